What follows belongs to an exercise in optimizing a design on an open flow for small area and a short achievable clock period; a production flow would make more cautious choices.
Where RTL was checked, it was by simulation tests only, not by an equivalence proof against the original.
Runs are listed by start time; runs that overlapped did not see each other's results, and the first one shown may already differ from the original design.
The series may have gaps, and a smaller design here may also do less where the tests do not look.
The RTL of runs 2 to 5, 13 and 15 to 20 was laid out without a check of its function.

**flow/config.mk**
```make
export PLATFORM = sky130hd
export DESIGN_NAME = cordic
export DESIGN_NICKNAME = cordic
export VERILOG_FILES = /design/flow/design.v
export SDC_FILE = /design/flow/constraint.sdc
export NUM_CORES = 4
export LEC_CHECK = 0
export CAP_MARGIN = 20
export CORE_MARGIN = 2
export CORE_UTILIZATION = 40
export PLACE_DENSITY = 0.6
export SLEW_MARGIN = 20
```
**flow/constraint.sdc**
```tcl
create_clock -name core_clock -period 13.0 [get_ports {clk}]
set_input_delay 2.6000 -clock core_clock [delete_from_list [all_inputs] [get_ports {clk}]]
set_output_delay 2.6000 -clock core_clock [all_outputs]
set_load 0.01 [all_outputs]
```
**flow/design.v**
```verilog
module lut (
    input   [7:0] index,
    input         enable,
    output  logic [15:0] value
);
    always_comb begin
        value = 0;
        if(enable == 1) begin
            case (index)
                0: value = 1;
                1: value = 16'h4dbc;
                2: value = 16'h4dbc;
                3: value = 16'h679f;
                4: value = 16'h4db7;
                5: value = 16'h3e2c;
                6: value = 16'h33cf;
                7: value = 16'h2c68;
                8: value = 16'h26db;
                9: value = 16'h228a;
                10: value = 16'h1f16;
                11: value = 16'h1c42;
                12: value = 16'h19e7;
                13: value = 16'h17e9;
                14: value = 16'h1634;
                15: value = 16'h14b9;
                16: value = 16'h136d;
                17: value = 16'h1249;
                18: value = 16'h1145;
                19: value = 16'h105c;
                20: value = 16'h0f8b;
                21: value = 16'h0ecd;
                22: value = 16'h0e21;
                23: value = 16'h0d84;
                24: value = 16'h0cf3;
                25: value = 16'h0c6f;
                26: value = 16'h0bf4;
                27: value = 16'h0b83;
                28: value = 16'h0b1a;
                29: value = 16'h0ab8;
                30: value = 16'h0a5c;
                31: value = 16'h0a07;
                32: value = 16'h09b6;
                33: value = 16'h096b;
                34: value = 16'h0924;
                35: value = 16'h08e1;
                36: value = 16'h08a2;
                37: value = 16'h0866;
                38: value = 16'h082e;
                39: value = 16'h07f8;
                40: value = 16'h07c5;
                41: value = 16'h0795;
                42: value = 16'h0766;
                43: value = 16'h073a;
                44: value = 16'h0710;
                45: value = 16'h06e8;
                46: value = 16'h06c2;
                47: value = 16'h069d;
                48: value = 16'h0679;
                49: value = 16'h0658;
                50: value = 16'h0637;
                51: value = 16'h0618;
                52: value = 16'h05fa;
                53: value = 16'h05dd;
                54: value = 16'h05c1;
                55: value = 16'h05a6;
                56: value = 16'h058d;
                57: value = 16'h0574;
                58: value = 16'h055c;
                59: value = 16'h0544;
                60: value = 16'h052e;
                61: value = 16'h0518;
                62: value = 16'h0503;
                63: value = 16'h04ef;
                64: value = 16'h04db;
                65: value = 16'h04c8;
                66: value = 16'h04b5;
                67: value = 16'h04a3;
                68: value = 16'h0492;
                69: value = 16'h0481;
                70: value = 16'h0470;
                71: value = 16'h0460;
                72: value = 16'h0451;
                73: value = 16'h0442;
                74: value = 16'h0433;
                75: value = 16'h0425;
                76: value = 16'h0417;
                77: value = 16'h0409;
                78: value = 16'h03fc;
                79: value = 16'h03ef;
                80: value = 16'h03e2;
                81: value = 16'h03d6;
                82: value = 16'h03ca;
                83: value = 16'h03be;
                84: value = 16'h03b3;
                85: value = 16'h03a8;
                86: value = 16'h039d;
                87: value = 16'h0392;
                88: value = 16'h0388;
                89: value = 16'h037e;
                90: value = 16'h0374;
                91: value = 16'h036a;
                92: value = 16'h0361;
                93: value = 16'h0357;
                94: value = 16'h034e;
                95: value = 16'h0345;
                96: value = 16'h033c;
                97: value = 16'h0334;
                98: value = 16'h032c;
                99: value = 16'h0323;
                100: value = 16'h031b;
                101: value = 16'h0313;
                102: value = 16'h030c;
                103: value = 16'h0304;
                104: value = 16'h02fd;
                105: value = 16'h02f5;
                106: value = 16'h02ee;
                107: value = 16'h02e7;
                108: value = 16'h02e0;
                109: value = 16'h02da;
                110: value = 16'h02d3;
                111: value = 16'h02cc;
                112: value = 16'h02c6;
                113: value = 16'h02c0;
                114: value = 16'h02ba;
                115: value = 16'h02b4;
                116: value = 16'h02ae;
                117: value = 16'h02a8;
                118: value = 16'h02a2;
                119: value = 16'h029c;
                120: value = 16'h0297;
                121: value = 16'h0291;
                122: value = 16'h028c;
                123: value = 16'h0287;
                124: value = 16'h0281;
                125: value = 16'h027c;
                126: value = 16'h0277;
                127: value = 16'h0272;
                128: value = 16'h026d;
                129: value = 16'h0268;
                130: value = 16'h0264;
                131: value = 16'h025f;
                132: value = 16'h025a;
                133: value = 16'h0256;
                134: value = 16'h0251;
                135: value = 16'h024d;
                136: value = 16'h0249;
                137: value = 16'h0244;
                138: value = 16'h0240;
                139: value = 16'h023c;
                140: value = 16'h0238;
                141: value = 16'h0234;
                142: value = 16'h0230;
                143: value = 16'h022c;
                144: value = 16'h0228;
                145: value = 16'h0224;
                146: value = 16'h0221;
                147: value = 16'h021d;
                148: value = 16'h0219;
                149: value = 16'h0216;
                150: value = 16'h0212;
                151: value = 16'h020f;
                152: value = 16'h020b;
                153: value = 16'h0208;
                154: value = 16'h0204;
                155: value = 16'h0201;
                156: value = 16'h01fe;
                157: value = 16'h01fa;
                158: value = 16'h01f7;
                159: value = 16'h01f4;
                160: value = 16'h01f1;
                161: value = 16'h01ee;
                162: value = 16'h01eb;
                163: value = 16'h01e8;
                164: value = 16'h01e5;
                165: value = 16'h01e2;
                166: value = 16'h01df;
                167: value = 16'h01dc;
                168: value = 16'h01d9;
                169: value = 16'h01d6;
                170: value = 16'h01d4;
                171: value = 16'h01d1;
                172: value = 16'h01ce;
                173: value = 16'h01cc;
                174: value = 16'h01c9;
                175: value = 16'h01c6;
                176: value = 16'h01c4;
                177: value = 16'h01c1;
                178: value = 16'h01bf;
                179: value = 16'h01bc;
                180: value = 16'h01ba;
                181: value = 16'h01b7;
                182: value = 16'h01b5;
                183: value = 16'h01b2;
                184: value = 16'h01b0;
                185: value = 16'h01ae;
                186: value = 16'h01ab;
                187: value = 16'h01a9;
                188: value = 16'h01a7;
                189: value = 16'h01a5;
                190: value = 16'h01a2;
                191: value = 16'h01a0;
                192: value = 16'h019e;
                193: value = 16'h019c;
                194: value = 16'h019a;
                195: value = 16'h0198;
                196: value = 16'h0196;
                197: value = 16'h0193;
                198: value = 16'h0191;
                199: value = 16'h018f;
                200: value = 16'h018d;
                201: value = 16'h018b;
                202: value = 16'h0189;
                203: value = 16'h0188;
                204: value = 16'h0186;
                205: value = 16'h0184;
                206: value = 16'h0182;
                207: value = 16'h0180;
                208: value = 16'h017e;
                209: value = 16'h017c;
                210: value = 16'h017a;
                211: value = 16'h0179;
                212: value = 16'h0177;
                213: value = 16'h0175;
                214: value = 16'h0173;
                215: value = 16'h0172;
                216: value = 16'h0170;
                217: value = 16'h016e;
                218: value = 16'h016d;
                219: value = 16'h016b;
                220: value = 16'h0169;
                221: value = 16'h0168;
                222: value = 16'h0166;
                223: value = 16'h0164;
                224: value = 16'h0163;
                225: value = 16'h0161;
                226: value = 16'h0160;
                227: value = 16'h015e;
                228: value = 16'h015d;
                229: value = 16'h015b;
                230: value = 16'h015a;
                231: value = 16'h0158;
                232: value = 16'h0157;
                233: value = 16'h0155;
                234: value = 16'h0154;
                235: value = 16'h0152;
                236: value = 16'h0151;
                237: value = 16'h014f;
                238: value = 16'h014e;
                239: value = 16'h014c;
                240: value = 16'h014b;
                241: value = 16'h014a;
                242: value = 16'h0148;
                243: value = 16'h0147;
                244: value = 16'h0146;
                245: value = 16'h0144;
                246: value = 16'h0143;
                247: value = 16'h0142;
                248: value = 16'h0140;
                249: value = 16'h013f;
                250: value = 16'h013e;
                251: value = 16'h013d;
                252: value = 16'h013b;
                253: value = 16'h013a;
                254: value = 16'h0139;
                255: value = 16'h0138;
            endcase
        end
    end
endmodule
module cordic # (parameter DATA_WIDTH = 16) (
    input                       clk,
    input                       rst_n,
    input                       start,
    input  [2:0]                mode,
    input  [3:0]                shift,
    input  [DATA_WIDTH*2 - 1 : 0] opa,
    input  [DATA_WIDTH*2 - 1 : 0] opb,
    output logic [DATA_WIDTH*2 - 1 : 0] data_o
);
    localparam [15:0] SCL = 16'sh4dbc;
    logic [DATA_WIDTH-1:0] opa_r, opa_i, opb_r, opb_i, out_r, out_i;
    assign opa_r = opa[DATA_WIDTH*2-1:DATA_WIDTH];
    assign opa_i = opa[DATA_WIDTH-1:0];
    assign opb_r = opb[DATA_WIDTH*2-1:DATA_WIDTH];
    assign opb_i = opb[DATA_WIDTH-1:0];
    assign data_o = {out_r,out_i};
    logic  start1;
    logic  [2:0] mode1;
    always_ff @ (posedge clk or negedge rst_n) begin
        if (rst_n == 0) begin
            start1 <= '0;
        end
        else begin
            start1 <= start;
        end
    end
    always_ff @ (posedge clk or negedge rst_n) begin
        if (rst_n == 0) begin
            mode1 <= '0;
        end
        else if (start) begin
            mode1 <= mode;
        end
    end
    logic signed  [DATA_WIDTH - 1 : 0] real_opa_r;
    logic signed  [DATA_WIDTH - 1 : 0] real_opa_i;
    logic signed  [DATA_WIDTH - 1 : 0] real_opb_r;
    logic signed  [DATA_WIDTH - 1 : 0] real_opb_i;
    assign real_opa_r = (start == 1)? opa_r : '0;
    assign real_opa_i = (start == 1)? opa_i : '0;
    assign real_opb_r = (start == 1)? opb_r : '0;
    assign real_opb_i = (start == 1)? opb_i : '0;
    logic [3:0] shiftd;
    logic signed [DATA_WIDTH + 2 : 0] xs, ys;
    logic signed [DATA_WIDTH - 1 : 0] zs;
    logic signed [DATA_WIDTH/2 - 1 : 0] ws;
    logic signed [DATA_WIDTH + 2 : 0] x0, y0;
    logic signed [DATA_WIDTH - 1 : 0] z0;
    logic signed [DATA_WIDTH/2 - 1 : 0] w0;
    logic pre_shift, x_small, y_small, w_small;
    assign x_small = real_opa_r[DATA_WIDTH-1:8] == '1 || real_opa_r[DATA_WIDTH-1:8] == 0;
    assign y_small = real_opa_i[DATA_WIDTH-1:8] == '1 || real_opa_i[DATA_WIDTH-1:8] == 0;
    assign w_small = real_opb_r[DATA_WIDTH-1:8] == '1 || real_opb_r[DATA_WIDTH-1:8] == 0;
    assign pre_shift = x_small && y_small;
    always_comb begin
        xs = 0;
        ys = 0;
        ws = 0;
        if (pre_shift == 1) begin
            xs = {real_opa_r[DATA_WIDTH-1], real_opa_r[DATA_WIDTH-1], real_opa_r[DATA_WIDTH-1], real_opa_r[7:0], 8'b0};
            ys = {real_opa_i[DATA_WIDTH-1], real_opa_i[DATA_WIDTH-1], real_opa_i[DATA_WIDTH-1], real_opa_i[7:0], 8'b0};
        end
        else begin
            xs = {real_opa_r[DATA_WIDTH-1], real_opa_r[DATA_WIDTH-1], real_opa_r[DATA_WIDTH-1], real_opa_r};
            ys = {real_opa_i[DATA_WIDTH-1], real_opa_i[DATA_WIDTH-1], real_opa_i[DATA_WIDTH-1], real_opa_i};
        end
        if (w_small == 1) begin
            ws = real_opb_r [DATA_WIDTH/2 - 1 : 0];
        end
        else begin
            ws = real_opb_r [DATA_WIDTH - 1 : DATA_WIDTH/2];
        end
    end
    assign zs = (mode[2] == 1)? (~real_opb_i + 1) : real_opb_r;
    logic  vectoring;
    assign vectoring = (mode[2] == 0 && mode [1:0] != 0);
    assign w0 = ws;
    always_comb begin
       x0 = 0;
       y0 = 0;
       z0 = 0;
       if (vectoring == 1) begin
          case ({ys[DATA_WIDTH+2], xs[DATA_WIDTH+2]})
             2'b00: begin
                x0 = xs;
                y0 = ys;
                z0 = {2'b00, zs[DATA_WIDTH - 3 : 0]};
             end
             2'b01: begin
                x0 = ys;
                y0 = ~xs + 1;
                z0 = {2'b01, zs[DATA_WIDTH - 3 : 0]};
             end
             2'b10: begin
                x0 = ~xs+1;
                y0 = ~ys+1;
                z0 = {2'b10, zs[DATA_WIDTH - 3 : 0]};
             end
             2'b11: begin
                x0 = ~ys + 1;
                y0 = xs;
                z0 = {2'b11, zs[DATA_WIDTH - 3 : 0]};
             end
          endcase
       end
       else begin
          z0 = {2'b00, zs[DATA_WIDTH-3:0]};
          case (zs[DATA_WIDTH-1 : DATA_WIDTH-2])
              2'b00: begin
                 x0 = xs;
                 y0 = ys;
              end
              2'b01: begin
                 x0 = ~ys + 1;
                 y0 = xs;
              end
              2'b10: begin
                 x0 = ~xs + 1;
                 y0 = ~ys + 1;
              end
              2'b11: begin
                 x0 = ys;
                 y0 = ~xs + 1;
              end
          endcase
       end
    end
    logic signed [DATA_WIDTH + 2 : 0] x1, y1;
    logic signed [DATA_WIDTH - 1 : 0] z1;
    logic signed [DATA_WIDTH/2 - 1 : 0] w1;
    logic pre_shiftd, wsmalld;
    logic wactivate;
    always_ff @ (posedge clk or negedge rst_n) begin
       if (rst_n == 0) begin
          x1 <= '0;
          y1 <= '0;
          z1 <= '0;
          w1 <= '0;
          pre_shiftd <= '0;
          wsmalld <= '0;
          shiftd <= '0;
          wactivate <= '0;
       end
       else if (start ==1) begin
          x1 <= x0;
          y1 <= y0;
          z1 <= z0;
          w1 <= w0;
          pre_shiftd <= pre_shift;
          wsmalld <= w_small;
          shiftd <= shift;
          wactivate <= mode[2];
       end
    end
    logic signed [5:0][DATA_WIDTH + 2 : 0] x_pipe, y_pipe;
    logic signed [5:0][DATA_WIDTH - 1 : 0] z_pipe;
    logic [5:0] preshift_pipe;
    logic [5:0] [2:0] mode_pipe;
    assign x_pipe[0] = x1;
    assign y_pipe[0] = y1;
    assign z_pipe[0] = z1;
    assign mode_pipe[0] = mode1;
    assign preshift_pipe [0] = pre_shiftd;
    genvar i;
    generate
        for (i = 0; i < 5; i = i + 1) begin
            corker #(.DATA_WIDTH(DATA_WIDTH), .ITER(i)) ck (
                .clk(clk),
                .rst_n(rst_n),
                .start(start),
                .mode (mode_pipe[i]),
                .moded (mode_pipe[i+1]),
                .preshift (preshift_pipe[i]),
                .preshiftd (preshift_pipe[i+1]),
                .x (x_pipe[i]),
                .y (y_pipe[i]),
                .z (z_pipe[i]),
                .x_new (x_pipe[i+1]),
                .y_new (y_pipe[i+1]),
                .z_new (z_pipe[i+1])
            );
        end
    endgenerate
    logic [DATA_WIDTH - 1 : 0] mult_value;
    logic [5:0] final_shift;
    reciprocal r1 (
        .*,
        .shift(shiftd)
    );
    logic signed [DATA_WIDTH - 1 : 0]  final_mult;
    logic [5:0]  shift_amount;
    assign final_mult = (mode_pipe[5][2]) ? mult_value : $signed(SCL);
    assign shift_amount  = (mode_pipe[5][2]) ? final_shift : ((preshift_pipe[5])? 23 : 15);
    logic signed [2*DATA_WIDTH + 2 : 0] m_result0_pre, m_result1_pre;
    logic signed [2*DATA_WIDTH + 2 : 0] m_result0_sat, m_result1_sat;
    logic signed [DATA_WIDTH - 1 : 0] m_result0, m_result1;
    assign m_result0_pre = final_mult * $signed(x_pipe[5]);
    assign m_result1_pre = final_mult * $signed(y_pipe[5]);
    assign m_result0_sat = m_result0_pre >>> shift_amount;
    assign m_result1_sat = m_result1_pre >>> shift_amount;
    logic [DATA_WIDTH - 1 : 0] pos_ext, neg_ext;
    assign pos_ext = {1'b0, {(DATA_WIDTH-1){1'b1}}};
    assign neg_ext = {1'b1, {(DATA_WIDTH-1){1'b0}}};
    always_comb begin
        m_result0 = '0;
        if (m_result0_sat[2*DATA_WIDTH + 2] == 0) begin
            if (m_result0_sat[2*DATA_WIDTH + 2 : DATA_WIDTH - 1] == 0) m_result0 = m_result0_sat [DATA_WIDTH - 1 : 0];
            else m_result0 = pos_ext;
        end
        else begin
            if (m_result0_sat[2*DATA_WIDTH + 2 : DATA_WIDTH - 1] == '1) m_result0 = m_result0_sat [DATA_WIDTH - 1 : 0];
            else m_result0 = neg_ext;
        end
    end
    always_comb begin
        m_result1 = '0;
        if (m_result1_sat[2*DATA_WIDTH + 2] == 0) begin
            if (m_result1_sat[2*DATA_WIDTH + 2 : DATA_WIDTH - 1] == 0) m_result1 = m_result1_sat [DATA_WIDTH - 1 : 0];
            else m_result1 = pos_ext;
        end
        else begin
            if (m_result1_sat[2*DATA_WIDTH + 2 : DATA_WIDTH - 1] == '1) m_result1 = m_result1_sat [DATA_WIDTH - 1 : 0];
            else m_result1 = neg_ext;
        end
    end
    logic [DATA_WIDTH - 1 : 0] out_r_pre, out_i_pre;
    always_comb begin
        out_r_pre = '0;
        out_i_pre = '0;
        if (mode_pipe[5][2] == 1 || mode_pipe[5][1:0] == 0) begin
            out_r_pre = m_result0;
            out_i_pre = m_result1;
        end
        else if (mode_pipe[5][1:0] == 1) begin
            out_r_pre = z_pipe[5];
            out_i_pre = '0;
        end
        else if (mode_pipe[5][1:0] == 2) begin
            out_r_pre = m_result0;
            out_i_pre = '0;
        end
        else if (mode_pipe[5][1:0] == 3) begin
            out_r_pre = m_result0;
            out_i_pre = z_pipe[5];
        end
    end
    assign out_r = out_r_pre;
    assign out_i = out_i_pre;
endmodule
module reciprocal #(parameter DATA_WIDTH = 8) (
    input               clk,
    input               rst_n,
    input  [DATA_WIDTH - 1 : 0] w1,
    input               pre_shiftd,   
    input               wsmalld,      
    input               wactivate,
    input               start,
    input  [3:0]        shift,
    output logic  [2*DATA_WIDTH - 1 : 0] mult_value,
    output logic  [5:0]     final_shift
);
    logic [2*DATA_WIDTH - 1 : 0] lut_value0, lut_value1;
    logic [5:0] constant_shift, shift0, shift1;
    lut l1 (.index(w1), .enable(wactivate), .value(lut_value0));
    assign shift0 = constant_shift - shift;
    always_comb begin
       constant_shift = '0;
       if (w1 == 1) begin
       constant_shift = 15;
       case ({pre_shiftd, wsmalld})
           2'b10: constant_shift = 31;
           2'b00: constant_shift = 23;
           2'b11: constant_shift = 23;
           default: begin
           end
       endcase
       end
       else if (w1 == 2) begin
       constant_shift = 16;
       case ({pre_shiftd, wsmalld})
           2'b10: constant_shift = 32;
           2'b00: constant_shift = 24;
           2'b11: constant_shift = 24;
           default: begin
           end
       endcase
       end
       else begin
       constant_shift = 17;
       case ({pre_shiftd, wsmalld})
           2'b10: constant_shift = 33;
           2'b00: constant_shift = 25;
           2'b11: constant_shift = 25;
           default: begin
           end
       endcase
       end
    end
    logic start0, start1, start2, start3, start4;
    assign start0 = wactivate;
    always_ff @ (posedge clk or negedge rst_n) begin
       if (rst_n == 0) begin
          start1 <= '0;
          start2 <= '0;
          start3 <= '0;
          start4 <= '0;
       end
       else if (start) begin
          start1 <= start0;
          start2 <= start1;
          start3 <= start2;
          start4 <= start3;
       end
    end
    always_ff @(posedge clk or negedge rst_n) begin
       if (rst_n == 0) begin
          lut_value1 <= '0;
          shift1 <= '0;
       end
       else if (start && start0) begin
          lut_value1 <= lut_value0;
          shift1 <= shift0;
       end
    end
    logic [2*DATA_WIDTH - 1 : 0] lut_value2, lut_value3, lut_value4, lut_value2_pre;
    logic [5:0] shift2, shift3, shift4;
    assign lut_value2_pre = lut_value1;
    always_ff @ (posedge clk or negedge rst_n) begin
       if (rst_n == 0) begin
          lut_value2 <= '0;
          shift2 <= '0;
       end
       else if (start && start1) begin
          lut_value2 <= lut_value2_pre;
          shift2 <= shift1;
       end
    end
    always_ff @ (posedge clk or negedge rst_n) begin
       if (rst_n == 0) begin
          lut_value3 <= '0;
          shift3 <= '0;
       end
       else if (start && start2) begin
          lut_value3 <= lut_value2;
          shift3 <= shift2;
       end
    end
    always_ff @ (posedge clk or negedge rst_n) begin
       if (rst_n == 0) begin
          lut_value4 <= '0;
          shift4 <= '0;
       end
       else if (start && start3) begin
          lut_value4 <= lut_value3;
          shift4 <= shift3;
       end
    end
    always_ff @ (posedge clk or negedge rst_n) begin
       if (rst_n == 0) begin
          mult_value <= '0;
          final_shift <= '0;
       end
       else if (start && start4) begin
          mult_value <= lut_value4;
          final_shift <= shift4;
       end
    end
endmodule
module corker #(parameter DATA_WIDTH = 16, ITER = 0) (
    input   clk,
    input   rst_n,
    input   preshift,
    output logic preshiftd,
    input  [2:0] mode,
    input start,
    output logic [2:0] moded,
    input signed [DATA_WIDTH + 2 : 0] x,
    input signed [DATA_WIDTH + 2 : 0] y,
    input signed [DATA_WIDTH - 1 : 0] z,
    output logic signed [DATA_WIDTH + 2 : 0] x_new,
    output logic signed [DATA_WIDTH + 2 : 0] y_new,
    output logic signed [DATA_WIDTH - 1 : 0] z_new
);
    localparam [159:0] NEW_ATAN = {
        16'd0020,
        16'd0040,
        16'd0081,
        16'd0162,
        16'd0325,
        16'd0651,
        16'd1297,
        16'd2555,
        16'd4836,
        16'd8192
    };
    logic signed [DATA_WIDTH + 2 : 0] ximm1, yimm1, ximm2, yimm2;
    logic signed [DATA_WIDTH - 1 : 0] zimm1, zimm2;
    logic vectoring;
    assign vectoring = mode [2] == 0 && mode[1:0] != 0;
    always_comb begin
        ximm1 = 0;
        yimm1 = 0;
        zimm1 = 0;
        ximm2 = 0;
        yimm2 = 0;
        zimm2 = 0;
        if (start == 1 && vectoring == 1) begin
            if (y[DATA_WIDTH + 2] == 1) begin
                ximm1 = x - $signed(y >>> 2*ITER);
                yimm1 = y + $signed(x >>> 2*ITER);
                zimm1 = z - $signed(NEW_ATAN[16*(2*ITER) +: 16]);
            end
            else begin
                ximm1 = x + $signed(y >>> 2*ITER);
                yimm1 = y - $signed(x >>> 2*ITER);
                zimm1 = z + $signed(NEW_ATAN[16*(2*ITER) +: 16]);
            end
            if (yimm1[DATA_WIDTH + 2] == 1) begin
                ximm2 = ximm1 - $signed(yimm1 >>> (2*ITER+1));
                yimm2 = yimm1 + $signed(ximm1 >>> (2*ITER+1));
                zimm2 = zimm1 - $signed(NEW_ATAN[16*(2*ITER+1) +: 16]);
            end
            else begin
                ximm2 = ximm1 + $signed(yimm1 >>> (2*ITER+1));
                yimm2 = yimm1 - $signed(ximm1 >>> (2*ITER+1));
                zimm2 = zimm1 + $signed(NEW_ATAN[16*(2*ITER+1) +: 16]);
            end
        end
        else if (start == 1) begin
            if (z[DATA_WIDTH - 1] == 1) begin
                ximm1 = x + $signed(y >>> 2*ITER);
                yimm1 = y - $signed(x >>> 2*ITER);
                zimm1 = z + $signed(NEW_ATAN[16*(2*ITER) +: 16]);
            end
            else begin
                ximm1 = x - $signed(y >>> 2*ITER);
                yimm1 = y + $signed(x >>> 2*ITER);
                zimm1 = z - $signed(NEW_ATAN[16*(2*ITER) +: 16]);
            end
            if (zimm1[DATA_WIDTH - 1] == 1) begin
                ximm2 = ximm1 + $signed(yimm1 >>> (2*ITER+1));
                yimm2 = yimm1 - $signed(ximm1 >>> (2*ITER+1));
                zimm2 = zimm1 + $signed(NEW_ATAN[16*(2*ITER+1) +: 16]);
            end
            else begin
                ximm2 = ximm1 - $signed(yimm1 >>> (2*ITER+1));
                yimm2 = yimm1 + $signed(ximm1 >>> (2*ITER+1));
                zimm2 = zimm1 - $signed(NEW_ATAN[16*(2*ITER+1) +: 16]);
            end
        end
    end
    always_ff @ (posedge clk or negedge rst_n) begin
        if (rst_n == 0) begin
            moded <= '0;
            x_new <= '0;
            y_new <= '0;
            z_new <= '0;
            preshiftd <= '0;
        end
        else if (start == 1) begin
            moded <= mode;
            x_new <= ximm2;
            y_new <= yimm2;
            z_new <= zimm2;
            preshiftd <= preshift;
        end
    end
endmodule
```
**flow/run.sh**
```bash
#!/bin/bash
# synth_recipe.tcl (not shown) runs the flow's synth.tcl, then flattens the netlist and writes it again
# the make line also repeats each setting of config.mk as NAME=value (left out here)
make -C /OpenROAD-flow-scripts/flow DESIGN_CONFIG=/design/flow/config.mk WORK_HOME=/design/flow/orfs CLKGATE_MAP_FILE= SYNTH_SCRIPT=/design/flow/synth_recipe.tcl finish
```
==> qor.txt, run 1 <==
Critical Path AT -> 10.12 ns
Wire per inst -> 20.9 µm
Port-buffer cells -> 105
GRT Resource Usage Total -> 0.259
FF/Latch Area -> 11700 µm²
Largest cells by area after synthesis -> ha_1 (13%), fa_1 (12%), dfrtp_1 (11%)
Critical path class -> flop to output port
# DRC -> 0
Root buffer cell -> clkbuf_16
FILL cells -> 26.4k
Initial antenna violation count -> 4
Crit-path max FO -> 25
Placed inst area -> 107000 µm²
Die width -> 511 µm
Hold_ws -> 0.478 ns
Drt initial violations -> 8592
I/O pin count -> 106
Dominant cell type by area after synthesis -> ha_1
Die Ht -> 511 µm
Fin crit share -> 0.979
Buffer depth of the longest clock path -> 3
Fraction of registers with async set/reset -> 1.00
Worst slew pin tran -> 1.17 ns
Pin count of the biggest net entering global routing -> 140
Die ar. -> 261000 µm²
Final hold violations -> 0
FF+latch count, synth -> 466
Clock transition at the registers of the reported paths -> 0.06 ns
Crit-path max cell delay -> 0.56 ns
H-Tree Level Count -> 3
Fin area -> 110000 µm²
CTS Hold Bufs -> 0
Peak Freq -> 78.6 MHz
Critical path's slowest cell -> dfrtp_4
Critical path startpoint category -> flop
Final setup skew -> 0.0328 ns
TritonCTS Buffers -> 67
Layout area overhead -> 6.90%
HPWL Detailed -> 277 mm
Mapped Avg Cell Area -> 7.56 µm²
Row count -> 186
Clock latency at the later pin of the worst-skew pair -> 0.73 ns
Synth cell types -> 119
Critical Path End Type -> output port
Pre-antenna DRT Iters -> 6
Core area -> 256000 µm²
Sequential area share after synthesis -> 0.113
Layout cells sized above 1 -> 0.0556
Total grt overflow -> 0
CTS tree -> yes
Vias per inst -> 5.78
Gp weighted congestion -> 0.980
Worst R2R Path Depth -> 31
Via count -> 96.5k
WP data required -> 10.40 ns
Multi-input logic area -> 83800 µm²
Post-DRT Antenna Nets -> 0
Post-synth EDFFs -> 0
Initial Util -> 0.402
Slew headroom -> 0.212
Mapped cell area -> 103000 µm²
Main synth FF type -> dfrtp_1
Worst hold stages -> 2
Slack of the critical path -> 0.275 ns
Minimum clock period -> 12.72 ns
Crit-path most repeated cell -> fa_1
Slew Viols, Final -> 0
Synthesized instance count -> 13.6k
Yosys top cell area share -> 0.129
Status -> complete, no violations
Final Setup Violations -> 0
Final #Nets -> 15.0k
Final Core Density -> 0.429
Vias in the first global route -> 91.9k
Routed Wire Length -> 349 mm
HP Class -> flop to flop
Clock sinks -> 466
Place WS -> 0.531 ns
Total of warnings raised by yosys -> 8
MaxCap Viol Count -> 0
First-pass GRT wire length -> 542 mm
-- critical path: cells and delay by family (launching register included) --
family | cells | cell delay [ns]
adder cells (fa/ha/maj) | 7 | 3.33
XOR/XNOR | 1 | 0.11
flip-flops | 1 | 0.56
AO/OA/AOI/OAI | 6 | 1.66
multiplexers | 1 | 0.52
buffers and inverters | 10 | 1.81
AND/OR/NAND/NOR | 5 | 1.32
-- layout by cell type (no fill, tap or decap), types with 232 or more instances in the layout --
| cell | Yosys | final |
|---|---|---|
| xnor2_1 | 859 | 853 |
| a21oi_1 | 1093 | 1087 |
| ha_1 | 1064 | 1060 |
| fa_1 | 620 | 619 |
| inv_1 | 1332 | 1332 |
| nor2_1 | 1149 | 1142 |
| xor2_1 | 321 | 320 |
| and2_1 | 241 | 240 |
| nand3_1 | 232 | 232 |
| o21ai_0 | 907 | 904 |
| nor3_1 | 356 | 353 |
| dfrtp_1 | 466 | 454 |
| nand2_1 | 1204 | 1203 |
| mux2i_1 | 267 | 261 |
-- metal layers --
layer / up-vias / wire length, µm / share of wire / GRT usage
met4: 6 / 17100 / 0.049 / 0.113
met2: 3231 / 161000 / 0.46 / 0.428
li1: 46430 / - / - / -
met1: 46179 / 149000 / 0.43 / 0.339
met5: - / 37 / 0.00011 / 0
met3: 654 / 21400 / 0.061 / 0.0313
-- state kept, by name, indices dropped and copies added, names as in the netlist, 16 cells and up --
name              cells
genblk1.ck.x_new     95
genblk1.ck.y_new     95
genblk1.ck.z_new     80
x1                   19
y1                   19
z1                   16
-- metrics by stage --
stage / TNS [ns] / std cells
5_1_grt: -0.476 / 16706
2_1_floorplan: 0 / 13620
3_3_place_gp: 0 / 16569
4_1_cts: 0 / 16692
3_5_place_dp: 0 / 16569
6_report: 0 / 16708
-- cell type report --
| cell class | instances | area share |
|---|---|---|
| Multi-Input combinational cell | 11068 | 0.762 |
| Sequential cell | 466 | 0.106 |
| Inverter | 1346 | 0.0460 |
| Tap cell | 3384 | 0.0385 |
| Timing Repair Buffer | 320 | 0.0254 |
| Clock buffer | 84 | 0.0167 |
| Clock inverter | 38 | 0.00503 |
| Antenna cell | 2 | 0.0000455 |
-- cell usage after synthesis, drive strengths merged, types with 113 or more instances --
library cell / number
o21ai: 926
mux2: 184
clkbuf: 612
mux2i: 268
nor2: 1149
nand2b: 134
buf: 130
nor2b: 132
a31oi: 151
nand3: 232
o211ai: 160
a21oi: 1099
a21o: 196
xnor2: 859
ha: 1064
nor3: 358
inv: 1334
a211oi: 171
and2: 242
and3: 221
xor2: 321
or3: 141
o21a: 113
fa: 620
nand2: 1204
dfrtp: 466
-- worst paths after layout --
| kind | endpoint | slack [ns] | start |
|---|---|---|---|
| worst min register to register | r1.lut_value1[8]$_DFFE_PN0P_ | 0.48 | r1.lut_value1[8]$_DFFE_PN0P_ |
| max in group asynchronous | genblk1[4].ck.moded[2]$_DFFE_PN0P_ | 9.06 | rst_n |
| worst min-delay path | r1.lut_value1[8]$_DFFE_PN0P_ | 0.48 | r1.lut_value1[8]$_DFFE_PN0P_ |
| worst max register to register | genblk1[1].ck.y_new[17]$_DFFE_PN0P_ | 4.48 | genblk1[0].ck.x_new[2]$_DFFE_PN0P_ |
| worst max-delay path | data_o[22] | 0.28 | genblk1[4].ck.moded[2]$_DFFE_PN0P_ |
| min in group asynchronous | shiftd[2]$_DFFE_PN0P_ | 1.88 | rst_n |
-- what timing repair did --
item,in CTS,in global routing
gates cloned,0,3
setup buffers,1,11
gates resized for setup,8,66
setup endpoints to repair,30,30
pin swaps,0,9
-- cells by family after synthesis --
kind of cell	Yosys count	synth area share
xor+xnor	1186	0.102
compound gates	3611	0.221
buf+inv	2088	0.0767
simple gates	4126	0.189
flops	466	0.113
fa+ha+maj	1684	0.250
mux	459	0.0479
Power of run 1 is not shown: default switching activity piles up to over one toggle a cycle in this logic, so the estimate is an artifact.
==> inputs of run 2 (changes only) <==
==> flow/design.v (replaced) <==
module lut (
    input        [7:0]  index,
    output logic [15:0] value
);
    always_comb begin
        case (index)
            8'd0: value = 16'h0001;
            8'd1: value = 16'h4dbc;
            8'd2: value = 16'h4dbc;
            8'd3: value = 16'h679f;
            8'd4: value = 16'h4db7;
            8'd5: value = 16'h3e2c;
            8'd6: value = 16'h33cf;
            8'd7: value = 16'h2c68;
            8'd8: value = 16'h26db;
            8'd9: value = 16'h228a;
            8'd10: value = 16'h1f16;
            8'd11: value = 16'h1c42;
            8'd12: value = 16'h19e7;
            8'd13: value = 16'h17e9;
            8'd14: value = 16'h1634;
            8'd15: value = 16'h14b9;
            8'd16: value = 16'h136d;
            8'd17: value = 16'h1249;
            8'd18: value = 16'h1145;
            8'd19: value = 16'h105c;
            8'd20: value = 16'h0f8b;
            8'd21: value = 16'h0ecd;
            8'd22: value = 16'h0e21;
            8'd23: value = 16'h0d84;
            8'd24: value = 16'h0cf3;
            8'd25: value = 16'h0c6f;
            8'd26: value = 16'h0bf4;
            8'd27: value = 16'h0b83;
            8'd28: value = 16'h0b1a;
            8'd29: value = 16'h0ab8;
            8'd30: value = 16'h0a5c;
            8'd31: value = 16'h0a07;
            8'd32: value = 16'h09b6;
            8'd33: value = 16'h096b;
            8'd34: value = 16'h0924;
            8'd35: value = 16'h08e1;
            8'd36: value = 16'h08a2;
            8'd37: value = 16'h0866;
            8'd38: value = 16'h082e;
            8'd39: value = 16'h07f8;
            8'd40: value = 16'h07c5;
            8'd41: value = 16'h0795;
            8'd42: value = 16'h0766;
            8'd43: value = 16'h073a;
            8'd44: value = 16'h0710;
            8'd45: value = 16'h06e8;
            8'd46: value = 16'h06c2;
            8'd47: value = 16'h069d;
            8'd48: value = 16'h0679;
            8'd49: value = 16'h0658;
            8'd50: value = 16'h0637;
            8'd51: value = 16'h0618;
            8'd52: value = 16'h05fa;
            8'd53: value = 16'h05dd;
            8'd54: value = 16'h05c1;
            8'd55: value = 16'h05a6;
            8'd56: value = 16'h058d;
            8'd57: value = 16'h0574;
            8'd58: value = 16'h055c;
            8'd59: value = 16'h0544;
            8'd60: value = 16'h052e;
            8'd61: value = 16'h0518;
            8'd62: value = 16'h0503;
            8'd63: value = 16'h04ef;
            8'd64: value = 16'h04db;
            8'd65: value = 16'h04c8;
            8'd66: value = 16'h04b5;
            8'd67: value = 16'h04a3;
            8'd68: value = 16'h0492;
            8'd69: value = 16'h0481;
            8'd70: value = 16'h0470;
            8'd71: value = 16'h0460;
            8'd72: value = 16'h0451;
            8'd73: value = 16'h0442;
            8'd74: value = 16'h0433;
            8'd75: value = 16'h0425;
            8'd76: value = 16'h0417;
            8'd77: value = 16'h0409;
            8'd78: value = 16'h03fc;
            8'd79: value = 16'h03ef;
            8'd80: value = 16'h03e2;
            8'd81: value = 16'h03d6;
            8'd82: value = 16'h03ca;
            8'd83: value = 16'h03be;
            8'd84: value = 16'h03b3;
            8'd85: value = 16'h03a8;
            8'd86: value = 16'h039d;
            8'd87: value = 16'h0392;
            8'd88: value = 16'h0388;
            8'd89: value = 16'h037e;
            8'd90: value = 16'h0374;
            8'd91: value = 16'h036a;
            8'd92: value = 16'h0361;
            8'd93: value = 16'h0357;
            8'd94: value = 16'h034e;
            8'd95: value = 16'h0345;
            8'd96: value = 16'h033c;
            8'd97: value = 16'h0334;
            8'd98: value = 16'h032c;
            8'd99: value = 16'h0323;
            8'd100: value = 16'h031b;
            8'd101: value = 16'h0313;
            8'd102: value = 16'h030c;
            8'd103: value = 16'h0304;
            8'd104: value = 16'h02fd;
            8'd105: value = 16'h02f5;
            8'd106: value = 16'h02ee;
            8'd107: value = 16'h02e7;
            8'd108: value = 16'h02e0;
            8'd109: value = 16'h02da;
            8'd110: value = 16'h02d3;
            8'd111: value = 16'h02cc;
            8'd112: value = 16'h02c6;
            8'd113: value = 16'h02c0;
            8'd114: value = 16'h02ba;
            8'd115: value = 16'h02b4;
            8'd116: value = 16'h02ae;
            8'd117: value = 16'h02a8;
            8'd118: value = 16'h02a2;
            8'd119: value = 16'h029c;
            8'd120: value = 16'h0297;
            8'd121: value = 16'h0291;
            8'd122: value = 16'h028c;
            8'd123: value = 16'h0287;
            8'd124: value = 16'h0281;
            8'd125: value = 16'h027c;
            8'd126: value = 16'h0277;
            8'd127: value = 16'h0272;
            8'd128: value = 16'h026d;
            8'd129: value = 16'h0268;
            8'd130: value = 16'h0264;
            8'd131: value = 16'h025f;
            8'd132: value = 16'h025a;
            8'd133: value = 16'h0256;
            8'd134: value = 16'h0251;
            8'd135: value = 16'h024d;
            8'd136: value = 16'h0249;
            8'd137: value = 16'h0244;
            8'd138: value = 16'h0240;
            8'd139: value = 16'h023c;
            8'd140: value = 16'h0238;
            8'd141: value = 16'h0234;
            8'd142: value = 16'h0230;
            8'd143: value = 16'h022c;
            8'd144: value = 16'h0228;
            8'd145: value = 16'h0224;
            8'd146: value = 16'h0221;
            8'd147: value = 16'h021d;
            8'd148: value = 16'h0219;
            8'd149: value = 16'h0216;
            8'd150: value = 16'h0212;
            8'd151: value = 16'h020f;
            8'd152: value = 16'h020b;
            8'd153: value = 16'h0208;
            8'd154: value = 16'h0204;
            8'd155: value = 16'h0201;
            8'd156: value = 16'h01fe;
            8'd157: value = 16'h01fa;
            8'd158: value = 16'h01f7;
            8'd159: value = 16'h01f4;
            8'd160: value = 16'h01f1;
            8'd161: value = 16'h01ee;
            8'd162: value = 16'h01eb;
            8'd163: value = 16'h01e8;
            8'd164: value = 16'h01e5;
            8'd165: value = 16'h01e2;
            8'd166: value = 16'h01df;
            8'd167: value = 16'h01dc;
            8'd168: value = 16'h01d9;
            8'd169: value = 16'h01d6;
            8'd170: value = 16'h01d4;
            8'd171: value = 16'h01d1;
            8'd172: value = 16'h01ce;
            8'd173: value = 16'h01cc;
            8'd174: value = 16'h01c9;
            8'd175: value = 16'h01c6;
            8'd176: value = 16'h01c4;
            8'd177: value = 16'h01c1;
            8'd178: value = 16'h01bf;
            8'd179: value = 16'h01bc;
            8'd180: value = 16'h01ba;
            8'd181: value = 16'h01b7;
            8'd182: value = 16'h01b5;
            8'd183: value = 16'h01b2;
            8'd184: value = 16'h01b0;
            8'd185: value = 16'h01ae;
            8'd186: value = 16'h01ab;
            8'd187: value = 16'h01a9;
            8'd188: value = 16'h01a7;
            8'd189: value = 16'h01a5;
            8'd190: value = 16'h01a2;
            8'd191: value = 16'h01a0;
            8'd192: value = 16'h019e;
            8'd193: value = 16'h019c;
            8'd194: value = 16'h019a;
            8'd195: value = 16'h0198;
            8'd196: value = 16'h0196;
            8'd197: value = 16'h0193;
            8'd198: value = 16'h0191;
            8'd199: value = 16'h018f;
            8'd200: value = 16'h018d;
            8'd201: value = 16'h018b;
            8'd202: value = 16'h0189;
            8'd203: value = 16'h0188;
            8'd204: value = 16'h0186;
            8'd205: value = 16'h0184;
            8'd206: value = 16'h0182;
            8'd207: value = 16'h0180;
            8'd208: value = 16'h017e;
            8'd209: value = 16'h017c;
            8'd210: value = 16'h017a;
            8'd211: value = 16'h0179;
            8'd212: value = 16'h0177;
            8'd213: value = 16'h0175;
            8'd214: value = 16'h0173;
            8'd215: value = 16'h0172;
            8'd216: value = 16'h0170;
            8'd217: value = 16'h016e;
            8'd218: value = 16'h016d;
            8'd219: value = 16'h016b;
            8'd220: value = 16'h0169;
            8'd221: value = 16'h0168;
            8'd222: value = 16'h0166;
            8'd223: value = 16'h0164;
            8'd224: value = 16'h0163;
            8'd225: value = 16'h0161;
            8'd226: value = 16'h0160;
            8'd227: value = 16'h015e;
            8'd228: value = 16'h015d;
            8'd229: value = 16'h015b;
            8'd230: value = 16'h015a;
            8'd231: value = 16'h0158;
            8'd232: value = 16'h0157;
            8'd233: value = 16'h0155;
            8'd234: value = 16'h0154;
            8'd235: value = 16'h0152;
            8'd236: value = 16'h0151;
            8'd237: value = 16'h014f;
            8'd238: value = 16'h014e;
            8'd239: value = 16'h014c;
            8'd240: value = 16'h014b;
            8'd241: value = 16'h014a;
            8'd242: value = 16'h0148;
            8'd243: value = 16'h0147;
            8'd244: value = 16'h0146;
            8'd245: value = 16'h0144;
            8'd246: value = 16'h0143;
            8'd247: value = 16'h0142;
            8'd248: value = 16'h0140;
            8'd249: value = 16'h013f;
            8'd250: value = 16'h013e;
            8'd251: value = 16'h013d;
            8'd252: value = 16'h013b;
            8'd253: value = 16'h013a;
            8'd254: value = 16'h0139;
            8'd255: value = 16'h0138;
            default: value = 16'h0000;
        endcase
    end
endmodule
module cordic # (parameter DATA_WIDTH = 16) (
    input                       clk,
    input                       rst_n,
    input                       start,
    input  [2:0]                mode,
    input  [3:0]                shift,
    input  [DATA_WIDTH*2 - 1 : 0] opa,
    input  [DATA_WIDTH*2 - 1 : 0] opb,
    output logic [DATA_WIDTH*2 - 1 : 0] data_o
);
    localparam [11:0] RA = 12'b0110_1001_0010;
    localparam [15:0] SCL = 16'h4dbc;
    localparam [159:0] ATAN = {
        16'd20, 16'd40, 16'd81, 16'd162, 16'd325,
        16'd651, 16'd1297, 16'd2555, 16'd4836, 16'd8192
    };
    wire [15:0] ar = opa[31:16];
    wire [15:0] ai = opa[15:0];
    wire [15:0] br = opb[31:16];
    wire [15:0] bi = opb[15:0];
    wire x_small = (&ar[15:8]) | ~(|ar[15:8]);
    wire y_small = (&ai[15:8]) | ~(|ai[15:8]);
    wire w_small = (&br[15:8]) | ~(|br[15:8]);
    logic [15:0] r1_ar, r1_ai, r1_z;
    logic        r1_ps, r1_ws, r1_zneg, r1_vec;
    logic [1:0]  r1_mode;
    logic [3:0]  r1_shift;
    logic [7:0]  r1_w;
    always_ff @(posedge clk or negedge rst_n) begin
        if (!rst_n) begin
            r1_ar <= '0; r1_ai <= '0; r1_z <= '0; r1_ps <= 1'b0; r1_ws <= 1'b0;
            r1_zneg <= 1'b0; r1_vec <= 1'b0; r1_mode <= '0; r1_shift <= '0; r1_w <= '0;
        end else if (start) begin
            r1_ar    <= ar;
            r1_ai    <= ai;
            r1_z     <= mode[2] ? bi : br;
            r1_zneg  <= mode[2];
            r1_vec   <= ~mode[2] & (|mode[1:0]);
            r1_mode  <= mode[1:0];
            r1_ps    <= x_small & y_small;
            r1_ws    <= w_small;
            r1_shift <= shift;
            r1_w     <= w_small ? br[7:0] : br[15:8];
        end
    end
    logic [5:0] cshift, shamt0;
    logic [7:0] widx0;
    always_comb begin
        if (r1_w == 8'd1)      cshift = 6'd15;
        else if (r1_w == 8'd2) cshift = 6'd16;
        else                   cshift = 6'd17;
        if (r1_ps & ~r1_ws)      cshift = cshift + 6'd16;
        else if (r1_ps == r1_ws) cshift = cshift + 6'd8;
        if (r1_zneg) shamt0 = cshift - {2'b00, r1_shift};
        else         shamt0 = r1_ps ? 6'd23 : 6'd15;
        widx0 = r1_zneg ? r1_w : 8'd1;    
    end
    logic signed [18:0] sx [0:12];
    logic signed [18:0] sy [0:12];
    logic        [15:0] sz [0:12];
    logic        [2:0]  sm [0:12];
    logic        [5:0]  ssh[0:12];
    logic        [7:0]  sw [0:12];
    logic        [14:0] sk [0:12];    
    logic signed [34:0] spx[0:12];
    logic signed [34:0] spy[0:12];
    logic        [31:0] sd [0:12];
    logic signed [18:0] nx [0:11];
    logic signed [18:0] ny [0:11];
    logic        [15:0] nz [0:11];
    logic        [2:0]  nm [0:11];
    logic        [5:0]  nsh[0:11];
    logic        [7:0]  nw [0:11];
    logic        [14:0] nk [0:11];
    logic signed [34:0] npx[0:11];
    logic signed [34:0] npy[0:11];
    logic        [31:0] nd [0:11];
    wire signed [18:0] xs = r1_ps ? {{3{r1_ar[15]}}, r1_ar[7:0], 8'b0} : {{3{r1_ar[15]}}, r1_ar};
    wire signed [18:0] ys = r1_ps ? {{3{r1_ai[15]}}, r1_ai[7:0], 8'b0} : {{3{r1_ai[15]}}, r1_ai};
    wire [15:0] zs = r1_zneg ? (~r1_z + 16'd1) : r1_z;
    wire vec0 = r1_vec;
    always_comb begin : p_step0
        logic signed [18:0] x0, y0;
        logic [15:0] z0;
        logic [1:0] q;
        q = vec0 ? {r1_ai[15], r1_ar[15]} : zs[15:14];
        case (q)
            2'b00: begin x0 = xs;  y0 = ys;  end
            2'b01: begin x0 = vec0 ? ys : -ys;  y0 = vec0 ? -xs : xs; end
            2'b10: begin x0 = -xs; y0 = -ys; end
            default: begin x0 = vec0 ? -ys : ys; y0 = vec0 ? xs : -xs; end
        endcase
        z0 = {vec0 ? q : 2'b00, zs[13:0]};
        if (vec0 ? y0[18] : ~z0[15]) begin
            nx[0] = x0 - y0;
            ny[0] = y0 + x0;
            nz[0] = z0 - 16'd8192;
        end else begin
            nx[0] = x0 + y0;
            ny[0] = y0 - x0;
            nz[0] = z0 + 16'd8192;
        end
        nm[0] = {r1_vec, r1_mode};
        nsh[0] = shamt0;
        nw[0] = widx0;
        nk[0] = '0;
        npx[0] = '0;
        npy[0] = '0;
        nd[0] = '0;
    end
    logic [15:0] lut_v;
    lut l1 (.index(sw[9]), .value(lut_v));
    genvar i;
    generate
        for (i = 1; i <= 9; i = i + 1) begin : g_rot
            always_comb begin : p_rot
                logic vec, neg;
                vec = sm[i][2];
                neg = vec ? sy[i][18] : ~sz[i][15];
                if (neg) begin
                    nx[i] = sx[i] - (sy[i] >>> i);
                    ny[i] = sy[i] + (sx[i] >>> i);
                    nz[i] = sz[i] - ATAN[16*i +: 16];
                end else begin
                    nx[i] = sx[i] + (sy[i] >>> i);
                    ny[i] = sy[i] - (sx[i] >>> i);
                    nz[i] = sz[i] + ATAN[16*i +: 16];
                end
                nm[i] = sm[i];
                nsh[i] = ssh[i];
                nw[i] = (i == 9) ? '0 : sw[i];
                nk[i] = (i == 9) ? lut_v[14:0] : '0;
                npx[i] = '0;
                npy[i] = '0;
                nd[i] = '0;
            end
        end
    endgenerate
    function automatic [34:0] bmul(input logic [14:0] k, input logic signed [18:0] x);
        logic [16:0] kk;
        logic [34:0] acc;
        logic b2, b1, b0, neg, one, two;
        logic [19:0] m, pp, row;
        kk = {2'b00, k};
        acc = 35'd0;
        for (int j = 0; j < 8; j++) begin
            b2 = kk[2*j+1];
            b1 = kk[2*j];
            b0 = (j == 0) ? 1'b0 : kk[2*j-1];
            neg = b2 & ~(b1 & b0);
            one = b1 ^ b0;
            two = (b2 & ~b1 & ~b0) | (~b2 & b1 & b0);
            m = one ? {x[18], x} : (two ? {x, 1'b0} : 20'd0);
            pp = m ^ {20{neg}};
            row = {~pp[19], pp[18:0]};
            acc = acc + ({15'd0, row} << (2*j)) + ({34'd0, neg} << (2*j));
        end
        bmul = acc - 35'h2AAA80000;
    endfunction
    always_comb begin : p_mul
        nx[10] = '0;
        ny[10] = '0;
        nz[10] = sz[10];
        nm[10] = sm[10];
        nsh[10] = ssh[10];
        nw[10] = '0;
        nk[10] = '0;
        npx[10] = bmul(sk[10], sx[10]);
        npy[10] = bmul(sk[10], sy[10]);
        nd[10] = '0;
    end
    function automatic [15:0] sat16(input logic signed [34:0] p, input logic [5:0] sh);
        logic [34:0] r;
        logic [19:0] e;
        logic ok;
        r = p >>> sh;
        e[19] = 1'b1;
        for (int j = 18; j >= 0; j--) e[j] = e[j+1] & (p[15+j] == p[34]);
        ok = (sh >= 6'd20) ? 1'b1 : e[sh];
        sat16 = ok ? r[15:0] : (p[34] ? 16'h8000 : 16'h7fff);
    endfunction
    always_comb begin : p_out
        logic [15:0] m0, m1;
        m0 = sat16(spx[11], ssh[11]);
        m1 = sat16(spy[11], ssh[11]);
        nx[11] = '0;
        ny[11] = '0;
        nz[11] = '0;
        nm[11] = '0;
        nsh[11] = '0;
        nw[11] = '0;
        nk[11] = '0;
        npx[11] = '0;
        npy[11] = '0;
        if (!sm[11][2])                      nd[11] = {m0, m1};
        else if (sm[11][1:0] == 2'd1)        nd[11] = {sz[11], 16'd0};
        else if (sm[11][1:0] == 2'd2)        nd[11] = {m0, 16'd0};
        else                                 nd[11] = {m0, sz[11]};
    end
    assign sx[0] = '0; assign sy[0] = '0; assign sz[0] = '0; assign sm[0] = '0;
    assign ssh[0] = '0; assign sw[0] = '0; assign sk[0] = '0;
    assign spx[0] = '0; assign spy[0] = '0; assign sd[0] = '0;
    generate
        for (i = 0; i < 12; i = i + 1) begin : g_stage
            if (RA[i]) begin : g_reg
                always_ff @(posedge clk or negedge rst_n) begin
                    if (!rst_n) begin
                        sx[i+1] <= '0; sy[i+1] <= '0; sz[i+1] <= '0; sm[i+1] <= '0;
                        ssh[i+1] <= '0; sw[i+1] <= '0; sk[i+1] <= '0;
                        spx[i+1] <= '0; spy[i+1] <= '0; sd[i+1] <= '0;
                    end else if (start) begin
                        sx[i+1] <= nx[i]; sy[i+1] <= ny[i]; sz[i+1] <= nz[i]; sm[i+1] <= nm[i];
                        ssh[i+1] <= nsh[i]; sw[i+1] <= nw[i]; sk[i+1] <= nk[i];
                        spx[i+1] <= npx[i]; spy[i+1] <= npy[i]; sd[i+1] <= nd[i];
                    end
                end
            end else begin : g_wire
                assign sx[i+1] = nx[i]; assign sy[i+1] = ny[i]; assign sz[i+1] = nz[i];
                assign sm[i+1] = nm[i]; assign ssh[i+1] = nsh[i]; assign sw[i+1] = nw[i];
                assign sk[i+1] = nk[i]; assign spx[i+1] = npx[i]; assign spy[i+1] = npy[i];
                assign sd[i+1] = nd[i];
            end
        end
    endgenerate
    assign data_o = RA[11] ? sd[12] : nd[11];
endmodule
==> run 2 against run 1 <==
Against the previous run: via count fell by 32%; sequential cell count shrank 14; critical endpoint is now sx[2][16]$_DFFE_PN0P_; global-route usage decreased by 1.8 points; wire length shrank 35%; clock skew increased by 0.0062 ns; first-iteration DRC count is 36% lower; cell count fell by 33%; largest cell class unchanged; fmax grew 6.4%; highest routed layer is now met4; critical path depth up 7; synthesized cell count shrank 34%.
==> qor.txt, run 2 <==
Die width -> 429 µm (-16%)
Count leader, synth -> nor2_1
Root buffer cell -> clkbuf_16
Core area -> 180000 µm² (-30%)
Critical path's slowest cell -> a2111oi_0
Pre-antenna DRT Iters -> 6 (unchanged)
Clock latency at the later pin of the worst-skew pair -> 0.69 ns (-0.04 ns)
CTS tree -> yes
HPWL Detailed -> 176 mm (-37%)
Max reg flops -> 80
I/O pin count -> 106 (unchanged)
Via count -> 65.4k (-32%)
Final Setup Violations -> 0 (unchanged)
FILL cells -> 18.2k (-31%)
Post-DRT Antenna Nets -> 0 (unchanged)
Peak Freq -> 83.6 MHz (+6.4%)
Crit-path max FO -> 18 (-28%)
Vias in the first global route -> 64.0k (-30%)
Fraction of registers with async set/reset -> 1.00 (unchanged)
Routed Wire Length -> 227 mm (-35%)
Total grt overflow -> 0 (unchanged)
Wire per inst -> 20.2 µm (-3.1%)
Crit-path most repeated cell -> o21ai_0
Final setup skew -> 0.0389 ns (+0.00616 ns)
Sequential area share after synthesis -> 0.156 (+0.0429)
Total of warnings raised by yosys -> 162 (+154)
Layout cells sized above 1 -> 0.0812 (+0.0256)
Setup TNS -> 0 ns (unchanged)
HP Class -> flop to flop
Synth cell types -> 120 (+0.84%)
RSZ-0062 raised after global routing -> false
Mapped cell area -> 72400 µm² (-30%)
Slew Viols, Final -> 0 (unchanged)
Most flop-heavy register -> sz
Placed inst area -> 75400 µm² (-30%)
Yosys top cell area share -> 0.156 (+0.0269)
CTS Hold Bufs -> 0 (unchanged)
Clock sinks -> 452 (-3.0%)
Buffer depth of the longest clock path -> 3 (unchanged)
Crit-path max cell delay -> 0.96 ns (+0.40 ns)
Final #Nets -> 9852 (-34%)
Dominant cell type by area after synthesis -> dfrtp_1
Final Core Density -> 0.430 (+0.000702)
Post-synth EDFFs -> 0 (unchanged)
# DRC -> 0 (unchanged)
Initial antenna violation count -> 2 (-2)
Main synth FF type -> dfrtp_1
Hold_ws -> 0.482 ns (+0.00329 ns)
Layout area overhead -> 7.13%
MaxCap Viol Count -> 0 (unchanged)
Row count -> 156 (-16%)
Mapped Avg Cell Area -> 8.00 µm² (+5.9%)
Slew headroom -> 0.249 (+0.0370)
Vias per inst -> 5.82 (+0.71%)
Pin count of the biggest net entering global routing -> 207 (+48%)
Most common cell after layout, fill and taps aside -> nor2_1
Largest cells by area after synthesis -> dfrtp_1 (16%), ha_1 (13%), xnor2_1 (8.3%)
WP data required -> 13.57 ns (+3.17 ns)
Gp weighted congestion -> 0.915 (-6.7%)
Die ar. -> 184000 µm² (-29%)
H-Tree Level Count -> 2 (-1)
Worst slew pin tran -> 1.10 ns (-0.0691 ns)
GRT Resource Usage Total -> 0.240 (-0.0185)
Die Ht -> 429 µm (-16%)
Commonest non-fill, non-tap cells in the layout -> nor2_1 (912), ha_1 (723), xnor2_1 (684), a21oi_1 (665), nand2_1 (663)
TritonCTS Buffers -> 60 (-10%)
Critical path class -> flop to flop
FF+latch count, synth -> 452 (-3.0%)
Critical path startpoint category -> flop
Clock transition at the registers of the reported paths -> 0.06 ns (about the same)
Synthesized instance count -> 9049 (-34%)
Fin crit share -> 0.920 (-0.0586)
Port-buffer cells -> 105 (unchanged)
First-pass GRT wire length -> 362 mm (-33%)
Fin area -> 77600 µm² (-29%)
Synth cell count leaders -> nor2_1 (912), ha_1 (730), xnor2_1 (684)
Drt initial violations -> 5539 (-36%)
Minimum clock period -> 11.96 ns (-0.762 ns)
Final hold violations -> 0 (unchanged)
Critical Path End Type -> flop
Critical Path AT -> 12.54 ns (+2.42 ns)
Initial Util -> 0.401 (about the same)
Status -> complete, no violations
-- run 2: changes by cell type in the layout (fill, tap and decap cells not counted), moves of 337 or more --
| cell | before | now |
|---|---|---|
| o21ai_0 | 904 | 567 |
| inv_1 | 1332 | 582 |
| ha_1 | 1060 | 723 |
| fa_1 | 619 | 230 |
| a21oi_1 | 1087 | 665 |
| nand2_1 | 1203 | 663 |
-- run 2: through the flow --
step           cells  worst slack [ns]
5_1_grt        11236             0.178
6_report       11237              1.04
4_1_cts        11232              1.07
2_1_floorplan   9049              2.93
3_3_place_gp   11121              1.27
3_5_place_dp   11122              1.16
-- run 2: final timing paths --
check | slack [ns] | cells past startpoint | from | end
worst max-delay path | 1.04 | 37 | r1_z[4]$_DFFE_PN0P_ | sx[2][16]$_DFFE_PN0P_
worst min-delay path | 0.48 | 2 | sw[5][4]$_DFFE_PN0P_ | sw[8][4]$_DFFE_PN0P_
worst max register to register | 1.04 | 37 | r1_z[4]$_DFFE_PN0P_ | sx[2][16]$_DFFE_PN0P_
worst min register to register | 0.48 | 2 | sw[5][4]$_DFFE_PN0P_ | sw[8][4]$_DFFE_PN0P_
max in group asynchronous | 8.84 | 3 | rst_n | spy[11][34]$_DFFE_PN0P_
min in group asynchronous | 1.96 | 1 | rst_n | sk[10][8]$_DFFE_PN0P_
-- run 2: logic make-up (layout without fill, tap and decap cells) --
family / Yosys count / after routing / share of synthesized area
adder cells (fa/ha/maj): 961 / 961 / 0.190
flip-flops: 452 / 452 / 0.156
buffers and inverters: 1095 / 912 / 0.0573
other: 0 / 1 / 0
XOR/XNOR: 946 / 946 / 0.117
AO/OA/AOI/OAI: 2364 / 2364 / 0.209
AND/OR/NAND/NOR: 2532 / 2532 / 0.162
multiplexers: 699 / 699 / 0.109
-- run 2: critical path, delay by kind of cell (launching register included) --
family / cells / cell delay [ns]
AO/OA/AOI/OAI: 21 / 6.41
multiplexers: 1 / 0.26
AND/OR/NAND/NOR: 9 / 2.29
buffers and inverters: 2 / 0.67
XOR/XNOR: 2 / 0.89
flip-flops: 1 / 0.44
adder cells (fa/ha/maj): 2 / 0.84
-- run 2: layout make-up --
type                    instances  area (µm²)  share of cell area
flip-flops and latches        452       11300               0.146
diodes                          1        2.50           0.0000323
clock buffers                  78        1720              0.0222
clock inverters                32         388             0.00500
repair buffers                207        1860              0.0239
multi-input cells            7502       57100               0.736
inverters                     595        2240              0.0289
well taps                    2370        2970              0.0382
-- run 2: routing by layer --
layer / vias to the layer above / global-route usage / wire length [µm]
met5: - / 0 / 0
met4: 0 / 0.0756 / 7670
met3: 384 / 0.0294 / 13000
met2: 1981 / 0.406 / 106000
met1: 31479 / 0.319 / 101000
li1: 31516 / - / -
-- run 2: repair_timing --
action                     in CTS  in global routing
setup endpoints to repair       0                  1
buffers inserted                0                  4
gates resized for setup         0                  1
Power of run 2 is left out for the same reason.
==> inputs of run 3 (changes only) <==
--- a/flow/design.v
+++ b/flow/design.v
@@ -275,5 +275,5 @@
     output logic [DATA_WIDTH*2 - 1 : 0] data_o
 );
-    localparam [11:0] RA = 12'b0110_1001_0010;
+    localparam [11:0] RA = 12'b1101_0010_0100;
     localparam [15:0] SCL = 16'h4dbc;
     localparam [159:0] ATAN = {
==> run 3 against run 2 <==
Against the previous run: die area down 6.1%; global-route usage increased by 0.26 points; non-clock buffer count grew 87; synthesized cell count shrank 5.0%; cell count shrank 4.2%; critical path type unchanged; critical endpoint is now sx[3][18]$_DFFE_PN0P_; largest cell class unchanged; highest routed layer unchanged.
==> qor.txt, run 3 <==
Status -> complete, no violations
Clock sinks -> 406 (-10%)
Clock latency at the later pin of the worst-skew pair -> 0.66 ns (-0.03 ns)
Slew Viols, Final -> 0 (unchanged)
Final hold violations -> 0 (unchanged)
Routed Wire Length -> 217 mm (-4.2%)
Clock transition at the registers of the reported paths -> 0.06 ns (about the same)
Fraction of registers with async set/reset -> 1.00 (unchanged)
Final Setup Violations -> 0 (unchanged)
Fin crit share -> 0.936 (+0.0163)
FILL cells -> 16.9k (-7.3%)
Total grt overflow -> 0 (unchanged)
CTS tree -> yes
Yosys top cell area share -> 0.149 (-0.00675)
Pin count of the biggest net entering global routing -> 197 (-4.8%)
Pre-antenna DRT Iters -> 6 (unchanged)
Row count -> 151 (-3.2%)
Die ar. -> 173000 µm² (-6.1%)
Critical path class -> flop to flop
Mapped cell area -> 68000 µm² (-6.1%)
MaxCap Viol Count -> 0 (unchanged)
WP data required -> 13.53 ns (-0.04 ns)
Final setup skew -> 0.0449 ns (+0.00602 ns)
GRT Resource Usage Total -> 0.243 (+0.00261)
Post-synth EDFFs -> 0 (unchanged)
Most common cell after layout, fill and taps aside -> nor2_1
HPWL Detailed -> 168 mm (-4.0%)
Most flop-heavy register -> sz
Total of warnings raised by yosys -> 142 (-12%)
Core area -> 169000 µm² (-6.2%)
Synthesized instance count -> 8597 (-5.0%)
Main synth FF type -> dfrtp_1
Largest cells by area after synthesis -> dfrtp_1 (15%), ha_1 (13%), xnor2_1 (7.8%)
Count leader, synth -> nor2_1
I/O pin count -> 106 (unchanged)
Worst slew pin tran -> 1.13 ns (+0.0335 ns)
First-pass GRT wire length -> 344 mm (-5.2%)
Slew headroom -> 0.243 (-0.00598)
Met3 usage -> 0.0227 (-0.00672)
CTS Hold Bufs -> 0 (unchanged)
Dominant cell type by area after synthesis -> dfrtp_1
TritonCTS Buffers -> 51 (-15%)
Peak Freq -> 82.1 MHz (-1.7%)
N_diodes -> 0 (-1)
Synth cell count leaders -> nor2_1 (739), ha_1 (733), a21oi_1 (681)
Gp weighted congestion -> 0.918 (+0.27%)
Die width -> 416 µm (-3.1%)
Sequential area share after synthesis -> 0.149 (-0.00675)
Vias per inst -> 5.88 (+1.1%)
Root buffer cell -> clkbuf_16
Critical path startpoint category -> flop
Critical path's slowest cell -> or4b_2
HP Class -> flop to flop
Mapped Avg Cell Area -> 7.91 µm² (-1.2%)
Max reg flops -> 64 (-20%)
Synth cell types -> 101 (-16%)
Critical Path End Type -> flop
Port-buffer cells -> 105 (unchanged)
Buffer depth of the longest clock path -> 3 (unchanged)
Final #Nets -> 9546 (-3.1%)
Crit-path max cell delay -> 0.65 ns (-0.31 ns)
Commonest non-fill, non-tap cells in the layout -> nor2_1 (735), ha_1 (726), a21oi_1 (674), inv_1 (609), nand2_1 (605)
Drt initial violations -> 5203 (-6.1%)
Initial Util -> 0.402 (+0.000526)
Layout cells sized above 1 -> 0.0841 (+0.00290)
Met2 GRT Util -> 0.418 (+0.0123)
Crit-path most repeated cell -> a21oi_1
Met1 usage -> 0.315 (-0.00367)
Crit-path max FO -> 12 (-6)
Post-DRT Antenna Nets -> 0 (unchanged)
Wire per inst -> 20.2 µm (about the same)
FF+latch count, synth -> 406 (-10%)
Hold_ws -> 0.490 ns (+0.00818 ns)
Die Ht -> 416 µm (-3.1%)
GR peak layer -> met2
Via count -> 63.3k (-3.1%)
H-Tree Level Count -> 2 (unchanged)
# DRC -> 0 (unchanged)
Minimum clock period -> 12.17 ns (+0.212 ns)
Critical Path AT -> 12.71 ns (+0.17 ns)
Layout area overhead -> 8.48%
Initial antenna violation count -> 1 (-1)
Vias in the first global route -> 61.4k (-4.1%)
## run 3: worst paths after layout
check                                startpoint  cells past startpoint                      to  slack, ns
max                         r1_z[0]$_DFFE_PN0P_                     55   sx[3][18]$_DFFE_PN0P_       0.83
min                        sz[3][6]$_DFFE_PN0P_                      1    sz[3][6]$_DFFE_PN0P_       0.49
max reg2reg                 r1_z[0]$_DFFE_PN0P_                     55   sx[3][18]$_DFFE_PN0P_       0.83
min reg2reg                sz[3][6]$_DFFE_PN0P_                      1    sz[3][6]$_DFFE_PN0P_       0.49
max in group asynchronous                 rst_n                      3  ssh[11][1]$_DFFE_PN0P_       9.18
min in group asynchronous                 rst_n                      1    r1_ar[7]$_DFFE_PN0P_       1.87
## run 3: logic make-up (layout without fill, tap and decap cells)
family,Yosys count,after routing,synth area share
AO/OA/AOI/OAI,2464,2464,0.232
AND/OR/NAND/NOR,2324,2324,0.160
buffers and inverters,1059,1010,0.0587
adder cells (fa/ha/maj),963,963,0.203
XOR/XNOR,952,952,0.124
multiplexers,429,429,0.0736
flip-flops,406,406,0.149
## run 3: per-stage QoR
stage | instances | area, µm² | setup TNS [ns] | setup slack (ns) | util
floorplan | 8597 | 68000 | 0 | 0.551 | -
global placement | 10670 | 71700 | 0 | 0.499 | 0.424
detailed placement | 10670 | 71700 | 0 | 0.379 | 0.424
CTS | 10762 | 73500 | 0 | 0.234 | 0.435
global route | 10766 | 73700 | -0.158 | -0.0673 | 0.436
finish | 10766 | 73700 | 0 | 0.826 | 0.436
## run 3: cell type report
class,count,area [µm²],share of cell area
Tap cell,2218,2780,0.0376
Clock inverter,25,375,0.00509
Timing Repair Buffer,294,2520,0.0342
Inverter,624,2360,0.0320
Clock buffer,67,1480,0.0200
Multi-Input combinational cell,7132,54000,0.733
Sequential cell,406,10200,0.138
## run 3: repair_timing
| item | CTS | global route |
|---|---|---|
| buffers inserted | 0 | 4 |
| resized for setup | 0 | 39 |
| endpoints found under the hold margin | 0 | 0 |
| setup endpoints to repair | 0 | 24 |
## run 3: metal layers
layer / vias to the layer above / wire length (µm)
met5: - / 0
li1: 30459 / -
met2: 1825 / 105000
met1: 30597 / 94400
met3: 426 / 9950
met4: 0 / 8570
## run 3: critical path, delay by kind of cell (launching register included)
family                   cells  cell delay (ns)
AO/OA/AOI/OAI               33             6.74
XOR/XNOR                     5             0.73
adder cells (fa/ha/maj)      4             1.23
buffers and inverters        4             0.61
flip-flops                   1             0.38
AND/OR/NAND/NOR              9             2.33
Power of run 3 is left out for the same reason.
==> inputs of run 4 (changes only) <==
--- a/flow/design.v
+++ b/flow/design.v
@@ -275,10 +275,30 @@
     output logic [DATA_WIDTH*2 - 1 : 0] data_o
 );
-    localparam [11:0] RA = 12'b1101_0010_0100;
-    localparam [15:0] SCL = 16'h4dbc;
     localparam [159:0] ATAN = {
         16'd20, 16'd40, 16'd81, 16'd162, 16'd325,
         16'd651, 16'd1297, 16'd2555, 16'd4836, 16'd8192
     };
+    function automatic [53:0] urot(input logic signed [18:0] x, input logic signed [18:0] y,
+                                   input logic [15:0] z, input logic vec, input integer k);
+        logic neg;
+        logic signed [18:0] xn, yn;
+        logic [15:0] zn;
+        neg = vec ? y[18] : ~z[15];
+        if (neg) begin
+            xn = x - (y >>> k);
+            yn = y + (x >>> k);
+            zn = z - ATAN[16*k +: 16];
+        end else begin
+            xn = x + (y >>> k);
+            yn = y - (x >>> k);
+            zn = z + ATAN[16*k +: 16];
+        end
+        urot = {xn, yn, zn};
+    endfunction
+    logic [6:1] vld;
+    always_ff @(posedge clk or negedge rst_n) begin
+        if (!rst_n)     vld <= '0;
+        else if (start) vld <= {vld[5:1], 1'b1};
+    end
     wire [15:0] ar = opa[31:16];
     wire [15:0] ai = opa[15:0];
@@ -288,151 +308,198 @@
     wire y_small = (&ai[15:8]) | ~(|ai[15:8]);
     wire w_small = (&br[15:8]) | ~(|br[15:8]);
-    logic [15:0] r1_ar, r1_ai, r1_z;
-    logic        r1_ps, r1_ws, r1_zneg, r1_vec;
-    logic [1:0]  r1_mode;
-    logic [3:0]  r1_shift;
-    logic [7:0]  r1_w;
-    always_ff @(posedge clk or negedge rst_n) begin
-        if (!rst_n) begin
-            r1_ar <= '0; r1_ai <= '0; r1_z <= '0; r1_ps <= 1'b0; r1_ws <= 1'b0;
-            r1_zneg <= 1'b0; r1_vec <= 1'b0; r1_mode <= '0; r1_shift <= '0; r1_w <= '0;
-        end else if (start) begin
-            r1_ar    <= ar;
-            r1_ai    <= ai;
-            r1_z     <= mode[2] ? bi : br;
-            r1_zneg  <= mode[2];
-            r1_vec   <= ~mode[2] & (|mode[1:0]);
-            r1_mode  <= mode[1:0];
-            r1_ps    <= x_small & y_small;
-            r1_ws    <= w_small;
-            r1_shift <= shift;
-            r1_w     <= w_small ? br[7:0] : br[15:8];
+    wire pre_shift = x_small & y_small;
+    wire vec_in = ~mode[2] & (|mode[1:0]);
+    wire signed [18:0] xs = pre_shift ? {{3{ar[15]}}, ar[7:0], 8'b0} : {{3{ar[15]}}, ar};
+    wire signed [18:0] ys = pre_shift ? {{3{ai[15]}}, ai[7:0], 8'b0} : {{3{ai[15]}}, ai};
+    wire [15:0] nbi = ~bi + 16'd1;
+    wire [15:0] zs = mode[2] ? nbi : br;
+    logic [1:0] qe;
+    always_comb begin
+        if (!vec_in)      qe = zs[15:14];
+        else if (ai[15])  qe = 2'b01;
+        else if (ar[15])  qe = 2'b10;
+        else              qe = 2'b11;
+    end
+    wire cx = qe[1] ^ qe[0];
+    wire dx = ~qe[1];
+    wire cy = qe[1];
+    wire dy = qe[1] ^ qe[0];
+    wire signed [18:0] x1_in = (xs ^ {19{cx}}) + (ys ^ {19{dx}}) + {17'd0, cx & dx, cx ^ dx};
+    wire signed [18:0] y1_in = (xs ^ {19{cy}}) + (ys ^ {19{dy}}) + {17'd0, cy & dy, cy ^ dy};
+    logic [15:0] z1_in;
+    always_comb begin
+        if (!vec_in)                   z1_in = {2'b00, zs[13:0]} - 16'd8192;
+        else if (ai[15] & ar[15])      z1_in = {2'b11, zs[13:0]} - 16'd8192;
+        else                           z1_in = {ai[15], ar[15], zs[13:0]} + 16'd8192;
+    end
+    logic signed [18:0] x1, y1;
+    logic [15:0] z1;
+    logic        vec1, ps1, ws1, m2_1;
+    logic [1:0]  md1;
+    logic [3:0]  sft1;
+    logic [7:0]  w1;
+    always_ff @(posedge clk) begin
+        if (start) begin
+            x1   <= x1_in;
+            y1   <= y1_in;
+            z1   <= z1_in;
+            vec1 <= vec_in;
+            md1  <= mode[1:0];
+            m2_1 <= mode[2];
+            ps1  <= pre_shift;
+            ws1  <= w_small;
+            sft1 <= shift;
+            w1   <= w_small ? br[7:0] : br[15:8];
         end
     end
-    logic [5:0] cshift, shamt0;
-    logic [7:0] widx0;
+    logic [5:0] cshift, shamt_1;
     always_comb begin
-        if (r1_w == 8'd1)      cshift = 6'd15;
-        else if (r1_w == 8'd2) cshift = 6'd16;
-        else                   cshift = 6'd17;
-        if (r1_ps & ~r1_ws)      cshift = cshift + 6'd16;
-        else if (r1_ps == r1_ws) cshift = cshift + 6'd8;
-        if (r1_zneg) shamt0 = cshift - {2'b00, r1_shift};
-        else         shamt0 = r1_ps ? 6'd23 : 6'd15;
-        widx0 = r1_zneg ? r1_w : 8'd1;    
-    end
-    logic signed [18:0] sx [0:12];
-    logic signed [18:0] sy [0:12];
-    logic        [15:0] sz [0:12];
-    logic        [2:0]  sm [0:12];
-    logic        [5:0]  ssh[0:12];
-    logic        [7:0]  sw [0:12];
-    logic        [14:0] sk [0:12];    
-    logic signed [34:0] spx[0:12];
-    logic signed [34:0] spy[0:12];
-    logic        [31:0] sd [0:12];
-    logic signed [18:0] nx [0:11];
-    logic signed [18:0] ny [0:11];
-    logic        [15:0] nz [0:11];
-    logic        [2:0]  nm [0:11];
-    logic        [5:0]  nsh[0:11];
-    logic        [7:0]  nw [0:11];
-    logic        [14:0] nk [0:11];
-    logic signed [34:0] npx[0:11];
-    logic signed [34:0] npy[0:11];
-    logic        [31:0] nd [0:11];
-    wire signed [18:0] xs = r1_ps ? {{3{r1_ar[15]}}, r1_ar[7:0], 8'b0} : {{3{r1_ar[15]}}, r1_ar};
-    wire signed [18:0] ys = r1_ps ? {{3{r1_ai[15]}}, r1_ai[7:0], 8'b0} : {{3{r1_ai[15]}}, r1_ai};
-    wire [15:0] zs = r1_zneg ? (~r1_z + 16'd1) : r1_z;
-    wire vec0 = r1_vec;
-    always_comb begin : p_step0
-        logic signed [18:0] x0, y0;
-        logic [15:0] z0;
-        logic [1:0] q;
-        q = vec0 ? {r1_ai[15], r1_ar[15]} : zs[15:14];
-        case (q)
-            2'b00: begin x0 = xs;  y0 = ys;  end
-            2'b01: begin x0 = vec0 ? ys : -ys;  y0 = vec0 ? -xs : xs; end
-            2'b10: begin x0 = -xs; y0 = -ys; end
-            default: begin x0 = vec0 ? -ys : ys; y0 = vec0 ? xs : -xs; end
-        endcase
-        z0 = {vec0 ? q : 2'b00, zs[13:0]};
-        if (vec0 ? y0[18] : ~z0[15]) begin
-            nx[0] = x0 - y0;
-            ny[0] = y0 + x0;
-            nz[0] = z0 - 16'd8192;
-        end else begin
-            nx[0] = x0 + y0;
-            ny[0] = y0 - x0;
-            nz[0] = z0 + 16'd8192;
-        end
-        nm[0] = {r1_vec, r1_mode};
-        nsh[0] = shamt0;
-        nw[0] = widx0;
-        nk[0] = '0;
-        npx[0] = '0;
-        npy[0] = '0;
-        nd[0] = '0;
-    end
-    logic [15:0] lut_v;
-    lut l1 (.index(sw[9]), .value(lut_v));
-    genvar i;
-    generate
-        for (i = 1; i <= 9; i = i + 1) begin : g_rot
-            always_comb begin : p_rot
-                logic vec, neg;
-                vec = sm[i][2];
-                neg = vec ? sy[i][18] : ~sz[i][15];
-                if (neg) begin
-                    nx[i] = sx[i] - (sy[i] >>> i);
-                    ny[i] = sy[i] + (sx[i] >>> i);
-                    nz[i] = sz[i] - ATAN[16*i +: 16];
-                end else begin
-                    nx[i] = sx[i] + (sy[i] >>> i);
-                    ny[i] = sy[i] - (sx[i] >>> i);
-                    nz[i] = sz[i] + ATAN[16*i +: 16];
-                end
-                nm[i] = sm[i];
-                nsh[i] = ssh[i];
-                nw[i] = (i == 9) ? '0 : sw[i];
-                nk[i] = (i == 9) ? lut_v[14:0] : '0;
-                npx[i] = '0;
-                npy[i] = '0;
-                nd[i] = '0;
-            end
+        if (w1 == 8'd1)      cshift = 6'd15;
+        else if (w1 == 8'd2) cshift = 6'd16;
+        else                 cshift = 6'd17;
+        if (ps1 & ~ws1)      cshift = cshift + 6'd16;
+        else if (ps1 == ws1) cshift = cshift + 6'd8;
+        if (m2_1) shamt_1 = cshift - {2'b00, sft1};
+        else      shamt_1 = ps1 ? 6'd23 : 6'd15;
+    end
+    logic [53:0] r1a, r1b;
+    assign r1a = urot(x1, y1, z1, vec1, 1);
+    assign r1b = urot(r1a[53:35], r1a[34:16], r1a[15:0], vec1, 2);
+    logic signed [18:0] x2, y2;
+    logic [15:0] z2;
+    logic        vec2;
+    logic [1:0]  md2;
+    logic [5:0]  sh2;
+    logic [7:0]  w2;
+    always_ff @(posedge clk) begin
+        if (start) begin
+            {x2, y2, z2} <= r1b;
+            vec2 <= vec1;
+            md2  <= md1;
+            sh2  <= shamt_1;
+            w2   <= m2_1 ? w1 : 8'd1;    
+        end
+    end
+    logic [53:0] r2a, r2b;
+    assign r2a = urot(x2, y2, z2, vec2, 3);
+    assign r2b = urot(r2a[53:35], r2a[34:16], r2a[15:0], vec2, 4);
+    logic signed [18:0] x3, y3;
+    logic [15:0] z3;
+    logic        vec3;
+    logic [1:0]  md3;
+    logic [5:0]  sh3;
+    logic [7:0]  w3;
+    always_ff @(posedge clk) begin
+        if (start) begin
+            {x3, y3, z3} <= r2b;
+            vec3 <= vec2;
+            md3  <= md2;
+            sh3  <= sh2;
+            w3   <= w2;
         end
-    endgenerate
-    function automatic [34:0] bmul(input logic [14:0] k, input logic signed [18:0] x);
+    end
+    logic [53:0] r3a, r3b;
+    assign r3a = urot(x3, y3, z3, vec3, 5);
+    assign r3b = urot(r3a[53:35], r3a[34:16], r3a[15:0], vec3, 6);
+    logic signed [18:0] x4, y4;
+    logic [15:0] z4;
+    logic        vec4;
+    logic [1:0]  md4;
+    logic [5:0]  sh4;
+    logic [7:0]  w4;
+    always_ff @(posedge clk) begin
+        if (start) begin
+            {x4, y4, z4} <= r3b;
+            vec4 <= vec3;
+            md4  <= md3;
+            sh4  <= sh3;
+            w4   <= w3;
+        end
+    end
+    logic [53:0] r4a, r4b;
+    assign r4a = urot(x4, y4, z4, vec4, 7);
+    assign r4b = urot(r4a[53:35], r4a[34:16], r4a[15:0], vec4, 8);
+    logic [15:0] kval;
+    lut l1 (.index(w4), .value(kval));
+    logic [7:0] bneg_4, bone_4, btwo_4;
+    always_comb begin : p_booth
         logic [16:0] kk;
-        logic [34:0] acc;
-        logic b2, b1, b0, neg, one, two;
-        logic [19:0] m, pp, row;
-        kk = {2'b00, k};
-        acc = 35'd0;
+        logic b2, b1, b0;
+        kk = {1'b0, kval};
         for (int j = 0; j < 8; j++) begin
             b2 = kk[2*j+1];
             b1 = kk[2*j];
             b0 = (j == 0) ? 1'b0 : kk[2*j-1];
-            neg = b2 & ~(b1 & b0);
-            one = b1 ^ b0;
-            two = (b2 & ~b1 & ~b0) | (~b2 & b1 & b0);
-            m = one ? {x[18], x} : (two ? {x, 1'b0} : 20'd0);
-            pp = m ^ {20{neg}};
-            row = {~pp[19], pp[18:0]};
-            acc = acc + ({15'd0, row} << (2*j)) + ({34'd0, neg} << (2*j));
+            bneg_4[j] = b2 & ~(b1 & b0);
+            bone_4[j] = b1 ^ b0;
+            btwo_4[j] = (b2 & ~b1 & ~b0) | (~b2 & b1 & b0);
+        end
+    end
+    logic signed [18:0] x5, y5;
+    logic [15:0] z5;
+    logic        vec5;
+    logic [1:0]  md5;
+    logic [5:0]  sh5;
+    logic [7:0]  bneg5, bone5, btwo5;
+    always_ff @(posedge clk) begin
+        if (start) begin
+            {x5, y5, z5} <= r4b;
+            vec5  <= vec4;
+            md5   <= md4;
+            sh5   <= sh4;
+            bneg5 <= bneg_4;
+            bone5 <= bone_4;
+            btwo5 <= btwo_4;
+        end
+    end
+    logic [53:0] r5a;
+    assign r5a = urot(x5, y5, z5, vec5, 9);
+    function automatic [69:0] bmul_cs(input logic [7:0] bneg, input logic [7:0] bone,
+                                      input logic [7:0] btwo, input logic signed [18:0] x);
+        logic [34:0] row [0:8];
+        logic [34:0] s, c, t0, t1, t2;
+        logic [19:0] m, pp;
+        for (int j = 0; j < 8; j++) begin
+            m = bone[j] ? {x[18], x} : (btwo[j] ? {x, 1'b0} : 20'd0);
+            pp = m ^ {20{bneg[j]}};
+            row[j] = ({15'd0, ~pp[19], pp[18:0]} << (2*j)) | ((j > 0) ? ({34'd0, bneg[j-1]} << (2*j-2)) : 35'd0);
+        end
+        row[8] = 35'h555580000 | ({34'd0, bneg[7]} << 14);
+        for (int j = 0; j < 3; j++) begin
+            t0 = row[3*j] ^ row[3*j+1] ^ row[3*j+2];
+            t1 = ((row[3*j] & row[3*j+1]) | (row[3*j] & row[3*j+2]) | (row[3*j+1] & row[3*j+2])) << 1;
+            row[2*j] = t0;
+            row[2*j+1] = t1;
         end
-        bmul = acc - 35'h2AAA80000;
+        for (int j = 0; j < 2; j++) begin
+            t0 = row[3*j] ^ row[3*j+1] ^ row[3*j+2];
+            t1 = ((row[3*j] & row[3*j+1]) | (row[3*j] & row[3*j+2]) | (row[3*j+1] & row[3*j+2])) << 1;
+            row[2*j] = t0;
+            row[2*j+1] = t1;
+        end
+        t0 = row[0] ^ row[1] ^ row[2];
+        t1 = ((row[0] & row[1]) | (row[0] & row[2]) | (row[1] & row[2])) << 1;
+        t2 = row[3];
+        s = t0 ^ t1 ^ t2;
+        c = ((t0 & t1) | (t0 & t2) | (t1 & t2)) << 1;
+        bmul_cs = {s, c};
     endfunction
-    always_comb begin : p_mul
-        nx[10] = '0;
-        ny[10] = '0;
-        nz[10] = sz[10];
-        nm[10] = sm[10];
-        nsh[10] = ssh[10];
-        nw[10] = '0;
-        nk[10] = '0;
-        npx[10] = bmul(sk[10], sx[10]);
-        npy[10] = bmul(sk[10], sy[10]);
-        nd[10] = '0;
+    logic [69:0] csx, csy;
+    assign csx = bmul_cs(bneg5, bone5, btwo5, r5a[53:35]);
+    assign csy = bmul_cs(bneg5, bone5, btwo5, r5a[34:16]);
+    logic [34:0] px_s, px_c, py_s, py_c;
+    logic [15:0] z6;
+    logic        vec6;
+    logic [1:0]  md6;
+    logic [5:0]  sh6;
+    always_ff @(posedge clk) begin
+        if (start) begin
+            {px_s, px_c} <= csx;
+            {py_s, py_c} <= csy;
+            z6   <= r5a[15:0];
+            vec6 <= vec5;
+            md6  <= md5;
+            sh6  <= sh5;
+        end
     end
     function automatic [15:0] sat16(input logic signed [34:0] p, input logic [5:0] sh);
@@ -446,47 +513,15 @@
         sat16 = ok ? r[15:0] : (p[34] ? 16'h8000 : 16'h7fff);
     endfunction
-    always_comb begin : p_out
-        logic [15:0] m0, m1;
-        m0 = sat16(spx[11], ssh[11]);
-        m1 = sat16(spy[11], ssh[11]);
-        nx[11] = '0;
-        ny[11] = '0;
-        nz[11] = '0;
-        nm[11] = '0;
-        nsh[11] = '0;
-        nw[11] = '0;
-        nk[11] = '0;
-        npx[11] = '0;
-        npy[11] = '0;
-        if (!sm[11][2])                      nd[11] = {m0, m1};
-        else if (sm[11][1:0] == 2'd1)        nd[11] = {sz[11], 16'd0};
-        else if (sm[11][1:0] == 2'd2)        nd[11] = {m0, 16'd0};
-        else                                 nd[11] = {m0, sz[11]};
-    end
-    assign sx[0] = '0; assign sy[0] = '0; assign sz[0] = '0; assign sm[0] = '0;
-    assign ssh[0] = '0; assign sw[0] = '0; assign sk[0] = '0;
-    assign spx[0] = '0; assign spy[0] = '0; assign sd[0] = '0;
-    generate
-        for (i = 0; i < 12; i = i + 1) begin : g_stage
-            if (RA[i]) begin : g_reg
-                always_ff @(posedge clk or negedge rst_n) begin
-                    if (!rst_n) begin
-                        sx[i+1] <= '0; sy[i+1] <= '0; sz[i+1] <= '0; sm[i+1] <= '0;
-                        ssh[i+1] <= '0; sw[i+1] <= '0; sk[i+1] <= '0;
-                        spx[i+1] <= '0; spy[i+1] <= '0; sd[i+1] <= '0;
-                    end else if (start) begin
-                        sx[i+1] <= nx[i]; sy[i+1] <= ny[i]; sz[i+1] <= nz[i]; sm[i+1] <= nm[i];
-                        ssh[i+1] <= nsh[i]; sw[i+1] <= nw[i]; sk[i+1] <= nk[i];
-                        spx[i+1] <= npx[i]; spy[i+1] <= npy[i]; sd[i+1] <= nd[i];
-                    end
-                end
-            end else begin : g_wire
-                assign sx[i+1] = nx[i]; assign sy[i+1] = ny[i]; assign sz[i+1] = nz[i];
-                assign sm[i+1] = nm[i]; assign ssh[i+1] = nsh[i]; assign sw[i+1] = nw[i];
-                assign sk[i+1] = nk[i]; assign spx[i+1] = npx[i]; assign spy[i+1] = npy[i];
-                assign sd[i+1] = nd[i];
-            end
-        end
-    endgenerate
-    assign data_o = RA[11] ? sd[12] : nd[11];
+    wire signed [34:0] px = px_s + px_c;
+    wire signed [34:0] py = py_s + py_c;
+    wire [15:0] m0 = sat16(px, sh6);
+    wire [15:0] m1 = sat16(py, sh6);
+    logic [31:0] dout;
+    always_comb begin
+        if (!vec6)               dout = {m0, m1};
+        else if (md6 == 2'd1)    dout = {z6, 16'd0};
+        else if (md6 == 2'd2)    dout = {m0, 16'd0};
+        else                     dout = {m0, z6};
+    end
+    assign data_o = vld[6] ? dout : 32'd0;
 endmodule
==> run 4 against run 3 <==
Against the previous run: via count fell by 6.8%; core utilization hardly changed; design area is 1.8% higher; cell count shrank 5.5%; die area is 2.0% higher; global-route usage is 2.0 points lower; sequential share of layout area increased by 7.9 points; non-clock buffer count is 101 lower; highest routed layer unchanged.
==> qor.txt, run 4 <==
Status -> complete, no violations
First-pass GRT wire length -> 317 mm (-7.6%)
Final #Nets -> 8854 (-7.2%)
Pre-antenna DRT Iters -> 6 (unchanged)
Critical path class -> primary input to flop
Critical path buffer and inverter count -> 4 (unchanged)
Port-buffer cells -> 105 (unchanged)
Vias per inst -> 5.80 (-1.4%)
Mapped cell area -> 69300 µm² (+2.0%)
Multiplexer share of the synthesized area -> 0.0336 (-0.0400)
Worst reg2reg path startpoint -> vec1$_DFFE_PP_
Die Ht -> 420 µm (+0.98%)
Post-Synth XOR/XNOR Area -> 0.126 (+0.00220)
Largest family of logic cells by synthesized area -> compound AO/OA/AOI/OAI gates
RSZ-0062 raised after global routing -> false
FF+latch count, synth -> 547 (+35%)
Slew Viols, Final -> 0 (unchanged)
# DRC -> 0 (unchanged)
CTS Hold Bufs -> 0 (unchanged)
Largest cells by area after synthesis -> edfxtp_1 (23%), ha_1 (13%), xnor2_1 (7.5%)
Drt initial violations -> 4731 (-9.1%)
WP data required -> 13.40 ns (-0.13 ns)
Post-DRT Antenna Nets -> 0 (unchanged)
Slew headroom -> 0.251 (+0.00826)
Root buffer cell -> clkbuf_16
Critical Path AT -> 10.32 ns (-2.39 ns)
Wire per inst -> 19.6 µm (-2.9%)
Sequential area share after synthesis -> 0.234 (+0.0849)
Clock sinks -> 547 (+35%)
HP Class -> flop to flop
Clock transition at the registers of the reported paths -> 0.07 ns (about the same)
Worst Setup SP -> opb[3]
Synth cell types -> 123 (+22%)
Dominant cell type by area after synthesis -> edfxtp_1
Main synth FF type -> edfxtp_1
FILL cells -> 16.9k (+0.40%)
Vias in the first global route -> 58.0k (-5.5%)
Final Setup Violations -> 0 (unchanged)
Routed Wire Length -> 200 mm (-8.2%)
TritonCTS Buffers -> 70 (+37%)
Mapped Avg Cell Area -> 8.78 µm² (+11%)
Flop-to-flop setup slack -> 4.13 ns (+3.30 ns)
RR Endpoint -> y2[18]$_DFFE_PP_
Most common cell after layout, fill and taps aside -> ha_1
Synthesized instance count -> 7896 (-8.2%)
Die width -> 420 µm (+0.98%)
MaxCap Viol Count -> 0 (unchanged)
WP depth -> 30 (-45%)
Post-Synth Adder-Cell Area -> 0.201 (-0.00177)
Commonest non-fill, non-tap cells in the layout -> ha_1 (737), nor2_1 (634), xnor2_1 (593), inv_1 (574), nand2_1 (534)
Final setup skew -> 0.0417 ns (-0.00328 ns)
Layout area overhead -> 8.26%
Post-CTS Setup Inserts -> 0 (unchanged)
Synth cell count leaders -> ha_1 (737), nor2_1 (636), xnor2_1 (597)
Total of warnings raised by yosys -> 4 (-97%)
Worst slew pin tran -> 1.12 ns (-0.0109 ns)
Critical Path End Type -> flop
Slack of the critical path -> 3.07 ns (+2.25 ns)
FF/Latch Area -> 16200 µm² (+60%)
Row count -> 152 (+0.66%)
Layout cells sized above 1 -> 0.0521 (-0.0320)
Initial Util -> 0.403 (+0.00121)
Place WS -> 2.50 ns (+2.12 ns)
Total grt overflow -> 0 (unchanged)
Peak Freq -> 101 MHz (+23%)
CTS tree -> yes
Crit-path max FO -> 36 (+24)
Fraction of registers with async set/reset -> 0.0110 (-0.989)
Crit-path max cell delay -> 0.80 ns (+0.15 ns)
Via count -> 59.0k (-6.8%)
H-Tree Level Count -> 3 (+1)
Critical path's slowest cell -> ha_1
Final hold violations -> 0 (unchanged)
Count leader, synth -> ha_1
Critical path capture point -> y1[17]$_DFFE_PP_
HPWL Detailed -> 152 mm (-9.5%)
Critical path startpoint category -> primary input
GRT Resource Usage Total -> 0.223 (-0.0201)
Setup TNS -> 0 ns (unchanged)
Simple-gate area share of the yosys netlist -> 0.141 (-0.0191)
Post-synth EDFFs -> 526 (+526)
Initial antenna violation count -> 2 (+1)
Post-CTS resize count -> 0 (unchanged)
Buffer depth of the longest clock path -> 3 (unchanged)
Worst R2R Path Depth -> 33 (-40%)
Yosys top cell area share -> 0.228 (+0.0784)
Clock latency at the later pin of the worst-skew pair -> 0.70 ns (+0.04 ns)
Minimum clock period -> 9.93 ns (-2.25 ns)
Crit-path leading delay family -> compound AO/OA/AOI/OAI gates
Core area -> 172000 µm² (+1.7%)
Synth Area in Compound Gates -> 0.212 (-0.0192)
Gp weighted congestion -> 0.916 (-0.14%)
Multi-input logic area -> 49700 µm² (-8.0%)
Die ar. -> 177000 µm² (+2.0%)
Pin count of the biggest net entering global routing -> 165 (-16%)
I/O pin count -> 106 (unchanged)
Crit-path most repeated cell -> o21ai_0
Fin crit share -> 0.763 (-0.173)
[run 4: changes by cell type after synthesis, sizes merged, moves of 121 or more]
cell	before	now
a21oi	682	518
a22oi	146	267
dfrtp	406	6
edfxtp	0	526
mux2	261	59
o21ai	581	456
[run 4: layer usage]
metal  up-vias  part of all wire  GRT usage
li1      28484                 -          -
met1     28437              0.43      0.282
met2      1725              0.48      0.389
met3       360             0.050     0.0262
met4         0             0.036     0.0797
met5         -                 0          0
[run 4: kinds of logic after synthesis]
family                     after synthesis
adders and majority gates              972
xor gates and xnor gates               985
AOI/OAI and AO/OA                     2190
and+or+nand+nor                       2070
muxes                                  195
DFF                                    547
buffers and inverters                  937
[run 4: worst min path at each step]
stage,start,to,slack [ns],depth (start not counted)
2_1_floorplan,md1[0]$_DFFE_PP_,md2[0]$_DFFE_PP_,0.40,0
3_3_place_gp,sh5[0]$_DFFE_PP_,sh6[0]$_DFFE_PP_,0.40,0
3_5_place_dp,md5[1]$_DFFE_PP_,md6[1]$_DFFE_PP_,0.40,0
4_1_cts,w2[7]$_SDFFCE_PN0P_,w3[7]$_DFFE_PP_,0.40,0
5_1_grt,w2[1]$_SDFFCE_PN0P_,w3[1]$_DFFE_PP_,0.40,0
6_report,w2[7]$_SDFFCE_PN0P_,w3[7]$_DFFE_PP_,0.40,0
[run 4: final cells by class]
cell class,instances,share of cell area
Tap cell,2310,0.0385
Multi-Input combinational cell,6412,0.662
Clock buffer,86,0.0250
Sequential cell,547,0.217
Antenna cell,3,0.000100
Clock inverter,41,0.00519
Timing Repair Buffer,193,0.0232
Inverter,584,0.0292
[run 4: worst register-to-register path, delay by kind of cell (launching register included)]
family	cells	cell delay, ns
AO/OA/AOI/OAI	18	4.65
buffers and inverters	6	1.52
adder cells (fa/ha/maj)	2	0.74
XOR/XNOR	4	0.66
flip-flops	1	0.53
AND/OR/NAND/NOR	2	0.27
multiplexers	1	0.25
[run 4: per-stage QoR]
step	utilization	cell area (µm²)	hold slack (ns)	std cells
2_1_floorplan	-	69300	0.400	7896
3_3_place_gp	0.423	72800	0.401	10046
3_5_place_dp	0.423	72800	0.405	10046
4_1_cts	0.436	75000	0.398	10173
5_1_grt	0.436	75000	0.395	10174
6_report	0.436	75000	0.395	10176
Power of run 4 is left out for the same reason.
==> inputs of run 5 (changes only) <==
--- a/flow/config.mk
+++ b/flow/config.mk
@@ -6,4 +6,5 @@
 export NUM_CORES = 4
 export LEC_CHECK = 0
+export ABC_AREA = 1
 export CAP_MARGIN = 20
 export CORE_MARGIN = 2
==> run 5 against run 4 <==
Against the previous run: critical path depth is 7 higher; sequential share of layout area is 0.22 points lower; die area is 1.2% higher; area after synthesis is 1.2% higher; core utilization is 0.082 points lower; synthesized cell count is 19% higher; fmax is 5.4% higher; first-iteration DRC count is 3.8% higher; hold slack better by 0.020 ns; critical endpoint unchanged; wire length is 13% higher; global-route usage is 2.4 points higher; clock skew is 0.014 ns lower.
==> qor.txt, run 5 <==
Status -> complete, no violations
Main synth FF type -> edfxtp_1
Via count -> 63.1k (+7.0%)
Largest cells by area after synthesis -> edfxtp_1 (23%), ha_1 (13%), nand2_1 (11%)
Die width -> 423 µm (+0.61%)
Final #Nets -> 10.4k (+18%)
Most common cell after layout, fill and taps aside -> nand2_1
Post-CTS Setup Inserts -> 0 (unchanged)
Mapped Avg Cell Area -> 7.47 µm² (-15%)
Final setup skew -> 0.0273 ns (-0.0143 ns)
Mapped cell area -> 70200 µm² (+1.2%)
Pin count of the biggest net entering global routing -> 159 (-3.6%)
Fraction of registers with async set/reset -> 0.0110 (unchanged)
Slew Viols, Final -> 0 (unchanged)
Peak Freq -> 106 MHz (+5.4%)
Fin crit share -> 0.725 (-0.0389)
Final Setup Violations -> 0 (unchanged)
Drt initial violations -> 4911 (+3.8%)
RSZ-0062 raised after global routing -> false
Root buffer cell -> clkbuf_16
Fin area -> 75800 µm² (+1.0%)
First-pass GRT wire length -> 350 mm (+10%)
Dominant cell type by area after synthesis -> edfxtp_1
Crit-path most repeated cell -> nand2_1
Post-CTS resize count -> 0 (unchanged)
Port-buffer cells -> 105 (unchanged)
Post-synth EDFFs -> 526 (unchanged)
Slew headroom -> 0.250 (-0.00128)
HP Class -> flop to flop
Critical Path End Type -> flop
Total grt overflow -> 0 (unchanged)
Count leader, synth -> nand2_1
TritonCTS Buffers -> 67 (-4.3%)
Critical Path AT -> 9.84 ns (-0.48 ns)
I/O pin count -> 106 (unchanged)
Synth cell types -> 85 (-31%)
Core area -> 174000 µm² (+1.2%)
Die Ht -> 423 µm (+0.61%)
Worst slew pin tran -> 1.13 ns (+0.00431 ns)
Layout cells sized above 1 -> 0.0444 (-0.00771)
Crit-path max FO -> 37 (+2.8%)
Clock transition at the registers of the reported paths -> 0.06 ns (about the same)
Gp weighted congestion -> 0.981 (+7.0%)
GRT Resource Usage Total -> 0.247 (+0.0243)
Die ar. -> 179000 µm² (+1.2%)
Vias per inst -> 5.37 (-7.4%)
Vias in the first global route -> 62.1k (+7.0%)
Clock sinks -> 547 (unchanged)
Clock latency at the later pin of the worst-skew pair -> 0.68 ns (-0.02 ns)
Routed Wire Length -> 225 mm (+13%)
FF+latch count, synth -> 547 (unchanged)
Final hold violations -> 0 (unchanged)
CTS tree -> yes
Wire per inst -> 19.2 µm (-2.4%)
HPWL Detailed -> 181 mm (+19%)
Initial Util -> 0.403 (about the same)
FILL cells -> 17.8k (+4.8%)
Synthesized instance count -> 9391 (+19%)
Row count -> 153 (+0.66%)
Critical path class -> primary input to flop
Crit-path max cell delay -> 1.13 ns (+0.33 ns)
Pre-antenna DRT Iters -> 8 (+2)
Yosys top cell area share -> 0.225 (-0.00276)
MaxCap Viol Count -> 0 (unchanged)
Sequential area share after synthesis -> 0.232 (-0.00284)
Critical path startpoint category -> primary input
Minimum clock period -> 9.42 ns (-0.506 ns)
CTS Hold Bufs -> 0 (unchanged)
Buffer depth of the longest clock path -> 3 (unchanged)
Post-DRT Antenna Nets -> 0 (unchanged)
Hold_ws -> 0.415 ns (+0.0196 ns)
Commonest non-fill, non-tap cells in the layout -> nand2_1 (2098), inv_1 (1333), xor2_1 (818), ha_1 (737), a21oi_1 (592)
Setup TNS -> 0 ns (unchanged)
Total of warnings raised by yosys -> 4 (unchanged)
Placed inst area -> 73600 µm² (+1.2%)
WP data required -> 13.42 ns (+0.02 ns)
# DRC -> 0 (unchanged)
H-Tree Level Count -> 3 (unchanged)
Critical path's slowest cell -> ha_1
Initial antenna violation count -> 6 (+4)
Synth cell count leaders -> nand2_1 (2099), inv_1 (1333), xor2_1 (821)
Layout area overhead -> 8.05%
## run 5: cell types whose count changed after synthesis, sizes merged, moves of 98 or more
cell | previous run | this run
a21o | 141 | 30
a21oi | 518 | 619
a22oi | 267 | 6
clkbuf | 285 | 187
inv | 581 | 1363
mux2i | 112 | 5
nand2 | 535 | 2149
nand3 | 131 | 474
nor2b | 99 | 0
nor3 | 251 | 120
o22ai | 18 | 273
xnor2 | 599 | 192
xor2 | 380 | 822
## run 5: final timing paths
check	startpoint	endpoint	slack, ns	cells after the start
worst max-delay path	opb[2]	y1[17]$_DFFE_PP_	3.58	37
worst min-delay path	sh5[0]$_DFFE_PP_	sh6[0]$_DFFE_PP_	0.42	0
worst max register to register	vec3$_DFFE_PP_	y4[16]$_DFFE_PP_	5.04	35
worst min register to register	sh5[0]$_DFFE_PP_	sh6[0]$_DFFE_PP_	0.42	0
max in group asynchronous	rst_n	vld[6]$_DFFE_PN0P_	10.42	1
min in group asynchronous	rst_n	vld[2]$_DFFE_PN0P_	2.25	1
## run 5: final cells by class
class	count	area, µm²	area share
Clock buffer	80	1770	0.0233
Antenna cell	5	12.5	0.000165
Tap cell	2325	2910	0.0384
Multi-Input combinational cell	7190	47600	0.628
Clock inverter	37	370	0.00489
Timing Repair Buffer	191	1710	0.0226
Sequential cell	547	16200	0.214
Inverter	1385	5200	0.0686
## run 5: kinds of logic (layout without fill, tap and decap cells)
logic type | count (synthesis) | after routing | synth area share
xor+xnor | 1014 | 1014 | 0.127
mux | 6 | 6 | 0.000874
compound gates | 1709 | 1709 | 0.142
simple gates | 3489 | 3489 | 0.210
other cells | 0 | 5 | 0
fa+ha+maj | 972 | 972 | 0.198
flops | 547 | 547 | 0.232
buf+inv | 1654 | 1693 | 0.0910
## run 5: metrics by stage
stage / std cells / util / setup WS (ns)
floorplan: 9391 / - / 4.64
global placement: 11638 / 0.423 / 2.67
CTS: 11755 / 0.436 / 3.60
finish: 11760 / 0.436 / 3.58
global route: 11759 / 0.436 / 2.95
detailed placement: 11638 / 0.423 / 2.90
## run 5: critical path, delay by kind of cell
family / cells / cell delay, ns
simple gates: 20 / 2.70
fa+ha+maj: 4 / 2.31
buf+inv: 5 / 1.08
compound gates: 5 / 0.69
xor+xnor: 3 / 0.43
## run 5: layer usage
metal | GRT usage | wire, µm | up-vias
met4 | 0.123 | 11800 | 4
met3 | 0.0268 | 12300 | 453
met5 | 0 | 22 | -
met1 | 0.307 | 94400 | 29594
met2 | 0.425 | 107000 | 1924
li1 | - | - | 31142
Power of run 5 is left out for the same reason.
==> inputs of run 6 (changes only) <==
--- a/flow/design.v
+++ b/flow/design.v
@@ -275,25 +275,4 @@
     output logic [DATA_WIDTH*2 - 1 : 0] data_o
 );
-    localparam [159:0] ATAN = {
-        16'd20, 16'd40, 16'd81, 16'd162, 16'd325,
-        16'd651, 16'd1297, 16'd2555, 16'd4836, 16'd8192
-    };
-    function automatic [53:0] urot(input logic signed [18:0] x, input logic signed [18:0] y,
-                                   input logic [15:0] z, input logic vec, input integer k);
-        logic neg;
-        logic signed [18:0] xn, yn;
-        logic [15:0] zn;
-        neg = vec ? y[18] : ~z[15];
-        if (neg) begin
-            xn = x - (y >>> k);
-            yn = y + (x >>> k);
-            zn = z - ATAN[16*k +: 16];
-        end else begin
-            xn = x + (y >>> k);
-            yn = y - (x >>> k);
-            zn = z + ATAN[16*k +: 16];
-        end
-        urot = {xn, yn, zn};
-    endfunction
     logic [6:1] vld;
     always_ff @(posedge clk or negedge rst_n) begin
@@ -314,23 +293,8 @@
     wire [15:0] nbi = ~bi + 16'd1;
     wire [15:0] zs = mode[2] ? nbi : br;
-    logic [1:0] qe;
-    always_comb begin
-        if (!vec_in)      qe = zs[15:14];
-        else if (ai[15])  qe = 2'b01;
-        else if (ar[15])  qe = 2'b10;
-        else              qe = 2'b11;
-    end
-    wire cx = qe[1] ^ qe[0];
-    wire dx = ~qe[1];
-    wire cy = qe[1];
-    wire dy = qe[1] ^ qe[0];
-    wire signed [18:0] x1_in = (xs ^ {19{cx}}) + (ys ^ {19{dx}}) + {17'd0, cx & dx, cx ^ dx};
-    wire signed [18:0] y1_in = (xs ^ {19{cy}}) + (ys ^ {19{dy}}) + {17'd0, cy & dy, cy ^ dy};
+    logic signed [18:0] x1_in, y1_in;
     logic [15:0] z1_in;
-    always_comb begin
-        if (!vec_in)                   z1_in = {2'b00, zs[13:0]} - 16'd8192;
-        else if (ai[15] & ar[15])      z1_in = {2'b11, zs[13:0]} - 16'd8192;
-        else                           z1_in = {ai[15], ar[15], zs[13:0]} + 16'd8192;
-    end
+    cordic_pre u_pre (.xs(xs), .ys(ys), .zs(zs), .vec(vec_in), .sx(ar[15]), .sy(ai[15]),
+                      .x1(x1_in), .y1(y1_in), .z1(z1_in));
     logic signed [18:0] x1, y1;
     logic [15:0] z1;
@@ -363,7 +327,6 @@
         else      shamt_1 = ps1 ? 6'd23 : 6'd15;
     end
-    logic [53:0] r1a, r1b;
-    assign r1a = urot(x1, y1, z1, vec1, 1);
-    assign r1b = urot(r1a[53:35], r1a[34:16], r1a[15:0], vec1, 2);
+    logic [53:0] r1b;
+    cordic_rot2 #(.K(1)) u_rot1 (.x(x1), .y(y1), .z(z1), .vec(vec1), .r(r1b));
     logic signed [18:0] x2, y2;
     logic [15:0] z2;
@@ -381,7 +344,6 @@
         end
     end
-    logic [53:0] r2a, r2b;
-    assign r2a = urot(x2, y2, z2, vec2, 3);
-    assign r2b = urot(r2a[53:35], r2a[34:16], r2a[15:0], vec2, 4);
+    logic [53:0] r2b;
+    cordic_rot2 #(.K(3)) u_rot3 (.x(x2), .y(y2), .z(z2), .vec(vec2), .r(r2b));
     logic signed [18:0] x3, y3;
     logic [15:0] z3;
@@ -399,7 +361,6 @@
         end
     end
-    logic [53:0] r3a, r3b;
-    assign r3a = urot(x3, y3, z3, vec3, 5);
-    assign r3b = urot(r3a[53:35], r3a[34:16], r3a[15:0], vec3, 6);
+    logic [53:0] r3b;
+    cordic_rot2 #(.K(5)) u_rot5 (.x(x3), .y(y3), .z(z3), .vec(vec3), .r(r3b));
     logic signed [18:0] x4, y4;
     logic [15:0] z4;
@@ -417,7 +378,6 @@
         end
     end
-    logic [53:0] r4a, r4b;
-    assign r4a = urot(x4, y4, z4, vec4, 7);
-    assign r4b = urot(r4a[53:35], r4a[34:16], r4a[15:0], vec4, 8);
+    logic [53:0] r4b;
+    cordic_rot2 #(.K(7)) u_rot7 (.x(x4), .y(y4), .z(z4), .vec(vec4), .r(r4b));
     logic [15:0] kval;
     lut l1 (.index(w4), .value(kval));
@@ -454,5 +414,119 @@
     end
     logic [53:0] r5a;
-    assign r5a = urot(x5, y5, z5, vec5, 9);
+    cordic_rot1 #(.K(9)) u_rot9 (.x(x5), .y(y5), .z(z5), .vec(vec5), .r(r5a));
+    logic [69:0] csx, csy;
+    cordic_mulcs u_mulx (.bneg(bneg5), .bone(bone5), .btwo(btwo5), .x(r5a[53:35]), .cs(csx));
+    cordic_mulcs u_muly (.bneg(bneg5), .bone(bone5), .btwo(btwo5), .x(r5a[34:16]), .cs(csy));
+    logic [34:0] px_s, px_c, py_s, py_c;
+    logic [15:0] z6;
+    logic        vec6;
+    logic [1:0]  md6;
+    logic [5:0]  sh6;
+    always_ff @(posedge clk) begin
+        if (start) begin
+            {px_s, px_c} <= csx;
+            {py_s, py_c} <= csy;
+            z6   <= r5a[15:0];
+            vec6 <= vec5;
+            md6  <= md5;
+            sh6  <= sh5;
+        end
+    end
+    logic [31:0] dout;
+    cordic_out u_out (.px_s(px_s), .px_c(px_c), .py_s(py_s), .py_c(py_c), .z(z6), .vec(vec6),
+                      .md(md6), .sh(sh6), .dout(dout));
+    assign data_o = vld[6] ? dout : 32'd0;
+endmodule
+module cordic_pre (
+    input  logic signed [18:0] xs, ys,
+    input  logic [15:0] zs,
+    input  logic vec, sx, sy,
+    output logic signed [18:0] x1, y1,
+    output logic [15:0] z1
+);
+    logic [1:0] qe;
+    always_comb begin
+        if (!vec)      qe = zs[15:14];
+        else if (sy)   qe = 2'b01;
+        else if (sx)   qe = 2'b10;
+        else           qe = 2'b11;
+    end
+    wire cx = qe[1] ^ qe[0];
+    wire dx = ~qe[1];
+    wire cy = qe[1];
+    wire dy = qe[1] ^ qe[0];
+    assign x1 = (xs ^ {19{cx}}) + (ys ^ {19{dx}}) + {17'd0, cx & dx, cx ^ dx};
+    assign y1 = (xs ^ {19{cy}}) + (ys ^ {19{dy}}) + {17'd0, cy & dy, cy ^ dy};
+    always_comb begin
+        if (!vec)          z1 = {2'b00, zs[13:0]} - 16'd8192;
+        else if (sy & sx)  z1 = {2'b11, zs[13:0]} - 16'd8192;
+        else               z1 = {sy, sx, zs[13:0]} + 16'd8192;
+    end
+endmodule
+module cordic_rot2 #(parameter K = 1) (
+    input  logic signed [18:0] x, y,
+    input  logic [15:0] z,
+    input  logic vec,
+    output logic [53:0] r
+);
+    localparam [159:0] ATAN = {
+        16'd20, 16'd40, 16'd81, 16'd162, 16'd325,
+        16'd651, 16'd1297, 16'd2555, 16'd4836, 16'd8192
+    };
+    function automatic [53:0] urot(input logic signed [18:0] x, input logic signed [18:0] y,
+                                   input logic [15:0] z, input logic vec, input integer k);
+        logic neg;
+        logic signed [18:0] xn, yn;
+        logic [15:0] zn;
+        neg = vec ? y[18] : ~z[15];
+        if (neg) begin
+            xn = x - (y >>> k);
+            yn = y + (x >>> k);
+            zn = z - ATAN[16*k +: 16];
+        end else begin
+            xn = x + (y >>> k);
+            yn = y - (x >>> k);
+            zn = z + ATAN[16*k +: 16];
+        end
+        urot = {xn, yn, zn};
+    endfunction
+    logic [53:0] ra;
+    assign ra = urot(x, y, z, vec, K);
+    assign r = urot(ra[53:35], ra[34:16], ra[15:0], vec, K + 1);
+endmodule
+module cordic_rot1 #(parameter K = 9) (
+    input  logic signed [18:0] x, y,
+    input  logic [15:0] z,
+    input  logic vec,
+    output logic [53:0] r
+);
+    localparam [159:0] ATAN = {
+        16'd20, 16'd40, 16'd81, 16'd162, 16'd325,
+        16'd651, 16'd1297, 16'd2555, 16'd4836, 16'd8192
+    };
+    function automatic [53:0] urot(input logic signed [18:0] x, input logic signed [18:0] y,
+                                   input logic [15:0] z, input logic vec, input integer k);
+        logic neg;
+        logic signed [18:0] xn, yn;
+        logic [15:0] zn;
+        neg = vec ? y[18] : ~z[15];
+        if (neg) begin
+            xn = x - (y >>> k);
+            yn = y + (x >>> k);
+            zn = z - ATAN[16*k +: 16];
+        end else begin
+            xn = x + (y >>> k);
+            yn = y - (x >>> k);
+            zn = z + ATAN[16*k +: 16];
+        end
+        urot = {xn, yn, zn};
+    endfunction
+    assign r = urot(x, y, z, vec, K);
+endmodule
+module cordic_mulcs (
+    input  logic [7:0] bneg, bone, btwo,
+    input  logic signed [18:0] x,
+    output logic [69:0] cs
+);
     function automatic [69:0] bmul_cs(input logic [7:0] bneg, input logic [7:0] bone,
                                       input logic [7:0] btwo, input logic signed [18:0] x);
@@ -485,22 +559,14 @@
         bmul_cs = {s, c};
     endfunction
-    logic [69:0] csx, csy;
-    assign csx = bmul_cs(bneg5, bone5, btwo5, r5a[53:35]);
-    assign csy = bmul_cs(bneg5, bone5, btwo5, r5a[34:16]);
-    logic [34:0] px_s, px_c, py_s, py_c;
-    logic [15:0] z6;
-    logic        vec6;
-    logic [1:0]  md6;
-    logic [5:0]  sh6;
-    always_ff @(posedge clk) begin
-        if (start) begin
-            {px_s, px_c} <= csx;
-            {py_s, py_c} <= csy;
-            z6   <= r5a[15:0];
-            vec6 <= vec5;
-            md6  <= md5;
-            sh6  <= sh5;
-        end
-    end
+    assign cs = bmul_cs(bneg, bone, btwo, x);
+endmodule
+module cordic_out (
+    input  logic [34:0] px_s, px_c, py_s, py_c,
+    input  logic [15:0] z,
+    input  logic vec,
+    input  logic [1:0] md,
+    input  logic [5:0] sh,
+    output logic [31:0] dout
+);
     function automatic [15:0] sat16(input logic signed [34:0] p, input logic [5:0] sh);
         logic [34:0] r;
@@ -515,13 +581,11 @@
     wire signed [34:0] px = px_s + px_c;
     wire signed [34:0] py = py_s + py_c;
-    wire [15:0] m0 = sat16(px, sh6);
-    wire [15:0] m1 = sat16(py, sh6);
-    logic [31:0] dout;
+    wire [15:0] m0 = sat16(px, sh);
+    wire [15:0] m1 = sat16(py, sh);
     always_comb begin
-        if (!vec6)               dout = {m0, m1};
-        else if (md6 == 2'd1)    dout = {z6, 16'd0};
-        else if (md6 == 2'd2)    dout = {m0, 16'd0};
-        else                     dout = {m0, z6};
+        if (!vec)               dout = {m0, m1};
+        else if (md == 2'd1)    dout = {z, 16'd0};
+        else if (md == 2'd2)    dout = {m0, 16'd0};
+        else                     dout = {m0, z};
     end
-    assign data_o = vld[6] ? dout : 32'd0;
 endmodule
--- a/flow/config.mk
+++ b/flow/config.mk
@@ -6,5 +6,4 @@
 export NUM_CORES = 4
 export LEC_CHECK = 0
-export ABC_AREA = 1
 export CAP_MARGIN = 20
 export CORE_MARGIN = 2
@@ -12,2 +11,3 @@
 export PLACE_DENSITY = 0.6
 export SLEW_MARGIN = 20
+export SYNTH_HIERARCHICAL = 1
==> run 6 against run 5 <==
Against the previous run: first-iteration DRC count rose by 3.8%; global-route usage down 2.5 points; clock-buffer cell count shrank 2; non-clock buffer count increased by 21; critical endpoint is now data_o[11]; fmax increased by 3.9%; area after synthesis increased by 5.5%; critical path depth decreased by 20.
==> qor.txt, run 6 <==
Status -> complete, no violations
Commonest non-fill, non-tap cells in the layout -> ha_1 (757), xnor2_1 (718), nand2_1 (684), edfxtp_1 (537), o21ai_0 (536)
Peak Freq -> 110 MHz (+3.9%)
Yosys top cell area share -> 0.218 (-0.00720)
First-pass GRT wire length -> 339 mm (-3.0%)
GRT Resource Usage Total -> 0.222 (-0.0252)
Critical Path End Type -> output port
Die width -> 434 µm (+2.7%)
Mapped Avg Cell Area -> 8.81 µm² (+18%)
Port-buffer cells -> 105 (unchanged)
Drt initial violations -> 5100 (+3.8%)
Synth cell types -> 156 (+84%)
Post-CTS resize count -> 0 (unchanged)
Fraction of registers with async set/reset -> 0.0110 (+0.0000808)
Multi-input logic area -> 53500 µm² (+12%)
Synth cell count leaders -> ha_1 (758), xnor2_1 (720), nand2_1 (684)
FF/Latch Area -> 16300 µm² (+0.18%)
Total of warnings raised by yosys -> 17 (+13)
Place WS -> 4.24 ns (+1.35 ns)
FILL cells -> 18.1k (+1.8%)
Pre-antenna DRT Iters -> 6 (-2)
Largest cells by area after synthesis -> edfxtp_1 (22%), ha_1 (13%), xnor2_1 (8.5%)
Slack of the critical path -> 3.93 ns (+0.353 ns)
Vias in the first global route -> 60.8k (-2.1%)
Final #Nets -> 9305 (-11%)
WP data required -> 10.40 ns (-3.02 ns)
Count leader, synth -> ha_1
Initial Util -> 0.403 (about the same)
Final setup skew -> 0.0311 ns (+0.00372 ns)
CTS Hold Bufs -> 0 (unchanged)
Routed Wire Length -> 212 mm (-5.7%)
Row count -> 157 (+2.6%)
Layout cells sized above 1 -> 0.0685 (+0.0241)
Main synth FF type -> edfxtp_1
HP Class -> flop to flop
Sequential area share after synthesis -> 0.220 (-0.0116)
HPWL Detailed -> 162 mm (-10%)
# DRC -> 0 (unchanged)
Die Ht -> 434 µm (+2.7%)
Die ar. -> 188000 µm² (+5.4%)
MaxCap Viol Count -> 0 (unchanged)
Critical path class -> flop to output port
Post-CTS Setup Inserts -> 0 (unchanged)
Critical path startpoint category -> flop
TritonCTS Buffers -> 68 (+1.5%)
Buffer depth of the longest clock path -> 3 (unchanged)
RSZ-0062 raised after global routing -> false
Clock sinks -> 543 (-0.73%)
Final Core Density -> 0.430 (-0.00532)
Setup TNS -> 0 ns (unchanged)
Post-DRT Antenna Nets -> 0 (unchanged)
Synthesized instance count -> 8397 (-11%)
Slew Viols, Final -> 0 (unchanged)
I/O pin count -> 106 (unchanged)
Mapped cell area -> 74000 µm² (+5.5%)
Layout area overhead -> 6.70%
Worst slew pin tran -> 1.24 ns (+0.115 ns)
Wire per inst -> 19.8 µm (+3.2%)
Root buffer cell -> clkbuf_16
Post-synth EDFFs -> 537 (+2.1%)
Clock transition at the registers of the reported paths -> 0.08 ns (+0.02 ns)
Slew headroom -> 0.172 (-0.0775)
Crit-path max FO -> 24 (-35%)
CTS tree -> yes
Minimum clock period -> 9.07 ns (-0.354 ns)
H-Tree Level Count -> 3 (unchanged)
N_diodes -> 0 (-5)
Final Setup Violations -> 0 (unchanged)
Core area -> 183000 µm² (+5.4%)
Gp weighted congestion -> 0.933 (-4.8%)
Critical Path AT -> 6.47 ns (-3.37 ns)
Vias per inst -> 5.80 (+8.1%)
Most common cell after layout, fill and taps aside -> ha_1
Pin count of the biggest net entering global routing -> 156 (-1.9%)
Total grt overflow -> 0 (unchanged)
Fin crit share -> 0.697 (-0.0272)
Clock latency at the later pin of the worst-skew pair -> 0.68 ns (about the same)
Initial antenna violation count -> 1 (-5)
Final hold violations -> 0 (unchanged)
Dominant cell type by area after synthesis -> edfxtp_1
FF+latch count, synth -> 543 (-0.73%)
Via count -> 62.4k (-1.1%)
==> run 6: cell families after synthesis <==
kind of cell    synth area share
buf+inv                   0.0590
xor+xnor                   0.134
mux                       0.0302
compound gates             0.216
flops                      0.220
other cells             0.000152
simple gates               0.149
fa+ha+maj                  0.192
==> run 6: path summary, 6_finish.rpt <==
| kind | startpoint | end | slack, ns | cells after the start |
|---|---|---|---|---|
| setup reg to reg | vec3$_DFFE_PP_ | y4[17]$_DFFE_PP_ | 4.73 | 27 |
| setup / recovery | py_s[0]$_DFFE_PP_ | data_o[11] | 3.93 | 17 |
| hold reg to reg | md3[1]$_DFFE_PP_ | md4[1]$_DFFE_PP_ | 0.41 | 0 |
| max in group asynchronous | rst_n | vld[6]$_DFFE_PN0P_ | 10.62 | 1 |
| hold / removal | md3[1]$_DFFE_PP_ | md4[1]$_DFFE_PP_ | 0.41 | 0 |
| min in group asynchronous | rst_n | vld[1]$_DFFE_PN0P_ | 2.18 | 1 |
==> run 6: per-module statistics from Yosys (local to each module, per instance), excerpt <==
module	copies in the design	flops+latches	area, µm²	cells
cordic	1	543	18200	806
cordic_mulcs	2	0	6830	827
cordic_out	1	0	9280	1407
cordic_pre	1	0	3030	363
lut	1	0	3280	503
==> run 6: critical path, cell delays in order (launching register included) <==
cell and delay, ns:
edfxtp_1 0.37, ha_1 0.24, fa_1 0.41, a21oi_1 0.29, o22ai_2 0.18, a22oi_1 0.35
a21oi_1 0.21, o21ai_1 0.19, nand3b_1 0.62, o41ai_1 0.54, o311ai_0 0.15, a2111o_1 0.42
o2111a_1 0.17, a2111o_1 0.55, a21oi_4 0.26, a221o_1 0.18, and2_1 0.12, clkdlybuf4s50_1 0.54
==> run 6: final cells by class <==
| type | instances | area share |
|---|---|---|
| clock inverters | 44 | 0.00494 |
| multi-input cells | 6865 | 0.677 |
| repair buffers | 212 | 0.0238 |
| clock buffers | 78 | 0.0228 |
| inverters | 549 | 0.0261 |
| well taps | 2464 | 0.0390 |
| flip-flops and latches | 543 | 0.206 |
==> run 6: routing by layer <==
| layer | global-route usage | up-vias | part of all wire |
|---|---|---|---|
| met5 | 0 | - | 0.000094 |
| met4 | 0.0644 | 2 | 0.029 |
| met3 | 0.0321 | 370 | 0.061 |
| met2 | 0.360 | 1972 | 0.45 |
| met1 | 0.305 | 29976 | 0.46 |
| li1 | - | 30091 | - |
==> run 6: metrics by stage <==
step | area [µm²] | hold slack, ns | std cells
finish | 79000 | 0.407 | 10755
global route | 79000 | 0.423 | 10755
CTS | 78900 | 0.415 | 10753
detailed placement | 76700 | 0.405 | 10631
global placement | 76700 | 0.401 | 10631
floorplan | 74000 | 0.400 | 8405
Power of run 6 is left out for the same reason.
==> inputs of run 7 (changes only) <==
--- a/flow/config.mk
+++ b/flow/config.mk
@@ -6,4 +6,5 @@
 export NUM_CORES = 4
 export LEC_CHECK = 0
+export ABC_AREA = 1
 export CAP_MARGIN = 20
 export CORE_MARGIN = 2
==> run 7 against run 6 <==
Against the previous run: sequential cell count did not move; still clean on timing, DRC and antenna; die area rose by 9.7%; sequential share of layout area fell by 1.9 points; highest routed layer is now met4; register-to-register slack improved by 0.83 ns; design area rose by 9.9%; area after synthesis rose by 9.8%; clock-buffer cell count rose by 3; via count rose by 27%; wire length rose by 29%.
==> qor.txt, run 7 <==
Status -> complete, no violations
Vias per inst -> 5.34 (-8.1%)
Post-CTS Setup Inserts -> 0 (unchanged)
Flop-to-flop setup slack -> 5.56 ns (+0.83 ns)
Main synth FF type -> edfxtp_1
TritonCTS Buffers -> 73 (+7.4%)
Synth cell types -> 79 (-49%)
Slew Viols, Final -> 0 (unchanged)
Gp weighted congestion -> 0.961 (+2.9%)
Placed Cells -> 14.7k (+39%)
Clock latency at the later pin of the worst-skew pair -> 0.71 ns (+0.03 ns)
GR peak layer -> met2
Final setup skew -> 0.0337 ns (+0.00263 ns)
I/O pin count -> 106 (unchanged)
# DRC -> 0 (unchanged)
First-pass GRT wire length -> 430 mm (+27%)
Final Core Density -> 0.429 (-0.000986)
HPWL Detailed -> 218 mm (+34%)
GRT Resource Usage Total -> 0.262 (+0.0400)
RSZ-0062 raised after global routing -> false
CTS tree -> yes
Routed Wire Length -> 275 mm (+29%)
Pin count of the biggest net entering global routing -> 156 (unchanged)
Slew headroom -> 0.318 (+0.146)
Buffer depth of the longest clock path -> 3 (unchanged)
Port-buffer cells -> 105 (unchanged)
HP Class -> flop to flop
Core area -> 202000 µm² (+10%)
Layout area overhead -> 6.80% (about the same)
Dominant cell type by area after synthesis -> edfxtp_1
Fin crit share -> 0.623 (-0.0748)
Worst slew pin tran -> 1.02 ns (-0.222 ns)
Drt initial violations -> 6741 (+32%)
Crit-path max FO -> 4 (-83%)
Post-DRT Antenna Nets -> 0 (unchanged)
Pre-antenna DRT Iters -> 7 (+1)
FF+latch count, synth -> 543 (unchanged)
Met2 GRT Util -> 0.433 (+0.0731)
Initial Util -> 0.402 (-0.00131)
Synthesized instance count -> 12.3k (+46%)
Critical path class -> flop to output port
Total grt overflow -> 0 (unchanged)
Peak Freq -> 124 MHz (+12%)
Placed inst area -> 84200 µm² (+9.8%)
Total of warnings raised by yosys -> 17 (unchanged)
MaxCap Viol Count -> 0 (unchanged)
Clock transition at the registers of the reported paths -> 0.06 ns (-0.02 ns)
WP data required -> 10.40 ns (about the same)
Post-synth EDFFs -> 537 (unchanged)
Fin area -> 86800 µm² (+9.9%)
Wire per inst -> 18.4 µm (-6.6%)
Fin cells -> 14.9k (+38%)
Fraction of registers with async set/reset -> 0.0110 (unchanged)
Row count -> 165 (+5.1%)
Largest cells by area after synthesis -> edfxtp_1 (20%), nand2_1 (17%), ha_1 (12%)
Post-CTS resize count -> 0 (unchanged)
Synth cell count leaders -> nand2_1 (3687), inv_1 (1806), nor2_1 (798)
Most common cell after layout, fill and taps aside -> nand2_1
Mapped cell area -> 81200 µm² (+9.8%)
Vias in the first global route -> 76.1k (+25%)
Die ar. -> 207000 µm² (+9.7%)
Sequential area share after synthesis -> 0.200 (-0.0196)
Final #Nets -> 13.2k (+42%)
Initial antenna violation count -> 3 (+2)
Layout cells sized above 1 -> 0.0509 (-0.0176)
Critical path startpoint category -> flop
Final Setup Violations -> 0 (unchanged)
Count leader, synth -> nand2_1
Final hold violations -> 0 (unchanged)
Clock sinks -> 543 (unchanged)
H-Tree Level Count -> 3 (unchanged)
Via count -> 79.4k (+27%)
Root buffer cell -> clkbuf_16
Commonest non-fill, non-tap cells in the layout -> nand2_1 (3687), inv_1 (1806), nor2_1 (797), nand3_1 (785), ha_1 (757)
Met3 usage -> 0.0414 (+0.00929)
Mapped Avg Cell Area -> 6.63 µm² (-25%)
Critical Path AT -> 5.49 ns (-0.98 ns)
Critical Path End Type -> output port
Yosys top cell area share -> 0.198 (-0.0195)
Die width -> 455 µm (+4.7%)
Die Ht -> 455 µm (+4.7%)
Met1 usage -> 0.343 (+0.0382)
Minimum clock period -> 8.09 ns (-0.972 ns)
Setup TNS -> 0 ns (unchanged)
CTS Hold Bufs -> 0 (unchanged)
-- run 7: cell types whose count changed after synthesis, sizes merged, moves of 98 or more --
cell,previous run,this run
a21o,162,25
a21oi,547,645
a22oi,184,1
and2,117,17
inv,545,1910
nand2,685,3780
nand2b,110,1
nand3,127,802
nor2,495,837
nor2b,113,0
o21ai,595,1008
xnor2,728,215
-- run 7: layer usage --
layer  routed length [µm]  share of wire
met3                19200          0.070
met4                10900          0.040
met5                    0              0
met1               120000           0.44
met2               124000           0.45
-- run 7: cells by family (layout without fill, tap and decap cells) --
kind of cell,after synthesis,count (layout),synth area share
fa+ha+maj,992,992,0.174
simple gates,5738,5738,0.294
flops,543,543,0.200
mux,6,6,0.000739
buf+inv,2268,2218,0.113
xor+xnor,685,685,0.0765
compound gates,2016,2016,0.141
other cells,3,14,0.000139
-- run 7: final timing paths --
kind | cells after the start | from | endpoint
max reg2reg | 21 | z5[15]$_DFFE_PP_ | px_s[21]$_DFFE_PP_
min in group asynchronous | 1 | rst_n | vld[5]$_DFFE_PN0P_
max | 26 | py_s[0]$_DFFE_PP_ | data_o[6]
min | 0 | w3[7]$_DFFE_PP_ | w4[7]$_DFFE_PP_
max in group asynchronous | 1 | rst_n | vld[1]$_DFFE_PN0P_
min reg2reg | 0 | w3[7]$_DFFE_PP_ | w4[7]$_DFFE_PP_
-- run 7: worst max-delay path, stage by stage, from the launching register on --
cell and delay, ns:
edfxtp_1 0.37, ha_1 0.29, fa_1 0.51, nand3_1 0.11, nand3_1 0.13, nand2_1 0.09, nand2_1 0.13, nand2_1 0.10
nand2_1 0.13, nand2_1 0.10, nand2_1 0.10, xor2_1 0.38, nand2_1 0.08, o21ai_0 0.16, nand2_1 0.13, nand3_1 0.14
nand3_1 0.08, a21oi_1 0.37, o21ai_0 0.18, nand2_1 0.11, nand2_1 0.07, nand2_1 0.07, nand2_1 0.19, nand2_1 0.12
nand2_1 0.05, inv_1 0.08, clkdlybuf4s50_1 0.53
-- run 7: layout make-up --
class	instances	area, µm²
Fill cell	21158	115000
Multi-Input combinational cell	9448	55900
Sequential cell	543	16300
Inverter	1920	7220
Tap cell	2672	3340
Clock buffer	81	1900
Timing Repair Buffer	166	1560
Clock inverter	51	613
Antenna cell	3	7.51
-- run 7: stage by stage --
step,hold WS [ns],setup slack (ns)
floorplan,0.400,6.24
global placement,0.402,4.42
detailed placement,0.405,4.46
CTS,0.418,4.93
global route,0.423,4.37
finish,0.416,4.91
-- run 7: modules after synthesis (local to each module, per instance), excerpt --
module / cells inside / cell area, µm²
cordic: 989 / 18500
cordic_mulcs: 1338 / 8160
cordic_out: 2105 / 9900
cordic_pre: 533 / 3610
lut: 593 / 2730
Power of run 7 is left out for the same reason.
==> inputs of run 8 (changes only) <==
--- a/flow/design.v
+++ b/flow/design.v
@@ -289,11 +289,9 @@
     wire pre_shift = x_small & y_small;
     wire vec_in = ~mode[2] & (|mode[1:0]);
-    wire signed [18:0] xs = pre_shift ? {{3{ar[15]}}, ar[7:0], 8'b0} : {{3{ar[15]}}, ar};
-    wire signed [18:0] ys = pre_shift ? {{3{ai[15]}}, ai[7:0], 8'b0} : {{3{ai[15]}}, ai};
     wire [15:0] nbi = ~bi + 16'd1;
     wire [15:0] zs = mode[2] ? nbi : br;
     logic signed [18:0] x1_in, y1_in;
     logic [15:0] z1_in;
-    cordic_pre u_pre (.xs(xs), .ys(ys), .zs(zs), .vec(vec_in), .sx(ar[15]), .sy(ai[15]),
+    cordic_pre u_pre (.ar(ar), .ai(ai), .ps(pre_shift), .zs(zs), .vec(vec_in), .sx(ar[15]), .sy(ai[15]),
                       .x1(x1_in), .y1(y1_in), .z1(z1_in));
     logic signed [18:0] x1, y1;
@@ -413,10 +411,12 @@
         end
     end
-    logic [53:0] r5a;
-    cordic_rot1 #(.K(9)) u_rot9 (.x(x5), .y(y5), .z(z5), .vec(vec5), .r(r5a));
-    logic [69:0] csx, csy;
-    cordic_mulcs u_mulx (.bneg(bneg5), .bone(bone5), .btwo(btwo5), .x(r5a[53:35]), .cs(csx));
-    cordic_mulcs u_muly (.bneg(bneg5), .bone(bone5), .btwo(btwo5), .x(r5a[34:16]), .cs(csy));
-    logic [34:0] px_s, px_c, py_s, py_c;
+    wire neg9 = vec5 ? y5[18] : ~z5[15];
+    wire signed [18:0] x5s = x5 >>> 9;
+    wire signed [18:0] y5s = y5 >>> 9;
+    wire [15:0] z9 = neg9 ? z5 - 16'd20 : z5 + 16'd20;
+    logic signed [34:0] px_n, py_n;
+    cordic_mul9 u_mulx (.bneg(bneg5), .bone(bone5), .btwo(btwo5), .x(x5), .v(y5s[9:0]), .vneg(neg9),  .p(px_n));
+    cordic_mul9 u_muly (.bneg(bneg5), .bone(bone5), .btwo(btwo5), .x(y5), .v(x5s[9:0]), .vneg(~neg9), .p(py_n));
+    logic signed [34:0] px, py;
     logic [15:0] z6;
     logic        vec6;
@@ -425,7 +425,7 @@
     always_ff @(posedge clk) begin
         if (start) begin
-            {px_s, px_c} <= csx;
-            {py_s, py_c} <= csy;
-            z6   <= r5a[15:0];
+            px   <= px_n;
+            py   <= py_n;
+            z6   <= z9;
             vec6 <= vec5;
             md6  <= md5;
@@ -434,10 +434,10 @@
     end
     logic [31:0] dout;
-    cordic_out u_out (.px_s(px_s), .px_c(px_c), .py_s(py_s), .py_c(py_c), .z(z6), .vec(vec6),
-                      .md(md6), .sh(sh6), .dout(dout));
+    cordic_out u_out (.px(px), .py(py), .z(z6), .vec(vec6), .md(md6), .sh(sh6), .dout(dout));
     assign data_o = vld[6] ? dout : 32'd0;
 endmodule
 module cordic_pre (
-    input  logic signed [18:0] xs, ys,
+    input  logic [15:0] ar, ai,
+    input  logic ps,
     input  logic [15:0] zs,
     input  logic vec, sx, sy,
@@ -445,4 +445,13 @@
     output logic [15:0] z1
 );
+    wire signed [17:0] a = {{2{ar[15]}}, ar};
+    wire signed [17:0] b = {{2{ai[15]}}, ai};
+    wire signed [17:0] sa  = a + b;
+    wire signed [17:0] sb  = a - b;
+    wire signed [17:0] sna = ~a + ~b + 18'd2;
+    wire signed [17:0] snb = b - a;
+    function automatic [18:0] scl(input logic signed [17:0] v, input logic p);
+        scl = p ? {v[10:0], 8'b0} : {v[17], v};
+    endfunction
     logic [1:0] qe;
     always_comb begin
@@ -452,10 +461,15 @@
         else           qe = 2'b11;
     end
-    wire cx = qe[1] ^ qe[0];
-    wire dx = ~qe[1];
-    wire cy = qe[1];
-    wire dy = qe[1] ^ qe[0];
-    assign x1 = (xs ^ {19{cx}}) + (ys ^ {19{dx}}) + {17'd0, cx & dx, cx ^ dx};
-    assign y1 = (xs ^ {19{cy}}) + (ys ^ {19{dy}}) + {17'd0, cy & dy, cy ^ dy};
+    logic signed [17:0] x1v, y1v;
+    always_comb begin
+        case (qe)
+            2'b00:   begin x1v = sb;  y1v = sa;  end
+            2'b01:   begin x1v = sna; y1v = sb;  end
+            2'b10:   begin x1v = snb; y1v = sna; end
+            default: begin x1v = sa;  y1v = snb; end
+        endcase
+    end
+    assign x1 = scl(x1v, ps);
+    assign y1 = scl(y1v, ps);
     always_comb begin
         if (!vec)          z1 = {2'b00, zs[13:0]} - 16'd8192;
@@ -524,43 +538,50 @@
     assign r = urot(x, y, z, vec, K);
 endmodule
-module cordic_mulcs (
+module cordic_mul9 (
     input  logic [7:0] bneg, bone, btwo,
     input  logic signed [18:0] x,
-    output logic [69:0] cs
+    input  logic signed [9:0] v,
+    input  logic vneg,
+    output logic signed [34:0] p
 );
-    function automatic [69:0] bmul_cs(input logic [7:0] bneg, input logic [7:0] bone,
-                                      input logic [7:0] btwo, input logic signed [18:0] x);
-        logic [34:0] row [0:8];
-        logic [34:0] s, c, t0, t1, t2;
+    logic [17:0][34:0] r;
+    logic [11:0][34:0] l1;
+    logic [7:0][34:0]  l2;
+    logic [5:0][34:0]  l3;
+    logic [3:0][34:0]  l4;
+    logic [2:0][34:0]  l5;
+    logic [1:0][34:0]  l6;
+    function automatic [69:0] csa(input logic [34:0] a, input logic [34:0] b, input logic [34:0] c);
+        csa = {a ^ b ^ c, ((a & b) | (a & c) | (b & c)) << 1};
+    endfunction
+    always_comb begin : p_rows
         logic [19:0] m, pp;
+        logic [10:0] mv, ppv;
+        logic nv;
         for (int j = 0; j < 8; j++) begin
             m = bone[j] ? {x[18], x} : (btwo[j] ? {x, 1'b0} : 20'd0);
             pp = m ^ {20{bneg[j]}};
-            row[j] = ({15'd0, ~pp[19], pp[18:0]} << (2*j)) | ((j > 0) ? ({34'd0, bneg[j-1]} << (2*j-2)) : 35'd0);
-        end
-        row[8] = 35'h555580000 | ({34'd0, bneg[7]} << 14);
-        for (int j = 0; j < 3; j++) begin
-            t0 = row[3*j] ^ row[3*j+1] ^ row[3*j+2];
-            t1 = ((row[3*j] & row[3*j+1]) | (row[3*j] & row[3*j+2]) | (row[3*j+1] & row[3*j+2])) << 1;
-            row[2*j] = t0;
-            row[2*j+1] = t1;
-        end
-        for (int j = 0; j < 2; j++) begin
-            t0 = row[3*j] ^ row[3*j+1] ^ row[3*j+2];
-            t1 = ((row[3*j] & row[3*j+1]) | (row[3*j] & row[3*j+2]) | (row[3*j+1] & row[3*j+2])) << 1;
-            row[2*j] = t0;
-            row[2*j+1] = t1;
-        end
-        t0 = row[0] ^ row[1] ^ row[2];
-        t1 = ((row[0] & row[1]) | (row[0] & row[2]) | (row[1] & row[2])) << 1;
-        t2 = row[3];
-        s = t0 ^ t1 ^ t2;
-        c = ((t0 & t1) | (t0 & t2) | (t1 & t2)) << 1;
-        bmul_cs = {s, c};
-    endfunction
-    assign cs = bmul_cs(bneg, bone, btwo, x);
+            r[j] = ({15'd0, ~pp[19], pp[18:0]} << (2*j)) | ((j > 0) ? ({34'd0, bneg[j-1]} << (2*j-2)) : 35'd0);
+            nv = bneg[j] ^ vneg;
+            mv = bone[j] ? {v[9], v} : (btwo[j] ? {v, 1'b0} : 11'd0);
+            ppv = mv ^ {11{nv}};
+            r[8+j] = ({24'd0, ~ppv[10], ppv[9:0]} << (2*j)) | ((j > 0) ? ({34'd0, bneg[j-1] ^ vneg} << (2*j-2)) : 35'd0);
+        end
+        r[16] = 35'h555580000 + 35'h7FEAAAC00;
+        r[17] = ({34'd0, bneg[7]} << 14) + ({34'd0, bneg[7] ^ vneg} << 14);
+        for (int j = 0; j < 6; j++) {l1[2*j+1], l1[2*j]} = csa(r[3*j], r[3*j+1], r[3*j+2]);
+        for (int j = 0; j < 4; j++) {l2[2*j+1], l2[2*j]} = csa(l1[3*j], l1[3*j+1], l1[3*j+2]);
+        for (int j = 0; j < 2; j++) {l3[2*j+1], l3[2*j]} = csa(l2[3*j], l2[3*j+1], l2[3*j+2]);
+        l3[4] = l2[6];
+        l3[5] = l2[7];
+        for (int j = 0; j < 2; j++) {l4[2*j+1], l4[2*j]} = csa(l3[3*j], l3[3*j+1], l3[3*j+2]);
+        {l5[1], l5[0]} = csa(l4[0], l4[1], l4[2]);
+        l5[2] = l4[3];
+        {l6[1], l6[0]} = csa(l5[0], l5[1], l5[2]);
+    end
+    assign p = l6[0] + l6[1];
 endmodule
 module cordic_out (
-    input  logic [34:0] px_s, px_c, py_s, py_c,
+    input  logic signed [34:0] px, py,
     input  logic [15:0] z,
     input  logic vec,
@@ -579,6 +600,4 @@
         sat16 = ok ? r[15:0] : (p[34] ? 16'h8000 : 16'h7fff);
     endfunction
-    wire signed [34:0] px = px_s + px_c;
-    wire signed [34:0] py = py_s + py_c;
     wire [15:0] m0 = sat16(px, sh);
     wire [15:0] m1 = sat16(py, sh);
@@ -587,5 +606,5 @@
         else if (md == 2'd1)    dout = {z, 16'd0};
         else if (md == 2'd2)    dout = {m0, 16'd0};
-        else                     dout = {m0, z};
+        else                    dout = {m0, z};
     end
 endmodule
--- a/flow/config.mk
+++ b/flow/config.mk
@@ -6,9 +6,9 @@
 export NUM_CORES = 4
 export LEC_CHECK = 0
-export ABC_AREA = 1
 export CAP_MARGIN = 20
 export CORE_MARGIN = 2
 export CORE_UTILIZATION = 40
 export PLACE_DENSITY = 0.6
+export SETUP_SLACK_MARGIN = 5
 export SLEW_MARGIN = 20
 export SYNTH_HIERARCHICAL = 1
==> run 8 against run 7 <==
Against the previous run: still clean on timing, DRC and antenna; area after synthesis shrank 3.9%; fmax increased by 6.0%; non-clock buffer count up 70; design area fell by 4.2%; register-to-register slack worse by 0.20 ns; first-iteration DRC count shrank 21%; hold slack got worse by 0.00073 ns.
==> qor.txt, run 8 <==
Count leader, synth -> ha_1
N_diodes -> 0 (-3)
Flop-to-flop setup slack -> 5.36 ns (-0.20 ns)
Initial Util -> 0.402 (-0.000444)
# DRC -> 0 (unchanged)
Clock transition at the registers of the reported paths -> 0.06 ns (about the same)
Die Ht -> 446 µm (-2.0%)
Slew Viols, Final -> 0 (unchanged)
Status -> complete, no violations
Drt initial violations -> 5310 (-21%)
FF+latch count, synth -> 473 (-13%)
Place WS -> 4.81 ns (+0.349 ns)
Pin count of the biggest net entering global routing -> 94 (-40%)
Fin crit share -> 0.587 (-0.0353)
Synth cell types -> 141 (+78%)
FILL cells -> 19.0k (-10%)
Vias in the first global route -> 65.6k (-14%)
Buffer depth of the longest clock path -> 3 (unchanged)
Port-buffer cells -> 105 (unchanged)
Row count -> 162 (-1.8%)
Multiplexer share of the synthesized area -> 0.0386 (+0.0378)
Vias per inst -> 5.85 (+9.6%)
Layout area overhead -> 6.55%
Multi-input logic area -> 58900 µm² (+5.4%)
RSZ-0062 raised after global routing -> true
Post-synth EDFFs -> 467 (-13%)
Pre-antenna DRT Iters -> 7 (unchanged)
Post-DRT Antenna Nets -> 0 (unchanged)
Met2 GRT Util -> 0.394 (-0.0394)
Synthesized instance count -> 8995 (-27%)
Die width -> 446 µm (-2.0%)
Wire per inst -> 20.9 µm (+13%)
Worst slew pin tran -> 1.09 ns (+0.0672 ns)
GR peak layer -> met2
Via count -> 66.4k (-16%)
Setup TNS -> 0 ns (unchanged)
Final #Nets -> 10.1k (-24%)
HP Class -> flop to flop
Minimum clock period -> 7.64 ns (-0.459 ns)
FF/Latch Area -> 14200 µm² (-13%)
Mapped Avg Cell Area -> 8.68 µm² (+31%)
Die ar. -> 199000 µm² (-3.9%)
WP data required -> 13.41 ns (+3.01 ns)
Slew headroom -> 0.272 (-0.0455)
Critical path startpoint category -> flop
Fraction of registers with async set/reset -> 0.0127 (+0.00164)
Mapped cell area -> 78100 µm² (-3.9%)
Fin cells -> 11.4k (-24%)
Met1 usage -> 0.313 (-0.0307)
Most common cell after layout, fill and taps aside -> ha_1
Critical Path AT -> 8.04 ns (+2.55 ns)
Synth Area in Compound Gates -> 0.200 (+0.0594)
I/O pin count -> 106 (unchanged)
Final hold violations -> 0 (unchanged)
Initial antenna violation count -> 2 (-1)
HPWL Detailed -> 182 mm (-16%)
Layout cells sized above 1 -> 0.0564 (+0.00541)
Gp weighted congestion -> 0.949 (-1.2%)
Root buffer cell -> clkbuf_16
Total of warnings raised by yosys -> 15 (-2)
Fin area -> 83200 µm² (-4.2%)
Clock sinks -> 473 (-13%)
Core area -> 194000 µm² (-3.8%)
Placed Cells -> 11.2k (-24%)
Post-Synth XOR/XNOR Area -> 0.134 (+0.0577)
Met3 usage -> 0.0310 (-0.0104)
Peak Freq -> 131 MHz (+6.0%)
TritonCTS Buffers -> 57 (-22%)
MaxCap Viol Count -> 0 (unchanged)
Dominant cell type by area after synthesis -> edfxtp_1
GRT Resource Usage Total -> 0.234 (-0.0279)
H-Tree Level Count -> 2 (-1)
First-pass GRT wire length -> 374 mm (-13%)
Crit-path max FO -> 34 (+30)
Final Setup Violations -> 0 (unchanged)
Routed Wire Length -> 238 mm (-13%)
Post-Synth Adder-Cell Area -> 0.244 (+0.0695)
Commonest non-fill, non-tap cells in the layout -> ha_1 (835), xnor2_1 (778), inv_1 (753), nand2_1 (708), a21oi_1 (542)
Final setup skew -> 0.0523 ns (+0.0186 ns)
Total grt overflow -> 0 (unchanged)
Synth cell count leaders -> ha_1 (835), xnor2_1 (782), inv_1 (754)
Sequential area share after synthesis -> 0.182 (-0.0187)
Critical Path End Type -> flop
Slack of the critical path -> 5.36 ns (+0.459 ns)
Placed inst area -> 81000 µm² (-3.8%)
Simple-gate area share of the yosys netlist -> 0.135 (-0.159)
Yosys top cell area share -> 0.180 (-0.0188)
Largest cells by area after synthesis -> edfxtp_1 (18%), ha_1 (13%), fa_1 (11%)
CTS tree -> yes
Critical path class -> flop to flop
Largest family of logic cells by synthesized area -> adder cells
Clock latency at the later pin of the worst-skew pair -> 0.71 ns (about the same)
Main synth FF type -> edfxtp_1
==> run 8: cell count changes in the layout (fill, tap and decap cells not counted), moves of 112 or more <==
cell,change
fa_1,+194
nor2_1,-299
inv_1,-1053
a21o_1,+112
o21ai_1,-401
nand2_1,-2979
a22oi_1,+319
xnor2_1,+583
nand3_1,-666
==> run 8: layer usage <==
metal / up-vias / wire length, µm / share of wire
li1: 31393 / - / -
met1: 32280 / 103000 / 0.43
met2: 2373 / 111000 / 0.47
met3: 365 / 16300 / 0.069
met4: 0 / 6740 / 0.028
met5: - / 0 / 0
==> run 8: logic make-up (layout without fill, tap and decap cells) <==
group,Yosys count,count (layout)
AND/OR/NAND/NOR,2174,2174
buffers and inverters,1290,1114
other,1,1
XOR/XNOR,1186,1186
multiplexers,226,226
flip-flops,473,473
adder cells (fa/ha/maj),1265,1265
AO/OA/AOI/OAI,2380,2380
==> run 8: metrics by stage <==
step,hold WS [ns],util
after floorplan,0.400,-
after global placement,0.401,0.417
after detailed placement,0.405,0.417
after CTS,0.418,0.427
after global routing,0.421,0.428
final,0.415,0.428
==> run 8: worst paths after layout <==
| check | start | to | cells past startpoint |
|---|---|---|---|
| worst max-delay path | y5[18]$_DFFE_PP_ | px[34]$_DFFE_PP_ | 22 |
| worst min-delay path | w2[5]$_SDFFCE_PN0P_ | w3[5]$_DFFE_PP_ | 0 |
| worst max register to register | y5[18]$_DFFE_PP_ | px[34]$_DFFE_PP_ | 22 |
| worst min register to register | w2[5]$_SDFFCE_PN0P_ | w3[5]$_DFFE_PP_ | 0 |
| max in group asynchronous | rst_n | vld[2]$_DFFE_PN0P_ | 1 |
| min in group asynchronous | rst_n | vld[3]$_DFFE_PN0P_ | 1 |
==> run 8: final cells by class <==
class / instances / area share
multi-input combinational: 7232 / 0.708
sequential: 473 / 0.170
inverter: 771 / 0.0350
clock buffer: 65 / 0.0175
tap: 2542 / 0.0382
clock inverter: 42 / 0.00579
timing repair buffer: 236 / 0.0247
==> run 8: modules after synthesis, one instance, submodules excluded, a selection <==
module | area [µm²] | times used
cordic_mul9 | 12900 | 2
cordic_pre | 4820 | 1
lut | 3180 | 1
cordic_out | 4320 | 1
cordic | 16500 | 1
==> run 8: timing repair <==
item,4_1_cts,5_1_grt
pin swaps,0,0
resized for setup,4,28
hold buffers,0,0
endpoints found under the setup margin,13,43
setup buffers,1,8
hold endpoints to repair,0,0
==> run 8: critical path, cell delays in order (launching register included) <==
cell	delay [ns]
edfxtp_1	0.43
buf_4	0.30
nand2b_1	0.27
and2_2	0.36
xnor2_1	0.66
buf_4	0.28
xnor2_1	0.19
fa_1	0.49
fa_1	0.51
inv_1	0.05
fa_1	0.45
fa_1	0.44
fa_1	0.49
inv_1	0.05
fa_1	0.40
ha_1	0.37
a21o_1	0.23
a311o_1	0.37
a2111oi_2	0.26
a21bo_2	0.29
a21o_1	0.22
a31oi_1	0.18
a21oi_1	0.06
Power of run 8 is left out for the same reason.
==> inputs of run 9 (changes only) <==
==> flow/design.v: back to that of run 6 <==
==> run 9 against run 8 <==
Against the previous run: design area down 3.3%; non-clock buffer count up 52; global-route usage down 1.1 points; critical path depth down 3; cell count down 4.6%; critical path type is now flop to output port; critical endpoint is now data_o[11].
==> qor.txt, run 9 <==
Dominant cell type by area after synthesis -> edfxtp_1
Most common cell after layout, fill and taps aside -> ha_1
Critical Path AT -> 5.30 ns (-2.74 ns)
Worst slew pin tran -> 1.25 ns (+0.168 ns)
RSZ-0062 raised after global routing -> true
WP data required -> 10.40 ns (-3.01 ns)
Row count -> 157 (-3.1%)
Die width -> 434 µm (-2.6%)
Final hold violations -> 0 (unchanged)
Synth cell count leaders -> ha_1 (758), xnor2_1 (720), nand2_1 (684)
Critical Path End Type -> output port
TritonCTS Buffers -> 68 (+19%)
Routed Wire Length -> 215 mm (-9.6%)
Clock transition at the registers of the reported paths -> 0.08 ns (+0.02 ns)
Die Ht -> 434 µm (-2.6%)
Critical path capture point -> data_o[11]
# DRC -> 0 (unchanged)
Setup TNS -> 0 ns (unchanged)
First-pass GRT wire length -> 341 mm (-8.8%)
Critical path's slowest cell -> a2111o_1
HP Class -> flop to flop
Via count -> 62.8k (-5.4%)
Vias in the first global route -> 61.2k (-6.7%)
Critical path class -> flop to output port
Post-synth EDFFs -> 537 (+15%)
Status -> complete, no violations
Yosys top cell area share -> 0.218 (+0.0383)
Slew Viols, Final -> 0 (unchanged)
Vias per inst -> 5.80 (-0.82%)
Final #Nets -> 9384 (-7.2%)
Pre-antenna DRT Iters -> 6 (-1)
I/O pin count -> 106 (unchanged)
Commonest non-fill, non-tap cells in the layout -> ha_1 (729), xnor2_1 (713), nand2_1 (684), edfxtp_1 (537), inv_1 (531)
Count leader, synth -> ha_1
CTS tree -> yes
Minimum clock period -> 7.90 ns (+0.265 ns)
Fraction of registers with async set/reset -> 0.0110 (-0.00164)
Root buffer cell -> clkbuf_16
RR Endpoint -> y2[17]$_DFFE_PP_
Mapped cell area -> 74000 µm² (-5.2%)
Worst path cell trace -> ha_4, and2_4, a221oi_4, a21oi_2, o2111a_2, nor3_4, xor2_1, a2111oi_2, o311ai_1, a2111o_1, o2111a_2, a2111o_1, a21oi_4, buf_4, buf_6, buf_4, a221o_1, and2_1, buf_2
Worst reg2reg path startpoint -> x1[2]$_DFFE_PP_
Synth cell types -> 156 (+11%)
Final Setup Violations -> 0 (unchanged)
H-Tree Level Count -> 3 (+1)
Wire per inst -> 19.8 µm (-5.2%)
Drt initial violations -> 5244 (-1.2%)
Initial antenna violation count -> 1 (-1)
Buffer depth of the longest clock path -> 3 (unchanged)
Largest cells by area after synthesis -> edfxtp_1 (22%), ha_1 (13%), xnor2_1 (8.5%)
Worst R2R Path Depth -> 26 (+18%)
MaxCap Viol Count -> 0 (unchanged)
Flop-to-flop setup slack -> 5.46 ns (+0.10 ns)
Critical path startpoint category -> flop
Main synth FF type -> edfxtp_1
Core area -> 183000 µm² (-5.6%)
Mapped Avg Cell Area -> 8.81 µm² (+1.6%)
GRT Resource Usage Total -> 0.223 (-0.0107)
FF+latch count, synth -> 543 (+15%)
Peak Freq -> 127 MHz (-3.4%)
Critical path buffer and inverter count -> 4 (unchanged)
Port-buffer cells -> 105 (unchanged)
Initial Util -> 0.403 (+0.00176)
Clock sinks -> 543 (+15%)
Clock latency at the later pin of the worst-skew pair -> 0.68 ns (-0.03 ns)
Pin count of the biggest net entering global routing -> 156 (+66%)
Total grt overflow -> 0 (unchanged)
Post-DRT Antenna Nets -> 0 (unchanged)
Fin crit share -> 0.608 (+0.0204)
Crit-path leading delay family -> compound AO/OA/AOI/OAI gates
Crit-path max FO -> 6 (-82%)
Slew headroom -> 0.163 (-0.109)
HPWL Detailed -> 162 mm (-11%)
Synthesized instance count -> 8397 (-6.6%)
Total of warnings raised by yosys -> 17 (+2)
Layout area overhead -> 8.70%
WP depth -> 19 (-14%)
Final setup skew -> 0.0330 ns (-0.0193 ns)
N_diodes -> 0 (unchanged)
Crit-path max cell delay -> 0.53 ns (-0.13 ns)
Sequential area share after synthesis -> 0.220 (+0.0384)
Layout cells sized above 1 -> 0.0933 (+0.0370)
CTS Hold Bufs -> 0 (unchanged)
Die ar. -> 188000 µm² (-5.2%)
Worst Setup SP -> py_c[4]$_DFFE_PP_
Gp weighted congestion -> 0.933 (-1.7%)
## run 9: cell count changes after synthesis, sizes merged, moves of 77 or more
cell,before,now
inv,765,545
fa,428,234
clkbuf,351,179
a22oi,320,184
buf,168,269
ha,835,758
## run 9: repair_timing
item,4_1_cts,5_1_grt
resized for setup,109,143
pin swaps,23,40
setup buffers,30,44
setup endpoints to repair,36,64
cloned,4,2
## run 9: cell families after synthesis
kind of cell,synth area share
other,0.000152
and+or+nand+nor,0.149
xor gates and xnor gates,0.134
AOI/OAI and AO/OA,0.216
adders and majority gates,0.192
DFF,0.220
muxes,0.0302
buffers and inverters,0.0590
## run 9: layout make-up
type | count | area, µm²
sequential | 543 | 16300
clock buffer | 78 | 1800
timing repair buffer | 288 | 2460
clock inverter | 44 | 390
multi-input combinational | 6867 | 54300
inverter | 549 | 2080
fill | 17934 | 103000
tap | 2464 | 3080
timing repair inverter | 1 | 5.00
## run 9: worst min path at each step
stage / from / end / slack (ns) / cells after the start
6_report: md3[1]$_DFFE_PP_ / md4[1]$_DFFE_PP_ / 0.40 / 0
5_1_grt: w3[2]$_DFFE_PP_ / w4[2]$_DFFE_PP_ / 0.42 / 0
4_1_cts: w2[7]$_SDFFCE_PN0P_ / w3[7]$_DFFE_PP_ / 0.42 / 0
3_5_place_dp: md1[0]$_DFFE_PP_ / md2[0]$_DFFE_PP_ / 0.40 / 0
3_3_place_gp: w3[7]$_DFFE_PP_ / w4[7]$_DFFE_PP_ / 0.40 / 0
2_1_floorplan: md1[0]$_DFFE_PP_ / md2[0]$_DFFE_PP_ / 0.40 / 0
## run 9: modules after synthesis (local to each module, per instance), a selection
| module | times used | area [µm²] | cells inside | flip-flops and latches |
|---|---|---|---|---|
| lut | 1 | 3280 | 503 | 0 |
| cordic | 1 | 18200 | 806 | 543 |
| cordic_pre | 1 | 3030 | 363 | 0 |
| cordic_out | 1 | 9280 | 1407 | 0 |
| cordic_mulcs | 2 | 6830 | 827 | 0 |
## run 9: metrics by stage
step                       util  cells  hold WS, ns  cell area (µm²)  worst slack [ns]
after global placement    0.418  10631        0.401            76700              4.20
after CTS                 0.434  10787        0.415            79600              4.89
after global routing      0.438  10834        0.423            80400              4.82
after floorplan               -   8405        0.400            74000              5.06
final                     0.438  10834        0.405            80400              5.10
after detailed placement  0.418  10631        0.405            76700              4.24
## run 9: worst reg2reg max path, stage by stage (launching register included)
cell and delay, ns:
edfxtp_1 0.50, or4_1 0.53, or4_1 0.53, or3b_2 0.50, o21ai_0 0.20, xnor2_1 0.16
ha_1 0.30, a21o_1 0.20, or2_2 0.30, a2bb2oi_1 0.15, o21ai_1 0.12, a31o_2 0.32
xnor2_2 0.31, mux2i_4 0.18, buf_12 0.23, o21ai_0 0.23, ha_1 0.27, a21o_1 0.15
a21oi_1 0.27, o21ai_0 0.17, a211oi_1 0.33, o31ai_1 0.18, nor4_1 0.45, o41ai_2 0.22
a21o_1 0.22, a21oi_1 0.17, xnor2_1 0.09
## run 9: layer usage
layer,vias up,part of all wire,GRT usage
li1,30225,-,-
met5,-,0.000093,0
met2,1960,0.45,0.363
met4,2,0.031,0.0655
met1,30228,0.46,0.306
met3,396,0.060,0.0330
Power of run 9 is left out for the same reason.
==> inputs of run 10 (changes only) <==
==> flow/design.v: back to that of run 8 <==
--- a/flow/config.mk
+++ b/flow/config.mk
@@ -8,6 +8,6 @@
 export CAP_MARGIN = 20
 export CORE_MARGIN = 2
-export CORE_UTILIZATION = 40
-export PLACE_DENSITY = 0.6
+export CORE_UTILIZATION = 60
+export PLACE_DENSITY = 0.8
 export SETUP_SLACK_MARGIN = 5
 export SLEW_MARGIN = 20
==> run 10 against run 9 <==
Against the previous run: critical path depth increased by 2; highest routed layer unchanged; global-route usage increased by 12 points; sequential cell count decreased by 70.
==> qor.txt, run 10 <==
Sequential area share after synthesis -> 0.182 (-0.0384)
Count leader, synth -> ha_1
Slew Viols, Final -> 0 (unchanged)
Dominant cell type by area after synthesis -> edfxtp_1
# DRC -> 0 (unchanged)
Fin crit share -> 0.592 (-0.0154)
Status -> complete, no violations
Crit-path max cell delay -> 0.87 ns (+0.34 ns)
Crit-path max FO -> 33 (+27)
Total grt overflow -> 0 (unchanged)
Critical path's slowest cell -> edfxtp_1
Fin area -> 82300 µm² (+2.3%)
Die Ht -> 365 µm (-16%)
Clock sinks -> 473 (-13%)
Final hold violations -> 0 (unchanged)
Wire per inst -> 21.7 µm (+9.3%)
Mapped cell area -> 78100 µm² (+5.5%)
FF+latch count, synth -> 473 (-13%)
H-Tree Level Count -> 2 (-1)
Root buffer cell -> clkbuf_16
Critical path class -> flop to flop
Pin count of the biggest net entering global routing -> 158 (+1.3%)
Fraction of registers with async set/reset -> 0.0127 (+0.00164)
Via count -> 68.4k (+8.9%)
Die ar. -> 133000 µm² (-29%)
Gp weighted congestion -> 0.968 (+3.7%)
Placed inst area -> 80100 µm² (+4.4%)
Peak Freq -> 130 MHz (+2.6%)
Core area -> 129000 µm² (-30%)
MaxCap Viol Count -> 0 (unchanged)
Final Setup Violations -> 0 (unchanged)
Row count -> 132 (-16%)
Final #Nets -> 10.1k (+7.8%)
Buffer depth of the longest clock path -> 3 (unchanged)
Clock latency at the later pin of the worst-skew pair -> 0.74 ns (+0.06 ns)
Critical Path AT -> 8.12 ns (+2.82 ns)
Post-DRT Antenna Nets -> 0 (unchanged)
WP data required -> 13.42 ns (+3.02 ns)
Crit-path most repeated cell -> fa_1
Final setup skew -> 0.0665 ns (+0.0335 ns)
RSZ-0062 raised after global routing -> true
Synth cell count leaders -> ha_1 (835), xnor2_1 (782), inv_1 (754)
Vias in the first global route -> 67.2k (+9.7%)
Setup TNS -> 0 ns (unchanged)
Layout area overhead -> 5.42%
GRT Resource Usage Total -> 0.339 (+0.116)
TritonCTS Buffers -> 56 (-18%)
CTS tree -> yes
Critical Path End Type -> flop
Most common cell after layout, fill and taps aside -> ha_1
I/O pin count -> 106 (unchanged)
Die width -> 365 µm (-16%)
Clock transition at the registers of the reported paths -> 0.07 ns (about the same)
Initial antenna violation count -> 10 (+9)
Mapped Avg Cell Area -> 8.68 µm² (-1.5%)
Final Core Density -> 0.636 (+0.198)
Post-synth EDFFs -> 467 (-13%)
Layout cells sized above 1 -> 0.0570 (-0.0363)
Total of warnings raised by yosys -> 15 (-2)
Port-buffer cells -> 105 (unchanged)
Drt initial violations -> 7780 (+48%)
Largest cells by area after synthesis -> edfxtp_1 (18%), ha_1 (13%), fa_1 (11%)
Synth cell types -> 141 (-9.6%)
HPWL Detailed -> 172 mm (+6.2%)
Worst slew pin tran -> 1.10 ns (-0.149 ns)
Worst path cell trace -> buf_4, xnor2_1, inv_2, xnor2_1, fa_1, inv_1, ha_1, inv_1, fa_1, fa_1, fa_1, inv_1, fa_1, ha_1, a21o_1, a311o_1, a2111oi_2, a21bo_2, a21o_1, a31oi_1, a21oi_1
Main synth FF type -> edfxtp_1
First-pass GRT wire length -> 364 mm (+6.5%)
Critical path startpoint category -> flop
Routed Wire Length -> 229 mm (+6.7%)
Vias per inst -> 6.47 (+12%)
Slew headroom -> 0.262 (+0.0987)
FILL cells -> 10.7k (-40%)
Yosys top cell area share -> 0.180 (-0.0383)
Commonest non-fill, non-tap cells in the layout -> ha_1 (835), xnor2_1 (780), inv_1 (753), nand2_1 (708), a21oi_1 (542)
HP Class -> flop to flop
Minimum clock period -> 7.70 ns (-0.200 ns)
Synthesized instance count -> 8995 (+7.1%)
Pre-antenna DRT Iters -> 9 (+3)
CTS Hold Bufs -> 0 (unchanged)
Initial Util -> 0.604 (+0.200)
-- run 10: changes by cell type in the layout (fill, tap and decap cells not counted), sizes merged, moves of 27 or more --
cell           change
o21ai             -32
edfxtp            -70
nand4             -29
xnor2             +59
a22oi            +136
ha                +77
nor3              +34
mux2i             +43
fa               +194
clkbuf            -29
inv              +221
clkdlybuf4s50     +27
buf               -43
-- run 10: cell type report --
| cell class | instances | area [µm²] | area share |
|---|---|---|---|
| diodes | 1 | 2.50 | 0.0000304 |
| multi-input cells | 7233 | 58900 | 0.716 |
| well taps | 1742 | 2180 | 0.0265 |
| repair inverters | 1 | 5.00 | 0.0000608 |
| repair buffers | 245 | 2130 | 0.0259 |
| clock buffers | 61 | 1420 | 0.0173 |
| inverters | 771 | 2910 | 0.0353 |
| flip-flops and latches | 473 | 14200 | 0.172 |
| clock inverters | 44 | 578 | 0.00703 |
-- run 10: layer usage --
metal,track usage,up-vias,part of all wire,wire (µm)
li1,-,31435,-,-
met1,0.437,32760,0.40,91200
met2,0.557,3449,0.46,106000
met3,0.0639,740,0.096,21900
met4,0.146,10,0.045,10300
met5,0,-,0.00030,69
-- run 10: cells by family after synthesis --
group | after synthesis | share of synthesized area
AO/OA/AOI/OAI | 2380 | 0.200
AND/OR/NAND/NOR | 2174 | 0.135
buffers and inverters | 1290 | 0.0659
adder cells (fa/ha/maj) | 1265 | 0.244
XOR/XNOR | 1186 | 0.134
flip-flops | 473 | 0.182
multiplexers | 226 | 0.0386
other | 1 | 0.0000480
-- run 10: final timing paths --
check / startpoint / to / slack, ns / depth (start not counted)
setup / recovery: bneg5[6]$_DFFE_PP_ / px[34]$_DFFE_PP_ / 5.30 / 21
hold / removal: sh3[1]$_DFFE_PP_ / sh4[1]$_DFFE_PP_ / 0.42 / 0
setup reg to reg: bneg5[6]$_DFFE_PP_ / px[34]$_DFFE_PP_ / 5.30 / 21
hold reg to reg: sh3[1]$_DFFE_PP_ / sh4[1]$_DFFE_PP_ / 0.42 / 0
min in group asynchronous: rst_n / vld[3]$_DFFE_PN0P_ / 2.15 / 1
max in group asynchronous: rst_n / vld[5]$_DFFE_PN0P_ / 10.64 / 1
-- run 10: per-stage QoR --
step | setup WS, ns | std cells | hold slack [ns]
global placement | 4.79 | 10453 | 0.402
global route | 4.87 | 10570 | 0.424
finish | 5.30 | 10571 | 0.419
detailed placement | 4.63 | 10453 | 0.405
CTS | 5.05 | 10561 | 0.418
floorplan | 5.81 | 8995 | 0.400
-- run 10: per-module statistics from Yosys, one instance, submodules excluded, excerpt --
module / flip-flops and latches / cells
cordic_mul9: 0 / 1558
cordic_out: 0 / 604
cordic: 473 / 795
cordic_pre: 0 / 673
lut: 0 / 514
-- run 10: critical path, delay by kind of cell (launching register included) --
kind / cells / cell delay [ns]
xor gates and xnor gates: 2 / 0.69
buffers and inverters: 5 / 1.15
DFF: 1 / 0.87
adders and majority gates: 7 / 2.96
AOI/OAI and AO/OA: 7 / 1.66
-- run 10: repair_timing --
| item | 4_1_cts | 5_1_grt |
|---|---|---|
| setup buffers | 1 | 9 |
| resized for setup | 1 | 24 |
| endpoints found under the setup margin | 2 | 39 |
| cloned | 2 | 0 |
Power of run 10 is left out for the same reason.
==> inputs of run 11 (changes only) <==
==> flow/flow/run.sh (new file) <==
#!/bin/bash
# Layout with the standard flow (standard synthesis, floorplan, placement, CTS, routing);
# the only change is a larger setup margin for the resizer's repair_timing, so that it keeps
# improving the slowest paths past the point where they just meet the clock period.
set -euo pipefail
bash standard.sh SETUP_SLACK_MARGIN=7 finish > standard_flow.log 2>&1
==> flow/standard.sh (new file) <==
#!/bin/bash
# synth_recipe.tcl (not shown) runs the flow's synth.tcl, then flattens the netlist and writes it again
# the make line also repeats each setting of config.mk as NAME=value (left out here)
make -C /OpenROAD-flow-scripts/flow DESIGN_CONFIG=/design/flow/config.mk WORK_HOME=/design/flow/orfs CLKGATE_MAP_FILE= SYNTH_SCRIPT=/design/flow/synth_recipe.tcl "${@:-finish}"
--- a/flow/config.mk
+++ b/flow/config.mk
@@ -8,7 +8,6 @@
 export CAP_MARGIN = 20
 export CORE_MARGIN = 2
-export CORE_UTILIZATION = 60
-export PLACE_DENSITY = 0.8
-export SETUP_SLACK_MARGIN = 5
+export CORE_UTILIZATION = 40
+export PLACE_DENSITY = 0.6
 export SLEW_MARGIN = 20
 export SYNTH_HIERARCHICAL = 1
removed: flow/run.sh
==> run 11 against run 10 <==
Against the previous run: still clean on timing, DRC and antenna; die area up 49%; non-clock buffer count up 738; sequential share of layout area down 2.6 points; fmax up 17%; clock-buffer cell count up 6; setup slack better by 1.1 ns; design area up 18%; clock skew up 0.0080 ns; via count up 4.9%; critical endpoint is now x2[18]$_DFFE_PP_.
==> qor.txt, run 11 <==
Synthesized instance count -> 8995 (unchanged)
Setup TNS -> 0 ns (unchanged)
Total of warnings raised by yosys -> 15 (unchanged)
MaxCap Viol Count -> 0 (unchanged)
GRT Resource Usage Total -> 0.260 (-0.0793)
Crit-path max cell delay -> 0.57 ns (-0.30 ns)
Clock latency at the later pin of the worst-skew pair -> 0.75 ns (about the same)
Minimum clock period -> 6.59 ns (-1.11 ns)
Critical path buffer and inverter count -> 2 (-3)
First-pass GRT wire length -> 409 mm (+13%)
Mapped cell area -> 78100 µm² (unchanged)
Via count -> 71.8k (+4.9%)
Critical path class -> flop to flop
Yosys top cell area share -> 0.180 (unchanged)
Flop-to-flop setup slack -> 6.41 ns (+1.11 ns)
TritonCTS Buffers -> 60 (+7.1%)
Critical Path End Type -> flop
Fin crit share -> 0.507 (-0.0857)
Status -> complete, no violations
Slew Viols, Final -> 0 (unchanged)
Final hold violations -> 0 (unchanged)
Die width -> 446 µm (+22%)
Vias in the first global route -> 69.9k (+4.1%)
Worst slew pin tran -> 1.03 ns (-0.0785 ns)
FILL cells -> 17.7k (+65%)
Critical path startpoint category -> flop
Final Setup Violations -> 0 (unchanged)
RSZ-0062 raised after global routing -> true
Worst reg2reg path startpoint -> x1[8]$_DFFE_PP_
Post-synth EDFFs -> 467 (unchanged)
Place WS -> 5.38 ns (+0.752 ns)
Most common cell after layout, fill and taps aside -> ha_1
Met2 GRT Util -> 0.424 (-0.133)
Layout cells sized above 1 -> 0.225 (+0.168)
Peak Freq -> 152 MHz (+17%)
Dominant cell type by area after synthesis -> edfxtp_1
H-Tree Level Count -> 2 (unchanged)
Die ar. -> 199000 µm² (+49%)
Crit-path max FO -> 6 (-82%)
Final #Nets -> 10.9k (+7.4%)
Core area -> 194000 µm² (+50%)
Commonest non-fill, non-tap cells in the layout -> ha_1 (769), xnor2_1 (710), inv_1 (704), nand2_1 (687), buf_4 (600)
Vias per inst -> 5.92 (-8.5%)
Slack of the critical path -> 6.41 ns (+1.11 ns)
Drt initial violations -> 7007 (-9.9%)
Clock sinks -> 473 (unchanged)
GR peak layer -> met2
Post-DRT Antenna Nets -> 0 (unchanged)
Gp weighted congestion -> 0.932 (-3.8%)
Synth cell types -> 141 (unchanged)
HP Class -> flop to flop
Initial Util -> 0.402 (-0.202)
Wire per inst -> 22.4 µm (+3.3%)
Initial antenna violation count -> 10 (unchanged)
WP data required -> 13.49 ns (+0.07 ns)
Crit-path leading delay family -> simple AND/OR/NAND/NOR gates
Fraction of registers with async set/reset -> 0.0127 (unchanged)
Buffer depth of the longest clock path -> 3 (unchanged)
Critical path's slowest cell -> or4_4
Met1 usage -> 0.339 (-0.0975)
# DRC -> 0 (unchanged)
Met3 usage -> 0.0431 (-0.0208)
Final setup skew -> 0.0745 ns (+0.00798 ns)
I/O pin count -> 106 (unchanged)
Root buffer cell -> clkbuf_16
Clock transition at the registers of the reported paths -> 0.06 ns (about the same)
Row count -> 162 (+23%)
Mapped Avg Cell Area -> 8.68 µm² (unchanged)
Worst R2R Path Depth -> 27 (+29%)
RR Endpoint -> x2[18]$_DFFE_PP_
CTS tree -> yes
Port-buffer cells -> 105 (unchanged)
Synth cell count leaders -> ha_1 (835), xnor2_1 (782), inv_1 (754)
Critical path capture point -> x2[18]$_DFFE_PP_
FF+latch count, synth -> 473 (unchanged)
Layout area overhead -> 24.3%
HPWL Detailed -> 184 mm (+7.0%)
Main synth FF type -> edfxtp_1
Sequential area share after synthesis -> 0.182 (unchanged)
Worst Setup SP -> x1[8]$_DFFE_PP_
Pre-antenna DRT Iters -> 8 (-1)
Routed Wire Length -> 271 mm (+18%)
Largest cells by area after synthesis -> edfxtp_1 (18%), ha_1 (13%), fa_1 (11%)
Count leader, synth -> ha_1
Total grt overflow -> 0 (unchanged)
Slew headroom -> 0.307 (+0.0452)
Pin count of the biggest net entering global routing -> 152 (-3.8%)
WP depth -> 27 (+29%)
N_diodes -> 0 (-1)
Worst hold stages -> 0 (unchanged)
CTS Hold Bufs -> 0 (unchanged)
Die Ht -> 446 µm (+22%)
Critical Path AT -> 7.08 ns (-1.04 ns)
-- run 11: changes by cell type in the layout (fill, tap and decap cells not counted), sizes merged, moves of 3 or more --
cell	previous run	this run
buf	141	881
inv	771	774
bufinv	10	4
clkbuf	61	69
clkdlybuf4s50	104	74
bufbuf	0	25
clkinv	29	33
-- run 11: area by class of cell --
class | count | area (µm²) | share of cell area
Timing Repair Buffer | 983 | 10000 | 0.104
Clock buffer | 67 | 1530 | 0.0157
Multi-Input combinational cell | 7235 | 64600 | 0.665
Inverter | 771 | 3030 | 0.0312
Sequential cell | 473 | 14200 | 0.146
Tap cell | 2542 | 3180 | 0.0328
Clock inverter | 43 | 454 | 0.00468
Timing Repair inverter | 5 | 40.0 | 0.000413
-- run 11: what timing repair did --
| action | 4_1_cts | 5_1_grt |
|---|---|---|
| pin swaps | 404 | 463 |
| cloned | 46 | 2 |
| gates resized for setup | 952 | 599 |
| setup endpoints to repair | 234 | 186 |
| setup buffers | 473 | 243 |
| hold endpoints to repair | 0 | 0 |
-- run 11: kinds of logic (layout without fill, tap and decap cells) --
group | after synthesis | count (layout) | synth area share
AO/OA/AOI/OAI | 2380 | 2382 | 0.200
AND/OR/NAND/NOR | 2174 | 2175 | 0.135
buffers and inverters | 1290 | 1869 | 0.0659
adder cells (fa/ha/maj) | 1265 | 1265 | 0.244
XOR/XNOR | 1186 | 1186 | 0.134
flip-flops | 473 | 473 | 0.182
multiplexers | 226 | 226 | 0.0386
other | 1 | 1 | 0.0000480
-- run 11: worst register-to-register path, delay by kind of cell, from the launching register on --
family / cells / cell delay, ns
AO/OA/AOI/OAI: 11 / 1.82
XOR/XNOR: 3 / 0.39
adder cells (fa/ha/maj): 2 / 0.72
buffers and inverters: 2 / 0.23
flip-flops: 1 / 0.42
multiplexers: 1 / 0.17
AND/OR/NAND/NOR: 8 / 2.55
-- run 11: through the flow --
step | cell area [µm²] | hold slack [ns] | util | std cells
floorplan | 79300 | 0.400 | - | 8995
global placement | 81900 | 0.402 | 0.422 | 11245
detailed placement | 81900 | 0.405 | 0.422 | 11245
CTS | 92500 | 0.419 | 0.476 | 11874
global route | 97000 | 0.424 | 0.499 | 12119
finish | 97000 | 0.415 | 0.499 | 12119
-- run 11: per-module statistics from Yosys, one instance, submodules excluded, excerpt --
module	times used	cells	flops+latches
cordic	1	795	473
cordic_out	1	604	0
lut	1	514	0
cordic_mul9	2	1558	0
cordic_pre	1	673	0
-- run 11: per-layer routing --
layer  up-vias  wire length (µm)
met5         -                69
met4        10             13600
met3       700             20800
met2      3030            125000
met1     35099            112000
li1      32935                 -
-- run 11: worst min path at each step --
stage                           from               end  slack [ns]
floorplan           md1[0]$_DFFE_PP_  md2[0]$_DFFE_PP_        0.40
global placement     w3[0]$_DFFE_PP_   w4[0]$_DFFE_PP_        0.40
detailed placement   w3[6]$_DFFE_PP_   w4[6]$_DFFE_PP_        0.40
CTS                  w3[7]$_DFFE_PP_   w4[7]$_DFFE_PP_        0.42
global route        md4[0]$_DFFE_PP_  md5[0]$_DFFE_PP_        0.42
finish              md4[1]$_DFFE_PP_  md5[1]$_DFFE_PP_        0.41
Power of run 11 is left out for the same reason.
==> inputs of run 12 (changes only) <==
--- a/flow/flow/run.sh
+++ b/flow/flow/run.sh
@@ -4,3 +4,3 @@
 # improving the slowest paths past the point where they just meet the clock period.
 set -euo pipefail
-bash standard.sh SETUP_SLACK_MARGIN=7 finish > standard_flow.log 2>&1
+bash standard.sh SETUP_SLACK_MARGIN=6 finish > standard_flow.log 2>&1
==> run 12 against run 11 <==
Against the previous run: synthesized cell count stayed put; clock-buffer cell count is 1 higher; wire length is 11% lower; critical path depth is 4 lower; first-iteration DRC count is 20% lower; cell count is 5.2% lower; setup slack worse by 0.32 ns; clock skew is 0.022 ns lower; via count is 6.4% lower; register-to-register slack worse by 0.32 ns; highest routed layer unchanged.
==> qor.txt, run 12 <==
Status -> complete, no violations
WP data required -> 13.44 ns (-0.05 ns)
Final #Nets -> 10.2k (-5.8%)
CTS tree -> yes
Synth cell types -> 141 (unchanged)
Die ar. -> 199000 µm² (unchanged)
Worst R2R Path Depth -> 23 (-15%)
# DRC -> 0 (unchanged)
Critical path class -> flop to flop
Final setup skew -> 0.0522 ns (-0.0223 ns)
FF+latch count, synth -> 473 (unchanged)
Sequential area share after synthesis -> 0.182 (unchanged)
Largest cells by area after synthesis -> edfxtp_1 (18%), ha_1 (13%), fa_1 (11%)
Fin crit share -> 0.531 (+0.0246)
Crit-path max FO -> 11 (+5)
Count leader, synth -> ha_1
Yosys top cell area share -> 0.180 (unchanged)
Endpoint, Worst Hold -> sh6[4]$_DFFE_PP_
CTS Hold Bufs -> 0 (unchanged)
Critical path startpoint category -> flop
Layout cells sized above 1 -> 0.0833 (-0.142)
Slew headroom -> 0.269 (-0.0379)
Initial antenna violation count -> 4 (-6)
Clock latency at the later pin of the worst-skew pair -> 0.71 ns (-0.04 ns)
Main synth FF type -> edfxtp_1
Initial Util -> 0.402 (unchanged)
Post-DRT Antenna Nets -> 0 (unchanged)
Mapped Avg Cell Area -> 8.68 µm² (unchanged)
Root buffer cell -> clkbuf_16
Pin count of the biggest net entering global routing -> 136 (-11%)
Final Setup Violations -> 0 (unchanged)
Routed Wire Length -> 243 mm (-11%)
Worst path cell trace -> nand2b_4, and2_4, clkinvlp_4, buf_12, xor2_2, buf_6, xnor2_1, ha_1, fa_1, inv_1, fa_1, fa_1, fa_1, inv_1, fa_1, ha_2, a21o_1, a311o_1, a2111oi_2, a21bo_2, a21o_1, a21oi_2, xnor2_1
Gp weighted congestion -> 0.924 (-0.83%)
Critical path buffer and inverter count -> 5 (+3)
First-pass GRT wire length -> 379 mm (-7.3%)
Vias in the first global route -> 66.6k (-4.6%)
RR Endpoint -> py[26]$_DFFE_PP_
Worst Setup SP -> vec5$_DFFE_PP_
Row count -> 162 (unchanged)
Minimum clock period -> 6.91 ns (+0.320 ns)
Die Ht -> 446 µm (unchanged)
Dominant cell type by area after synthesis -> edfxtp_1
Worst hold stages -> 0 (unchanged)
Critical Path AT -> 7.35 ns (+0.27 ns)
Port-buffer cells -> 105 (unchanged)
Layout area overhead -> 9.51%
Slew Viols, Final -> 0 (unchanged)
Vias per inst -> 5.85 (-1.3%)
Final hold violations -> 0 (unchanged)
TritonCTS Buffers -> 56 (-6.7%)
Total of warnings raised by yosys -> 15 (unchanged)
Total grt overflow -> 0 (unchanged)
Setup TNS -> 0 ns (unchanged)
Wire per inst -> 21.1 µm (-5.6%)
Pre-antenna DRT Iters -> 9 (+1)
Synth cell count leaders -> ha_1 (835), xnor2_1 (782), inv_1 (754)
Crit-path leading delay family -> adder cells
Most common cell after layout, fill and taps aside -> ha_1
HP Class -> flop to flop
Die width -> 446 µm (unchanged)
Buffer depth of the longest clock path -> 3 (unchanged)
I/O pin count -> 106 (unchanged)
HPWL Detailed -> 181 mm (-1.6%)
Peak Freq -> 145 MHz (-4.6%)
GRT Resource Usage Total -> 0.237 (-0.0223)
Critical Path End Type -> flop
Flop-to-flop setup slack -> 6.09 ns (-0.32 ns)
Commonest non-fill, non-tap cells in the layout -> ha_1 (822), xnor2_1 (767), inv_1 (750), nand2_1 (708), a21oi_1 (528)
Crit-path most repeated cell -> fa_1
RSZ-0062 raised after global routing -> true
Min-delay src -> sh5[4]$_DFFE_PP_
Critical path's slowest cell -> edfxtp_1
Worst slew pin tran -> 1.09 ns (+0.0621 ns)
Crit-path max cell delay -> 0.62 ns (+0.05 ns)
Clock sinks -> 473 (unchanged)
Via count -> 67.2k (-6.4%)
FILL cells -> 18.9k (+6.9%)
H-Tree Level Count -> 2 (unchanged)
Drt initial violations -> 5583 (-20%)
Clock transition at the registers of the reported paths -> 0.06 ns (about the same)
Fraction of registers with async set/reset -> 0.0127 (unchanged)
Worst reg2reg path startpoint -> vec5$_DFFE_PP_
Post-synth EDFFs -> 467 (unchanged)
Core area -> 194000 µm² (unchanged)
MaxCap Viol Count -> 0 (unchanged)
Mapped cell area -> 78100 µm² (unchanged)
Synthesized instance count -> 8995 (unchanged)
## run 12: per-layer routing
layer  up-vias  global-route usage  routed length [µm]
met5         -                   0                  56
li1      31701                   -                   -
met2      2515               0.396              113000
met4         2              0.0798                9030
met3       493              0.0404               18800
met1     32454               0.310              102000
## run 12: modules after synthesis (local to each module, per instance), excerpt
module / cells inside / flip-flops and latches / copies in the design
cordic: 795 / 473 / 1
cordic_mul9: 1558 / 0 / 2
cordic_pre: 673 / 0 / 1
cordic_out: 604 / 0 / 1
lut: 514 / 0 / 1
## run 12: area by class of cell
class | count | area, µm² | share of cell area
tap | 2542 | 3180 | 0.0372
clock buffer | 68 | 1470 | 0.0172
inverter | 771 | 2940 | 0.0344
timing repair buffer | 366 | 3660 | 0.0428
multi-input combinational | 7232 | 59600 | 0.698
timing repair inverter | 1 | 7.51 | 0.0000878
clock inverter | 33 | 405 | 0.00474
sequential | 473 | 14200 | 0.166
antenna | 2 | 5.00 | 0.0000586
## run 12: cell families after synthesis
family | share of synthesized area
buf+inv | 0.0659
xor+xnor | 0.134
mux | 0.0386
compound gates | 0.200
fa+ha+maj | 0.244
flops | 0.182
simple gates | 0.135
other cells | 0.0000480
## run 12: timing repair
| item | in CTS | in global routing |
|---|---|---|
| endpoints found under the setup margin | 129 | 105 |
| pin swaps | 9 | 36 |
| setup buffers | 60 | 76 |
| cloned | 2 | 7 |
| gates resized for setup | 120 | 174 |
| endpoints found under the hold margin | 0 | 0 |
## run 12: worst max path at each step
stage | end | cells past startpoint
5_1_grt | y4[16]$_DFFE_PP_ | 31
6_report | py[26]$_DFFE_PP_ | 23
4_1_cts | y4[16]$_DFFE_PP_ | 30
3_5_place_dp | y4[16]$_DFFE_PP_ | 30
2_1_floorplan | y3[18]$_DFFE_PP_ | 31
3_3_place_gp | y4[16]$_DFFE_PP_ | 30
## run 12: metrics by stage
stage | utilization | instances | instance area (µm²) | hold WS, ns | setup WS (ns)
CTS | 0.432 | 11403 | 84000 | 0.405 | 6.00
detailed placement | 0.417 | 11240 | 81000 | 0.405 | 4.94
finish | 0.440 | 11488 | 85500 | 0.392 | 6.09
floorplan | - | 8995 | 78100 | 0.400 | 6.00
global route | 0.440 | 11486 | 85500 | 0.419 | 5.85
global placement | 0.417 | 11240 | 81000 | 0.401 | 4.85
Power of run 12 is left out for the same reason.
==> inputs of run 13 (changes only) <==
--- a/flow/design.v
+++ b/flow/design.v
@@ -377,21 +377,7 @@
     end
     logic [53:0] r4b;
-    cordic_rot2 #(.K(7)) u_rot7 (.x(x4), .y(y4), .z(z4), .vec(vec4), .r(r4b));
-    logic [15:0] kval;
-    lut l1 (.index(w4), .value(kval));
     logic [7:0] bneg_4, bone_4, btwo_4;
-    always_comb begin : p_booth
-        logic [16:0] kk;
-        logic b2, b1, b0;
-        kk = {1'b0, kval};
-        for (int j = 0; j < 8; j++) begin
-            b2 = kk[2*j+1];
-            b1 = kk[2*j];
-            b0 = (j == 0) ? 1'b0 : kk[2*j-1];
-            bneg_4[j] = b2 & ~(b1 & b0);
-            bone_4[j] = b1 ^ b0;
-            btwo_4[j] = (b2 & ~b1 & ~b0) | (~b2 & b1 & b0);
-        end
-    end
+    cordic_rot78 u_rot7 (.x(x4), .y(y4), .z(z4), .vec(vec4), .w(w4), .r(r4b),
+                         .bneg(bneg_4), .bone(bone_4), .btwo(btwo_4));
     logic signed [18:0] x5, y5;
     logic [15:0] z5;
@@ -486,4 +472,52 @@
     localparam [159:0] ATAN = {
         16'd20, 16'd40, 16'd81, 16'd162, 16'd325,
+        16'd651, 16'd1297, 16'd2555, 16'd4836, 16'd8192
+    };
+    function automatic [53:0] urot(input logic signed [18:0] x, input logic signed [18:0] y,
+                                   input logic [15:0] z, input logic vec, input integer k);
+        logic neg;
+        logic signed [18:0] xn, yn;
+        logic [15:0] zn;
+        neg = vec ? y[18] : ~z[15];
+        if (neg) begin
+            xn = x - (y >>> k);
+            yn = y + (x >>> k);
+            zn = z - ATAN[16*k +: 16];
+        end else begin
+            xn = x + (y >>> k);
+            yn = y - (x >>> k);
+            zn = z + ATAN[16*k +: 16];
+        end
+        urot = {xn, yn, zn};
+    endfunction
+    logic [53:0] ra;
+    assign ra = urot(x, y, z, vec, K);
+    assign r = urot(ra[53:35], ra[34:16], ra[15:0], vec, K + 1);
+endmodule
+module cordic_rot78 #(parameter K = 7) (
+    input  logic signed [18:0] x, y,
+    input  logic [15:0] z,
+    input  logic vec,
+    input  logic [7:0] w,
+    output logic [53:0] r,
+    output logic [7:0] bneg, bone, btwo
+);
+    logic [15:0] kval;
+    lut l1 (.index(w), .value(kval));
+    always_comb begin : p_booth
+        logic [16:0] kk;
+        logic b2, b1, b0;
+        kk = {1'b0, kval};
+        for (int j = 0; j < 8; j++) begin
+            b2 = kk[2*j+1];
+            b1 = kk[2*j];
+            b0 = (j == 0) ? 1'b0 : kk[2*j-1];
+            bneg[j] = b2 & ~(b1 & b0);
+            bone[j] = b1 ^ b0;
+            btwo[j] = (b2 & ~b1 & ~b0) | (~b2 & b1 & b0);
+        end
+    end
+    localparam [159:0] ATAN = {
+        16'd20, 16'd40, 16'd81, 16'd162, 16'd325,
         16'd651, 16'd1297, 16'd2555, 16'd4836, 16'd8192
     };
--- a/flow/config.mk
+++ b/flow/config.mk
@@ -12,2 +12,3 @@
 export SLEW_MARGIN = 20
 export SYNTH_HIERARCHICAL = 1
+export SYNTH_MINIMUM_KEEP_SIZE = 1000
==> run 13 against run 12 <==
Against the previous run: clock skew increased by 0.042 ns; clock-buffer cell count fell by 5; global-route usage fell by 0.47 points; hold slack gained 0.024 ns.
==> qor.txt, run 13 <==
Mapped cell area -> 76700 µm² (-1.7%)
Layout cells sized above 1 -> 0.0930 (+0.00972)
Status -> complete, no violations
Pre-antenna DRT Iters -> 8 (-1)
Initial antenna violation count -> 2 (-2)
Root buffer cell -> clkbuf_16
I/O pin count -> 106 (unchanged)
Critical Path End Type -> flop
Count leader, synth -> ha_1
TritonCTS Buffers -> 58 (+3.6%)
Sequential area share after synthesis -> 0.184 (+0.00279)
Slew Viols, Final -> 0 (unchanged)
Synth cell types -> 121 (-14%)
Die width -> 442 µm (-0.86%)
HP Class -> flop to flop
Total grt overflow -> 0 (unchanged)
Yosys top cell area share -> 0.182 (+0.00276)
Worst slew pin tran -> 1.09 ns (+0.00228 ns)
Drt initial violations -> 5591 (+0.14%)
Most common cell after layout, fill and taps aside -> ha_1
Synthesized instance count -> 8844 (-1.7%)
Clock transition at the registers of the reported paths -> 0.06 ns (about the same)
Slew headroom -> 0.273 (+0.00369)
Setup TNS -> 0 ns (unchanged)
H-Tree Level Count -> 2 (unchanged)
Critical path capture point -> y3[17]$_DFFE_PP_
Final #Nets -> 10.2k (-0.86%)
Post-DRT Antenna Nets -> 0 (unchanged)
Crit-path most repeated cell -> a21o_1
MaxCap Viol Count -> 0 (unchanged)
Synth cell count leaders -> ha_1 (827), xnor2_1 (775), inv_1 (751)
FF+latch count, synth -> 472 (-0.21%)
Final setup skew -> 0.0941 ns (+0.0419 ns)
Pin count of the biggest net entering global routing -> 130 (-4.4%)
Layout area overhead -> 10.8%
Critical path's slowest cell -> or4_4
Critical path buffer and inverter count -> 2 (-3)
Via count -> 66.1k (-1.6%)
RR Endpoint -> y3[17]$_DFFE_PP_
HPWL Detailed -> 176 mm (-2.6%)
Fin crit share -> 0.527 (-0.00436)
Core area -> 190000 µm² (-2.1%)
Critical Path AT -> 7.33 ns (-0.02 ns)
Crit-path max cell delay -> 0.59 ns (-0.03 ns)
Row count -> 160 (-1.2%)
Dominant cell type by area after synthesis -> edfxtp_1
Vias per inst -> 5.81 (-0.68%)
Critical path startpoint category -> flop
Post-synth EDFFs -> 466 (-0.21%)
Clock latency at the later pin of the worst-skew pair -> 0.74 ns (+0.03 ns)
Crit-path max FO -> 8 (-3)
WP depth -> 28 (+22%)
Minimum clock period -> 6.85 ns (-0.0567 ns)
Worst Setup SP -> x2[7]$_DFFE_PP_
Crit-path leading delay family -> compound AO/OA/AOI/OAI gates
Routed Wire Length -> 238 mm (-2.2%)
N_diodes -> 0 (-2)
Clock sinks -> 472 (-0.21%)
Gp weighted congestion -> 0.932 (+0.87%)
Commonest non-fill, non-tap cells in the layout -> ha_1 (816), xnor2_1 (760), inv_1 (744), nand2_1 (719), a21oi_1 (535)
Die ar. -> 195000 µm² (-1.7%)
Flop-to-flop setup slack -> 6.15 ns (+0.06 ns)
Vias in the first global route -> 65.0k (-2.5%)
Mapped Avg Cell Area -> 8.67 µm² (about the same)
Final hold violations -> 0 (unchanged)
Worst R2R Path Depth -> 28 (+22%)
Buffer depth of the longest clock path -> 3 (unchanged)
Largest cells by area after synthesis -> edfxtp_1 (18%), ha_1 (13%), fa_1 (11%)
GRT Resource Usage Total -> 0.233 (-0.00474)
Port-buffer cells -> 105 (unchanged)
Critical path class -> flop to flop
CTS tree -> yes
First-pass GRT wire length -> 369 mm (-2.7%)
RSZ-0062 raised after global routing -> true
Main synth FF type -> edfxtp_1
# DRC -> 0 (unchanged)
Wire per inst -> 20.9 µm (-1.3%)
Die Ht -> 442 µm (-0.86%)
Initial Util -> 0.403 (+0.00137)
WP data required -> 13.48 ns (+0.04 ns)
Final Setup Violations -> 0 (unchanged)
Worst reg2reg path startpoint -> x2[7]$_DFFE_PP_
Fraction of registers with async set/reset -> 0.0127 (+0.0000269)
Peak Freq -> 146 MHz (+0.83%)
Total of warnings raised by yosys -> 15 (unchanged)
-- run 13: worst min path at each step --
stage | slack (ns) | from | depth (start not counted) | to
after floorplan | 0.40 | md1[0]$_DFFE_PP_ | 0 | md2[0]$_DFFE_PP_
after global placement | 0.40 | md5[1]$_DFFE_PP_ | 0 | md6[1]$_DFFE_PP_
after detailed placement | 0.40 | md1[0]$_DFFE_PP_ | 0 | md2[0]$_DFFE_PP_
after CTS | 0.42 | w3[4]$_DFFE_PP_ | 0 | w4[4]$_DFFE_PP_
after global routing | 0.42 | w3[4]$_DFFE_PP_ | 0 | w4[4]$_DFFE_PP_
final | 0.42 | md1[0]$_DFFE_PP_ | 0 | md2[0]$_DFFE_PP_
-- run 13: timing repair --
action,4_1_cts,5_1_grt
setup endpoints to repair,186,112
pin swaps,8,58
gates cloned,4,10
hold buffers,0,0
setup buffers,61,113
resized for setup,127,212
-- run 13: metrics by stage --
stage          cell area [µm²]  cells  worst slack, ns  hold WS, ns   util
3_5_place_dp             79800  11082             4.37        0.405  0.419
2_1_floorplan            76700   8844             6.01        0.400      -
3_3_place_gp             79800  11081             4.28        0.400  0.419
5_1_grt                  85000  11380             5.91        0.422  0.446
4_1_cts                  83000  11257             5.93        0.418  0.436
6_report                 85000  11380             6.15        0.416  0.446
-- run 13: routing by layer --
| layer | vias to the layer above | track usage | wire (µm) |
|---|---|---|---|
| met2 | 2439 | 0.377 | 107000 |
| met3 | 412 | 0.0354 | 18300 |
| li1 | 31190 | - | - |
| met4 | 0 | 0.0677 | 7200 |
| met1 | 32043 | 0.320 | 105000 |
| met5 | - | 0 | 0 |
-- run 13: cells by family after synthesis --
group,Yosys count,share of synthesized area
AND/OR/NAND/NOR,2114,0.131
buffers and inverters,1264,0.0640
flip-flops,472,0.184
adder cells (fa/ha/maj),1257,0.247
AO/OA/AOI/OAI,2328,0.199
other,1,0.0000489
multiplexers,217,0.0374
XOR/XNOR,1191,0.137
-- run 13: cell type report --
class | instances | area [µm²]
fillers | 18327 | 105000
multi-input cells | 7111 | 58800
flip-flops and latches | 472 | 14100
repair buffers | 411 | 3980
well taps | 2511 | 3140
inverters | 765 | 2930
clock buffers | 63 | 1470
clock inverters | 47 | 510
-- run 13: modules after synthesis (local to each module, per instance) --
module        cells  area, µm²  flops+latches  copies in the design
cordic         3810      37600            472                     1
cordic_mul9    1558      12900              0                     2
cordic_rot78    817       5920              0                     1
cordic_out      604       4320              0                     1
lut             497       3130              0                     1
Power of run 13 is left out for the same reason.
==> inputs of run 14 (changes only) <==
==> flow/design.v: back to that of run 8 <==
--- a/flow/config.mk
+++ b/flow/config.mk
@@ -11,4 +11,2 @@
 export PLACE_DENSITY = 0.6
 export SLEW_MARGIN = 20
-export SYNTH_HIERARCHICAL = 1
-export SYNTH_MINIMUM_KEEP_SIZE = 1000
==> run 14 against run 13 <==
Against the previous run: still clean; clock skew decreased by 0.070 ns; hold slack improved by 0.0015 ns; via count decreased by 1.8%; critical path depth decreased by 8; die area decreased by 4.0%; fmax decreased by 5.6%; register-to-register slack got worse by 0.41 ns; core utilization increased by 1.6 points; area after synthesis decreased by 4.1%; clock-buffer cell count increased by 3.
==> qor.txt, run 14 <==
Synthesized instance count -> 8504 (-3.8%)
Clock sinks -> 486 (+3.0%)
Initial antenna violation count -> 6 (+4)
Fin crit share -> 0.558 (+0.0315)
WP data required -> 13.42 ns (-0.06 ns)
HPWL Detailed -> 180 mm (+2.0%)
Post-synth EDFFs -> 465 (-0.21%)
MaxCap Viol Count -> 0 (unchanged)
Fin cells -> 11.2k (-1.8%)
Placed Cells -> 10.7k (-3.0%)
TritonCTS Buffers -> 57 (-1.7%)
Row count -> 157 (-1.9%)
# DRC -> 0 (unchanged)
Minimum clock period -> 7.26 ns (+0.410 ns)
H-Tree Level Count -> 2 (unchanged)
CTS Hold Bufs -> 0 (unchanged)
Count leader, synth -> ha_1
FILL cells -> 17.4k (-4.8%)
Sequential area share after synthesis -> 0.196 (+0.0115)
Critical Path End Type -> flop
Setup TNS -> 0 ns (unchanged)
Yosys top cell area share -> 0.190 (+0.00732)
Vias per inst -> 5.81 (about the same)
Wire per inst -> 22.0 µm (+5.2%)
HP Class -> flop to flop
Peak Freq -> 138 MHz (-5.6%)
Die width -> 433 µm (-2.0%)
Total grt overflow -> 0 (unchanged)
Synth cell types -> 100 (-17%)
Critical path class -> flop to flop
Root buffer cell -> clkbuf_16
Final Setup Violations -> 0 (unchanged)
Worst slew pin tran -> 1.13 ns (+0.0393 ns)
Layout cells sized above 1 -> 0.114 (+0.0211)
Port-buffer cells -> 105 (unchanged)
Final #Nets -> 9975 (-1.7%)
Dominant cell type by area after synthesis -> edfxtp_1
Most common cell after layout, fill and taps aside -> ha_1
Critical path startpoint category -> flop
Clock transition at the registers of the reported paths -> 0.06 ns (about the same)
Slew Viols, Final -> 0 (unchanged)
Die ar. -> 187000 µm² (-4.0%)
Pin count of the biggest net entering global routing -> 97 (-25%)
FF+latch count, synth -> 486 (+3.0%)
Fraction of registers with async set/reset -> 0.0123 (-0.000366)
Core area -> 183000 µm² (-3.9%)
Commonest non-fill, non-tap cells in the layout -> ha_1 (789), inv_1 (750), nor2_1 (637), xnor2_1 (617), nand2_1 (585)
Pre-antenna DRT Iters -> 6 (-2)
Slew headroom -> 0.247 (-0.0262)
GRT Resource Usage Total -> 0.253 (+0.0204)
Largest cells by area after synthesis -> edfxtp_1 (19%), ha_1 (14%), fa_1 (12%)
Routed Wire Length -> 245 mm (+3.3%)
Via count -> 64.9k (-1.8%)
Gp weighted congestion -> 0.997 (+7.0%)
Final setup skew -> 0.0238 ns (-0.0703 ns)
Final hold violations -> 0 (unchanged)
First-pass GRT wire length -> 372 mm (+0.77%)
Post-DRT Antenna Nets -> 0 (unchanged)
Mapped Avg Cell Area -> 8.65 µm² (-0.23%)
Die Ht -> 433 µm (-2.0%)
Critical Path AT -> 7.68 ns (+0.35 ns)
RSZ-0062 raised after global routing -> true
I/O pin count -> 106 (unchanged)
Drt initial violations -> 6146 (+9.9%)
CTS tree -> yes
Buffer depth of the longest clock path -> 3 (unchanged)
Final Core Density -> 0.462 (+0.0160)
Clock latency at the later pin of the worst-skew pair -> 0.69 ns (-0.05 ns)
Total of warnings raised by yosys -> 9 (-6)
Main synth FF type -> edfxtp_1
Slack of the critical path -> 5.74 ns (-0.410 ns)
Status -> complete, no violations
Synth cell count leaders -> ha_1 (816), inv_1 (765), nor2_1 (653)
Vias in the first global route -> 63.6k (-2.1%)
Place WS -> 4.18 ns (-0.195 ns)
Initial Util -> 0.402 (-0.000529)
Mapped cell area -> 73600 µm² (-4.1%)
Crit-path max FO -> 16 (+8)
Layout area overhead -> 14.9%
[run 14: repair_timing]
item                                    CTS  global route
gates resized for setup                 315           227
setup buffers                           195            86
hold endpoints to repair                  0             0
gates cloned                             26             9
pin swaps                               103           126
endpoints found under the setup margin  154           119
[run 14: critical path, stage by stage, from the launching register on]
cell,delay (ns)
edfxtp_1,1.09
a22oi_1,0.25
xor2_1,0.23
fa_1,0.49
fa_2,0.68
fa_1,0.46
fa_1,0.49
fa_1,0.51
inv_1,0.05
fa_1,0.53
ha_4,0.31
nand2_1,0.09
or3_1,0.37
a211oi_2,0.28
nor3_2,0.08
o31ai_2,0.31
o211ai_1,0.16
a31oi_1,0.27
o21a_1,0.18
nor2_2,0.04
xnor2_1,0.13
[run 14: final cells by class]
| cell class | instances | area, µm² | share of cell area |
|---|---|---|---|
| multi-input cells | 6842 | 56900 | 0.673 |
| flip-flops and latches | 486 | 14400 | 0.170 |
| repair inverters | 2 | 12.5 | 0.000148 |
| clock buffers | 66 | 1530 | 0.0181 |
| repair buffers | 495 | 5200 | 0.0615 |
| clock inverters | 41 | 497 | 0.00587 |
| inverters | 772 | 2920 | 0.0346 |
| diodes | 3 | 7.51 | 0.0000888 |
| well taps | 2464 | 3080 | 0.0365 |
[run 14: stage by stage]
stage          area (µm²)  hold WS, ns
6_report            84600        0.417
5_1_grt             84600        0.424
4_1_cts             82700        0.419
3_5_place_dp        77000        0.405
3_3_place_gp        77000        0.401
2_1_floorplan       73600        0.400
[run 14: final timing paths]
kind / endpoint / from / cells past startpoint / slack [ns]
hold / removal: md5[0]$_DFFE_PP_ / md4[0]$_DFFE_PP_ / 0 / 0.42
setup reg to reg: py[33]$_DFFE_PP_ / y5[1]$_DFFE_PP_ / 20 / 5.74
min in group asynchronous: vld[3]$_DFFE_PN0P_ / rst_n / 1 / 2.17
hold reg to reg: md5[0]$_DFFE_PP_ / md4[0]$_DFFE_PP_ / 0 / 0.42
max in group asynchronous: vld[1]$_DFFE_PN0P_ / rst_n / 1 / 10.60
setup / recovery: py[33]$_DFFE_PP_ / y5[1]$_DFFE_PP_ / 20 / 5.74
[run 14: routing by layer]
| metal | up-vias | GRT usage | routed length (µm) | share of wire |
|---|---|---|---|---|
| li1 | 30383 | - | - | - |
| met1 | 31357 | 0.316 | 98400 | 0.40 |
| met2 | 2531 | 0.429 | 115000 | 0.47 |
| met3 | 628 | 0.0438 | 18700 | 0.076 |
| met4 | 4 | 0.108 | 12800 | 0.052 |
| met5 | - | 0 | 30 | 0.00012 |
[run 14: kinds of logic after synthesis]
| logic type | after synthesis | share of synthesized area |
|---|---|---|
| AO/OA/AOI/OAI | 2247 | 0.196 |
| AND/OR/NAND/NOR | 2082 | 0.132 |
| adder cells (fa/ha/maj) | 1245 | 0.255 |
| buffers and inverters | 1179 | 0.0602 |
| XOR/XNOR | 1085 | 0.129 |
| flip-flops | 486 | 0.196 |
| multiplexers | 180 | 0.0316 |
Power of run 14 is left out for the same reason.
==> inputs of run 15 (changes only) <==
==> flow/design.v: back to that of run 13 <==
--- a/flow/flow/run.sh
+++ b/flow/flow/run.sh
@@ -4,3 +4,3 @@
 # improving the slowest paths past the point where they just meet the clock period.
 set -euo pipefail
-bash standard.sh SETUP_SLACK_MARGIN=6 finish > standard_flow.log 2>&1
+bash standard.sh SETUP_SLACK_MARGIN=5.5 finish > standard_flow.log 2>&1
--- a/flow/config.mk
+++ b/flow/config.mk
@@ -11,2 +11,4 @@
 export PLACE_DENSITY = 0.6
 export SLEW_MARGIN = 20
+export SYNTH_HIERARCHICAL = 1
+export SYNTH_MINIMUM_KEEP_SIZE = 1000
==> run 15 against run 14 <==
Against the previous run: sequential share of layout area grew 0.069 points; clock-buffer cell count grew 5; cell count grew 0.70%; still clean on timing, DRC and antenna; hold slack is essentially flat; critical path depth shrank 9; core utilization shrank 2.8 points; critical path type is now flop to output port; wire length shrank 6.1%; first-iteration DRC count shrank 7.9%; synthesized cell count grew 4.0%; design area shrank 2.3%.
==> qor.txt, run 15 <==
GRT Resource Usage Total -> 0.229 (-0.0246)
Flop-to-flop setup slack -> 5.81 ns (+0.07 ns)
Worst reg2reg path startpoint -> y5[18]$_DFFE_PP_
Endpoint, Worst Hold -> md4[1]$_DFFE_PP_
Final Setup Violations -> 0 (unchanged)
Total grt overflow -> 0 (unchanged)
Most common cell after layout, fill and taps aside -> ha_1
RSZ-0062 raised after global routing -> true
Pin count of the biggest net entering global routing -> 154 (+59%)
Slew Viols, Final -> 0 (unchanged)
HPWL Detailed -> 175 mm (-3.0%)
Root buffer cell -> clkbuf_16
Die ar. -> 195000 µm² (+4.2%)
Layout cells sized above 1 -> 0.0651 (-0.0490)
FF+latch count, synth -> 472 (-2.9%)
CTS Hold Bufs -> 0 (unchanged)
Critical path startpoint category -> flop
MaxCap Viol Count -> 0 (unchanged)
Die Ht -> 442 µm (+2.1%)
Final setup skew -> 0.0390 ns (+0.0152 ns)
First-pass GRT wire length -> 364 mm (-2.2%)
# DRC -> 0 (unchanged)
Clock transition at the registers of the reported paths -> 0.06 ns (about the same)
Mapped cell area -> 76700 µm² (+4.2%)
RR Endpoint -> px[34]$_DFFE_PP_
Total of warnings raised by yosys -> 15 (+6)
Critical path class -> flop to output port
Worst slew pin tran -> 1.01 ns (-0.119 ns)
Clock sinks -> 472 (-2.9%)
Routed Wire Length -> 230 mm (-6.1%)
H-Tree Level Count -> 2 (unchanged)
Final hold violations -> 0 (unchanged)
Final #Nets -> 10.0k (+0.44%)
Peak Freq -> 137 MHz (-0.62%)
Critical Path End Type -> output port
Minimum clock period -> 7.30 ns (+0.0455 ns)
Setup TNS -> 0 ns (unchanged)
Wire per inst -> 20.5 µm (-6.7%)
Fin crit share -> 0.562 (+0.00350)
TritonCTS Buffers -> 58 (+1.8%)
Vias in the first global route -> 64.4k (+1.2%)
Vias per inst -> 5.80 (-0.22%)
CTS tree -> yes
Via count -> 65.2k (+0.48%)
Sequential area share after synthesis -> 0.184 (-0.0115)
Yosys top cell area share -> 0.182 (-0.00732)
Post-synth EDFFs -> 466 (+0.22%)
HP Class -> flop to flop
Layout area overhead -> 7.73%
Main synth FF type -> edfxtp_1
Count leader, synth -> ha_1
Post-DRT Antenna Nets -> 0 (unchanged)
Worst R2R Path Depth -> 23 (+15%)
Status -> complete, no violations
Critical Path AT -> 4.70 ns (-2.98 ns)
I/O pin count -> 106 (unchanged)
Initial Util -> 0.403 (+0.000529)
Gp weighted congestion -> 0.941 (-5.6%)
Pre-antenna DRT Iters -> 6 (unchanged)
Clock latency at the later pin of the worst-skew pair -> 0.71 ns (+0.02 ns)
Synth cell count leaders -> ha_1 (827), xnor2_1 (775), inv_1 (751)
Min-delay src -> md3[1]$_DFFE_PP_
Drt initial violations -> 5658 (-7.9%)
Crit-path max FO -> 36 (+20)
Buffer depth of the longest clock path -> 3 (unchanged)
Die width -> 442 µm (+2.1%)
WP data required -> 10.40 ns (-3.02 ns)
Mapped Avg Cell Area -> 8.67 µm² (+0.23%)
Commonest non-fill, non-tap cells in the layout -> ha_1 (827), xnor2_1 (769), inv_1 (746), nand2_1 (722), a21oi_1 (553)
Core area -> 190000 µm² (+4.1%)
Row count -> 160 (+1.9%)
Synthesized instance count -> 8844 (+4.0%)
Largest cells by area after synthesis -> edfxtp_1 (18%), ha_1 (13%), fa_1 (11%)
Dominant cell type by area after synthesis -> edfxtp_1
Worst hold stages -> 0 (unchanged)
Fraction of registers with async set/reset -> 0.0127 (+0.000366)
Port-buffer cells -> 105 (unchanged)
Slew headroom -> 0.326 (+0.0793)
Synth cell types -> 121 (+21%)
Initial antenna violation count -> 2 (-4)
N_diodes -> 0 (-3)
run 15: modules after synthesis, one instance, submodules excluded:
module        copies in the design  cells  flip-flops and latches
cordic_out                       1    604                       0
cordic_rot78                     1    817                       0
lut                              1    497                       0
cordic                           1   3810                     472
cordic_mul9                      2   1558                       0
run 15: logic make-up (layout without fill, tap and decap cells):
logic type | count (synthesis) | in the layout | synth area share
flip-flops | 472 | 472 | 0.184
adder cells (fa/ha/maj) | 1257 | 1257 | 0.247
multiplexers | 217 | 219 | 0.0374
other | 1 | 1 | 0.0000489
XOR/XNOR | 1191 | 1191 | 0.137
AND/OR/NAND/NOR | 2114 | 2114 | 0.131
AO/OA/AOI/OAI | 2328 | 2329 | 0.199
buffers and inverters | 1264 | 1155 | 0.0640
run 15: timing repair:
item / CTS / global route
resized for setup: 34 / 61
setup endpoints to repair: 103 / 103
pin swaps: 0 / 7
gates cloned: 2 / 1
endpoints found under the hold margin: 0 / 0
setup buffers: 10 / 37
run 15: area by class of cell:
| class | count | area (µm²) |
|---|---|---|
| fill | 18569 | 108000 |
| multi-input combinational | 7111 | 58000 |
| sequential | 472 | 14100 |
| tap | 2511 | 3140 |
| inverter | 765 | 2900 |
| timing repair buffer | 280 | 2540 |
| clock buffer | 71 | 1550 |
| clock inverter | 39 | 342 |
run 15: worst max-delay path by stage:
stage	cells past startpoint	end	start	slack, ns
after floorplan	28	y4[17]$_DFFE_PP_	vec3$_DFFE_PP_	5.88
after global placement	31	x2[18]$_DFFE_PP_	vec1$_DFFE_PP_	4.44
after detailed placement	31	x2[18]$_DFFE_PP_	vec1$_DFFE_PP_	4.40
after CTS	27	y3[17]$_DFFE_PP_	x2[5]$_DFFE_PP_	5.50
after global routing	31	x2[17]$_DFFE_PP_	vec1$_DFFE_PP_	5.41
final	11	data_o[27]	sh6[0]$_DFFE_PP_	5.70
run 15: critical path: stages (launching register included):
cell	delay, ns
edfxtp_1	0.47
clkinvlp_4	0.27
buf_4	0.46
a2111oi_1	0.17
o21ai_0	0.39
a22oi_2	0.13
o211ai_2	0.41
nor2_1	0.10
a211oi_2	0.58
nor3_1	0.13
and2_1	0.30
clkdlybuf4s50_1	0.57
run 15: per-layer routing:
layer	routed length (µm)	global-route usage	vias up
met5	0	0	-
met3	16100	0.0343	385
met1	104000	0.314	31653
li1	-	-	30937
met4	6970	0.0678	0
met2	104000	0.370	2238
run 15: metrics by stage:
step	worst slack (ns)	area, µm²	instances	util	hold WS, ns
2_1_floorplan	5.88	76700	8844	-	0.400
3_3_place_gp	4.44	79900	11088	0.419	0.400
3_5_place_dp	4.40	79900	11089	0.420	0.405
4_1_cts	5.50	82100	11211	0.431	0.418
5_1_grt	5.41	82600	11249	0.434	0.425
6_report	5.70	82600	11249	0.434	0.417
Power of run 15 is left out for the same reason.
==> inputs of run 16 (changes only) <==
--- a/flow/flow/run.sh
+++ b/flow/flow/run.sh
@@ -4,3 +4,3 @@
 # improving the slowest paths past the point where they just meet the clock period.
 set -euo pipefail
-bash standard.sh SETUP_SLACK_MARGIN=5.5 finish > standard_flow.log 2>&1
+bash standard.sh SETUP_SLACK_MARGIN=6.5 finish > standard_flow.log 2>&1
==> run 16 against run 15 <==
Against the previous run: still clean; fmax is 11% higher; global-route usage grew 1.6 points; clock skew increased by 0.0024 ns; wire length increased by 8.2%; design area grew 8.6%; first-iteration DRC count grew 1.7%; cell count is 3.3% higher; clock-buffer cell count shrank 6; critical path type is now flop to flop; highest routed layer is now met5.
==> qor.txt, run 16 <==
Slew Viols, Final -> 0 (unchanged)
Critical path startpoint category -> flop
Sequential area share after synthesis -> 0.184 (unchanged)
Worst slew pin tran -> 0.987 ns (-0.0241 ns)
Pre-antenna DRT Iters -> 7 (+1)
Total of warnings raised by yosys -> 15 (unchanged)
Worst hold stages -> 0 (unchanged)
Drt initial violations -> 5752 (+1.7%)
Critical Path AT -> 7.01 ns (+2.31 ns)
Crit-path max cell delay -> 0.57 ns (about the same)
Slew headroom -> 0.342 (+0.0161)
Port-buffer cells -> 105 (unchanged)
Worst path cell trace -> buf_8, nor2b_4, buf_4, a22oi_1, xnor2_1, fa_1, inv_1, fa_1, fa_1, fa_1, fa_1, inv_2, fa_2, ha_4, a21o_1, a311o_1, a2111oi_4, a21bo_4, a21o_1, a31oi_1, a21oi_1
Peak Freq -> 152 MHz (+11%)
Worst Setup SP -> btwo5[1]$_DFFE_PP_
Via count -> 67.5k (+3.5%)
Clock latency at the later pin of the worst-skew pair -> 0.70 ns (about the same)
Fraction of registers with async set/reset -> 0.0127 (unchanged)
Largest cells by area after synthesis -> edfxtp_1 (18%), ha_1 (13%), fa_1 (11%)
Pin count of the biggest net entering global routing -> 82 (-47%)
Yosys top cell area share -> 0.182 (unchanged)
Synth cell types -> 121 (unchanged)
Vias per inst -> 5.81 (+0.19%)
MaxCap Viol Count -> 0 (unchanged)
Critical path buffer and inverter count -> 4 (+1)
H-Tree Level Count -> 2 (unchanged)
Core area -> 190000 µm² (unchanged)
Final #Nets -> 10.4k (+3.8%)
Final hold violations -> 0 (unchanged)
Endpoint, Worst Hold -> sh3[5]$_DFFE_PP_
Count leader, synth -> ha_1
Worst reg2reg path startpoint -> btwo5[1]$_DFFE_PP_
Die Ht -> 442 µm (unchanged)
Initial antenna violation count -> 2 (unchanged)
HP Class -> flop to flop
CTS Hold Bufs -> 0 (unchanged)
Row count -> 160 (unchanged)
Layout cells sized above 1 -> 0.154 (+0.0889)
Fin crit share -> 0.507 (-0.0550)
Mapped Avg Cell Area -> 8.67 µm² (unchanged)
Layout area overhead -> 17.0%
Commonest non-fill, non-tap cells in the layout -> ha_1 (783), xnor2_1 (739), nand2_1 (716), inv_1 (714)
Mapped cell area -> 76700 µm² (unchanged)
Min-delay src -> sh2[5]$_SDFFCE_PN0P_
Clock transition at the registers of the reported paths -> 0.06 ns (about the same)
RSZ-0062 raised after global routing -> true
Post-DRT Antenna Nets -> 0 (unchanged)
Buffer depth of the longest clock path -> 3 (unchanged)
Vias in the first global route -> 66.6k (+3.4%)
Synthesized instance count -> 8844 (unchanged)
Crit-path max FO -> 17 (-53%)
Die width -> 442 µm (unchanged)
Flop-to-flop setup slack -> 6.41 ns (+0.60 ns)
Main synth FF type -> edfxtp_1
Critical Path End Type -> flop
Final setup skew -> 0.0414 ns (+0.00244 ns)
Minimum clock period -> 6.59 ns (-0.715 ns)
Final Setup Violations -> 0 (unchanged)
Crit-path most repeated cell -> fa_1
Initial Util -> 0.403 (unchanged)
Dominant cell type by area after synthesis -> edfxtp_1
I/O pin count -> 106 (unchanged)
GRT Resource Usage Total -> 0.244 (+0.0157)
# DRC -> 0 (unchanged)
Root buffer cell -> clkbuf_16
CTS tree -> yes
Crit-path leading delay family -> adder cells
HPWL Detailed -> 177 mm (+1.3%)
Most common cell after layout, fill and taps aside -> ha_1
Die ar. -> 195000 µm² (unchanged)
Wire per inst -> 21.5 µm (+4.8%)
Critical path's slowest cell -> fa_1
Routed Wire Length -> 249 mm (+8.2%)
Total grt overflow -> 0 (unchanged)
Status -> complete, no violations
Gp weighted congestion -> 0.923 (-1.9%)
RR Endpoint -> px[34]$_DFFE_PP_
FF+latch count, synth -> 472 (unchanged)
Post-synth EDFFs -> 466 (unchanged)
TritonCTS Buffers -> 57 (-1.7%)
Clock sinks -> 472 (unchanged)
N_diodes -> 0 (unchanged)
Setup TNS -> 0 ns (unchanged)
Worst R2R Path Depth -> 21 (-8.7%)
WP data required -> 13.42 ns (+3.02 ns)
Critical path class -> flop to flop
Synth cell count leaders -> ha_1 (827), xnor2_1 (775), inv_1 (751)
First-pass GRT wire length -> 383 mm (+5.4%)
==> run 16: Yosys stat by module (local to each module, per instance) <==
module,cell area [µm²],cells,flip-flops and latches,copies in the design
cordic,37600,3810,472,1
cordic_mul9,12900,1558,0,2
cordic_out,4320,604,0,1
cordic_rot78,5920,817,0,1
lut,3130,497,0,1
==> run 16: worst max-delay path by stage <==
| stage | cells past startpoint | end | slack, ns |
|---|---|---|---|
| floorplan | 22 | py[34]$_DFFE_PP_ | 6.44 |
| global placement | 23 | py[33]$_DFFE_PP_ | 4.82 |
| detailed placement | 22 | py[34]$_DFFE_PP_ | 5.06 |
| CTS | 29 | y3[18]$_DFFE_PP_ | 6.36 |
| global route | 26 | py[23]$_DFFE_PP_ | 6.22 |
| finish | 21 | px[34]$_DFFE_PP_ | 6.41 |
==> run 16: through the flow <==
step	instance area [µm²]	utilization	cells	setup WS, ns	hold slack [ns]
after floorplan	77000	-	8844	6.44	0.400
after global placement	80000	0.420	11077	4.82	0.401
after detailed placement	80000	0.420	11077	5.06	0.405
after CTS	86900	0.456	11478	6.36	0.418
after global routing	89800	0.472	11622	6.22	0.422
final	89800	0.472	11622	6.41	0.417
==> run 16: kinds of logic (layout without fill, tap and decap cells) <==
family / after synthesis / count (layout) / synth area share
compound gates: 2328 / 2329 / 0.199
xor+xnor: 1191 / 1191 / 0.137
fa+ha+maj: 1257 / 1257 / 0.247
buf+inv: 1264 / 1526 / 0.0640
flops: 472 / 472 / 0.184
mux: 217 / 219 / 0.0374
other cells: 1 / 1 / 0.0000489
simple gates: 2114 / 2116 / 0.131
==> run 16: worst reg2reg max path, cell delays in order, from the launching register on <==
cell and delay, ns:
edfxtp_1 0.40, buf_8 0.24, nor2b_4 0.31, buf_4 0.16, a22oi_1 0.07, xnor2_1 0.19
fa_1 0.53, inv_1 0.05, fa_1 0.48, fa_1 0.44, fa_1 0.52, fa_1 0.57
inv_2 0.04, fa_2 0.57, ha_4 0.21, a21o_1 0.17, a311o_1 0.43, a2111oi_4 0.21
a21bo_4 0.30, a21o_1 0.21, a31oi_1 0.17, a21oi_1 0.06
==> run 16: routing by layer <==
metal  up-vias  wire length [µm]  GRT usage
met2      2534            115000      0.402
met1     32799            107000      0.326
met3       483             18000     0.0353
met5         -                17          0
li1      31685                 -          -
met4         2              9690     0.0859
==> run 16: timing repair <==
action / 4_1_cts / 5_1_grt
setup endpoints to repair: 203 / 129
cloned: 24 / 5
buffers inserted: 273 / 139
pin swaps: 185 / 284
gates resized for setup: 487 / 381
==> run 16: area by class of cell <==
| cell class | instances | area, µm² |
|---|---|---|
| clock buffer | 65 | 1480 |
| tap | 2511 | 3140 |
| clock inverter | 39 | 448 |
| sequential | 472 | 14100 |
| inverter | 765 | 2930 |
| fill | 17891 | 101000 |
| timing repair buffer | 655 | 6640 |
| timing repair inverter | 2 | 13.8 |
| multi-input combinational | 7113 | 61000 |
Power of run 16 is left out for the same reason.
==> inputs of run 17 (changes only) <==
--- a/flow/design.v
+++ b/flow/design.v
@@ -397,11 +397,8 @@
         end
     end
-    wire neg9 = vec5 ? y5[18] : ~z5[15];
-    wire signed [18:0] x5s = x5 >>> 9;
-    wire signed [18:0] y5s = y5 >>> 9;
-    wire [15:0] z9 = neg9 ? z5 - 16'd20 : z5 + 16'd20;
     logic signed [34:0] px_n, py_n;
-    cordic_mul9 u_mulx (.bneg(bneg5), .bone(bone5), .btwo(btwo5), .x(x5), .v(y5s[9:0]), .vneg(neg9),  .p(px_n));
-    cordic_mul9 u_muly (.bneg(bneg5), .bone(bone5), .btwo(btwo5), .x(y5), .v(x5s[9:0]), .vneg(~neg9), .p(py_n));
+    logic [15:0] z9;
+    cordic_s5 u_s5 (.x(x5), .y(y5), .z(z5), .vec(vec5), .bneg(bneg5), .bone(bone5), .btwo(btwo5),
+                    .px(px_n), .py(py_n), .z9(z9));
     logic signed [34:0] px, py;
     logic [15:0] z6;
@@ -543,10 +540,13 @@
     assign r = urot(ra[53:35], ra[34:16], ra[15:0], vec, K + 1);
 endmodule
-module cordic_rot1 #(parameter K = 9) (
+module cordic_s5 #(parameter K = 9) (
     input  logic signed [18:0] x, y,
     input  logic [15:0] z,
     input  logic vec,
-    output logic [53:0] r
+    input  logic [7:0] bneg, bone, btwo,
+    output logic signed [34:0] px, py,
+    output logic [15:0] z9
 );
+    logic [53:0] r;
     localparam [159:0] ATAN = {
         16'd20, 16'd40, 16'd81, 16'd162, 16'd325,
@@ -571,19 +571,18 @@
     endfunction
     assign r = urot(x, y, z, vec, K);
+    assign z9 = r[15:0];
+    cordic_mul u_mulx (.bneg(bneg), .bone(bone), .btwo(btwo), .x(r[53:35]), .p(px));
+    cordic_mul u_muly (.bneg(bneg), .bone(bone), .btwo(btwo), .x(r[34:16]), .p(py));
 endmodule
-module cordic_mul9 (
+module cordic_mul (
     input  logic [7:0] bneg, bone, btwo,
     input  logic signed [18:0] x,
-    input  logic signed [9:0] v,
-    input  logic vneg,
     output logic signed [34:0] p
 );
-    logic [17:0][34:0] r;
-    logic [11:0][34:0] l1;
-    logic [7:0][34:0]  l2;
-    logic [5:0][34:0]  l3;
-    logic [3:0][34:0]  l4;
-    logic [2:0][34:0]  l5;
-    logic [1:0][34:0]  l6;
+    logic [8:0][34:0] r;
+    logic [5:0][34:0] l1;
+    logic [3:0][34:0] l2;
+    logic [2:0][34:0] l3;
+    logic [1:0][34:0] l4;
     function automatic [69:0] csa(input logic [34:0] a, input logic [34:0] b, input logic [34:0] c);
         csa = {a ^ b ^ c, ((a & b) | (a & c) | (b & c)) << 1};
@@ -591,28 +590,17 @@
     always_comb begin : p_rows
         logic [19:0] m, pp;
-        logic [10:0] mv, ppv;
-        logic nv;
         for (int j = 0; j < 8; j++) begin
             m = bone[j] ? {x[18], x} : (btwo[j] ? {x, 1'b0} : 20'd0);
             pp = m ^ {20{bneg[j]}};
             r[j] = ({15'd0, ~pp[19], pp[18:0]} << (2*j)) | ((j > 0) ? ({34'd0, bneg[j-1]} << (2*j-2)) : 35'd0);
-            nv = bneg[j] ^ vneg;
-            mv = bone[j] ? {v[9], v} : (btwo[j] ? {v, 1'b0} : 11'd0);
-            ppv = mv ^ {11{nv}};
-            r[8+j] = ({24'd0, ~ppv[10], ppv[9:0]} << (2*j)) | ((j > 0) ? ({34'd0, bneg[j-1] ^ vneg} << (2*j-2)) : 35'd0);
-        end
-        r[16] = 35'h555580000 + 35'h7FEAAAC00;
-        r[17] = ({34'd0, bneg[7]} << 14) + ({34'd0, bneg[7] ^ vneg} << 14);
-        for (int j = 0; j < 6; j++) {l1[2*j+1], l1[2*j]} = csa(r[3*j], r[3*j+1], r[3*j+2]);
-        for (int j = 0; j < 4; j++) {l2[2*j+1], l2[2*j]} = csa(l1[3*j], l1[3*j+1], l1[3*j+2]);
-        for (int j = 0; j < 2; j++) {l3[2*j+1], l3[2*j]} = csa(l2[3*j], l2[3*j+1], l2[3*j+2]);
-        l3[4] = l2[6];
-        l3[5] = l2[7];
-        for (int j = 0; j < 2; j++) {l4[2*j+1], l4[2*j]} = csa(l3[3*j], l3[3*j+1], l3[3*j+2]);
-        {l5[1], l5[0]} = csa(l4[0], l4[1], l4[2]);
-        l5[2] = l4[3];
-        {l6[1], l6[0]} = csa(l5[0], l5[1], l5[2]);
+        end
+        r[8] = 35'h555580000 | ({34'd0, bneg[7]} << 14);
+        for (int j = 0; j < 3; j++) {l1[2*j+1], l1[2*j]} = csa(r[3*j], r[3*j+1], r[3*j+2]);
+        for (int j = 0; j < 2; j++) {l2[2*j+1], l2[2*j]} = csa(l1[3*j], l1[3*j+1], l1[3*j+2]);
+        {l3[1], l3[0]} = csa(l2[0], l2[1], l2[2]);
+        l3[2] = l2[3];
+        {l4[1], l4[0]} = csa(l3[0], l3[1], l3[2]);
     end
-    assign p = l6[0] + l6[1];
+    assign p = l4[0] + l4[1];
 endmodule
 module cordic_out (
--- a/flow/flow/run.sh
+++ b/flow/flow/run.sh
@@ -4,3 +4,3 @@
 # improving the slowest paths past the point where they just meet the clock period.
 set -euo pipefail
-bash standard.sh SETUP_SLACK_MARGIN=6.5 finish > standard_flow.log 2>&1
+bash standard.sh SETUP_SLACK_MARGIN=6 finish > standard_flow.log 2>&1
--- a/flow/config.mk
+++ b/flow/config.mk
@@ -12,3 +12,2 @@
 export SLEW_MARGIN = 20
 export SYNTH_HIERARCHICAL = 1
-export SYNTH_MINIMUM_KEEP_SIZE = 1000
==> run 17 against run 16 <==
Against the previous run: still clean; clock-buffer cell count rose by 1; global-route usage shrank 0.85 points; clock skew up 0.0082 ns; wire length is 11% lower; die area fell by 7.0%; sequential cell count increased by 1; highest routed layer is now met4.
==> qor.txt, run 17 <==
I/O pin count -> 106 (unchanged)
Critical Path AT -> 7.82 ns (+0.81 ns)
Crit-path max cell delay -> 0.55 ns (-0.02 ns)
Peak Freq -> 136 MHz (-10%)
Wire per inst -> 20.6 µm (-4.1%)
Slew Viols, Final -> 0 (unchanged)
Clock sinks -> 473 (+0.21%)
Main synth FF type -> edfxtp_1
Status -> complete, no violations
TritonCTS Buffers -> 60 (+5.3%)
Slew headroom -> 0.171 (-0.172)
Initial antenna violation count -> 2 (unchanged)
CTS tree -> yes
Initial Util -> 0.403 (+0.000514)
Row count -> 154 (-3.8%)
Final Setup Violations -> 0 (unchanged)
First-pass GRT wire length -> 347 mm (-9.5%)
CTS Hold Bufs -> 0 (unchanged)
Post-synth EDFFs -> 467 (+0.21%)
Sequential area share after synthesis -> 0.199 (+0.0145)
Total grt overflow -> 0 (unchanged)
Final setup skew -> 0.0497 ns (+0.00824 ns)
Synth cell count leaders -> ha_1 (764), xnor2_1 (649), nand2_1 (643)
Synthesized instance count -> 8286 (-6.3%)
H-Tree Level Count -> 2 (unchanged)
Synth cell types -> 154 (+27%)
Clock latency at the later pin of the worst-skew pair -> 0.71 ns (about the same)
WP data required -> 13.46 ns (+0.04 ns)
Pin count of the biggest net entering global routing -> 178 (+120%)
RSZ-0062 raised after global routing -> true
Endpoint, Worst Hold -> sh5[1]$_DFFE_PP_
Commonest non-fill, non-tap cells in the layout -> ha_1 (708), nand2_1 (628), xnor2_1 (623), inv_1 (576)
Mapped Avg Cell Area -> 8.60 µm² (-0.81%)
Port-buffer cells -> 105 (unchanged)
Critical path's slowest cell -> fa_1
MaxCap Viol Count -> 0 (unchanged)
FF+latch count, synth -> 473 (+0.21%)
Pre-antenna DRT Iters -> 6 (-1)
Worst R2R Path Depth -> 30 (+43%)
Worst slew pin tran -> 1.24 ns (+0.255 ns)
Vias per inst -> 5.86 (+0.91%)
Vias in the first global route -> 62.0k (-6.9%)
Place WS -> 4.80 ns (-0.268 ns)
Critical path startpoint category -> flop
Die Ht -> 426 µm (-3.6%)
# DRC -> 0 (unchanged)
Final hold violations -> 0 (unchanged)
Dominant cell type by area after synthesis -> edfxtp_1
Min-delay src -> sh4[1]$_DFFE_PP_
Critical Path End Type -> flop
HP Class -> flop to flop
Total of warnings raised by yosys -> 16 (+1)
Slack of the critical path -> 5.64 ns (-0.767 ns)
HPWL Detailed -> 164 mm (-7.2%)
Final #Nets -> 9469 (-8.9%)
Placed inst area -> 74100 µm² (-7.3%)
Layout cells sized above 1 -> 0.144 (-0.0101)
Count leader, synth -> ha_1
Yosys top cell area share -> 0.197 (+0.0143)
GRT Resource Usage Total -> 0.236 (-0.00847)
Mapped cell area -> 71300 µm² (-7.1%)
Fin area -> 81600 µm² (-9.1%)
Drt initial violations -> 5667 (-1.5%)
Fraction of registers with async set/reset -> 0.0127 (-0.0000269)
Worst hold stages -> 0 (unchanged)
Minimum clock period -> 7.36 ns (+0.767 ns)
Buffer depth of the longest clock path -> 3 (unchanged)
FILL cells -> 16.8k (-5.8%)
Crit-path max FO -> 7 (-10)
Flop-to-flop setup slack -> 5.64 ns (-0.77 ns)
Most common cell after layout, fill and taps aside -> ha_1
Crit-path most repeated cell -> fa_1
Core area -> 177000 µm² (-7.2%)
Layout area overhead -> 14.4%
Gp weighted congestion -> 0.934 (+1.2%)
Largest cells by area after synthesis -> edfxtp_1 (20%), ha_1 (13%), xnor2_1 (8.0%)
Critical path class -> flop to flop
Die width -> 426 µm (-3.6%)
Routed Wire Length -> 222 mm (-11%)
Die ar. -> 182000 µm² (-7.0%)
Worst reg2reg path startpoint -> y5[18]$_DFFE_PP_
Root buffer cell -> clkbuf_16
RR Endpoint -> py[33]$_DFFE_PP_
Via count -> 63.2k (-6.3%)
Setup TNS -> 0 ns (unchanged)
Clock transition at the registers of the reported paths -> 0.07 ns (about the same)
Post-DRT Antenna Nets -> 0 (unchanged)
Final Core Density -> 0.462 (-0.00985)
Fin crit share -> 0.566 (+0.0590)
run 17: cell count changes after synthesis, sizes merged, moves of 46 or more:
cell,previous run,this run
nand2,723,646
inv,758,617
xnor2,779,655
clkbuf,368,304
ha,827,764
o21ai,528,482
fa,430,235
a22oi,317,233
run 17: timing repair:
action                                  in CTS  in global routing
buffers inserted                           153                127
cloned                                       6                  3
gates resized for setup                    360                318
pin swaps                                  172                181
endpoints found under the setup margin     122                110
run 17: layout make-up:
class	instances	area [µm²]	area share
Tap cell	2340	2930	0.0359
Inverter	622	2380	0.0291
Timing Repair Buffer	504	4520	0.0554
Timing Repair inverter	3	30.0	0.000368
Clock buffer	66	1520	0.0187
Antenna cell	2	5.00	0.0000613
Clock inverter	48	601	0.00736
Multi-Input combinational cell	6732	55400	0.679
Sequential cell	473	14200	0.174
run 17: logic make-up (layout without fill, tap and decap cells):
group,after synthesis,after routing,synth area share
adder cells (fa/ha/maj),1000,1000,0.200
flip-flops,473,473,0.199
AO/OA/AOI/OAI,2325,2325,0.220
multiplexers,196,196,0.0381
other,1,3,0.0000526
buffers and inverters,1081,1243,0.0623
XOR/XNOR,1027,1027,0.128
AND/OR/NAND/NOR,2183,2183,0.152
run 17: per-layer routing:
layer / routed length, µm / part of all wire / track usage / up-vias
met5: 0 / 0 / 0 / -
met4: 11100 / 0.050 / 0.106 / 0
met2: 105000 / 0.47 / 0.400 / 2075
li1: - / - / - / 30109
met3: 13800 / 0.062 / 0.0338 / 485
met1: 92000 / 0.41 / 0.296 / 30575
run 17: per-module statistics from Yosys, one instance, submodules excluded, excerpt:
module        cells  copies in the design  flops+latches  cell area (µm²)
cordic_rot78    849                     1              0             6070
cordic_mul      994                     2              0             7990
cordic          662                     1            473            15500
cordic_pre      721                     1              0             4970
cordic_out      600                     1              0             4540
cordic_s5       402                     1              0             2950
lut             510                     1              0             3010
run 17: how the worst max path moves through the flow:
stage	start	endpoint	slack (ns)	depth (start not counted)
after CTS	x5[10]$_DFFE_PP_	py[33]$_DFFE_PP_	5.75	33
final	y5[18]$_DFFE_PP_	py[33]$_DFFE_PP_	5.64	30
after global routing	x5[9]$_DFFE_PP_	py[33]$_DFFE_PP_	5.44	34
after floorplan	vec5$_DFFE_PP_	px[33]$_DFFE_PP_	6.00	31
after detailed placement	y5[18]$_DFFE_PP_	py[33]$_DFFE_PP_	4.80	28
after global placement	y5[18]$_DFFE_PP_	px[22]$_DFFE_PP_	4.87	30
run 17: stage by stage:
stage               hold WS [ns]  instances
finish                     0.416      10790
global route               0.422      10788
CTS                        0.419      10658
detailed placement         0.405      10385
global placement           0.400      10385
floorplan                  0.400       8286
run 17: critical path, delay by kind of cell (launching register included):
family	cells	cell delay [ns]
flops	1	0.39
buf+inv	6	0.59
xor+xnor	4	0.66
simple gates	6	1.18
mux	1	0.31
fa+ha+maj	6	2.79
compound gates	7	1.16
Power of run 17 is left out for the same reason.
==> inputs of run 18 (changes only) <==
==> flow/design.v: back to that of run 13 <==
--- a/flow/config.mk
+++ b/flow/config.mk
@@ -6,8 +6,9 @@
 export NUM_CORES = 4
 export LEC_CHECK = 0
-export CAP_MARGIN = 20
+export CAP_MARGIN = 5
 export CORE_MARGIN = 2
 export CORE_UTILIZATION = 40
 export PLACE_DENSITY = 0.6
-export SLEW_MARGIN = 20
+export SLEW_MARGIN = 5
 export SYNTH_HIERARCHICAL = 1
+export SYNTH_MINIMUM_KEEP_SIZE = 1000
==> run 18 against run 17 <==
Against the previous run: still clean on timing, DRC and antenna; register-to-register slack improved by 0.56 ns; global-route usage decreased by 0.37 points; core utilization decreased by 1.7 points; clock skew increased by 0.029 ns; area after synthesis increased by 7.6%; cell count increased by 5.4%.
==> qor.txt, run 18 <==
Worst hold stages -> 0 (unchanged)
Port-buffer cells -> 105 (unchanged)
Routed Wire Length -> 236 mm (+6.2%)
Crit-path most repeated cell -> a2111oi_1
Worst R2R Path Depth -> 28 (-6.7%)
Critical path startpoint category -> flop
Final Setup Violations -> 0 (unchanged)
Placed inst area -> 79800 µm² (+7.7%)
Worst slew pin tran -> 1.18 ns (-0.0599 ns)
Peak Freq -> 145 MHz (+6.7%)
Largest cells by area after synthesis -> edfxtp_1 (18%), ha_1 (13%), fa_1 (11%)
Root buffer cell -> clkbuf_16
H-Tree Level Count -> 2 (unchanged)
Main synth FF type -> edfxtp_1
Slew Viols, Final -> 0 (unchanged)
CTS tree -> yes
Fin crit share -> 0.531 (-0.0353)
Critical Path End Type -> output port
HP Class -> flop to flop
Buffer depth of the longest clock path -> 3 (unchanged)
Setup TNS -> 0 ns (unchanged)
Synth cell types -> 121 (-21%)
Via count -> 65.9k (+4.2%)
Sequential area share after synthesis -> 0.184 (-0.0145)
Clock transition at the registers of the reported paths -> 0.06 ns (about the same)
Status -> complete, no violations
RR Endpoint -> y3[17]$_DFFE_PP_
HPWL Detailed -> 176 mm (+7.5%)
Wire per inst -> 20.7 µm (+0.72%)
Synth cell count leaders -> ha_1 (827), xnor2_1 (775), inv_1 (751)
I/O pin count -> 106 (unchanged)
Pin count of the biggest net entering global routing -> 130 (-27%)
# DRC -> 0 (unchanged)
Final Core Density -> 0.445 (-0.0167)
Initial antenna violation count -> 3 (+1)
Slew headroom -> 0.207 (+0.0363)
Layout cells sized above 1 -> 0.0914 (-0.0525)
Final #Nets -> 10.1k (+7.1%)
Final hold violations -> 0 (unchanged)
Pre-antenna DRT Iters -> 6 (unchanged)
Synthesized instance count -> 8844 (+6.7%)
FILL cells -> 18.4k (+9.1%)
FF+latch count, synth -> 472 (-0.21%)
Crit-path max cell delay -> 0.52 ns (-0.03 ns)
TritonCTS Buffers -> 58 (-3.3%)
Total grt overflow -> 0 (unchanged)
First-pass GRT wire length -> 368 mm (+6.1%)
RSZ-0062 raised after global routing -> true
Worst reg2reg path startpoint -> x2[7]$_DFFE_PP_
Endpoint, Worst Hold -> w3[7]$_DFFE_PP_
MaxCap Viol Count -> 0 (unchanged)
Min-delay src -> w2[7]$_SDFFCE_PN0P_
Post-synth EDFFs -> 466 (-0.21%)
Layout area overhead -> 10.5%
Total of warnings raised by yosys -> 15 (-1)
Dominant cell type by area after synthesis -> edfxtp_1
Fin area -> 84700 µm² (+3.9%)
Yosys top cell area share -> 0.182 (-0.0143)
Initial Util -> 0.403 (-0.000514)
Die width -> 442 µm (+3.7%)
Crit-path max FO -> 25 (+18)
Vias per inst -> 5.79 (-1.2%)
Minimum clock period -> 6.90 ns (-0.459 ns)
Clock sinks -> 472 (-0.21%)
Critical path's slowest cell -> a311o_2
Die ar. -> 195000 µm² (+7.5%)
GRT Resource Usage Total -> 0.232 (-0.00366)
Die Ht -> 442 µm (+3.7%)
Flop-to-flop setup slack -> 6.20 ns (+0.56 ns)
Critical path class -> flop to output port
Count leader, synth -> ha_1
WP data required -> 10.40 ns (-3.06 ns)
Critical Path AT -> 4.30 ns (-3.52 ns)
Mapped Avg Cell Area -> 8.67 µm² (+0.82%)
Clock latency at the later pin of the worst-skew pair -> 0.73 ns (+0.02 ns)
Vias in the first global route -> 64.8k (+4.6%)
Mapped cell area -> 76700 µm² (+7.6%)
Core area -> 190000 µm² (+7.7%)
Row count -> 160 (+3.9%)
Commonest non-fill, non-tap cells in the layout -> ha_1 (816), xnor2_1 (763), inv_1 (744), nand2_1 (720), a21oi_1 (537)
Post-DRT Antenna Nets -> 0 (unchanged)
Fraction of registers with async set/reset -> 0.0127 (+0.0000269)
Worst path cell trace -> buf_12, buf_16, clkinvlp_4, buf_4, a21oi_1, nor2_1, a2111oi_1, a31oi_1, a311o_2, a2111oi_1, o21ai_1, and2_1, clkdlybuf4s50_1
Most common cell after layout, fill and taps aside -> ha_1
Gp weighted congestion -> 0.932 (-0.22%)
Drt initial violations -> 5550 (-2.1%)
Final setup skew -> 0.0783 ns (+0.0287 ns)
run 18: worst max-delay path, delay by kind of cell, from the launching register on:
family	cells	cell delay, ns
flip-flops	1	0.41
AO/OA/AOI/OAI	6	1.80
AND/OR/NAND/NOR	2	0.24
buffers and inverters	5	1.17
run 18: logic make-up (layout without fill, tap and decap cells):
group,after synthesis,after routing,share of synthesized area
compound gates,2328,2329,0.199
xor+xnor,1191,1191,0.137
buf+inv,1264,1278,0.0640
simple gates,2114,2114,0.131
fa+ha+maj,1257,1257,0.247
mux,217,219,0.0374
flops,472,472,0.184
other cells,1,2,0.0000489
run 18: how the worst max path moves through the flow:
stage | start | end | slack, ns | cells past startpoint
6_report | sh6[1]$_DFFE_PP_ | data_o[11] | 6.10 | 13
5_1_grt | x2[7]$_DFFE_PP_ | x3[18]$_DFFE_PP_ | 5.92 | 28
4_1_cts | y5[18]$_DFFE_PP_ | px[26]$_DFFE_PP_ | 5.93 | 23
3_5_place_dp | vec1$_DFFE_PP_ | x2[18]$_DFFE_PP_ | 4.44 | 32
3_3_place_gp | vec1$_DFFE_PP_ | x2[18]$_DFFE_PP_ | 4.28 | 32
2_1_floorplan | y5[18]$_DFFE_PP_ | py[34]$_DFFE_PP_ | 6.01 | 23
run 18: layout make-up:
class	instances	area [µm²]	area share
sequential	472	14100	0.167
timing repair buffer	404	3830	0.0452
inverter	765	2920	0.0344
tap	2511	3140	0.0371
multi-input combinational	7111	58700	0.693
antenna	1	2.50	0.0000295
clock inverter	49	514	0.00607
clock buffer	60	1460	0.0172
run 18: repair_timing:
item / CTS / global route
pin swaps: 5 / 62
setup endpoints to repair: 183 / 108
cloned: 6 / 4
hold buffers: 0 / 0
setup buffers: 65 / 107
gates resized for setup: 119 / 195
run 18: Yosys stat by module, one instance, submodules excluded:
module / times used / area, µm²
cordic: 1 / 37600
cordic_mul9: 2 / 12900
cordic_rot78: 1 / 5920
cordic_out: 1 / 4320
lut: 1 / 3130
run 18: metrics by stage:
| step | worst slack, ns | instances | hold WS [ns] |
|---|---|---|---|
| global placement | 4.28 | 11081 | 0.400 |
| detailed placement | 4.44 | 11081 | 0.405 |
| finish | 6.10 | 11373 | 0.418 |
| global route | 5.92 | 11372 | 0.422 |
| floorplan | 6.01 | 8844 | 0.400 |
| CTS | 5.93 | 11261 | 0.419 |
run 18: per-layer routing:
layer	routed length [µm]	GRT usage
met5	7	0
met4	6660	0.0635
met3	17000	0.0339
met2	107000	0.378
met1	105000	0.320
Power of run 18 is left out for the same reason.
==> inputs of run 19 (changes only) <==
--- a/flow/config.mk
+++ b/flow/config.mk
@@ -6,9 +6,9 @@
 export NUM_CORES = 4
 export LEC_CHECK = 0
-export CAP_MARGIN = 5
+export CAP_MARGIN = 20
 export CORE_MARGIN = 2
-export CORE_UTILIZATION = 40
-export PLACE_DENSITY = 0.6
-export SLEW_MARGIN = 5
+export CORE_UTILIZATION = 50
+export PLACE_DENSITY = 0.7
+export SLEW_MARGIN = 20
 export SYNTH_HIERARCHICAL = 1
 export SYNTH_MINIMUM_KEEP_SIZE = 1000
==> run 19 against run 18 <==
Against the previous run: non-clock buffer count down 17; sequential share of layout area is 0.15 points higher; critical path depth is 11 higher; sequential cell count did not move; via count up 1.7%; area after synthesis stayed put; cell count decreased by 4.4%.
==> qor.txt, run 19 <==
Total grt overflow -> 0 (unchanged)
Worst reg2reg path startpoint -> x3[11]$_DFFE_PP_
Critical path startpoint category -> flop
CTS tree -> yes
Synth cell types -> 121 (unchanged)
MaxCap Viol Count -> 0 (unchanged)
Clock sinks -> 472 (unchanged)
Worst path cell trace -> or4_4, or4_4, o21ai_1, xnor2_1, ha_2, a21o_1, a21o_1, a21o_1, or4_4, nand2_2, xnor2_2, or4_4, or4_4, nor3_2, nor4b_1, a211o_1, ha_1, a21oi_1, a31oi_1, a21o_1, a21oi_1, nor2b_1, o41ai_2, xnor2_1
Layout area overhead -> 9.44%
Wire per inst -> 21.2 µm (+2.2%)
Drt initial violations -> 6356 (+15%)
Status -> complete, no violations
Clock transition at the registers of the reported paths -> 0.06 ns (about the same)
Slew headroom -> 0.314 (+0.107)
Die Ht -> 396 µm (-10%)
Vias per inst -> 6.16 (+6.4%)
HPWL Detailed -> 169 mm (-4.2%)
Peak Freq -> 145 MHz (-0.12%)
Critical Path AT -> 7.32 ns (+3.02 ns)
Crit-path max FO -> 6 (-76%)
Post-DRT Antenna Nets -> 0 (unchanged)
Commonest non-fill, non-tap cells in the layout -> ha_1 (815), xnor2_1 (766), inv_1 (746), nand2_1 (720), a21oi_1 (538)
Layout cells sized above 1 -> 0.0888 (-0.00261)
Metal3 WL -> 18.8 mm (+10%)
RSZ-0062 raised after global routing -> true
Row count -> 143 (-11%)
FF+latch count, synth -> 472 (unchanged)
# DRC -> 0 (unchanged)
Initial Util -> 0.504 (+0.101)
Synth cell count leaders -> ha_1 (827), xnor2_1 (775), inv_1 (751)
Final setup skew -> 0.0441 ns (-0.0342 ns)
Pin count of the biggest net entering global routing -> 165 (+27%)
Final hold violations -> 0 (unchanged)
Mapped cell area -> 76700 µm² (unchanged)
Min-delay src -> sh4[2]$_DFFE_PP_
GRT Resource Usage Total -> 0.282 (+0.0496)
Post-synth EDFFs -> 466 (unchanged)
Die ar. -> 157000 µm² (-20%)
Clock latency at the later pin of the worst-skew pair -> 0.68 ns (-0.05 ns)
Critical path's slowest cell -> or4_4
Yosys top cell area share -> 0.182 (unchanged)
DR WL met2 -> 106 mm (-0.92%)
Slew Viols, Final -> 0 (unchanged)
Uppermost routed layer -> met5
Minimum clock period -> 6.91 ns (+0.00828 ns)
Final Setup Violations -> 0 (unchanged)
Routed Wire Length -> 230 mm (-2.3%)
Buffer depth of the longest clock path -> 3 (unchanged)
Setup TNS -> 0 ns (unchanged)
Sequential area share after synthesis -> 0.184 (unchanged)
Die width -> 396 µm (-10%)
Crit-path most repeated cell -> or4_4
Pre-antenna DRT Iters -> 9 (+3)
Total of warnings raised by yosys -> 15 (unchanged)
First-pass GRT wire length -> 358 mm (-2.8%)
Core area -> 152000 µm² (-20%)
HP Class -> flop to flop
Main synth FF type -> edfxtp_1
Routed met1 length -> 96.4 mm (-8.4%)
Via count -> 67.0k (+1.7%)
WP data required -> 13.41 ns (+3.01 ns)
H-Tree Level Count -> 2 (unchanged)
FILL cells -> 13.6k (-26%)
Mapped Avg Cell Area -> 8.67 µm² (unchanged)
Vias in the first global route -> 64.8k (-0.037%)
Port-buffer cells -> 105 (unchanged)
Largest cells by area after synthesis -> edfxtp_1 (18%), ha_1 (13%), fa_1 (11%)
Synthesized instance count -> 8844 (unchanged)
Initial antenna violation count -> 2 (-1)
Root buffer cell -> clkbuf_16
Fin crit share -> 0.531 (+0.000637)
Fraction of registers with async set/reset -> 0.0127 (unchanged)
Critical Path End Type -> flop
Critical path class -> flop to flop
I/O pin count -> 106 (unchanged)
CTS Hold Bufs -> 0 (unchanged)
Gp weighted congestion -> 0.951 (+2.0%)
Final #Nets -> 10.1k (-0.18%)
Dominant cell type by area after synthesis -> edfxtp_1
Crit-path max cell delay -> 0.58 ns (+0.06 ns)
Worst slew pin tran -> 1.02 ns (-0.166 ns)
Worst Setup SP -> x3[11]$_DFFE_PP_
TritonCTS Buffers -> 56 (-3.4%)
Most common cell after layout, fill and taps aside -> ha_1
Count leader, synth -> ha_1
-- run 19: kinds of logic after synthesis --
group                      after synthesis  share of synthesized area
muxes                                  217                     0.0374
DFF                                    472                      0.184
and+or+nand+nor                       2114                      0.131
adders and majority gates             1257                      0.247
xor gates and xnor gates              1191                      0.137
other                                    1                  0.0000489
AOI/OAI and AO/OA                     2328                      0.199
buffers and inverters                 1264                     0.0640
-- run 19: worst paths after layout --
check / end / slack, ns / cells past startpoint
worst max register to register: x4[18]$_DFFE_PP_ / 6.09 / 24
worst min register to register: sh5[2]$_DFFE_PP_ / 0.42 / 0
worst max-delay path: x4[18]$_DFFE_PP_ / 6.09 / 24
worst min-delay path: sh5[2]$_DFFE_PP_ / 0.42 / 0
min in group asynchronous: vld[2]$_DFFE_PN0P_ / 2.20 / 1
max in group asynchronous: vld[1]$_DFFE_PN0P_ / 10.59 / 1
-- run 19: timing repair --
item                                    CTS  global route
gates resized for setup                 113           189
pin swaps                                 3            45
cloned                                    4             8
buffers inserted                         59            91
endpoints found under the setup margin  166           119
-- run 19: layout make-up --
cell class / instances / area (µm²) / area share
repair buffers: 387 / 3790 / 0.0451
clock inverters: 40 / 409 / 0.00487
clock buffers: 64 / 1450 / 0.0173
multi-input cells: 7112 / 58700 / 0.699
flip-flops and latches: 472 / 14100 / 0.168
inverters: 765 / 2920 / 0.0348
diodes: 2 / 5.00 / 0.0000596
well taps: 2030 / 2540 / 0.0303
-- run 19: metrics by stage --
step	cells	util	hold slack (ns)	cell area, µm²	worst slack (ns)
after floorplan	8844	-	0.400	76700	6.01
after global placement	10604	0.521	0.402	79300	4.58
after detailed placement	10604	0.521	0.405	79300	4.56
after CTS	10771	0.541	0.415	82200	5.88
after global routing	10870	0.552	0.421	83900	5.90
final	10872	0.552	0.416	84000	6.09
-- run 19: modules after synthesis (local to each module, per instance) --
module / copies in the design / flops+latches / cell area [µm²] / cells inside
cordic_mul9: 2 / 0 / 12900 / 1558
cordic_out: 1 / 0 / 4320 / 604
cordic: 1 / 472 / 37600 / 3810
cordic_rot78: 1 / 0 / 5920 / 817
lut: 1 / 0 / 3130 / 497
-- run 19: worst max-delay path: cells and delay by family, from the launching register on --
kind                       cells  cell delay, ns
adders and majority gates      2            0.68
DFF                            1            0.43
xor gates and xnor gates       3            0.45
and+or+nand+nor                9            3.13
AOI/OAI and AO/OA             10            1.94
-- run 19: per-layer routing --
metal,GRT usage,vias up
li1,-,31151
met1,0.375,32393
met2,0.465,2857
met3,0.0411,589
met4,0.101,4
met5,0.00154,-
Power of run 19 is left out for the same reason.
==> inputs of run 20 (changes only) <==
--- a/flow/design.v
+++ b/flow/design.v
@@ -289,9 +289,11 @@
     wire pre_shift = x_small & y_small;
     wire vec_in = ~mode[2] & (|mode[1:0]);
+    wire signed [18:0] xs = pre_shift ? {{3{ar[15]}}, ar[7:0], 8'b0} : {{3{ar[15]}}, ar};
+    wire signed [18:0] ys = pre_shift ? {{3{ai[15]}}, ai[7:0], 8'b0} : {{3{ai[15]}}, ai};
     wire [15:0] nbi = ~bi + 16'd1;
     wire [15:0] zs = mode[2] ? nbi : br;
     logic signed [18:0] x1_in, y1_in;
     logic [15:0] z1_in;
-    cordic_pre u_pre (.ar(ar), .ai(ai), .ps(pre_shift), .zs(zs), .vec(vec_in), .sx(ar[15]), .sy(ai[15]),
+    cordic_pre u_pre (.xs(xs), .ys(ys), .zs(zs), .vec(vec_in), .sx(ar[15]), .sy(ai[15]),
                       .x1(x1_in), .y1(y1_in), .z1(z1_in));
     logic signed [18:0] x1, y1;
@@ -424,6 +426,5 @@
 endmodule
 module cordic_pre (
-    input  logic [15:0] ar, ai,
-    input  logic ps,
+    input  logic signed [18:0] xs, ys,
     input  logic [15:0] zs,
     input  logic vec, sx, sy,
@@ -431,13 +432,4 @@
     output logic [15:0] z1
 );
-    wire signed [17:0] a = {{2{ar[15]}}, ar};
-    wire signed [17:0] b = {{2{ai[15]}}, ai};
-    wire signed [17:0] sa  = a + b;
-    wire signed [17:0] sb  = a - b;
-    wire signed [17:0] sna = ~a + ~b + 18'd2;
-    wire signed [17:0] snb = b - a;
-    function automatic [18:0] scl(input logic signed [17:0] v, input logic p);
-        scl = p ? {v[10:0], 8'b0} : {v[17], v};
-    endfunction
     logic [1:0] qe;
     always_comb begin
@@ -447,15 +439,10 @@
         else           qe = 2'b11;
     end
-    logic signed [17:0] x1v, y1v;
-    always_comb begin
-        case (qe)
-            2'b00:   begin x1v = sb;  y1v = sa;  end
-            2'b01:   begin x1v = sna; y1v = sb;  end
-            2'b10:   begin x1v = snb; y1v = sna; end
-            default: begin x1v = sa;  y1v = snb; end
-        endcase
-    end
-    assign x1 = scl(x1v, ps);
-    assign y1 = scl(y1v, ps);
+    wire cx = qe[1] ^ qe[0];
+    wire dx = ~qe[1];
+    wire cy = qe[1];
+    wire dy = qe[1] ^ qe[0];
+    assign x1 = (xs ^ {19{cx}}) + (ys ^ {19{dx}}) + {17'd0, cx & dx, cx ^ dx};
+    assign y1 = (xs ^ {19{cy}}) + (ys ^ {19{dy}}) + {17'd0, cy & dy, cy ^ dy};
     always_comb begin
         if (!vec)          z1 = {2'b00, zs[13:0]} - 16'd8192;
@@ -543,33 +530,4 @@
     assign r = urot(ra[53:35], ra[34:16], ra[15:0], vec, K + 1);
 endmodule
-module cordic_rot1 #(parameter K = 9) (
-    input  logic signed [18:0] x, y,
-    input  logic [15:0] z,
-    input  logic vec,
-    output logic [53:0] r
-);
-    localparam [159:0] ATAN = {
-        16'd20, 16'd40, 16'd81, 16'd162, 16'd325,
-        16'd651, 16'd1297, 16'd2555, 16'd4836, 16'd8192
-    };
-    function automatic [53:0] urot(input logic signed [18:0] x, input logic signed [18:0] y,
-                                   input logic [15:0] z, input logic vec, input integer k);
-        logic neg;
-        logic signed [18:0] xn, yn;
-        logic [15:0] zn;
-        neg = vec ? y[18] : ~z[15];
-        if (neg) begin
-            xn = x - (y >>> k);
-            yn = y + (x >>> k);
-            zn = z - ATAN[16*k +: 16];
-        end else begin
-            xn = x + (y >>> k);
-            yn = y - (x >>> k);
-            zn = z + ATAN[16*k +: 16];
-        end
-        urot = {xn, yn, zn};
-    endfunction
-    assign r = urot(x, y, z, vec, K);
-endmodule
 module cordic_mul9 (
     input  logic [7:0] bneg, bone, btwo,
--- a/flow/config.mk
+++ b/flow/config.mk
@@ -8,6 +8,6 @@
 export CAP_MARGIN = 20
 export CORE_MARGIN = 2
-export CORE_UTILIZATION = 50
-export PLACE_DENSITY = 0.7
+export CORE_UTILIZATION = 40
+export PLACE_DENSITY = 0.6
 export SLEW_MARGIN = 20
 export SYNTH_HIERARCHICAL = 1
==> run 20 against run 19 <==
Against the previous run: critical path depth up 4; wire length shrank 0.67%; first-iteration DRC count decreased by 15%; core utilization decreased by 10 points; global-route usage decreased by 5.5 points; still clean; fmax fell by 9.6%; clock skew grew 0.015 ns; critical endpoint is now x1[15]$_DFFE_PP_; area after synthesis shrank 1.5%; register-to-register slack about the same; design area grew 1.2%.
==> qor.txt, run 20 <==
Status -> complete, no violations
Initial antenna violation count -> 4 (+2)
GRT Resource Usage Total -> 0.227 (-0.0545)
HP Class -> flop to flop
Core area -> 188000 µm² (+23%)
Mapped cell area -> 75600 µm² (-1.5%)
WP data required -> 13.47 ns (+0.06 ns)
Root buffer cell -> clkbuf_16
Pin count of the biggest net entering global routing -> 150 (-9.1%)
Synth cell types -> 118 (-2.5%)
Port-buffer cells -> 105 (unchanged)
Clock sinks -> 473 (+0.21%)
Crit-path max FO -> 8 (+2)
TritonCTS Buffers -> 57 (+1.8%)
Final setup skew -> 0.0591 ns (+0.0150 ns)
Initial Util -> 0.402 (-0.102)
Met1 usage -> 0.310 (-0.0645)
Synthesized instance count -> 8662 (-2.1%)
Gp weighted congestion -> 0.922 (-3.0%)
MaxCap Viol Count -> 0 (unchanged)
Vias per inst -> 5.73 (-7.0%)
Synth cell count leaders -> ha_1 (816), xnor2_1 (798), inv_1 (723)
Fraction of registers with async set/reset -> 0.0127 (-0.0000269)
Met2 GRT Util -> 0.378 (-0.0872)
Mapped Avg Cell Area -> 8.73 µm² (+0.61%)
Post-DRT Antenna Nets -> 0 (unchanged)
Clock latency at the later pin of the worst-skew pair -> 0.72 ns (+0.04 ns)
Drt initial violations -> 5383 (-15%)
GR peak layer -> met2
Critical path startpoint category -> primary input
Total grt overflow -> 0 (unchanged)
Die Ht -> 439 µm (+11%)
Fin crit share -> 0.588 (+0.0567)
Die width -> 439 µm (+11%)
Dominant cell type by area after synthesis -> edfxtp_1
Commonest non-fill, non-tap cells in the layout -> ha_1 (793), xnor2_1 (781), inv_1 (712), nand2_1 (693), nor2_1 (516)
Count leader, synth -> ha_1
Crit-path max cell delay -> 0.55 ns (-0.03 ns)
Worst slew pin tran -> 1.06 ns (+0.0404 ns)
Routed Wire Length -> 229 mm (-0.67%)
Clock transition at the registers of the reported paths -> 0.06 ns (about the same)
Critical path class -> primary input to flop
Via count -> 64.5k (-3.7%)
Post-synth EDFFs -> 467 (+0.21%)
Layout area overhead -> 12.4%
Yosys top cell area share -> 0.186 (+0.00310)
Setup TNS -> 0 ns (unchanged)
Total of warnings raised by yosys -> 15 (unchanged)
I/O pin count -> 106 (unchanged)
Most common cell after layout, fill and taps aside -> ha_1
Final Setup Violations -> 0 (unchanged)
First-pass GRT wire length -> 353 mm (-1.3%)
RSZ-0062 raised after global routing -> true
Largest cells by area after synthesis -> edfxtp_1 (19%), ha_1 (14%), fa_1 (11%)
Critical Path End Type -> flop
Buffer depth of the longest clock path -> 3 (unchanged)
Critical Path AT -> 8.12 ns (+0.80 ns)
# DRC -> 0 (unchanged)
Minimum clock period -> 7.64 ns (+0.737 ns)
Peak Freq -> 131 MHz (-9.6%)
Slew headroom -> 0.285 (-0.0292)
Final #Nets -> 10.0k (-0.85%)
Pre-antenna DRT Iters -> 26 (+17)
Met3 usage -> 0.0283 (-0.0128)
Layout cells sized above 1 -> 0.106 (+0.0172)
CTS tree -> yes
Wire per inst -> 20.3 µm (-4.1%)
Main synth FF type -> edfxtp_1
Die ar. -> 192000 µm² (+23%)
Sequential area share after synthesis -> 0.188 (+0.00313)
Final hold violations -> 0 (unchanged)
Row count -> 159 (+11%)
HPWL Detailed -> 170 mm (+0.27%)
FF+latch count, synth -> 473 (+0.21%)
Vias in the first global route -> 62.9k (-3.0%)
H-Tree Level Count -> 2 (unchanged)
Slew Viols, Final -> 0 (unchanged)
Critical path's slowest cell -> or4_4
[run 20: cell count changes after synthesis, moves of 16 or more]
| cell | previous run | this run |
|---|---|---|
| nand2_1 | 722 | 697 |
| xor2_1 | 410 | 435 |
| clkbuf_1 | 368 | 350 |
| inv_1 | 751 | 723 |
| a21oi_1 | 557 | 477 |
| a21o_1 | 141 | 119 |
| mux2_2 | 71 | 53 |
| nor2_1 | 507 | 526 |
| o21ai_1 | 22 | 39 |
| xnor2_1 | 775 | 798 |
| o21bai_1 | 65 | 47 |
| nor2b_1 | 121 | 100 |
| o31ai_1 | 58 | 42 |
[run 20: cells by family after synthesis]
group | count (synthesis) | share of synthesized area
other | 1 | 0.0000496
and+or+nand+nor | 2110 | 0.133
adders and majority gates | 1247 | 0.249
xor gates and xnor gates | 1237 | 0.144
DFF | 473 | 0.188
buffers and inverters | 1221 | 0.0635
AOI/OAI and AO/OA | 2175 | 0.188
muxes | 198 | 0.0345
[run 20: repair_timing]
item                       4_1_cts  5_1_grt
gates resized for setup        189      263
hold buffers                     0        0
gates cloned                     6       10
pin swaps                       51      102
buffers inserted               105      135
setup endpoints to repair      218      137
[run 20: cell type report]
class / count / area [µm²]
antenna: 1 / 2.50
clock buffer: 60 / 1440
clock inverter: 43 / 526
fill: 18138 / 103000
inverter: 736 / 2830
multi-input combinational: 6970 / 58200
sequential: 473 / 14200
tap: 2495 / 3120
timing repair buffer: 477 / 4700
timing repair inverter: 3 / 18.8
[run 20: layer usage]
metal,wire (µm),vias to the layer above
li1,-,30658
met1,101000,31277
met2,106000,2207
met3,15000,385
met4,6400,4
met5,26,-
[run 20: path summary, 6_finish.rpt]
check,from,to,slack (ns),cells past startpoint
setup / recovery,opb[4],x1[15]$_DFFE_PP_,5.36,28
hold / removal,z5[1]$_DFFE_PP_,z6[1]$_DFFE_PP_,0.42,0
setup reg to reg,bone5[2]$_DFFE_PP_,px[34]$_DFFE_PP_,6.09,21
hold reg to reg,z5[1]$_DFFE_PP_,z6[1]$_DFFE_PP_,0.42,0
max in group asynchronous,rst_n,vld[3]$_DFFE_PN0P_,10.61,1
min in group asynchronous,rst_n,vld[4]$_DFFE_PN0P_,2.18,1
[run 20: critical path, delay by kind of cell]
family | cells | cell delay [ns]
AO/OA/AOI/OAI | 9 | 1.44
XOR/XNOR | 3 | 0.39
AND/OR/NAND/NOR | 7 | 1.93
adder cells (fa/ha/maj) | 4 | 1.22
buffers and inverters | 5 | 0.53
[run 20: per-module statistics from Yosys, one instance, submodules excluded]
module,flip-flops and latches,cell area (µm²)
cordic,473,36600
cordic_out,0,4320
cordic_mul9,0,12900
cordic_rot78,0,5810
lut,0,3110
[run 20: metrics by stage]
stage | setup slack [ns] | utilization | std cells | hold WS (ns) | cell area, µm²
6_report | 5.36 | 0.452 | 11258 | 0.419 | 85000
5_1_grt | 5.15 | 0.452 | 11257 | 0.424 | 85000
4_1_cts | 5.31 | 0.440 | 11112 | 0.417 | 82600
3_5_place_dp | 3.41 | 0.420 | 10898 | 0.405 | 78800
3_3_place_gp | 3.33 | 0.420 | 10897 | 0.401 | 78800
2_1_floorplan | 4.61 | - | 8662 | 0.400 | 75800
Power of run 20 is left out for the same reason.
==> inputs of run 21 (changes only) <==
--- a/flow/design.v
+++ b/flow/design.v
@@ -289,11 +289,9 @@
     wire pre_shift = x_small & y_small;
     wire vec_in = ~mode[2] & (|mode[1:0]);
-    wire signed [18:0] xs = pre_shift ? {{3{ar[15]}}, ar[7:0], 8'b0} : {{3{ar[15]}}, ar};
-    wire signed [18:0] ys = pre_shift ? {{3{ai[15]}}, ai[7:0], 8'b0} : {{3{ai[15]}}, ai};
     wire [15:0] nbi = ~bi + 16'd1;
     wire [15:0] zs = mode[2] ? nbi : br;
     logic signed [18:0] x1_in, y1_in;
     logic [15:0] z1_in;
-    cordic_pre u_pre (.xs(xs), .ys(ys), .zs(zs), .vec(vec_in), .sx(ar[15]), .sy(ai[15]),
+    cordic_pre u_pre (.ar(ar), .ai(ai), .ps(pre_shift), .zs(zs), .vec(vec_in), .sx(ar[15]), .sy(ai[15]),
                       .x1(x1_in), .y1(y1_in), .z1(z1_in));
     logic signed [18:0] x1, y1;
@@ -426,5 +424,6 @@
 endmodule
 module cordic_pre (
-    input  logic signed [18:0] xs, ys,
+    input  logic [15:0] ar, ai,
+    input  logic ps,
     input  logic [15:0] zs,
     input  logic vec, sx, sy,
@@ -432,4 +431,13 @@
     output logic [15:0] z1
 );
+    wire signed [17:0] a = {{2{ar[15]}}, ar};
+    wire signed [17:0] b = {{2{ai[15]}}, ai};
+    wire signed [17:0] sa  = a + b;
+    wire signed [17:0] sb  = a - b;
+    wire signed [17:0] sna = ~a + ~b + 18'd2;
+    wire signed [17:0] snb = b - a;
+    function automatic [18:0] scl(input logic signed [17:0] v, input logic p);
+        scl = p ? {v[10:0], 8'b0} : {v[17], v};
+    endfunction
     logic [1:0] qe;
     always_comb begin
@@ -439,10 +447,15 @@
         else           qe = 2'b11;
     end
-    wire cx = qe[1] ^ qe[0];
-    wire dx = ~qe[1];
-    wire cy = qe[1];
-    wire dy = qe[1] ^ qe[0];
-    assign x1 = (xs ^ {19{cx}}) + (ys ^ {19{dx}}) + {17'd0, cx & dx, cx ^ dx};
-    assign y1 = (xs ^ {19{cy}}) + (ys ^ {19{dy}}) + {17'd0, cy & dy, cy ^ dy};
+    logic signed [17:0] x1v, y1v;
+    always_comb begin
+        case (qe)
+            2'b00:   begin x1v = sb;  y1v = sa;  end
+            2'b01:   begin x1v = sna; y1v = sb;  end
+            2'b10:   begin x1v = snb; y1v = sna; end
+            default: begin x1v = sa;  y1v = snb; end
+        endcase
+    end
+    assign x1 = scl(x1v, ps);
+    assign y1 = scl(y1v, ps);
     always_comb begin
         if (!vec)          z1 = {2'b00, zs[13:0]} - 16'd8192;
==> run 21 against run 20 <==
Against the previous run: still clean on timing, DRC and antenna; synthesized cell count increased by 1.9%; core utilization decreased by 0.93 points; fmax increased by 12%; die area increased by 1.0%; critical path type is now flop to flop.
==> qor.txt, run 21 <==
MaxCap Viol Count -> 0 (unchanged)
Critical path's slowest cell -> fa_1
Setup TNS -> 0 ns (unchanged)
Pin count of the biggest net entering global routing -> 158 (+5.3%)
Dominant cell type by area after synthesis -> edfxtp_1
Critical path class -> flop to flop
Post-DRT Antenna Nets -> 0 (unchanged)
Initial antenna violation count -> 1 (-3)
Clock transition at the registers of the reported paths -> 0.06 ns (about the same)
Layout area overhead -> 10.2%
Clock latency at the later pin of the worst-skew pair -> 0.73 ns (about the same)
Root buffer cell -> clkbuf_16
Critical path buffer and inverter count -> 4 (-1)
I/O pin count -> 106 (unchanged)
Buffer depth of the longest clock path -> 3 (unchanged)
Vias in the first global route -> 64.1k (+2.0%)
Main synth FF type -> edfxtp_1
Met2 GRT Util -> 0.377 (-0.000727)
Drt initial violations -> 6061 (+13%)
HP Class -> flop to flop
Total of warnings raised by yosys -> 15 (unchanged)
Met1 usage -> 0.327 (+0.0164)
Count leader, synth -> ha_1
Die width -> 441 µm (+0.52%)
Die ar. -> 194000 µm² (+1.0%)
Most common cell after layout, fill and taps aside -> ha_1
Fin crit share -> 0.525 (-0.0626)
Post-synth EDFFs -> 466 (-0.21%)
Slack of the critical path -> 6.17 ns (+0.814 ns)
First-pass GRT wire length -> 366 mm (+3.7%)
Synthesized instance count -> 8823 (+1.9%)
GRT Resource Usage Total -> 0.235 (+0.00779)
GR peak layer -> met2
Final Setup Violations -> 0 (unchanged)
# DRC -> 0 (unchanged)
Placed inst area -> 79600 µm² (+0.99%)
CTS Hold Bufs -> 0 (unchanged)
Worst slew pin tran -> 1.16 ns (+0.103 ns)
Routed Wire Length -> 237 mm (+3.5%)
Synth cell count leaders -> ha_1 (827), xnor2_1 (770), inv_1 (745)
Sequential area share after synthesis -> 0.185 (-0.00236)
Crit-path max FO -> 30 (+22)
Clock sinks -> 472 (-0.21%)
Initial Util -> 0.402 (-0.000408)
Peak Freq -> 146 MHz (+12%)
Crit-path max cell delay -> 0.60 ns (+0.05 ns)
Commonest non-fill, non-tap cells in the layout -> ha_1 (818), xnor2_1 (760), inv_1 (741), nand2_1 (702), a21oi_1 (530)
Worst path cell trace -> buf_12, buf_16, nor2b_4, buf_8, a22oi_1, xor2_1, fa_1, fa_1, fa_1, fa_1, fa_1, inv_1, fa_1, ha_4, a21o_1, a311o_1, a2111oi_2, a21bo_2, a21o_1, a31oi_1, a21oi_1
Port-buffer cells -> 105 (unchanged)
Layout cells sized above 1 -> 0.0802 (-0.0258)
Crit-path most repeated cell -> fa_1
Slew headroom -> 0.217 (-0.0673)
WP data required -> 13.41 ns (-0.06 ns)
Final #Nets -> 10.1k (+0.45%)
Status -> complete, no violations
Mapped Avg Cell Area -> 8.66 µm² (-0.78%)
Slew Viols, Final -> 0 (unchanged)
Pre-antenna DRT Iters -> 8 (-69%)
Via count -> 65.8k (+2.0%)
Core area -> 190000 µm² (+1.2%)
Gp weighted congestion -> 0.937 (+1.6%)
TritonCTS Buffers -> 56 (-1.8%)
Crit-path leading delay family -> adder cells
H-Tree Level Count -> 2 (unchanged)
CTS tree -> yes
Wire per inst -> 20.9 µm (+3.0%)
Row count -> 160 (+0.63%)
Critical Path AT -> 7.24 ns (-0.88 ns)
HPWL Detailed -> 177 mm (+4.3%)
Total grt overflow -> 0 (unchanged)
Synth cell types -> 113 (-4.2%)
Die Ht -> 441 µm (+0.52%)
Yosys top cell area share -> 0.183 (-0.00234)
FF+latch count, synth -> 472 (-0.21%)
Vias per inst -> 5.82 (+1.5%)
Fraction of registers with async set/reset -> 0.0127 (+0.0000269)
Largest cells by area after synthesis -> edfxtp_1 (18%), ha_1 (14%), fa_1 (11%)
Final setup skew -> 0.0681 ns (+0.00893 ns)
N_diodes -> 0 (-1)
Critical path startpoint category -> flop
Final hold violations -> 0 (unchanged)
Mapped cell area -> 76400 µm² (+1.1%)
RSZ-0062 raised after global routing -> false
Critical Path End Type -> flop
Fin area -> 84200 µm² (-0.91%)
Met3 usage -> 0.0361 (+0.00785)
Minimum clock period -> 6.83 ns (-0.814 ns)
Place WS -> 4.67 ns (+1.26 ns)
-- run 21: changes by cell type after synthesis, sizes merged, moves of 12 or more --
| cell | change |
|---|---|
| a21oi | +64 |
| clkbuf | +28 |
| xnor2 | -27 |
| inv | +21 |
| or3 | +21 |
| nor2b | +20 |
| o21bai | +20 |
| o31ai | +19 |
| a211o | +13 |
| xor2 | -13 |
| and3 | -12 |
| nand2b | -12 |
| o22ai | +12 |
-- run 21: path summary, 6_finish.rpt --
check / startpoint / endpoint / slack, ns / cells after the start
worst max-delay path: bone5[3]$_DFFE_PP_ / px[34]$_DFFE_PP_ / 6.17 / 21
worst min-delay path: w2[0]$_SDFFCE_PN1P_ / w3[0]$_DFFE_PP_ / 0.42 / 0
worst max register to register: bone5[3]$_DFFE_PP_ / px[34]$_DFFE_PP_ / 6.17 / 21
worst min register to register: w2[0]$_SDFFCE_PN1P_ / w3[0]$_DFFE_PP_ / 0.42 / 0
max in group asynchronous: rst_n / vld[2]$_DFFE_PN0P_ / 10.61 / 1
min in group asynchronous: rst_n / vld[4]$_DFFE_PN0P_ / 2.18 / 1
-- run 21: routing by layer --
metal  vias to the layer above  wire length (µm)
li1                      30999                 -
met3                       469             18000
met4                         0              7700
met5                         -                 0
met2                      2546            107000
met1                     31817            104000
-- run 21: repair_timing --
| item | in CTS | in global routing |
|---|---|---|
| resized for setup | 104 | 182 |
| endpoints found under the setup margin | 154 | 118 |
| buffers inserted | 38 | 89 |
| pin swaps | 4 | 25 |
| gates cloned | 2 | 10 |
-- run 21: layout make-up --
type,instances,area (µm²)
Clock buffer,60,1420
Sequential cell,472,14100
Clock inverter,45,588
Multi-Input combinational cell,7093,58200
Inverter,758,2870
Fill cell,18246,106000
Timing Repair Buffer,372,3830
Tap cell,2511,3140
-- run 21: kinds of logic (layout without fill, tap and decap cells) --
group / after synthesis / count (layout) / synth area share
AOI/OAI and AO/OA: 2299 / 2300 / 0.197
and+or+nand+nor: 2131 / 2131 / 0.133
other: 1 / 1 / 0.0000491
DFF: 472 / 472 / 0.185
adders and majority gates: 1257 / 1257 / 0.248
muxes: 208 / 209 / 0.0360
xor gates and xnor gates: 1195 / 1195 / 0.137
buffers and inverters: 1260 / 1235 / 0.0639
-- run 21: modules after synthesis, one instance, submodules excluded --
module | flops+latches | area, µm²
cordic | 472 | 37200
lut | 0 | 3130
cordic_mul9 | 0 | 12900
cordic_rot78 | 0 | 5920
cordic_out | 0 | 4320
-- run 21: per-stage QoR --
stage                     cells  utilization  hold slack, ns
after floorplan            8823            -           0.400
after global placement    11067        0.419           0.400
after detailed placement  11067        0.419           0.405
after CTS                 11212        0.434           0.419
after global routing      11311        0.443           0.425
final                     11311        0.443           0.416
Power of run 21 is left out for the same reason.
==> inputs of run 22 (changes only) <==
--- a/flow/config.mk
+++ b/flow/config.mk
@@ -6,9 +6,9 @@
 export NUM_CORES = 4
 export LEC_CHECK = 0
-export CAP_MARGIN = 20
+export CAP_MARGIN = 5
 export CORE_MARGIN = 2
 export CORE_UTILIZATION = 40
 export PLACE_DENSITY = 0.6
-export SLEW_MARGIN = 20
+export SLEW_MARGIN = 5
 export SYNTH_HIERARCHICAL = 1
 export SYNTH_MINIMUM_KEEP_SIZE = 1000
==> run 22 against run 21 <==
Against the previous run: still clean on timing, DRC and antenna; non-clock buffer count unchanged; via count about the same; clock-buffer cell count unchanged; design area about the same; clock skew about the same; area after synthesis unchanged; die area unchanged; sequential cell count unchanged; setup slack got worse by 0.013 ns; cell count unchanged; fmax decreased by 0.19%; critical path type unchanged; sequential share of layout area about the same.
==> qor.txt, run 22 <==
Critical path class -> flop to flop
Post-synth EDFFs -> 466 (unchanged)
Buffer depth of the longest clock path -> 3 (unchanged)
Crit-path max cell delay -> 0.56 ns (-0.04 ns)
Core area -> 190000 µm² (unchanged)
FF+latch count, synth -> 472 (unchanged)
Wire per inst -> 21.0 µm (about the same)
Setup TNS -> 0 ns (unchanged)
Minimum clock period -> 6.84 ns (+0.0131 ns)
Slew Viols, Final -> 0 (unchanged)
Critical Path AT -> 7.25 ns (about the same)
# DRC -> 0 (unchanged)
Slew headroom -> 0.218 (+0.000759)
Final hold violations -> 0 (unchanged)
Mapped Avg Cell Area -> 8.66 µm² (unchanged)
Worst reg2reg path startpoint -> bone5[0]$_DFFE_PP_
Worst path cell trace -> buf_12, buf_16, nor2b_1, buf_6, a22oi_1, xor2_1, fa_1, fa_1, fa_1, fa_1, fa_1, inv_1, fa_1, ha_4, a21o_1, a311o_1, a2111oi_2, a21bo_2, a21o_1, a31oi_1, a21oi_1
WP depth -> 21 (unchanged)
Port-buffer cells -> 105 (unchanged)
Clock latency at the later pin of the worst-skew pair -> 0.73 ns (about the same)
Synthesized instance count -> 8823 (unchanged)
Pre-antenna DRT Iters -> 6 (-2)
Fraction of registers with async set/reset -> 0.0127 (unchanged)
First-pass GRT wire length -> 366 mm (unchanged)
Place WS -> 4.67 ns (unchanged)
WP data required -> 13.41 ns (about the same)
Clock transition at the registers of the reported paths -> 0.07 ns (about the same)
Sequential area share after synthesis -> 0.185 (unchanged)
Critical path buffer and inverter count -> 4 (unchanged)
Total grt overflow -> 0 (unchanged)
TritonCTS Buffers -> 56 (unchanged)
Via count -> 65.8k (+0.0076%)
Gp weighted congestion -> 0.937 (unchanged)
Dominant cell type by area after synthesis -> edfxtp_1
Status -> complete, no violations
Critical path's slowest cell -> fa_1
RR Endpoint -> px[34]$_DFFE_PP_
Crit-path leading delay family -> adder cells
Initial Util -> 0.402 (unchanged)
Critical path capture point -> px[34]$_DFFE_PP_
Root buffer cell -> clkbuf_16
CTS tree -> yes
Fin crit share -> 0.526 (+0.00101)
Final Setup Violations -> 0 (unchanged)
Flop-to-flop setup slack -> 6.16 ns (about the same)
Worst Setup SP -> bone5[0]$_DFFE_PP_
Pin count of the biggest net entering global routing -> 158 (unchanged)
Final setup skew -> 0.0680 ns (-0.0000557 ns)
Peak Freq -> 146 MHz (-0.19%)
Layout area overhead -> 10.2% (about the same)
Vias in the first global route -> 64.1k (unchanged)
Initial antenna violation count -> 1 (unchanged)
HP Class -> flop to flop
HPWL Detailed -> 177 mm (unchanged)
Worst R2R Path Depth -> 21 (unchanged)
Largest cells by area after synthesis -> edfxtp_1 (18%), ha_1 (14%), fa_1 (11%)
Post-DRT Antenna Nets -> 0 (unchanged)
Final Core Density -> 0.443 (about the same)
Synth cell types -> 113 (unchanged)
Vias per inst -> 5.82 (about the same)
MaxCap Viol Count -> 0 (unchanged)
Drt initial violations -> 6389 (+5.4%)
Slack of the critical path -> 6.16 ns (-0.0131 ns)
Final #Nets -> 10.1k (unchanged)
Row count -> 160 (unchanged)
Crit-path max FO -> 33 (+10%)
Most common cell after layout, fill and taps aside -> ha_1
Routed Wire Length -> 237 mm (about the same)
Critical Path End Type -> flop
Yosys top cell area share -> 0.183 (unchanged)
Critical path startpoint category -> flop
Commonest non-fill, non-tap cells in the layout -> ha_1 (818), xnor2_1 (760), inv_1 (741), nand2_1 (702), a21oi_1 (530)
Synth cell count leaders -> ha_1 (827), xnor2_1 (770), inv_1 (745)
Die width -> 441 µm (unchanged)
Worst slew pin tran -> 1.16 ns (-0.00112 ns)
Total of warnings raised by yosys -> 15 (unchanged)
GRT Resource Usage Total -> 0.235 (unchanged)
Count leader, synth -> ha_1
I/O pin count -> 106 (unchanged)
Clock sinks -> 472 (unchanged)
Mapped cell area -> 76400 µm² (unchanged)
N_diodes -> 0 (unchanged)
Hold_ws -> 0.416 ns (-0.00000700 ns)
RSZ-0062 raised after global routing -> false
H-Tree Level Count -> 2 (unchanged)
Crit-path most repeated cell -> fa_1
Layout cells sized above 1 -> 0.0801 (-0.000114)
Die Ht -> 441 µm (unchanged)
Die ar. -> 194000 µm² (unchanged)
Main synth FF type -> edfxtp_1
run 22: layout make-up:
type,instances,area (µm²)
timing repair buffer,372,3830
multi-input combinational,7093,58200
inverter,758,2870
fill,18247,106000
clock buffer,60,1420
tap,2511,3140
sequential,472,14100
clock inverter,45,588
run 22: timing repair:
action | in CTS | in global routing
gates resized for setup | 104 | 182
hold buffers | 0 | 0
setup endpoints to repair | 154 | 118
setup buffers | 38 | 89
cloned | 2 | 10
pin swaps | 4 | 25
run 22: per-stage QoR:
stage / cell area [µm²] / instances
after detailed placement: 79600 / 11067
after floorplan: 76400 / 8823
after global routing: 84200 / 11311
after global placement: 79600 / 11067
final: 84200 / 11311
after CTS: 82500 / 11212
run 22: cell families after synthesis:
family / synth area share
AO/OA/AOI/OAI: 0.197
AND/OR/NAND/NOR: 0.133
buffers and inverters: 0.0639
adder cells (fa/ha/maj): 0.248
XOR/XNOR: 0.137
flip-flops: 0.185
multiplexers: 0.0360
other: 0.0000491
run 22: worst min path at each step:
stage / start / to / slack [ns] / depth (start not counted)
4_1_cts: w2[0]$_SDFFCE_PN1P_ / w3[0]$_DFFE_PP_ / 0.42 / 0
5_1_grt: w2[1]$_SDFFCE_PN0P_ / w3[1]$_DFFE_PP_ / 0.43 / 0
6_report: w2[0]$_SDFFCE_PN1P_ / w3[0]$_DFFE_PP_ / 0.42 / 0
3_5_place_dp: md2[1]$_DFFE_PP_ / md3[1]$_DFFE_PP_ / 0.40 / 0
2_1_floorplan: md1[0]$_DFFE_PP_ / md2[0]$_DFFE_PP_ / 0.40 / 0
3_3_place_gp: md3[1]$_DFFE_PP_ / md4[1]$_DFFE_PP_ / 0.40 / 0
run 22: modules after synthesis (local to each module, per instance):
module | flops+latches | area (µm²)
lut | 0 | 3130
cordic_out | 0 | 4320
cordic | 472 | 37200
cordic_rot78 | 0 | 5920
cordic_mul9 | 0 | 12900
run 22: per-layer routing:
layer	vias up	track usage	share of wire
li1	31003	-	-
met4	0	0.0642	0.032
met1	31884	0.327	0.44
met3	459	0.0361	0.074
met2	2490	0.377	0.45
met5	-	0	0
Power of run 22 is left out for the same reason.
==> inputs of run 23 (changes only) <==
--- a/flow/flow/run.sh
+++ b/flow/flow/run.sh
@@ -4,3 +4,3 @@
 # improving the slowest paths past the point where they just meet the clock period.
 set -euo pipefail
-bash standard.sh SETUP_SLACK_MARGIN=6 finish > standard_flow.log 2>&1
+bash standard.sh SETUP_SLACK_MARGIN=6.25 finish > standard_flow.log 2>&1
==> run 23 against run 22 <==
Against the previous run: sequential cell count unchanged; cell count increased by 1.3%; register-to-register slack improved by 0.18 ns; wire length increased by 2.5%; critical path depth increased by 4; via count increased by 0.81%; fmax increased by 2.7%; synthesized cell count unchanged; sequential share of layout area decreased by 0.42 points; critical path type unchanged; largest cell class unchanged.
==> qor.txt, run 23 <==
Status -> complete, no violations
Final #Nets -> 10.2k (+1.4%)
Slew headroom -> 0.239 (+0.0208)
Layout cells sized above 1 -> 0.110 (+0.0299)
Main synth FF type -> edfxtp_1
Root buffer cell -> clkbuf_16
Crit-path most repeated cell -> fa_1
Gp weighted congestion -> 0.940 (+0.35%)
Dominant cell type by area after synthesis -> edfxtp_1
Clock latency at the later pin of the worst-skew pair -> 0.70 ns (-0.03 ns)
H-Tree Level Count -> 2 (unchanged)
Final setup skew -> 0.0406 ns (-0.0274 ns)
Clock sinks -> 472 (unchanged)
Fraction of registers with async set/reset -> 0.0127 (unchanged)
Total of warnings raised by yosys -> 15 (unchanged)
Minimum clock period -> 6.66 ns (-0.182 ns)
FF+latch count, synth -> 472 (unchanged)
Worst hold stages -> 0 (unchanged)
Met3 usage -> 0.0339 (-0.00223)
Flop-to-flop setup slack -> 6.34 ns (+0.18 ns)
Mapped cell area -> 76400 µm² (unchanged)
Clock transition at the registers of the reported paths -> 0.09 ns (+0.02 ns)
Critical path's slowest cell -> fa_1
Critical Path AT -> 7.11 ns (-0.14 ns)
CTS Hold Bufs -> 0 (unchanged)
Synth cell count leaders -> ha_1 (827), xnor2_1 (770), inv_1 (745)
Layout area overhead -> 13.0%
Worst slew pin tran -> 1.13 ns (-0.0242 ns)
Vias in the first global route -> 64.4k (+0.49%)
Port-buffer cells -> 105 (unchanged)
Sequential area share after synthesis -> 0.185 (unchanged)
# DRC -> 0 (unchanged)
MaxCap Viol Count -> 0 (unchanged)
Die width -> 441 µm (unchanged)
First-pass GRT wire length -> 370 mm (+1.0%)
Worst R2R Path Depth -> 25 (+19%)
CTS tree -> yes
Yosys top cell area share -> 0.183 (unchanged)
Initial antenna violation count -> 1 (unchanged)
Largest cells by area after synthesis -> edfxtp_1 (18%), ha_1 (14%), fa_1 (11%)
FILL cells -> 18.3k (+0.25%)
Mapped Avg Cell Area -> 8.66 µm² (unchanged)
Vias per inst -> 5.79 (-0.45%)
WP data required -> 13.45 ns (+0.04 ns)
Setup TNS -> 0 ns (unchanged)
Post-DRT Antenna Nets -> 0 (unchanged)
RR Endpoint -> py[23]$_DFFE_PP_
TritonCTS Buffers -> 56 (unchanged)
HPWL Detailed -> 177 mm (about the same)
Total grt overflow -> 0 (unchanged)
Critical path class -> flop to flop
GR peak layer -> met2
Fin crit share -> 0.512 (-0.0140)
Post-synth EDFFs -> 466 (unchanged)
Most common cell after layout, fill and taps aside -> ha_1
Synth cell types -> 113 (unchanged)
Die ar. -> 194000 µm² (unchanged)
Initial Util -> 0.402 (unchanged)
Buffer depth of the longest clock path -> 3 (unchanged)
Min-delay src -> w3[0]$_DFFE_PP_
Commonest non-fill, non-tap cells in the layout -> ha_1 (800), xnor2_1 (751), inv_1 (732), nand2_1 (701), a21oi_1 (516)
Die Ht -> 441 µm (unchanged)
RSZ-0062 raised after global routing -> true
Count leader, synth -> ha_1
Critical Path End Type -> flop
Final hold violations -> 0 (unchanged)
GRT Resource Usage Total -> 0.238 (+0.00292)
Met1 usage -> 0.329 (+0.00182)
Pin count of the biggest net entering global routing -> 140 (-11%)
Endpoint, Worst Hold -> w4[0]$_DFFE_PP_
HP Class -> flop to flop
Slew Viols, Final -> 0 (unchanged)
Core area -> 190000 µm² (unchanged)
Peak Freq -> 150 MHz (+2.7%)
Critical path startpoint category -> flop
Drt initial violations -> 5603 (-12%)
Via count -> 66.4k (+0.81%)
Routed Wire Length -> 243 mm (+2.5%)
Worst reg2reg path startpoint -> y5[18]$_DFFE_PP_
Wire per inst -> 21.2 µm (+1.3%)
Crit-path max cell delay -> 0.52 ns (-0.04 ns)
Crit-path max FO -> 5 (-85%)
Final Setup Violations -> 0 (unchanged)
Synthesized instance count -> 8823 (unchanged)
Pre-antenna DRT Iters -> 8 (+2)
I/O pin count -> 106 (unchanged)
Row count -> 160 (unchanged)
Met2 GRT Util -> 0.383 (+0.00588)
[run 23: cell counts after synthesis]
Identical to the previous run, type by type.
[run 23: repair_timing]
action / 4_1_cts / 5_1_grt
cloned: 6 / 20
setup endpoints to repair: 176 / 123
setup buffers: 80 / 175
pin swaps: 18 / 131
gates resized for setup: 190 / 316
[run 23: critical path: cells and delay by family, from the launching register on]
family	cells	cell delay (ns)
AOI/OAI and AO/OA	5	0.95
xor gates and xnor gates	3	0.47
adders and majority gates	7	3.17
buffers and inverters	8	0.88
DFF	1	0.45
muxes	1	0.32
and+or+nand+nor	1	0.19
[run 23: how the worst max path moves through the flow]
stage	startpoint	to	cells after the start
final	y5[18]$_DFFE_PP_	py[23]$_DFFE_PP_	25
after detailed placement	y5[18]$_DFFE_PP_	py[33]$_DFFE_PP_	23
after global routing	vec1$_DFFE_PP_	y2[18]$_DFFE_PP_	33
after floorplan	x1[1]$_SDFFCE_PP0P_	y2[18]$_DFFE_PP_	32
after global placement	y5[18]$_DFFE_PP_	py[33]$_DFFE_PP_	23
after CTS	bone5[5]$_DFFE_PP_	py[26]$_DFFE_PP_	22
[run 23: area by class of cell]
type | count | area, µm² | share of cell area
flip-flops and latches | 472 | 14100 | 0.164
multi-input cells | 7094 | 59200 | 0.685
diodes | 4 | 10.0 | 0.000116
repair inverters | 1 | 8.76 | 0.000101
clock buffers | 64 | 1450 | 0.0168
well taps | 2511 | 3140 | 0.0364
repair buffers | 508 | 5070 | 0.0587
inverters | 758 | 2890 | 0.0335
clock inverters | 42 | 447 | 0.00517
[run 23: per-module statistics from Yosys, one instance, submodules excluded]
module        times used  cells
cordic                 1   3789
lut                    1    497
cordic_mul9            2   1558
cordic_out             1    604
cordic_rot78           1    817
[run 23: routing by layer]
metal / vias up / share of wire
met5: - / 0
met4: 0 / 0.035
met3: 454 / 0.076
met2: 2534 / 0.45
met1: 32078 / 0.44
li1: 31304 / -
[run 23: per-stage QoR]
stage | cells | setup WS, ns | hold WS, ns | util | instance area, µm²
6_report | 11454 | 6.34 | 0.417 | 0.454 | 86300
5_1_grt | 11450 | 6.12 | 0.423 | 0.454 | 86300
4_1_cts | 11255 | 6.13 | 0.412 | 0.438 | 83200
3_5_place_dp | 11063 | 5.06 | 0.405 | 0.419 | 79600
3_3_place_gp | 11062 | 5.16 | 0.401 | 0.419 | 79600
2_1_floorplan | 8823 | 6.23 | 0.400 | - | 76500
[run 23: cells by family (layout without fill, tap and decap cells)]
family | count (synthesis) | after routing | synth area share
xor gates and xnor gates | 1195 | 1195 | 0.137
DFF | 472 | 472 | 0.185
and+or+nand+nor | 2131 | 2131 | 0.133
adders and majority gates | 1257 | 1257 | 0.248
other | 1 | 5 | 0.0000491
AOI/OAI and AO/OA | 2299 | 2300 | 0.197
buffers and inverters | 1260 | 1373 | 0.0639
muxes | 208 | 210 | 0.0360
Power of run 23 is left out for the same reason.
==> inputs of run 24 (changes only) <==
--- a/flow/design.v
+++ b/flow/design.v
@@ -477,16 +477,12 @@
                                    input logic [15:0] z, input logic vec, input integer k);
         logic neg;
-        logic signed [18:0] xn, yn;
+        logic signed [18:0] xn, yn, xs, ys;
         logic [15:0] zn;
         neg = vec ? y[18] : ~z[15];
-        if (neg) begin
-            xn = x - (y >>> k);
-            yn = y + (x >>> k);
-            zn = z - ATAN[16*k +: 16];
-        end else begin
-            xn = x + (y >>> k);
-            yn = y - (x >>> k);
-            zn = z + ATAN[16*k +: 16];
-        end
+        ys = y >>> k;
+        xs = x >>> k;
+        xn = x + (ys ^ {19{neg}}) + {18'd0, neg};
+        yn = y + (xs ^ {19{~neg}}) + {18'd0, ~neg};
+        zn = z + (ATAN[16*k +: 16] ^ {16{neg}}) + {15'd0, neg};
         urot = {xn, yn, zn};
     endfunction
@@ -525,16 +521,12 @@
                                    input logic [15:0] z, input logic vec, input integer k);
         logic neg;
-        logic signed [18:0] xn, yn;
+        logic signed [18:0] xn, yn, xs, ys;
         logic [15:0] zn;
         neg = vec ? y[18] : ~z[15];
-        if (neg) begin
-            xn = x - (y >>> k);
-            yn = y + (x >>> k);
-            zn = z - ATAN[16*k +: 16];
-        end else begin
-            xn = x + (y >>> k);
-            yn = y - (x >>> k);
-            zn = z + ATAN[16*k +: 16];
-        end
+        ys = y >>> k;
+        xs = x >>> k;
+        xn = x + (ys ^ {19{neg}}) + {18'd0, neg};
+        yn = y + (xs ^ {19{~neg}}) + {18'd0, ~neg};
+        zn = z + (ATAN[16*k +: 16] ^ {16{neg}}) + {15'd0, neg};
         urot = {xn, yn, zn};
     endfunction
--- a/flow/flow/run.sh
+++ b/flow/flow/run.sh
@@ -4,3 +4,3 @@
 # improving the slowest paths past the point where they just meet the clock period.
 set -euo pipefail
-bash standard.sh SETUP_SLACK_MARGIN=6.25 finish > standard_flow.log 2>&1
+bash standard.sh SETUP_SLACK_MARGIN=6 finish > standard_flow.log 2>&1
--- a/flow/config.mk
+++ b/flow/config.mk
@@ -6,9 +6,9 @@
 export NUM_CORES = 4
 export LEC_CHECK = 0
-export CAP_MARGIN = 5
+export CAP_MARGIN = 20
 export CORE_MARGIN = 2
 export CORE_UTILIZATION = 40
 export PLACE_DENSITY = 0.6
-export SLEW_MARGIN = 5
+export SLEW_MARGIN = 20
 export SYNTH_HIERARCHICAL = 1
 export SYNTH_MINIMUM_KEEP_SIZE = 1000
==> run 24 against run 23 <==
Against the previous run: still clean on timing, DRC and antenna; setup slack got worse by 0.22 ns; area after synthesis down 1.2%; via count decreased by 2.6%; hold slack is essentially flat.
==> qor.txt, run 24 <==
Status -> complete, no violations
MaxCap Viol Count -> 0 (unchanged)
Fraction of registers with async set/reset -> 0.0127 (unchanged)
Final setup skew -> 0.0373 ns (-0.00328 ns)
H-Tree Level Count -> 2 (unchanged)
Gp weighted congestion -> 0.926 (-1.5%)
Clock sinks -> 472 (unchanged)
# DRC -> 0 (unchanged)
Yosys top cell area share -> 0.185 (+0.00216)
Root buffer cell -> clkbuf_16
CTS tree -> yes
Slew Viols, Final -> 0 (unchanged)
Placed Cells -> 10.8k (-2.0%)
Largest family of logic cells by synthesized area -> adder cells
HPWL Detailed -> 177 mm (about the same)
Dominant cell type by area after synthesis -> edfxtp_1
Post-synth EDFFs -> 466 (unchanged)
Mapped cell area -> 75500 µm² (-1.2%)
Total grt overflow -> 0 (unchanged)
Clock latency at the later pin of the worst-skew pair -> 0.71 ns (about the same)
Worst slew pin tran -> 1.13 ns (-0.00607 ns)
Largest cells by area after synthesis -> edfxtp_1 (19%), ha_1 (13%), fa_1 (11%)
Drt initial violations -> 5332 (-4.8%)
Port-buffer cells -> 105 (unchanged)
Most common cell after layout, fill and taps aside -> xnor2_1
Fin crit share -> 0.530 (+0.0172)
Synth cell types -> 121 (+7.1%)
Count leader, synth -> xnor2_1
Final #Nets -> 9778 (-4.3%)
Layout area overhead -> 8.84%
Row count -> 159 (-0.63%)
Crit-path max FO -> 27 (+22)
Fin cells -> 11.1k (-3.5%)
Vias per inst -> 5.85 (+0.94%)
Routed Wire Length -> 234 mm (-3.5%)
Synth cell count leaders -> xnor2_1 (858), ha_1 (764), nand2_1 (701)
Worst hold stages -> 0 (unchanged)
Synth Area in Compound Gates -> 0.201 (+0.00482)
Multi-input logic area -> 57200 µm² (-3.3%)
Die Ht -> 438 µm (-0.58%)
Initial antenna violation count -> 2 (+1)
Minimum clock period -> 6.88 ns (+0.224 ns)
Pin count of the biggest net entering global routing -> 161 (+15%)
Buffer depth of the longest clock path -> 3 (unchanged)
HP Class -> flop to flop
Core area -> 188000 µm² (-1.3%)
Worst R2R Path Depth -> 22 (-12%)
I/O pin count -> 106 (unchanged)
Critical Path End Type -> output port
FF/Latch Area -> 14100 µm² (unchanged)
N_diodes -> 0 (-4)
FF+latch count, synth -> 472 (unchanged)
Pre-antenna DRT Iters -> 8 (unchanged)
Slew headroom -> 0.244 (+0.00463)
Final hold violations -> 0 (unchanged)
First-pass GRT wire length -> 368 mm (-0.57%)
TritonCTS Buffers -> 57 (+1.8%)
Post-Synth Adder-Cell Area -> 0.241 (-0.00751)
Die width -> 438 µm (-0.58%)
WP data required -> 10.40 ns (-3.05 ns)
Critical path startpoint category -> flop
RSZ-0062 raised after global routing -> true
GRT Resource Usage Total -> 0.238 (about the same)
Multiplexer share of the synthesized area -> 0.0347 (-0.00133)
Commonest non-fill, non-tap cells in the layout -> xnor2_1 (848), ha_1 (754), nand2_1 (701), inv_1 (667), a21oi_1 (533)
Simple-gate area share of the yosys netlist -> 0.129 (-0.00362)
Critical path class -> flop to output port
Critical Path AT -> 4.28 ns (-2.83 ns)
Synthesized instance count -> 8646 (-2.0%)
FILL cells -> 18.2k (-0.31%)
Peak Freq -> 145 MHz (-3.3%)
Die ar. -> 192000 µm² (-1.2%)
Clock transition at the registers of the reported paths -> 0.06 ns (-0.03 ns)
Mapped Avg Cell Area -> 8.73 µm² (+0.86%)
Vias in the first global route -> 63.9k (-0.81%)
Final Setup Violations -> 0 (unchanged)
Layout cells sized above 1 -> 0.0707 (-0.0393)
Total of warnings raised by yosys -> 15 (unchanged)
Wire per inst -> 21.2 µm (about the same)
Post-DRT Antenna Nets -> 0 (unchanged)
Initial Util -> 0.402 (about the same)
Via count -> 64.6k (-2.6%)
Setup TNS -> 0 ns (unchanged)
Sequential area share after synthesis -> 0.187 (+0.00218)
Main synth FF type -> edfxtp_1
Post-Synth XOR/XNOR Area -> 0.144 (+0.00621)
## run 24: metrics by stage
step,util,setup WS (ns),hold WS [ns],area (µm²)
after floorplan,-,6.01,0.400,75500
after global routing,0.438,5.86,0.420,82200
after detailed placement,0.418,4.60,0.405,78500
after CTS,0.434,5.87,0.418,81300
final,0.438,6.12,0.417,82200
after global placement,0.418,4.82,0.401,78500
## run 24: per-module statistics from Yosys (local to each module, per instance)
module / flops+latches / cells / copies in the design / area [µm²]
cordic: 472 / 3629 / 1 / 36700
cordic_out: 0 / 604 / 1 / 4320
cordic_rot78: 0 / 774 / 1 / 5560
cordic_mul9: 0 / 1558 / 2 / 12900
lut: 0 / 523 / 1 / 3180
## run 24: path summary, 6_finish.rpt
| kind | startpoint | end | slack (ns) |
|---|---|---|---|
| worst min register to register | sh5[2]$_DFFE_PP_ | sh6[2]$_DFFE_PP_ | 0.42 |
| worst min-delay path | sh5[2]$_DFFE_PP_ | sh6[2]$_DFFE_PP_ | 0.42 |
| max in group asynchronous | rst_n | vld[4]$_DFFE_PN0P_ | 10.63 |
| worst max register to register | y5[18]$_DFFE_PP_ | px[26]$_DFFE_PP_ | 6.19 |
| worst max-delay path | px[34]$_DFFE_PP_ | data_o[23] | 6.12 |
| min in group asynchronous | rst_n | vld[3]$_DFFE_PN0P_ | 2.16 |
## run 24: area by class of cell
cell class | instances | area share
clock buffers | 64 | 0.0177
clock inverters | 41 | 0.00554
inverters | 683 | 0.0316
multi-input cells | 6974 | 0.696
flip-flops and latches | 472 | 0.172
well taps | 2495 | 0.0380
repair buffers | 321 | 0.0387
repair inverters | 1 | 0.0000609
## run 24: cell families after synthesis
group | count (synthesis)
XOR/XNOR | 1234
buffers and inverters | 1203
other | 1
AO/OA/AOI/OAI | 2306
multiplexers | 198
flip-flops | 472
adder cells (fa/ha/maj) | 1194
AND/OR/NAND/NOR | 2038
## run 24: repair_timing
action	CTS	global route
gates cloned	5	2
pin swaps	6	12
setup endpoints to repair	162	93
resized for setup	90	105
hold buffers	0	0
buffers inserted	55	39
## run 24: worst max-delay path, cell delays in order (launching register included)
cell             delay [ns]
edfxtp_1               0.37
buf_4                  0.24
or4_1                  0.60
mux2i_4                0.26
o2111ai_1              0.17
a22oi_2                0.33
o211ai_4               0.13
nor2_2                 0.16
a211oi_4               0.07
buf_12                 0.17
a211oi_2               0.26
and2_2                 0.24
clkdlybuf4s50_1        0.59
## run 24: routing by layer
metal	global-route usage	part of all wire	up-vias
met1	0.319	0.43	31291
li1	-	-	30373
met3	0.0346	0.071	474
met2	0.391	0.46	2497
met5	0	0.00014	-
met4	0.0831	0.038	4
Power of run 24 is left out for the same reason.
==> inputs of run 25 (changes only) <==
--- a/flow/design.v
+++ b/flow/design.v
@@ -404,5 +404,5 @@
     cordic_mul9 u_mulx (.bneg(bneg5), .bone(bone5), .btwo(btwo5), .x(x5), .v(y5s[9:0]), .vneg(neg9),  .p(px_n));
     cordic_mul9 u_muly (.bneg(bneg5), .bone(bone5), .btwo(btwo5), .x(y5), .v(x5s[9:0]), .vneg(~neg9), .p(py_n));
-    logic signed [34:0] px, py;
+    logic signed [32:0] px, py;
     logic [15:0] z6;
     logic        vec6;
@@ -411,6 +411,6 @@
     always_ff @(posedge clk) begin
         if (start) begin
-            px   <= px_n;
-            py   <= py_n;
+            px   <= px_n[32:0];
+            py   <= py_n[32:0];
             z6   <= z9;
             vec6 <= vec5;
@@ -420,5 +420,5 @@
     end
     logic [31:0] dout;
-    cordic_out u_out (.px(px), .py(py), .z(z6), .vec(vec6), .md(md6), .sh(sh6), .dout(dout));
+    cordic_out u_out (.px({{2{px[32]}}, px}), .py({{2{py[32]}}, py}), .z(z6), .vec(vec6), .md(md6), .sh(sh6), .dout(dout));
     assign data_o = vld[6] ? dout : 32'd0;
 endmodule
==> run 25 against run 24 <==
Against the previous run: still clean on timing, DRC and antenna; critical path depth increased by 9; register-to-register slack about the same; area after synthesis fell by 0.68%; setup slack improved by 0.061 ns; global-route usage is 0.34 points lower; first-iteration DRC count increased by 13%; design area down 0.70%; sequential cell count shrank 4; clock skew up 0.034 ns; wire length fell by 0.79%; synthesized cell count fell by 0.76%; critical endpoint is now px[26]$_DFFE_PP_.
==> qor.txt, run 25 <==
Status -> complete, no violations
Flop-to-flop setup slack -> 6.18 ns (about the same)
FF/Latch Area -> 14000 µm² (-0.85%)
Crit-path max FO -> 51 (+89%)
Row count -> 158 (-0.63%)
TritonCTS Buffers -> 56 (-1.8%)
Mapped Avg Cell Area -> 8.74 µm² (about the same)
CTS tree -> yes
Layout cells sized above 1 -> 0.0718 (+0.00112)
Post-DRT Antenna Nets -> 0 (unchanged)
Via count -> 63.9k (-1.1%)
Critical path class -> flop to flop
Routed Wire Length -> 233 mm (-0.79%)
Wire per inst -> 21.2 µm (-0.20%)
Core area -> 186000 µm² (-0.95%)
Critical Path End Type -> flop
Drt initial violations -> 6001 (+13%)
FILL cells -> 18.2k (+0.055%)
GRT Resource Usage Total -> 0.235 (-0.00337)
Total grt overflow -> 0 (unchanged)
Root buffer cell -> clkbuf_16
HPWL Detailed -> 175 mm (-0.91%)
Pin count of the biggest net entering global routing -> 85 (-47%)
First-pass GRT wire length -> 361 mm (-1.8%)
Final Setup Violations -> 0 (unchanged)
Place WS -> 4.91 ns (+0.304 ns)
Initial Util -> 0.404 (+0.00109)
H-Tree Level Count -> 2 (unchanged)
Layout area overhead -> 8.82% (about the same)
Most common cell after layout, fill and taps aside -> xnor2_1
Critical Path AT -> 7.25 ns (+2.97 ns)
N_diodes -> 0 (unchanged)
Fin crit share -> 0.525 (-0.00470)
Slew headroom -> 0.298 (+0.0543)
# DRC -> 0 (unchanged)
Slew Viols, Final -> 0 (unchanged)
Clock latency at the later pin of the worst-skew pair -> 0.72 ns (about the same)
Peak Freq -> 147 MHz (+0.90%)
MaxCap Viol Count -> 0 (unchanged)
Port-buffer cells -> 105 (unchanged)
Final #Nets -> 9721 (-0.58%)
Setup TNS -> 0 ns (unchanged)
Initial antenna violation count -> 1 (-1)
Final hold violations -> 0 (unchanged)
WP data required -> 13.43 ns (+3.03 ns)
Synthesized instance count -> 8580 (-0.76%)
Slack of the critical path -> 6.18 ns (+0.0611 ns)
Critical path startpoint category -> flop
Minimum clock period -> 6.82 ns (-0.0611 ns)
Mapped cell area -> 75000 µm² (-0.68%)
Vias in the first global route -> 62.9k (-1.6%)
Multi-input logic area -> 56800 µm² (-0.73%)
Clock sinks -> 468 (-0.85%)
Placed inst area -> 78000 µm² (-0.59%)
Gp weighted congestion -> 0.923 (-0.33%)
Die ar. -> 191000 µm² (-0.67%)
RSZ-0062 raised after global routing -> true
Die width -> 437 µm (-0.34%)
Commonest non-fill, non-tap cells in the layout -> xnor2_1 (850), ha_1 (748), nand2_1 (697), inv_1 (658), a21oi_1 (525)
Total of warnings raised by yosys -> 15 (unchanged)
Pre-antenna DRT Iters -> 7 (-1)
Clock transition at the registers of the reported paths -> 0.06 ns (about the same)
I/O pin count -> 106 (unchanged)
HP Class -> flop to flop
Worst slew pin tran -> 1.05 ns (-0.0757 ns)
Final setup skew -> 0.0715 ns (+0.0343 ns)
Die Ht -> 437 µm (-0.34%)
CTS Hold Bufs -> 0 (unchanged)
Vias per inst -> 5.82 (-0.51%)
Buffer depth of the longest clock path -> 3 (unchanged)
Fin area -> 81600 µm² (-0.70%)
run 25: through the flow:
step                instances  hold slack [ns]   util
floorplan                8580            0.400      -
global placement        10779            0.400  0.420
detailed placement      10779            0.405  0.420
CTS                     10915            0.414  0.433
global route            10986            0.422  0.439
finish                  10986            0.413  0.439
run 25: repair_timing:
action,in CTS,in global routing
pin swaps,2,13
endpoints found under the setup margin,125,97
resized for setup,74,123
buffers inserted,27,62
cloned,4,9
run 25: worst paths after layout:
kind | from | depth (start not counted) | end
max | bone5[3]$_DFFE_PP_ | 21 | px[26]$_DFFE_PP_
min | md3[1]$_DFFE_PP_ | 0 | md4[1]$_DFFE_PP_
max reg2reg | bone5[3]$_DFFE_PP_ | 21 | px[26]$_DFFE_PP_
min reg2reg | md3[1]$_DFFE_PP_ | 0 | md4[1]$_DFFE_PP_
max in group asynchronous | rst_n | 1 | vld[1]$_DFFE_PN0P_
min in group asynchronous | rst_n | 1 | vld[6]$_DFFE_PN0P_
run 25: per-layer routing:
layer / up-vias / track usage / part of all wire
li1: 30177 / - / -
met1: 31093 / 0.314 / 0.43
met2: 2228 / 0.392 / 0.47
met3: 430 / 0.0292 / 0.066
met4: 0 / 0.0736 / 0.034
met5: - / 0 / 0
run 25: cell type report:
type,count,area share
Multi-Input combinational cell,6924,0.696
Tap cell,2480,0.0380
Sequential cell,468,0.172
Clock buffer,71,0.0179
Clock inverter,34,0.00428
Inverter,673,0.0313
Timing Repair Buffer,336,0.0406
run 25: worst max-delay path, stage by stage, from the launching register on:
cell	delay, ns
edfxtp_1	0.40
buf_8	0.20
buf_16	0.21
nor2b_2	0.24
buf_6	0.22
a22oi_1	0.10
xor2_1	0.19
fa_1	0.42
fa_1	0.57
fa_1	0.45
fa_1	0.50
fa_1	0.54
inv_1	0.06
fa_1	0.52
ha_2	0.33
a21o_1	0.21
a311o_1	0.36
a2111oi_2	0.26
a21bo_2	0.31
a21o_1	0.22
a21oi_2	0.15
xnor2_1	0.07
Power of run 25 is left out for the same reason.

re-timing with driven ports:
No port has a modelled driver above. Below, the same layouts with a new extraction and two added sets of constraints. Step 1, drivers: a clkbuf_16 drives clk and a buf_2 each remaining input, both assumed. Step 2 moves the port delays by t, midway between the first and last clock arrival at a register: inputs arrive t later, outputs are due t later. That takes back most of the time a late clock gives input paths. Three values: no drivers, after step 1, after step 2; two values: the first two.
run | t, ns | slack for setup (ns) | worst setup path at the end | clock arrival spread, ns | cell pins on the clock port's net
run 1 | 0.786 | 0.275 / 0.201 / 0.988 | register to output | 0.039 / 0.039 | 1
run 2 | 0.752 | 1.038 / 1.038 / 1.038 | register to register | 0.040 / 0.041 | 1
run 3 | 0.713 | 0.826 / 0.826 / 0.826 | register to register | 0.048 / 0.048 | 1
run 4 | 0.753 | 3.075 / 3.132 / 2.379 | input to register | 0.044 / 0.044 | 1
run 5 | 0.749 | 3.580 / 3.638 / 2.889 | input to register | 0.041 / 0.042 | 1
run 6 | 0.746 | 3.934 / 3.852 / 4.223 | input to register | 0.033 / 0.033 | 1
run 7 | 0.777 | 4.906 / 4.829 / 4.571 | input to register | 0.043 / 0.042 | 1
run 8 | 0.766 | 5.365 / 5.289 / 5.365 | register to register | 0.057 / 0.057 | 1
run 9 | 0.746 | 5.100 / 5.018 / 4.600 | input to register | 0.034 / 0.034 | 1
run 10 | 0.773 | 5.299 / 5.299 / 5.299 | register to register | 0.074 / 0.074 | 1
run 11 | 0.801 | 6.414 / 6.414 / 6.401 | input to register | 0.083 / 0.083 | 1
run 12 | 0.774 | 6.093 / 6.093 / 5.871 | input to register | 0.056 / 0.056 | 1
run 13 | 0.773 | 6.150 / 6.105 / 6.146 | input to register | 0.100 / 0.101 | 1
run 14 | 0.762 | 5.741 / 5.741 / 5.496 | input to register | 0.025 / 0.025 | 1
run 15 | 0.774 | 5.695 / 5.611 / 5.813 | register to register | 0.039 / 0.039 | 1
run 16 | 0.766 | 6.410 / 6.410 / 6.152 | input to register | 0.044 / 0.044 | 1
run 17 | 0.766 | 5.643 / 5.643 / 5.643 | register to register | 0.052 / 0.053 | 1
run 18 | 0.769 | 6.102 / 6.019 / 6.180 | input to register | 0.086 / 0.086 | 1
run 19 | 0.736 | 6.094 / 6.086 / 6.081 | input to register | 0.051 / 0.050 | 1
run 20 | 0.778 | 5.357 / 5.404 / 4.627 | input to register | 0.064 / 0.063 | 1
run 21 | 0.772 | 6.171 / 6.115 / 6.098 | input to register | 0.074 / 0.075 | 1
run 22 | 0.770 | 6.158 / 6.111 / 6.124 | input to register | 0.075 / 0.075 | 1
run 23 | 0.762 | 6.340 / 6.299 / 6.132 | input to register | 0.045 / 0.045 | 1
run 24 | 0.770 | 6.116 / 6.036 / 6.019 | input to register | 0.038 / 0.037 | 1
run 25 | 0.770 | 6.177 / 6.125 / 6.177 | register to register | 0.072 / 0.072 | 1
After both steps every run listed still meets setup and hold. For run 20, which loses most, drivers alone change the setup slack by +0.047 ns; drivers and shift together by -0.730 ns.
